Background: an optimization exercise with open tools, aiming at small area. Do not read the settings as production practice.
The RTL was checked by simulation tests, not by an equivalence proof against the original design.
The runs stand in the order in which they began. Some may have run side by side, so a run need not build on the results above it, and the first need not be the original design.
Not every run is shown, and edits may drop behaviour that the tests do not exercise.
Power figures rest on the tool's default switching activity, not on a simulated workload.

==> flow/design.v <==
module hvsync_generator(
	input clk,
	input reset,
	output vga_h_sync,
	output vga_v_sync,
	output reg inDisplayArea,
	output reg [9:0] CounterX,
	output reg [8:0] CounterY
);
	wire CounterXmaxed = (CounterX==10'h2FF);
	always @(posedge clk)
		if(reset) CounterX <= 0;
		else if(CounterXmaxed) CounterX <= 0;
		else CounterX <= CounterX + 1;
	always @(posedge clk)
		if(reset) CounterY <= 0;
		else if(CounterXmaxed) CounterY <= CounterY + 1;
	reg vga_HS, vga_VS;
	always @(posedge clk)
	begin
		if(reset) begin
			vga_HS <= 1'b0;
			vga_VS <= 1'b0;
		end else begin
			vga_HS <= (CounterX[9:4]==45);
			vga_VS <= (CounterY==500);
		end
	end
	always @(posedge clk)
		if(reset) inDisplayArea <= 1'b0;
		else if(inDisplayArea==0)
			inDisplayArea <= (CounterXmaxed) && (CounterY<480);
		else
			inDisplayArea <= !(CounterX==639);
	assign vga_h_sync = ~vga_HS;
	assign vga_v_sync = ~vga_VS;
endmodule
`timescale 1ns / 1ps
module ChangeBullet(
		input clk,
		input reset,
		input shoot,
		input shot1,
		input shot2,
		input shot3,
		input shot4,
		input shot5,
		output reg [4:0] changebullet
    );
	reg shoot_q;
	always @(posedge clk)
	begin
		shoot_q <= shoot;
		if(reset==1)
			changebullet<=0;
		else if(shoot_q==1 && shoot==0)
		begin
		if(shot1==0)
			changebullet<=0;
		else if(shot2==0)
			changebullet<=1;
		else if(shot3==0)
			changebullet<=2;
		else if(shot4==0)
			changebullet<=3;
		else if(shot5==0)
			changebullet<=4;
		end
	end
endmodule
`timescale 1ns / 1ps
module bulletPosition(
	input clk,
	input frameTick,
	input wire [9:0] drawingPositionX,
	input wire [8:0] drawingPositionY,	
	input wire [9:0] characterPositionX,
	input wire [8:0] characterPositionY,
	input wire [1:0] characterDirection,
	input _isBulletFire,
	input isHitEnemy,
	input wire [4:0] bulletID,
	input wire [4:0] shootingBulletID,
	input reset,
	output reg isBulletShooting,
	output reg isBulletExistInScreen,
	output reg [9:0] bulletPositionX,
	output reg [8:0] bulletPositionY
);
	reg [1:0] bulletDirection;
	reg [9:0] diffPositionX;
	reg [8:0] diffPositionY; 
	reg recentBulletFire;
	always @(posedge clk) begin
		if (reset == 1'b1) begin
			bulletPositionX   <=  'd0;
			bulletPositionY   <=  'd0;
			bulletDirection   <= 2'b00;
			isBulletShooting  <= 1'b0;
			recentBulletFire  <= 1'b0;
		end else if (frameTick) begin
			if (recentBulletFire == 0 && _isBulletFire == 0) begin  
				if (bulletID == shootingBulletID) begin
					bulletPositionX  <= characterPositionX;
					bulletPositionY  <= characterPositionY;
					bulletDirection  <= characterDirection;
					recentBulletFire <= 1'b1;
					isBulletShooting <= 1'b1;				
				end
			end else if(
				isBulletShooting == 1'b1 &&
				isHitEnemy       == 1'b0 && 
				bulletPositionX > 0 && bulletPositionX < 600 && bulletPositionY > 0 && bulletPositionY < 440
			) begin
				case(bulletDirection)
					2'b00: begin  
						bulletPositionY <= bulletPositionY - 1;
					end
					2'b01: begin  
						bulletPositionY <= bulletPositionY + 1;
					end
					2'b10: begin  
						bulletPositionX <= bulletPositionX - 1;
					end
					2'b11: begin  
						bulletPositionX <= bulletPositionX + 1;
					end
				endcase
			end else begin
				bulletPositionX   <=  'd0;
				bulletPositionY   <=  'd0;
				isBulletShooting  <= 1'b0;
				recentBulletFire  <= 1'b0;
			end
		end
	end
	always @(posedge clk) begin
		diffPositionX <= bulletPositionX + 3 + 1 - drawingPositionX;
		diffPositionY <= bulletPositionY + 3 + 1 - drawingPositionY;
		if (reset == 1'b1) begin
		 	isBulletExistInScreen <= 1'b0;
		 	diffPositionX <= 'd0;
		 	diffPositionY <= 'd0;
		end else if (diffPositionX > 0 && diffPositionX < 7 && diffPositionY > 0 && diffPositionY < 7) begin
			isBulletExistInScreen <= 1'b1;
		end else begin
			isBulletExistInScreen <= 1'b0;
		end
	end
endmodule
`timescale 1ns / 1ps
module enemyPosition(
	input clk,
	input frameTick,
	input isEnemyActive,
	input wire [7:0] _randomSeed,
	input [3:0] uid,
	input reset,
	output reg [9:0] enemyPositionX,
	output reg [8:0] enemyPositionY
);
	parameter top = 20;
	parameter bottom = 440;
	parameter center = 220;
	parameter left = 20;
	parameter right = 600;
	parameter middle = 300;
	parameter north = 2'b00;
	parameter south = 2'b01;
	parameter west = 2'b10;
	parameter east = 2'b11;
	reg [1:0] enemyDirectionFrom;
	reg [1:0] enemyDirectionTo;
	reg recentEnemyActive;
	reg [10:0] randomSeed;
	always @* randomSeed = (_randomSeed[6:0] * uid)+uid;
	always @(posedge clk) begin
		if(reset == 1'b1) begin
			enemyPositionX     <=  'd0;
			enemyPositionY     <=  'd0;
			enemyDirectionFrom <= 2'b00;
			enemyDirectionTo   <= 2'b00;
			recentEnemyActive  <= 1'b0;
		end else if(frameTick == 1'b0) begin
		end else if(isEnemyActive == 1'b1) begin
			case(recentEnemyActive)
				1'b0: begin
					enemyDirectionFrom <= randomSeed[1:0];
					enemyDirectionTo   <= randomSeed[3:2];
					if(enemyDirectionFrom == enemyDirectionTo) begin
						enemyDirectionTo <= enemyDirectionFrom + 1;
					end
					case(enemyDirectionFrom)
						north: begin  
							if (randomSeed[3] == 1'b1) begin
								enemyPositionX <= middle + (randomSeed[2:0] * 30);
							end else begin
								enemyPositionX <= middle - (randomSeed[2:0] * 30);
							end
							enemyPositionY <= top+1;
						end
						south: begin  
							if (randomSeed[3] == 1'b1) begin
								enemyPositionX <= middle + (randomSeed[2:0] * 30);
							end else begin
								enemyPositionX <= middle - (randomSeed[2:0] * 30);
							end
							enemyPositionY <= bottom-1;
						end
						west: begin  
							enemyPositionX <= left+1;
							if (randomSeed[3] == 1'b1) begin
								enemyPositionY <= center + (randomSeed[2:0] * 25);
							end else begin
								enemyPositionY <= center - (randomSeed[2:0] * 25);
							end
						end
						east: begin  
							enemyPositionX <= right-1;
							if (randomSeed[3] == 1'b1) begin
								enemyPositionY <= center + (randomSeed[2:0] * 25);
							end else begin
								enemyPositionY <= center - (randomSeed[2:0] * 25);
							end
						end
					endcase
					recentEnemyActive <= 1'b1;
				end
				1'b1: begin
					if (enemyPositionX >= left && enemyPositionX <= right && enemyPositionY >= top && enemyPositionY <= bottom) begin
						case(enemyDirectionFrom)
							north: begin  
								enemyPositionY <= enemyPositionY + 1;
							end
							south: begin  
								enemyPositionY <= enemyPositionY - 1;
							end
							west: begin  
								enemyPositionX <= enemyPositionX + 1;
							end
							east: begin  
								enemyPositionX <= enemyPositionX - 1;
							end
						endcase
						case(enemyDirectionTo)
							north: begin  
									enemyPositionY <= enemyPositionY - 1;
							end
							south: begin  
									enemyPositionY <= enemyPositionY + 1;
							end
							west: begin  
									enemyPositionX <= enemyPositionX - 1;
							end
							east: begin  
									enemyPositionX <= enemyPositionX + 1;
							end
						endcase
					end else begin
						enemyDirectionFrom <= enemyDirectionTo;
						enemyDirectionTo   <= randomSeed[3:2];
						if(enemyDirectionFrom == enemyDirectionTo) begin
							enemyDirectionTo <= enemyDirectionFrom + 1;
						end
						if (enemyPositionY > top) begin
							enemyPositionY <= enemyPositionY - 2;
						end else begin
							enemyPositionY <= top + 2;
						end
						if (enemyPositionX > left) begin
							enemyPositionX <= enemyPositionX - 2;
						end else begin
							enemyPositionX <= left + 2;
						end
						case(enemyDirectionFrom)
							north: begin  
								enemyPositionY <= enemyPositionY + 2;
							end
							south: begin  
								enemyPositionY <= enemyPositionY - 2;
							end
							west: begin  
								enemyPositionX <= enemyPositionX + 2;
							end
							east: begin  
								enemyPositionX <= enemyPositionX - 2;
							end
						endcase
					end
				end
			endcase
		end else begin
			enemyPositionX     <=  'd0;
			enemyPositionY     <=  'd0;
			enemyDirectionFrom <= 2'b00;
			enemyDirectionTo   <= 2'b00;
			recentEnemyActive  <= 1'b0;
		end
	end
endmodule
module drawMainCharacter(
	input clk,
	input wire [9:0] characterPositionX,
	input wire [8:0] characterPositionY,
	input wire [9:0] drawingPositionX,
	input wire [8:0] drawingPositionY,
	output reg [2:0] rgb
);
	reg [9:0] x;
	reg [9:0] y;
	always @(posedge clk) begin
		x <= (drawingPositionX - characterPositionX + 26);
		y <= (drawingPositionY - characterPositionY + 26);
		if(x == 25 && y == 25 || x == 25 && y == 24 || x == 25 && y == 26 || x == 24 && y == 25 || x == 24 && y == 24 || x == 24 && y == 26 || x == 26 && y == 25 || x == 26 && y == 24 || x == 26 && y == 26 )	begin 	end
		else if(x==27 && y==1) begin	rgb <= 3'b101;	end
		else if(x==28 && y==1) begin	rgb <= 3'b101;	end
		else if(x==29 && y==1) begin	rgb <= 3'b101;	end
		else if(x==30 && y==1) begin	rgb <= 3'b101;	end
		else if(x==31 && y==1) begin	rgb <= 3'b101;	end
		else if(x==25 && y==2) begin	rgb <= 3'b101;	end
		else if(x==26 && y==2) begin	rgb <= 3'b101;	end
		else if(x==27 && y==2) begin	rgb <= 3'b101;	end
		else if(x==28 && y==2) begin	rgb <= 3'b101;	end
		else if(x==29 && y==2) begin	rgb <= 3'b101;	end
		else if(x==25 && y==3) begin	rgb <= 3'b101;	end
		else if(x==26 && y==3) begin	rgb <= 3'b101;	end
		else if(x==27 && y==3) begin	rgb <= 3'b101;	end
		else if(x==28 && y==3) begin	rgb <= 3'b101;	end
		else if(x==29 && y==3) begin	rgb <= 3'b101;	end
		else if(x==25 && y==4) begin	rgb <= 3'b101;	end
		else if(x==26 && y==4) begin	rgb <= 3'b101;	end
		else if(x==27 && y==4) begin	rgb <= 3'b101;	end
		else if(x==28 && y==4) begin	rgb <= 3'b101;	end
		else if(x==29 && y==4) begin	rgb <= 3'b101;	end
		else if(x==22 && y==5) begin	rgb <= 3'b101;	end
		else if(x==23 && y==5) begin	rgb <= 3'b101;	end
		else if(x==24 && y==5) begin	rgb <= 3'b101;	end
		else if(x==25 && y==5) begin	rgb <= 3'b101;	end
		else if(x==26 && y==5) begin	rgb <= 3'b101;	end
		else if(x==22 && y==6) begin	rgb <= 3'b101;	end
		else if(x==23 && y==6) begin	rgb <= 3'b101;	end
		else if(x==24 && y==6) begin	rgb <= 3'b101;	end
		else if(x==25 && y==6) begin	rgb <= 3'b101;	end
		else if(x==26 && y==6) begin	rgb <= 3'b101;	end
		else if(x==17 && y==7) begin	rgb <= 3'b101;	end
		else if(x==18 && y==7) begin	rgb <= 3'b101;	end
		else if(x==19 && y==7) begin	rgb <= 3'b101;	end
		else if(x==20 && y==7) begin	rgb <= 3'b101;	end
		else if(x==21 && y==7) begin	rgb <= 3'b101;	end
		else if(x==22 && y==7) begin	rgb <= 3'b111;	end
		else if(x==23 && y==7) begin	rgb <= 3'b111;	end
		else if(x==24 && y==7) begin	rgb <= 3'b111;	end
		else if(x==25 && y==7) begin	rgb <= 3'b111;	end
		else if(x==26 && y==7) begin	rgb <= 3'b111;	end
		else if(x==27 && y==7) begin	rgb <= 3'b111;	end
		else if(x==28 && y==7) begin	rgb <= 3'b101;	end
		else if(x==29 && y==7) begin	rgb <= 3'b101;	end
		else if(x==30 && y==7) begin	rgb <= 3'b101;	end
		else if(x==31 && y==7) begin	rgb <= 3'b101;	end
		else if(x==17 && y==8) begin	rgb <= 3'b101;	end
		else if(x==18 && y==8) begin	rgb <= 3'b101;	end
		else if(x==19 && y==8) begin	rgb <= 3'b101;	end
		else if(x==20 && y==8) begin	rgb <= 3'b101;	end
		else if(x==21 && y==8) begin	rgb <= 3'b101;	end
		else if(x==22 && y==8) begin	rgb <= 3'b111;	end
		else if(x==23 && y==8) begin	rgb <= 3'b111;	end
		else if(x==24 && y==8) begin	rgb <= 3'b111;	end
		else if(x==25 && y==8) begin	rgb <= 3'b111;	end
		else if(x==26 && y==8) begin	rgb <= 3'b111;	end
		else if(x==27 && y==8) begin	rgb <= 3'b111;	end
		else if(x==28 && y==8) begin	rgb <= 3'b101;	end
		else if(x==29 && y==8) begin	rgb <= 3'b101;	end
		else if(x==30 && y==8) begin	rgb <= 3'b101;	end
		else if(x==31 && y==8) begin	rgb <= 3'b101;	end
		else if(x==12 && y==9) begin	rgb <= 3'b101;	end
		else if(x==13 && y==9) begin	rgb <= 3'b101;	end
		else if(x==14 && y==9) begin	rgb <= 3'b101;	end
		else if(x==15 && y==9) begin	rgb <= 3'b101;	end
		else if(x==16 && y==9) begin	rgb <= 3'b101;	end
		else if(x==17 && y==9) begin	rgb <= 3'b111;	end
		else if(x==18 && y==9) begin	rgb <= 3'b111;	end
		else if(x==19 && y==9) begin	rgb <= 3'b111;	end
		else if(x==20 && y==9) begin	rgb <= 3'b111;	end
		else if(x==21 && y==9) begin	rgb <= 3'b111;	end
		else if(x==22 && y==9) begin	rgb <= 3'b111;	end
		else if(x==23 && y==9) begin	rgb <= 3'b111;	end
		else if(x==24 && y==9) begin	rgb <= 3'b111;	end
		else if(x==25 && y==9) begin	rgb <= 3'b111;	end
		else if(x==26 && y==9) begin	rgb <= 3'b111;	end
		else if(x==27 && y==9) begin	rgb <= 3'b111;	end
		else if(x==28 && y==9) begin	rgb <= 3'b111;	end
		else if(x==29 && y==9) begin	rgb <= 3'b111;	end
		else if(x==30 && y==9) begin	rgb <= 3'b111;	end
		else if(x==31 && y==9) begin	rgb <= 3'b111;	end
		else if(x==32 && y==9) begin	rgb <= 3'b111;	end
		else if(x==33 && y==9) begin	rgb <= 3'b101;	end
		else if(x==34 && y==9) begin	rgb <= 3'b101;	end
		else if(x==35 && y==9) begin	rgb <= 3'b101;	end
		else if(x==36 && y==9) begin	rgb <= 3'b101;	end
		else if(x==37 && y==9) begin	rgb <= 3'b101;	end
		else if(x==12 && y==10) begin	rgb <= 3'b101;	end
		else if(x==13 && y==10) begin	rgb <= 3'b101;	end
		else if(x==14 && y==10) begin	rgb <= 3'b101;	end
		else if(x==15 && y==10) begin	rgb <= 3'b101;	end
		else if(x==16 && y==10) begin	rgb <= 3'b101;	end
		else if(x==17 && y==10) begin	rgb <= 3'b111;	end
		else if(x==18 && y==10) begin	rgb <= 3'b111;	end
		else if(x==19 && y==10) begin	rgb <= 3'b111;	end
		else if(x==20 && y==10) begin	rgb <= 3'b111;	end
		else if(x==21 && y==10) begin	rgb <= 3'b111;	end
		else if(x==22 && y==10) begin	rgb <= 3'b111;	end
		else if(x==23 && y==10) begin	rgb <= 3'b111;	end
		else if(x==24 && y==10) begin	rgb <= 3'b111;	end
		else if(x==25 && y==10) begin	rgb <= 3'b111;	end
		else if(x==26 && y==10) begin	rgb <= 3'b111;	end
		else if(x==27 && y==10) begin	rgb <= 3'b111;	end
		else if(x==28 && y==10) begin	rgb <= 3'b111;	end
		else if(x==29 && y==10) begin	rgb <= 3'b111;	end
		else if(x==30 && y==10) begin	rgb <= 3'b111;	end
		else if(x==31 && y==10) begin	rgb <= 3'b111;	end
		else if(x==32 && y==10) begin	rgb <= 3'b111;	end
		else if(x==33 && y==10) begin	rgb <= 3'b101;	end
		else if(x==34 && y==10) begin	rgb <= 3'b101;	end
		else if(x==35 && y==10) begin	rgb <= 3'b101;	end
		else if(x==36 && y==10) begin	rgb <= 3'b101;	end
		else if(x==10 && y==11) begin	rgb <= 3'b101;	end
		else if(x==11 && y==11) begin	rgb <= 3'b101;	end
		else if(x==12 && y==11) begin	rgb <= 3'b111;	end
		else if(x==13 && y==11) begin	rgb <= 3'b111;	end
		else if(x==14 && y==11) begin	rgb <= 3'b111;	end
		else if(x==15 && y==11) begin	rgb <= 3'b111;	end
		else if(x==16 && y==11) begin	rgb <= 3'b111;	end
		else if(x==17 && y==11) begin	rgb <= 3'b111;	end
		else if(x==18 && y==11) begin	rgb <= 3'b111;	end
		else if(x==19 && y==11) begin	rgb <= 3'b111;	end
		else if(x==20 && y==11) begin	rgb <= 3'b111;	end
		else if(x==21 && y==11) begin	rgb <= 3'b111;	end
		else if(x==22 && y==11) begin	rgb <= 3'b111;	end
		else if(x==23 && y==11) begin	rgb <= 3'b111;	end
		else if(x==24 && y==11) begin	rgb <= 3'b111;	end
		else if(x==25 && y==11) begin	rgb <= 3'b111;	end
		else if(x==26 && y==11) begin	rgb <= 3'b111;	end
		else if(x==27 && y==11) begin	rgb <= 3'b111;	end
		else if(x==28 && y==11) begin	rgb <= 3'b111;	end
		else if(x==29 && y==11) begin	rgb <= 3'b111;	end
		else if(x==30 && y==11) begin	rgb <= 3'b111;	end
		else if(x==31 && y==11) begin	rgb <= 3'b111;	end
		else if(x==32 && y==11) begin	rgb <= 3'b111;	end
		else if(x==33 && y==11) begin	rgb <= 3'b111;	end
		else if(x==34 && y==11) begin	rgb <= 3'b111;	end
		else if(x==35 && y==11) begin	rgb <= 3'b111;	end
		else if(x==36 && y==11) begin	rgb <= 3'b111;	end
		else if(x==37 && y==11) begin	rgb <= 3'b111;	end
		else if(x==38 && y==11) begin	rgb <= 3'b101;	end
		else if(x==39 && y==11) begin	rgb <= 3'b101;	end
		else if(x==10 && y==12) begin	rgb <= 3'b101;	end
		else if(x==11 && y==12) begin	rgb <= 3'b101;	end
		else if(x==12 && y==12) begin	rgb <= 3'b111;	end
		else if(x==13 && y==12) begin	rgb <= 3'b111;	end
		else if(x==14 && y==12) begin	rgb <= 3'b111;	end
		else if(x==15 && y==12) begin	rgb <= 3'b111;	end
		else if(x==16 && y==12) begin	rgb <= 3'b111;	end
		else if(x==17 && y==12) begin	rgb <= 3'b111;	end
		else if(x==18 && y==12) begin	rgb <= 3'b111;	end
		else if(x==19 && y==12) begin	rgb <= 3'b111;	end
		else if(x==20 && y==12) begin	rgb <= 3'b111;	end
		else if(x==21 && y==12) begin	rgb <= 3'b111;	end
		else if(x==22 && y==12) begin	rgb <= 3'b111;	end
		else if(x==23 && y==12) begin	rgb <= 3'b111;	end
		else if(x==24 && y==12) begin	rgb <= 3'b111;	end
		else if(x==25 && y==12) begin	rgb <= 3'b111;	end
		else if(x==26 && y==12) begin	rgb <= 3'b111;	end
		else if(x==27 && y==12) begin	rgb <= 3'b111;	end
		else if(x==28 && y==12) begin	rgb <= 3'b111;	end
		else if(x==29 && y==12) begin	rgb <= 3'b111;	end
		else if(x==30 && y==12) begin	rgb <= 3'b111;	end
		else if(x==31 && y==12) begin	rgb <= 3'b111;	end
		else if(x==32 && y==12) begin	rgb <= 3'b111;	end
		else if(x==33 && y==12) begin	rgb <= 3'b111;	end
		else if(x==34 && y==12) begin	rgb <= 3'b111;	end
		else if(x==35 && y==12) begin	rgb <= 3'b111;	end
		else if(x==36 && y==12) begin	rgb <= 3'b111;	end
		else if(x==37 && y==12) begin	rgb <= 3'b111;	end
		else if(x==38 && y==12) begin	rgb <= 3'b101;	end
		else if(x==39 && y==12) begin	rgb <= 3'b101;	end
		else if(x==10 && y==13) begin	rgb <= 3'b101;	end
		else if(x==11 && y==13) begin	rgb <= 3'b101;	end
		else if(x==12 && y==13) begin	rgb <= 3'b111;	end
		else if(x==13 && y==13) begin	rgb <= 3'b111;	end
		else if(x==14 && y==13) begin	rgb <= 3'b111;	end
		else if(x==15 && y==13) begin	rgb <= 3'b111;	end
		else if(x==16 && y==13) begin	rgb <= 3'b111;	end
		else if(x==17 && y==13) begin	rgb <= 3'b111;	end
		else if(x==18 && y==13) begin	rgb <= 3'b111;	end
		else if(x==19 && y==13) begin	rgb <= 3'b111;	end
		else if(x==20 && y==13) begin	rgb <= 3'b111;	end
		else if(x==21 && y==13) begin	rgb <= 3'b111;	end
		else if(x==22 && y==13) begin	rgb <= 3'b111;	end
		else if(x==23 && y==13) begin	rgb <= 3'b111;	end
		else if(x==24 && y==13) begin	rgb <= 3'b111;	end
		else if(x==25 && y==13) begin	rgb <= 3'b111;	end
		else if(x==26 && y==13) begin	rgb <= 3'b111;	end
		else if(x==27 && y==13) begin	rgb <= 3'b111;	end
		else if(x==28 && y==13) begin	rgb <= 3'b111;	end
		else if(x==29 && y==13) begin	rgb <= 3'b111;	end
		else if(x==30 && y==13) begin	rgb <= 3'b111;	end
		else if(x==31 && y==13) begin	rgb <= 3'b111;	end
		else if(x==32 && y==13) begin	rgb <= 3'b111;	end
		else if(x==33 && y==13) begin	rgb <= 3'b111;	end
		else if(x==34 && y==13) begin	rgb <= 3'b111;	end
		else if(x==35 && y==13) begin	rgb <= 3'b111;	end
		else if(x==36 && y==13) begin	rgb <= 3'b111;	end
		else if(x==37 && y==13) begin	rgb <= 3'b111;	end
		else if(x==38 && y==13) begin	rgb <= 3'b101;	end
		else if(x==39 && y==13) begin	rgb <= 3'b101;	end
		else if(x==7 && y==14) begin	rgb <= 3'b101;	end
		else if(x==8 && y==14) begin	rgb <= 3'b101;	end
		else if(x==9 && y==14) begin	rgb <= 3'b101;	end
		else if(x==10 && y==14) begin	rgb <= 3'b111;	end
		else if(x==11 && y==14) begin	rgb <= 3'b111;	end
		else if(x==12 && y==14) begin	rgb <= 3'b111;	end
		else if(x==13 && y==14) begin	rgb <= 3'b111;	end
		else if(x==14 && y==14) begin	rgb <= 3'b111;	end
		else if(x==15 && y==14) begin	rgb <= 3'b111;	end
		else if(x==16 && y==14) begin	rgb <= 3'b111;	end
		else if(x==17 && y==14) begin	rgb <= 3'b111;	end
		else if(x==18 && y==14) begin	rgb <= 3'b111;	end
		else if(x==19 && y==14) begin	rgb <= 3'b111;	end
		else if(x==20 && y==14) begin	rgb <= 3'b111;	end
		else if(x==21 && y==14) begin	rgb <= 3'b111;	end
		else if(x==22 && y==14) begin	rgb <= 3'b111;	end
		else if(x==23 && y==14) begin	rgb <= 3'b111;	end
		else if(x==24 && y==14) begin	rgb <= 3'b111;	end
		else if(x==25 && y==14) begin	rgb <= 3'b111;	end
		else if(x==26 && y==14) begin	rgb <= 3'b111;	end
		else if(x==27 && y==14) begin	rgb <= 3'b111;	end
		else if(x==28 && y==14) begin	rgb <= 3'b111;	end
		else if(x==29 && y==14) begin	rgb <= 3'b111;	end
		else if(x==30 && y==14) begin	rgb <= 3'b111;	end
		else if(x==31 && y==14) begin	rgb <= 3'b111;	end
		else if(x==32 && y==14) begin	rgb <= 3'b111;	end
		else if(x==33 && y==14) begin	rgb <= 3'b111;	end
		else if(x==34 && y==14) begin	rgb <= 3'b111;	end
		else if(x==35 && y==14) begin	rgb <= 3'b111;	end
		else if(x==36 && y==14) begin	rgb <= 3'b111;	end
		else if(x==37 && y==14) begin	rgb <= 3'b111;	end
		else if(x==38 && y==14) begin	rgb <= 3'b111;	end
		else if(x==39 && y==14) begin	rgb <= 3'b111;	end
		else if(x==40 && y==14) begin	rgb <= 3'b101;	end
		else if(x==41 && y==14) begin	rgb <= 3'b101;	end
		else if(x==7 && y==15) begin	rgb <= 3'b101;	end
		else if(x==8 && y==15) begin	rgb <= 3'b101;	end
		else if(x==9 && y==15) begin	rgb <= 3'b101;	end
		else if(x==10 && y==15) begin	rgb <= 3'b111;	end
		else if(x==11 && y==15) begin	rgb <= 3'b111;	end
		else if(x==12 && y==15) begin	rgb <= 3'b111;	end
		else if(x==13 && y==15) begin	rgb <= 3'b111;	end
		else if(x==14 && y==15) begin	rgb <= 3'b111;	end
		else if(x==15 && y==15) begin	rgb <= 3'b111;	end
		else if(x==16 && y==15) begin	rgb <= 3'b111;	end
		else if(x==17 && y==15) begin	rgb <= 3'b111;	end
		else if(x==18 && y==15) begin	rgb <= 3'b111;	end
		else if(x==19 && y==15) begin	rgb <= 3'b111;	end
		else if(x==20 && y==15) begin	rgb <= 3'b111;	end
		else if(x==21 && y==15) begin	rgb <= 3'b111;	end
		else if(x==22 && y==15) begin	rgb <= 3'b111;	end
		else if(x==23 && y==15) begin	rgb <= 3'b111;	end
		else if(x==24 && y==15) begin	rgb <= 3'b111;	end
		else if(x==25 && y==15) begin	rgb <= 3'b111;	end
		else if(x==26 && y==15) begin	rgb <= 3'b111;	end
		else if(x==27 && y==15) begin	rgb <= 3'b111;	end
		else if(x==28 && y==15) begin	rgb <= 3'b111;	end
		else if(x==29 && y==15) begin	rgb <= 3'b111;	end
		else if(x==30 && y==15) begin	rgb <= 3'b111;	end
		else if(x==31 && y==15) begin	rgb <= 3'b111;	end
		else if(x==32 && y==15) begin	rgb <= 3'b111;	end
		else if(x==33 && y==15) begin	rgb <= 3'b111;	end
		else if(x==34 && y==15) begin	rgb <= 3'b111;	end
		else if(x==35 && y==15) begin	rgb <= 3'b111;	end
		else if(x==36 && y==15) begin	rgb <= 3'b111;	end
		else if(x==37 && y==15) begin	rgb <= 3'b111;	end
		else if(x==38 && y==15) begin	rgb <= 3'b111;	end
		else if(x==39 && y==15) begin	rgb <= 3'b111;	end
		else if(x==40 && y==15) begin	rgb <= 3'b101;	end
		else if(x==41 && y==15) begin	rgb <= 3'b101;	end
		else if(x==7 && y==16) begin	rgb <= 3'b101;	end
		else if(x==8 && y==16) begin	rgb <= 3'b101;	end
		else if(x==9 && y==16) begin	rgb <= 3'b101;	end
		else if(x==10 && y==16) begin	rgb <= 3'b111;	end
		else if(x==11 && y==16) begin	rgb <= 3'b111;	end
		else if(x==12 && y==16) begin	rgb <= 3'b111;	end
		else if(x==13 && y==16) begin	rgb <= 3'b111;	end
		else if(x==14 && y==16) begin	rgb <= 3'b111;	end
		else if(x==15 && y==16) begin	rgb <= 3'b111;	end
		else if(x==16 && y==16) begin	rgb <= 3'b111;	end
		else if(x==17 && y==16) begin	rgb <= 3'b111;	end
		else if(x==18 && y==16) begin	rgb <= 3'b111;	end
		else if(x==19 && y==16) begin	rgb <= 3'b111;	end
		else if(x==20 && y==16) begin	rgb <= 3'b101;	end
		else if(x==21 && y==16) begin	rgb <= 3'b101;	end
		else if(x==22 && y==16) begin	rgb <= 3'b111;	end
		else if(x==23 && y==16) begin	rgb <= 3'b111;	end
		else if(x==24 && y==16) begin	rgb <= 3'b111;	end
		else if(x==25 && y==16) begin	rgb <= 3'b111;	end
		else if(x==26 && y==16) begin	rgb <= 3'b111;	end
		else if(x==27 && y==16) begin	rgb <= 3'b111;	end
		else if(x==28 && y==16) begin	rgb <= 3'b101;	end
		else if(x==29 && y==16) begin	rgb <= 3'b101;	end
		else if(x==30 && y==16) begin	rgb <= 3'b111;	end
		else if(x==31 && y==16) begin	rgb <= 3'b111;	end
		else if(x==32 && y==16) begin	rgb <= 3'b111;	end
		else if(x==33 && y==16) begin	rgb <= 3'b111;	end
		else if(x==34 && y==16) begin	rgb <= 3'b111;	end
		else if(x==35 && y==16) begin	rgb <= 3'b111;	end
		else if(x==36 && y==16) begin	rgb <= 3'b111;	end
		else if(x==37 && y==16) begin	rgb <= 3'b111;	end
		else if(x==38 && y==16) begin	rgb <= 3'b111;	end
		else if(x==39 && y==16) begin	rgb <= 3'b111;	end
		else if(x==40 && y==16) begin	rgb <= 3'b101;	end
		else if(x==41 && y==16) begin	rgb <= 3'b101;	end
		else if(x==7 && y==17) begin	rgb <= 3'b101;	end
		else if(x==8 && y==17) begin	rgb <= 3'b101;	end
		else if(x==9 && y==17) begin	rgb <= 3'b101;	end
		else if(x==10 && y==17) begin	rgb <= 3'b111;	end
		else if(x==11 && y==17) begin	rgb <= 3'b111;	end
		else if(x==12 && y==17) begin	rgb <= 3'b111;	end
		else if(x==13 && y==17) begin	rgb <= 3'b111;	end
		else if(x==14 && y==17) begin	rgb <= 3'b111;	end
		else if(x==15 && y==17) begin	rgb <= 3'b111;	end
		else if(x==16 && y==17) begin	rgb <= 3'b111;	end
		else if(x==17 && y==17) begin	rgb <= 3'b111;	end
		else if(x==18 && y==17) begin	rgb <= 3'b111;	end
		else if(x==19 && y==17) begin	rgb <= 3'b111;	end
		else if(x==20 && y==17) begin	rgb <= 3'b101;	end
		else if(x==21 && y==17) begin	rgb <= 3'b101;	end
		else if(x==22 && y==17) begin	rgb <= 3'b111;	end
		else if(x==23 && y==17) begin	rgb <= 3'b111;	end
		else if(x==24 && y==17) begin	rgb <= 3'b111;	end
		else if(x==25 && y==17) begin	rgb <= 3'b111;	end
		else if(x==26 && y==17) begin	rgb <= 3'b111;	end
		else if(x==27 && y==17) begin	rgb <= 3'b111;	end
		else if(x==28 && y==17) begin	rgb <= 3'b101;	end
		else if(x==29 && y==17) begin	rgb <= 3'b101;	end
		else if(x==30 && y==17) begin	rgb <= 3'b111;	end
		else if(x==31 && y==17) begin	rgb <= 3'b111;	end
		else if(x==32 && y==17) begin	rgb <= 3'b111;	end
		else if(x==33 && y==17) begin	rgb <= 3'b111;	end
		else if(x==34 && y==17) begin	rgb <= 3'b111;	end
		else if(x==35 && y==17) begin	rgb <= 3'b111;	end
		else if(x==36 && y==17) begin	rgb <= 3'b111;	end
		else if(x==37 && y==17) begin	rgb <= 3'b111;	end
		else if(x==38 && y==17) begin	rgb <= 3'b111;	end
		else if(x==39 && y==17) begin	rgb <= 3'b111;	end
		else if(x==40 && y==17) begin	rgb <= 3'b101;	end
		else if(x==41 && y==17) begin	rgb <= 3'b101;	end
		else if(x==5 && y==18) begin	rgb <= 3'b101;	end
		else if(x==6 && y==18) begin	rgb <= 3'b101;	end
		else if(x==7 && y==18) begin	rgb <= 3'b111;	end
		else if(x==8 && y==18) begin	rgb <= 3'b111;	end
		else if(x==9 && y==18) begin	rgb <= 3'b111;	end
		else if(x==10 && y==18) begin	rgb <= 3'b111;	end
		else if(x==11 && y==18) begin	rgb <= 3'b111;	end
		else if(x==12 && y==18) begin	rgb <= 3'b111;	end
		else if(x==13 && y==18) begin	rgb <= 3'b111;	end
		else if(x==14 && y==18) begin	rgb <= 3'b111;	end
		else if(x==15 && y==18) begin	rgb <= 3'b111;	end
		else if(x==16 && y==18) begin	rgb <= 3'b111;	end
		else if(x==17 && y==18) begin	rgb <= 3'b111;	end
		else if(x==18 && y==18) begin	rgb <= 3'b111;	end
		else if(x==19 && y==18) begin	rgb <= 3'b111;	end
		else if(x==20 && y==18) begin	rgb <= 3'b101;	end
		else if(x==21 && y==18) begin	rgb <= 3'b101;	end
		else if(x==22 && y==18) begin	rgb <= 3'b111;	end
		else if(x==23 && y==18) begin	rgb <= 3'b111;	end
		else if(x==24 && y==18) begin	rgb <= 3'b111;	end
		else if(x==25 && y==18) begin	rgb <= 3'b111;	end
		else if(x==26 && y==18) begin	rgb <= 3'b111;	end
		else if(x==27 && y==18) begin	rgb <= 3'b111;	end
		else if(x==28 && y==18) begin	rgb <= 3'b101;	end
		else if(x==29 && y==18) begin	rgb <= 3'b101;	end
		else if(x==30 && y==18) begin	rgb <= 3'b101;	end
		else if(x==31 && y==18) begin	rgb <= 3'b101;	end
		else if(x==32 && y==18) begin	rgb <= 3'b111;	end
		else if(x==33 && y==18) begin	rgb <= 3'b111;	end
		else if(x==34 && y==18) begin	rgb <= 3'b111;	end
		else if(x==35 && y==18) begin	rgb <= 3'b111;	end
		else if(x==36 && y==18) begin	rgb <= 3'b111;	end
		else if(x==37 && y==18) begin	rgb <= 3'b111;	end
		else if(x==38 && y==18) begin	rgb <= 3'b111;	end
		else if(x==39 && y==18) begin	rgb <= 3'b111;	end
		else if(x==40 && y==18) begin	rgb <= 3'b111;	end
		else if(x==41 && y==18) begin	rgb <= 3'b111;	end
		else if(x==42 && y==18) begin	rgb <= 3'b111;	end
		else if(x==43 && y==18) begin	rgb <= 3'b101;	end
		else if(x==44 && y==18) begin	rgb <= 3'b101;	end
		else if(x==5 && y==19) begin	rgb <= 3'b101;	end
		else if(x==6 && y==19) begin	rgb <= 3'b101;	end
		else if(x==7 && y==19) begin	rgb <= 3'b111;	end
		else if(x==8 && y==19) begin	rgb <= 3'b111;	end
		else if(x==9 && y==19) begin	rgb <= 3'b111;	end
		else if(x==10 && y==19) begin	rgb <= 3'b111;	end
		else if(x==11 && y==19) begin	rgb <= 3'b111;	end
		else if(x==12 && y==19) begin	rgb <= 3'b111;	end
		else if(x==13 && y==19) begin	rgb <= 3'b111;	end
		else if(x==14 && y==19) begin	rgb <= 3'b111;	end
		else if(x==15 && y==19) begin	rgb <= 3'b111;	end
		else if(x==16 && y==19) begin	rgb <= 3'b111;	end
		else if(x==17 && y==19) begin	rgb <= 3'b111;	end
		else if(x==18 && y==19) begin	rgb <= 3'b111;	end
		else if(x==19 && y==19) begin	rgb <= 3'b111;	end
		else if(x==20 && y==19) begin	rgb <= 3'b101;	end
		else if(x==21 && y==19) begin	rgb <= 3'b101;	end
		else if(x==22 && y==19) begin	rgb <= 3'b111;	end
		else if(x==23 && y==19) begin	rgb <= 3'b111;	end
		else if(x==24 && y==19) begin	rgb <= 3'b111;	end
		else if(x==25 && y==19) begin	rgb <= 3'b111;	end
		else if(x==26 && y==19) begin	rgb <= 3'b111;	end
		else if(x==27 && y==19) begin	rgb <= 3'b111;	end
		else if(x==28 && y==19) begin	rgb <= 3'b101;	end
		else if(x==29 && y==19) begin	rgb <= 3'b101;	end
		else if(x==30 && y==19) begin	rgb <= 3'b101;	end
		else if(x==31 && y==19) begin	rgb <= 3'b101;	end
		else if(x==32 && y==19) begin	rgb <= 3'b111;	end
		else if(x==33 && y==19) begin	rgb <= 3'b111;	end
		else if(x==34 && y==19) begin	rgb <= 3'b111;	end
		else if(x==35 && y==19) begin	rgb <= 3'b111;	end
		else if(x==36 && y==19) begin	rgb <= 3'b111;	end
		else if(x==37 && y==19) begin	rgb <= 3'b111;	end
		else if(x==38 && y==19) begin	rgb <= 3'b111;	end
		else if(x==39 && y==19) begin	rgb <= 3'b111;	end
		else if(x==40 && y==19) begin	rgb <= 3'b111;	end
		else if(x==41 && y==19) begin	rgb <= 3'b111;	end
		else if(x==42 && y==19) begin	rgb <= 3'b111;	end
		else if(x==43 && y==19) begin	rgb <= 3'b101;	end
		else if(x==44 && y==19) begin	rgb <= 3'b101;	end
		else if(x==5 && y==20) begin	rgb <= 3'b101;	end
		else if(x==6 && y==20) begin	rgb <= 3'b101;	end
		else if(x==7 && y==20) begin	rgb <= 3'b111;	end
		else if(x==8 && y==20) begin	rgb <= 3'b111;	end
		else if(x==9 && y==20) begin	rgb <= 3'b111;	end
		else if(x==10 && y==20) begin	rgb <= 3'b111;	end
		else if(x==11 && y==20) begin	rgb <= 3'b111;	end
		else if(x==12 && y==20) begin	rgb <= 3'b111;	end
		else if(x==13 && y==20) begin	rgb <= 3'b111;	end
		else if(x==14 && y==20) begin	rgb <= 3'b111;	end
		else if(x==15 && y==20) begin	rgb <= 3'b111;	end
		else if(x==16 && y==20) begin	rgb <= 3'b111;	end
		else if(x==17 && y==20) begin	rgb <= 3'b111;	end
		else if(x==18 && y==20) begin	rgb <= 3'b101;	end
		else if(x==19 && y==20) begin	rgb <= 3'b101;	end
		else if(x==20 && y==20) begin	rgb <= 3'b111;	end
		else if(x==21 && y==20) begin	rgb <= 3'b111;	end
		else if(x==22 && y==20) begin	rgb <= 3'b111;	end
		else if(x==23 && y==20) begin	rgb <= 3'b101;	end
		else if(x==24 && y==20) begin	rgb <= 3'b101;	end
		else if(x==25 && y==20) begin	rgb <= 3'b111;	end
		else if(x==26 && y==20) begin	rgb <= 3'b111;	end
		else if(x==27 && y==20) begin	rgb <= 3'b111;	end
		else if(x==28 && y==20) begin	rgb <= 3'b101;	end
		else if(x==29 && y==20) begin	rgb <= 3'b101;	end
		else if(x==30 && y==20) begin	rgb <= 3'b111;	end
		else if(x==31 && y==20) begin	rgb <= 3'b111;	end
		else if(x==32 && y==20) begin	rgb <= 3'b111;	end
		else if(x==33 && y==20) begin	rgb <= 3'b101;	end
		else if(x==34 && y==20) begin	rgb <= 3'b101;	end
		else if(x==35 && y==20) begin	rgb <= 3'b111;	end
		else if(x==36 && y==20) begin	rgb <= 3'b111;	end
		else if(x==37 && y==20) begin	rgb <= 3'b111;	end
		else if(x==38 && y==20) begin	rgb <= 3'b111;	end
		else if(x==39 && y==20) begin	rgb <= 3'b111;	end
		else if(x==40 && y==20) begin	rgb <= 3'b111;	end
		else if(x==41 && y==20) begin	rgb <= 3'b111;	end
		else if(x==42 && y==20) begin	rgb <= 3'b111;	end
		else if(x==43 && y==20) begin	rgb <= 3'b101;	end
		else if(x==44 && y==20) begin	rgb <= 3'b101;	end
		else if(x==5 && y==21) begin	rgb <= 3'b101;	end
		else if(x==6 && y==21) begin	rgb <= 3'b101;	end
		else if(x==7 && y==21) begin	rgb <= 3'b111;	end
		else if(x==8 && y==21) begin	rgb <= 3'b111;	end
		else if(x==9 && y==21) begin	rgb <= 3'b111;	end
		else if(x==10 && y==21) begin	rgb <= 3'b111;	end
		else if(x==11 && y==21) begin	rgb <= 3'b111;	end
		else if(x==12 && y==21) begin	rgb <= 3'b111;	end
		else if(x==13 && y==21) begin	rgb <= 3'b111;	end
		else if(x==14 && y==21) begin	rgb <= 3'b111;	end
		else if(x==15 && y==21) begin	rgb <= 3'b111;	end
		else if(x==16 && y==21) begin	rgb <= 3'b111;	end
		else if(x==17 && y==21) begin	rgb <= 3'b111;	end
		else if(x==18 && y==21) begin	rgb <= 3'b101;	end
		else if(x==19 && y==21) begin	rgb <= 3'b101;	end
		else if(x==20 && y==21) begin	rgb <= 3'b111;	end
		else if(x==21 && y==21) begin	rgb <= 3'b111;	end
		else if(x==22 && y==21) begin	rgb <= 3'b111;	end
		else if(x==23 && y==21) begin	rgb <= 3'b101;	end
		else if(x==24 && y==21) begin	rgb <= 3'b101;	end
		else if(x==25 && y==21) begin	rgb <= 3'b111;	end
		else if(x==26 && y==21) begin	rgb <= 3'b111;	end
		else if(x==27 && y==21) begin	rgb <= 3'b111;	end
		else if(x==28 && y==21) begin	rgb <= 3'b101;	end
		else if(x==29 && y==21) begin	rgb <= 3'b101;	end
		else if(x==30 && y==21) begin	rgb <= 3'b111;	end
		else if(x==31 && y==21) begin	rgb <= 3'b111;	end
		else if(x==32 && y==21) begin	rgb <= 3'b111;	end
		else if(x==33 && y==21) begin	rgb <= 3'b101;	end
		else if(x==34 && y==21) begin	rgb <= 3'b101;	end
		else if(x==35 && y==21) begin	rgb <= 3'b111;	end
		else if(x==36 && y==21) begin	rgb <= 3'b111;	end
		else if(x==37 && y==21) begin	rgb <= 3'b111;	end
		else if(x==38 && y==21) begin	rgb <= 3'b111;	end
		else if(x==39 && y==21) begin	rgb <= 3'b111;	end
		else if(x==40 && y==21) begin	rgb <= 3'b111;	end
		else if(x==41 && y==21) begin	rgb <= 3'b111;	end
		else if(x==42 && y==21) begin	rgb <= 3'b111;	end
		else if(x==43 && y==21) begin	rgb <= 3'b101;	end
		else if(x==44 && y==21) begin	rgb <= 3'b101;	end
		else if(x==5 && y==22) begin	rgb <= 3'b101;	end
		else if(x==6 && y==22) begin	rgb <= 3'b101;	end
		else if(x==7 && y==22) begin	rgb <= 3'b111;	end
		else if(x==8 && y==22) begin	rgb <= 3'b111;	end
		else if(x==9 && y==22) begin	rgb <= 3'b111;	end
		else if(x==10 && y==22) begin	rgb <= 3'b111;	end
		else if(x==11 && y==22) begin	rgb <= 3'b111;	end
		else if(x==12 && y==22) begin	rgb <= 3'b111;	end
		else if(x==13 && y==22) begin	rgb <= 3'b111;	end
		else if(x==14 && y==22) begin	rgb <= 3'b111;	end
		else if(x==15 && y==22) begin	rgb <= 3'b111;	end
		else if(x==16 && y==22) begin	rgb <= 3'b111;	end
		else if(x==17 && y==22) begin	rgb <= 3'b111;	end
		else if(x==18 && y==22) begin	rgb <= 3'b101;	end
		else if(x==19 && y==22) begin	rgb <= 3'b101;	end
		else if(x==20 && y==22) begin	rgb <= 3'b111;	end
		else if(x==21 && y==22) begin	rgb <= 3'b111;	end
		else if(x==22 && y==22) begin	rgb <= 3'b111;	end
		else if(x==23 && y==22) begin	rgb <= 3'b101;	end
		else if(x==24 && y==22) begin	rgb <= 3'b101;	end
		else if(x==25 && y==22) begin	rgb <= 3'b111;	end
		else if(x==26 && y==22) begin	rgb <= 3'b111;	end
		else if(x==27 && y==22) begin	rgb <= 3'b111;	end
		else if(x==28 && y==22) begin	rgb <= 3'b101;	end
		else if(x==29 && y==22) begin	rgb <= 3'b101;	end
		else if(x==30 && y==22) begin	rgb <= 3'b111;	end
		else if(x==31 && y==22) begin	rgb <= 3'b111;	end
		else if(x==32 && y==22) begin	rgb <= 3'b111;	end
		else if(x==33 && y==22) begin	rgb <= 3'b101;	end
		else if(x==34 && y==22) begin	rgb <= 3'b101;	end
		else if(x==35 && y==22) begin	rgb <= 3'b111;	end
		else if(x==36 && y==22) begin	rgb <= 3'b111;	end
		else if(x==37 && y==22) begin	rgb <= 3'b111;	end
		else if(x==38 && y==22) begin	rgb <= 3'b111;	end
		else if(x==39 && y==22) begin	rgb <= 3'b111;	end
		else if(x==40 && y==22) begin	rgb <= 3'b111;	end
		else if(x==41 && y==22) begin	rgb <= 3'b111;	end
		else if(x==42 && y==22) begin	rgb <= 3'b111;	end
		else if(x==43 && y==22) begin	rgb <= 3'b101;	end
		else if(x==44 && y==22) begin	rgb <= 3'b101;	end
		else if(x==5 && y==23) begin	rgb <= 3'b101;	end
		else if(x==6 && y==23) begin	rgb <= 3'b101;	end
		else if(x==7 && y==23) begin	rgb <= 3'b111;	end
		else if(x==8 && y==23) begin	rgb <= 3'b111;	end
		else if(x==9 && y==23) begin	rgb <= 3'b111;	end
		else if(x==10 && y==23) begin	rgb <= 3'b111;	end
		else if(x==11 && y==23) begin	rgb <= 3'b111;	end
		else if(x==12 && y==23) begin	rgb <= 3'b111;	end
		else if(x==13 && y==23) begin	rgb <= 3'b111;	end
		else if(x==14 && y==23) begin	rgb <= 3'b111;	end
		else if(x==15 && y==23) begin	rgb <= 3'b101;	end
		else if(x==16 && y==23) begin	rgb <= 3'b101;	end
		else if(x==17 && y==23) begin	rgb <= 3'b111;	end
		else if(x==18 && y==23) begin	rgb <= 3'b111;	end
		else if(x==19 && y==23) begin	rgb <= 3'b111;	end
		else if(x==20 && y==23) begin	rgb <= 3'b111;	end
		else if(x==21 && y==23) begin	rgb <= 3'b111;	end
		else if(x==22 && y==23) begin	rgb <= 3'b111;	end
		else if(x==23 && y==23) begin	rgb <= 3'b101;	end
		else if(x==24 && y==23) begin	rgb <= 3'b101;	end
		else if(x==25 && y==23) begin	rgb <= 3'b111;	end
		else if(x==26 && y==23) begin	rgb <= 3'b111;	end
		else if(x==27 && y==23) begin	rgb <= 3'b111;	end
		else if(x==28 && y==23) begin	rgb <= 3'b101;	end
		else if(x==29 && y==23) begin	rgb <= 3'b101;	end
		else if(x==30 && y==23) begin	rgb <= 3'b111;	end
		else if(x==31 && y==23) begin	rgb <= 3'b111;	end
		else if(x==32 && y==23) begin	rgb <= 3'b111;	end
		else if(x==33 && y==23) begin	rgb <= 3'b101;	end
		else if(x==34 && y==23) begin	rgb <= 3'b101;	end
		else if(x==35 && y==23) begin	rgb <= 3'b111;	end
		else if(x==36 && y==23) begin	rgb <= 3'b111;	end
		else if(x==37 && y==23) begin	rgb <= 3'b111;	end
		else if(x==38 && y==23) begin	rgb <= 3'b111;	end
		else if(x==39 && y==23) begin	rgb <= 3'b111;	end
		else if(x==40 && y==23) begin	rgb <= 3'b111;	end
		else if(x==41 && y==23) begin	rgb <= 3'b111;	end
		else if(x==42 && y==23) begin	rgb <= 3'b111;	end
		else if(x==43 && y==23) begin	rgb <= 3'b101;	end
		else if(x==44 && y==23) begin	rgb <= 3'b101;	end
		else if(x==5 && y==24) begin	rgb <= 3'b101;	end
		else if(x==6 && y==24) begin	rgb <= 3'b101;	end
		else if(x==7 && y==24) begin	rgb <= 3'b111;	end
		else if(x==8 && y==24) begin	rgb <= 3'b111;	end
		else if(x==9 && y==24) begin	rgb <= 3'b111;	end
		else if(x==10 && y==24) begin	rgb <= 3'b111;	end
		else if(x==11 && y==24) begin	rgb <= 3'b111;	end
		else if(x==12 && y==24) begin	rgb <= 3'b111;	end
		else if(x==13 && y==24) begin	rgb <= 3'b111;	end
		else if(x==14 && y==24) begin	rgb <= 3'b111;	end
		else if(x==15 && y==24) begin	rgb <= 3'b101;	end
		else if(x==16 && y==24) begin	rgb <= 3'b101;	end
		else if(x==17 && y==24) begin	rgb <= 3'b111;	end
		else if(x==18 && y==24) begin	rgb <= 3'b111;	end
		else if(x==19 && y==24) begin	rgb <= 3'b111;	end
		else if(x==20 && y==24) begin	rgb <= 3'b111;	end
		else if(x==21 && y==24) begin	rgb <= 3'b111;	end
		else if(x==22 && y==24) begin	rgb <= 3'b111;	end
		else if(x==23 && y==24) begin	rgb <= 3'b101;	end
		else if(x==24 && y==24) begin	rgb <= 3'b101;	end
		else if(x==25 && y==24) begin	rgb <= 3'b111;	end
		else if(x==26 && y==24) begin	rgb <= 3'b111;	end
		else if(x==27 && y==24) begin	rgb <= 3'b111;	end
		else if(x==28 && y==24) begin	rgb <= 3'b101;	end
		else if(x==29 && y==24) begin	rgb <= 3'b101;	end
		else if(x==30 && y==24) begin	rgb <= 3'b111;	end
		else if(x==31 && y==24) begin	rgb <= 3'b111;	end
		else if(x==32 && y==24) begin	rgb <= 3'b111;	end
		else if(x==33 && y==24) begin	rgb <= 3'b101;	end
		else if(x==34 && y==24) begin	rgb <= 3'b101;	end
		else if(x==35 && y==24) begin	rgb <= 3'b111;	end
		else if(x==36 && y==24) begin	rgb <= 3'b111;	end
		else if(x==37 && y==24) begin	rgb <= 3'b111;	end
		else if(x==38 && y==24) begin	rgb <= 3'b111;	end
		else if(x==39 && y==24) begin	rgb <= 3'b111;	end
		else if(x==40 && y==24) begin	rgb <= 3'b111;	end
		else if(x==41 && y==24) begin	rgb <= 3'b111;	end
		else if(x==42 && y==24) begin	rgb <= 3'b111;	end
		else if(x==43 && y==24) begin	rgb <= 3'b101;	end
		else if(x==44 && y==24) begin	rgb <= 3'b101;	end
		else if(x==2 && y==25) begin	rgb <= 3'b101;	end
		else if(x==3 && y==25) begin	rgb <= 3'b101;	end
		else if(x==4 && y==25) begin	rgb <= 3'b101;	end
		else if(x==5 && y==25) begin	rgb <= 3'b101;	end
		else if(x==6 && y==25) begin	rgb <= 3'b101;	end
		else if(x==7 && y==25) begin	rgb <= 3'b111;	end
		else if(x==8 && y==25) begin	rgb <= 3'b111;	end
		else if(x==9 && y==25) begin	rgb <= 3'b111;	end
		else if(x==10 && y==25) begin	rgb <= 3'b111;	end
		else if(x==11 && y==25) begin	rgb <= 3'b111;	end
		else if(x==12 && y==25) begin	rgb <= 3'b111;	end
		else if(x==13 && y==25) begin	rgb <= 3'b101;	end
		else if(x==14 && y==25) begin	rgb <= 3'b101;	end
		else if(x==15 && y==25) begin	rgb <= 3'b111;	end
		else if(x==16 && y==25) begin	rgb <= 3'b111;	end
		else if(x==17 && y==25) begin	rgb <= 3'b101;	end
		else if(x==20 && y==25) begin	rgb <= 3'b111;	end
		else if(x==21 && y==25) begin	rgb <= 3'b111;	end
		else if(x==22 && y==25) begin	rgb <= 3'b111;	end
		else if(x==23 && y==25) begin	rgb <= 3'b111;	end
		else if(x==24 && y==25) begin	rgb <= 3'b111;	end
		else if(x==25 && y==25) begin	rgb <= 3'b101;	end
		else if(x==26 && y==25) begin	rgb <= 3'b101;	end
		else if(x==27 && y==25) begin	rgb <= 3'b111;	end
		else if(x==28 && y==25) begin	rgb <= 3'b111;	end
		else if(x==29 && y==25) begin	rgb <= 3'b111;	end
		else if(x==32 && y==25) begin	rgb <= 3'b111;	end
		else if(x==33 && y==25) begin	rgb <= 3'b111;	end
		else if(x==34 && y==25) begin	rgb <= 3'b111;	end
		else if(x==35 && y==25) begin	rgb <= 3'b101;	end
		else if(x==36 && y==25) begin	rgb <= 3'b101;	end
		else if(x==37 && y==25) begin	rgb <= 3'b111;	end
		else if(x==38 && y==25) begin	rgb <= 3'b111;	end
		else if(x==39 && y==25) begin	rgb <= 3'b111;	end
		else if(x==40 && y==25) begin	rgb <= 3'b111;	end
		else if(x==41 && y==25) begin	rgb <= 3'b111;	end
		else if(x==42 && y==25) begin	rgb <= 3'b111;	end
		else if(x==43 && y==25) begin	rgb <= 3'b101;	end
		else if(x==44 && y==25) begin	rgb <= 3'b101;	end
		else if(x==45 && y==25) begin	rgb <= 3'b101;	end
		else if(x==46 && y==25) begin	rgb <= 3'b101;	end
		else if(x==2 && y==26) begin	rgb <= 3'b101;	end
		else if(x==3 && y==26) begin	rgb <= 3'b101;	end
		else if(x==4 && y==26) begin	rgb <= 3'b101;	end
		else if(x==5 && y==26) begin	rgb <= 3'b101;	end
		else if(x==6 && y==26) begin	rgb <= 3'b101;	end
		else if(x==7 && y==26) begin	rgb <= 3'b111;	end
		else if(x==8 && y==26) begin	rgb <= 3'b111;	end
		else if(x==9 && y==26) begin	rgb <= 3'b111;	end
		else if(x==10 && y==26) begin	rgb <= 3'b111;	end
		else if(x==11 && y==26) begin	rgb <= 3'b111;	end
		else if(x==12 && y==26) begin	rgb <= 3'b111;	end
		else if(x==13 && y==26) begin	rgb <= 3'b101;	end
		else if(x==14 && y==26) begin	rgb <= 3'b101;	end
		else if(x==15 && y==26) begin	rgb <= 3'b111;	end
		else if(x==16 && y==26) begin	rgb <= 3'b111;	end
		else if(x==17 && y==26) begin	rgb <= 3'b111;	end
		else if(x==20 && y==26) begin	rgb <= 3'b111;	end
		else if(x==21 && y==26) begin	rgb <= 3'b111;	end
		else if(x==22 && y==26) begin	rgb <= 3'b111;	end
		else if(x==23 && y==26) begin	rgb <= 3'b111;	end
		else if(x==24 && y==26) begin	rgb <= 3'b111;	end
		else if(x==25 && y==26) begin	rgb <= 3'b101;	end
		else if(x==26 && y==26) begin	rgb <= 3'b101;	end
		else if(x==27 && y==26) begin	rgb <= 3'b111;	end
		else if(x==28 && y==26) begin	rgb <= 3'b111;	end
		else if(x==29 && y==26) begin	rgb <= 3'b111;	end
		else if(x==32 && y==26) begin	rgb <= 3'b111;	end
		else if(x==33 && y==26) begin	rgb <= 3'b111;	end
		else if(x==34 && y==26) begin	rgb <= 3'b111;	end
		else if(x==35 && y==26) begin	rgb <= 3'b101;	end
		else if(x==36 && y==26) begin	rgb <= 3'b101;	end
		else if(x==37 && y==26) begin	rgb <= 3'b111;	end
		else if(x==38 && y==26) begin	rgb <= 3'b111;	end
		else if(x==39 && y==26) begin	rgb <= 3'b111;	end
		else if(x==40 && y==26) begin	rgb <= 3'b111;	end
		else if(x==41 && y==26) begin	rgb <= 3'b111;	end
		else if(x==42 && y==26) begin	rgb <= 3'b111;	end
		else if(x==43 && y==26) begin	rgb <= 3'b101;	end
		else if(x==44 && y==26) begin	rgb <= 3'b101;	end
		else if(x==45 && y==26) begin	rgb <= 3'b101;	end
		else if(x==46 && y==26) begin	rgb <= 3'b101;	end
		else if(x==1 && y==27) begin	rgb <= 3'b101;	end
		else if(x==2 && y==27) begin	rgb <= 3'b101;	end
		else if(x==3 && y==27) begin	rgb <= 3'b101;	end
		else if(x==4 && y==27) begin	rgb <= 3'b101;	end
		else if(x==7 && y==27) begin	rgb <= 3'b101;	end
		else if(x==8 && y==27) begin	rgb <= 3'b101;	end
		else if(x==9 && y==27) begin	rgb <= 3'b101;	end
		else if(x==10 && y==27) begin	rgb <= 3'b111;	end
		else if(x==11 && y==27) begin	rgb <= 3'b111;	end
		else if(x==12 && y==27) begin	rgb <= 3'b111;	end
		else if(x==13 && y==27) begin	rgb <= 3'b101;	end
		else if(x==14 && y==27) begin	rgb <= 3'b101;	end
		else if(x==15 && y==27) begin	rgb <= 3'b111;	end
		else if(x==16 && y==27) begin	rgb <= 3'b111;	end
		else if(x==17 && y==27) begin	rgb <= 3'b111;	end
		else if(x==18 && y==27) begin	rgb <= 3'b001;	end
		else if(x==19 && y==27) begin	rgb <= 3'b001;	end
		else if(x==20 && y==27) begin	rgb <= 3'b111;	end
		else if(x==21 && y==27) begin	rgb <= 3'b111;	end
		else if(x==22 && y==27) begin	rgb <= 3'b111;	end
		else if(x==23 && y==27) begin	rgb <= 3'b111;	end
		else if(x==24 && y==27) begin	rgb <= 3'b111;	end
		else if(x==25 && y==27) begin	rgb <= 3'b111;	end
		else if(x==26 && y==27) begin	rgb <= 3'b111;	end
		else if(x==27 && y==27) begin	rgb <= 3'b111;	end
		else if(x==28 && y==27) begin	rgb <= 3'b111;	end
		else if(x==29 && y==27) begin	rgb <= 3'b111;	end
		else if(x==30 && y==27) begin	rgb <= 3'b001;	end
		else if(x==31 && y==27) begin	rgb <= 3'b001;	end
		else if(x==32 && y==27) begin	rgb <= 3'b111;	end
		else if(x==33 && y==27) begin	rgb <= 3'b111;	end
		else if(x==34 && y==27) begin	rgb <= 3'b111;	end
		else if(x==35 && y==27) begin	rgb <= 3'b101;	end
		else if(x==36 && y==27) begin	rgb <= 3'b101;	end
		else if(x==37 && y==27) begin	rgb <= 3'b111;	end
		else if(x==38 && y==27) begin	rgb <= 3'b111;	end
		else if(x==39 && y==27) begin	rgb <= 3'b111;	end
		else if(x==40 && y==27) begin	rgb <= 3'b101;	end
		else if(x==41 && y==27) begin	rgb <= 3'b101;	end
		else if(x==45 && y==27) begin	rgb <= 3'b101;	end
		else if(x==46 && y==27) begin	rgb <= 3'b101;	end
		else if(x==47 && y==27) begin	rgb <= 3'b101;	end
		else if(x==48 && y==27) begin	rgb <= 3'b101;	end
		else if(x==49 && y==27) begin	rgb <= 3'b101;	end
		else if(x==1 && y==28) begin	rgb <= 3'b101;	end
		else if(x==2 && y==28) begin	rgb <= 3'b101;	end
		else if(x==3 && y==28) begin	rgb <= 3'b101;	end
		else if(x==4 && y==28) begin	rgb <= 3'b101;	end
		else if(x==7 && y==28) begin	rgb <= 3'b101;	end
		else if(x==8 && y==28) begin	rgb <= 3'b101;	end
		else if(x==9 && y==28) begin	rgb <= 3'b101;	end
		else if(x==10 && y==28) begin	rgb <= 3'b111;	end
		else if(x==11 && y==28) begin	rgb <= 3'b111;	end
		else if(x==12 && y==28) begin	rgb <= 3'b111;	end
		else if(x==13 && y==28) begin	rgb <= 3'b101;	end
		else if(x==14 && y==28) begin	rgb <= 3'b101;	end
		else if(x==15 && y==28) begin	rgb <= 3'b111;	end
		else if(x==16 && y==28) begin	rgb <= 3'b111;	end
		else if(x==17 && y==28) begin	rgb <= 3'b111;	end
		else if(x==18 && y==28) begin	rgb <= 3'b001;	end
		else if(x==19 && y==28) begin	rgb <= 3'b001;	end
		else if(x==20 && y==28) begin	rgb <= 3'b111;	end
		else if(x==21 && y==28) begin	rgb <= 3'b111;	end
		else if(x==22 && y==28) begin	rgb <= 3'b111;	end
		else if(x==23 && y==28) begin	rgb <= 3'b111;	end
		else if(x==24 && y==28) begin	rgb <= 3'b111;	end
		else if(x==25 && y==28) begin	rgb <= 3'b111;	end
		else if(x==26 && y==28) begin	rgb <= 3'b111;	end
		else if(x==27 && y==28) begin	rgb <= 3'b111;	end
		else if(x==28 && y==28) begin	rgb <= 3'b111;	end
		else if(x==29 && y==28) begin	rgb <= 3'b111;	end
		else if(x==30 && y==28) begin	rgb <= 3'b001;	end
		else if(x==31 && y==28) begin	rgb <= 3'b001;	end
		else if(x==32 && y==28) begin	rgb <= 3'b111;	end
		else if(x==33 && y==28) begin	rgb <= 3'b111;	end
		else if(x==34 && y==28) begin	rgb <= 3'b111;	end
		else if(x==35 && y==28) begin	rgb <= 3'b101;	end
		else if(x==36 && y==28) begin	rgb <= 3'b101;	end
		else if(x==37 && y==28) begin	rgb <= 3'b111;	end
		else if(x==38 && y==28) begin	rgb <= 3'b111;	end
		else if(x==39 && y==28) begin	rgb <= 3'b111;	end
		else if(x==40 && y==28) begin	rgb <= 3'b101;	end
		else if(x==41 && y==28) begin	rgb <= 3'b101;	end
		else if(x==45 && y==28) begin	rgb <= 3'b101;	end
		else if(x==46 && y==28) begin	rgb <= 3'b101;	end
		else if(x==47 && y==28) begin	rgb <= 3'b101;	end
		else if(x==48 && y==28) begin	rgb <= 3'b101;	end
		else if(x==49 && y==28) begin	rgb <= 3'b101;	end
		else if(x==1 && y==29) begin	rgb <= 3'b101;	end
		else if(x==2 && y==29) begin	rgb <= 3'b101;	end
		else if(x==3 && y==29) begin	rgb <= 3'b101;	end
		else if(x==4 && y==29) begin	rgb <= 3'b101;	end
		else if(x==7 && y==29) begin	rgb <= 3'b101;	end
		else if(x==8 && y==29) begin	rgb <= 3'b101;	end
		else if(x==9 && y==29) begin	rgb <= 3'b101;	end
		else if(x==10 && y==29) begin	rgb <= 3'b111;	end
		else if(x==11 && y==29) begin	rgb <= 3'b111;	end
		else if(x==12 && y==29) begin	rgb <= 3'b111;	end
		else if(x==13 && y==29) begin	rgb <= 3'b101;	end
		else if(x==14 && y==29) begin	rgb <= 3'b101;	end
		else if(x==15 && y==29) begin	rgb <= 3'b111;	end
		else if(x==16 && y==29) begin	rgb <= 3'b111;	end
		else if(x==17 && y==29) begin	rgb <= 3'b111;	end
		else if(x==18 && y==29) begin	rgb <= 3'b001;	end
		else if(x==19 && y==29) begin	rgb <= 3'b001;	end
		else if(x==20 && y==29) begin	rgb <= 3'b111;	end
		else if(x==21 && y==29) begin	rgb <= 3'b111;	end
		else if(x==22 && y==29) begin	rgb <= 3'b111;	end
		else if(x==23 && y==29) begin	rgb <= 3'b111;	end
		else if(x==24 && y==29) begin	rgb <= 3'b111;	end
		else if(x==25 && y==29) begin	rgb <= 3'b111;	end
		else if(x==26 && y==29) begin	rgb <= 3'b111;	end
		else if(x==27 && y==29) begin	rgb <= 3'b111;	end
		else if(x==28 && y==29) begin	rgb <= 3'b111;	end
		else if(x==29 && y==29) begin	rgb <= 3'b111;	end
		else if(x==30 && y==29) begin	rgb <= 3'b001;	end
		else if(x==31 && y==29) begin	rgb <= 3'b001;	end
		else if(x==32 && y==29) begin	rgb <= 3'b111;	end
		else if(x==33 && y==29) begin	rgb <= 3'b111;	end
		else if(x==34 && y==29) begin	rgb <= 3'b111;	end
		else if(x==35 && y==29) begin	rgb <= 3'b101;	end
		else if(x==36 && y==29) begin	rgb <= 3'b101;	end
		else if(x==37 && y==29) begin	rgb <= 3'b111;	end
		else if(x==38 && y==29) begin	rgb <= 3'b111;	end
		else if(x==39 && y==29) begin	rgb <= 3'b111;	end
		else if(x==40 && y==29) begin	rgb <= 3'b101;	end
		else if(x==41 && y==29) begin	rgb <= 3'b101;	end
		else if(x==45 && y==29) begin	rgb <= 3'b101;	end
		else if(x==46 && y==29) begin	rgb <= 3'b101;	end
		else if(x==47 && y==29) begin	rgb <= 3'b101;	end
		else if(x==48 && y==29) begin	rgb <= 3'b101;	end
		else if(x==49 && y==29) begin	rgb <= 3'b101;	end
		else if(x==7 && y==30) begin	rgb <= 3'b101;	end
		else if(x==8 && y==30) begin	rgb <= 3'b101;	end
		else if(x==9 && y==30) begin	rgb <= 3'b101;	end
		else if(x==10 && y==30) begin	rgb <= 3'b111;	end
		else if(x==11 && y==30) begin	rgb <= 3'b111;	end
		else if(x==12 && y==30) begin	rgb <= 3'b111;	end
		else if(x==13 && y==30) begin	rgb <= 3'b101;	end
		else if(x==14 && y==30) begin	rgb <= 3'b101;	end
		else if(x==15 && y==30) begin	rgb <= 3'b111;	end
		else if(x==16 && y==30) begin	rgb <= 3'b111;	end
		else if(x==17 && y==30) begin	rgb <= 3'b111;	end
		else if(x==18 && y==30) begin	rgb <= 3'b111;	end
		else if(x==19 && y==30) begin	rgb <= 3'b111;	end
		else if(x==20 && y==30) begin	rgb <= 3'b111;	end
		else if(x==21 && y==30) begin	rgb <= 3'b111;	end
		else if(x==22 && y==30) begin	rgb <= 3'b111;	end
		else if(x==23 && y==30) begin	rgb <= 3'b101;	end
		else if(x==24 && y==30) begin	rgb <= 3'b101;	end
		else if(x==25 && y==30) begin	rgb <= 3'b101;	end
		else if(x==26 && y==30) begin	rgb <= 3'b101;	end
		else if(x==27 && y==30) begin	rgb <= 3'b111;	end
		else if(x==28 && y==30) begin	rgb <= 3'b111;	end
		else if(x==29 && y==30) begin	rgb <= 3'b111;	end
		else if(x==30 && y==30) begin	rgb <= 3'b111;	end
		else if(x==31 && y==30) begin	rgb <= 3'b111;	end
		else if(x==32 && y==30) begin	rgb <= 3'b111;	end
		else if(x==33 && y==30) begin	rgb <= 3'b111;	end
		else if(x==34 && y==30) begin	rgb <= 3'b111;	end
		else if(x==35 && y==30) begin	rgb <= 3'b101;	end
		else if(x==36 && y==30) begin	rgb <= 3'b101;	end
		else if(x==37 && y==30) begin	rgb <= 3'b111;	end
		else if(x==38 && y==30) begin	rgb <= 3'b111;	end
		else if(x==39 && y==30) begin	rgb <= 3'b111;	end
		else if(x==40 && y==30) begin	rgb <= 3'b101;	end
		else if(x==41 && y==30) begin	rgb <= 3'b101;	end
		else if(x==7 && y==31) begin	rgb <= 3'b101;	end
		else if(x==8 && y==31) begin	rgb <= 3'b101;	end
		else if(x==9 && y==31) begin	rgb <= 3'b101;	end
		else if(x==10 && y==31) begin	rgb <= 3'b111;	end
		else if(x==11 && y==31) begin	rgb <= 3'b111;	end
		else if(x==12 && y==31) begin	rgb <= 3'b111;	end
		else if(x==13 && y==31) begin	rgb <= 3'b101;	end
		else if(x==14 && y==31) begin	rgb <= 3'b101;	end
		else if(x==15 && y==31) begin	rgb <= 3'b111;	end
		else if(x==16 && y==31) begin	rgb <= 3'b111;	end
		else if(x==17 && y==31) begin	rgb <= 3'b111;	end
		else if(x==18 && y==31) begin	rgb <= 3'b111;	end
		else if(x==19 && y==31) begin	rgb <= 3'b111;	end
		else if(x==20 && y==31) begin	rgb <= 3'b111;	end
		else if(x==21 && y==31) begin	rgb <= 3'b111;	end
		else if(x==22 && y==31) begin	rgb <= 3'b111;	end
		else if(x==23 && y==31) begin	rgb <= 3'b101;	end
		else if(x==24 && y==31) begin	rgb <= 3'b101;	end
		else if(x==25 && y==31) begin	rgb <= 3'b101;	end
		else if(x==26 && y==31) begin	rgb <= 3'b101;	end
		else if(x==27 && y==31) begin	rgb <= 3'b111;	end
		else if(x==28 && y==31) begin	rgb <= 3'b111;	end
		else if(x==29 && y==31) begin	rgb <= 3'b111;	end
		else if(x==30 && y==31) begin	rgb <= 3'b111;	end
		else if(x==31 && y==31) begin	rgb <= 3'b111;	end
		else if(x==32 && y==31) begin	rgb <= 3'b111;	end
		else if(x==33 && y==31) begin	rgb <= 3'b111;	end
		else if(x==34 && y==31) begin	rgb <= 3'b111;	end
		else if(x==35 && y==31) begin	rgb <= 3'b101;	end
		else if(x==36 && y==31) begin	rgb <= 3'b101;	end
		else if(x==37 && y==31) begin	rgb <= 3'b111;	end
		else if(x==38 && y==31) begin	rgb <= 3'b111;	end
		else if(x==39 && y==31) begin	rgb <= 3'b111;	end
		else if(x==40 && y==31) begin	rgb <= 3'b101;	end
		else if(x==41 && y==31) begin	rgb <= 3'b101;	end
		else if(x==42 && y==31) begin	rgb <= 3'b101;	end
		else if(x==10 && y==32) begin	rgb <= 3'b111;	end
		else if(x==11 && y==32) begin	rgb <= 3'b111;	end
		else if(x==12 && y==32) begin	rgb <= 3'b111;	end
		else if(x==13 && y==32) begin	rgb <= 3'b101;	end
		else if(x==14 && y==32) begin	rgb <= 3'b101;	end
		else if(x==15 && y==32) begin	rgb <= 3'b100;	end
		else if(x==16 && y==32) begin	rgb <= 3'b100;	end
		else if(x==17 && y==32) begin	rgb <= 3'b111;	end
		else if(x==18 && y==32) begin	rgb <= 3'b111;	end
		else if(x==19 && y==32) begin	rgb <= 3'b111;	end
		else if(x==20 && y==32) begin	rgb <= 3'b111;	end
		else if(x==21 && y==32) begin	rgb <= 3'b111;	end
		else if(x==22 && y==32) begin	rgb <= 3'b111;	end
		else if(x==23 && y==32) begin	rgb <= 3'b111;	end
		else if(x==24 && y==32) begin	rgb <= 3'b111;	end
		else if(x==25 && y==32) begin	rgb <= 3'b111;	end
		else if(x==26 && y==32) begin	rgb <= 3'b111;	end
		else if(x==27 && y==32) begin	rgb <= 3'b111;	end
		else if(x==28 && y==32) begin	rgb <= 3'b111;	end
		else if(x==29 && y==32) begin	rgb <= 3'b111;	end
		else if(x==30 && y==32) begin	rgb <= 3'b111;	end
		else if(x==31 && y==32) begin	rgb <= 3'b111;	end
		else if(x==32 && y==32) begin	rgb <= 3'b111;	end
		else if(x==33 && y==32) begin	rgb <= 3'b100;	end
		else if(x==34 && y==32) begin	rgb <= 3'b100;	end
		else if(x==35 && y==32) begin	rgb <= 3'b101;	end
		else if(x==36 && y==32) begin	rgb <= 3'b101;	end
		else if(x==37 && y==32) begin	rgb <= 3'b111;	end
		else if(x==38 && y==32) begin	rgb <= 3'b111;	end
		else if(x==39 && y==32) begin	rgb <= 3'b111;	end
		else if(x==10 && y==33) begin	rgb <= 3'b111;	end
		else if(x==11 && y==33) begin	rgb <= 3'b111;	end
		else if(x==12 && y==33) begin	rgb <= 3'b111;	end
		else if(x==13 && y==33) begin	rgb <= 3'b101;	end
		else if(x==14 && y==33) begin	rgb <= 3'b101;	end
		else if(x==15 && y==33) begin	rgb <= 3'b100;	end
		else if(x==16 && y==33) begin	rgb <= 3'b100;	end
		else if(x==17 && y==33) begin	rgb <= 3'b111;	end
		else if(x==18 && y==33) begin	rgb <= 3'b111;	end
		else if(x==19 && y==33) begin	rgb <= 3'b111;	end
		else if(x==20 && y==33) begin	rgb <= 3'b111;	end
		else if(x==21 && y==33) begin	rgb <= 3'b111;	end
		else if(x==22 && y==33) begin	rgb <= 3'b111;	end
		else if(x==23 && y==33) begin	rgb <= 3'b111;	end
		else if(x==24 && y==33) begin	rgb <= 3'b111;	end
		else if(x==25 && y==33) begin	rgb <= 3'b111;	end
		else if(x==26 && y==33) begin	rgb <= 3'b111;	end
		else if(x==27 && y==33) begin	rgb <= 3'b111;	end
		else if(x==28 && y==33) begin	rgb <= 3'b111;	end
		else if(x==29 && y==33) begin	rgb <= 3'b111;	end
		else if(x==30 && y==33) begin	rgb <= 3'b111;	end
		else if(x==31 && y==33) begin	rgb <= 3'b111;	end
		else if(x==32 && y==33) begin	rgb <= 3'b111;	end
		else if(x==33 && y==33) begin	rgb <= 3'b100;	end
		else if(x==34 && y==33) begin	rgb <= 3'b100;	end
		else if(x==35 && y==33) begin	rgb <= 3'b101;	end
		else if(x==36 && y==33) begin	rgb <= 3'b101;	end
		else if(x==37 && y==33) begin	rgb <= 3'b111;	end
		else if(x==38 && y==33) begin	rgb <= 3'b111;	end
		else if(x==39 && y==33) begin	rgb <= 3'b111;	end
		else if(x==7 && y==34) begin	rgb <= 3'b101;	end
		else if(x==8 && y==34) begin	rgb <= 3'b101;	end
		else if(x==9 && y==34) begin	rgb <= 3'b101;	end
		else if(x==10 && y==34) begin	rgb <= 3'b111;	end
		else if(x==11 && y==34) begin	rgb <= 3'b111;	end
		else if(x==12 && y==34) begin	rgb <= 3'b111;	end
		else if(x==13 && y==34) begin	rgb <= 3'b111;	end
		else if(x==14 && y==34) begin	rgb <= 3'b111;	end
		else if(x==15 && y==34) begin	rgb <= 3'b100;	end
		else if(x==16 && y==34) begin	rgb <= 3'b100;	end
		else if(x==17 && y==34) begin	rgb <= 3'b100;	end
		else if(x==18 && y==34) begin	rgb <= 3'b100;	end
		else if(x==19 && y==34) begin	rgb <= 3'b100;	end
		else if(x==20 && y==34) begin	rgb <= 3'b100;	end
		else if(x==21 && y==34) begin	rgb <= 3'b100;	end
		else if(x==27 && y==34) begin	rgb <= 3'b100;	end
		else if(x==28 && y==34) begin	rgb <= 3'b100;	end
		else if(x==29 && y==34) begin	rgb <= 3'b100;	end
		else if(x==30 && y==34) begin	rgb <= 3'b100;	end
		else if(x==31 && y==34) begin	rgb <= 3'b100;	end
		else if(x==32 && y==34) begin	rgb <= 3'b100;	end
		else if(x==33 && y==34) begin	rgb <= 3'b100;	end
		else if(x==34 && y==34) begin	rgb <= 3'b100;	end
		else if(x==35 && y==34) begin	rgb <= 3'b111;	end
		else if(x==36 && y==34) begin	rgb <= 3'b111;	end
		else if(x==37 && y==34) begin	rgb <= 3'b111;	end
		else if(x==38 && y==34) begin	rgb <= 3'b111;	end
		else if(x==39 && y==34) begin	rgb <= 3'b111;	end
		else if(x==40 && y==34) begin	rgb <= 3'b101;	end
		else if(x==41 && y==34) begin	rgb <= 3'b101;	end
		else if(x==7 && y==35) begin	rgb <= 3'b101;	end
		else if(x==8 && y==35) begin	rgb <= 3'b101;	end
		else if(x==9 && y==35) begin	rgb <= 3'b101;	end
		else if(x==10 && y==35) begin	rgb <= 3'b111;	end
		else if(x==11 && y==35) begin	rgb <= 3'b111;	end
		else if(x==12 && y==35) begin	rgb <= 3'b111;	end
		else if(x==13 && y==35) begin	rgb <= 3'b111;	end
		else if(x==14 && y==35) begin	rgb <= 3'b111;	end
		else if(x==15 && y==35) begin	rgb <= 3'b100;	end
		else if(x==16 && y==35) begin	rgb <= 3'b100;	end
		else if(x==17 && y==35) begin	rgb <= 3'b100;	end
		else if(x==18 && y==35) begin	rgb <= 3'b100;	end
		else if(x==19 && y==35) begin	rgb <= 3'b100;	end
		else if(x==20 && y==35) begin	rgb <= 3'b100;	end
		else if(x==21 && y==35) begin	rgb <= 3'b100;	end
		else if(x==27 && y==35) begin	rgb <= 3'b100;	end
		else if(x==28 && y==35) begin	rgb <= 3'b100;	end
		else if(x==29 && y==35) begin	rgb <= 3'b100;	end
		else if(x==30 && y==35) begin	rgb <= 3'b100;	end
		else if(x==31 && y==35) begin	rgb <= 3'b100;	end
		else if(x==32 && y==35) begin	rgb <= 3'b100;	end
		else if(x==33 && y==35) begin	rgb <= 3'b100;	end
		else if(x==34 && y==35) begin	rgb <= 3'b100;	end
		else if(x==35 && y==35) begin	rgb <= 3'b111;	end
		else if(x==36 && y==35) begin	rgb <= 3'b111;	end
		else if(x==37 && y==35) begin	rgb <= 3'b111;	end
		else if(x==38 && y==35) begin	rgb <= 3'b111;	end
		else if(x==39 && y==35) begin	rgb <= 3'b111;	end
		else if(x==40 && y==35) begin	rgb <= 3'b101;	end
		else if(x==41 && y==35) begin	rgb <= 3'b101;	end
		else if(x==7 && y==36) begin	rgb <= 3'b101;	end
		else if(x==8 && y==36) begin	rgb <= 3'b101;	end
		else if(x==9 && y==36) begin	rgb <= 3'b101;	end
		else if(x==10 && y==36) begin	rgb <= 3'b111;	end
		else if(x==11 && y==36) begin	rgb <= 3'b111;	end
		else if(x==12 && y==36) begin	rgb <= 3'b111;	end
		else if(x==13 && y==36) begin	rgb <= 3'b111;	end
		else if(x==14 && y==36) begin	rgb <= 3'b111;	end
		else if(x==15 && y==36) begin	rgb <= 3'b100;	end
		else if(x==16 && y==36) begin	rgb <= 3'b100;	end
		else if(x==17 && y==36) begin	rgb <= 3'b100;	end
		else if(x==18 && y==36) begin	rgb <= 3'b100;	end
		else if(x==19 && y==36) begin	rgb <= 3'b100;	end
		else if(x==22 && y==36) begin	rgb <= 3'b111;	end
		else if(x==23 && y==36) begin	rgb <= 3'b111;	end
		else if(x==24 && y==36) begin	rgb <= 3'b111;	end
		else if(x==25 && y==36) begin	rgb <= 3'b111;	end
		else if(x==26 && y==36) begin	rgb <= 3'b111;	end
		else if(x==30 && y==36) begin	rgb <= 3'b100;	end
		else if(x==31 && y==36) begin	rgb <= 3'b100;	end
		else if(x==32 && y==36) begin	rgb <= 3'b100;	end
		else if(x==33 && y==36) begin	rgb <= 3'b100;	end
		else if(x==34 && y==36) begin	rgb <= 3'b100;	end
		else if(x==35 && y==36) begin	rgb <= 3'b111;	end
		else if(x==36 && y==36) begin	rgb <= 3'b111;	end
		else if(x==37 && y==36) begin	rgb <= 3'b111;	end
		else if(x==38 && y==36) begin	rgb <= 3'b111;	end
		else if(x==39 && y==36) begin	rgb <= 3'b111;	end
		else if(x==40 && y==36) begin	rgb <= 3'b101;	end
		else if(x==41 && y==36) begin	rgb <= 3'b101;	end
		else if(x==7 && y==37) begin	rgb <= 3'b101;	end
		else if(x==8 && y==37) begin	rgb <= 3'b101;	end
		else if(x==9 && y==37) begin	rgb <= 3'b101;	end
		else if(x==10 && y==37) begin	rgb <= 3'b111;	end
		else if(x==11 && y==37) begin	rgb <= 3'b111;	end
		else if(x==12 && y==37) begin	rgb <= 3'b111;	end
		else if(x==13 && y==37) begin	rgb <= 3'b111;	end
		else if(x==14 && y==37) begin	rgb <= 3'b111;	end
		else if(x==15 && y==37) begin	rgb <= 3'b100;	end
		else if(x==16 && y==37) begin	rgb <= 3'b100;	end
		else if(x==17 && y==37) begin	rgb <= 3'b100;	end
		else if(x==18 && y==37) begin	rgb <= 3'b100;	end
		else if(x==19 && y==37) begin	rgb <= 3'b100;	end
		else if(x==22 && y==37) begin	rgb <= 3'b111;	end
		else if(x==23 && y==37) begin	rgb <= 3'b111;	end
		else if(x==24 && y==37) begin	rgb <= 3'b111;	end
		else if(x==25 && y==37) begin	rgb <= 3'b111;	end
		else if(x==26 && y==37) begin	rgb <= 3'b111;	end
		else if(x==30 && y==37) begin	rgb <= 3'b100;	end
		else if(x==31 && y==37) begin	rgb <= 3'b100;	end
		else if(x==32 && y==37) begin	rgb <= 3'b100;	end
		else if(x==33 && y==37) begin	rgb <= 3'b100;	end
		else if(x==34 && y==37) begin	rgb <= 3'b100;	end
		else if(x==35 && y==37) begin	rgb <= 3'b111;	end
		else if(x==36 && y==37) begin	rgb <= 3'b111;	end
		else if(x==37 && y==37) begin	rgb <= 3'b111;	end
		else if(x==38 && y==37) begin	rgb <= 3'b111;	end
		else if(x==39 && y==37) begin	rgb <= 3'b111;	end
		else if(x==40 && y==37) begin	rgb <= 3'b101;	end
		else if(x==41 && y==37) begin	rgb <= 3'b101;	end
		else if(x==7 && y==38) begin	rgb <= 3'b101;	end
		else if(x==8 && y==38) begin	rgb <= 3'b101;	end
		else if(x==9 && y==38) begin	rgb <= 3'b101;	end
		else if(x==10 && y==38) begin	rgb <= 3'b111;	end
		else if(x==11 && y==38) begin	rgb <= 3'b111;	end
		else if(x==12 && y==38) begin	rgb <= 3'b111;	end
		else if(x==13 && y==38) begin	rgb <= 3'b111;	end
		else if(x==14 && y==38) begin	rgb <= 3'b111;	end
		else if(x==15 && y==38) begin	rgb <= 3'b100;	end
		else if(x==16 && y==38) begin	rgb <= 3'b100;	end
		else if(x==17 && y==38) begin	rgb <= 3'b100;	end
		else if(x==18 && y==38) begin	rgb <= 3'b100;	end
		else if(x==19 && y==38) begin	rgb <= 3'b100;	end
		else if(x==22 && y==38) begin	rgb <= 3'b100;	end
		else if(x==23 && y==38) begin	rgb <= 3'b111;	end
		else if(x==24 && y==38) begin	rgb <= 3'b111;	end
		else if(x==25 && y==38) begin	rgb <= 3'b111;	end
		else if(x==26 && y==38) begin	rgb <= 3'b111;	end
		else if(x==30 && y==38) begin	rgb <= 3'b100;	end
		else if(x==31 && y==38) begin	rgb <= 3'b100;	end
		else if(x==32 && y==38) begin	rgb <= 3'b100;	end
		else if(x==33 && y==38) begin	rgb <= 3'b100;	end
		else if(x==34 && y==38) begin	rgb <= 3'b100;	end
		else if(x==35 && y==38) begin	rgb <= 3'b111;	end
		else if(x==36 && y==38) begin	rgb <= 3'b111;	end
		else if(x==37 && y==38) begin	rgb <= 3'b111;	end
		else if(x==38 && y==38) begin	rgb <= 3'b111;	end
		else if(x==39 && y==38) begin	rgb <= 3'b111;	end
		else if(x==40 && y==38) begin	rgb <= 3'b101;	end
		else if(x==41 && y==38) begin	rgb <= 3'b101;	end
		else if(x==10 && y==39) begin	rgb <= 3'b111;	end
		else if(x==11 && y==39) begin	rgb <= 3'b111;	end
		else if(x==12 && y==39) begin	rgb <= 3'b111;	end
		else if(x==13 && y==39) begin	rgb <= 3'b101;	end
		else if(x==14 && y==39) begin	rgb <= 3'b101;	end
		else if(x==15 && y==39) begin	rgb <= 3'b100;	end
		else if(x==16 && y==39) begin	rgb <= 3'b100;	end
		else if(x==33 && y==39) begin	rgb <= 3'b100;	end
		else if(x==34 && y==39) begin	rgb <= 3'b100;	end
		else if(x==35 && y==39) begin	rgb <= 3'b101;	end
		else if(x==36 && y==39) begin	rgb <= 3'b101;	end
		else if(x==37 && y==39) begin	rgb <= 3'b111;	end
		else if(x==38 && y==39) begin	rgb <= 3'b111;	end
		else if(x==39 && y==39) begin	rgb <= 3'b111;	end
		else if(x==10 && y==40) begin	rgb <= 3'b111;	end
		else if(x==11 && y==40) begin	rgb <= 3'b111;	end
		else if(x==12 && y==40) begin	rgb <= 3'b111;	end
		else if(x==13 && y==40) begin	rgb <= 3'b101;	end
		else if(x==14 && y==40) begin	rgb <= 3'b101;	end
		else if(x==15 && y==40) begin	rgb <= 3'b100;	end
		else if(x==16 && y==40) begin	rgb <= 3'b100;	end
		else if(x==33 && y==40) begin	rgb <= 3'b100;	end
		else if(x==34 && y==40) begin	rgb <= 3'b100;	end
		else if(x==35 && y==40) begin	rgb <= 3'b101;	end
		else if(x==36 && y==40) begin	rgb <= 3'b101;	end
		else if(x==37 && y==40) begin	rgb <= 3'b111;	end
		else if(x==38 && y==40) begin	rgb <= 3'b111;	end
		else if(x==39 && y==40) begin	rgb <= 3'b111;	end
		else if(x==10 && y==41) begin	rgb <= 3'b111;	end
		else if(x==11 && y==41) begin	rgb <= 3'b111;	end
		else if(x==12 && y==41) begin	rgb <= 3'b111;	end
		else if(x==13 && y==41) begin	rgb <= 3'b101;	end
		else if(x==14 && y==41) begin	rgb <= 3'b101;	end
		else if(x==15 && y==41) begin	rgb <= 3'b111;	end
		else if(x==16 && y==41) begin	rgb <= 3'b111;	end
		else if(x==17 && y==41) begin	rgb <= 3'b111;	end
		else if(x==18 && y==41) begin	rgb <= 3'b100;	end
		else if(x==19 && y==41) begin	rgb <= 3'b100;	end
		else if(x==22 && y==41) begin	rgb <= 3'b101;	end
		else if(x==23 && y==41) begin	rgb <= 3'b101;	end
		else if(x==24 && y==41) begin	rgb <= 3'b101;	end
		else if(x==25 && y==41) begin	rgb <= 3'b101;	end
		else if(x==26 && y==41) begin	rgb <= 3'b101;	end
		else if(x==27 && y==41) begin	rgb <= 3'b101;	end
		else if(x==30 && y==41) begin	rgb <= 3'b100;	end
		else if(x==31 && y==41) begin	rgb <= 3'b100;	end
		else if(x==32 && y==41) begin	rgb <= 3'b111;	end
		else if(x==33 && y==41) begin	rgb <= 3'b111;	end
		else if(x==34 && y==41) begin	rgb <= 3'b111;	end
		else if(x==35 && y==41) begin	rgb <= 3'b101;	end
		else if(x==36 && y==41) begin	rgb <= 3'b101;	end
		else if(x==37 && y==41) begin	rgb <= 3'b111;	end
		else if(x==38 && y==41) begin	rgb <= 3'b111;	end
		else if(x==39 && y==41) begin	rgb <= 3'b111;	end
		else if(x==10 && y==42) begin	rgb <= 3'b111;	end
		else if(x==11 && y==42) begin	rgb <= 3'b111;	end
		else if(x==12 && y==42) begin	rgb <= 3'b111;	end
		else if(x==13 && y==42) begin	rgb <= 3'b101;	end
		else if(x==14 && y==42) begin	rgb <= 3'b101;	end
		else if(x==15 && y==42) begin	rgb <= 3'b111;	end
		else if(x==16 && y==42) begin	rgb <= 3'b111;	end
		else if(x==17 && y==42) begin	rgb <= 3'b111;	end
		else if(x==18 && y==42) begin	rgb <= 3'b100;	end
		else if(x==19 && y==42) begin	rgb <= 3'b100;	end
		else if(x==22 && y==42) begin	rgb <= 3'b101;	end
		else if(x==23 && y==42) begin	rgb <= 3'b101;	end
		else if(x==24 && y==42) begin	rgb <= 3'b101;	end
		else if(x==25 && y==42) begin	rgb <= 3'b101;	end
		else if(x==26 && y==42) begin	rgb <= 3'b101;	end
		else if(x==27 && y==42) begin	rgb <= 3'b101;	end
		else if(x==30 && y==42) begin	rgb <= 3'b100;	end
		else if(x==31 && y==42) begin	rgb <= 3'b100;	end
		else if(x==32 && y==42) begin	rgb <= 3'b111;	end
		else if(x==33 && y==42) begin	rgb <= 3'b111;	end
		else if(x==34 && y==42) begin	rgb <= 3'b111;	end
		else if(x==35 && y==42) begin	rgb <= 3'b101;	end
		else if(x==36 && y==42) begin	rgb <= 3'b101;	end
		else if(x==37 && y==42) begin	rgb <= 3'b111;	end
		else if(x==38 && y==42) begin	rgb <= 3'b111;	end
		else if(x==39 && y==42) begin	rgb <= 3'b111;	end
		else if(x==10 && y==43) begin	rgb <= 3'b111;	end
		else if(x==11 && y==43) begin	rgb <= 3'b111;	end
		else if(x==12 && y==43) begin	rgb <= 3'b111;	end
		else if(x==13 && y==43) begin	rgb <= 3'b101;	end
		else if(x==14 && y==43) begin	rgb <= 3'b101;	end
		else if(x==15 && y==43) begin	rgb <= 3'b100;	end
		else if(x==16 && y==43) begin	rgb <= 3'b100;	end
		else if(x==17 && y==43) begin	rgb <= 3'b101;	end
		else if(x==18 && y==43) begin	rgb <= 3'b101;	end
		else if(x==19 && y==43) begin	rgb <= 3'b101;	end
		else if(x==20 && y==43) begin	rgb <= 3'b101;	end
		else if(x==21 && y==43) begin	rgb <= 3'b101;	end
		else if(x==22 && y==43) begin	rgb <= 3'b101;	end
		else if(x==23 && y==43) begin	rgb <= 3'b101;	end
		else if(x==24 && y==43) begin	rgb <= 3'b101;	end
		else if(x==25 && y==43) begin	rgb <= 3'b101;	end
		else if(x==26 && y==43) begin	rgb <= 3'b101;	end
		else if(x==27 && y==43) begin	rgb <= 3'b101;	end
		else if(x==28 && y==43) begin	rgb <= 3'b101;	end
		else if(x==29 && y==43) begin	rgb <= 3'b101;	end
		else if(x==30 && y==43) begin	rgb <= 3'b101;	end
		else if(x==31 && y==43) begin	rgb <= 3'b101;	end
		else if(x==32 && y==43) begin	rgb <= 3'b101;	end
		else if(x==33 && y==43) begin	rgb <= 3'b100;	end
		else if(x==34 && y==43) begin	rgb <= 3'b100;	end
		else if(x==35 && y==43) begin	rgb <= 3'b101;	end
		else if(x==36 && y==43) begin	rgb <= 3'b101;	end
		else if(x==37 && y==43) begin	rgb <= 3'b111;	end
		else if(x==38 && y==43) begin	rgb <= 3'b111;	end
		else if(x==39 && y==43) begin	rgb <= 3'b111;	end
		else if(x==10 && y==44) begin	rgb <= 3'b111;	end
		else if(x==11 && y==44) begin	rgb <= 3'b111;	end
		else if(x==12 && y==44) begin	rgb <= 3'b111;	end
		else if(x==13 && y==44) begin	rgb <= 3'b101;	end
		else if(x==14 && y==44) begin	rgb <= 3'b101;	end
		else if(x==15 && y==44) begin	rgb <= 3'b100;	end
		else if(x==16 && y==44) begin	rgb <= 3'b100;	end
		else if(x==17 && y==44) begin	rgb <= 3'b101;	end
		else if(x==18 && y==44) begin	rgb <= 3'b101;	end
		else if(x==19 && y==44) begin	rgb <= 3'b101;	end
		else if(x==20 && y==44) begin	rgb <= 3'b101;	end
		else if(x==21 && y==44) begin	rgb <= 3'b101;	end
		else if(x==22 && y==44) begin	rgb <= 3'b101;	end
		else if(x==23 && y==44) begin	rgb <= 3'b101;	end
		else if(x==24 && y==44) begin	rgb <= 3'b101;	end
		else if(x==25 && y==44) begin	rgb <= 3'b101;	end
		else if(x==26 && y==44) begin	rgb <= 3'b101;	end
		else if(x==27 && y==44) begin	rgb <= 3'b101;	end
		else if(x==28 && y==44) begin	rgb <= 3'b101;	end
		else if(x==29 && y==44) begin	rgb <= 3'b101;	end
		else if(x==30 && y==44) begin	rgb <= 3'b101;	end
		else if(x==31 && y==44) begin	rgb <= 3'b101;	end
		else if(x==32 && y==44) begin	rgb <= 3'b101;	end
		else if(x==33 && y==44) begin	rgb <= 3'b100;	end
		else if(x==34 && y==44) begin	rgb <= 3'b100;	end
		else if(x==35 && y==44) begin	rgb <= 3'b101;	end
		else if(x==36 && y==44) begin	rgb <= 3'b101;	end
		else if(x==37 && y==44) begin	rgb <= 3'b111;	end
		else if(x==38 && y==44) begin	rgb <= 3'b111;	end
		else if(x==39 && y==44) begin	rgb <= 3'b111;	end
		else if(x==10 && y==45) begin	rgb <= 3'b101;	end
		else if(x==11 && y==45) begin	rgb <= 3'b101;	end
		else if(x==15 && y==45) begin	rgb <= 3'b100;	end
		else if(x==16 && y==45) begin	rgb <= 3'b100;	end
		else if(x==17 && y==45) begin	rgb <= 3'b100;	end
		else if(x==18 && y==45) begin	rgb <= 3'b100;	end
		else if(x==19 && y==45) begin	rgb <= 3'b100;	end
		else if(x==20 && y==45) begin	rgb <= 3'b111;	end
		else if(x==21 && y==45) begin	rgb <= 3'b111;	end
		else if(x==22 && y==45) begin	rgb <= 3'b111;	end
		else if(x==23 && y==45) begin	rgb <= 3'b100;	end
		else if(x==24 && y==45) begin	rgb <= 3'b100;	end
		else if(x==25 && y==45) begin	rgb <= 3'b100;	end
		else if(x==26 && y==45) begin	rgb <= 3'b100;	end
		else if(x==27 && y==45) begin	rgb <= 3'b111;	end
		else if(x==28 && y==45) begin	rgb <= 3'b111;	end
		else if(x==29 && y==45) begin	rgb <= 3'b111;	end
		else if(x==30 && y==45) begin	rgb <= 3'b100;	end
		else if(x==31 && y==45) begin	rgb <= 3'b100;	end
		else if(x==32 && y==45) begin	rgb <= 3'b100;	end
		else if(x==33 && y==45) begin	rgb <= 3'b100;	end
		else if(x==34 && y==45) begin	rgb <= 3'b100;	end
		else if(x==37 && y==45) begin	rgb <= 3'b101;	end
		else if(x==38 && y==45) begin	rgb <= 3'b101;	end
		else if(x==39 && y==45) begin	rgb <= 3'b101;	end
		else if(x==10 && y==46) begin	rgb <= 3'b101;	end
		else if(x==11 && y==46) begin	rgb <= 3'b101;	end
		else if(x==15 && y==46) begin	rgb <= 3'b100;	end
		else if(x==16 && y==46) begin	rgb <= 3'b100;	end
		else if(x==17 && y==46) begin	rgb <= 3'b100;	end
		else if(x==18 && y==46) begin	rgb <= 3'b100;	end
		else if(x==19 && y==46) begin	rgb <= 3'b100;	end
		else if(x==20 && y==46) begin	rgb <= 3'b111;	end
		else if(x==21 && y==46) begin	rgb <= 3'b111;	end
		else if(x==22 && y==46) begin	rgb <= 3'b111;	end
		else if(x==23 && y==46) begin	rgb <= 3'b100;	end
		else if(x==24 && y==46) begin	rgb <= 3'b100;	end
		else if(x==25 && y==46) begin	rgb <= 3'b100;	end
		else if(x==26 && y==46) begin	rgb <= 3'b100;	end
		else if(x==27 && y==46) begin	rgb <= 3'b111;	end
		else if(x==28 && y==46) begin	rgb <= 3'b111;	end
		else if(x==29 && y==46) begin	rgb <= 3'b111;	end
		else if(x==30 && y==46) begin	rgb <= 3'b100;	end
		else if(x==31 && y==46) begin	rgb <= 3'b100;	end
		else if(x==32 && y==46) begin	rgb <= 3'b100;	end
		else if(x==33 && y==46) begin	rgb <= 3'b100;	end
		else if(x==34 && y==46) begin	rgb <= 3'b100;	end
		else if(x==37 && y==46) begin	rgb <= 3'b101;	end
		else if(x==38 && y==46) begin	rgb <= 3'b101;	end
		else if(x==39 && y==46) begin	rgb <= 3'b101;	end
		else if(x==10 && y==47) begin	rgb <= 3'b101;	end
		else if(x==11 && y==47) begin	rgb <= 3'b101;	end
		else if(x==15 && y==47) begin	rgb <= 3'b100;	end
		else if(x==16 && y==47) begin	rgb <= 3'b100;	end
		else if(x==17 && y==47) begin	rgb <= 3'b100;	end
		else if(x==18 && y==47) begin	rgb <= 3'b100;	end
		else if(x==19 && y==47) begin	rgb <= 3'b100;	end
		else if(x==20 && y==47) begin	rgb <= 3'b111;	end
		else if(x==21 && y==47) begin	rgb <= 3'b111;	end
		else if(x==22 && y==47) begin	rgb <= 3'b111;	end
		else if(x==23 && y==47) begin	rgb <= 3'b100;	end
		else if(x==24 && y==47) begin	rgb <= 3'b100;	end
		else if(x==25 && y==47) begin	rgb <= 3'b100;	end
		else if(x==26 && y==47) begin	rgb <= 3'b100;	end
		else if(x==27 && y==47) begin	rgb <= 3'b111;	end
		else if(x==28 && y==47) begin	rgb <= 3'b111;	end
		else if(x==29 && y==47) begin	rgb <= 3'b111;	end
		else if(x==30 && y==47) begin	rgb <= 3'b100;	end
		else if(x==31 && y==47) begin	rgb <= 3'b100;	end
		else if(x==32 && y==47) begin	rgb <= 3'b100;	end
		else if(x==33 && y==47) begin	rgb <= 3'b100;	end
		else if(x==34 && y==47) begin	rgb <= 3'b100;	end
		else if(x==37 && y==47) begin	rgb <= 3'b101;	end
		else if(x==38 && y==47) begin	rgb <= 3'b101;	end
		else if(x==39 && y==47) begin	rgb <= 3'b101;	end
		else if(x==20 && y==48) begin	rgb <= 3'b111;	end
		else if(x==21 && y==48) begin	rgb <= 3'b111;	end
		else if(x==27 && y==48) begin	rgb <= 3'b111;	end
		else if(x==28 && y==48) begin	rgb <= 3'b111;	end
		else if(x==29 && y==48) begin	rgb <= 3'b111;	end
		else if(x==20 && y==49) begin	rgb <= 3'b111;	end
		else if(x==21 && y==49) begin	rgb <= 3'b111;	end
		else if(x==22 && y==49) begin	rgb <= 3'b111;	end
		else if(x==27 && y==49) begin	rgb <= 3'b111;	end
		else if(x==28 && y==49) begin	rgb <= 3'b111;	end
		else if(x==29 && y==49) begin	rgb <= 3'b111;	end
		else begin rgb <= 3'b000; end 
	end
endmodule
module drawBullet(
	input clk,
	input wire [9:0] characterPositionX,
	input wire [8:0] characterPositionY,
	input wire [9:0] drawingPositionX,
	input wire [8:0] drawingPositionY,
	output reg [2:0] rgb
);
	reg [9:0] x;
	reg [9:0] y;
	always @(posedge clk) begin
		x <= (drawingPositionX - characterPositionX + 8);
		y <= (drawingPositionY - characterPositionY + 11);
		if(x==6 && y==1) begin	rgb <= 3'b100;	end
		else if(x==7 && y==1) begin	rgb <= 3'b100;	end
		else if(x==8 && y==1) begin	rgb <= 3'b100;	end
		else if(x==9 && y==1) begin	rgb <= 3'b100;	end
		else if(x==10 && y==1) begin	rgb <= 3'b100;	end
		else if(x==6 && y==2) begin	rgb <= 3'b100;	end
		else if(x==7 && y==2) begin	rgb <= 3'b110;	end
		else if(x==8 && y==2) begin	rgb <= 3'b100;	end
		else if(x==9 && y==2) begin	rgb <= 3'b100;	end
		else if(x==10 && y==2) begin	rgb <= 3'b100;	end
		else if(x==11 && y==2) begin	rgb <= 3'b100;	end
		else if(x==12 && y==2) begin	rgb <= 3'b100;	end
		else if(x==6 && y==3) begin	rgb <= 3'b100;	end
		else if(x==7 && y==3) begin	rgb <= 3'b110;	end
		else if(x==8 && y==3) begin	rgb <= 3'b110;	end
		else if(x==9 && y==3) begin	rgb <= 3'b110;	end
		else if(x==10 && y==3) begin	rgb <= 3'b110;	end
		else if(x==11 && y==3) begin	rgb <= 3'b100;	end
		else if(x==12 && y==3) begin	rgb <= 3'b100;	end
		else if(x==13 && y==3) begin	rgb <= 3'b100;	end
		else if(x==6 && y==4) begin	rgb <= 3'b100;	end
		else if(x==7 && y==4) begin	rgb <= 3'b110;	end
		else if(x==8 && y==4) begin	rgb <= 3'b100;	end
		else if(x==9 && y==4) begin	rgb <= 3'b100;	end
		else if(x==10 && y==4) begin	rgb <= 3'b110;	end
		else if(x==11 && y==4) begin	rgb <= 3'b110;	end
		else if(x==12 && y==4) begin	rgb <= 3'b110;	end
		else if(x==13 && y==4) begin	rgb <= 3'b100;	end
		else if(x==6 && y==5) begin	rgb <= 3'b100;	end
		else if(x==7 && y==5) begin	rgb <= 3'b110;	end
		else if(x==8 && y==5) begin	rgb <= 3'b100;	end
		else if(x==9 && y==5) begin	rgb <= 3'b100;	end
		else if(x==10 && y==5) begin	rgb <= 3'b110;	end
		else if(x==11 && y==5) begin	rgb <= 3'b110;	end
		else if(x==12 && y==5) begin	rgb <= 3'b110;	end
		else if(x==13 && y==5) begin	rgb <= 3'b100;	end
		else if(x==6 && y==6) begin	rgb <= 3'b100;	end
		else if(x==7 && y==6) begin	rgb <= 3'b110;	end
		else if(x==8 && y==6) begin	rgb <= 3'b100;	end
		else if(x==9 && y==6) begin	rgb <= 3'b100;	end
		else if(x==10 && y==6) begin	rgb <= 3'b100;	end
		else if(x==11 && y==6) begin	rgb <= 3'b100;	end
		else if(x==12 && y==6) begin	rgb <= 3'b100;	end
		else if(x==13 && y==6) begin	rgb <= 3'b100;	end
		else if(x==6 && y==7) begin	rgb <= 3'b100;	end
		else if(x==7 && y==7) begin	rgb <= 3'b110;	end
		else if(x==8 && y==7) begin	rgb <= 3'b100;	end
		else if(x==9 && y==7) begin	rgb <= 3'b100;	end
		else if(x==6 && y==8) begin	rgb <= 3'b100;	end
		else if(x==7 && y==8) begin	rgb <= 3'b110;	end
		else if(x==8 && y==8) begin	rgb <= 3'b100;	end
		else if(x==9 && y==8) begin	rgb <= 3'b100;	end
		else if(x==6 && y==9) begin	rgb <= 3'b100;	end
		else if(x==7 && y==9) begin	rgb <= 3'b110;	end
		else if(x==8 && y==9) begin	rgb <= 3'b100;	end
		else if(x==9 && y==9) begin	rgb <= 3'b100;	end
		else if(x==6 && y==10) begin	rgb <= 3'b100;	end
		else if(x==7 && y==10) begin	rgb <= 3'b110;	end
		else if(x==8 && y==10) begin	rgb <= 3'b100;	end
		else if(x==9 && y==10) begin	rgb <= 3'b100;	end
		else if(x==1 && y==11) begin	rgb <= 3'b100;	end
		else if(x==2 && y==11) begin	rgb <= 3'b100;	end
		else if(x==3 && y==11) begin	rgb <= 3'b100;	end
		else if(x==4 && y==11) begin	rgb <= 3'b100;	end
		else if(x==5 && y==11) begin	rgb <= 3'b100;	end
		else if(x==6 && y==11) begin	rgb <= 3'b100;	end
		else if(x==7 && y==11) begin	rgb <= 3'b110;	end
		else if(x==8 && y==11) begin	rgb <= 3'b100;	end
		else if(x==9 && y==11) begin	rgb <= 3'b100;	end
		else if(x==1 && y==12) begin	rgb <= 3'b100;	end
		else if(x==2 && y==12) begin	rgb <= 3'b100;	end
		else if(x==3 && y==12) begin	rgb <= 3'b100;	end
		else if(x==4 && y==12) begin	rgb <= 3'b100;	end
		else if(x==5 && y==12) begin	rgb <= 3'b100;	end
		else if(x==6 && y==12) begin	rgb <= 3'b100;	end
		else if(x==7 && y==12) begin	rgb <= 3'b110;	end
		else if(x==8 && y==12) begin	rgb <= 3'b100;	end
		else if(x==9 && y==12) begin	rgb <= 3'b100;	end
		else if(x==1 && y==13) begin	rgb <= 3'b110;	end
		else if(x==2 && y==13) begin	rgb <= 3'b110;	end
		else if(x==3 && y==13) begin	rgb <= 3'b110;	end
		else if(x==4 && y==13) begin	rgb <= 3'b110;	end
		else if(x==5 && y==13) begin	rgb <= 3'b110;	end
		else if(x==6 && y==13) begin	rgb <= 3'b111;	end
		else if(x==7 && y==13) begin	rgb <= 3'b110;	end
		else if(x==8 && y==13) begin	rgb <= 3'b100;	end
		else if(x==9 && y==13) begin	rgb <= 3'b100;	end
		else if(x==1 && y==14) begin	rgb <= 3'b110;	end
		else if(x==2 && y==14) begin	rgb <= 3'b110;	end
		else if(x==3 && y==14) begin	rgb <= 3'b110;	end
		else if(x==4 && y==14) begin	rgb <= 3'b110;	end
		else if(x==5 && y==14) begin	rgb <= 3'b110;	end
		else if(x==6 && y==14) begin	rgb <= 3'b111;	end
		else if(x==7 && y==14) begin	rgb <= 3'b110;	end
		else if(x==8 && y==14) begin	rgb <= 3'b100;	end
		else if(x==9 && y==14) begin	rgb <= 3'b100;	end
		else if(x==1 && y==15) begin	rgb <= 3'b110;	end
		else if(x==2 && y==15) begin	rgb <= 3'b110;	end
		else if(x==3 && y==15) begin	rgb <= 3'b110;	end
		else if(x==4 && y==15) begin	rgb <= 3'b110;	end
		else if(x==5 && y==15) begin	rgb <= 3'b110;	end
		else if(x==6 && y==15) begin	rgb <= 3'b111;	end
		else if(x==7 && y==15) begin	rgb <= 3'b110;	end
		else if(x==8 && y==15) begin	rgb <= 3'b100;	end
		else if(x==9 && y==15) begin	rgb <= 3'b100;	end
		else if(x==1 && y==16) begin	rgb <= 3'b110;	end
		else if(x==2 && y==16) begin	rgb <= 3'b110;	end
		else if(x==3 && y==16) begin	rgb <= 3'b110;	end
		else if(x==4 && y==16) begin	rgb <= 3'b110;	end
		else if(x==5 && y==16) begin	rgb <= 3'b110;	end
		else if(x==6 && y==16) begin	rgb <= 3'b110;	end
		else if(x==7 && y==16) begin	rgb <= 3'b110;	end
		else if(x==8 && y==16) begin	rgb <= 3'b100;	end
		else if(x==9 && y==16) begin	rgb <= 3'b100;	end
		else if(x==1 && y==17) begin	rgb <= 3'b110;	end
		else if(x==2 && y==17) begin	rgb <= 3'b110;	end
		else if(x==3 && y==17) begin	rgb <= 3'b110;	end
		else if(x==4 && y==17) begin	rgb <= 3'b110;	end
		else if(x==5 && y==17) begin	rgb <= 3'b110;	end
		else if(x==6 && y==17) begin	rgb <= 3'b110;	end
		else if(x==7 && y==17) begin	rgb <= 3'b110;	end
		else if(x==8 && y==17) begin	rgb <= 3'b100;	end
		else if(x==9 && y==17) begin	rgb <= 3'b100;	end
		else if(x==1 && y==18) begin	rgb <= 3'b100;	end
		else if(x==2 && y==18) begin	rgb <= 3'b100;	end
		else if(x==3 && y==18) begin	rgb <= 3'b100;	end
		else if(x==4 && y==18) begin	rgb <= 3'b100;	end
		else if(x==5 && y==18) begin	rgb <= 3'b100;	end
		else if(x==6 && y==18) begin	rgb <= 3'b100;	end
		else if(x==7 && y==18) begin	rgb <= 3'b100;	end
		else if(x==8 && y==18) begin	rgb <= 3'b100;	end
		else if(x==1 && y==19) begin	rgb <= 3'b100;	end
		else if(x==2 && y==19) begin	rgb <= 3'b100;	end
		else if(x==3 && y==19) begin	rgb <= 3'b100;	end
		else if(x==4 && y==19) begin	rgb <= 3'b100;	end
		else if(x==5 && y==19) begin	rgb <= 3'b100;	end
		else if(x==6 && y==19) begin	rgb <= 3'b100;	end
		else if(x==7 && y==19) begin	rgb <= 3'b100;	end
		else begin rgb <= 3'b000; end 
	end
endmodule
module drawEnemy(
	input clk,
	input wire [9:0] characterPositionX,
	input wire [8:0] characterPositionY,
	input wire [9:0] drawingPositionX,
	input wire [8:0] drawingPositionY,
	output reg [2:0] rgb
);
	reg [9:0] x;
	reg [9:0] y;
	always @(posedge clk) begin
		x <= (drawingPositionX - characterPositionX + 16);
		y <= (drawingPositionY - characterPositionY + 16);
		if(x==4 && y==1) begin	rgb <= 3'b001;	end
		else if(x==5 && y==1) begin	rgb <= 3'b001;	end
		else if(x==6 && y==1) begin	rgb <= 3'b001;	end
		else if(x==7 && y==1) begin	rgb <= 3'b001;	end
		else if(x==20 && y==1) begin	rgb <= 3'b001;	end
		else if(x==21 && y==1) begin	rgb <= 3'b001;	end
		else if(x==22 && y==1) begin	rgb <= 3'b001;	end
		else if(x==4 && y==2) begin	rgb <= 3'b001;	end
		else if(x==5 && y==2) begin	rgb <= 3'b001;	end
		else if(x==6 && y==2) begin	rgb <= 3'b001;	end
		else if(x==7 && y==2) begin	rgb <= 3'b001;	end
		else if(x==8 && y==2) begin	rgb <= 3'b001;	end
		else if(x==18 && y==2) begin	rgb <= 3'b001;	end
		else if(x==19 && y==2) begin	rgb <= 3'b001;	end
		else if(x==20 && y==2) begin	rgb <= 3'b001;	end
		else if(x==21 && y==2) begin	rgb <= 3'b001;	end
		else if(x==22 && y==2) begin	rgb <= 3'b001;	end
		else if(x==4 && y==3) begin	rgb <= 3'b001;	end
		else if(x==5 && y==3) begin	rgb <= 3'b001;	end
		else if(x==6 && y==3) begin	rgb <= 3'b001;	end
		else if(x==7 && y==3) begin	rgb <= 3'b001;	end
		else if(x==8 && y==3) begin	rgb <= 3'b001;	end
		else if(x==9 && y==3) begin	rgb <= 3'b101;	end
		else if(x==10 && y==3) begin	rgb <= 3'b101;	end
		else if(x==11 && y==3) begin	rgb <= 3'b101;	end
		else if(x==12 && y==3) begin	rgb <= 3'b101;	end
		else if(x==13 && y==3) begin	rgb <= 3'b101;	end
		else if(x==14 && y==3) begin	rgb <= 3'b101;	end
		else if(x==15 && y==3) begin	rgb <= 3'b101;	end
		else if(x==16 && y==3) begin	rgb <= 3'b101;	end
		else if(x==17 && y==3) begin	rgb <= 3'b001;	end
		else if(x==18 && y==3) begin	rgb <= 3'b001;	end
		else if(x==19 && y==3) begin	rgb <= 3'b001;	end
		else if(x==20 && y==3) begin	rgb <= 3'b001;	end
		else if(x==21 && y==3) begin	rgb <= 3'b001;	end
		else if(x==22 && y==3) begin	rgb <= 3'b001;	end
		else if(x==4 && y==4) begin	rgb <= 3'b001;	end
		else if(x==5 && y==4) begin	rgb <= 3'b001;	end
		else if(x==6 && y==4) begin	rgb <= 3'b101;	end
		else if(x==7 && y==4) begin	rgb <= 3'b101;	end
		else if(x==8 && y==4) begin	rgb <= 3'b101;	end
		else if(x==9 && y==4) begin	rgb <= 3'b101;	end
		else if(x==10 && y==4) begin	rgb <= 3'b101;	end
		else if(x==11 && y==4) begin	rgb <= 3'b101;	end
		else if(x==12 && y==4) begin	rgb <= 3'b101;	end
		else if(x==13 && y==4) begin	rgb <= 3'b101;	end
		else if(x==14 && y==4) begin	rgb <= 3'b101;	end
		else if(x==15 && y==4) begin	rgb <= 3'b101;	end
		else if(x==16 && y==4) begin	rgb <= 3'b001;	end
		else if(x==17 && y==4) begin	rgb <= 3'b001;	end
		else if(x==18 && y==4) begin	rgb <= 3'b001;	end
		else if(x==19 && y==4) begin	rgb <= 3'b001;	end
		else if(x==20 && y==4) begin	rgb <= 3'b001;	end
		else if(x==21 && y==4) begin	rgb <= 3'b001;	end
		else if(x==22 && y==4) begin	rgb <= 3'b001;	end
		else if(x==4 && y==5) begin	rgb <= 3'b001;	end
		else if(x==5 && y==5) begin	rgb <= 3'b101;	end
		else if(x==6 && y==5) begin	rgb <= 3'b101;	end
		else if(x==7 && y==5) begin	rgb <= 3'b101;	end
		else if(x==8 && y==5) begin	rgb <= 3'b101;	end
		else if(x==9 && y==5) begin	rgb <= 3'b101;	end
		else if(x==10 && y==5) begin	rgb <= 3'b101;	end
		else if(x==11 && y==5) begin	rgb <= 3'b101;	end
		else if(x==12 && y==5) begin	rgb <= 3'b101;	end
		else if(x==13 && y==5) begin	rgb <= 3'b101;	end
		else if(x==14 && y==5) begin	rgb <= 3'b101;	end
		else if(x==15 && y==5) begin	rgb <= 3'b101;	end
		else if(x==16 && y==5) begin	rgb <= 3'b001;	end
		else if(x==17 && y==5) begin	rgb <= 3'b001;	end
		else if(x==18 && y==5) begin	rgb <= 3'b001;	end
		else if(x==19 && y==5) begin	rgb <= 3'b001;	end
		else if(x==20 && y==5) begin	rgb <= 3'b001;	end
		else if(x==21 && y==5) begin	rgb <= 3'b001;	end
		else if(x==22 && y==5) begin	rgb <= 3'b001;	end
		else if(x==4 && y==6) begin	rgb <= 3'b101;	end
		else if(x==5 && y==6) begin	rgb <= 3'b101;	end
		else if(x==6 && y==6) begin	rgb <= 3'b101;	end
		else if(x==7 && y==6) begin	rgb <= 3'b101;	end
		else if(x==8 && y==6) begin	rgb <= 3'b101;	end
		else if(x==9 && y==6) begin	rgb <= 3'b101;	end
		else if(x==10 && y==6) begin	rgb <= 3'b101;	end
		else if(x==11 && y==6) begin	rgb <= 3'b101;	end
		else if(x==12 && y==6) begin	rgb <= 3'b101;	end
		else if(x==13 && y==6) begin	rgb <= 3'b101;	end
		else if(x==14 && y==6) begin	rgb <= 3'b101;	end
		else if(x==15 && y==6) begin	rgb <= 3'b101;	end
		else if(x==16 && y==6) begin	rgb <= 3'b101;	end
		else if(x==17 && y==6) begin	rgb <= 3'b001;	end
		else if(x==18 && y==6) begin	rgb <= 3'b001;	end
		else if(x==19 && y==6) begin	rgb <= 3'b001;	end
		else if(x==20 && y==6) begin	rgb <= 3'b001;	end
		else if(x==21 && y==6) begin	rgb <= 3'b001;	end
		else if(x==22 && y==6) begin	rgb <= 3'b001;	end
		else if(x==4 && y==7) begin	rgb <= 3'b101;	end
		else if(x==5 && y==7) begin	rgb <= 3'b101;	end
		else if(x==6 && y==7) begin	rgb <= 3'b101;	end
		else if(x==7 && y==7) begin	rgb <= 3'b101;	end
		else if(x==8 && y==7) begin	rgb <= 3'b101;	end
		else if(x==9 && y==7) begin	rgb <= 3'b101;	end
		else if(x==10 && y==7) begin	rgb <= 3'b101;	end
		else if(x==11 && y==7) begin	rgb <= 3'b101;	end
		else if(x==12 && y==7) begin	rgb <= 3'b101;	end
		else if(x==13 && y==7) begin	rgb <= 3'b101;	end
		else if(x==14 && y==7) begin	rgb <= 3'b101;	end
		else if(x==15 && y==7) begin	rgb <= 3'b101;	end
		else if(x==16 && y==7) begin	rgb <= 3'b101;	end
		else if(x==17 && y==7) begin	rgb <= 3'b101;	end
		else if(x==18 && y==7) begin	rgb <= 3'b101;	end
		else if(x==19 && y==7) begin	rgb <= 3'b001;	end
		else if(x==20 && y==7) begin	rgb <= 3'b001;	end
		else if(x==21 && y==7) begin	rgb <= 3'b001;	end
		else if(x==22 && y==7) begin	rgb <= 3'b001;	end
		else if(x==3 && y==8) begin	rgb <= 3'b101;	end
		else if(x==4 && y==8) begin	rgb <= 3'b101;	end
		else if(x==5 && y==8) begin	rgb <= 3'b101;	end
		else if(x==6 && y==8) begin	rgb <= 3'b101;	end
		else if(x==7 && y==8) begin	rgb <= 3'b101;	end
		else if(x==8 && y==8) begin	rgb <= 3'b101;	end
		else if(x==9 && y==8) begin	rgb <= 3'b101;	end
		else if(x==10 && y==8) begin	rgb <= 3'b101;	end
		else if(x==11 && y==8) begin	rgb <= 3'b101;	end
		else if(x==12 && y==8) begin	rgb <= 3'b101;	end
		else if(x==13 && y==8) begin	rgb <= 3'b101;	end
		else if(x==14 && y==8) begin	rgb <= 3'b101;	end
		else if(x==15 && y==8) begin	rgb <= 3'b101;	end
		else if(x==16 && y==8) begin	rgb <= 3'b101;	end
		else if(x==17 && y==8) begin	rgb <= 3'b101;	end
		else if(x==18 && y==8) begin	rgb <= 3'b101;	end
		else if(x==19 && y==8) begin	rgb <= 3'b101;	end
		else if(x==20 && y==8) begin	rgb <= 3'b101;	end
		else if(x==21 && y==8) begin	rgb <= 3'b101;	end
		else if(x==22 && y==8) begin	rgb <= 3'b101;	end
		else if(x==3 && y==9) begin	rgb <= 3'b101;	end
		else if(x==4 && y==9) begin	rgb <= 3'b101;	end
		else if(x==5 && y==9) begin	rgb <= 3'b101;	end
		else if(x==6 && y==9) begin	rgb <= 3'b101;	end
		else if(x==7 && y==9) begin	rgb <= 3'b101;	end
		else if(x==8 && y==9) begin	rgb <= 3'b101;	end
		else if(x==9 && y==9) begin	rgb <= 3'b101;	end
		else if(x==10 && y==9) begin	rgb <= 3'b101;	end
		else if(x==11 && y==9) begin	rgb <= 3'b101;	end
		else if(x==12 && y==9) begin	rgb <= 3'b101;	end
		else if(x==13 && y==9) begin	rgb <= 3'b101;	end
		else if(x==14 && y==9) begin	rgb <= 3'b101;	end
		else if(x==15 && y==9) begin	rgb <= 3'b101;	end
		else if(x==16 && y==9) begin	rgb <= 3'b101;	end
		else if(x==17 && y==9) begin	rgb <= 3'b101;	end
		else if(x==18 && y==9) begin	rgb <= 3'b101;	end
		else if(x==19 && y==9) begin	rgb <= 3'b101;	end
		else if(x==20 && y==9) begin	rgb <= 3'b101;	end
		else if(x==21 && y==9) begin	rgb <= 3'b101;	end
		else if(x==22 && y==9) begin	rgb <= 3'b101;	end
		else if(x==29 && y==9) begin	rgb <= 3'b001;	end
		else if(x==3 && y==10) begin	rgb <= 3'b101;	end
		else if(x==4 && y==10) begin	rgb <= 3'b101;	end
		else if(x==5 && y==10) begin	rgb <= 3'b101;	end
		else if(x==6 && y==10) begin	rgb <= 3'b111;	end
		else if(x==7 && y==10) begin	rgb <= 3'b101;	end
		else if(x==8 && y==10) begin	rgb <= 3'b101;	end
		else if(x==9 && y==10) begin	rgb <= 3'b101;	end
		else if(x==10 && y==10) begin	rgb <= 3'b101;	end
		else if(x==11 && y==10) begin	rgb <= 3'b101;	end
		else if(x==12 && y==10) begin	rgb <= 3'b101;	end
		else if(x==13 && y==10) begin	rgb <= 3'b101;	end
		else if(x==14 && y==10) begin	rgb <= 3'b111;	end
		else if(x==15 && y==10) begin	rgb <= 3'b101;	end
		else if(x==16 && y==10) begin	rgb <= 3'b101;	end
		else if(x==17 && y==10) begin	rgb <= 3'b101;	end
		else if(x==18 && y==10) begin	rgb <= 3'b101;	end
		else if(x==19 && y==10) begin	rgb <= 3'b101;	end
		else if(x==20 && y==10) begin	rgb <= 3'b101;	end
		else if(x==21 && y==10) begin	rgb <= 3'b101;	end
		else if(x==22 && y==10) begin	rgb <= 3'b101;	end
		else if(x==28 && y==10) begin	rgb <= 3'b001;	end
		else if(x==29 && y==10) begin	rgb <= 3'b001;	end
		else if(x==3 && y==11) begin	rgb <= 3'b101;	end
		else if(x==4 && y==11) begin	rgb <= 3'b101;	end
		else if(x==5 && y==11) begin	rgb <= 3'b111;	end
		else if(x==7 && y==11) begin	rgb <= 3'b111;	end
		else if(x==8 && y==11) begin	rgb <= 3'b101;	end
		else if(x==9 && y==11) begin	rgb <= 3'b101;	end
		else if(x==10 && y==11) begin	rgb <= 3'b101;	end
		else if(x==11 && y==11) begin	rgb <= 3'b101;	end
		else if(x==12 && y==11) begin	rgb <= 3'b101;	end
		else if(x==13 && y==11) begin	rgb <= 3'b111;	end
		else if(x==15 && y==11) begin	rgb <= 3'b111;	end
		else if(x==16 && y==11) begin	rgb <= 3'b101;	end
		else if(x==17 && y==11) begin	rgb <= 3'b101;	end
		else if(x==18 && y==11) begin	rgb <= 3'b101;	end
		else if(x==19 && y==11) begin	rgb <= 3'b101;	end
		else if(x==20 && y==11) begin	rgb <= 3'b101;	end
		else if(x==21 && y==11) begin	rgb <= 3'b101;	end
		else if(x==22 && y==11) begin	rgb <= 3'b101;	end
		else if(x==26 && y==11) begin	rgb <= 3'b001;	end
		else if(x==27 && y==11) begin	rgb <= 3'b001;	end
		else if(x==28 && y==11) begin	rgb <= 3'b001;	end
		else if(x==29 && y==11) begin	rgb <= 3'b001;	end
		else if(x==3 && y==12) begin	rgb <= 3'b101;	end
		else if(x==4 && y==12) begin	rgb <= 3'b101;	end
		else if(x==5 && y==12) begin	rgb <= 3'b111;	end
		else if(x==7 && y==12) begin	rgb <= 3'b111;	end
		else if(x==8 && y==12) begin	rgb <= 3'b101;	end
		else if(x==9 && y==12) begin	rgb <= 3'b101;	end
		else if(x==10 && y==12) begin	rgb <= 3'b101;	end
		else if(x==11 && y==12) begin	rgb <= 3'b101;	end
		else if(x==12 && y==12) begin	rgb <= 3'b101;	end
		else if(x==13 && y==12) begin	rgb <= 3'b111;	end
		else if(x==15 && y==12) begin	rgb <= 3'b111;	end
		else if(x==16 && y==12) begin	rgb <= 3'b101;	end
		else if(x==17 && y==12) begin	rgb <= 3'b101;	end
		else if(x==18 && y==12) begin	rgb <= 3'b101;	end
		else if(x==19 && y==12) begin	rgb <= 3'b101;	end
		else if(x==20 && y==12) begin	rgb <= 3'b101;	end
		else if(x==21 && y==12) begin	rgb <= 3'b101;	end
		else if(x==22 && y==12) begin	rgb <= 3'b101;	end
		else if(x==26 && y==12) begin	rgb <= 3'b001;	end
		else if(x==27 && y==12) begin	rgb <= 3'b001;	end
		else if(x==28 && y==12) begin	rgb <= 3'b001;	end
		else if(x==3 && y==13) begin	rgb <= 3'b101;	end
		else if(x==4 && y==13) begin	rgb <= 3'b101;	end
		else if(x==5 && y==13) begin	rgb <= 3'b101;	end
		else if(x==6 && y==13) begin	rgb <= 3'b111;	end
		else if(x==7 && y==13) begin	rgb <= 3'b101;	end
		else if(x==8 && y==13) begin	rgb <= 3'b101;	end
		else if(x==9 && y==13) begin	rgb <= 3'b101;	end
		else if(x==10 && y==13) begin	rgb <= 3'b101;	end
		else if(x==11 && y==13) begin	rgb <= 3'b101;	end
		else if(x==12 && y==13) begin	rgb <= 3'b101;	end
		else if(x==13 && y==13) begin	rgb <= 3'b101;	end
		else if(x==14 && y==13) begin	rgb <= 3'b111;	end
		else if(x==15 && y==13) begin	rgb <= 3'b101;	end
		else if(x==16 && y==13) begin	rgb <= 3'b101;	end
		else if(x==17 && y==13) begin	rgb <= 3'b101;	end
		else if(x==18 && y==13) begin	rgb <= 3'b101;	end
		else if(x==19 && y==13) begin	rgb <= 3'b101;	end
		else if(x==20 && y==13) begin	rgb <= 3'b101;	end
		else if(x==21 && y==13) begin	rgb <= 3'b101;	end
		else if(x==22 && y==13) begin	rgb <= 3'b101;	end
		else if(x==25 && y==13) begin	rgb <= 3'b101;	end
		else if(x==3 && y==14) begin	rgb <= 3'b101;	end
		else if(x==4 && y==14) begin	rgb <= 3'b101;	end
		else if(x==5 && y==14) begin	rgb <= 3'b101;	end
		else if(x==6 && y==14) begin	rgb <= 3'b101;	end
		else if(x==7 && y==14) begin	rgb <= 3'b101;	end
		else if(x==8 && y==14) begin	rgb <= 3'b101;	end
		else if(x==9 && y==14) begin	rgb <= 3'b101;	end
		else if(x==10 && y==14) begin	rgb <= 3'b101;	end
		else if(x==11 && y==14) begin	rgb <= 3'b101;	end
		else if(x==12 && y==14) begin	rgb <= 3'b101;	end
		else if(x==13 && y==14) begin	rgb <= 3'b101;	end
		else if(x==14 && y==14) begin	rgb <= 3'b101;	end
		else if(x==15 && y==14) begin	rgb <= 3'b101;	end
		else if(x==16 && y==14) begin	rgb <= 3'b101;	end
		else if(x==17 && y==14) begin	rgb <= 3'b101;	end
		else if(x==18 && y==14) begin	rgb <= 3'b101;	end
		else if(x==19 && y==14) begin	rgb <= 3'b101;	end
		else if(x==20 && y==14) begin	rgb <= 3'b101;	end
		else if(x==21 && y==14) begin	rgb <= 3'b101;	end
		else if(x==22 && y==14) begin	rgb <= 3'b101;	end
		else if(x==23 && y==14) begin	rgb <= 3'b101;	end
		else if(x==25 && y==14) begin	rgb <= 3'b101;	end
		else if(x==3 && y==15) begin	rgb <= 3'b101;	end
		else if(x==4 && y==15) begin	rgb <= 3'b101;	end
		else if(x==5 && y==15) begin	rgb <= 3'b101;	end
		else if(x==6 && y==15) begin	rgb <= 3'b101;	end
		else if(x==7 && y==15) begin	rgb <= 3'b101;	end
		else if(x==9 && y==15) begin	rgb <= 3'b101;	end
		else if(x==11 && y==15) begin	rgb <= 3'b101;	end
		else if(x==13 && y==15) begin	rgb <= 3'b101;	end
		else if(x==14 && y==15) begin	rgb <= 3'b101;	end
		else if(x==15 && y==15) begin	rgb <= 3'b101;	end
		else if(x==16 && y==15) begin	rgb <= 3'b101;	end
		else if(x==17 && y==15) begin	rgb <= 3'b101;	end
		else if(x==18 && y==15) begin	rgb <= 3'b101;	end
		else if(x==19 && y==15) begin	rgb <= 3'b101;	end
		else if(x==20 && y==15) begin	rgb <= 3'b101;	end
		else if(x==21 && y==15) begin	rgb <= 3'b101;	end
		else if(x==22 && y==15) begin	rgb <= 3'b101;	end
		else if(x==23 && y==15) begin	rgb <= 3'b101;	end
		else if(x==25 && y==15) begin	rgb <= 3'b101;	end
		else if(x==3 && y==16) begin	rgb <= 3'b101;	end
		else if(x==4 && y==16) begin	rgb <= 3'b101;	end
		else if(x==5 && y==16) begin	rgb <= 3'b101;	end
		else if(x==6 && y==16) begin	rgb <= 3'b101;	end
		else if(x==7 && y==16) begin	rgb <= 3'b101;	end
		else if(x==8 && y==16) begin	rgb <= 3'b101;	end
		else if(x==10 && y==16) begin	rgb <= 3'b111;	end
		else if(x==12 && y==16) begin	rgb <= 3'b111;	end
		else if(x==13 && y==16) begin	rgb <= 3'b111;	end
		else if(x==14 && y==16) begin	rgb <= 3'b111;	end
		else if(x==15 && y==16) begin	rgb <= 3'b111;	end
		else if(x==16 && y==16) begin	rgb <= 3'b101;	end
		else if(x==17 && y==16) begin	rgb <= 3'b101;	end
		else if(x==18 && y==16) begin	rgb <= 3'b101;	end
		else if(x==19 && y==16) begin	rgb <= 3'b101;	end
		else if(x==20 && y==16) begin	rgb <= 3'b101;	end
		else if(x==21 && y==16) begin	rgb <= 3'b101;	end
		else if(x==22 && y==16) begin	rgb <= 3'b101;	end
		else if(x==23 && y==16) begin	rgb <= 3'b101;	end
		else if(x==25 && y==16) begin	rgb <= 3'b101;	end
		else if(x==3 && y==17) begin	rgb <= 3'b101;	end
		else if(x==4 && y==17) begin	rgb <= 3'b101;	end
		else if(x==6 && y==17) begin	rgb <= 3'b101;	end
		else if(x==7 && y==17) begin	rgb <= 3'b111;	end
		else if(x==8 && y==17) begin	rgb <= 3'b111;	end
		else if(x==9 && y==17) begin	rgb <= 3'b111;	end
		else if(x==10 && y==17) begin	rgb <= 3'b111;	end
		else if(x==11 && y==17) begin	rgb <= 3'b111;	end
		else if(x==12 && y==17) begin	rgb <= 3'b111;	end
		else if(x==13 && y==17) begin	rgb <= 3'b111;	end
		else if(x==14 && y==17) begin	rgb <= 3'b111;	end
		else if(x==15 && y==17) begin	rgb <= 3'b111;	end
		else if(x==17 && y==17) begin	rgb <= 3'b111;	end
		else if(x==18 && y==17) begin	rgb <= 3'b101;	end
		else if(x==19 && y==17) begin	rgb <= 3'b101;	end
		else if(x==20 && y==17) begin	rgb <= 3'b101;	end
		else if(x==21 && y==17) begin	rgb <= 3'b101;	end
		else if(x==22 && y==17) begin	rgb <= 3'b101;	end
		else if(x==23 && y==17) begin	rgb <= 3'b101;	end
		else if(x==26 && y==17) begin	rgb <= 3'b101;	end
		else if(x==3 && y==18) begin	rgb <= 3'b101;	end
		else if(x==4 && y==18) begin	rgb <= 3'b101;	end
		else if(x==6 && y==18) begin	rgb <= 3'b111;	end
		else if(x==7 && y==18) begin	rgb <= 3'b111;	end
		else if(x==8 && y==18) begin	rgb <= 3'b111;	end
		else if(x==9 && y==18) begin	rgb <= 3'b111;	end
		else if(x==10 && y==18) begin	rgb <= 3'b111;	end
		else if(x==11 && y==18) begin	rgb <= 3'b111;	end
		else if(x==12 && y==18) begin	rgb <= 3'b111;	end
		else if(x==13 && y==18) begin	rgb <= 3'b111;	end
		else if(x==14 && y==18) begin	rgb <= 3'b111;	end
		else if(x==15 && y==18) begin	rgb <= 3'b111;	end
		else if(x==17 && y==18) begin	rgb <= 3'b111;	end
		else if(x==18 && y==18) begin	rgb <= 3'b111;	end
		else if(x==19 && y==18) begin	rgb <= 3'b101;	end
		else if(x==20 && y==18) begin	rgb <= 3'b101;	end
		else if(x==21 && y==18) begin	rgb <= 3'b101;	end
		else if(x==22 && y==18) begin	rgb <= 3'b101;	end
		else if(x==23 && y==18) begin	rgb <= 3'b101;	end
		else if(x==26 && y==18) begin	rgb <= 3'b101;	end
		else if(x==2 && y==19) begin	rgb <= 3'b101;	end
		else if(x==6 && y==19) begin	rgb <= 3'b111;	end
		else if(x==7 && y==19) begin	rgb <= 3'b111;	end
		else if(x==8 && y==19) begin	rgb <= 3'b111;	end
		else if(x==9 && y==19) begin	rgb <= 3'b111;	end
		else if(x==10 && y==19) begin	rgb <= 3'b111;	end
		else if(x==11 && y==19) begin	rgb <= 3'b111;	end
		else if(x==12 && y==19) begin	rgb <= 3'b111;	end
		else if(x==13 && y==19) begin	rgb <= 3'b111;	end
		else if(x==17 && y==19) begin	rgb <= 3'b111;	end
		else if(x==18 && y==19) begin	rgb <= 3'b111;	end
		else if(x==19 && y==19) begin	rgb <= 3'b111;	end
		else if(x==20 && y==19) begin	rgb <= 3'b101;	end
		else if(x==21 && y==19) begin	rgb <= 3'b101;	end
		else if(x==22 && y==19) begin	rgb <= 3'b101;	end
		else if(x==23 && y==19) begin	rgb <= 3'b101;	end
		else if(x==27 && y==19) begin	rgb <= 3'b101;	end
		else if(x==2 && y==20) begin	rgb <= 3'b101;	end
		else if(x==3 && y==20) begin	rgb <= 3'b101;	end
		else if(x==4 && y==20) begin	rgb <= 3'b111;	end
		else if(x==5 && y==20) begin	rgb <= 3'b111;	end
		else if(x==6 && y==20) begin	rgb <= 3'b111;	end
		else if(x==7 && y==20) begin	rgb <= 3'b111;	end
		else if(x==8 && y==20) begin	rgb <= 3'b111;	end
		else if(x==9 && y==20) begin	rgb <= 3'b111;	end
		else if(x==10 && y==20) begin	rgb <= 3'b111;	end
		else if(x==11 && y==20) begin	rgb <= 3'b111;	end
		else if(x==12 && y==20) begin	rgb <= 3'b111;	end
		else if(x==13 && y==20) begin	rgb <= 3'b111;	end
		else if(x==14 && y==20) begin	rgb <= 3'b111;	end
		else if(x==15 && y==20) begin	rgb <= 3'b111;	end
		else if(x==16 && y==20) begin	rgb <= 3'b111;	end
		else if(x==17 && y==20) begin	rgb <= 3'b111;	end
		else if(x==18 && y==20) begin	rgb <= 3'b111;	end
		else if(x==19 && y==20) begin	rgb <= 3'b111;	end
		else if(x==20 && y==20) begin	rgb <= 3'b111;	end
		else if(x==21 && y==20) begin	rgb <= 3'b101;	end
		else if(x==22 && y==20) begin	rgb <= 3'b101;	end
		else if(x==23 && y==20) begin	rgb <= 3'b101;	end
		else if(x==27 && y==20) begin	rgb <= 3'b101;	end
		else if(x==2 && y==21) begin	rgb <= 3'b101;	end
		else if(x==3 && y==21) begin	rgb <= 3'b101;	end
		else if(x==4 && y==21) begin	rgb <= 3'b111;	end
		else if(x==5 && y==21) begin	rgb <= 3'b111;	end
		else if(x==6 && y==21) begin	rgb <= 3'b111;	end
		else if(x==7 && y==21) begin	rgb <= 3'b111;	end
		else if(x==8 && y==21) begin	rgb <= 3'b111;	end
		else if(x==9 && y==21) begin	rgb <= 3'b111;	end
		else if(x==10 && y==21) begin	rgb <= 3'b111;	end
		else if(x==11 && y==21) begin	rgb <= 3'b111;	end
		else if(x==12 && y==21) begin	rgb <= 3'b111;	end
		else if(x==13 && y==21) begin	rgb <= 3'b111;	end
		else if(x==14 && y==21) begin	rgb <= 3'b111;	end
		else if(x==15 && y==21) begin	rgb <= 3'b111;	end
		else if(x==16 && y==21) begin	rgb <= 3'b111;	end
		else if(x==17 && y==21) begin	rgb <= 3'b111;	end
		else if(x==18 && y==21) begin	rgb <= 3'b111;	end
		else if(x==19 && y==21) begin	rgb <= 3'b111;	end
		else if(x==20 && y==21) begin	rgb <= 3'b111;	end
		else if(x==21 && y==21) begin	rgb <= 3'b101;	end
		else if(x==22 && y==21) begin	rgb <= 3'b101;	end
		else if(x==23 && y==21) begin	rgb <= 3'b101;	end
		else if(x==27 && y==21) begin	rgb <= 3'b101;	end
		else if(x==2 && y==22) begin	rgb <= 3'b101;	end
		else if(x==3 && y==22) begin	rgb <= 3'b101;	end
		else if(x==4 && y==22) begin	rgb <= 3'b111;	end
		else if(x==5 && y==22) begin	rgb <= 3'b111;	end
		else if(x==6 && y==22) begin	rgb <= 3'b111;	end
		else if(x==7 && y==22) begin	rgb <= 3'b111;	end
		else if(x==8 && y==22) begin	rgb <= 3'b111;	end
		else if(x==9 && y==22) begin	rgb <= 3'b111;	end
		else if(x==10 && y==22) begin	rgb <= 3'b111;	end
		else if(x==11 && y==22) begin	rgb <= 3'b111;	end
		else if(x==12 && y==22) begin	rgb <= 3'b111;	end
		else if(x==13 && y==22) begin	rgb <= 3'b111;	end
		else if(x==14 && y==22) begin	rgb <= 3'b111;	end
		else if(x==15 && y==22) begin	rgb <= 3'b111;	end
		else if(x==16 && y==22) begin	rgb <= 3'b111;	end
		else if(x==17 && y==22) begin	rgb <= 3'b111;	end
		else if(x==18 && y==22) begin	rgb <= 3'b111;	end
		else if(x==19 && y==22) begin	rgb <= 3'b111;	end
		else if(x==20 && y==22) begin	rgb <= 3'b111;	end
		else if(x==21 && y==22) begin	rgb <= 3'b101;	end
		else if(x==22 && y==22) begin	rgb <= 3'b101;	end
		else if(x==23 && y==22) begin	rgb <= 3'b101;	end
		else if(x==26 && y==22) begin	rgb <= 3'b101;	end
		else if(x==2 && y==23) begin	rgb <= 3'b101;	end
		else if(x==3 && y==23) begin	rgb <= 3'b101;	end
		else if(x==4 && y==23) begin	rgb <= 3'b111;	end
		else if(x==5 && y==23) begin	rgb <= 3'b111;	end
		else if(x==6 && y==23) begin	rgb <= 3'b111;	end
		else if(x==7 && y==23) begin	rgb <= 3'b111;	end
		else if(x==8 && y==23) begin	rgb <= 3'b111;	end
		else if(x==9 && y==23) begin	rgb <= 3'b111;	end
		else if(x==10 && y==23) begin	rgb <= 3'b111;	end
		else if(x==11 && y==23) begin	rgb <= 3'b111;	end
		else if(x==12 && y==23) begin	rgb <= 3'b111;	end
		else if(x==13 && y==23) begin	rgb <= 3'b111;	end
		else if(x==14 && y==23) begin	rgb <= 3'b111;	end
		else if(x==15 && y==23) begin	rgb <= 3'b111;	end
		else if(x==16 && y==23) begin	rgb <= 3'b111;	end
		else if(x==17 && y==23) begin	rgb <= 3'b111;	end
		else if(x==18 && y==23) begin	rgb <= 3'b111;	end
		else if(x==19 && y==23) begin	rgb <= 3'b111;	end
		else if(x==20 && y==23) begin	rgb <= 3'b111;	end
		else if(x==21 && y==23) begin	rgb <= 3'b101;	end
		else if(x==22 && y==23) begin	rgb <= 3'b101;	end
		else if(x==23 && y==23) begin	rgb <= 3'b101;	end
		else if(x==26 && y==23) begin	rgb <= 3'b101;	end
		else if(x==2 && y==24) begin	rgb <= 3'b101;	end
		else if(x==3 && y==24) begin	rgb <= 3'b101;	end
		else if(x==4 && y==24) begin	rgb <= 3'b101;	end
		else if(x==5 && y==24) begin	rgb <= 3'b111;	end
		else if(x==6 && y==24) begin	rgb <= 3'b111;	end
		else if(x==7 && y==24) begin	rgb <= 3'b111;	end
		else if(x==8 && y==24) begin	rgb <= 3'b111;	end
		else if(x==9 && y==24) begin	rgb <= 3'b111;	end
		else if(x==10 && y==24) begin	rgb <= 3'b111;	end
		else if(x==11 && y==24) begin	rgb <= 3'b111;	end
		else if(x==12 && y==24) begin	rgb <= 3'b111;	end
		else if(x==13 && y==24) begin	rgb <= 3'b111;	end
		else if(x==14 && y==24) begin	rgb <= 3'b111;	end
		else if(x==15 && y==24) begin	rgb <= 3'b111;	end
		else if(x==16 && y==24) begin	rgb <= 3'b111;	end
		else if(x==17 && y==24) begin	rgb <= 3'b111;	end
		else if(x==18 && y==24) begin	rgb <= 3'b111;	end
		else if(x==19 && y==24) begin	rgb <= 3'b111;	end
		else if(x==20 && y==24) begin	rgb <= 3'b101;	end
		else if(x==21 && y==24) begin	rgb <= 3'b101;	end
		else if(x==22 && y==24) begin	rgb <= 3'b101;	end
		else if(x==23 && y==24) begin	rgb <= 3'b101;	end
		else if(x==24 && y==24) begin	rgb <= 3'b101;	end
		else if(x==25 && y==24) begin	rgb <= 3'b101;	end
		else if(x==2 && y==25) begin	rgb <= 3'b101;	end
		else if(x==3 && y==25) begin	rgb <= 3'b101;	end
		else if(x==4 && y==25) begin	rgb <= 3'b101;	end
		else if(x==5 && y==25) begin	rgb <= 3'b101;	end
		else if(x==6 && y==25) begin	rgb <= 3'b111;	end
		else if(x==7 && y==25) begin	rgb <= 3'b111;	end
		else if(x==8 && y==25) begin	rgb <= 3'b111;	end
		else if(x==9 && y==25) begin	rgb <= 3'b111;	end
		else if(x==10 && y==25) begin	rgb <= 3'b111;	end
		else if(x==11 && y==25) begin	rgb <= 3'b111;	end
		else if(x==12 && y==25) begin	rgb <= 3'b111;	end
		else if(x==13 && y==25) begin	rgb <= 3'b111;	end
		else if(x==14 && y==25) begin	rgb <= 3'b111;	end
		else if(x==15 && y==25) begin	rgb <= 3'b111;	end
		else if(x==16 && y==25) begin	rgb <= 3'b111;	end
		else if(x==17 && y==25) begin	rgb <= 3'b111;	end
		else if(x==18 && y==25) begin	rgb <= 3'b111;	end
		else if(x==19 && y==25) begin	rgb <= 3'b101;	end
		else if(x==20 && y==25) begin	rgb <= 3'b101;	end
		else if(x==21 && y==25) begin	rgb <= 3'b101;	end
		else if(x==22 && y==25) begin	rgb <= 3'b101;	end
		else if(x==2 && y==26) begin	rgb <= 3'b101;	end
		else if(x==3 && y==26) begin	rgb <= 3'b101;	end
		else if(x==4 && y==26) begin	rgb <= 3'b101;	end
		else if(x==5 && y==26) begin	rgb <= 3'b101;	end
		else if(x==6 && y==26) begin	rgb <= 3'b101;	end
		else if(x==7 && y==26) begin	rgb <= 3'b111;	end
		else if(x==8 && y==26) begin	rgb <= 3'b111;	end
		else if(x==9 && y==26) begin	rgb <= 3'b111;	end
		else if(x==10 && y==26) begin	rgb <= 3'b111;	end
		else if(x==11 && y==26) begin	rgb <= 3'b111;	end
		else if(x==12 && y==26) begin	rgb <= 3'b111;	end
		else if(x==13 && y==26) begin	rgb <= 3'b111;	end
		else if(x==14 && y==26) begin	rgb <= 3'b111;	end
		else if(x==15 && y==26) begin	rgb <= 3'b111;	end
		else if(x==16 && y==26) begin	rgb <= 3'b111;	end
		else if(x==17 && y==26) begin	rgb <= 3'b111;	end
		else if(x==18 && y==26) begin	rgb <= 3'b101;	end
		else if(x==19 && y==26) begin	rgb <= 3'b101;	end
		else if(x==5 && y==27) begin	rgb <= 3'b101;	end
		else if(x==6 && y==27) begin	rgb <= 3'b101;	end
		else if(x==7 && y==27) begin	rgb <= 3'b101;	end
		else if(x==8 && y==27) begin	rgb <= 3'b101;	end
		else if(x==9 && y==27) begin	rgb <= 3'b111;	end
		else if(x==10 && y==27) begin	rgb <= 3'b111;	end
		else if(x==11 && y==27) begin	rgb <= 3'b111;	end
		else if(x==12 && y==27) begin	rgb <= 3'b111;	end
		else if(x==13 && y==27) begin	rgb <= 3'b111;	end
		else if(x==14 && y==27) begin	rgb <= 3'b111;	end
		else if(x==15 && y==27) begin	rgb <= 3'b111;	end
		else if(x==16 && y==27) begin	rgb <= 3'b101;	end
		else if(x==17 && y==27) begin	rgb <= 3'b101;	end
		else if(x==7 && y==28) begin	rgb <= 3'b101;	end
		else if(x==8 && y==28) begin	rgb <= 3'b101;	end
		else if(x==9 && y==28) begin	rgb <= 3'b101;	end
		else if(x==10 && y==28) begin	rgb <= 3'b101;	end
		else if(x==11 && y==28) begin	rgb <= 3'b101;	end
		else if(x==12 && y==28) begin	rgb <= 3'b101;	end
		else if(x==13 && y==28) begin	rgb <= 3'b101;	end
		else if(x==14 && y==28) begin	rgb <= 3'b101;	end
		else if(x==15 && y==28) begin	rgb <= 3'b101;	end
		else begin rgb <= 3'b000; end 
	end
endmodule
module drawGameover(
	input clk,
	input wire [9:0] drawingPositionX,
	input wire [8:0] drawingPositionY,
	output reg [2:0] rgb
);
	reg [9:0] x;
	reg [9:0] y;
	reg [296:0] rowbits;
	always @* begin
		case(y[3:0])
			4'd0: rowbits = 297'h00000000000000000000000003ffff0000000000000000000000000000000000001ffff8000;
			4'd1: rowbits = 297'h0000000000000000000000001f803fe00000000000000000000000000000000000ff803fe00;
			4'd2: rowbits = 297'h000000000000000000000000fc0000fc0000000000000000000000000000000000000000fc0;
			4'd3: rowbits = 297'h000000000000000000000000fc00001f80000000000000000000000000000000000000001f8;
			4'd4: rowbits = 297'h1ff03ffc7fff000fc0007ff8fc00001f8000007fff00003ffc7ff8fff007fff0000000001f8;
			4'd5: rowbits = 297'h007fff1ffe07e00fc0007e3ffc000003f000007e07e0003f1ffe3ffc7e07e07fc000000003f;
			4'd6: rowbits = 297'h0001ff007e00fc01f803fe00fc000003f000007e00fc003f03fe07fc0007e001f81ffff803f;
			4'd7: rowbits = 297'h0001ff000ff81f803f03f0001f800003f000000ff81f803f03fe07fc0007fc01f81ff03f03f;
			4'd8: rowbits = 297'h00003fe0003fff8007e3f0001f800003f00000003fff8007e07e00ff8000ff803f03f00003f;
			4'd9: rowbits = 297'h000007e000001f8000fff00003f0001ff0000000001f8007e00fc01f8000fff03f03fe001ff;
			4'd10: rowbits = 297'h000007e07e001f80001ff000007fc01f8000007e001f8fc7e00fc01f81fffffe3f03fe00ff8;
			4'd11: rowbits = 297'h000007e00ffffc000003f000000ffffc0000000ffffc01ffe00fc01ff007fc0fff03fffffc0;
			4'd12: rowbits = 297'h000000000000000000000000000000000000000000000000000000000000000000007e00000;
			4'd13: rowbits = 297'h000000000000000000000000000000000000000000000000000000000000000000000fc01f8;
			4'd14: rowbits = 297'h0000000000000000000000000000000000000000000000000000000000000000000001ffff8;
			default: rowbits = 297'h0;
		endcase
	end
	always @(posedge clk) begin
		x <= drawingPositionX - 10'd271;
		y <= drawingPositionY - 10'd150;
		if(x < 99 && y < 15) rgb <= rowbits[3*x +: 3];
		else rgb <= 3'b000;
	end
endmodule
`timescale 1ns / 1ps
module DrawScore #(parameter SCORE_DIV = 29'd100000000)
					(input  Clks,
						input Reset,
						input [9:0] CounterX,
						input [8:0] CounterY,
						input [9:0] charPositionX,
						input [8:0] charPositionY,
						input [9:0] enemyPositionX1,
						input [9:0] enemyPositionX2,
						input [9:0] enemyPositionX3,
						input [9:0] enemyPositionX4,
						input [9:0] enemyPositionX5,
						input [9:0] enemyPositionX6,
						input [9:0] enemyPositionX7,
						input [9:0] enemyPositionX8,
						input [9:0] enemyPositionX9,
						input [9:0] enemyPositionX10,
						input [8:0] enemyPositionY1,
						input [8:0] enemyPositionY2,
						input [8:0] enemyPositionY3,
						input [8:0] enemyPositionY4,
						input [8:0] enemyPositionY5,
						input [8:0] enemyPositionY6,
						input [8:0] enemyPositionY7,
						input [8:0] enemyPositionY8,
						input [8:0] enemyPositionY9,
						input [8:0] enemyPositionY10,
						input [9:0] BulletX1,
						input [9:0] BulletX2,
						input [9:0] BulletX3,
						input [9:0] BulletX4,
						input [9:0] BulletX5,
						input [8:0] BulletY1,
						input [8:0] BulletY2,
						input [8:0] BulletY3,
						input [8:0] BulletY4,
						input [8:0] BulletY5,
						output reg enemyActive1,
						output reg enemyActive2,
						output reg enemyActive3,
						output reg enemyActive4,
						output reg enemyActive5,
						output reg enemyActive6,
						output reg enemyActive7,
						output reg enemyActive8,
						output reg enemyActive9,
						output reg enemyActive10,
						output reg hit1,
						output reg hit2,
						output reg hit3,
						output reg hit4,
						output reg hit5,
						output reg R_Score_on,
						output reg G_Score_on,
						output reg B_Score_on,
						output reg R_Score_off,
						output reg G_Score_off,
						output reg B_Score_off,
						output reg  dead);
reg [15:0] ScorePositionX;
reg [15:0] ScorePositionY;
wire char = (CounterX<=charPositionX+24) && (CounterX>=charPositionX-24) && (CounterY>=charPositionY-24)&& (CounterY<=charPositionY+24);
wire bullet1 =(CounterX<=BulletX1+6) && (CounterX>=BulletX1-6) && (CounterY>=BulletY1-9)&& (CounterY<=BulletY1+9);
wire bullet2 =(CounterX<=BulletX2+6) && (CounterX>=BulletX2-6) && (CounterY>=BulletY2-9)&& (CounterY<=BulletY2+9);
wire bullet3 =(CounterX<=BulletX3+6) && (CounterX>=BulletX3-6) && (CounterY>=BulletY3-9)&& (CounterY<=BulletY3+9);
wire bullet4 =(CounterX<=BulletX4+6) && (CounterX>=BulletX4-6) && (CounterY>=BulletY4-9)&& (CounterY<=BulletY4+9);
wire bullet5 =(CounterX<=BulletX5+6) && (CounterX>=BulletX5-6) && (CounterY>=BulletY5-9)&& (CounterY<=BulletY5+9);
wire enemy1 = (CounterX<=enemyPositionX1+14) && (CounterX>=enemyPositionX1-14) && (CounterY>=enemyPositionY1-14)&& (CounterY<=enemyPositionY1+14);
wire enemy2 = (CounterX<=enemyPositionX2+14) && (CounterX>=enemyPositionX2-14) && (CounterY>=enemyPositionY2-14)&& (CounterY<=enemyPositionY2+14);
wire enemy3 = (CounterX<=enemyPositionX3+14) && (CounterX>=enemyPositionX3-14) && (CounterY>=enemyPositionY3-14)&& (CounterY<=enemyPositionY3+14);
wire enemy4 = (CounterX<=enemyPositionX4+14) && (CounterX>=enemyPositionX4-14) && (CounterY>=enemyPositionY4-14)&& (CounterY<=enemyPositionY4+14);
wire enemy5 = (CounterX<=enemyPositionX5+14) && (CounterX>=enemyPositionX5-14) && (CounterY>=enemyPositionY5-14)&& (CounterY<=enemyPositionY5+14);
wire enemy6 = (CounterX<=enemyPositionX6+14) && (CounterX>=enemyPositionX6-14) && (CounterY>=enemyPositionY6-14)&& (CounterY<=enemyPositionY6+14);
wire enemy7 = (CounterX<=enemyPositionX7+14) && (CounterX>=enemyPositionX7-14) && (CounterY>=enemyPositionY7-14)&& (CounterY<=enemyPositionY7+14);
wire enemy8 = (CounterX<=enemyPositionX8+14) && (CounterX>=enemyPositionX8-14) && (CounterY>=enemyPositionY8-14)&& (CounterY<=enemyPositionY8+14);
wire enemy9 = (CounterX<=enemyPositionX9+14) && (CounterX>=enemyPositionX9-14) && (CounterY>=enemyPositionY9-14)&& (CounterY<=enemyPositionY9+14);
wire enemy10 = (CounterX<=enemyPositionX10+14) && (CounterX>=enemyPositionX10-14) && (CounterY>=enemyPositionY10-14)&& (CounterY<=enemyPositionY10+14);
integer Ten;
integer Unit;
reg [29:0]count;
reg ZeroBlack,ZeroWhite,OneBlack,OneWhite,TwoBlack,TwoWhite,ThreeBlack,ThreeWhite,FourBlack,FourWhite,FiveBlack,FiveWhite,SixBlack,SixWhite,SevenBlack,SevenWhite,EightBlack,EightWhite,NineBlack,NineWhite;
reg ScoreWhiteUnit,ScoreBlackUnit,ScoreWhiteTen,ScoreBlackTen;
always @ (posedge Clks)
begin
if (Reset)
begin
ScorePositionX <= 600;
ScorePositionY <= 10;
Ten <= 0;
Unit <= 0;
dead<=0;
enemyActive1<=1;
			enemyActive2<=1;
			enemyActive3<=1;
			enemyActive4<=1;
			enemyActive5<=1;
			enemyActive6<=1;
			enemyActive7<=0;
			enemyActive8<=0;
			enemyActive9<=0;
			enemyActive10<=0;
			hit1<=0;hit2<=0;hit3<=0;hit4<=0;hit5<=0;
end
if (dead==0)
begin			
	if(bullet1 & enemy1)
	begin
	enemyActive1<=0;
	hit1<=1;
 	end
	if(bullet2 & enemy1)
	begin
		enemyActive1<=0;
		hit2<=1;		
	end
if(bullet3 & enemy1)
	begin
		enemyActive1<=0;
		hit3<=1;
 	end
if(bullet4 & enemy1)
begin
 enemyActive1<=0;
 hit4<=1;
end
if(bullet5 & enemy1)
begin
 enemyActive1<=0;
 hit5<=1;
end
if(bullet1 & enemy2)
begin
 enemyActive2<=0;
 hit1<=1;
end
if(bullet2 & enemy2)
begin
 enemyActive2<=0;
 hit2<=1;
end
if(bullet3 & enemy2)
begin
 enemyActive2<=0;
 hit3<=1;
end
if(bullet4 & enemy2)
begin
 enemyActive2<=0;
 hit4<=1;
end
if(bullet5 & enemy2)
begin
 enemyActive2<=0;
 hit5<=1;
end
if(bullet1 & enemy3)
begin
 enemyActive3<=0;
 hit1<=1;
end 
if(bullet2 & enemy3)
begin
 enemyActive3<=0;
 hit2<=1;
end
if(bullet3 & enemy3)
begin
 enemyActive3<=0;
 hit3<=1;
end
if(bullet4&enemy3)
begin
 enemyActive3<=0;
 hit4<=1;
end
if(bullet5&enemy3)
begin
 enemyActive3<=0;
 hit5<=1;
end
if(bullet1&enemy4)
begin
 enemyActive4<=0;
 hit1<=1;
end
if(bullet2&enemy4)
begin
 enemyActive4<=0;
 hit2<=1;
 			end
if(bullet3&enemy4)
begin
 enemyActive4<=0;
 hit3<=1;
end
if(bullet4&enemy4)
begin
 enemyActive4<=0;
 hit4<=1;
end
if(bullet5&enemy4)
begin
 enemyActive4<=0;
 hit5<=1;
end
if(bullet1&enemy5)
begin
 enemyActive5<=0;
 hit1<=1;
 end
if(bullet2&enemy5)
begin
 enemyActive5<=0;
 hit2<=1;
 end
if(bullet3&enemy5)
begin
 enemyActive5<=0;
 hit3<=1;
 end
if(bullet4&enemy5)
begin
 enemyActive5<=0;
 hit4<=1;
 end
if(bullet5&enemy5)
begin
 enemyActive5<=0;
 hit5<=1;
 end
if(bullet1&enemy6)
begin
 enemyActive6<=0;
 hit1<=1;
 end
if(bullet2&enemy6)
begin
 enemyActive6<=0;
 hit2<=1;
 end
if(bullet3&enemy6)
begin
 enemyActive6<=0;
 hit3<=1;
 end
if(bullet4&enemy6)
begin
 enemyActive6<=0;
 hit4<=1;
 end
if(bullet5&enemy6)
begin
 enemyActive6<=0;
 hit5<=1;
 end
end
		if(dead==0)begin
		if(count==SCORE_DIV)
		begin
		count <=29'b0;
		if (Unit == 9)
				begin
				Ten <= Ten + 1;
				Unit <= 0;
				enemyActive2<=1;
				enemyActive3<=1;
				enemyActive4<=1;
				enemyActive5<=1;
				enemyActive6<=1;
				if (Ten>=1)
				begin enemyActive7<=1;enemyActive8<=1;end
				if (Ten>=2)
				begin enemyActive9<=1;enemyActive10<=1;end
				end
			else if (Ten == 10) begin  Ten <= 0; Unit <= Unit + 1; end
			else Unit <= Unit + 1;
		end
		else
			count <= count +29'd1;
	end
			if (dead == 1)
				begin 
	ScorePositionY <= 185;
	ScorePositionX <= 320;
				end
		if(char&enemy1 | char&enemy2| char&enemy3| char&enemy4| char&enemy5| char&enemy6| char&enemy7| char&enemy8| char&enemy9| char&enemy10)
				begin
					dead<=1;
				end
if (Reset)
	count <= 30'd0;
end
always @*
begin
ScoreBlackUnit = 1'b0;
ScoreWhiteUnit = 1'b0;
ScoreBlackTen = 1'b0;
ScoreWhiteTen = 1'b0;
case (Unit)
0 : begin
ScoreBlackUnit = (CounterX>=ScorePositionX+3+0*3) && (CounterX<=ScorePositionX+3+9*3) && (CounterY>=ScorePositionY+0*3) && (CounterY<=ScorePositionY+1*3)
||          (CounterX>=ScorePositionX+3+0*3) && (CounterX<=ScorePositionX+3+1*3) && (CounterY>=ScorePositionY+1*3) && (CounterY<=ScorePositionY+4*3)
||          (CounterX>=ScorePositionX+3+8*3) && (CounterX<=ScorePositionX+3+9*3) && (CounterY>=ScorePositionY+1*3) && (CounterY<=ScorePositionY+4*3)
||          (CounterX>=ScorePositionX+3+0*3) && (CounterX<=ScorePositionX+3+1*3) && (CounterY>=ScorePositionY+4*3) && (CounterY<=ScorePositionY+10*3)
||          (CounterX>=ScorePositionX+3+4*3) && (CounterX<=ScorePositionX+3+5*3) && (CounterY>=ScorePositionY+4*3) && (CounterY<=ScorePositionY+10*3)
||          (CounterX>=ScorePositionX+3+8*3) && (CounterX<=ScorePositionX+3+9*3) && (CounterY>=ScorePositionY+4*3) && (CounterY<=ScorePositionY+10*3)
||          (CounterX>=ScorePositionX+3+0*3) && (CounterX<=ScorePositionX+3+1*3) && (CounterY>=ScorePositionY+10*3) && (CounterY<=ScorePositionY+13*3)
||          (CounterX>=ScorePositionX+3+8*3) && (CounterX<=ScorePositionX+3+9*3) && (CounterY>=ScorePositionY+10*3) && (CounterY<=ScorePositionY+13*3)
||	    (CounterX>=ScorePositionX+3+0*3) && (CounterX<=ScorePositionX+3+9*3) && (CounterY>=ScorePositionY+13*3) && (CounterY<=ScorePositionY+14*3);
ScoreWhiteUnit =  (CounterX>=ScorePositionX+3+1*3) && (CounterX<=ScorePositionX+3+8*3) && (CounterY>=ScorePositionY+1*3) && (CounterY<=ScorePositionY+4*3)
||	    (CounterX>=ScorePositionX+3+1*3) && (CounterX<=ScorePositionX+3+4*3) && (CounterY>=ScorePositionY+4*3) && (CounterY<=ScorePositionY+10*3)
||	    (CounterX>=ScorePositionX+3+5*3) && (CounterX<=ScorePositionX+3+8*3) && (CounterY>=ScorePositionY+4*3) && (CounterY<=ScorePositionY+10*3)
||	    (CounterX>=ScorePositionX+3+1*3) && (CounterX<=ScorePositionX+3+8*3) && (CounterY>=ScorePositionY+10*3) && (CounterY<=ScorePositionY+13*3);
end
1 : begin
ScoreBlackUnit = (CounterX>=ScorePositionX+3+2*3) && (CounterX<=ScorePositionX+3+8*3) && (CounterY>=ScorePositionY+0*3) && (CounterY<=ScorePositionY+1*3)
||          (CounterX>=ScorePositionX+3+2*3) && (CounterX<=ScorePositionX+3+3*3) && (CounterY>=ScorePositionY+1*3) && (CounterY<=ScorePositionY+4*3)
||          (CounterX>=ScorePositionX+3+7*3) && (CounterX<=ScorePositionX+3+8*3) && (CounterY>=ScorePositionY+1*3) && (CounterY<=ScorePositionY+4*3)
||          (CounterX>=ScorePositionX+3+2*3) && (CounterX<=ScorePositionX+3+4*3) && (CounterY>=ScorePositionY+4*3) && (CounterY<=ScorePositionY+5*3)
||          (CounterX>=ScorePositionX+3+7*3) && (CounterX<=ScorePositionX+3+8*3) && (CounterY>=ScorePositionY+4*3) && (CounterY<=ScorePositionY+5*3)
||          (CounterX>=ScorePositionX+3+3*3) && (CounterX<=ScorePositionX+3+4*3) && (CounterY>=ScorePositionY+5*3) && (CounterY<=ScorePositionY+13*3)
||          (CounterX>=ScorePositionX+3+7*3) && (CounterX<=ScorePositionX+3+8*3) && (CounterY>=ScorePositionY+5*3) && (CounterY<=ScorePositionY+13*3)
||	    (CounterX>=ScorePositionX+3+3*3) && (CounterX<=ScorePositionX+3+8*3) && (CounterY>=ScorePositionY+13*3) && (CounterY<=ScorePositionY+14*3);
ScoreWhiteUnit =  (CounterX>=ScorePositionX+3+3*3) && (CounterX<=ScorePositionX+3+7*3) && (CounterY>=ScorePositionY+1*3) && (CounterY<=ScorePositionY+4*3)
||	    (CounterX>=ScorePositionX+3+4*3) && (CounterX<=ScorePositionX+3+7*3) && (CounterY>=ScorePositionY+4*3) && (CounterY<=ScorePositionY+13*3);
end
2 : begin
ScoreBlackUnit = (CounterX>=ScorePositionX+3+0*3) && (CounterX<=ScorePositionX+3+9*3) && (CounterY>=ScorePositionY+0*3) && (CounterY<=ScorePositionY+1*3)
||          (CounterX>=ScorePositionX+3+0*3) && (CounterX<=ScorePositionX+3+1*3) && (CounterY>=ScorePositionY+1*3) && (CounterY<=ScorePositionY+4*3)
||          (CounterX>=ScorePositionX+3+8*3) && (CounterX<=ScorePositionX+3+9*3) && (CounterY>=ScorePositionY+1*3) && (CounterY<=ScorePositionY+4*3)
||          (CounterX>=ScorePositionX+3+0*3) && (CounterX<=ScorePositionX+3+5*3) && (CounterY>=ScorePositionY+4*3) && (CounterY<=ScorePositionY+5*3)
||          (CounterX>=ScorePositionX+3+8*3) && (CounterX<=ScorePositionX+3+9*3) && (CounterY>=ScorePositionY+4*3) && (CounterY<=ScorePositionY+5*3)
||          (CounterX>=ScorePositionX+3+0*3) && (CounterX<=ScorePositionX+3+1*3) && (CounterY>=ScorePositionY+5*3) && (CounterY<=ScorePositionY+9*3)
||          (CounterX>=ScorePositionX+3+8*3) && (CounterX<=ScorePositionX+3+9*3) && (CounterY>=ScorePositionY+5*3) && (CounterY<=ScorePositionY+9*3)
||          (CounterX>=ScorePositionX+3+0*3) && (CounterX<=ScorePositionX+3+1*3) && (CounterY>=ScorePositionY+9*3) && (CounterY<=ScorePositionY+10*3)
||          (CounterX>=ScorePositionX+3+4*3) && (CounterX<=ScorePositionX+3+9*3) && (CounterY>=ScorePositionY+9*3) && (CounterY<=ScorePositionY+10*3)
||          (CounterX>=ScorePositionX+3+0*3) && (CounterX<=ScorePositionX+3+1*3) && (CounterY>=ScorePositionY+10*3) && (CounterY<=ScorePositionY+13*3)
||          (CounterX>=ScorePositionX+3+8*3) && (CounterX<=ScorePositionX+3+9*3) && (CounterY>=ScorePositionY+10*3) && (CounterY<=ScorePositionY+13*3)
||	    (CounterX>=ScorePositionX+3+0*3) && (CounterX<=ScorePositionX+3+9*3) && (CounterY>=ScorePositionY+13*3) && (CounterY<=ScorePositionY+14*3);
ScoreWhiteUnit = (CounterX>=ScorePositionX+3+1*3) && (CounterX<=ScorePositionX+3+8*3) && (CounterY>=ScorePositionY+1*3) && (CounterY<=ScorePositionY+4*3)
||          (CounterX>=ScorePositionX+3+5*3) && (CounterX<=ScorePositionX+3+8*3) && (CounterY>=ScorePositionY+4*3) && (CounterY<=ScorePositionY+5*3)
||          (CounterX>=ScorePositionX+3+1*3) && (CounterX<=ScorePositionX+3+8*3) && (CounterY>=ScorePositionY+5*3) && (CounterY<=ScorePositionY+9*3)
||          (CounterX>=ScorePositionX+3+1*3) && (CounterX<=ScorePositionX+3+4*3) && (CounterY>=ScorePositionY+9*3) && (CounterY<=ScorePositionY+10*3)
||          (CounterX>=ScorePositionX+3+1*3) && (CounterX<=ScorePositionX+3+8*3) && (CounterY>=ScorePositionY+10*3) && (CounterY<=ScorePositionY+13*3);
end
3 : begin
ScoreBlackUnit = (CounterX>=ScorePositionX+3+0*3) && (CounterX<=ScorePositionX+3+9*3) && (CounterY>=ScorePositionY+0*3) && (CounterY<=ScorePositionY+1*3)
||          (CounterX>=ScorePositionX+3+0*3) && (CounterX<=ScorePositionX+3+1*3) && (CounterY>=ScorePositionY+1*3) && (CounterY<=ScorePositionY+4*3)
||          (CounterX>=ScorePositionX+3+8*3) && (CounterX<=ScorePositionX+3+9*3) && (CounterY>=ScorePositionY+1*3) && (CounterY<=ScorePositionY+4*3)
||          (CounterX>=ScorePositionX+3+0*3) && (CounterX<=ScorePositionX+3+5*3) && (CounterY>=ScorePositionY+4*3) && (CounterY<=ScorePositionY+5*3)
||          (CounterX>=ScorePositionX+3+8*3) && (CounterX<=ScorePositionX+3+9*3) && (CounterY>=ScorePositionY+4*3) && (CounterY<=ScorePositionY+5*3)
||          (CounterX>=ScorePositionX+3+0*3) && (CounterX<=ScorePositionX+3+1*3) && (CounterY>=ScorePositionY+5*3) && (CounterY<=ScorePositionY+9*3)
||          (CounterX>=ScorePositionX+3+8*3) && (CounterX<=ScorePositionX+3+9*3) && (CounterY>=ScorePositionY+5*3) && (CounterY<=ScorePositionY+9*3)
||          (CounterX>=ScorePositionX+3+0*3) && (CounterX<=ScorePositionX+3+5*3) && (CounterY>=ScorePositionY+9*3) && (CounterY<=ScorePositionY+10*3)
||          (CounterX>=ScorePositionX+3+8*3) && (CounterX<=ScorePositionX+3+9*3) && (CounterY>=ScorePositionY+9*3) && (CounterY<=ScorePositionY+10*3)
||          (CounterX>=ScorePositionX+3+0*3) && (CounterX<=ScorePositionX+3+1*3) && (CounterY>=ScorePositionY+10*3) && (CounterY<=ScorePositionY+13*3)
||          (CounterX>=ScorePositionX+3+8*3) && (CounterX<=ScorePositionX+3+9*3) && (CounterY>=ScorePositionY+10*3) && (CounterY<=ScorePositionY+13*3)
||	    (CounterX>=ScorePositionX+3+0*3) && (CounterX<=ScorePositionX+3+9*3) && (CounterY>=ScorePositionY+13*3) && (CounterY<=ScorePositionY+14*3);
ScoreWhiteUnit = (CounterX>=ScorePositionX+3+1*3) && (CounterX<=ScorePositionX+3+8*3) && (CounterY>=ScorePositionY+1*3) && (CounterY<=ScorePositionY+4*3)
||          (CounterX>=ScorePositionX+3+5*3) && (CounterX<=ScorePositionX+3+8*3) && (CounterY>=ScorePositionY+4*3) && (CounterY<=ScorePositionY+5*3)
||          (CounterX>=ScorePositionX+3+1*3) && (CounterX<=ScorePositionX+3+8*3) && (CounterY>=ScorePositionY+5*3) && (CounterY<=ScorePositionY+9*3)
||          (CounterX>=ScorePositionX+3+5*3) && (CounterX<=ScorePositionX+3+8*3) && (CounterY>=ScorePositionY+9*3) && (CounterY<=ScorePositionY+10*3)
||          (CounterX>=ScorePositionX+3+1*3) && (CounterX<=ScorePositionX+3+8*3) && (CounterY>=ScorePositionY+10*3) && (CounterY<=ScorePositionY+13*3);
end
4 : begin
ScoreBlackUnit = (CounterX>=ScorePositionX+3+0*3) && (CounterX<=ScorePositionX+3+9*3) && (CounterY>=ScorePositionY+0*3) && (CounterY<=ScorePositionY+1*3)
||          (CounterX>=ScorePositionX+3+0*3) && (CounterX<=ScorePositionX+3+1*3) && (CounterY>=ScorePositionY+1*3) && (CounterY<=ScorePositionY+9*3)
||          (CounterX>=ScorePositionX+3+4*3) && (CounterX<=ScorePositionX+3+5*3) && (CounterY>=ScorePositionY+1*3) && (CounterY<=ScorePositionY+6*3)
||          (CounterX>=ScorePositionX+3+8*3) && (CounterX<=ScorePositionX+3+9*3) && (CounterY>=ScorePositionY+1*3) && (CounterY<=ScorePositionY+13*3)
||          (CounterX>=ScorePositionX+3+0*3) && (CounterX<=ScorePositionX+3+5*3) && (CounterY>=ScorePositionY+9*3) && (CounterY<=ScorePositionY+10*3)
||          (CounterX>=ScorePositionX+3+4*3) && (CounterX<=ScorePositionX+3+5*3) && (CounterY>=ScorePositionY+10*3) && (CounterY<=ScorePositionY+13*3)
||	    (CounterX>=ScorePositionX+3+4*3) && (CounterX<=ScorePositionX+3+9*3) && (CounterY>=ScorePositionY+13*3) && (CounterY<=ScorePositionY+14*3);
ScoreWhiteUnit = (CounterX>=ScorePositionX+3+1*3) && (CounterX<=ScorePositionX+3+4*3) && (CounterY>=ScorePositionY+1*3) && (CounterY<=ScorePositionY+9*3)
||          (CounterX>=ScorePositionX+3+4*3) && (CounterX<=ScorePositionX+3+5*3) && (CounterY>=ScorePositionY+6*3) && (CounterY<=ScorePositionY+9*3)
||          (CounterX>=ScorePositionX+3+5*3) && (CounterX<=ScorePositionX+3+8*3) && (CounterY>=ScorePositionY+1*3) && (CounterY<=ScorePositionY+13*3);
end
5 : begin
ScoreBlackUnit = (CounterX>=ScorePositionX+3+0*3) && (CounterX<=ScorePositionX+3+9*3) && (CounterY>=ScorePositionY+0*3) && (CounterY<=ScorePositionY+1*3)
||          (CounterX>=ScorePositionX+3+0*3) && (CounterX<=ScorePositionX+3+1*3) && (CounterY>=ScorePositionY+1*3) && (CounterY<=ScorePositionY+13*3)
||          (CounterX>=ScorePositionX+3+8*3) && (CounterX<=ScorePositionX+3+9*3) && (CounterY>=ScorePositionY+1*3) && (CounterY<=ScorePositionY+13*3)
||          (CounterX>=ScorePositionX+3+4*3) && (CounterX<=ScorePositionX+3+8*3) && (CounterY>=ScorePositionY+4*3) && (CounterY<=ScorePositionY+5*3)
||          (CounterX>=ScorePositionX+3+1*3) && (CounterX<=ScorePositionX+3+5*3) && (CounterY>=ScorePositionY+9*3) && (CounterY<=ScorePositionY+10*3)
||	    (CounterX>=ScorePositionX+3+0*3) && (CounterX<=ScorePositionX+3+9*3) && (CounterY>=ScorePositionY+13*3) && (CounterY<=ScorePositionY+14*3);
ScoreWhiteUnit = (CounterX>=ScorePositionX+3+1*3) && (CounterX<=ScorePositionX+3+8*3) && (CounterY>=ScorePositionY+1*3) && (CounterY<=ScorePositionY+4*3)
||          (CounterX>=ScorePositionX+3+1*3) && (CounterX<=ScorePositionX+3+4*3) && (CounterY>=ScorePositionY+4*3) && (CounterY<=ScorePositionY+5*3)
||          (CounterX>=ScorePositionX+3+1*3) && (CounterX<=ScorePositionX+3+8*3) && (CounterY>=ScorePositionY+5*3) && (CounterY<=ScorePositionY+9*3)
||          (CounterX>=ScorePositionX+3+5*3) && (CounterX<=ScorePositionX+3+8*3) && (CounterY>=ScorePositionY+9*3) && (CounterY<=ScorePositionY+10*3)
||          (CounterX>=ScorePositionX+3+1*3) && (CounterX<=ScorePositionX+3+8*3) && (CounterY>=ScorePositionY+10*3) && (CounterY<=ScorePositionY+13*3);
end
6 : begin
ScoreBlackUnit = (CounterX>=ScorePositionX+3+0*3) && (CounterX<=ScorePositionX+3+9*3) && (CounterY>=ScorePositionY+0*3) && (CounterY<=ScorePositionY+1*3)
||          (CounterX>=ScorePositionX+3+0*3) && (CounterX<=ScorePositionX+3+1*3) && (CounterY>=ScorePositionY+1*3) && (CounterY<=ScorePositionY+13*3)
||          (CounterX>=ScorePositionX+3+8*3) && (CounterX<=ScorePositionX+3+9*3) && (CounterY>=ScorePositionY+1*3) && (CounterY<=ScorePositionY+13*3)
||          (CounterX>=ScorePositionX+3+4*3) && (CounterX<=ScorePositionX+3+8*3) && (CounterY>=ScorePositionY+4*3) && (CounterY<=ScorePositionY+5*3)
||          (CounterX>=ScorePositionX+3+4*3) && (CounterX<=ScorePositionX+3+5*3) && (CounterY>=ScorePositionY+9*3) && (CounterY<=ScorePositionY+10*3)
||	    (CounterX>=ScorePositionX+3+0*3) && (CounterX<=ScorePositionX+3+9*3) && (CounterY>=ScorePositionY+13*3) && (CounterY<=ScorePositionY+14*3);
ScoreWhiteUnit = (CounterX>=ScorePositionX+3+1*3) && (CounterX<=ScorePositionX+3+8*3) && (CounterY>=ScorePositionY+1*3) && (CounterY<=ScorePositionY+4*3)
||          (CounterX>=ScorePositionX+3+1*3) && (CounterX<=ScorePositionX+3+4*3) && (CounterY>=ScorePositionY+4*3) && (CounterY<=ScorePositionY+5*3)
||          (CounterX>=ScorePositionX+3+1*3) && (CounterX<=ScorePositionX+3+8*3) && (CounterY>=ScorePositionY+5*3) && (CounterY<=ScorePositionY+9*3)
||          (CounterX>=ScorePositionX+3+1*3) && (CounterX<=ScorePositionX+3+4*3) && (CounterY>=ScorePositionY+9*3) && (CounterY<=ScorePositionY+10*3)
||          (CounterX>=ScorePositionX+3+5*3) && (CounterX<=ScorePositionX+3+8*3) && (CounterY>=ScorePositionY+9*3) && (CounterY<=ScorePositionY+10*3)
||          (CounterX>=ScorePositionX+3+1*3) && (CounterX<=ScorePositionX+3+8*3) && (CounterY>=ScorePositionY+10*3) && (CounterY<=ScorePositionY+13*3);
end
7 : begin
ScoreBlackUnit = (CounterX>=ScorePositionX+3+0*3) && (CounterX<=ScorePositionX+3+9*3) && (CounterY>=ScorePositionY+0*3) && (CounterY<=ScorePositionY+1*3)
||          (CounterX>=ScorePositionX+3+0*3) && (CounterX<=ScorePositionX+3+1*3) && (CounterY>=ScorePositionY+1*3) && (CounterY<=ScorePositionY+4*3)
||          (CounterX>=ScorePositionX+3+0*3) && (CounterX<=ScorePositionX+3+5*3) && (CounterY>=ScorePositionY+4*3) && (CounterY<=ScorePositionY+5*3)
||          (CounterX>=ScorePositionX+3+4*3) && (CounterX<=ScorePositionX+3+5*3) && (CounterY>=ScorePositionY+5*3) && (CounterY<=ScorePositionY+13*3)
||          (CounterX>=ScorePositionX+3+8*3) && (CounterX<=ScorePositionX+3+9*3) && (CounterY>=ScorePositionY+1*3) && (CounterY<=ScorePositionY+13*3)
||	    (CounterX>=ScorePositionX+3+4*3) && (CounterX<=ScorePositionX+3+9*3) && (CounterY>=ScorePositionY+13*3) && (CounterY<=ScorePositionY+14*3);
ScoreWhiteUnit = (CounterX>=ScorePositionX+3+1*3) && (CounterX<=ScorePositionX+3+8*3) && (CounterY>=ScorePositionY+1*3) && (CounterY<=ScorePositionY+4*3)
||          (CounterX>=ScorePositionX+3+5*3) && (CounterX<=ScorePositionX+3+8*3) && (CounterY>=ScorePositionY+4*3) && (CounterY<=ScorePositionY+13*3);
end
8 : begin
ScoreBlackUnit = (CounterX>=ScorePositionX+3+0*3) && (CounterX<=ScorePositionX+3+9*3) && (CounterY>=ScorePositionY+0*3) && (CounterY<=ScorePositionY+1*3)
||          (CounterX>=ScorePositionX+3+0*3) && (CounterX<=ScorePositionX+3+1*3) && (CounterY>=ScorePositionY+1*3) && (CounterY<=ScorePositionY+13*3)
||          (CounterX>=ScorePositionX+3+8*3) && (CounterX<=ScorePositionX+3+9*3) && (CounterY>=ScorePositionY+1*3) && (CounterY<=ScorePositionY+13*3)
||          (CounterX>=ScorePositionX+3+4*3) && (CounterX<=ScorePositionX+3+5*3) && (CounterY>=ScorePositionY+4*3) && (CounterY<=ScorePositionY+5*3)
||          (CounterX>=ScorePositionX+3+4*3) && (CounterX<=ScorePositionX+3+5*3) && (CounterY>=ScorePositionY+9*3) && (CounterY<=ScorePositionY+10*3)
||	    (CounterX>=ScorePositionX+3+0*3) && (CounterX<=ScorePositionX+3+9*3) && (CounterY>=ScorePositionY+13*3) && (CounterY<=ScorePositionY+14*3);
ScoreWhiteUnit = (CounterX>=ScorePositionX+3+1*3) && (CounterX<=ScorePositionX+3+4*3) && (CounterY>=ScorePositionY+1*3) && (CounterY<=ScorePositionY+13*3)
||          (CounterX>=ScorePositionX+3+5*3) && (CounterX<=ScorePositionX+3+8*3) && (CounterY>=ScorePositionY+1*3) && (CounterY<=ScorePositionY+13*3)
||          (CounterX>=ScorePositionX+3+4*3) && (CounterX<=ScorePositionX+3+5*3) && (CounterY>=ScorePositionY+1*3) && (CounterY<=ScorePositionY+4*3)
||          (CounterX>=ScorePositionX+3+4*3) && (CounterX<=ScorePositionX+3+5*3) && (CounterY>=ScorePositionY+5*3) && (CounterY<=ScorePositionY+9*3)
||          (CounterX>=ScorePositionX+3+4*3) && (CounterX<=ScorePositionX+3+5*3) && (CounterY>=ScorePositionY+10*3) && (CounterY<=ScorePositionY+13*3);
end
9 : begin
ScoreBlackUnit = (CounterX>=ScorePositionX+3+0*3) && (CounterX<=ScorePositionX+3+9*3) && (CounterY>=ScorePositionY+0*3) && (CounterY<=ScorePositionY+1*3)
||          (CounterX>=ScorePositionX+3+0*3) && (CounterX<=ScorePositionX+3+1*3) && (CounterY>=ScorePositionY+1*3) && (CounterY<=ScorePositionY+13*3)
||          (CounterX>=ScorePositionX+3+8*3) && (CounterX<=ScorePositionX+3+9*3) && (CounterY>=ScorePositionY+1*3) && (CounterY<=ScorePositionY+13*3)
||          (CounterX>=ScorePositionX+3+4*3) && (CounterX<=ScorePositionX+3+5*3) && (CounterY>=ScorePositionY+4*3) && (CounterY<=ScorePositionY+5*3)
||          (CounterX>=ScorePositionX+3+1*3) && (CounterX<=ScorePositionX+3+5*3) && (CounterY>=ScorePositionY+9*3) && (CounterY<=ScorePositionY+10*3)
||	    (CounterX>=ScorePositionX+3+0*3) && (CounterX<=ScorePositionX+3+9*3) && (CounterY>=ScorePositionY+13*3) && (CounterY<=ScorePositionY+14*3);
ScoreWhiteUnit = (CounterX>=ScorePositionX+3+1*3) && (CounterX<=ScorePositionX+3+4*3) && (CounterY>=ScorePositionY+1*3) && (CounterY<=ScorePositionY+9*3)
||          (CounterX>=ScorePositionX+3+5*3) && (CounterX<=ScorePositionX+3+8*3) && (CounterY>=ScorePositionY+1*3) && (CounterY<=ScorePositionY+13*3)
||          (CounterX>=ScorePositionX+3+1*3) && (CounterX<=ScorePositionX+3+5*3) && (CounterY>=ScorePositionY+10*3) && (CounterY<=ScorePositionY+13*3)
||          (CounterX>=ScorePositionX+3+4*3) && (CounterX<=ScorePositionX+3+5*3) && (CounterY>=ScorePositionY+1*3) && (CounterY<=ScorePositionY+4*3)
||          (CounterX>=ScorePositionX+3+4*3) && (CounterX<=ScorePositionX+3+5*3) && (CounterY>=ScorePositionY+5*3) && (CounterY<=ScorePositionY+9*3);
end
endcase
if (Ten > 0)
case (Ten)
0 : begin
ScoreBlackTen = (CounterX>=ScorePositionX-30+0*3) && (CounterX<=ScorePositionX-30+9*3) && (CounterY>=ScorePositionY+0*3) && (CounterY<=ScorePositionY+1*3)
||          (CounterX>=ScorePositionX-30+0*3) && (CounterX<=ScorePositionX-30+1*3) && (CounterY>=ScorePositionY+1*3) && (CounterY<=ScorePositionY+4*3)
||          (CounterX>=ScorePositionX-30+8*3) && (CounterX<=ScorePositionX-30+9*3) && (CounterY>=ScorePositionY+1*3) && (CounterY<=ScorePositionY+4*3)
||          (CounterX>=ScorePositionX-30+0*3) && (CounterX<=ScorePositionX-30+1*3) && (CounterY>=ScorePositionY+4*3) && (CounterY<=ScorePositionY+10*3)
||          (CounterX>=ScorePositionX-30+4*3) && (CounterX<=ScorePositionX-30+5*3) && (CounterY>=ScorePositionY+4*3) && (CounterY<=ScorePositionY+10*3)
||          (CounterX>=ScorePositionX-30+8*3) && (CounterX<=ScorePositionX-30+9*3) && (CounterY>=ScorePositionY+4*3) && (CounterY<=ScorePositionY+10*3)
||          (CounterX>=ScorePositionX-30+0*3) && (CounterX<=ScorePositionX-30+1*3) && (CounterY>=ScorePositionY+10*3) && (CounterY<=ScorePositionY+13*3)
||          (CounterX>=ScorePositionX-30+8*3) && (CounterX<=ScorePositionX-30+9*3) && (CounterY>=ScorePositionY+10*3) && (CounterY<=ScorePositionY+13*3)
||	    (CounterX>=ScorePositionX-30+0*3) && (CounterX<=ScorePositionX-30+9*3) && (CounterY>=ScorePositionY+13*3) && (CounterY<=ScorePositionY+14*3);
ScoreWhiteTen =  (CounterX>=ScorePositionX-30+1*3) && (CounterX<=ScorePositionX-30+8*3) && (CounterY>=ScorePositionY+1*3) && (CounterY<=ScorePositionY+4*3)
||	    (CounterX>=ScorePositionX-30+1*3) && (CounterX<=ScorePositionX-30+4*3) && (CounterY>=ScorePositionY+4*3) && (CounterY<=ScorePositionY+10*3)
||	    (CounterX>=ScorePositionX-30+5*3) && (CounterX<=ScorePositionX-30+8*3) && (CounterY>=ScorePositionY+4*3) && (CounterY<=ScorePositionY+10*3)
||	    (CounterX>=ScorePositionX-30+1*3) && (CounterX<=ScorePositionX-30+8*3) && (CounterY>=ScorePositionY+10*3) && (CounterY<=ScorePositionY+13*3);
end
1 : begin
ScoreBlackTen = (CounterX>=ScorePositionX-30+2*3) && (CounterX<=ScorePositionX-30+8*3) && (CounterY>=ScorePositionY+0*3) && (CounterY<=ScorePositionY+1*3)
||          (CounterX>=ScorePositionX-30+2*3) && (CounterX<=ScorePositionX-30+3*3) && (CounterY>=ScorePositionY+1*3) && (CounterY<=ScorePositionY+4*3)
||          (CounterX>=ScorePositionX-30+7*3) && (CounterX<=ScorePositionX-30+8*3) && (CounterY>=ScorePositionY+1*3) && (CounterY<=ScorePositionY+4*3)
||          (CounterX>=ScorePositionX-30+2*3) && (CounterX<=ScorePositionX-30+4*3) && (CounterY>=ScorePositionY+4*3) && (CounterY<=ScorePositionY+5*3)
||          (CounterX>=ScorePositionX-30+7*3) && (CounterX<=ScorePositionX-30+8*3) && (CounterY>=ScorePositionY+4*3) && (CounterY<=ScorePositionY+5*3)
||          (CounterX>=ScorePositionX-30+3*3) && (CounterX<=ScorePositionX-30+4*3) && (CounterY>=ScorePositionY+5*3) && (CounterY<=ScorePositionY+13*3)
||          (CounterX>=ScorePositionX-30+7*3) && (CounterX<=ScorePositionX-30+8*3) && (CounterY>=ScorePositionY+5*3) && (CounterY<=ScorePositionY+13*3)
||	    (CounterX>=ScorePositionX-30+3*3) && (CounterX<=ScorePositionX-30+8*3) && (CounterY>=ScorePositionY+13*3) && (CounterY<=ScorePositionY+14*3);
ScoreWhiteTen =  (CounterX>=ScorePositionX-30+3*3) && (CounterX<=ScorePositionX-30+7*3) && (CounterY>=ScorePositionY+1*3) && (CounterY<=ScorePositionY+4*3)
||	    (CounterX>=ScorePositionX-30+4*3) && (CounterX<=ScorePositionX-30+7*3) && (CounterY>=ScorePositionY+4*3) && (CounterY<=ScorePositionY+13*3);
end
2 : begin
ScoreBlackTen = (CounterX>=ScorePositionX-30+0*3) && (CounterX<=ScorePositionX-30+9*3) && (CounterY>=ScorePositionY+0*3) && (CounterY<=ScorePositionY+1*3)
||          (CounterX>=ScorePositionX-30+0*3) && (CounterX<=ScorePositionX-30+1*3) && (CounterY>=ScorePositionY+1*3) && (CounterY<=ScorePositionY+4*3)
||          (CounterX>=ScorePositionX-30+8*3) && (CounterX<=ScorePositionX-30+9*3) && (CounterY>=ScorePositionY+1*3) && (CounterY<=ScorePositionY+4*3)
||          (CounterX>=ScorePositionX-30+0*3) && (CounterX<=ScorePositionX-30+5*3) && (CounterY>=ScorePositionY+4*3) && (CounterY<=ScorePositionY+5*3)
||          (CounterX>=ScorePositionX-30+8*3) && (CounterX<=ScorePositionX-30+9*3) && (CounterY>=ScorePositionY+4*3) && (CounterY<=ScorePositionY+5*3)
||          (CounterX>=ScorePositionX-30+0*3) && (CounterX<=ScorePositionX-30+1*3) && (CounterY>=ScorePositionY+5*3) && (CounterY<=ScorePositionY+9*3)
||          (CounterX>=ScorePositionX-30+8*3) && (CounterX<=ScorePositionX-30+9*3) && (CounterY>=ScorePositionY+5*3) && (CounterY<=ScorePositionY+9*3)
||          (CounterX>=ScorePositionX-30+0*3) && (CounterX<=ScorePositionX-30+1*3) && (CounterY>=ScorePositionY+9*3) && (CounterY<=ScorePositionY+10*3)
||          (CounterX>=ScorePositionX-30+4*3) && (CounterX<=ScorePositionX-30+9*3) && (CounterY>=ScorePositionY+9*3) && (CounterY<=ScorePositionY+10*3)
||          (CounterX>=ScorePositionX-30+0*3) && (CounterX<=ScorePositionX-30+1*3) && (CounterY>=ScorePositionY+10*3) && (CounterY<=ScorePositionY+13*3)
||          (CounterX>=ScorePositionX-30+8*3) && (CounterX<=ScorePositionX-30+9*3) && (CounterY>=ScorePositionY+10*3) && (CounterY<=ScorePositionY+13*3)
||	    (CounterX>=ScorePositionX-30+0*3) && (CounterX<=ScorePositionX-30+9*3) && (CounterY>=ScorePositionY+13*3) && (CounterY<=ScorePositionY+14*3);
ScoreWhiteTen = (CounterX>=ScorePositionX-30+1*3) && (CounterX<=ScorePositionX-30+8*3) && (CounterY>=ScorePositionY+1*3) && (CounterY<=ScorePositionY+4*3)
||          (CounterX>=ScorePositionX-30+5*3) && (CounterX<=ScorePositionX-30+8*3) && (CounterY>=ScorePositionY+4*3) && (CounterY<=ScorePositionY+5*3)
||          (CounterX>=ScorePositionX-30+1*3) && (CounterX<=ScorePositionX-30+8*3) && (CounterY>=ScorePositionY+5*3) && (CounterY<=ScorePositionY+9*3)
||          (CounterX>=ScorePositionX-30+1*3) && (CounterX<=ScorePositionX-30+4*3) && (CounterY>=ScorePositionY+9*3) && (CounterY<=ScorePositionY+10*3)
||          (CounterX>=ScorePositionX-30+1*3) && (CounterX<=ScorePositionX-30+8*3) && (CounterY>=ScorePositionY+10*3) && (CounterY<=ScorePositionY+13*3);
end
3 : begin
ScoreBlackTen = (CounterX>=ScorePositionX-30+0*3) && (CounterX<=ScorePositionX-30+9*3) && (CounterY>=ScorePositionY+0*3) && (CounterY<=ScorePositionY+1*3)
||          (CounterX>=ScorePositionX-30+0*3) && (CounterX<=ScorePositionX-30+1*3) && (CounterY>=ScorePositionY+1*3) && (CounterY<=ScorePositionY+4*3)
||          (CounterX>=ScorePositionX-30+8*3) && (CounterX<=ScorePositionX-30+9*3) && (CounterY>=ScorePositionY+1*3) && (CounterY<=ScorePositionY+4*3)
||          (CounterX>=ScorePositionX-30+0*3) && (CounterX<=ScorePositionX-30+5*3) && (CounterY>=ScorePositionY+4*3) && (CounterY<=ScorePositionY+5*3)
||          (CounterX>=ScorePositionX-30+8*3) && (CounterX<=ScorePositionX-30+9*3) && (CounterY>=ScorePositionY+4*3) && (CounterY<=ScorePositionY+5*3)
||          (CounterX>=ScorePositionX-30+0*3) && (CounterX<=ScorePositionX-30+1*3) && (CounterY>=ScorePositionY+5*3) && (CounterY<=ScorePositionY+9*3)
||          (CounterX>=ScorePositionX-30+8*3) && (CounterX<=ScorePositionX-30+9*3) && (CounterY>=ScorePositionY+5*3) && (CounterY<=ScorePositionY+9*3)
||          (CounterX>=ScorePositionX-30+0*3) && (CounterX<=ScorePositionX-30+5*3) && (CounterY>=ScorePositionY+9*3) && (CounterY<=ScorePositionY+10*3)
||          (CounterX>=ScorePositionX-30+8*3) && (CounterX<=ScorePositionX-30+9*3) && (CounterY>=ScorePositionY+9*3) && (CounterY<=ScorePositionY+10*3)
||          (CounterX>=ScorePositionX-30+0*3) && (CounterX<=ScorePositionX-30+1*3) && (CounterY>=ScorePositionY+10*3) && (CounterY<=ScorePositionY+13*3)
||          (CounterX>=ScorePositionX-30+8*3) && (CounterX<=ScorePositionX-30+9*3) && (CounterY>=ScorePositionY+10*3) && (CounterY<=ScorePositionY+13*3)
||	    (CounterX>=ScorePositionX-30+0*3) && (CounterX<=ScorePositionX-30+9*3) && (CounterY>=ScorePositionY+13*3) && (CounterY<=ScorePositionY+14*3);
ScoreWhiteTen = (CounterX>=ScorePositionX-30+1*3) && (CounterX<=ScorePositionX-30+8*3) && (CounterY>=ScorePositionY+1*3) && (CounterY<=ScorePositionY+4*3)
||          (CounterX>=ScorePositionX-30+5*3) && (CounterX<=ScorePositionX-30+8*3) && (CounterY>=ScorePositionY+4*3) && (CounterY<=ScorePositionY+5*3)
||          (CounterX>=ScorePositionX-30+1*3) && (CounterX<=ScorePositionX-30+8*3) && (CounterY>=ScorePositionY+5*3) && (CounterY<=ScorePositionY+9*3)
||          (CounterX>=ScorePositionX-30+5*3) && (CounterX<=ScorePositionX-30+8*3) && (CounterY>=ScorePositionY+9*3) && (CounterY<=ScorePositionY+10*3)
||          (CounterX>=ScorePositionX-30+1*3) && (CounterX<=ScorePositionX-30+8*3) && (CounterY>=ScorePositionY+10*3) && (CounterY<=ScorePositionY+13*3);
end
4 : begin
ScoreBlackTen = (CounterX>=ScorePositionX-30+0*3) && (CounterX<=ScorePositionX-30+9*3) && (CounterY>=ScorePositionY+0*3) && (CounterY<=ScorePositionY+1*3)
||          (CounterX>=ScorePositionX-30+0*3) && (CounterX<=ScorePositionX-30+1*3) && (CounterY>=ScorePositionY+1*3) && (CounterY<=ScorePositionY+9*3)
||          (CounterX>=ScorePositionX-30+4*3) && (CounterX<=ScorePositionX-30+5*3) && (CounterY>=ScorePositionY+1*3) && (CounterY<=ScorePositionY+6*3)
||          (CounterX>=ScorePositionX-30+8*3) && (CounterX<=ScorePositionX-30+9*3) && (CounterY>=ScorePositionY+1*3) && (CounterY<=ScorePositionY+13*3)
||          (CounterX>=ScorePositionX-30+0*3) && (CounterX<=ScorePositionX-30+5*3) && (CounterY>=ScorePositionY+9*3) && (CounterY<=ScorePositionY+10*3)
||          (CounterX>=ScorePositionX-30+4*3) && (CounterX<=ScorePositionX-30+5*3) && (CounterY>=ScorePositionY+10*3) && (CounterY<=ScorePositionY+13*3)
||	    (CounterX>=ScorePositionX-30+4*3) && (CounterX<=ScorePositionX-30+9*3) && (CounterY>=ScorePositionY+13*3) && (CounterY<=ScorePositionY+14*3);
ScoreWhiteTen = (CounterX>=ScorePositionX-30+1*3) && (CounterX<=ScorePositionX-30+4*3) && (CounterY>=ScorePositionY+1*3) && (CounterY<=ScorePositionY+9*3)
||          (CounterX>=ScorePositionX-30+4*3) && (CounterX<=ScorePositionX-30+5*3) && (CounterY>=ScorePositionY+6*3) && (CounterY<=ScorePositionY+9*3)
||          (CounterX>=ScorePositionX-30+5*3) && (CounterX<=ScorePositionX-30+8*3) && (CounterY>=ScorePositionY+1*3) && (CounterY<=ScorePositionY+13*3);
end
5 : begin
ScoreBlackTen = (CounterX>=ScorePositionX-30+0*3) && (CounterX<=ScorePositionX-30+9*3) && (CounterY>=ScorePositionY+0*3) && (CounterY<=ScorePositionY+1*3)
||          (CounterX>=ScorePositionX-30+0*3) && (CounterX<=ScorePositionX-30+1*3) && (CounterY>=ScorePositionY+1*3) && (CounterY<=ScorePositionY+13*3)
||          (CounterX>=ScorePositionX-30+8*3) && (CounterX<=ScorePositionX-30+9*3) && (CounterY>=ScorePositionY+1*3) && (CounterY<=ScorePositionY+13*3)
||          (CounterX>=ScorePositionX-30+4*3) && (CounterX<=ScorePositionX-30+8*3) && (CounterY>=ScorePositionY+4*3) && (CounterY<=ScorePositionY+5*3)
||          (CounterX>=ScorePositionX-30+1*3) && (CounterX<=ScorePositionX-30+5*3) && (CounterY>=ScorePositionY+9*3) && (CounterY<=ScorePositionY+10*3)
||	    (CounterX>=ScorePositionX-30+0*3) && (CounterX<=ScorePositionX-30+9*3) && (CounterY>=ScorePositionY+13*3) && (CounterY<=ScorePositionY+14*3);
ScoreWhiteTen = (CounterX>=ScorePositionX-30+1*3) && (CounterX<=ScorePositionX-30+8*3) && (CounterY>=ScorePositionY+1*3) && (CounterY<=ScorePositionY+4*3)
||          (CounterX>=ScorePositionX-30+1*3) && (CounterX<=ScorePositionX-30+4*3) && (CounterY>=ScorePositionY+4*3) && (CounterY<=ScorePositionY+5*3)
||          (CounterX>=ScorePositionX-30+1*3) && (CounterX<=ScorePositionX-30+8*3) && (CounterY>=ScorePositionY+5*3) && (CounterY<=ScorePositionY+9*3)
||          (CounterX>=ScorePositionX-30+5*3) && (CounterX<=ScorePositionX-30+8*3) && (CounterY>=ScorePositionY+9*3) && (CounterY<=ScorePositionY+10*3)
||          (CounterX>=ScorePositionX-30+1*3) && (CounterX<=ScorePositionX-30+8*3) && (CounterY>=ScorePositionY+10*3) && (CounterY<=ScorePositionY+13*3);
end
6 : begin
ScoreBlackTen = (CounterX>=ScorePositionX-30+0*3) && (CounterX<=ScorePositionX-30+9*3) && (CounterY>=ScorePositionY+0*3) && (CounterY<=ScorePositionY+1*3)
||          (CounterX>=ScorePositionX-30+0*3) && (CounterX<=ScorePositionX-30+1*3) && (CounterY>=ScorePositionY+1*3) && (CounterY<=ScorePositionY+13*3)
||          (CounterX>=ScorePositionX-30+8*3) && (CounterX<=ScorePositionX-30+9*3) && (CounterY>=ScorePositionY+1*3) && (CounterY<=ScorePositionY+13*3)
||          (CounterX>=ScorePositionX-30+4*3) && (CounterX<=ScorePositionX-30+8*3) && (CounterY>=ScorePositionY+4*3) && (CounterY<=ScorePositionY+5*3)
||          (CounterX>=ScorePositionX-30+4*3) && (CounterX<=ScorePositionX-30+5*3) && (CounterY>=ScorePositionY+9*3) && (CounterY<=ScorePositionY+10*3)
||	    (CounterX>=ScorePositionX-30+0*3) && (CounterX<=ScorePositionX-30+9*3) && (CounterY>=ScorePositionY+13*3) && (CounterY<=ScorePositionY+14*3);
ScoreWhiteTen = (CounterX>=ScorePositionX-30+1*3) && (CounterX<=ScorePositionX-30+8*3) && (CounterY>=ScorePositionY+1*3) && (CounterY<=ScorePositionY+4*3)
||          (CounterX>=ScorePositionX-30+1*3) && (CounterX<=ScorePositionX-30+4*3) && (CounterY>=ScorePositionY+4*3) && (CounterY<=ScorePositionY+5*3)
||          (CounterX>=ScorePositionX-30+1*3) && (CounterX<=ScorePositionX-30+8*3) && (CounterY>=ScorePositionY+5*3) && (CounterY<=ScorePositionY+9*3)
||          (CounterX>=ScorePositionX-30+1*3) && (CounterX<=ScorePositionX-30+4*3) && (CounterY>=ScorePositionY+9*3) && (CounterY<=ScorePositionY+10*3)
||          (CounterX>=ScorePositionX-30+5*3) && (CounterX<=ScorePositionX-30+8*3) && (CounterY>=ScorePositionY+9*3) && (CounterY<=ScorePositionY+10*3)
||          (CounterX>=ScorePositionX-30+1*3) && (CounterX<=ScorePositionX-30+8*3) && (CounterY>=ScorePositionY+10*3) && (CounterY<=ScorePositionY+13*3);
end
7 : begin
ScoreBlackTen = (CounterX>=ScorePositionX-30+0*3) && (CounterX<=ScorePositionX-30+9*3) && (CounterY>=ScorePositionY+0*3) && (CounterY<=ScorePositionY+1*3)
||          (CounterX>=ScorePositionX-30+0*3) && (CounterX<=ScorePositionX-30+1*3) && (CounterY>=ScorePositionY+1*3) && (CounterY<=ScorePositionY+4*3)
||          (CounterX>=ScorePositionX-30+0*3) && (CounterX<=ScorePositionX-30+5*3) && (CounterY>=ScorePositionY+4*3) && (CounterY<=ScorePositionY+5*3)
||          (CounterX>=ScorePositionX-30+4*3) && (CounterX<=ScorePositionX-30+5*3) && (CounterY>=ScorePositionY+5*3) && (CounterY<=ScorePositionY+13*3)
||          (CounterX>=ScorePositionX-30+8*3) && (CounterX<=ScorePositionX-30+9*3) && (CounterY>=ScorePositionY+1*3) && (CounterY<=ScorePositionY+13*3)
||	    (CounterX>=ScorePositionX-30+4*3) && (CounterX<=ScorePositionX-30+9*3) && (CounterY>=ScorePositionY+13*3) && (CounterY<=ScorePositionY+14*3);
ScoreWhiteTen = (CounterX>=ScorePositionX-30+1*3) && (CounterX<=ScorePositionX-30+8*3) && (CounterY>=ScorePositionY+1*3) && (CounterY<=ScorePositionY+4*3)
||          (CounterX>=ScorePositionX-30+5*3) && (CounterX<=ScorePositionX-30+8*3) && (CounterY>=ScorePositionY+4*3) && (CounterY<=ScorePositionY+13*3);
end
8 : begin
ScoreBlackTen = (CounterX>=ScorePositionX-30+0*3) && (CounterX<=ScorePositionX-30+9*3) && (CounterY>=ScorePositionY+0*3) && (CounterY<=ScorePositionY+1*3)
||          (CounterX>=ScorePositionX-30+0*3) && (CounterX<=ScorePositionX-30+1*3) && (CounterY>=ScorePositionY+1*3) && (CounterY<=ScorePositionY+13*3)
||          (CounterX>=ScorePositionX-30+8*3) && (CounterX<=ScorePositionX-30+9*3) && (CounterY>=ScorePositionY+1*3) && (CounterY<=ScorePositionY+13*3)
||          (CounterX>=ScorePositionX-30+4*3) && (CounterX<=ScorePositionX-30+5*3) && (CounterY>=ScorePositionY+4*3) && (CounterY<=ScorePositionY+5*3)
||          (CounterX>=ScorePositionX-30+4*3) && (CounterX<=ScorePositionX-30+5*3) && (CounterY>=ScorePositionY+9*3) && (CounterY<=ScorePositionY+10*3)
||	    (CounterX>=ScorePositionX-30+0*3) && (CounterX<=ScorePositionX-30+9*3) && (CounterY>=ScorePositionY+13*3) && (CounterY<=ScorePositionY+14*3);
ScoreWhiteTen = (CounterX>=ScorePositionX-30+1*3) && (CounterX<=ScorePositionX-30+4*3) && (CounterY>=ScorePositionY+1*3) && (CounterY<=ScorePositionY+13*3)
||          (CounterX>=ScorePositionX-30+5*3) && (CounterX<=ScorePositionX-30+8*3) && (CounterY>=ScorePositionY+1*3) && (CounterY<=ScorePositionY+13*3)
||          (CounterX>=ScorePositionX-30+4*3) && (CounterX<=ScorePositionX-30+5*3) && (CounterY>=ScorePositionY+1*3) && (CounterY<=ScorePositionY+4*3)
||          (CounterX>=ScorePositionX-30+4*3) && (CounterX<=ScorePositionX-30+5*3) && (CounterY>=ScorePositionY+5*3) && (CounterY<=ScorePositionY+9*3)
||          (CounterX>=ScorePositionX-30+4*3) && (CounterX<=ScorePositionX-30+5*3) && (CounterY>=ScorePositionY+10*3) && (CounterY<=ScorePositionY+13*3);
end
9 : begin
ScoreBlackTen = (CounterX>=ScorePositionX-30+0*3) && (CounterX<=ScorePositionX-30+9*3) && (CounterY>=ScorePositionY+0*3) && (CounterY<=ScorePositionY+1*3)
||          (CounterX>=ScorePositionX-30+0*3) && (CounterX<=ScorePositionX-30+1*3) && (CounterY>=ScorePositionY+1*3) && (CounterY<=ScorePositionY+13*3)
||          (CounterX>=ScorePositionX-30+8*3) && (CounterX<=ScorePositionX-30+9*3) && (CounterY>=ScorePositionY+1*3) && (CounterY<=ScorePositionY+13*3)
||          (CounterX>=ScorePositionX-30+4*3) && (CounterX<=ScorePositionX-30+5*3) && (CounterY>=ScorePositionY+4*3) && (CounterY<=ScorePositionY+5*3)
||          (CounterX>=ScorePositionX-30+1*3) && (CounterX<=ScorePositionX-30+5*3) && (CounterY>=ScorePositionY+9*3) && (CounterY<=ScorePositionY+10*3)
||	    (CounterX>=ScorePositionX-30+0*3) && (CounterX<=ScorePositionX-30+9*3) && (CounterY>=ScorePositionY+13*3) && (CounterY<=ScorePositionY+14*3);
ScoreWhiteTen = (CounterX>=ScorePositionX-30+1*3) && (CounterX<=ScorePositionX-30+4*3) && (CounterY>=ScorePositionY+1*3) && (CounterY<=ScorePositionY+9*3)
||          (CounterX>=ScorePositionX-30+5*3) && (CounterX<=ScorePositionX-30+8*3) && (CounterY>=ScorePositionY+1*3) && (CounterY<=ScorePositionY+13*3)
||          (CounterX>=ScorePositionX-30+1*3) && (CounterX<=ScorePositionX-30+5*3) && (CounterY>=ScorePositionY+10*3) && (CounterY<=ScorePositionY+13*3)
||          (CounterX>=ScorePositionX-30+4*3) && (CounterX<=ScorePositionX-30+5*3) && (CounterY>=ScorePositionY+1*3) && (CounterY<=ScorePositionY+4*3)
||          (CounterX>=ScorePositionX-30+4*3) && (CounterX<=ScorePositionX-30+5*3) && (CounterY>=ScorePositionY+5*3) && (CounterY<=ScorePositionY+9*3);
end
endcase
R_Score_on =   ScoreWhiteUnit | ScoreWhiteTen;
G_Score_on =	ScoreWhiteUnit | ScoreWhiteTen;
B_Score_on =	ScoreWhiteUnit | ScoreWhiteTen;
R_Score_off =  ScoreBlackUnit | ScoreBlackTen;
G_Score_off =  ScoreBlackUnit | ScoreBlackTen;
B_Score_off =  ScoreBlackUnit | ScoreBlackTen;
end
endmodule
`timescale 1ns / 1ps
module vgagame(clk, vga_h_sync, vga_v_sync, vga_R, vga_G, vga_B,up, down,left,right,shoot,test,reset );
parameter DIV50 = 22'd511;
parameter DIV24 = 22'd255;
parameter SCORE_DIV = 29'd4095;
input clk;
output vga_h_sync, vga_v_sync, vga_R, vga_G, vga_B;
input up, down,left,right;
input shoot;
output reg test;
input reset;
wire inDisplayArea;
wire [9:0] CounterX;
wire [8:0] CounterY;
reg dead;  
wire temp;
wire enemyActive1;
wire enemyActive2;
wire enemyActive3;
wire enemyActive4;
wire enemyActive5;
wire enemyActive6;
wire enemyActive7;
wire enemyActive8;
wire enemyActive9;
wire enemyActive10;
hvsync_generator syncgen(.clk(clk), .reset(reset), .vga_h_sync(vga_h_sync), .vga_v_sync(vga_v_sync), 
  .inDisplayArea(inDisplayArea), .CounterX(CounterX), .CounterY(CounterY));
reg [8:0] charPositionX;
reg [8:0] charPositionY;
reg [1:0] charPo;
reg [21:0] count;
reg clk50;
wire tick50 = (count==DIV50) && (clk50==0);
always @(posedge clk)
	begin 
		if(reset==1)
		begin
		count <=22'b0;
		clk50 <= 1'b0;
		end
		else if(count==DIV50)
		begin
		count <=22'b0;
		clk50 <= ~clk50;
		end
		else
		 count <= count +22'd1;
	end
reg [21:0] count24;
reg clk24;
wire tick24 = (count24==DIV24) && (clk24==0);
always @(posedge clk)
	begin 
		if(reset==1)
		begin
		count24 <=22'b0;
		clk24 <= 1'b0;
		end
		else if(count24==DIV24)
		begin
		count24 <=22'b0;
		clk24 <= ~clk24;
		end
		else
		 count24 <= count24 +22'd1;
	end
	always @ (posedge clk)
	begin
	if(reset==1)
	begin
	dead<=0;
	end
	if(temp==1)
	dead<=1;
	end
reg [7:0] num;
wire [31:0] ran = 32'b01000101011101100111010001010110;
integer ranResult;
reg [7:0] clkCnt;
always @* ranResult = ran[num[6:3]+:8];  
always @(posedge clk) begin 
		if(reset==1) begin
		num <= 'd2;
		clkCnt <= 'd0;
		end else begin
		num <= {num[6:0], num[7]^num[5]}+ranResult+clkCnt;
		clkCnt <= clkCnt + 1;
		end
	end
always @(posedge clk)
begin
	if(reset==1)
	begin
	charPositionX<=320;
	charPositionY<=240;
	charPo<=2'd0;
	end
	else if(tick50)
	begin
	if(up==0 && charPositionY>=0 && reset==0)
	begin
	charPositionY <= charPositionY -1;
	charPo <= 2'd0;
	end
	if(down==0 && charPositionY<=480 && reset==0)
	begin
	charPositionY <= charPositionY +1;
	charPo <= 2'd1;
	end
	if(left==0 && charPositionX<=640&& reset==0)
	begin
	charPositionX <= charPositionX -1;
	charPo <= 2'd2;
	end
	if(right==0 && charPositionX>=0)
	begin
	charPositionX <= charPositionX + 1;
	charPo <= 2'd3;
	end
	end
end
wire border = (CounterX[9:3]==0) || (CounterX[9:3]==79) || (CounterY[8:3]==0) || (CounterY[8:3]==59);
wire [2:0] rgbchar,rgbenemy,rgb;
wire [2:0] rgbBullet1,rgbBullet2,rgbBullet3,rgbBullet4,rgbBullet5;
wire [2:0]rgbEn1,rgbEn2,rgbEn3,rgbEn4,rgbEn5,rgbEn6,rgbEn7,rgbEn8,rgbEn9,rgbEn10;
wire isBullet1,isBullet2,isBullet3,isBullet4,isBullet5;
wire[4:0] Mag;
wire Bulletexist1,Bulletexist2,Bulletexist3,Bulletexist4,Bulletexist5,hit1,hit2,hit3,hit4,hit5;
wire [9:0]BulletX1,BulletX2,BulletX3,BulletX4,BulletX5,enemyPositionX1,enemyPositionX2,enemyPositionX3,enemyPositionX4,enemyPositionX5,enemyPositionX6,enemyPositionX7,enemyPositionX8,enemyPositionX9,enemyPositionX10;
wire [8:0]BulletY1,BulletY2,BulletY3,BulletY4,BulletY5,enemyPositionY1,enemyPositionY2,enemyPositionY3,enemyPositionY4,enemyPositionY5,enemyPositionY6,enemyPositionY7,enemyPositionY8,enemyPositionY9,enemyPositionY10;
wire R_Score_on,G_Score_on,B_Score_on;
drawMainCharacter drawChar(clk,charPositionX,charPositionY,CounterX,CounterY,rgbchar);
ChangeBullet org(clk,reset,shoot,isBullet1,isBullet2,isBullet3,isBullet4,isBullet5,Mag);
bulletPosition Bullet1(clk,tick24,CounterX,CounterY,charPositionX,charPositionY,charPo,shoot,hit1,0,Mag,reset,isBullet1,Bulletexist1,BulletX1,BulletY1);
bulletPosition Bullet2(clk,tick24,CounterX,CounterY,charPositionX,charPositionY,charPo,shoot,hit2,1,Mag,reset,isBullet2,Bulletexist2,BulletX2,BulletY2);
bulletPosition Bullet3(clk,tick24,CounterX,CounterY,charPositionX,charPositionY,charPo,shoot,hit3,2,Mag,reset,isBullet3,Bulletexist3,BulletX3,BulletY3);
bulletPosition Bullet4(clk,tick24,CounterX,CounterY,charPositionX,charPositionY,charPo,shoot,hit4,3,Mag,reset,isBullet4,Bulletexist4,BulletX4,BulletY4);
bulletPosition Bullet5(clk,tick24,CounterX,CounterY,charPositionX,charPositionY,charPo,shoot,hit5,4,Mag,reset,isBullet5,Bulletexist5,BulletX5,BulletY5);
drawBullet BulletDraw1(clk,BulletX1,BulletY1,CounterX,CounterY,rgbBullet1);
drawBullet BulletDraw2(clk,BulletX2,BulletY2,CounterX,CounterY,rgbBullet2);
drawBullet BulletDraw3(clk,BulletX3,BulletY3,CounterX,CounterY,rgbBullet3);
drawBullet BulletDraw4(clk,BulletX4,BulletY4,CounterX,CounterY,rgbBullet4);
drawBullet BulletDraw5(clk,BulletX5,BulletY5,CounterX,CounterY,rgbBullet5);
enemyPosition en1(clk,tick50,enemyActive1,num,1,reset,enemyPositionX1,enemyPositionY1);
enemyPosition en2(clk,tick50,enemyActive2,num,2,reset,enemyPositionX2,enemyPositionY2);
enemyPosition en3(clk,tick50,enemyActive3,num,3,reset,enemyPositionX3,enemyPositionY3);
enemyPosition en4(clk,tick50,enemyActive4,num,4,reset,enemyPositionX4,enemyPositionY4);
enemyPosition en5(clk,tick50,enemyActive5,num,5,reset,enemyPositionX5,enemyPositionY5);
enemyPosition en6(clk,tick50,enemyActive6,num,6,reset,enemyPositionX6,enemyPositionY6);
enemyPosition en7(clk,tick50,enemyActive7,num,7,reset,enemyPositionX7,enemyPositionY7);
enemyPosition en8(clk,tick50,enemyActive8,num,8,reset,enemyPositionX8,enemyPositionY8);
enemyPosition en9(clk,tick50,enemyActive9,num,9,reset,enemyPositionX9,enemyPositionY9);
enemyPosition en10(clk,tick50,enemyActive10,num,10,reset,enemyPositionX10,enemyPositionY10);
drawEnemy DrawEn1(clk,enemyPositionX1,enemyPositionY1,CounterX,CounterY,rgbEn1);
drawEnemy DrawEn2(clk,enemyPositionX2,enemyPositionY2,CounterX,CounterY,rgbEn2);
drawEnemy DrawEn3(clk,enemyPositionX3,enemyPositionY3,CounterX,CounterY,rgbEn3);
drawEnemy DrawEn4(clk,enemyPositionX4,enemyPositionY4,CounterX,CounterY,rgbEn4);
drawEnemy DrawEn5(clk,enemyPositionX5,enemyPositionY5,CounterX,CounterY,rgbEn5);
drawEnemy DrawEn6(clk,enemyPositionX6,enemyPositionY6,CounterX,CounterY,rgbEn6);
drawEnemy DrawEn7(clk,enemyPositionX7,enemyPositionY7,CounterX,CounterY,rgbEn7);
drawEnemy DrawEn8(clk,enemyPositionX8,enemyPositionY8,CounterX,CounterY,rgbEn8);
drawEnemy DrawEn9(clk,enemyPositionX9,enemyPositionY9,CounterX,CounterY,rgbEn9);
drawEnemy DrawEn10(clk,enemyPositionX10,enemyPositionY10,CounterX,CounterY,rgbEn10);
wire R_Score_off,G_Score_off,B_Score_off;
DrawScore #(.SCORE_DIV(SCORE_DIV)) Score(clk,reset,CounterX,CounterY,charPositionX,charPositionY,enemyPositionX1,enemyPositionX2,enemyPositionX3,enemyPositionX4,enemyPositionX5,enemyPositionX6,enemyPositionX7,enemyPositionX8,enemyPositionX9,enemyPositionX10,enemyPositionY1,enemyPositionY2,enemyPositionY3,enemyPositionY4,enemyPositionY5,enemyPositionY6,enemyPositionY7,enemyPositionY8,enemyPositionY9,enemyPositionY10,BulletX1,BulletX2,BulletX3,BulletX4,BulletX5,BulletY1,BulletY2,BulletY3,BulletY4,BulletY5,enemyActive1,enemyActive2,enemyActive3,enemyActive4,enemyActive5,enemyActive6,enemyActive7,enemyActive8,enemyActive9,enemyActive10,hit1,hit2,hit3,hit4,hit5,R_Score_on,G_Score_on,B_Score_on,R_Score_off,G_Score_off,B_Score_off,temp);
drawGameover over(clk,CounterX,CounterY,rgb);
wire R = border |rgbchar[0] |rgbBullet1[0]|rgbBullet2[0]|rgbBullet3[0]|rgbBullet4[0]|rgbBullet5[0]|rgbEn1[0]|rgbEn2[1]|rgbEn3[2]|rgbEn4[0]|rgbEn5[0]|rgbEn6[0]|rgbEn7[0]|rgbEn8[0]|rgbEn9[2]|rgbEn10[2] |R_Score_on;
wire G = border  | rgbchar[1]|rgbBullet1[1]|rgbBullet2[1]|rgbBullet3[1]|rgbBullet4[1]|rgbBullet5[1]|rgbEn1[1]|rgbEn2[2]|rgbEn3[1]|rgbEn4[0]|rgbEn5[1]|rgbEn6[0] |rgbEn7[1]|rgbEn8[0]|rgbEn9[0]|rgbEn10[1]| G_Score_on;
wire B = border | rgbchar[2] |rgbBullet1[2]|rgbBullet2[2]|rgbBullet3[2]|rgbBullet4[2]|rgbBullet5[2]|rgbEn1[2]|rgbEn2[0]|rgbEn3[0]|rgbEn4[1]|rgbEn5[1]||rgbEn6[2]|rgbEn7[0]|rgbEn8[1]|rgbEn9[2]|rgbEn10[2]| B_Score_on;
wire   R1=rgb[0]|R_Score_off;
wire	G1=rgb[1]|G_Score_off;
wire	B1=rgb[2]|B_Score_off;
reg vga_R, vga_G, vga_B;
always @(posedge clk)
begin
	test<=isBullet1;
	if(reset==1)begin
	test<=1'b0;
	vga_R <= 1'b0;
	vga_G <= 1'b0;
	vga_B <= 1'b0;
	end
	else if(dead==1)begin 
	vga_R <= R1 & inDisplayArea;
	vga_G <= G1 & inDisplayArea;
	vga_B <= B1 & inDisplayArea;
	end
	else begin
	vga_R <= R & inDisplayArea;
	vga_G <= G & inDisplayArea;
	vga_B <= B & inDisplayArea;
	end
end
endmodule
==> flow/run.sh <==
#!/bin/bash
# synth_recipe.tcl (not shown) runs the flow's synth.tcl, then flattens the netlist and writes it again
# the make line also repeats each setting of config.mk as NAME=value (left out here)
make -C /OpenROAD-flow-scripts/flow DESIGN_CONFIG=/design/flow/config.mk WORK_HOME=/design/flow/orfs CLKGATE_MAP_FILE= SYNTH_SCRIPT=/design/flow/synth_recipe.tcl finish
==> flow/config.mk <==
export PLATFORM = sky130hd
export DESIGN_NAME = vgagame
export DESIGN_NICKNAME = vgagame
export VERILOG_FILES = /design/flow/design.v
export SDC_FILE = /design/flow/constraint.sdc
export NUM_CORES = 4
export LEC_CHECK = 0
export CAP_MARGIN = 20
export CORE_MARGIN = 2
export CORE_UTILIZATION = 30
export SLEW_MARGIN = 20
export SYNTH_MEMORY_MAX_BITS = 16384
==> flow/constraint.sdc <==
create_clock -name core_clock -period 10.0 [get_ports {clk}]
set_input_delay 2.0000 -clock core_clock [delete_from_list [all_inputs] [get_ports {clk}]]
set_output_delay 2.0000 -clock core_clock [all_outputs]
set_load 0.01 [all_outputs]
==> impl_metrics.json, run 1 <==
{
  "drt-wirelength-per-cell_um": 22.45,
  "grt_start_max_net_pins": 169,
  "synth_cells": 17810,
  "p_sw_uw": 8031,
  "critPathBufInv": 2,
  "whs_endpoint": "clkCnt[0]",
  "fin_crit_sh": 0.5125,
  "h-tree-depth": 4,
  "peakVddDrop_uv": 278.9,
  "antenna_found_initial": 20,
  "dr.pass1.iters": 9,
  "combPwrFrac": 0.486,
  "grt.total_usage": 0.2267,
  "power.density_nw_per_um2": 135.7,
  "period_minus_slack_ns": 5.125,
  "rows": 238,
  "grt_pass1_vias": 127800,
  "critPathCaptureType": "flop",
  "maxCapViolCount": 0,
  "critPathSlowestCell": "or4_1",
  "cp_common_cell": "buf_4",
  "p_leak_uw": 0.05206,
  "required_ns": 10.55,
  "hp-start": "clkCnt[0]",
  "io_pins": 13,
  "dpl_cell_area_um2": 131300,
  "rsz0062_at_grt": "false",
  "grt_pass1_wl_um": 777900,
  "clkSinkCount": 1008,
  "crit_family": "simple AND/OR/NAND/NOR gates",
  "setup_violations": 0,
  "clock-skew-final_ns": 0.06020,
  "core_um2": 419300,
  "final_area_um2": 135900,
  "synth_top_flop_cell": "dfxtp_1",
  "status": "timing/DRC/antenna clean",
  "async_flop_share": 0,
  "final_common_cell": "nand2_1",
  "r2r_start": "drawChar.x[1]",
  "insertion_delay_ns": 0.86,
  "p_int_uw": 10410,
  "final_cell_count_no_fill": 22720,
  "netlist.area_leader.share": 0.1595,
  "cp_max_fo": 56,
  "placed_cells": 22470,
  "cts_buffer_depth": 4,
  "drtIter0Drc": 16230,
  "fmax_ghz": 0.1951,
  "report.final.slew_viol_count": 0,
  "cts_made_buffers": 140,
  "vias": 137100,
  "cts.reportedPaths.clkPinSlew_ns": 0.06,
  "layout_common_cells": "nand2_1 (1712), nor2_1 (1702), ha_1 (1509)",
  "hold_depth": 1,
  "viasPerCell": 6.034,
  "swShare": 0.4355,
  "drc_errors": 0,
  "synth_edf_count": 3,
  "pwr-share-clk": 0.277,
  "regArea_um2": 20290,
  "worst_slew_pin_slew_ns": 1.318,
  "yosysWarningCount": 34,
  "syn_nets": 19390,
  "cp.arrival_ns": 5.67,
  "finalSetupTns_ns": 0,
  "r2r_cells": 10,
  "hold_viol_final": 0,
  "cts_tree": "yes",
  "max_stage_delay_ns": 0.71,
  "cts_setup_buffers": 0,
  "die_x_um": 652.4,
  "num-nets-final": 18670,
  "initial_core_util": 0.3008,
  "path_class": "flop to flop",
  "antenna_left": 0,
  "cts_root_buf": "clkbuf_16",
  "synthDistinctLibCells": 106,
  "die_h_um": 652.4,
  "startpoint_type": "flop",
  "dieArea_um2": 425600,
  "slew_headroom": 0.1194,
  "syn_to_final_growth_pct": 7.771,
  "syn_area_um2": 126100,
  "ctsHoldBuffers": 0,
  "seq_area_frac_synth": 0.1602,
  "r2r_slack_ns": 4.88,
  "routabilityCongestion": 1.030,
  "n_fill_cell": 45100,
  "multi_input_area_um2": 98290,
  "crit_chain": "buf_4, buf_4, nand2b_1, nand2_1, nand3_1, a31oi_1, or4_1, a2111oi_0, nand4_1, or4b_1",
  "port_buffers": 12,
  "synth_seq_cells": 1008,
  "hp-class": "flop to flop",
  "yosysTopAreaCell": "dfxtp_1",
  "reg2reg_to": "drawChar.rgb[0]",
  "drt-total-wl_um": 509900,
  "ys_top_cells_by_area": "dfxtp_1 (16%), ha_1 (15%), xnor2_1 (6.9%)",
  "syn_area_per_cell_um2": 7.080,
  "cts_resized": 0,
  "pwr-share-seq": 0.238,
  "dp_hpwl_um": 366000,
  "drive_gt1_frac": 0.04532,
  "grt_overflow": 0
}
-- power groups by stage --
stage	clock network [uW]	logic, uW	registers [uW]
6_report	5100	8960	4380
3_3_place_gp	0	8790	4460
3_5_place_dp	0	8710	4470
5_1_grt	5360	9810	4400
4_1_cts	5220	8770	4380
2_1_floorplan	0	6480	4300
-- kinds of logic (layout without fill, tap and decap cells) --
logic type,count (synthesis),after routing,synth area share
mux,142,142,0.01321
flops,1008,1008,0.1602
fa+ha+maj,1576,1576,0.1597
other cells,0,8,0
buf+inv,2079,1456,0.06300
compound gates,5548,5548,0.2835
xor+xnor,1271,1271,0.08838
simple gates,6189,6189,0.2320
-- area by class of cell --
type                    count  share of cell area
inverters                 891             0.02463
flip-flops and latches   1008              0.1493
multi-input cells       14730              0.7232
repair buffers            329             0.01861
diodes                      8           0.0001473
clock buffers             188             0.02906
clock inverters            48            0.004253
well taps                5520             0.05082
-- per-layer routing --
layer / share of wire / routed length [um] / GRT usage
met1: 0.43 / 219100 / 0.3042
met2: 0.43 / 221600 / 0.3558
met3: 0.085 / 43520 / 0.03515
met4: 0.050 / 25680 / 0.1029
met5: 0.000075 / 38 / 0
-- worst max-delay path by stage --
stage | start | slack [ns] | depth (start not counted) | endpoint
6_report | drawChar.x[1] | 4.88 | 10 | drawChar.rgb[0]
4_1_cts | num[2] | 5.01 | 16 | en9.enemyPositionX[8]
2_1_floorplan | num[0] | 4.73 | 17 | en7.enemyPositionX[8]
3_5_place_dp | down | 4.50 | 13 | charPositionY[8]
5_1_grt | num[2] | 4.54 | 16 | en9.enemyPositionX[9]
3_3_place_gp | down | 4.41 | 13 | charPositionY[8]
-- cells in the mapped netlist (252+ instances only) --
library cell  instances
nor3_1              515
a22oi_1             286
o21ai_0            1175
o22ai_1             252
nand4_1             271
inv_1               840
nand3_1             657
a31oi_1             264
a21oi_1            1507
nor2_1             1706
xor2_1              271
dfxtp_1            1005
xnor2_1             999
ha_1               1510
nand2_1            1712
clkbuf_1            989
-- worst register-to-register path: cells and delay by family (launching register included) --
kind	cells	cell delay, ns
AND/OR/NAND/NOR	6	2.87
AO/OA/AOI/OAI	2	0.53
flip-flops	1	0.31
buffers and inverters	2	1.13
-- registers in the layout, indices dropped and copies added (netlist names), 22 cells and up --
signal	count
count24	22
Score.count	30
count	22
Score.Ten	32
Score.Unit	32
over.rowbits	52
-- stage by stage --
| stage | power (uW) | utilization | setup slack (ns) | hold WS (ns) |
|---|---|---|---|---|
| 4_1_cts | 18370 | 0.3240 | 5.008 | 0.4391 |
| 5_1_grt | 19570 | 0.3241 | 4.536 | 0.4579 |
| 6_report | 18440 | 0.3242 | 4.875 | 0.4400 |
| 3_5_place_dp | 13170 | 0.3132 | 4.502 | 0.4265 |
| 3_3_place_gp | 13250 | 0.3131 | 4.407 | 0.4139 |
| 2_1_floorplan | 10780 | - | 4.729 | 0.4019 |
## Run 2: large edit since run 1, in outline
flow/design.v: 3186 -> 2816 lines; modules unchanged: 0
  vgagame: edited, 194 -> 198 lines, not shown
  bullet: new, 27 lines
  enemy: new, 55 lines
  romE: new, 541 lines, not shown
  romB: new, 145 lines, not shown
  romC: new, 1340 lines, shown in part
  romGO: new, 383 lines, not shown
  glyph: new, 127 lines, not shown
  removed: hvsync_generator, ChangeBullet, bulletPosition, enemyPosition, drawMainCharacter, drawBullet, drawEnemy, drawGameover, DrawScore
  code outside the modules changed too, not shown
==> module bullet as of run 2 <==
module bullet #(parameter [2:0] ID = 0) (
	input clk, input reset, input tick, input shoot, input hit,
	input [2:0] Mag, input [8:0] cX, input [8:0] cY, input [1:0] cPo,
	output reg sh, output reg [9:0] X, output reg [8:0] Y
);
	reg [1:0] dir;
	always @(posedge clk) begin
		if (reset) begin
			X <= 10'd0; Y <= 9'd0; dir <= 2'd0; sh <= 1'b0;
		end else if (tick) begin
			if (!sh && !shoot) begin
				if (Mag == ID) begin
					X <= {1'b0, cX}; Y <= cY; dir <= cPo; sh <= 1'b1;
				end
			end else if (sh && !hit && X != 10'd0 && X < 10'd600 && Y != 9'd0 && Y < 9'd440) begin
				case (dir)
					2'b00: Y <= Y - 9'd1;
					2'b01: Y <= Y + 9'd1;
					2'b10: X <= X - 10'd1;
					2'b11: X <= X + 10'd1;
				endcase
			end else begin
				X <= 10'd0; Y <= 9'd0; sh <= 1'b0;
			end
		end
	end
endmodule
==> module enemy as of run 2 <==
module enemy #(parameter [3:0] UID = 1) (
	input clk, input reset, input tick, input active, input [3:0] n,
	output reg [9:0] X, output reg [8:0] Y
);
	reg [1:0] fr, to;
	reg rc;
	wire [3:0] seed = (n + 4'd1) * UID;
	wire [2:0] s = seed[2:0];
	wire [9:0] sx = seed[3] ? 10'd300 + s * 10'd30 : 10'd300 - s * 10'd30;
	wire [8:0] sy = seed[3] ? 9'd220 + s * 9'd25 : 9'd220 - s * 9'd25;
	wire [1:0] nto = (fr == to) ? fr + 2'd1 : seed[3:2];
	wire inb = (X >= 10'd20) && (X <= 10'd600) && (Y >= 9'd20) && (Y <= 9'd440);
	reg [9:0] ax;
	reg [8:0] ay;
	always @* begin
		if (inb) begin
			ax = to[1] ? (to[0] ? 10'd1 : 10'h3FF) : (fr[1] ? (fr[0] ? 10'h3FF : 10'd1) : 10'd0);
			ay = !to[1] ? (to[0] ? 9'd1 : 9'h1FF) : (!fr[1] ? (fr[0] ? 9'h1FF : 9'd1) : 9'd0);
		end else begin
			ax = (fr == 2'b10) ? 10'd2 : 10'h3FE;
			ay = (fr == 2'b00) ? 9'd2 : 9'h1FE;
		end
	end
	wire [9:0] xs = X + ax;
	wire [8:0] ys = Y + ay;
	always @(posedge clk) begin
		if (reset) begin
			X <= 10'd0; Y <= 9'd0; fr <= 2'd0; to <= 2'd0; rc <= 1'b0;
		end else if (tick) begin
			if (active) begin
				if (!rc) begin
					fr <= seed[1:0];
					to <= nto;
					rc <= 1'b1;
					case (fr)
						2'b00: begin X <= sx; Y <= 9'd21; end
						2'b01: begin X <= sx; Y <= 9'd439; end
						2'b10: begin X <= 10'd21; Y <= sy; end
						2'b11: begin X <= 10'd599; Y <= sy; end
					endcase
				end else if (inb) begin
					X <= xs;
					Y <= ys;
				end else begin
					fr <= to;
					to <= nto;
					X <= (!fr[1] && X <= 10'd20) ? 10'd22 : xs;
					Y <= (fr[1] && Y <= 9'd20) ? 9'd22 : ys;
				end
			end else begin
				X <= 10'd0; Y <= 9'd0; fr <= 2'd0; to <= 2'd0; rc <= 1'b0;
			end
		end
	end
endmodule
==> module romC as of run 2, first 68 of 1340 lines <==
module romC(input [5:0] x, input [5:0] y, output reg [2:0] c);
always @* begin
	case ({y, x})
	{6'd1, 6'd27}: c = 3'd5;
	{6'd1, 6'd28}: c = 3'd5;
	{6'd1, 6'd29}: c = 3'd5;
	{6'd1, 6'd30}: c = 3'd5;
	{6'd1, 6'd31}: c = 3'd5;
	{6'd2, 6'd25}: c = 3'd5;
	{6'd2, 6'd26}: c = 3'd5;
	{6'd2, 6'd27}: c = 3'd5;
	{6'd2, 6'd28}: c = 3'd5;
	{6'd2, 6'd29}: c = 3'd5;
	{6'd3, 6'd25}: c = 3'd5;
	{6'd3, 6'd26}: c = 3'd5;
	{6'd3, 6'd27}: c = 3'd5;
	{6'd3, 6'd28}: c = 3'd5;
	{6'd3, 6'd29}: c = 3'd5;
	{6'd4, 6'd25}: c = 3'd5;
	{6'd4, 6'd26}: c = 3'd5;
	{6'd4, 6'd27}: c = 3'd5;
	{6'd4, 6'd28}: c = 3'd5;
	{6'd4, 6'd29}: c = 3'd5;
	{6'd5, 6'd22}: c = 3'd5;
	{6'd5, 6'd23}: c = 3'd5;
	{6'd5, 6'd24}: c = 3'd5;
	{6'd5, 6'd25}: c = 3'd5;
	{6'd5, 6'd26}: c = 3'd5;
	{6'd6, 6'd22}: c = 3'd5;
	{6'd6, 6'd23}: c = 3'd5;
	{6'd6, 6'd24}: c = 3'd5;
	{6'd6, 6'd25}: c = 3'd5;
	{6'd6, 6'd26}: c = 3'd5;
	{6'd7, 6'd17}: c = 3'd5;
	{6'd7, 6'd18}: c = 3'd5;
	{6'd7, 6'd19}: c = 3'd5;
	{6'd7, 6'd20}: c = 3'd5;
	{6'd7, 6'd21}: c = 3'd5;
	{6'd7, 6'd22}: c = 3'd7;
	{6'd7, 6'd23}: c = 3'd7;
	{6'd7, 6'd24}: c = 3'd7;
	{6'd7, 6'd25}: c = 3'd7;
	{6'd7, 6'd26}: c = 3'd7;
	{6'd7, 6'd27}: c = 3'd7;
	{6'd7, 6'd28}: c = 3'd5;
	{6'd7, 6'd29}: c = 3'd5;
	{6'd7, 6'd30}: c = 3'd5;
	{6'd7, 6'd31}: c = 3'd5;
	{6'd8, 6'd17}: c = 3'd5;
	{6'd8, 6'd18}: c = 3'd5;
	{6'd8, 6'd19}: c = 3'd5;
	{6'd8, 6'd20}: c = 3'd5;
	{6'd8, 6'd21}: c = 3'd5;
	{6'd8, 6'd22}: c = 3'd7;
	{6'd8, 6'd23}: c = 3'd7;
	{6'd8, 6'd24}: c = 3'd7;
	{6'd8, 6'd25}: c = 3'd7;
	{6'd8, 6'd26}: c = 3'd7;
	{6'd8, 6'd27}: c = 3'd7;
	{6'd8, 6'd28}: c = 3'd5;
	{6'd8, 6'd29}: c = 3'd5;
	{6'd8, 6'd30}: c = 3'd5;
	{6'd8, 6'd31}: c = 3'd5;
	{6'd9, 6'd12}: c = 3'd5;
	{6'd9, 6'd13}: c = 3'd5;
	{6'd9, 6'd14}: c = 3'd5;
	{6'd9, 6'd15}: c = 3'd5;
	{6'd9, 6'd16}: c = 3'd5;
==> impl_metrics.json, run 2 <==
{
  "status": "timing/DRC/antenna clean",
  "dpl_cell_area_um2": 74680,
  "ys_top_cells_by_area": "ha_1 (17%), dfxtp_1 (13%), a21oi_1 (6.6%)",
  "vias": 74360,
  "synth_fa_ha_area_frac": 0.1958,
  "rows": 178,
  "io_pins": 13,
  "synth-compound-area-share": 0.3170,
  "grt_pass1_wl_um": 391500,
  "synth_edf_count": 3,
  "period_minus_slack_ns": 5.986,
  "num-nets-final": 10830,
  "yosysTopAreaCell": "ha_1",
  "cts_made_buffers": 67,
  "synth_seq_cells": 452,
  "required_ns": 10.56,
  "syn_area_per_cell_um2": 7.116,
  "core_um2": 235900,
  "grt_start_max_net_pins": 196,
  "cts_setup_buffers": 0,
  "dr.pass1.iters": 6,
  "power.density_nw_per_um2": 146.0,
  "p_leak_uw": 0.03023,
  "ys_top_cells_by_count": "nor2_1 (1026), ha_1 (987), a21oi_1 (935)",
  "cts_tree": "yes",
  "n_fill_cell": 25540,
  "port_buffers": 12,
  "drtIter0Drc": 7484,
  "drive_gt1_frac": 0.04111,
  "yosys.area_share.xor_xnor": 0.07373,
  "seq_area_frac_synth": 0.1273,
  "insertion_delay_ns": 0.70,
  "yosysWarningCount": 21,
  "h-tree-depth": 3,
  "layout_common_cells": "nor2_1 (1025), ha_1 (986), a21oi_1 (935)",
  "report.final.slew_viol_count": 0,
  "antenna_left": 0,
  "hold_viol_final": 0,
  "hp-start": "G1",
  "syn_to_final_growth_pct": 7.999,
  "hp-class": "flop to flop",
  "clock-skew-final_ns": 0.03752,
  "initial_core_util": 0.3023,
  "worst_slew_pin_slew_ns": 1.309,
  "synth_top_family_by_area": "compound AO/OA/AOI/OAI gates",
  "cp_max_fo": 27,
  "hold_depth": 0,
  "grt.total_usage": 0.1977,
  "worst_slack_ns": 4.014,
  "antenna_found_initial": 9,
  "startpoint_type": "flop",
  "drt-total-wl_um": 251300,
  "die_x_um": 491.5,
  "r2r_slack_ns": 4.01,
  "synth_mux_area_frac": 0.01846,
  "grt_overflow": 0,
  "syn_area_um2": 71310,
  "dp_slack_ns": 4.103,
  "cts.reportedPaths.clkPinSlew_ns": 0.06,
  "die_h_um": 491.5,
  "r2r_cells": 16,
  "final_common_cell": "nor2_1",
  "final_area_um2": 77010,
  "cp.arrival_ns": 6.55,
  "maxCapViolCount": 0,
  "grt_pass1_vias": 67590,
  "cts_buffer_depth": 3,
  "dp_hpwl_um": 180200,
  "finalSetupTns_ns": 0,
  "crit_start": "CX[1]",
  "dieArea_um2": 241600,
  "async_flop_share": 0,
  "critPathCaptureType": "flop",
  "fin_crit_sh": 0.5986,
  "synth_cells": 10020,
  "syn_nets": 11100,
  "ctsHoldBuffers": 0,
  "peakVddDrop_uv": 268.8,
  "reg2reg_to": "C1[1]",
  "drc_errors": 0,
  "rsz0062_at_grt": "false",
  "netlist.area_leader.share": 0.1732,
  "synthDistinctLibCells": 111,
  "synthSimpleGateAreaFrac": 0.1977,
  "clkSinkCount": 452,
  "synth.most_common_cell": "nor2_1",
  "drt-wirelength-per-cell_um": 19.39,
  "endpoint": "C1[1]",
  "fmax_ghz": 0.1670,
  "cts_resized": 0,
  "slew_headroom": 0.1191,
  "cts_root_buf": "clkbuf_16",
  "path_class": "flop to flop",
  "synth_top_flop_cell": "dfxtp_1",
  "largest_register_ffs": 100,
  "routabilityCongestion": 0.9598,
  "viasPerCell": 5.739,
  "r2r_start": "CX[1]",
  "setup_violations": 0
}
## run 2: cell count changes in the layout (fill, tap and decap cells not counted), moves of 187 or more
cell,before,now
nand2_1,1712,736
nor3_1,503,239
nand4_1,271,84
nand3_1,657,228
dfxtp_1,977,432
xnor2_1,994,400
ha_1,1509,986
o21ai_0,1171,667
a21oi_1,1503,935
nor2_1,1702,1025
## run 2: kinds of logic after synthesis
logic type      count (synthesis)
compound gates               3474
simple gates                 3001
buf+inv                      1310
fa+ha+maj                    1068
xor+xnor                      593
flops                         452
mux                           123
## run 2: metrics by stage
| stage | total power, uW | hold slack, ns | instances | utilization |
|---|---|---|---|---|
| finish | 11250 | 0.3256 | 12960 | 0.3265 |
| global route | 11950 | 0.3347 | 12950 | 0.3265 |
| CTS | 11120 | 0.3252 | 12950 | 0.3264 |
| detailed placement | 8465 | 0.3121 | 12840 | 0.3166 |
| global placement | 8474 | 0.3124 | 12840 | 0.3166 |
| floorplan | 6615 | 0.3096 | 10020 | - |
## run 2: cell type report
cell class / instances / area [um^2] / share of cell area
inverters: 820 / 3078 / 0.03997
clock buffers: 85 / 1857 / 0.02411
diodes: 3 / 7.507 / 0.00009748
well taps: 3150 / 3941 / 0.05118
clock inverters: 30 / 442.9 / 0.005751
multi-input cells: 8259 / 57340 / 0.7446
repair buffers: 157 / 1226 / 0.01592
flip-flops and latches: 452 / 9120 / 0.1184
## run 2: layer usage
| metal | share of wire | global-route usage |
|---|---|---|
| met5 | 0.00012 | 0 |
| met4 | 0.035 | 0.06875 |
| met3 | 0.072 | 0.02616 |
| met2 | 0.44 | 0.3114 |
| met1 | 0.45 | 0.2747 |
## run 2: how the worst min path moves through the flow
stage               to
finish              G2
global route        G2
CTS                 G2
detailed placement  G2
global placement    G2
floorplan           G2
## run 2: critical path: stages, from the launching register on
cell and delay [ns]:
dfxtp_4 0.89, inv_1 0.39, ha_1 0.39, inv_1 0.04, ha_1 0.22, fa_1 1.10
clkinv_1 0.58, ha_1 0.46, nor2_1 0.22, nor3_1 0.07, a21oi_1 0.35, a21oi_1 0.12
o21ai_0 0.17, nand2_1 0.07, o311a_1 0.14, o41ai_1 0.43, and3_1 0.21
## run 2: where the power goes
group | switching [uW] | leakage (uW) | total [uW] | internal, uW
clock network | 1050 | 0.00112 | 2600 | 1550
logic | 4380 | 0.0254 | 6750 | 2360
registers | 78.9 | 0.00367 | 1900 | 1820
## Run 3: large edit since run 2, in outline
flow/design.v: 2816 -> 2873 lines; modules unchanged: 2
  vgagame: edited, 198 -> 337 lines, not shown
  romE: edited, 541 -> 541 lines, not shown
  romB: edited, 145 -> 145 lines, not shown
  romC: edited, 1340 -> 1340 lines, shown in part
  removed: bullet, enemy
==> module romC as of run 3, first 69 of 1340 lines <==
module romC(input [5:0] x, input [5:0] y, output reg [2:0] c);
always @* begin
	case ({y, x})
	{6'd0, 6'd1}: c = 3'd7;
	{6'd0, 6'd2}: c = 3'd7;
	{6'd0, 6'd3}: c = 3'd7;
	{6'd0, 6'd6}: c = 3'd7;
	{6'd0, 6'd7}: c = 3'd7;
	{6'd0, 6'd8}: c = 3'd7;
	{6'd0, 6'd9}: c = 3'd5;
	{6'd0, 6'd10}: c = 3'd5;
	{6'd0, 6'd11}: c = 3'd7;
	{6'd0, 6'd12}: c = 3'd7;
	{6'd0, 6'd13}: c = 3'd7;
	{6'd0, 6'd14}: c = 3'd7;
	{6'd0, 6'd15}: c = 3'd7;
	{6'd0, 6'd16}: c = 3'd7;
	{6'd0, 6'd17}: c = 3'd5;
	{6'd0, 6'd18}: c = 3'd5;
	{6'd0, 6'd19}: c = 3'd5;
	{6'd0, 6'd20}: c = 3'd5;
	{6'd0, 6'd40}: c = 3'd5;
	{6'd0, 6'd41}: c = 3'd5;
	{6'd0, 6'd42}: c = 3'd5;
	{6'd0, 6'd43}: c = 3'd5;
	{6'd0, 6'd44}: c = 3'd5;
	{6'd0, 6'd45}: c = 3'd7;
	{6'd0, 6'd46}: c = 3'd7;
	{6'd0, 6'd47}: c = 3'd7;
	{6'd0, 6'd48}: c = 3'd7;
	{6'd0, 6'd49}: c = 3'd7;
	{6'd0, 6'd50}: c = 3'd7;
	{6'd0, 6'd51}: c = 3'd5;
	{6'd0, 6'd52}: c = 3'd5;
	{6'd0, 6'd53}: c = 3'd7;
	{6'd0, 6'd54}: c = 3'd7;
	{6'd0, 6'd55}: c = 3'd7;
	{6'd0, 6'd58}: c = 3'd7;
	{6'd0, 6'd59}: c = 3'd7;
	{6'd0, 6'd60}: c = 3'd7;
	{6'd0, 6'd61}: c = 3'd7;
	{6'd1, 6'd0}: c = 3'd7;
	{6'd1, 6'd1}: c = 3'd7;
	{6'd1, 6'd2}: c = 3'd7;
	{6'd1, 6'd3}: c = 3'd7;
	{6'd1, 6'd4}: c = 3'd1;
	{6'd1, 6'd5}: c = 3'd1;
	{6'd1, 6'd6}: c = 3'd7;
	{6'd1, 6'd7}: c = 3'd7;
	{6'd1, 6'd8}: c = 3'd7;
	{6'd1, 6'd9}: c = 3'd5;
	{6'd1, 6'd10}: c = 3'd5;
	{6'd1, 6'd11}: c = 3'd7;
	{6'd1, 6'd12}: c = 3'd7;
	{6'd1, 6'd13}: c = 3'd7;
	{6'd1, 6'd14}: c = 3'd5;
	{6'd1, 6'd15}: c = 3'd5;
	{6'd1, 6'd19}: c = 3'd5;
	{6'd1, 6'd20}: c = 3'd5;
	{6'd1, 6'd21}: c = 3'd5;
	{6'd1, 6'd22}: c = 3'd5;
	{6'd1, 6'd23}: c = 3'd5;
	{6'd1, 6'd39}: c = 3'd5;
	{6'd1, 6'd40}: c = 3'd5;
	{6'd1, 6'd41}: c = 3'd5;
	{6'd1, 6'd42}: c = 3'd5;
	{6'd1, 6'd45}: c = 3'd5;
	{6'd1, 6'd46}: c = 3'd5;
	{6'd1, 6'd47}: c = 3'd5;
--- a/flow/config.mk
+++ b/flow/config.mk
@@ -5,6 +5,7 @@
 export SDC_FILE = /design/flow/constraint.sdc
 export NUM_CORES = 4
 export LEC_CHECK = 0
+export ABC_AREA = 1
 export CAP_MARGIN = 20
 export CORE_MARGIN = 2
 export CORE_UTILIZATION = 30
==> impl_metrics.json, run 3 <==
{
  "pwr-share-clk": 0.438,
  "swShare": 0.3285,
  "grt_pass1_wl_um": 276700,
  "cts_root_buf": "clkbuf_16",
  "cts_made_buffers": 58,
  "fin_crit_sh": 0.6660,
  "endpoint": "hit[2]",
  "synth_edf_count": 3,
  "hp-class": "flop to flop",
  "fmax_ghz": 0.1502,
  "dp_hpwl_um": 135100,
  "dr.pass1.iters": 9,
  "core_um2": 166700,
  "synth.most_common_cell": "inv_1",
  "required_ns": 10.60,
  "p_sw_uw": 1686,
  "io_pins": 13,
  "crit_start": "CX[0]",
  "hold_viol_final": 0,
  "power.density_nw_per_um2": 93.30,
  "die_x_um": 413.1,
  "rsz0062_at_grt": "false",
  "p_leak_uw": 0.02382,
  "drt-total-wl_um": 177800,
  "yosysTopAreaCell": "fa_1",
  "rows": 150,
  "ys_top_cells_by_area": "fa_1 (21%), dfxtp_1 (18%), inv_1 (9.0%)",
  "multi_input_area_um2": 35780,
  "regArea_um2": 9136,
  "yosysWarningCount": 13,
  "netlist.area_leader.share": 0.2066,
  "r2r_cells": 20,
  "drtIter0Drc": 5282,
  "final_area_um2": 55000,
  "status": "timing/DRC/antenna clean",
  "peakVddDrop_uv": 142.4,
  "num-nets-final": 7846,
  "p_int_uw": 3446,
  "met2_length_um": 79740,
  "dieArea_um2": 170600,
  "insertion_delay_ns": 0.69,
  "layout_common_cells": "inv_1 (1192), nand2_1 (1133), nor2_1 (862)",
  "async_flop_share": 0,
  "dpl_cell_area_um2": 53000,
  "period_minus_slack_ns": 6.660,
  "die_h_um": 413.1,
  "startpoint_type": "flop",
  "combPwrFrac": 0.193,
  "syn_area_um2": 50200,
  "drt-wirelength-per-cell_um": 19.11,
  "grt_start_max_net_pins": 45,
  "critPathCaptureType": "flop",
  "antenna_left": 0,
  "synth_cells": 7068,
  "synth_top_flop_cell": "dfxtp_1",
  "worst_slew_pin_slew_ns": 1.083,
  "drc_errors": 0,
  "cts_resized": 0,
  "initial_core_util": 0.3012,
  "wl_met1_um": 76930,
  "cts_tree": "yes",
  "seq_area_frac_synth": 0.1816,
  "vias": 49990,
  "cp.arrival_ns": 7.26,
  "ctsHoldBuffers": 0,
  "report.final.slew_viol_count": 0,
  "cts_buffer_depth": 3,
  "viasPerCell": 5.376,
  "syn_to_final_growth_pct": 9.561,
  "cts_setup_buffers": 0,
  "clkSinkCount": 454,
  "routabilityCongestion": 0.9646,
  "pwr-share-seq": 0.369,
  "top_layer": "met5",
  "h-tree-depth": 2,
  "drive_gt1_frac": 0.04328,
  "grt_overflow": 0,
  "port_buffers": 12,
  "met3WireLength_um": 14610,
  "cts.reportedPaths.clkPinSlew_ns": 0.07,
  "n_fill_cell": 17820,
  "path_class": "flop to flop",
  "synth_seq_cells": 454,
  "maxCapViolCount": 0,
  "largest_register_ffs": 100,
  "syn_area_per_cell_um2": 7.103,
  "cp_max_fo": 11,
  "grt.total_usage": 0.2050,
  "r2r_slack_ns": 3.34,
  "grt_pass1_vias": 47730,
  "slew_headroom": 0.2779,
  "reg2reg_to": "hit[2]",
  "ys_top_cells_by_count": "inv_1 (1197), nand2_1 (1133), nor2_1 (862)",
  "clock-skew-final_ns": 0.04292,
  "final_common_cell": "inv_1",
  "syn_nets": 7867,
  "finalSetupTns_ns": 0,
  "r2r_start": "CX[0]",
  "setup_violations": 0,
  "synthDistinctLibCells": 77,
  "antenna_found_initial": 6
}
==> run 3: cell types whose count changed in the layout (fill, tap and decap cells not counted), moves of 379 or more <==
cell / before / now
xnor2_1: 400 / 21
inv_1: 803 / 1192
a21oi_1: 935 / 551
ha_1: 986 / 274
fa_1: 80 / 518
nand2_1: 736 / 1133
==> run 3: worst min path at each step <==
stage	to	slack, ns	cells past startpoint	from
final	G2	0.35	0	G1
after global routing	G2	0.36	0	G1
after CTS	G2	0.34	0	G1
after detailed placement	G2	0.33	0	G1
after global placement	G2	0.32	0	G1
after floorplan	G2	0.31	0	G1
==> run 3: critical path: stages (launching register included) <==
cell and delay [ns]:
dfxtp_1 0.36, inv_2 0.35, buf_4 0.41, ha_1 0.22, fa_1 0.16, inv_1 0.05, fa_1 0.37, fa_1 0.39
fa_1 0.40, fa_1 0.40, fa_1 0.39, fa_1 0.39, fa_1 0.40, fa_1 0.51, nand4_1 0.07, nand3b_1 0.19
o32ai_1 0.72, a41oi_1 0.23, nand4_1 0.29, nand3_1 0.13, a21oi_1 0.14
==> run 3: area by class of cell <==
type	count	share of cell area
multi-input combinational	5207	0.6505
sequential	454	0.1661
inverter	1238	0.08449
tap	2204	0.05014
clock buffer	81	0.03053
timing repair buffer	88	0.01247
clock inverter	26	0.005687
antenna	1	0.00004550
==> run 3: layer usage <==
metal,global-route usage,up-vias
met5,0,-
met2,0.3264,2278
li1,-,23330
met4,0.06915,2
met1,0.2818,23990
met3,0.03155,390
==> run 3: power groups by stage <==
stage	combinational (uW)	clock (uW)	sequential, uW
finish	992	2250	1890
detailed placement	970	0	1930
global placement	968	0	1930
floorplan	678	0	1890
CTS	975	2290	1890
global route	1120	2350	1900
==> run 3: logic make-up after synthesis <==
logic type,Yosys count,synth area share
buffers and inverters,1407,0.1064
DFF,454,0.1816
and+or+nand+nor,2787,0.2392
muxes,39,0.008001
xor gates and xnor gates,49,0.008549
adders and majority gates,792,0.2749
AOI/OAI and AO/OA,1540,0.1813
==> run 3: metrics by stage <==
step | hold WS, ns | total power (uW) | util | worst slack, ns | std cells
after global placement | 0.3193 | 2900 | 0.3180 | 3.537 | 9189
after floorplan | 0.3096 | 2569 | - | 4.419 | 7068
final | 0.3455 | 5132 | 0.3300 | 3.340 | 9299
after detailed placement | 0.3324 | 2899 | 0.3180 | 3.477 | 9190
after CTS | 0.3449 | 5156 | 0.3300 | 3.479 | 9297
after global routing | 0.3561 | 5363 | 0.3300 | 3.104 | 9298
==> run 4, diff against run 3 <==
==> flow/design.v (replaced) <==
module vgagame(clk, vga_h_sync, vga_v_sync, vga_R, vga_G, vga_B, up, down, left, right, shoot, test, reset);
parameter DIV50 = 22'd511;
parameter DIV24 = 22'd255;
parameter SCORE_DIV = 29'd4095;
input clk;
output vga_h_sync, vga_v_sync;
output reg vga_R, vga_G, vga_B;
input up, down, left, right;
input shoot;
output reg test;
input reset;
function automatic ge(input [11:0] a, input [11:0] k);
	integer i;
	reg r;
	begin
		r = 1'b1;
		for (i = 0; i < 12; i = i + 1)
			r = k[i] ? (a[i] & r) : (a[i] | r);
		ge = r;
	end
endfunction
function automatic [10:0] sub(input [9:0] a, input [9:0] b);
	integer i;
	reg bw;
	reg [10:0] r;
	begin
		bw = 1'b0;
		for (i = 0; i < 10; i = i + 1) begin
			r[i] = a[i] ^ b[i] ^ bw;
			bw = (~a[i] & b[i]) | (~a[i] & bw) | (b[i] & bw);
		end
		r[10] = bw;
		sub = r;
	end
endfunction
function automatic [11:0] add(input [11:0] a, input [11:0] b, input ci);
	integer i;
	reg c;
	reg [11:0] r;
	begin
		c = ci;
		for (i = 0; i < 12; i = i + 1) begin
			r[i] = a[i] ^ b[i] ^ c;
			c = (a[i] & b[i]) | (a[i] & c) | (b[i] & c);
		end
		add = r;
	end
endfunction
function automatic [11:0] inc(input [11:0] a);
	integer i;
	reg c;
	reg [11:0] r;
	begin
		c = 1'b1;
		for (i = 0; i < 12; i = i + 1) begin
			r[i] = a[i] ^ c;
			c = a[i] & c;
		end
		inc = r;
	end
endfunction
function automatic [9:0] stepa(input [9:0] a, input neg, input b1, input b0);
	integer i;
	reg c;
	reg [9:0] r, b;
	begin
		b = {{8{neg}}, b1, b0};
		c = 1'b0;
		for (i = 0; i < 10; i = i + 1) begin
			r[i] = a[i] ^ b[i] ^ c;
			c = (a[i] & b[i]) | (a[i] & c) | (b[i] & c);
		end
		stepa = r;
	end
endfunction
function automatic near(input [10:0] d, input [4:0] k);
	begin
		near = ((d[10:5] == 6'b000000) && !ge({7'd0, d[4:0]}, {7'd0, k} + 12'd1))
		      || ((d[10:5] == 6'b111111) && ge({7'd0, d[4:0]}, 12'd32 - {7'd0, k}));
	end
endfunction
reg [9:0] CX;
reg [8:0] CY;
reg hs, vs, disp;
wire cxmax = CX[9] & (&CX[7:0]);    
always @(posedge clk) begin
	if (reset) begin
		CX <= 10'd0;
		CY <= 9'd0;
		disp <= 1'b0;
	end else begin
		CX <= cxmax ? 10'd0 : inc({2'b0, CX});
		if (cxmax) CY <= inc({3'b0, CY});
		disp <= disp ? !(CX == 10'd639) : (cxmax && !ge({3'b0, CY}, 12'd480));
	end
	hs <= (CX[9:4] == 6'd45);
	vs <= (CY == 9'd500);
end
assign vga_h_sync = ~hs;
assign vga_v_sync = ~vs;
reg [11:0] T;
always @(posedge clk)
	if (reset) T <= 12'd0;
	else T <= inc(T);
wire tick50 = (T[9:0] == 10'h1FF);
wire tick24 = (T[8:0] == 9'h0FF);
wire scoretick = &T;
reg [7:0] num;
wire [31:0] ran = 32'b01000101011101100111010001010110;
wire [7:0] ranResult = ran[num[6:3] +: 8];
wire [11:0] nsum = add({4'd0, num[6:0], num[7]^num[5]}, {4'd0, ranResult}, 1'b0);
always @(posedge clk)
	if (reset) num <= 8'd2;
	else num <= add(nsum, {4'd0, T[7:0]}, 1'b0);
reg [8:0] cX, cY;
reg [1:0] cPo;
wire cYle480 = !ge({3'b0, cY}, 12'd481);
always @(posedge clk) begin
	if (reset) begin
		cX <= 9'd320;
		cY <= 9'd240;
		cPo <= 2'd0;
	end else if (tick50) begin
		if (!down && cYle480) cY <= stepa({1'b0, cY}, 1'b0, 1'b0, 1'b1);
		else if (!up) cY <= stepa({1'b0, cY}, 1'b1, 1'b1, 1'b1);
		if (!right) cX <= stepa({1'b0, cX}, 1'b0, 1'b0, 1'b1);
		else if (!left) cX <= stepa({1'b0, cX}, 1'b1, 1'b1, 1'b1);
		if (!right) cPo <= 2'd3;
		else if (!left) cPo <= 2'd2;
		else if (!down && cYle480) cPo <= 2'd1;
		else if (!up) cPo <= 2'd0;
	end
end
reg [3:0] Ten, Unit;
reg D1, D2;
reg [10:1] act;
reg [5:1] hit;
reg [5:1] sh;
reg [9:0] BX [1:5];
reg [8:0] BY [1:5];
reg [1:0] Bdir [1:5];
reg [9:0] EX [1:10];
reg [8:0] EY [1:10];
reg [1:0] Efr [1:10];
reg [1:0] Eto [1:10];
reg [10:1] Erc;
reg shq;
reg [2:0] Mag;
always @(posedge clk) begin
	shq <= shoot;
	if (reset) Mag <= 3'd0;
	else if (shq && !shoot) begin
		if (!sh[1]) Mag <= 3'd0;
		else if (!sh[2]) Mag <= 3'd1;
		else if (!sh[3]) Mag <= 3'd2;
		else if (!sh[4]) Mag <= 3'd3;
		else if (!sh[5]) Mag <= 3'd4;
	end
end
genvar gi;
generate for (gi = 1; gi <= 5; gi = gi + 1) begin : gb
	wire [9:0] X = BX[gi];
	wire [8:0] Y = BY[gi];
	wire [1:0] dir = Bdir[gi];
	wire fly = sh[gi] && !hit[gi] && (|X) && !ge({2'b0, X}, 12'd600) && (|Y) && !ge({3'b0, Y}, 12'd440);
	wire fire = tick24 && !sh[gi] && !shoot && (Mag == gi - 1);
	wire clr = reset || (tick24 && (sh[gi] || shoot) && !fly);
	wire mx = tick24 && fly && dir[1];
	wire my = tick24 && fly && !dir[1];
	wire [9:0] Xs = stepa(X, mx & !dir[0], mx & !dir[0], mx);
	wire [9:0] Ys = stepa({1'b0, Y}, my & !dir[0], my & !dir[0], my);
	always @(posedge clk) begin
		BX[gi] <= clr ? 10'd0 : fire ? {1'b0, cX} : Xs;
		BY[gi] <= clr ? 9'd0 : fire ? cY : Ys[8:0];
		sh[gi] <= !clr && (sh[gi] || fire);
		if (reset) Bdir[gi] <= 2'd0;
		else if (fire) Bdir[gi] <= cPo;
	end
end endgenerate
function automatic [13:0] spawn(input [3:0] n, input integer uid);
	integer j;
	reg [3:0] s;
	reg [13:0] r;
	begin
		r = 14'd0;
		for (j = 0; j < 16; j = j + 1) begin
			s = (j + 1) * uid;
			if (n == j)
				r = {s, s[3] ? 10'd300 + s[2:0] * 10'd30 : 10'd300 - s[2:0] * 10'd30};
		end
		spawn = r;
	end
endfunction
generate for (gi = 1; gi <= 10; gi = gi + 1) begin : ge_
	wire [9:0] X = EX[gi];
	wire [8:0] Y = EY[gi];
	wire [1:0] fr = Efr[gi];
	wire [1:0] to = Eto[gi];
	wire [13:0] sp = spawn(num[3:0], gi);
	wire [3:0] seed = sp[13:10];
	wire [9:0] sx = sp[9:0];
	wire [1:0] nto = (fr == to) ? fr + 2'd1 : seed[3:2];
	wire xgt20 = ge({2'b0, X}, 12'd21);
	wire ygt20 = ge({3'b0, Y}, 12'd21);
	wire inb = ge({2'b0, X}, 12'd20) && !ge({2'b0, X}, 12'd601) && ge({3'b0, Y}, 12'd20) && !ge({3'b0, Y}, 12'd441);
	wire clr = reset || (tick50 && !act[gi]);
	wire spn = tick50 && !Erc[gi];
	wire mov = tick50 && Erc[gi];
	wire x1 = mov && inb && (to[1] || fr[1]);
	wire y1 = mov && inb && (!to[1] || !fr[1]);
	wire m2 = mov && !inb;
	wire xdec = inb ? (to[1] ? !to[0] : fr[0]) : !(fr == 2'b10);
	wire ydec = inb ? (!to[1] ? !to[0] : fr[0]) : !(fr == 2'b00);
	wire [9:0] Xs = stepa(X, (x1 | m2) & xdec, m2 | (x1 & xdec), x1);
	wire [9:0] Ys = stepa({1'b0, Y}, (y1 | m2) & ydec, m2 | (y1 & ydec), y1);
	wire x22 = m2 && !fr[1] && !xgt20;
	wire y22 = m2 && fr[1] && !ygt20;
	always @(posedge clk) begin
		EX[gi] <= clr ? 10'd0 : spn ? sx : x22 ? 10'd22 : Xs;
		EY[gi] <= clr ? 9'd0 : spn ? 9'd21 : y22 ? 9'd22 : Ys[8:0];
		Erc[gi] <= !clr && (Erc[gi] || tick50);
		if (clr) begin
			Efr[gi] <= 2'd0;
			Eto[gi] <= 2'd0;
		end else if (spn) begin
			Efr[gi] <= seed[1:0];
			Eto[gi] <= 2'd1;
		end else if (m2) begin
			Efr[gi] <= to;
			Eto[gi] <= nto;
		end
	end
end endgenerate
wire [5:1] bbox;
wire [10:1] ebox;
wire [2:0] brgb [1:5];
wire [2:0] ergb [1:10];
generate for (gi = 1; gi <= 5; gi = gi + 1) begin : gbd
	wire [10:0] dx = sub(CX, BX[gi]);
	wire [10:0] dy = sub({1'b0, CY}, {1'b0, BY[gi]});
	assign bbox[gi] = ge({2'b0, BX[gi]}, 12'd6) && near(dx, 5'd6) && ge({3'b0, BY[gi]}, 12'd9) && near(dy, 5'd9);
	wire [2:0] r;
	romB rb(.x(dx[3:0]), .y(dy[4:0]), .c(r));
	wire win = ((dx[9:3] == 7'd0) || (dx[9:3] == 7'h7F)) && ((dy[9:4] == 6'd0) || (dy[9:4] == 6'h3F));
	assign brgb[gi] = win ? r : 3'b000;
end endgenerate
generate for (gi = 1; gi <= 10; gi = gi + 1) begin : ged
	wire [10:0] dx = sub(CX, EX[gi]);
	wire [10:0] dy = sub({1'b0, CY}, {1'b0, EY[gi]});
	assign ebox[gi] = ge({2'b0, EX[gi]}, 12'd14) && near(dx, 5'd14) && ge({3'b0, EY[gi]}, 12'd14) && near(dy, 5'd14);
	wire [2:0] r;
	romE re(.x(dx[4:0]), .y(dy[4:0]), .c(r));
	wire win = ((dx[9:4] == 6'd0) || (dx[9:4] == 6'h3F)) && ((dy[9:4] == 6'd0) || (dy[9:4] == 6'h3F));
	assign ergb[gi] = win ? r : 3'b000;
end endgenerate
wire [10:0] cdx = sub(CX, {1'b0, cX});
wire [10:0] cdy = sub({1'b0, CY}, {1'b0, cY});
wire cbox = ge({3'b0, cX}, 12'd24) && near(cdx, 5'd24) && ge({3'b0, cY}, 12'd24) && near(cdy, 5'd24);
wire ccentre = ((cdx[9:0] == 10'd0) || (cdx[9:1] == 9'h1FF)) && ((cdy[9:0] == 10'd0) || (cdy[9:1] == 9'h1FF));
wire [2:0] crom;
romC rc(.x(cdx[5:0]), .y(cdy[5:0]), .c(crom));
wire cwin = ((cdx[9:5] == 5'd0) || (cdx[9:5] == 5'h1F)) && ((cdy[9:5] == 5'd0) || (cdy[9:5] == 5'h1F));
wire [2:0] crgb = cwin ? crom : 3'b000;
wire [5:1] bhit = bbox & {5{|ebox[6:1]}};
wire [6:1] ehit = ebox[6:1] & {6{|bbox}};
wire [3:0] Ten1 = inc({8'd0, Ten});
wire [3:0] Unit1 = inc({8'd0, Unit});
always @(posedge clk) begin
	if (reset) begin
		Ten <= 4'd0;
		Unit <= 4'd0;
		D1 <= 1'b0;
		act <= 10'b0000111111;
		hit <= 5'd0;
	end else begin
		if (!D1) begin
			act[6:1] <= act[6:1] & ~ehit;
			hit <= hit | bhit;
			if (scoretick) begin
				if (Unit == 4'd9) begin
					Ten <= Ten1;
					Unit <= 4'd0;
					act[6:2] <= 5'b11111;
					if (Ten != 4'd0) act[8:7] <= 2'b11;
					if (Ten[3:1] != 3'd0) act[10:9] <= 2'b11;
				end else begin
					if (Ten == 4'd10) Ten <= 4'd0;
					Unit <= Unit1;
				end
			end
		end
		if (cbox && (|ebox)) D1 <= 1'b1;
	end
	D2 <= !reset && D1;
end
wire shi = D2 ? ge({2'b0, CX}, 12'd320) : ge({2'b0, CX}, 12'd600);
wire [10:0] sx = sub(CX, D2 ? (shi ? 10'd323 : 10'd290) : (shi ? 10'd603 : 10'd570));
wire [10:0] sy = sub({1'b0, CY}, D2 ? 10'd185 : 10'd10);
wire xin = (sx[10:5] == 6'd0) && !ge({7'd0, sx[4:0]}, 12'd28) && (shi || (Ten != 4'd0));
wire yin = (sy[10:6] == 5'd0) && !ge({6'd0, sy[5:0]}, 12'd43);
wire gon;
glyph gg(.mode(D2), .dig(shi ? Unit : Ten), .rx(sx[4:0]), .ry(sy[5:0]), .on(gon));
wire score = gon && xin && yin;
wire [10:0] gx = sub(CX, 10'd271);
wire [10:0] gy = sub({1'b0, CY}, 10'd150);
wire gor;
romGO rg(.x(gx[6:0]), .y(gy[3:0]), .c(gor));
wire gopix = ge({2'b0, CX}, 12'd271) && !ge({2'b0, CX}, 12'd370) && ge({3'b0, CY}, 12'd150) && !ge({3'b0, CY}, 12'd165) && gor;
wire sR = brgb[1][0] | brgb[2][0] | brgb[3][0] | brgb[4][0] | brgb[5][0]
        | ergb[1][0] | ergb[2][1] | ergb[3][2] | ergb[4][0] | ergb[5][0] | ergb[6][0] | ergb[7][0] | ergb[8][0] | ergb[9][2] | ergb[10][2];
wire sG = brgb[1][1] | brgb[2][1] | brgb[3][1] | brgb[4][1] | brgb[5][1]
        | ergb[1][1] | ergb[2][2] | ergb[3][1] | ergb[4][0] | ergb[5][1] | ergb[6][0] | ergb[7][1] | ergb[8][0] | ergb[9][0] | ergb[10][1];
wire sB = brgb[1][2] | brgb[2][2] | brgb[3][2] | brgb[4][2] | brgb[5][2]
        | ergb[1][2] | ergb[2][0] | ergb[3][0] | ergb[4][1] | ergb[5][1] | ergb[6][2] | ergb[7][0] | ergb[8][1] | ergb[9][2] | ergb[10][2];
reg [2:0] P1, P2, C1;
reg G1, G2;
always @(posedge clk) begin
	P1 <= {sB, sG, sR};
	if (!ccentre) C1 <= crgb;
	P2 <= P1 | C1;
	G1 <= gopix;
	G2 <= G1;
end
wire border = (CX[9:3] == 7'd0) || (CX[9:3] == 7'd79) || (CY[8:3] == 6'd0) || (CY[8:3] == 6'd59);
always @(posedge clk) begin
	test <= sh[1];
	if (D2) begin
		vga_R <= (G2 | score) & disp;
		vga_G <= (G2 | score) & disp;
		vga_B <= (G2 | score) & disp;
	end else begin
		vga_R <= (border | P2[0] | score) & disp;
		vga_G <= (border | P2[1] | score) & disp;
		vga_B <= (border | P2[2] | score) & disp;
	end
end
endmodule
module romE(input [4:0] x, input [4:0] y, output [2:0] c);
  wire n14, n15, n16, n17, n18, n19, n20,
    n21, n22, n23, n24, n25, n26, n27, n28,
    n29, n30, n31, n32, n33, n34, n35, n36,
    n37, n38, n39, n40, n41, n42, n43, n44,
    n45, n46, n47, n48, n49, n50, n51, n52,
    n53, n54, n55, n56, n57, n58, n59, n60,
    n61, n62, n63, n64, n65, n66, n67, n68,
    n69, n70, n71, n72, n73, n74, n75, n76,
    n77, n78, n79, n80, n81, n82, n83, n84,
    n85, n86, n87, n88, n89, n90, n91, n92,
    n93, n94, n95, n96, n97, n98, n99,
    n100, n101, n102, n103, n104, n105, n106,
    n107, n108, n109, n110, n111, n112, n113,
    n114, n115, n116, n117, n118, n119, n120,
    n121, n122, n123, n124, n125, n126, n127,
    n128, n129, n130, n131, n132, n133, n134,
    n135, n136, n137, n139, n140, n141, n142,
    n143, n144, n145, n146, n147, n148, n149,
    n150, n151, n152, n153, n154, n155, n156,
    n157, n158, n159, n160, n161, n162, n163,
    n165, n166, n167, n168, n169, n170, n171,
    n172, n173, n174;
  assign n14 = ~y[3] & ~y[2];
  assign n15 = y[1] & y[0];
  assign n16 = ~x[0] & n15;
  assign n17 = x[0] & ~n15;
  assign n18 = ~x[3] & ~x[2];
  assign n19 = x[4] & n18;
  assign n20 = ~n17 & n19;
  assign n21 = ~n16 & n20;
  assign n22 = y[0] & ~x[3];
  assign n23 = x[2] & n22;
  assign n24 = y[4] & ~y[1];
  assign n25 = ~n23 & n24;
  assign n26 = ~n21 & ~n25;
  assign n27 = n14 & ~n26;
  assign n28 = ~y[1] & ~y[0];
  assign n29 = ~x[3] & ~x[1];
  assign n30 = x[2] & x[0];
  assign n31 = ~x[3] & ~n30;
  assign n32 = ~n29 & ~n31;
  assign n33 = n28 & n32;
  assign n34 = y[3] & y[2];
  assign n35 = ~n33 & n34;
  assign n36 = x[2] & x[1];
  assign n37 = x[3] & n15;
  assign n38 = n36 & n37;
  assign n39 = ~x[2] & ~x[0];
  assign n40 = x[4] & x[0];
  assign n41 = ~n39 & ~n40;
  assign n42 = ~n28 & n29;
  assign n43 = ~n41 & n42;
  assign n44 = ~n38 & ~n43;
  assign n45 = n14 & ~n44;
  assign n46 = ~n35 & ~n45;
  assign n47 = ~y[4] & ~n46;
  assign n48 = ~n27 & ~n47;
  assign n49 = ~y[4] & y[1];
  assign n50 = y[0] & x[1];
  assign n51 = ~x[2] & ~n50;
  assign n52 = n49 & ~n51;
  assign n53 = ~x[4] & ~n32;
  assign n54 = ~y[4] & ~y[2];
  assign n55 = ~y[0] & n54;
  assign n56 = y[3] & ~n36;
  assign n57 = ~n55 & ~n56;
  assign n58 = ~n53 & n57;
  assign n59 = ~n52 & ~n58;
  assign n60 = x[4] & ~n18;
  assign n61 = y[4] & ~y[3];
  assign n62 = y[2] & y[1];
  assign n63 = y[3] & ~n62;
  assign n64 = ~n61 & ~n63;
  assign n65 = ~n60 & ~n64;
  assign n66 = ~n59 & n65;
  assign n67 = ~y[2] & ~n15;
  assign n68 = ~n62 & ~n67;
  assign n69 = ~n30 & n68;
  assign n70 = x[1] & x[0];
  assign n71 = ~x[2] & ~n70;
  assign n72 = ~x[4] & ~n71;
  assign n73 = ~y[3] & ~x[2];
  assign n74 = n28 & n73;
  assign n75 = n40 & n74;
  assign n76 = ~n72 & ~n75;
  assign n77 = ~n69 & ~n76;
  assign n78 = y[2] & n16;
  assign n79 = n56 & n78;
  assign n80 = ~n77 & ~n79;
  assign n81 = ~y[2] & ~x[1];
  assign n82 = ~n28 & n81;
  assign n83 = x[3] & ~n82;
  assign n84 = ~n80 & n83;
  assign n85 = ~n66 & ~n84;
  assign n86 = n48 & n85;
  assign n87 = y[4] & y[2];
  assign n88 = ~n28 & ~n87;
  assign n89 = n28 & ~n54;
  assign n90 = ~n88 & ~n89;
  assign n91 = ~x[1] & ~n90;
  assign n92 = y[3] & x[1];
  assign n93 = ~n91 & ~n92;
  assign n94 = y[0] & n87;
  assign n95 = ~y[0] & ~n87;
  assign n96 = x[1] & ~n95;
  assign n97 = ~n94 & n96;
  assign n98 = ~n93 & ~n97;
  assign n99 = ~n15 & ~n28;
  assign n100 = y[3] & x[2];
  assign n101 = ~n99 & n100;
  assign n102 = ~n98 & n101;
  assign n103 = ~n18 & ~n102;
  assign n104 = x[1] & ~x[0];
  assign n105 = y[4] & n104;
  assign n106 = ~n103 & n105;
  assign n107 = ~x[1] & n18;
  assign n108 = n29 & n54;
  assign n109 = n16 & n108;
  assign n110 = ~n107 & ~n109;
  assign n111 = ~n106 & n110;
  assign n112 = x[4] & ~n111;
  assign n113 = n86 & ~n112;
  assign n114 = ~x[0] & n107;
  assign n115 = ~x[4] & ~n15;
  assign n116 = y[2] & ~n115;
  assign n117 = ~x[1] & n39;
  assign n118 = x[3] & ~n117;
  assign n119 = ~n116 & ~n118;
  assign n120 = ~n114 & n119;
  assign n121 = ~y[1] & n29;
  assign n122 = ~n72 & ~n121;
  assign n123 = n17 & ~n28;
  assign n124 = ~n122 & ~n123;
  assign n125 = ~n95 & ~n124;
  assign n126 = ~n120 & n125;
  assign n127 = n61 & ~n126;
  assign n128 = ~y[3] & ~n28;
  assign n129 = ~n68 & n128;
  assign n130 = ~y[1] & y[0];
  assign n131 = n63 & ~n130;
  assign n132 = ~x[0] & ~n131;
  assign n133 = ~n129 & n132;
  assign n134 = n93 & ~n133;
  assign n135 = ~x[4] & x[3];
  assign n136 = ~n134 & n135;
  assign n137 = ~n127 & ~n136;
  assign c[2] = n113 & n137;
  assign n139 = ~y[2] & n123;
  assign n140 = ~x[2] & ~n139;
  assign n141 = x[1] & ~n140;
  assign n142 = n31 & ~n141;
  assign n143 = ~x[4] & ~n142;
  assign n144 = x[2] & n108;
  assign n145 = ~y[4] & ~n144;
  assign n146 = ~x[0] & ~n99;
  assign n147 = n99 & ~n104;
  assign n148 = x[2] & n63;
  assign n149 = ~n147 & n148;
  assign n150 = ~n146 & n149;
  assign n151 = ~n145 & ~n150;
  assign n152 = ~y[3] & n49;
  assign n153 = ~n14 & ~n49;
  assign n154 = ~n152 & ~n153;
  assign n155 = ~n118 & n154;
  assign n156 = ~n147 & n155;
  assign n157 = ~y[4] & ~n34;
  assign n158 = ~y[1] & ~n87;
  assign n159 = ~n157 & n158;
  assign n160 = ~n19 & ~n159;
  assign n161 = ~n156 & n160;
  assign n162 = ~n151 & n161;
  assign n163 = ~n143 & n162;
  assign c[1] = n86 & n163;
  assign n165 = ~n107 & ~n118;
  assign n166 = n61 & n95;
  assign n167 = ~n165 & n166;
  assign n168 = y[4] & x[2];
  assign n169 = ~n98 & n168;
  assign n170 = n98 & ~n168;
  assign n171 = ~n133 & ~n170;
  assign n172 = ~n169 & n171;
  assign n173 = n135 & ~n172;
  assign n174 = ~n167 & ~n173;
  assign c[0] = n113 & n174;
endmodule
module romB(input [3:0] x, input [4:0] y, output [2:0] c);
  wire n13, n14, n15, n16, n17, n18, n19,
    n20, n21, n22, n23, n24, n25, n26, n27,
    n28, n29, n30, n31, n32, n33, n34, n35,
    n36, n37, n38, n39, n40, n41, n42, n43,
    n44, n45, n47, n48, n49, n50, n51, n52,
    n53, n54, n55, n56, n57, n58, n59, n60,
    n61, n62, n64, n65, n66, n67;
  assign n13 = x[2] & x[1];
  assign n14 = ~x[2] & ~x[1];
  assign n15 = ~n13 & ~n14;
  assign n16 = y[2] & n15;
  assign n17 = y[4] & ~n16;
  assign n18 = y[3] & ~n17;
  assign n19 = ~x[0] & n14;
  assign n20 = ~y[4] & ~n19;
  assign n21 = ~n13 & ~n20;
  assign n22 = y[1] & y[0];
  assign n23 = y[2] & n22;
  assign n24 = n14 & ~n23;
  assign n25 = ~x[3] & ~n24;
  assign n26 = ~n21 & n25;
  assign n27 = ~n18 & ~n26;
  assign n28 = ~y[1] & ~y[0];
  assign n29 = ~y[2] & x[3];
  assign n30 = n28 & n29;
  assign n31 = ~n27 & ~n30;
  assign n32 = x[3] & n21;
  assign n33 = x[1] & x[0];
  assign n34 = ~x[2] & ~n33;
  assign n35 = ~x[1] & x[0];
  assign n36 = ~n22 & ~n35;
  assign n37 = n15 & n36;
  assign n38 = ~n34 & n37;
  assign n39 = x[2] & n35;
  assign n40 = y[2] & y[1];
  assign n41 = ~n39 & n40;
  assign n42 = ~n38 & n41;
  assign n43 = y[4] & ~y[3];
  assign n44 = ~n42 & n43;
  assign n45 = ~n32 & ~n44;
  assign c[2] = ~n31 & n45;
  assign n47 = ~y[3] & ~n23;
  assign n48 = x[0] & n13;
  assign n49 = x[3] & ~n48;
  assign n50 = ~y[2] & ~y[1];
  assign n51 = ~n48 & n50;
  assign n52 = n20 & ~n51;
  assign n53 = ~n49 & ~n52;
  assign n54 = ~n47 & ~n53;
  assign n55 = ~n28 & ~n37;
  assign n56 = n28 & ~n34;
  assign n57 = y[4] & ~y[2];
  assign n58 = ~n56 & n57;
  assign n59 = ~n55 & n58;
  assign n60 = ~x[3] & ~n59;
  assign n61 = n47 & ~n52;
  assign n62 = ~n60 & ~n61;
  assign c[1] = ~n54 & n62;
  assign n64 = y[2] & ~n28;
  assign n65 = ~y[3] & n13;
  assign n66 = ~n64 & n65;
  assign n67 = n49 & n66;
  assign c[0] = n52 & n67;
endmodule
module romC(input [5:0] x, input [5:0] y, output [2:0] c);
  wire n16, n17, n18, n19, n20, n21, n22,
    n23, n24, n25, n26, n27, n28, n29, n30,
    n31, n32, n33, n34, n35, n36, n37, n38,
    n39, n40, n41, n42, n43, n44, n45, n46,
    n47, n48, n49, n50, n51, n52, n53, n54,
    n55, n56, n57, n58, n59, n60, n61, n62,
    n63, n64, n65, n66, n67, n68, n69, n70,
    n71, n72, n73, n74, n75, n76, n77, n78,
    n79, n80, n81, n82, n83, n84, n85, n86,
    n87, n88, n89, n90, n91, n92, n93, n94,
    n95, n96, n97, n98, n99, n100, n101,
    n102, n103, n104, n105, n106, n107, n108,
    n109, n110, n111, n112, n113, n114, n115,
    n116, n117, n118, n119, n120, n121, n122,
    n123, n124, n125, n126, n127, n128, n129,
    n130, n131, n132, n133, n134, n135, n136,
    n137, n138, n139, n140, n141, n142, n143,
    n144, n145, n146, n147, n148, n149, n150,
    n151, n152, n153, n154, n155, n156, n157,
    n158, n159, n160, n161, n162, n163, n164,
    n165, n166, n167, n168, n169, n170, n171,
    n172, n173, n174, n175, n176, n177, n178,
    n179, n180, n181, n182, n183, n184, n185,
    n186, n187, n188, n189, n190, n191, n192,
    n193, n194, n195, n196, n197, n198, n199,
    n200, n201, n202, n203, n204, n205, n206,
    n207, n208, n209, n210, n211, n212, n213,
    n214, n215, n216, n217, n218, n219, n220,
    n221, n222, n223, n224, n225, n226, n227,
    n228, n229, n230, n231, n232, n233, n234,
    n235, n236, n238, n239, n240, n241, n242,
    n243, n244, n245, n246, n247, n248, n249,
    n250, n251, n252, n253, n254, n255, n256,
    n257, n258, n259, n260, n261, n262, n263,
    n264, n265, n266, n267, n268, n269, n270,
    n271, n272, n273, n274, n275, n276, n277,
    n278, n279, n280, n281, n283, n284, n285,
    n286, n287, n288, n289, n290, n291, n292,
    n293, n294, n295, n296, n297, n298, n299,
    n300, n301, n302, n303, n304, n305, n306,
    n307, n308, n309, n310;
  assign n16 = ~x[5] & x[4];
  assign n17 = x[3] & x[2];
  assign n18 = x[1] & n17;
  assign n19 = ~x[5] & ~n18;
  assign n20 = ~x[4] & ~n19;
  assign n21 = ~n16 & ~n20;
  assign n22 = y[2] & y[1];
  assign n23 = y[0] & n22;
  assign n24 = ~x[3] & ~x[2];
  assign n25 = ~n17 & ~n24;
  assign n26 = ~x[4] & ~x[3];
  assign n27 = x[4] & x[3];
  assign n28 = ~n26 & ~n27;
  assign n29 = n25 & ~n28;
  assign n30 = ~x[1] & ~x[0];
  assign n31 = x[2] & ~n30;
  assign n32 = ~x[3] & n31;
  assign n33 = ~n29 & ~n32;
  assign n34 = ~y[4] & ~n33;
  assign n35 = ~x[4] & n24;
  assign n36 = x[1] & n35;
  assign n37 = y[4] & x[2];
  assign n38 = n27 & n37;
  assign n39 = ~y[2] & ~y[1];
  assign n40 = x[1] & x[0];
  assign n41 = ~n30 & ~n40;
  assign n42 = ~n39 & n41;
  assign n43 = n38 & n42;
  assign n44 = ~n36 & ~n43;
  assign n45 = ~n34 & n44;
  assign n46 = y[3] & ~n45;
  assign n47 = ~n25 & n28;
  assign n48 = ~x[2] & x[1];
  assign n49 = y[5] & ~n48;
  assign n50 = n47 & n49;
  assign n51 = ~y[3] & ~y[2];
  assign n52 = n50 & n51;
  assign n53 = ~n46 & ~n52;
  assign n54 = ~n23 & ~n53;
  assign n55 = ~y[1] & ~y[0];
  assign n56 = y[2] & ~n55;
  assign n57 = y[3] & n56;
  assign n58 = ~y[4] & ~n57;
  assign n59 = ~y[5] & ~n58;
  assign n60 = ~y[5] & ~n55;
  assign n61 = n32 & ~n60;
  assign n62 = ~n27 & ~n61;
  assign n63 = ~n59 & n62;
  assign n64 = ~n54 & n63;
  assign n65 = ~n21 & ~n64;
  assign n66 = x[5] & ~x[3];
  assign n67 = y[3] & n22;
  assign n68 = y[0] & n67;
  assign n69 = y[4] & n68;
  assign n70 = ~y[4] & ~y[2];
  assign n71 = ~y[3] & n70;
  assign n72 = ~n69 & ~n71;
  assign n73 = ~x[3] & ~n40;
  assign n74 = ~n24 & ~n73;
  assign n75 = ~n72 & n74;
  assign n76 = n66 & ~n75;
  assign n77 = ~y[0] & n39;
  assign n78 = ~y[3] & n77;
  assign n79 = x[5] & ~n31;
  assign n80 = ~x[2] & ~n40;
  assign n81 = n79 & ~n80;
  assign n82 = ~n78 & n81;
  assign n83 = ~x[5] & x[3];
  assign n84 = ~n66 & ~n83;
  assign n85 = x[1] & ~n39;
  assign n86 = n84 & n85;
  assign n87 = ~x[5] & ~x[3];
  assign n88 = n39 & n87;
  assign n89 = n30 & n88;
  assign n90 = ~n86 & ~n89;
  assign n91 = n78 & ~n90;
  assign n92 = ~n82 & ~n91;
  assign n93 = ~n76 & n92;
  assign n94 = y[4] & ~n66;
  assign n95 = ~x[4] & ~n94;
  assign n96 = ~n93 & n95;
  assign n97 = n29 & ~n72;
  assign n98 = ~x[1] & ~n97;
  assign n99 = y[5] & ~y[3];
  assign n100 = x[0] & n83;
  assign n101 = n99 & n100;
  assign n102 = n77 & n101;
  assign n103 = n38 & n67;
  assign n104 = x[1] & ~n103;
  assign n105 = ~n102 & n104;
  assign n106 = ~n98 & ~n105;
  assign n107 = x[5] & ~n74;
  assign n108 = ~x[5] & n74;
  assign n109 = ~n107 & ~n108;
  assign n110 = n57 & n109;
  assign n111 = ~y[4] & ~n17;
  assign n112 = ~n37 & n39;
  assign n113 = ~n28 & n112;
  assign n114 = ~n111 & n113;
  assign n115 = ~n110 & ~n114;
  assign n116 = ~y[0] & x[1];
  assign n117 = ~y[3] & ~n116;
  assign n118 = y[1] & y[0];
  assign n119 = ~y[5] & ~n118;
  assign n120 = ~n117 & n119;
  assign n121 = ~n115 & n120;
  assign n122 = ~x[2] & ~n90;
  assign n123 = ~y[4] & ~n122;
  assign n124 = ~y[2] & ~n118;
  assign n125 = ~y[5] & y[4];
  assign n126 = ~n124 & n125;
  assign n127 = ~x[2] & n83;
  assign n128 = n41 & n127;
  assign n129 = n126 & n128;
  assign n130 = n30 & n67;
  assign n131 = n35 & n130;
  assign n132 = ~y[5] & y[3];
  assign n133 = n16 & n99;
  assign n134 = ~n132 & ~n133;
  assign n135 = ~n131 & n134;
  assign n136 = ~n129 & n135;
  assign n137 = ~n123 & ~n136;
  assign n138 = ~x[2] & ~x[1];
  assign n139 = ~x[3] & ~n138;
  assign n140 = n79 & n139;
  assign n141 = n126 & n140;
  assign n142 = ~n137 & ~n141;
  assign n143 = ~n121 & n142;
  assign n144 = ~n106 & n143;
  assign n145 = ~n96 & n144;
  assign n146 = ~n65 & n145;
  assign n147 = ~x[5] & ~x[1];
  assign n148 = n31 & ~n147;
  assign n149 = ~x[5] & ~x[2];
  assign n150 = n30 & n149;
  assign n151 = ~n148 & ~n150;
  assign n152 = ~y[4] & ~n151;
  assign n153 = n48 & n84;
  assign n154 = x[2] & ~x[1];
  assign n155 = n87 & n154;
  assign n156 = ~n153 & ~n155;
  assign n157 = ~n152 & n156;
  assign n158 = ~n39 & ~n47;
  assign n159 = y[3] & ~n158;
  assign n160 = ~n157 & n159;
  assign n161 = ~y[3] & ~n77;
  assign n162 = ~n151 & ~n161;
  assign n163 = x[3] & ~x[1];
  assign n164 = x[2] & n125;
  assign n165 = ~n163 & n164;
  assign n166 = n21 & ~n165;
  assign n167 = ~n162 & ~n166;
  assign n168 = ~n124 & n138;
  assign n169 = x[3] & n124;
  assign n170 = y[0] & ~x[0];
  assign n171 = y[1] & x[2];
  assign n172 = ~n170 & n171;
  assign n173 = x[5] & ~n172;
  assign n174 = ~n169 & n173;
  assign n175 = ~n168 & n174;
  assign n176 = n24 & ~n124;
  assign n177 = ~n24 & n124;
  assign n178 = ~n176 & ~n177;
  assign n179 = ~x[2] & n30;
  assign n180 = ~n55 & n179;
  assign n181 = ~x[5] & ~n180;
  assign n182 = ~n178 & n181;
  assign n183 = n125 & ~n182;
  assign n184 = ~n175 & n183;
  assign n185 = ~n167 & ~n184;
  assign n186 = ~n160 & n185;
  assign n187 = ~y[5] & n22;
  assign n188 = ~n186 & n187;
  assign n189 = y[4] & ~n78;
  assign n190 = n87 & ~n179;
  assign n191 = ~x[3] & x[1];
  assign n192 = y[2] & ~n191;
  assign n193 = n84 & n192;
  assign n194 = n79 & n193;
  assign n195 = ~n190 & ~n194;
  assign n196 = n176 & ~n195;
  assign n197 = y[2] & y[0];
  assign n198 = n16 & ~n197;
  assign n199 = ~n196 & ~n198;
  assign n200 = y[3] & ~n56;
  assign n201 = x[4] & ~n77;
  assign n202 = n80 & n201;
  assign n203 = ~n200 & ~n202;
  assign n204 = ~n199 & ~n203;
  assign n205 = ~n50 & ~n204;
  assign n206 = ~n189 & ~n205;
  assign n207 = n132 & ~n197;
  assign n208 = ~n195 & n207;
  assign n209 = y[1] & ~x[2];
  assign n210 = n208 & n209;
  assign n211 = n16 & ~n80;
  assign n212 = y[3] & ~n80;
  assign n213 = ~x[4] & n79;
  assign n214 = ~n212 & n213;
  assign n215 = ~n211 & ~n214;
  assign n216 = ~n210 & n215;
  assign n217 = n72 & ~n216;
  assign n218 = ~x[4] & ~n179;
  assign n219 = n23 & n218;
  assign n220 = ~y[3] & ~n219;
  assign n221 = ~x[4] & ~x[1];
  assign n222 = ~n74 & ~n221;
  assign n223 = ~x[4] & n74;
  assign n224 = n56 & ~n223;
  assign n225 = ~n222 & n224;
  assign n226 = ~n40 & n124;
  assign n227 = n17 & ~n226;
  assign n228 = ~n35 & ~n68;
  assign n229 = ~n227 & n228;
  assign n230 = ~n225 & n229;
  assign n231 = ~n220 & ~n230;
  assign n232 = y[5] & ~y[4];
  assign n233 = ~n231 & n232;
  assign n234 = ~n217 & ~n233;
  assign n235 = ~n206 & n234;
  assign n236 = ~n188 & n235;
  assign c[2] = n146 & n236;
  assign n238 = ~x[3] & n81;
  assign n239 = ~n128 & ~n238;
  assign n240 = ~y[5] & ~n200;
  assign n241 = ~n68 & ~n240;
  assign n242 = ~n239 & ~n241;
  assign n243 = n40 & n69;
  assign n244 = ~y[4] & n22;
  assign n245 = ~n57 & ~n244;
  assign n246 = n31 & ~n40;
  assign n247 = ~n68 & n246;
  assign n248 = ~n245 & n247;
  assign n249 = ~n243 & ~n248;
  assign n250 = n66 & ~n249;
  assign n251 = ~n208 & ~n250;
  assign n252 = ~n242 & n251;
  assign n253 = y[3] & y[1];
  assign n254 = ~y[3] & ~y[1];
  assign n255 = n195 & n254;
  assign n256 = ~n253 & ~n255;
  assign n257 = ~y[5] & n193;
  assign n258 = ~n256 & n257;
  assign n259 = n78 & ~n109;
  assign n260 = n22 & n153;
  assign n261 = y[4] & ~n260;
  assign n262 = ~n259 & n261;
  assign n263 = y[5] & ~n110;
  assign n264 = ~n262 & n263;
  assign n265 = ~n258 & ~n264;
  assign n266 = n252 & n265;
  assign n267 = y[3] & ~n39;
  assign n268 = ~x[5] & n244;
  assign n269 = ~n267 & ~n268;
  assign n270 = ~x[4] & x[2];
  assign n271 = n40 & n270;
  assign n272 = ~x[4] & x[3];
  assign n273 = ~n30 & n272;
  assign n274 = ~x[2] & n163;
  assign n275 = ~n273 & n274;
  assign n276 = ~n271 & ~n275;
  assign n277 = ~n269 & ~n276;
  assign n278 = ~n231 & n277;
  assign n279 = ~n54 & n186;
  assign n280 = ~n278 & n279;
  assign n281 = n266 & n280;
  assign c[1] = n146 & n281;
  assign n283 = ~y[5] & n161;
  assign n284 = ~y[4] & ~n68;
  assign n285 = x[2] & ~n284;
  assign n286 = ~n283 & ~n285;
  assign n287 = x[4] & ~n286;
  assign n288 = n60 & n73;
  assign n289 = ~n287 & ~n288;
  assign n290 = ~y[3] & n124;
  assign n291 = y[4] & ~n290;
  assign n292 = ~n289 & ~n291;
  assign n293 = n125 & n221;
  assign n294 = ~n22 & ~n25;
  assign n295 = n293 & n294;
  assign n296 = ~n158 & n295;
  assign n297 = ~n292 & ~n296;
  assign n298 = ~y[3] & ~x[5];
  assign n299 = ~x[3] & n41;
  assign n300 = x[4] & ~n299;
  assign n301 = ~n298 & ~n300;
  assign n302 = ~n16 & ~n301;
  assign n303 = ~n297 & n302;
  assign n304 = n24 & ~n70;
  assign n305 = ~n293 & n304;
  assign n306 = ~y[5] & ~n273;
  assign n307 = ~n305 & n306;
  assign n308 = n72 & n307;
  assign n309 = ~n281 & n308;
  assign n310 = c[2] & ~n309;
  assign c[0] = n303 | n310;
endmodule
module romGO(input [6:0] x, input [3:0] y, output c);
  wire n13, n14, n15, n16, n17, n18, n19,
    n20, n21, n22, n23, n24, n25, n26, n27,
    n28, n29, n30, n31, n32, n33, n34, n35,
    n36, n37, n38, n39, n40, n41, n42, n43,
    n44, n45, n46, n47, n48, n49, n50, n51,
    n52, n53, n54, n55, n56, n57, n58, n59,
    n60, n61, n62, n63, n64, n65, n66, n67,
    n68, n69, n70, n71, n72, n73, n74, n75,
    n76, n77, n78, n79, n80, n81, n82, n83,
    n84, n85, n86, n87, n88, n89, n90, n91,
    n92, n93, n94, n95, n96, n97, n98, n99,
    n100, n101, n102, n103, n104, n105, n106,
    n107, n108, n109, n110, n111, n112, n113,
    n114, n115, n116, n117, n118, n119, n120,
    n121, n122, n123, n124, n125, n126, n127,
    n128, n129, n130, n131, n132, n133, n134,
    n135, n136, n137, n138, n139, n140, n141,
    n142, n143, n144, n145, n146, n147, n148,
    n149, n150, n151, n152, n153, n154, n155,
    n156, n157, n158, n159, n160, n161, n162,
    n163, n164, n165, n166, n167, n168, n169,
    n170, n171, n172, n173, n174, n175, n176,
    n177, n178, n179, n180, n181, n182, n183,
    n184, n185, n186, n187, n188, n189, n190,
    n191, n192, n193, n194, n195, n196, n197,
    n198, n199, n200, n201, n202, n203, n204,
    n205, n206, n207, n208, n209, n210, n211,
    n212, n213, n214, n215, n216, n217, n218,
    n219, n220, n221, n222, n223, n224, n225,
    n226, n227, n228, n229, n230, n231, n232,
    n233, n234, n235, n236, n237, n238, n239,
    n240, n241, n242, n243, n244, n245, n246,
    n247, n248, n249, n250, n251, n252, n253,
    n254, n255, n256, n257, n258, n259, n260,
    n261, n262, n263, n264, n265, n266, n267,
    n268, n269, n270, n271, n272, n273, n274,
    n275, n276, n277, n278, n279, n280, n281,
    n282, n283, n284, n285, n286, n287, n288,
    n289, n290, n291, n292, n293, n294, n295,
    n296, n297, n298, n299, n300, n301, n302,
    n303, n304, n305, n306, n307, n308, n309,
    n310, n311, n312, n313, n314, n315, n316,
    n317, n318, n319, n320, n321, n322, n323,
    n324, n325, n326, n327, n328, n329, n330,
    n331, n332, n333, n334, n335, n336, n337,
    n338, n339, n340;
  assign n13 = ~y[3] & y[2];
  assign n14 = x[4] & x[3];
  assign n15 = x[3] & x[1];
  assign n16 = x[1] & x[0];
  assign n17 = x[4] & n16;
  assign n18 = ~n15 & ~n17;
  assign n19 = ~n14 & ~n18;
  assign n20 = ~x[3] & x[1];
  assign n21 = x[3] & ~x[1];
  assign n22 = ~n20 & ~n21;
  assign n23 = x[4] & ~x[1];
  assign n24 = x[6] & ~n23;
  assign n25 = n22 & n24;
  assign n26 = ~n19 & ~n25;
  assign n27 = y[0] & ~n26;
  assign n28 = ~y[0] & ~x[0];
  assign n29 = y[1] & ~x[1];
  assign n30 = ~y[1] & n15;
  assign n31 = ~n29 & ~n30;
  assign n32 = n28 & n31;
  assign n33 = ~x[6] & x[4];
  assign n34 = ~n21 & ~n28;
  assign n35 = n33 & ~n34;
  assign n36 = ~n32 & n35;
  assign n37 = ~x[3] & ~x[0];
  assign n38 = n23 & n37;
  assign n39 = ~y[1] & ~n38;
  assign n40 = ~n36 & n39;
  assign n41 = ~n27 & n40;
  assign n42 = ~x[2] & x[1];
  assign n43 = n14 & n42;
  assign n44 = n41 & n43;
  assign n45 = ~x[5] & ~x[2];
  assign n46 = ~n41 & ~n45;
  assign n47 = ~y[0] & x[4];
  assign n48 = x[6] & ~x[3];
  assign n49 = n16 & n48;
  assign n50 = ~n47 & n49;
  assign n51 = ~n46 & ~n50;
  assign n52 = ~n44 & n51;
  assign n53 = ~n33 & ~n37;
  assign n54 = x[3] & x[0];
  assign n55 = ~y[0] & x[1];
  assign n56 = ~n54 & n55;
  assign n57 = n53 & n56;
  assign n58 = ~x[1] & ~x[0];
  assign n59 = n33 & n58;
  assign n60 = y[1] & ~n59;
  assign n61 = ~n57 & n60;
  assign n62 = ~x[6] & ~x[4];
  assign n63 = y[0] & x[0];
  assign n64 = n62 & n63;
  assign n65 = x[5] & ~n64;
  assign n66 = ~n61 & ~n65;
  assign n67 = ~n52 & n66;
  assign n68 = ~y[1] & ~y[0];
  assign n69 = ~x[3] & ~x[1];
  assign n70 = ~x[6] & x[0];
  assign n71 = n69 & n70;
  assign n72 = n68 & ~n71;
  assign n73 = ~x[5] & ~n72;
  assign n74 = x[6] & x[4];
  assign n75 = ~x[0] & n20;
  assign n76 = ~n74 & n75;
  assign n77 = ~n73 & ~n76;
  assign n78 = x[5] & x[4];
  assign n79 = ~n77 & ~n78;
  assign n80 = x[6] & ~x[4];
  assign n81 = x[5] & ~x[3];
  assign n82 = y[1] & ~n54;
  assign n83 = ~n81 & ~n82;
  assign n84 = n22 & ~n83;
  assign n85 = n80 & n84;
  assign n86 = ~n79 & ~n85;
  assign n87 = ~n36 & n86;
  assign n88 = ~y[0] & ~x[5];
  assign n89 = x[6] & n20;
  assign n90 = n88 & n89;
  assign n91 = n62 & n69;
  assign n92 = ~n68 & ~n91;
  assign n93 = ~n90 & n92;
  assign n94 = ~n86 & n93;
  assign n95 = ~x[2] & ~n94;
  assign n96 = ~n87 & n95;
  assign n97 = ~x[5] & x[4];
  assign n98 = ~n81 & ~n97;
  assign n99 = ~x[0] & ~n20;
  assign n100 = ~n98 & n99;
  assign n101 = ~x[3] & n74;
  assign n102 = ~y[1] & ~x[2];
  assign n103 = ~n62 & ~n102;
  assign n104 = ~n101 & ~n103;
  assign n105 = n100 & n104;
  assign n106 = ~y[1] & ~n20;
  assign n107 = y[1] & n20;
  assign n108 = ~n106 & ~n107;
  assign n109 = x[2] & ~n63;
  assign n110 = ~n108 & ~n109;
  assign n111 = ~x[2] & n63;
  assign n112 = x[5] & ~x[4];
  assign n113 = ~n111 & n112;
  assign n114 = ~n110 & n113;
  assign n115 = x[1] & n97;
  assign n116 = ~n114 & ~n115;
  assign n117 = x[2] & n20;
  assign n118 = ~x[6] & ~n117;
  assign n119 = ~n116 & n118;
  assign n120 = ~x[4] & n29;
  assign n121 = ~n119 & ~n120;
  assign n122 = y[1] & y[0];
  assign n123 = ~x[3] & ~n122;
  assign n124 = x[3] & ~n68;
  assign n125 = ~n123 & ~n124;
  assign n126 = ~y[0] & n16;
  assign n127 = ~n125 & ~n126;
  assign n128 = ~x[0] & n69;
  assign n129 = ~n48 & ~n128;
  assign n130 = n97 & ~n129;
  assign n131 = ~n62 & ~n130;
  assign n132 = ~n127 & ~n131;
  assign n133 = ~x[4] & n31;
  assign n134 = ~x[0] & ~n133;
  assign n135 = ~y[0] & x[3];
  assign n136 = ~x[6] & ~n135;
  assign n137 = ~x[5] & x[3];
  assign n138 = ~n136 & ~n137;
  assign n139 = ~n134 & ~n138;
  assign n140 = ~n132 & ~n139;
  assign n141 = ~n121 & ~n140;
  assign n142 = ~n105 & ~n141;
  assign n143 = ~n96 & n142;
  assign n144 = ~n67 & n143;
  assign n145 = n13 & ~n144;
  assign n146 = y[3] & ~y[2];
  assign n147 = x[5] & x[3];
  assign n148 = ~x[4] & n55;
  assign n149 = ~n23 & ~n148;
  assign n150 = n102 & ~n149;
  assign n151 = x[2] & n122;
  assign n152 = ~n150 & ~n151;
  assign n153 = n147 & ~n152;
  assign n154 = ~n28 & n97;
  assign n155 = ~n61 & ~n154;
  assign n156 = x[2] & n15;
  assign n157 = ~n155 & n156;
  assign n158 = y[1] & ~y[0];
  assign n159 = ~x[5] & ~x[3];
  assign n160 = n158 & n159;
  assign n161 = ~x[2] & n37;
  assign n162 = ~n160 & ~n161;
  assign n163 = ~x[1] & n162;
  assign n164 = ~x[2] & ~n37;
  assign n165 = ~n158 & ~n164;
  assign n166 = x[5] & n55;
  assign n167 = x[4] & ~n16;
  assign n168 = ~n166 & n167;
  assign n169 = ~n165 & n168;
  assign n170 = ~n163 & n169;
  assign n171 = ~x[2] & n122;
  assign n172 = ~x[4] & x[2];
  assign n173 = ~n68 & n172;
  assign n174 = ~n171 & ~n173;
  assign n175 = ~n21 & ~n166;
  assign n176 = ~n147 & ~n175;
  assign n177 = ~n174 & n176;
  assign n178 = ~n170 & ~n177;
  assign n179 = ~n157 & n178;
  assign n180 = ~n153 & n179;
  assign n181 = n146 & ~n180;
  assign n182 = ~n23 & ~n47;
  assign n183 = x[2] & ~n182;
  assign n184 = n42 & n63;
  assign n185 = ~n183 & ~n184;
  assign n186 = ~y[3] & ~y[2];
  assign n187 = ~y[1] & n186;
  assign n188 = n98 & ~n112;
  assign n189 = n187 & n188;
  assign n190 = ~n185 & n189;
  assign n191 = ~y[1] & ~x[5];
  assign n192 = ~x[4] & n191;
  assign n193 = ~y[3] & ~n192;
  assign n194 = ~n122 & ~n193;
  assign n195 = y[1] & n78;
  assign n196 = ~y[3] & y[0];
  assign n197 = n195 & n196;
  assign n198 = ~n194 & ~n197;
  assign n199 = x[0] & ~n198;
  assign n200 = ~x[2] & n21;
  assign n201 = ~y[2] & n200;
  assign n202 = n199 & n201;
  assign n203 = ~n190 & ~n202;
  assign n204 = ~n181 & n203;
  assign n205 = ~x[6] & ~n204;
  assign n206 = x[2] & ~n28;
  assign n207 = n62 & n206;
  assign n208 = ~x[2] & x[0];
  assign n209 = n80 & n208;
  assign n210 = ~n207 & ~n209;
  assign n211 = n187 & ~n210;
  assign n212 = x[6] & n13;
  assign n213 = y[3] & y[1];
  assign n214 = n62 & ~n213;
  assign n215 = ~n212 & ~n214;
  assign n216 = ~y[3] & ~y[1];
  assign n217 = n111 & ~n216;
  assign n218 = ~n215 & n217;
  assign n219 = ~n211 & ~n218;
  assign n220 = n69 & ~n219;
  assign n221 = x[2] & n146;
  assign n222 = n58 & n74;
  assign n223 = n221 & n222;
  assign n224 = ~y[1] & y[0];
  assign n225 = ~x[2] & ~n224;
  assign n226 = ~n128 & n212;
  assign n227 = ~n225 & n226;
  assign n228 = ~n223 & ~n227;
  assign n229 = y[0] & x[4];
  assign n230 = n82 & n229;
  assign n231 = ~x[4] & ~n122;
  assign n232 = n21 & ~n231;
  assign n233 = ~n14 & ~n21;
  assign n234 = n68 & n233;
  assign n235 = ~n232 & ~n234;
  assign n236 = ~n230 & n235;
  assign n237 = ~n228 & ~n236;
  assign n238 = x[6] & ~x[0];
  assign n239 = n68 & n238;
  assign n240 = ~y[1] & n28;
  assign n241 = ~n146 & ~n240;
  assign n242 = ~n239 & ~n241;
  assign n243 = ~n13 & ~n242;
  assign n244 = ~y[1] & n13;
  assign n245 = ~x[4] & ~n244;
  assign n246 = ~n238 & ~n245;
  assign n247 = n200 & ~n229;
  assign n248 = ~n246 & n247;
  assign n249 = ~n243 & n248;
  assign n250 = ~x[2] & n28;
  assign n251 = n108 & n250;
  assign n252 = n21 & n240;
  assign n253 = ~y[3] & n225;
  assign n254 = ~n252 & ~n253;
  assign n255 = ~n251 & n254;
  assign n256 = ~y[1] & n69;
  assign n257 = ~y[3] & ~n107;
  assign n258 = ~n256 & n257;
  assign n259 = ~y[2] & n80;
  assign n260 = ~n258 & n259;
  assign n261 = ~n255 & n260;
  assign n262 = ~n249 & ~n261;
  assign n263 = ~n237 & n262;
  assign n264 = ~n220 & n263;
  assign n265 = ~x[5] & ~n264;
  assign n266 = ~y[0] & n45;
  assign n267 = ~n191 & ~n266;
  assign n268 = ~n240 & ~n267;
  assign n269 = x[1] & ~n268;
  assign n270 = ~n117 & n162;
  assign n271 = ~y[2] & n109;
  assign n272 = ~y[2] & n68;
  assign n273 = ~x[2] & n58;
  assign n274 = ~n272 & n273;
  assign n275 = y[3] & ~n274;
  assign n276 = ~n271 & n275;
  assign n277 = ~n270 & n276;
  assign n278 = ~n269 & n277;
  assign n279 = y[0] & n13;
  assign n280 = n84 & n279;
  assign n281 = y[1] & ~x[0];
  assign n282 = y[2] & n281;
  assign n283 = ~n187 & ~n282;
  assign n284 = n88 & n117;
  assign n285 = ~n283 & n284;
  assign n286 = ~n280 & ~n285;
  assign n287 = ~n278 & n286;
  assign n288 = n62 & ~n287;
  assign n289 = ~x[4] & ~n106;
  assign n290 = ~x[6] & x[3];
  assign n291 = n45 & ~n290;
  assign n292 = ~n49 & n291;
  assign n293 = ~n289 & n292;
  assign n294 = ~n58 & n123;
  assign n295 = ~n74 & n224;
  assign n296 = ~n16 & ~n295;
  assign n297 = ~n294 & n296;
  assign n298 = n293 & ~n297;
  assign n299 = x[6] & ~x[1];
  assign n300 = ~n42 & ~n299;
  assign n301 = n47 & n191;
  assign n302 = ~n300 & n301;
  assign n303 = ~n293 & n302;
  assign n304 = ~n298 & ~n303;
  assign n305 = n146 & ~n304;
  assign n306 = ~n288 & ~n305;
  assign n307 = x[1] & n77;
  assign n308 = n132 & ~n307;
  assign n309 = ~n105 & ~n308;
  assign n310 = n221 & ~n309;
  assign n311 = n80 & n196;
  assign n312 = ~y[2] & n62;
  assign n313 = ~n186 & n229;
  assign n314 = ~n312 & ~n313;
  assign n315 = ~n191 & ~n314;
  assign n316 = ~n311 & ~n315;
  assign n317 = ~y[3] & ~x[0];
  assign n318 = ~n88 & ~n146;
  assign n319 = ~n317 & n318;
  assign n320 = x[5] & ~x[0];
  assign n321 = ~x[3] & ~n78;
  assign n322 = ~n320 & n321;
  assign n323 = ~n319 & n322;
  assign n324 = ~n316 & n323;
  assign n325 = x[5] & n146;
  assign n326 = n13 & n281;
  assign n327 = ~n325 & ~n326;
  assign n328 = ~n78 & ~n327;
  assign n329 = ~y[2] & n195;
  assign n330 = n186 & n192;
  assign n331 = ~n329 & ~n330;
  assign n332 = ~n328 & n331;
  assign n333 = n290 & ~n332;
  assign n334 = ~n199 & n333;
  assign n335 = ~n324 & ~n334;
  assign n336 = n42 & ~n335;
  assign n337 = ~n310 & ~n336;
  assign n338 = n306 & n337;
  assign n339 = ~n265 & n338;
  assign n340 = ~n205 & n339;
  assign c = n145 | ~n340;
endmodule
module glyph(input mode, input [3:0] dig, input [4:0] rx, input [5:0] ry, output on);
  wire n18, n19, n20, n21, n22, n23, n24,
    n25, n26, n27, n28, n29, n30, n31, n32,
    n33, n34, n35, n36, n37, n38, n39, n40,
    n41, n42, n43, n44, n45, n46, n47, n48,
    n49, n50, n51, n52, n53, n54, n55, n56,
    n57, n58, n59, n60, n61, n62, n63, n64,
    n65, n66, n67, n68, n69, n70, n71, n72,
    n73, n74, n75, n76, n77, n78, n79, n80,
    n81, n82, n83, n84, n85, n86, n87, n88,
    n89, n90, n91, n92, n93, n94, n95, n96,
    n97, n98, n99, n100, n101, n102, n103,
    n104, n105, n106, n107, n108, n109, n110,
    n111, n112, n113, n114, n115, n116, n117,
    n118, n119, n120, n121, n122, n123, n124,
    n125, n126, n127, n128, n129, n130, n131,
    n132, n133, n134, n135, n136, n137, n138,
    n139, n140, n141, n142, n143, n144, n145,
    n146, n147, n148, n149, n150, n151, n152,
    n153, n154, n155, n156, n157, n158, n159,
    n160, n161, n162, n163, n164, n165, n166,
    n167, n168, n169, n170, n171, n172, n173,
    n174, n175, n176, n177, n178, n179, n180,
    n181, n182, n183;
  assign n18 = rx[3] & rx[2];
  assign n19 = ~rx[4] & ~n18;
  assign n20 = ~rx[1] & n18;
  assign n21 = ~n19 & ~n20;
  assign n22 = dig[1] & ~dig[0];
  assign n23 = ~dig[1] & dig[0];
  assign n24 = ~n22 & ~n23;
  assign n25 = dig[2] & n24;
  assign n26 = mode & n18;
  assign n27 = n25 & ~n26;
  assign n28 = ~n21 & n27;
  assign n29 = ry[3] & ry[2];
  assign n30 = ry[1] & ry[0];
  assign n31 = ry[3] & n30;
  assign n32 = ~n29 & ~n31;
  assign n33 = ~n28 & n32;
  assign n34 = ~dig[2] & ~dig[1];
  assign n35 = ~dig[3] & n34;
  assign n36 = dig[0] & n35;
  assign n37 = ~rx[2] & n36;
  assign n38 = dig[2] & ~dig[0];
  assign n39 = dig[1] & ~n38;
  assign n40 = ~ry[4] & ~n39;
  assign n41 = ~n21 & n40;
  assign n42 = ~n37 & n41;
  assign n43 = dig[2] & ~n24;
  assign n44 = n21 & ~n43;
  assign n45 = ~ry[4] & ~n30;
  assign n46 = ~n25 & ~n45;
  assign n47 = mode & rx[2];
  assign n48 = ~ry[4] & ~ry[1];
  assign n49 = ~ry[0] & n48;
  assign n50 = ~n47 & ~n49;
  assign n51 = ~n46 & n50;
  assign n52 = ~n44 & n51;
  assign n53 = ~n42 & n52;
  assign n54 = rx[4] & ~rx[2];
  assign n55 = n36 & ~n54;
  assign n56 = ~rx[4] & ~rx[2];
  assign n57 = rx[3] & ~n56;
  assign n58 = ~rx[3] & n56;
  assign n59 = mode & ~n58;
  assign n60 = ~n57 & n59;
  assign n61 = ~n55 & n60;
  assign n62 = ~n25 & n47;
  assign n63 = ~n36 & n62;
  assign n64 = ~n61 & ~n63;
  assign n65 = ~n53 & n64;
  assign n66 = ~rx[1] & ~rx[0];
  assign n67 = rx[3] & ~n66;
  assign n68 = dig[0] & n67;
  assign n69 = ~rx[3] & n66;
  assign n70 = n35 & ~n69;
  assign n71 = ~n68 & n70;
  assign n72 = n62 & ~n71;
  assign n73 = n65 & n72;
  assign n74 = ~mode & n29;
  assign n75 = ry[4] & n29;
  assign n76 = n30 & n75;
  assign n77 = ~n74 & ~n76;
  assign n78 = ~n65 & ~n77;
  assign n79 = ~ry[5] & ~n78;
  assign n80 = ~n73 & n79;
  assign n81 = ~n33 & ~n80;
  assign n82 = ~ry[5] & ~ry[4];
  assign n83 = ry[0] & n29;
  assign n84 = n82 & ~n83;
  assign n85 = dig[0] & n84;
  assign n86 = ~ry[3] & ~ry[2];
  assign n87 = ~ry[1] & n86;
  assign n88 = ~dig[1] & ry[4];
  assign n89 = ~n29 & n88;
  assign n90 = ~n87 & n89;
  assign n91 = n25 & ~n90;
  assign n92 = ~n85 & n91;
  assign n93 = ~ry[4] & ~n29;
  assign n94 = ~n49 & ~n93;
  assign n95 = ~n36 & n94;
  assign n96 = n29 & ~n30;
  assign n97 = ~n35 & ~n96;
  assign n98 = ry[1] & n75;
  assign n99 = ~n97 & ~n98;
  assign n100 = n95 & n99;
  assign n101 = ~n92 & ~n100;
  assign n102 = rx[1] & rx[0];
  assign n103 = n18 & ~n66;
  assign n104 = ~n102 & n103;
  assign n105 = ~n101 & n104;
  assign n106 = n67 & n84;
  assign n107 = rx[2] & rx[1];
  assign n108 = ~rx[3] & ~n107;
  assign n109 = n35 & n108;
  assign n110 = ~n18 & n36;
  assign n111 = ~n109 & n110;
  assign n112 = ~n106 & n111;
  assign n113 = n58 & ~n102;
  assign n114 = rx[4] & n67;
  assign n115 = ~n113 & ~n114;
  assign n116 = ~ry[5] & ~n86;
  assign n117 = ry[2] & n30;
  assign n118 = ~ry[3] & ~n82;
  assign n119 = ~n117 & n118;
  assign n120 = ~n116 & ~n119;
  assign n121 = ~n30 & n120;
  assign n122 = n115 & ~n121;
  assign n123 = ~n112 & n122;
  assign n124 = ~n105 & n123;
  assign n125 = ~mode & ~n124;
  assign n126 = ~n32 & ~n93;
  assign n127 = rx[4] & n24;
  assign n128 = dig[1] & n38;
  assign n129 = n19 & n128;
  assign n130 = ~n127 & ~n129;
  assign n131 = n126 & n130;
  assign n132 = ~n120 & ~n131;
  assign n133 = ~dig[2] & ~dig[0];
  assign n134 = ~n19 & n133;
  assign n135 = ~rx[4] & ~n133;
  assign n136 = ry[4] & ~n135;
  assign n137 = ~n134 & n136;
  assign n138 = ~n132 & ~n137;
  assign n139 = ~n61 & ~n72;
  assign n140 = ~n138 & ~n139;
  assign n141 = n19 & ~n82;
  assign n142 = ~n67 & n141;
  assign n143 = n115 & ~n142;
  assign n144 = n36 & ~n143;
  assign n145 = rx[4] & n18;
  assign n146 = dig[3] & ~n34;
  assign n147 = ~n145 & ~n146;
  assign n148 = ~n144 & n147;
  assign n149 = ~n140 & n148;
  assign n150 = ~n125 & n149;
  assign n151 = ~ry[1] & n74;
  assign n152 = ~n27 & ~n151;
  assign n153 = n22 & n44;
  assign n154 = dig[0] & ~n35;
  assign n155 = ~n21 & n154;
  assign n156 = ~n153 & ~n155;
  assign n157 = ~n152 & ~n156;
  assign n158 = ~n30 & n86;
  assign n159 = n38 & n47;
  assign n160 = ~n158 & n159;
  assign n161 = n32 & n160;
  assign n162 = ~ry[5] & ~n161;
  assign n163 = ~n157 & n162;
  assign n164 = ry[4] & ~n163;
  assign n165 = n63 & n132;
  assign n166 = ~dig[1] & ~rx[4];
  assign n167 = ~dig[2] & rx[4];
  assign n168 = ~n166 & ~n167;
  assign n169 = n29 & ~n168;
  assign n170 = n61 & n169;
  assign n171 = mode & rx[3];
  assign n172 = ~n29 & n171;
  assign n173 = n116 & n172;
  assign n174 = ~n109 & ~n173;
  assign n175 = ~rx[2] & ~rx[1];
  assign n176 = dig[0] & ~rx[4];
  assign n177 = ~n175 & n176;
  assign n178 = ~n174 & n177;
  assign n179 = ~n170 & ~n178;
  assign n180 = ~n165 & n179;
  assign n181 = ~ry[4] & ~n180;
  assign n182 = ~n164 & ~n181;
  assign n183 = n150 & n182;
  assign on = ~n81 & n183;
endmodule
==> impl_metrics.json, run 4 <==
{
  "status": "timing/DRC/antenna clean",
  "layout_common_cells": "inv_1 (1191), nand2_1 (916), nor2_1 (846)",
  "initial_core_util": 0.3020,
  "hold_viol_final": 0,
  "synthDistinctLibCells": 74,
  "grt_overflow": 0,
  "ys_top_cells_by_area": "fa_1 (22%), dfxtp_1 (19%), inv_1 (9.7%)",
  "path_class": "flop to flop",
  "startpoint_type": "flop",
  "io_pins": 13,
  "drt-wirelength-per-cell_um": 18.80,
  "cts.reportedPaths.clkPinSlew_ns": 0.07,
  "grt_start_max_net_pins": 54,
  "core_um2": 154000,
  "drt-total-wl_um": 159400,
  "cts_buffer_depth": 3,
  "syn_area_um2": 46530,
  "cts_setup_buffers": 0,
  "slew_headroom": 0.2382,
  "multi_input_area_um2": 32240,
  "netlist.area_leader.share": 0.2229,
  "setup_violations": 0,
  "antenna_left": 0,
  "cp_max_fo": 15,
  "period_minus_slack_ns": 6.711,
  "final_util": 0.3325,
  "grt_pass1_vias": 42700,
  "syn_to_final_growth_pct": 10.07,
  "cts_tree": "yes",
  "ctsHoldBuffers": 0,
  "rsz0062_at_grt": "false",
  "worst_slew_pin_slew_ns": 1.139,
  "power.density_nw_per_um2": 99.93,
  "clock-skew-final_ns": 0.04538,
  "synth.most_common_cell": "inv_1",
  "drtIter0Drc": 4862,
  "fmax_ghz": 0.1490,
  "syn_nets": 7165,
  "regArea_um2": 9135,
  "maxCapViolCount": 0,
  "die_h_um": 397.8,
  "yosysWarningCount": 8,
  "n_fill_cell": 16340,
  "finalPower_uw": 5118,
  "p_leak_uw": 0.02220,
  "r2r_slack_ns": 3.29,
  "cts_resized": 0,
  "critPathCaptureType": "flop",
  "dieArea_um2": 158300,
  "async_flop_share": 0,
  "drc_errors": 0,
  "final_common_cell": "inv_1",
  "required_ns": 10.60,
  "seq_area_frac_synth": 0.1960,
  "peakVddDrop_uv": 134.9,
  "synth_cells": 6397,
  "viasPerCell": 5.254,
  "fin_crit_sh": 0.6711,
  "routabilityCongestion": 0.9684,
  "vias": 44560,
  "drive_gt1_frac": 0.04009,
  "dr.pass1.iters": 7,
  "largest_register_ffs": 100,
  "port_buffers": 12,
  "dp_hpwl_um": 119900,
  "finalSetupTns_ns": 0,
  "synth_top_flop_cell": "dfxtp_1",
  "ys_top_cells_by_count": "inv_1 (1198), nand2_1 (916), nor2_1 (846)",
  "num-nets-final": 7153,
  "cts_made_buffers": 59,
  "cts_root_buf": "clkbuf_16",
  "syn_area_per_cell_um2": 7.273,
  "clkSinkCount": 454,
  "yosysTopAreaCell": "fa_1",
  "hp-class": "flop to flop",
  "synth_edf_count": 3,
  "h-tree-depth": 2,
  "rows": 144,
  "cp.arrival_ns": 7.31,
  "report.final.slew_viol_count": 0,
  "grt.total_usage": 0.1980,
  "insertion_delay_ns": 0.71,
  "antenna_found_initial": 4,
  "grt_pass1_wl_um": 248300,
  "synth_seq_cells": 454,
  "die_x_um": 397.8
}
run 4: layer usage:
layer,up-vias,GRT usage,part of all wire,wire length [um]
met3,333,0.02692,0.077,12240
li1,20900,-,-,-
met1,21340,0.2683,0.43,68450
met2,1984,0.3216,0.46,72790
met4,2,0.07008,0.037,5961
met5,-,0,0.000082,13
run 4: area by class of cell:
type | instances | area share
Tap cell | 2044 | 0.04994
Clock buffer | 87 | 0.03442
Timing Repair Buffer | 73 | 0.01182
Sequential cell | 454 | 0.1784
Inverter | 1225 | 0.08978
Multi-Input combinational cell | 4572 | 0.6294
Antenna cell | 1 | 0.00004886
Clock inverter | 25 | 0.006181
run 4: cells by family after synthesis:
logic type                 share of synthesized area
xor gates and xnor gates                     0.01073
AOI/OAI and AO/OA                             0.1680
adders and majority gates                     0.2882
muxes                                       0.003899
and+or+nand+nor                               0.2217
buffers and inverters                         0.1114
DFF                                           0.1960
run 4: through the flow:
step	setup WS, ns	area (um^2)	hold slack [ns]	instances
6_report	3.289	51210	0.3258	8481
5_1_grt	2.886	51210	0.3468	8480
4_1_cts	3.298	51180	0.3254	8479
3_5_place_dp	3.319	49100	0.3121	8367
3_3_place_gp	3.299	49100	0.3113	8367
2_1_floorplan	3.912	46530	0.3096	6397
run 4: final timing paths:
check	start	endpoint	depth (start not counted)
worst max-delay path	CX[0]	hit[1]	23
worst min-delay path	G1	G2	0
worst max register to register	CX[0]	hit[1]	23
worst min register to register	G1	G2	0
run 4: report_power, final:
part | switching (uW) | internal (uW) | leakage [uW] | total [uW]
Combinational | 681 | 269 | 0.0175 | 951
Clock | 951 | 1350 | 0.00101 | 2300
Sequential | 32.8 | 1830 | 0.00368 | 1860
Total | 1660 | 3450 | 0.0222 | 5120
run 4: critical path: stages (launching register included):
cell and delay [ns]:
dfxtp_1 0.42, inv_2 0.48, buf_4 0.44, ha_1 0.22, fa_1 0.16, inv_1 0.05, fa_1 0.37, fa_1 0.39
fa_1 0.40, fa_1 0.40, fa_1 0.39, fa_1 0.38, fa_1 0.39, fa_1 0.49, inv_1 0.05, nor3_1 0.21
nand2_1 0.09, o22ai_1 0.15, nand4_1 0.36, nand2_1 0.20, nor2_1 0.06, nand2_1 0.23, nand3_1 0.12, a21oi_1 0.13
==> run 5, diff against run 4 <==
--- a/flow/config.mk
+++ b/flow/config.mk
@@ -8,6 +8,7 @@
 export ABC_AREA = 1
 export CAP_MARGIN = 20
 export CORE_MARGIN = 2
-export CORE_UTILIZATION = 30
+export CORE_UTILIZATION = 55
+export CTS_BUF_LIST = sky130_fd_sc_hd__clkbuf_4 sky130_fd_sc_hd__clkbuf_8
 export SLEW_MARGIN = 20
 export SYNTH_MEMORY_MAX_BITS = 16384
==> impl_metrics.json, run 5 <==
{
  "synth_fa_ha_area_frac": 0.2882,
  "required_ns": 10.72,
  "yosysWarningCount": 8,
  "viasPerCell": 5.851,
  "regArea_um2": 9135,
  "max_stage_delay_ns": 0.56,
  "port_buffers": 12,
  "synth_top_family_by_area": "adder cells",
  "peakVddDrop_uv": 182.9,
  "slew_headroom": 0.3175,
  "p_leak_uw": 0.02220,
  "cp.arrival_ns": 7.62,
  "synth_mux_area_frac": 0.003899,
  "finalSetupTns_ns": 0,
  "antenna_left": 0,
  "cts.reportedPaths.clkPinSlew_ns": 0.07,
  "cts_root_buf": "clkbuf_8",
  "cts_buffer_depth": 3,
  "io_pins": 13,
  "clock-skew-final_ns": 0.04944,
  "drc_errors": 0,
  "antenna_found_initial": 1,
  "dp_hpwl_um": 112800,
  "rows": 106,
  "hp-class": "flop to flop",
  "seq_area_frac_synth": 0.1960,
  "core_um2": 83690,
  "die_h_um": 294.9,
  "syn_area_per_cell_um2": 7.273,
  "rsz0062_at_grt": "false",
  "async_flop_share": 0,
  "fmax_ghz": 0.1448,
  "critPathCaptureType": "flop",
  "vias": 44550,
  "cp_max_fo": 19,
  "drive_gt1_frac": 0.04801,
  "synth_cells": 6397,
  "ys_top_cells_by_count": "inv_1 (1198), nand2_1 (916), nor2_1 (846)",
  "hold_viol_final": 0,
  "grt_pass1_wl_um": 237500,
  "cts_setup_buffers": 0,
  "syn_to_final_growth_pct": 7.304,
  "startpoint_type": "flop",
  "critPathSlowestCell": "nor4_1",
  "drt-wirelength-per-cell_um": 19.83,
  "maxCapViolCount": 0,
  "drt-total-wl_um": 151000,
  "yosys.area_share.xor_xnor": 0.01073,
  "drtIter0Drc": 4278,
  "syn_nets": 7165,
  "clkSinkCount": 454,
  "fin_hold_ws_ns": 0.3239,
  "synth.most_common_cell": "inv_1",
  "final_util": 0.5966,
  "synth_edf_count": 3,
  "largest_register_ffs": 100,
  "synthDistinctLibCells": 74,
  "cts_resized": 0,
  "netlist.area_leader.share": 0.2229,
  "crit_chain": "inv_2, buf_4, ha_1, inv_1, fa_1, fa_1, fa_1, fa_1, fa_1, fa_1, fa_1, fa_1, fa_1, inv_1, nor3_1, a21oi_1, nor4_1, nor2_1, nand2_1, nand3_1, a21oi_1",
  "routabilityCongestion": 1.024,
  "cts_made_buffers": 90,
  "synth_top_flop_cell": "dfxtp_1",
  "ctsHoldBuffers": 0,
  "initial_core_util": 0.5560,
  "cp_common_cell": "fa_1",
  "cts_tree": "yes",
  "final_common_cell": "inv_1",
  "multi_input_area_um2": 32240,
  "fin_crit_sh": 0.6908,
  "die_x_um": 294.9,
  "syn_area_um2": 46530,
  "setup_violations": 0,
  "synth_seq_cells": 454,
  "dieArea_um2": 86940,
  "insertion_delay_ns": 0.79,
  "status": "timing/DRC/antenna clean",
  "worst_slew_pin_slew_ns": 1.018,
  "grt_start_max_net_pins": 41,
  "power.density_nw_per_um2": 99.29,
  "report.final.slew_viol_count": 0,
  "h-tree-depth": 3,
  "dr.pass1.iters": 8,
  "num-nets-final": 7174,
  "path_class": "flop to flop",
  "period_minus_slack_ns": 6.908,
  "synth-compound-area-share": 0.1680,
  "yosysTopAreaCell": "fa_1",
  "grt_overflow": 0,
  "grt.total_usage": 0.3501,
  "ys_top_cells_by_area": "fa_1 (22%), dfxtp_1 (19%), inv_1 (9.7%)",
  "grt_pass1_vias": 42440,
  "layout_common_cells": "inv_1 (1193), nand2_1 (916), nor2_1 (846)",
  "synthSimpleGateAreaFrac": 0.2217,
  "n_fill_cell": 7856
}
## run 5: power breakdown
part / total [uW] / switching, uW / leakage (uW) / internal [uW]
sequential: 1880 / 53.7 / 0.00368 / 1830
combinational: 901 / 640 / 0.0175 / 260
clock: 2170 / 948 / 0.00106 / 1220
total: 4960 / 1640 / 0.0222 / 3310
## run 5: area by class of cell
class                   instances  share of cell area
diodes                          3           0.0001504
clock buffers                 140             0.03509
clock inverters                24            0.005238
inverters                    1225             0.09210
multi-input cells            4572              0.6457
flip-flops and latches        454              0.1830
well taps                    1134             0.02842
repair buffers                 63             0.01038
## run 5: worst max-delay path: cells and delay by family, from the launching register on
family	cells	cell delay, ns
compound gates	2	0.25
fa+ha+maj	10	3.86
buf+inv	4	0.92
flops	1	0.42
simple gates	5	1.35
## run 5: routing by layer
layer / GRT usage / wire length (um)
met4: 0.1640 / 7668
met3: 0.06033 / 12850
met1: 0.4750 / 63930
met5: 0 / 0
met2: 0.5441 / 66550
## run 5: final timing paths
path | start | endpoint | slack (ns) | cells past startpoint
setup reg to reg | CX[0] | hit[2] | 3.09 | 21
hold / removal | G1 | G2 | 0.32 | 0
setup / recovery | CX[0] | hit[2] | 3.09 | 21
hold reg to reg | G1 | G2 | 0.32 | 0
## run 5: kinds of logic (layout without fill, tap and decap cells)
kind of cell | Yosys count | after routing
multiplexers | 17 | 17
buffers and inverters | 1371 | 1452
AND/OR/NAND/NOR | 2420 | 2420
flip-flops | 454 | 454
other | 0 | 3
AO/OA/AOI/OAI | 1317 | 1317
XOR/XNOR | 57 | 57
adder cells (fa/ha/maj) | 761 | 761
## run 5: per-stage QoR
stage / instances / instance area (um^2) / worst slack, ns / total power [uW]
2_1_floorplan: 6397 / 46530 / 3.912 / 2488
3_3_place_gp: 7447 / 47880 / 3.341 / 2792
3_5_place_dp: 7447 / 47880 / 3.133 / 2793
4_1_cts: 7611 / 49890 / 3.156 / 4960
5_1_grt: 7614 / 49920 / 2.854 / 5156
6_report: 7615 / 49930 / 3.092 / 4957
==> run 6, diff against run 5 <==
==> flow/design.v (replaced) <==
module vgagame(clk, vga_h_sync, vga_v_sync, vga_R, vga_G, vga_B, up, down, left, right, shoot, test, reset);
parameter DIV50 = 22'd511;
parameter DIV24 = 22'd255;
parameter SCORE_DIV = 29'd4095;
input clk;
output vga_h_sync, vga_v_sync;
output reg vga_R, vga_G, vga_B;
input up, down, left, right;
input shoot;
output reg test;
input reset;
function automatic ge(input [11:0] a, input [11:0] k);
	integer i;
	reg r;
	begin
		r = 1'b1;
		for (i = 0; i < 12; i = i + 1)
			r = k[i] ? (a[i] & r) : (a[i] | r);
		ge = r;
	end
endfunction
function automatic [10:0] sub(input [9:0] a, input [9:0] b);
	integer i;
	reg bw;
	reg [10:0] r;
	begin
		bw = 1'b0;
		for (i = 0; i < 10; i = i + 1) begin
			r[i] = a[i] ^ b[i] ^ bw;
			bw = (~a[i] & b[i]) | (~a[i] & bw) | (b[i] & bw);
		end
		r[10] = bw;
		sub = r;
	end
endfunction
function automatic [10:0] subn(input [9:0] a, input [9:0] b);
	reg [10:0] s;
	begin
		s = addu(~a, b);
		subn = {s[10], ~s[9:0]};
	end
endfunction
function automatic [10:0] addu(input [9:0] a, input [9:0] b);
	integer i;
	reg c;
	reg [10:0] r;
	begin
		c = 1'b0;
		for (i = 0; i < 10; i = i + 1) begin
			r[i] = a[i] ^ b[i] ^ c;
			c = (a[i] & b[i]) | (a[i] & c) | (b[i] & c);
		end
		r[10] = c;
		addu = r;
	end
endfunction
function automatic [11:0] add(input [11:0] a, input [11:0] b, input ci);
	integer i;
	reg c;
	reg [11:0] r;
	begin
		c = ci;
		for (i = 0; i < 12; i = i + 1) begin
			r[i] = a[i] ^ b[i] ^ c;
			c = (a[i] & b[i]) | (a[i] & c) | (b[i] & c);
		end
		add = r;
	end
endfunction
function automatic [11:0] inc(input [11:0] a);
	integer i;
	reg c;
	reg [11:0] r;
	begin
		c = 1'b1;
		for (i = 0; i < 12; i = i + 1) begin
			r[i] = a[i] ^ c;
			c = a[i] & c;
		end
		inc = r;
	end
endfunction
function automatic [9:0] stepa(input [9:0] a, input neg, input b1, input b0);
	integer i;
	reg c;
	reg [9:0] r, b;
	begin
		b = {{8{neg}}, b1, b0};
		c = 1'b0;
		for (i = 0; i < 10; i = i + 1) begin
			r[i] = a[i] ^ b[i] ^ c;
			c = (a[i] & b[i]) | (a[i] & c) | (b[i] & c);
		end
		stepa = r;
	end
endfunction
function automatic nears(input [10:0] s, input [4:0] k);
	begin
		nears = (!s[10] && (s[9:5] == 5'h1F) && ge({7'd0, s[4:0]}, 12'd31 - {7'd0, k}))
		     || (s[10] && (s[9:5] == 5'h00) && !ge({7'd0, s[4:0]}, {7'd0, k}));
	end
endfunction
function automatic near(input [10:0] d, input [4:0] k);
	begin
		near = ((d[10:5] == 6'b000000) && !ge({7'd0, d[4:0]}, {7'd0, k} + 12'd1))
		      || ((d[10:5] == 6'b111111) && ge({7'd0, d[4:0]}, 12'd32 - {7'd0, k}));
	end
endfunction
reg [9:0] NX;
reg [8:0] NY;
wire [9:0] CX = ~NX;
wire [8:0] CY = ~NY;
reg hs, vs, disp;
wire cxmax = CX[9] & (&CX[7:0]);    
always @(posedge clk) begin
	if (reset) begin
		NX <= 10'h3FF;
		NY <= 9'h1FF;
		disp <= 1'b0;
	end else begin
		NX <= cxmax ? 10'h3FF : ~inc({2'b0, CX});
		if (cxmax) NY <= ~inc({3'b0, CY});
		disp <= disp ? !(CX == 10'd639) : (cxmax && !ge({3'b0, CY}, 12'd480));
	end
	hs <= (CX[9:4] == 6'd45);
	vs <= (CY == 9'd500);
end
assign vga_h_sync = ~hs;
assign vga_v_sync = ~vs;
reg [11:0] T;
always @(posedge clk)
	if (reset) T <= 12'd0;
	else T <= inc(T);
wire tick50 = (T[9:0] == 10'h1FF);
wire tick24 = (T[8:0] == 9'h0FF);
wire scoretick = &T;
reg [7:0] num;
wire [31:0] ran = 32'b01000101011101100111010001010110;
wire [7:0] ranResult = ran[num[6:3] +: 8];
wire [11:0] nsum = add({4'd0, num[6:0], num[7]^num[5]}, {4'd0, ranResult}, 1'b0);
always @(posedge clk)
	if (reset) num <= 8'd2;
	else num <= add(nsum, {4'd0, T[7:0]}, 1'b0);
reg [8:0] cX, cY;
reg [1:0] cPo;
wire cYle480 = !ge({3'b0, cY}, 12'd481);
always @(posedge clk) begin
	if (reset) begin
		cX <= 9'd320;
		cY <= 9'd240;
		cPo <= 2'd0;
	end else if (tick50) begin
		if (!down && cYle480) cY <= stepa({1'b0, cY}, 1'b0, 1'b0, 1'b1);
		else if (!up) cY <= stepa({1'b0, cY}, 1'b1, 1'b1, 1'b1);
		if (!right) cX <= stepa({1'b0, cX}, 1'b0, 1'b0, 1'b1);
		else if (!left) cX <= stepa({1'b0, cX}, 1'b1, 1'b1, 1'b1);
		if (!right) cPo <= 2'd3;
		else if (!left) cPo <= 2'd2;
		else if (!down && cYle480) cPo <= 2'd1;
		else if (!up) cPo <= 2'd0;
	end
end
reg [3:0] Ten, Unit;
reg D1, D2;
reg [10:1] act;
reg [5:1] hit;
reg [5:1] sh;
reg [9:0] BX [1:5];
reg [8:0] BY [1:5];
reg [1:0] Bdir [1:5];
reg [9:0] EX [1:10];
reg [8:0] EY [1:10];
reg [1:0] Efr [1:10];
reg [1:0] Eto [1:10];
reg [10:1] Erc;
reg shq;
reg [2:0] Mag;
always @(posedge clk) begin
	shq <= shoot;
	if (reset) Mag <= 3'd0;
	else if (shq && !shoot) begin
		if (!sh[1]) Mag <= 3'd0;
		else if (!sh[2]) Mag <= 3'd1;
		else if (!sh[3]) Mag <= 3'd2;
		else if (!sh[4]) Mag <= 3'd3;
		else if (!sh[5]) Mag <= 3'd4;
	end
end
genvar gi;
generate for (gi = 1; gi <= 5; gi = gi + 1) begin : gb
	wire [9:0] X = BX[gi];
	wire [8:0] Y = BY[gi];
	wire [1:0] dir = Bdir[gi];
	wire fly = sh[gi] && !hit[gi] && (|X) && !ge({2'b0, X}, 12'd600) && (|Y) && !ge({3'b0, Y}, 12'd440);
	wire fire = tick24 && !sh[gi] && !shoot && (Mag == gi - 1);
	wire stop = reset || (tick24 && (sh[gi] || shoot) && !fly);
	wire mv = tick24 && fly;
	wire [9:0] A = dir[1] ? X : {1'b0, Y};
	wire [9:0] As = stepa(A, !dir[0], !dir[0], 1'b1);
	always @(posedge clk) begin
		if (fire) begin
			BX[gi] <= {1'b0, cX};
			BY[gi] <= cY;
			Bdir[gi] <= cPo;
		end else if (mv) begin
			if (dir[1]) BX[gi] <= As;
			else BY[gi] <= As[8:0];
		end
		sh[gi] <= !stop && (sh[gi] || fire);
	end
end endgenerate
function automatic [13:0] spawn(input [3:0] n, input integer uid);
	integer j;
	reg [3:0] s;
	reg [13:0] r;
	begin
		r = 14'd0;
		for (j = 0; j < 16; j = j + 1) begin
			s = (j + 1) * uid;
			if (n == j)
				r = {s, s[3] ? 10'd300 + s[2:0] * 10'd30 : 10'd300 - s[2:0] * 10'd30};
		end
		spawn = r;
	end
endfunction
generate for (gi = 1; gi <= 10; gi = gi + 1) begin : ge_
	wire [9:0] X = EX[gi];
	wire [8:0] Y = EY[gi];
	wire [1:0] fr = Efr[gi];
	wire [1:0] to = Eto[gi];
	wire [13:0] sp = spawn(num[3:0], gi);
	wire [3:0] seed = sp[13:10];
	wire [9:0] sx = sp[9:0];
	wire [1:0] nto = (fr == to) ? fr + 2'd1 : seed[3:2];
	wire xgt20 = ge({2'b0, X}, 12'd21);
	wire ygt20 = ge({3'b0, Y}, 12'd21);
	wire inb = ge({2'b0, X}, 12'd20) && !ge({2'b0, X}, 12'd601) && ge({3'b0, Y}, 12'd20) && !ge({3'b0, Y}, 12'd441);
	wire clr = reset || (tick50 && !act[gi]);
	wire spn = tick50 && !Erc[gi];
	wire mov = tick50 && Erc[gi];
	wire x1 = mov && inb && (to[1] || fr[1]);
	wire y1 = mov && inb && (!to[1] || !fr[1]);
	wire m2 = mov && !inb;
	wire xdec = inb ? (to[1] ? !to[0] : fr[0]) : !(fr == 2'b10);
	wire ydec = inb ? (!to[1] ? !to[0] : fr[0]) : !(fr == 2'b00);
	wire [9:0] Xs = stepa(X, (x1 | m2) & xdec, m2 | (x1 & xdec), x1);
	wire [9:0] Ys = stepa({1'b0, Y}, (y1 | m2) & ydec, m2 | (y1 & ydec), y1);
	wire x22 = m2 && !fr[1] && !xgt20;
	wire y22 = m2 && fr[1] && !ygt20;
	always @(posedge clk) begin
		EX[gi] <= clr ? 10'd0 : spn ? sx : x22 ? 10'd22 : Xs;
		EY[gi] <= clr ? 9'd0 : spn ? 9'd21 : y22 ? 9'd22 : Ys[8:0];
		Erc[gi] <= !clr && (Erc[gi] || tick50);
		if (spn) begin
			Efr[gi] <= seed[1:0];
			Eto[gi] <= 2'd1;
		end else if (m2) begin
			Efr[gi] <= to;
			Eto[gi] <= nto;
		end
	end
end endgenerate
wire [5:1] bbox;
wire [10:1] ebox;
wire [2:0] brgb [1:5];
wire [2:0] ergb [1:10];
generate for (gi = 1; gi <= 5; gi = gi + 1) begin : gbd
	wire [10:0] sx = addu(NX, BX[gi]);
	wire [10:0] sy = addu({1'b1, NY}, {1'b0, BY[gi]});
	assign bbox[gi] = sh[gi] && ge({2'b0, BX[gi]}, 12'd6) && nears(sx, 5'd6) && ge({3'b0, BY[gi]}, 12'd9) && nears(sy, 5'd9);
	wire [2:0] r;
	romB rb(.x(sx[3:0]), .y(sy[4:0]), .c(r));
	wire win = ((sx[9:3] == 7'd0) || (sx[9:3] == 7'h7F)) && ((sy[9:4] == 6'd0) || (sy[9:4] == 6'h3F));
	assign brgb[gi] = (sh[gi] && win) ? r : 3'b000;
end endgenerate
generate for (gi = 1; gi <= 10; gi = gi + 1) begin : ged
	wire [10:0] sx = addu(NX, EX[gi]);
	wire [10:0] sy = addu({1'b1, NY}, {1'b0, EY[gi]});
	assign ebox[gi] = ge({2'b0, EX[gi]}, 12'd14) && nears(sx, 5'd14) && ge({3'b0, EY[gi]}, 12'd14) && nears(sy, 5'd14);
	wire [2:0] r;
	romE re(.x(sx[4:0]), .y(sy[4:0]), .c(r));
	wire win = ((sx[9:4] == 6'd0) || (sx[9:4] == 6'h3F)) && ((sy[9:4] == 6'd0) || (sy[9:4] == 6'h3F));
	assign ergb[gi] = win ? r : 3'b000;
end endgenerate
wire [10:0] csx = addu(NX, {1'b0, cX});
wire [10:0] csy = addu({1'b1, NY}, {1'b0, cY});
wire cbox = ge({3'b0, cX}, 12'd24) && nears(csx, 5'd24) && ge({3'b0, cY}, 12'd24) && nears(csy, 5'd24);
wire ccentre = ((csx[9:0] == 10'h3FF) || (csx[9:1] == 9'd0)) && ((csy[9:0] == 10'h3FF) || (csy[9:1] == 9'd0));
wire [2:0] crom;
romC rc(.x(csx[5:0]), .y(csy[5:0]), .c(crom));
wire cwin = ((csx[9:5] == 5'd0) || (csx[9:5] == 5'h1F)) && ((csy[9:5] == 5'd0) || (csy[9:5] == 5'h1F));
wire [2:0] crgb = cwin ? crom : 3'b000;
wire [5:1] bhit = bbox & {5{|ebox[6:1]}};
wire [6:1] ehit = ebox[6:1] & {6{|bbox}};
wire [3:0] Ten1 = inc({8'd0, Ten});
wire [3:0] Unit1 = inc({8'd0, Unit});
always @(posedge clk) begin
	if (reset) begin
		Ten <= 4'd0;
		Unit <= 4'd0;
		D1 <= 1'b0;
		act <= 10'b0000111111;
		hit <= 5'd0;
	end else begin
		if (!D1) begin
			act[6:1] <= act[6:1] & ~ehit;
			hit <= hit | bhit;
			if (scoretick) begin
				if (Unit == 4'd9) begin
					Ten <= Ten1;
					Unit <= 4'd0;
					act[6:2] <= 5'b11111;
					if (Ten != 4'd0) act[8:7] <= 2'b11;
					if (Ten[3:1] != 3'd0) act[10:9] <= 2'b11;
				end else begin
					if (Ten == 4'd10) Ten <= 4'd0;
					Unit <= Unit1;
				end
			end
		end
		if (cbox && (|ebox)) D1 <= 1'b1;
	end
	D2 <= !reset && D1;
end
wire shi = D2 ? ge({2'b0, CX}, 12'd320) : ge({2'b0, CX}, 12'd600);
wire [10:0] sx = sub(CX, D2 ? (shi ? 10'd323 : 10'd290) : (shi ? 10'd603 : 10'd570));
wire [10:0] sy = sub({1'b0, CY}, D2 ? 10'd185 : 10'd10);
wire xin = (sx[10:5] == 6'd0) && !ge({7'd0, sx[4:0]}, 12'd28) && (shi || (Ten != 4'd0));
wire yin = (sy[10:6] == 5'd0) && !ge({6'd0, sy[5:0]}, 12'd43);
wire gon;
glyph gg(.mode(D2), .dig(shi ? Unit : Ten), .rx(sx[4:0]), .ry(sy[5:0]), .on(gon));
wire score = gon && xin && yin;
wire [10:0] gx = sub(CX, 10'd271);
wire [10:0] gy = sub({1'b0, CY}, 10'd150);
wire gor;
romGO rg(.x(gx[6:0]), .y(gy[3:0]), .c(gor));
wire gopix = ge({2'b0, CX}, 12'd271) && !ge({2'b0, CX}, 12'd370) && ge({3'b0, CY}, 12'd150) && !ge({3'b0, CY}, 12'd165) && gor;
wire sR = brgb[1][0] | brgb[2][0] | brgb[3][0] | brgb[4][0] | brgb[5][0]
        | ergb[1][0] | ergb[2][1] | ergb[3][2] | ergb[4][0] | ergb[5][0] | ergb[6][0] | ergb[7][0] | ergb[8][0] | ergb[9][2] | ergb[10][2];
wire sG = brgb[1][1] | brgb[2][1] | brgb[3][1] | brgb[4][1] | brgb[5][1]
        | ergb[1][1] | ergb[2][2] | ergb[3][1] | ergb[4][0] | ergb[5][1] | ergb[6][0] | ergb[7][1] | ergb[8][0] | ergb[9][0] | ergb[10][1];
wire sB = brgb[1][2] | brgb[2][2] | brgb[3][2] | brgb[4][2] | brgb[5][2]
        | ergb[1][2] | ergb[2][0] | ergb[3][0] | ergb[4][1] | ergb[5][1] | ergb[6][2] | ergb[7][0] | ergb[8][1] | ergb[9][2] | ergb[10][2];
reg [2:0] P1, P2, C1;
reg G1, G2;
always @(posedge clk) begin
	P1 <= {sB, sG, sR};
	if (!ccentre) C1 <= crgb;
	P2 <= P1 | C1;
	G1 <= gopix;
	G2 <= G1;
end
wire border = (CX[9:3] == 7'd0) || (CX[9:3] == 7'd79) || (CY[8:3] == 6'd0) || (CY[8:3] == 6'd59);
always @(posedge clk) begin
	test <= sh[1];
	if (D2) begin
		vga_R <= (G2 | score) & disp;
		vga_G <= (G2 | score) & disp;
		vga_B <= (G2 | score) & disp;
	end else begin
		vga_R <= (border | P2[0] | score) & disp;
		vga_G <= (border | P2[1] | score) & disp;
		vga_B <= (border | P2[2] | score) & disp;
	end
end
endmodule
module romE(input [4:0] x, input [4:0] y, output [2:0] c);
  wire n14, n15, n16, n17, n18, n19, n20,
    n21, n22, n23, n24, n25, n26, n27, n28,
    n29, n30, n31, n32, n33, n34, n35, n36,
    n37, n38, n39, n40, n41, n42, n43, n44,
    n45, n46, n47, n48, n49, n50, n51, n52,
    n53, n54, n55, n56, n57, n58, n59, n60,
    n61, n62, n63, n64, n65, n66, n67, n68,
    n69, n70, n71, n72, n73, n74, n75, n76,
    n77, n78, n79, n80, n81, n82, n83, n84,
    n85, n86, n87, n88, n89, n90, n91, n92,
    n93, n94, n95, n96, n97, n98, n99,
    n100, n101, n102, n103, n104, n105, n106,
    n107, n108, n109, n110, n111, n112, n113,
    n114, n115, n116, n117, n118, n119, n120,
    n121, n122, n123, n124, n125, n126, n127,
    n128, n129, n130, n131, n132, n133, n134,
    n135, n136, n137, n138, n139, n140, n141,
    n142, n144, n145, n146, n147, n148, n149,
    n150, n151, n153, n154, n155, n156, n157,
    n158, n159, n160, n161, n162;
  assign n14 = y[1] & y[0];
  assign n15 = x[2] & x[1];
  assign n16 = x[0] & n15;
  assign n17 = ~n14 & n16;
  assign n18 = ~y[3] & ~y[1];
  assign n19 = x[3] & n18;
  assign n20 = ~n17 & ~n19;
  assign n21 = y[4] & x[1];
  assign n22 = x[1] & x[0];
  assign n23 = ~x[2] & ~n22;
  assign n24 = x[1] & ~x[0];
  assign n25 = ~n14 & ~n24;
  assign n26 = ~n23 & ~n25;
  assign n27 = ~y[1] & ~x[0];
  assign n28 = y[1] & x[0];
  assign n29 = y[3] & ~n28;
  assign n30 = ~n27 & n29;
  assign n31 = ~n26 & ~n30;
  assign n32 = ~n21 & ~n31;
  assign n33 = ~y[2] & ~n32;
  assign n34 = ~n14 & ~n28;
  assign n35 = x[1] & n34;
  assign n36 = ~y[1] & ~y[0];
  assign n37 = x[2] & n36;
  assign n38 = y[2] & ~n15;
  assign n39 = y[3] & x[0];
  assign n40 = n38 & ~n39;
  assign n41 = ~n37 & n40;
  assign n42 = ~n35 & n41;
  assign n43 = ~n14 & n21;
  assign n44 = ~y[2] & ~n14;
  assign n45 = ~y[4] & x[2];
  assign n46 = x[1] & n45;
  assign n47 = ~n44 & n46;
  assign n48 = ~n43 & ~n47;
  assign n49 = ~n42 & n48;
  assign n50 = ~n33 & n49;
  assign n51 = y[3] & y[2];
  assign n52 = x[2] & ~n51;
  assign n53 = x[4] & ~n52;
  assign n54 = ~n50 & ~n53;
  assign n55 = ~n20 & ~n54;
  assign n56 = ~x[1] & n36;
  assign n57 = n51 & n56;
  assign n58 = y[3] & x[2];
  assign n59 = ~x[3] & ~n15;
  assign n60 = ~n58 & n59;
  assign n61 = n57 & n60;
  assign n62 = y[4] & ~n61;
  assign n63 = ~y[3] & ~y[2];
  assign n64 = ~x[2] & ~x[1];
  assign n65 = ~x[0] & n64;
  assign n66 = x[3] & ~n65;
  assign n67 = n14 & ~n66;
  assign n68 = n63 & ~n67;
  assign n69 = x[4] & n60;
  assign n70 = ~n68 & ~n69;
  assign n71 = n62 & n70;
  assign n72 = ~n55 & n71;
  assign n73 = ~n36 & n51;
  assign n74 = ~x[3] & ~n16;
  assign n75 = y[2] & ~n74;
  assign n76 = x[3] & x[1];
  assign n77 = ~y[1] & ~n76;
  assign n78 = x[2] & ~n77;
  assign n79 = ~n14 & ~n78;
  assign n80 = n75 & n79;
  assign n81 = n73 & ~n80;
  assign n82 = y[1] & n63;
  assign n83 = y[2] & n18;
  assign n84 = ~n82 & ~n83;
  assign n85 = ~x[2] & ~n84;
  assign n86 = ~n14 & ~n36;
  assign n87 = ~x[1] & x[0];
  assign n88 = ~x[4] & n87;
  assign n89 = ~n86 & n88;
  assign n90 = n85 & n89;
  assign n91 = ~y[4] & ~n90;
  assign n92 = ~n81 & n91;
  assign n93 = ~n72 & ~n92;
  assign n94 = n63 & ~n64;
  assign n95 = ~x[4] & x[3];
  assign n96 = x[2] & n95;
  assign n97 = x[0] & ~n86;
  assign n98 = n86 & ~n87;
  assign n99 = ~n97 & ~n98;
  assign n100 = ~n51 & n99;
  assign n101 = ~n22 & n34;
  assign n102 = n51 & ~n101;
  assign n103 = ~n64 & ~n87;
  assign n104 = n38 & n103;
  assign n105 = ~n102 & ~n104;
  assign n106 = x[2] & n14;
  assign n107 = ~n87 & n106;
  assign n108 = ~x[3] & ~n107;
  assign n109 = ~n56 & ~n108;
  assign n110 = ~n105 & n109;
  assign n111 = ~n100 & n110;
  assign n112 = ~n96 & ~n111;
  assign n113 = ~x[4] & ~n112;
  assign n114 = ~n94 & ~n113;
  assign n115 = x[3] & ~n43;
  assign n116 = x[0] & ~n36;
  assign n117 = ~y[3] & ~x[0];
  assign n118 = ~n116 & ~n117;
  assign n119 = ~n115 & n118;
  assign n120 = ~x[1] & ~x[0];
  assign n121 = ~y[4] & y[3];
  assign n122 = n120 & ~n121;
  assign n123 = ~n57 & n122;
  assign n124 = y[4] & n87;
  assign n125 = ~n73 & n124;
  assign n126 = n96 & ~n125;
  assign n127 = ~n123 & n126;
  assign n128 = ~n119 & ~n127;
  assign n129 = ~n114 & ~n128;
  assign n130 = ~y[3] & ~y[0];
  assign n131 = y[4] & ~n130;
  assign n132 = ~n63 & ~n131;
  assign n133 = ~n82 & ~n132;
  assign n134 = n65 & ~n133;
  assign n135 = y[3] & ~n44;
  assign n136 = n97 & n135;
  assign n137 = ~n121 & ~n136;
  assign n138 = n50 & n137;
  assign n139 = ~x[3] & ~n138;
  assign n140 = ~n134 & ~n139;
  assign n141 = x[4] & ~n140;
  assign n142 = ~n129 & ~n141;
  assign c[0] = ~n93 & n142;
  assign n144 = n37 & ~n120;
  assign n145 = x[4] & ~n144;
  assign n146 = ~n34 & n76;
  assign n147 = ~n75 & ~n146;
  assign n148 = ~n145 & n147;
  assign n149 = n121 & ~n148;
  assign n150 = ~n69 & ~n149;
  assign n151 = ~n55 & ~n150;
  assign c[2] = c[0] & ~n151;
  assign n153 = ~n20 & ~n98;
  assign n154 = y[2] & ~n153;
  assign n155 = y[4] & ~y[3];
  assign n156 = ~n154 & n155;
  assign n157 = n85 & n99;
  assign n158 = ~n62 & ~n157;
  assign n159 = x[3] & ~n23;
  assign n160 = x[4] & ~n159;
  assign n161 = ~n158 & ~n160;
  assign n162 = ~n156 & n161;
  assign c[1] = n112 & n162;
endmodule
module romB(input [3:0] x, input [4:0] y, output [2:0] c);
  wire n13, n14, n15, n16, n17, n18, n19,
    n20, n21, n22, n23, n24, n25, n26, n27,
    n28, n29, n30, n31, n32, n33, n34, n35,
    n36, n37, n38, n39, n40, n41, n42, n44,
    n45, n46, n47, n48, n49, n50, n51, n52,
    n53, n54, n55, n56, n57, n58, n59, n60,
    n61, n62, n63, n65, n66, n67;
  assign n13 = ~x[2] & ~x[1];
  assign n14 = x[2] & x[1];
  assign n15 = ~n13 & ~n14;
  assign n16 = x[2] & x[0];
  assign n17 = ~x[2] & ~x[0];
  assign n18 = ~y[0] & ~n17;
  assign n19 = ~n16 & ~n18;
  assign n20 = n15 & n19;
  assign n21 = ~y[2] & ~y[1];
  assign n22 = ~n20 & n21;
  assign n23 = ~y[4] & y[3];
  assign n24 = ~n22 & n23;
  assign n25 = ~y[1] & ~y[0];
  assign n26 = ~y[2] & n25;
  assign n27 = n14 & ~n26;
  assign n28 = x[0] & n14;
  assign n29 = ~y[4] & ~n13;
  assign n30 = ~n28 & ~n29;
  assign n31 = x[3] & n30;
  assign n32 = ~n27 & n31;
  assign n33 = ~x[3] & ~n30;
  assign n34 = ~y[2] & n15;
  assign n35 = ~y[4] & ~n34;
  assign n36 = y[1] & y[0];
  assign n37 = y[2] & ~x[3];
  assign n38 = n36 & n37;
  assign n39 = ~y[3] & ~n38;
  assign n40 = ~n35 & n39;
  assign n41 = ~n33 & ~n40;
  assign n42 = ~n32 & n41;
  assign c[2] = ~n24 & n42;
  assign n44 = y[3] & ~n26;
  assign n45 = y[2] & y[1];
  assign n46 = ~n28 & ~n45;
  assign n47 = n44 & n46;
  assign n48 = ~x[0] & n13;
  assign n49 = ~n47 & ~n48;
  assign n50 = ~x[3] & ~n49;
  assign n51 = y[4] & n50;
  assign n52 = n44 & n51;
  assign n53 = n15 & ~n17;
  assign n54 = ~n36 & ~n53;
  assign n55 = ~n14 & ~n16;
  assign n56 = n36 & n55;
  assign n57 = y[2] & x[3];
  assign n58 = ~n25 & n57;
  assign n59 = ~n56 & n58;
  assign n60 = ~n54 & n59;
  assign n61 = ~n50 & ~n60;
  assign n62 = ~y[4] & ~n44;
  assign n63 = ~n61 & n62;
  assign c[1] = n52 | n63;
  assign n65 = ~y[2] & ~n36;
  assign n66 = x[0] & n13;
  assign n67 = ~n65 & n66;
  assign c[0] = n51 & n67;
endmodule
module romC(input [5:0] x, input [5:0] y, output [2:0] c);
  wire n16, n17, n18, n19, n20, n21, n22,
    n23, n24, n25, n26, n27, n28, n29, n30,
    n31, n32, n33, n34, n35, n36, n37, n38,
    n39, n40, n41, n42, n43, n44, n45, n46,
    n47, n48, n49, n50, n51, n52, n53, n54,
    n55, n56, n57, n58, n59, n60, n61, n62,
    n63, n64, n65, n66, n67, n68, n69, n70,
    n71, n72, n73, n74, n75, n76, n77, n78,
    n79, n80, n81, n82, n83, n84, n85, n86,
    n87, n88, n89, n90, n91, n92, n93, n94,
    n95, n96, n97, n98, n99, n100, n101,
    n102, n103, n104, n105, n106, n107, n108,
    n109, n110, n111, n112, n113, n114, n115,
    n116, n117, n118, n119, n120, n121, n122,
    n123, n124, n125, n126, n127, n128, n129,
    n130, n131, n132, n133, n134, n135, n136,
    n137, n138, n139, n140, n141, n142, n143,
    n144, n145, n146, n147, n148, n149, n150,
    n151, n152, n153, n154, n155, n156, n157,
    n158, n159, n160, n161, n162, n163, n164,
    n165, n166, n167, n168, n169, n170, n171,
    n172, n173, n174, n175, n176, n177, n178,
    n179, n180, n181, n182, n183, n184, n185,
    n186, n188, n189, n190, n191, n192, n193,
    n194, n195, n196, n197, n198, n199, n200,
    n201, n202, n203, n204, n205, n206, n207,
    n208, n209, n210, n211, n212, n213, n214,
    n215, n216, n217, n218, n219, n220, n221,
    n222, n223, n224, n225, n226, n227, n228,
    n229, n230, n231, n232, n233, n234, n235,
    n236, n237, n238, n239, n240, n241, n242,
    n243, n244, n245, n246, n247, n248, n249,
    n250, n251, n252, n253, n254, n255, n256,
    n257, n258, n259, n260, n261, n262, n263,
    n264, n265, n266, n267, n268, n270, n271,
    n272, n273, n274, n275, n276, n277, n278,
    n279;
  assign n16 = x[5] & x[3];
  assign n17 = ~x[2] & ~x[1];
  assign n18 = n16 & ~n17;
  assign n19 = ~y[3] & n18;
  assign n20 = ~x[5] & ~x[3];
  assign n21 = ~y[1] & ~y[0];
  assign n22 = y[2] & ~n21;
  assign n23 = n20 & ~n22;
  assign n24 = ~y[2] & ~y[1];
  assign n25 = ~y[0] & n24;
  assign n26 = ~x[1] & ~x[0];
  assign n27 = ~x[5] & ~x[2];
  assign n28 = n26 & n27;
  assign n29 = ~n25 & ~n28;
  assign n30 = ~n23 & n29;
  assign n31 = ~n19 & n30;
  assign n32 = x[3] & x[2];
  assign n33 = ~x[3] & ~x[2];
  assign n34 = ~n32 & ~n33;
  assign n35 = y[1] & y[0];
  assign n36 = ~y[2] & ~n35;
  assign n37 = n34 & ~n36;
  assign n38 = x[1] & x[0];
  assign n39 = x[2] & n38;
  assign n40 = n18 & ~n39;
  assign n41 = y[3] & ~n40;
  assign n42 = ~n37 & ~n41;
  assign n43 = ~n31 & n42;
  assign n44 = ~y[5] & ~n43;
  assign n45 = x[2] & ~n26;
  assign n46 = x[4] & n45;
  assign n47 = x[5] & ~n45;
  assign n48 = ~y[2] & y[1];
  assign n49 = n38 & n48;
  assign n50 = ~n35 & ~n49;
  assign n51 = ~n47 & n50;
  assign n52 = ~n46 & n51;
  assign n53 = y[3] & ~n52;
  assign n54 = ~n22 & ~n36;
  assign n55 = x[4] & n32;
  assign n56 = ~n38 & n55;
  assign n57 = n54 & n56;
  assign n58 = x[5] & ~x[4];
  assign n59 = ~x[2] & ~n38;
  assign n60 = ~x[5] & x[4];
  assign n61 = ~n59 & n60;
  assign n62 = ~n58 & ~n61;
  assign n63 = ~n57 & n62;
  assign n64 = ~n53 & ~n63;
  assign n65 = n38 & n55;
  assign n66 = ~x[4] & n33;
  assign n67 = ~n65 & ~n66;
  assign n68 = ~x[4] & x[1];
  assign n69 = y[3] & n68;
  assign n70 = y[5] & n35;
  assign n71 = y[2] & n70;
  assign n72 = ~n69 & n71;
  assign n73 = ~n67 & n72;
  assign n74 = ~n64 & ~n73;
  assign n75 = ~n44 & n74;
  assign n76 = y[4] & ~n75;
  assign n77 = x[2] & ~x[1];
  assign n78 = ~x[5] & x[2];
  assign n79 = x[5] & ~x[2];
  assign n80 = ~n78 & ~n79;
  assign n81 = x[1] & ~n80;
  assign n82 = ~n77 & ~n81;
  assign n83 = ~n35 & n82;
  assign n84 = n22 & ~n83;
  assign n85 = ~n16 & ~n20;
  assign n86 = n77 & ~n85;
  assign n87 = x[2] & n40;
  assign n88 = ~n86 & ~n87;
  assign n89 = y[5] & ~y[4];
  assign n90 = ~y[1] & y[0];
  assign n91 = n27 & n38;
  assign n92 = ~n90 & n91;
  assign n93 = n89 & ~n92;
  assign n94 = n88 & n93;
  assign n95 = ~n84 & n94;
  assign n96 = n24 & n95;
  assign n97 = y[4] & ~y[2];
  assign n98 = ~y[4] & ~n25;
  assign n99 = ~n97 & ~n98;
  assign n100 = ~n45 & ~n99;
  assign n101 = ~n59 & ~n97;
  assign n102 = y[4] & ~n35;
  assign n103 = x[5] & ~n102;
  assign n104 = ~n101 & n103;
  assign n105 = ~x[4] & x[3];
  assign n106 = ~n104 & n105;
  assign n107 = ~n100 & n106;
  assign n108 = y[3] & y[2];
  assign n109 = ~y[4] & ~y[3];
  assign n110 = ~n108 & ~n109;
  assign n111 = ~n98 & ~n110;
  assign n112 = x[1] & n34;
  assign n113 = x[4] & ~x[3];
  assign n114 = n112 & ~n113;
  assign n115 = n111 & n114;
  assign n116 = y[4] & y[3];
  assign n117 = ~n97 & n110;
  assign n118 = ~n116 & ~n117;
  assign n119 = n70 & n86;
  assign n120 = n118 & n119;
  assign n121 = ~n58 & ~n120;
  assign n122 = ~n115 & n121;
  assign n123 = ~n107 & ~n122;
  assign n124 = x[4] & n33;
  assign n125 = ~x[1] & n124;
  assign n126 = ~n60 & ~n125;
  assign n127 = ~y[2] & n59;
  assign n128 = y[3] & ~n127;
  assign n129 = ~y[1] & n97;
  assign n130 = ~n45 & ~n129;
  assign n131 = ~n128 & n130;
  assign n132 = ~n111 & ~n131;
  assign n133 = y[2] & n26;
  assign n134 = y[3] & ~n35;
  assign n135 = n133 & n134;
  assign n136 = x[3] & ~n135;
  assign n137 = ~n89 & ~n136;
  assign n138 = ~n132 & n137;
  assign n139 = ~n126 & ~n138;
  assign n140 = ~n123 & ~n139;
  assign n141 = ~n96 & n140;
  assign n142 = ~n39 & ~n59;
  assign n143 = n82 & ~n142;
  assign n144 = n85 & ~n143;
  assign n145 = ~n26 & ~n38;
  assign n146 = x[5] & n34;
  assign n147 = ~n145 & n146;
  assign n148 = ~n142 & n147;
  assign n149 = ~x[5] & x[3];
  assign n150 = n145 & n149;
  assign n151 = ~n54 & ~n150;
  assign n152 = n118 & n151;
  assign n153 = ~n148 & n152;
  assign n154 = ~n144 & n153;
  assign n155 = ~y[0] & ~n67;
  assign n156 = ~y[1] & ~n88;
  assign n157 = ~n155 & ~n156;
  assign n158 = ~n154 & n157;
  assign n159 = n21 & ~n77;
  assign n160 = y[5] & ~y[3];
  assign n161 = ~n159 & n160;
  assign n162 = ~n158 & n161;
  assign n163 = n24 & ~n68;
  assign n164 = ~n67 & n163;
  assign n165 = ~y[5] & ~y[3];
  assign n166 = ~n164 & n165;
  assign n167 = y[3] & ~n58;
  assign n168 = ~y[4] & ~n167;
  assign n169 = ~n166 & n168;
  assign n170 = x[1] & n78;
  assign n171 = ~n22 & n89;
  assign n172 = ~n170 & n171;
  assign n173 = ~n47 & n172;
  assign n174 = n144 & n173;
  assign n175 = n113 & n133;
  assign n176 = n32 & n68;
  assign n177 = ~n124 & ~n176;
  assign n178 = ~n175 & n177;
  assign n179 = n35 & n108;
  assign n180 = ~y[4] & ~n179;
  assign n181 = ~y[5] & ~n180;
  assign n182 = ~n178 & n181;
  assign n183 = ~n174 & ~n182;
  assign n184 = ~n169 & n183;
  assign n185 = ~n162 & n184;
  assign n186 = n141 & n185;
  assign c[2] = ~n76 & n186;
  assign n188 = ~n154 & c[2];
  assign n189 = x[3] & n17;
  assign n190 = y[5] & ~n189;
  assign n191 = ~n188 & n190;
  assign n192 = y[2] & y[1];
  assign n193 = ~x[3] & ~n192;
  assign n194 = n77 & ~n193;
  assign n195 = ~n34 & ~n192;
  assign n196 = y[4] & ~n195;
  assign n197 = ~n194 & ~n196;
  assign n198 = ~n144 & ~n197;
  assign n199 = ~n25 & n198;
  assign n200 = n26 & n149;
  assign n201 = n25 & n200;
  assign n202 = ~n198 & n201;
  assign n203 = ~n25 & ~n192;
  assign n204 = y[5] & ~y[2];
  assign n205 = n38 & n204;
  assign n206 = n20 & n205;
  assign n207 = ~n148 & ~n206;
  assign n208 = n203 & ~n207;
  assign n209 = ~n202 & ~n208;
  assign n210 = ~n199 & n209;
  assign n211 = ~y[3] & ~n210;
  assign n212 = ~x[3] & ~n45;
  assign n213 = ~y[3] & ~n36;
  assign n214 = ~n212 & ~n213;
  assign n215 = ~n26 & n32;
  assign n216 = n214 & ~n215;
  assign n217 = n144 & n216;
  assign n218 = n24 & n148;
  assign n219 = n49 & n55;
  assign n220 = ~n218 & ~n219;
  assign n221 = ~n43 & ~n220;
  assign n222 = ~n217 & ~n221;
  assign n223 = ~n44 & ~n222;
  assign n224 = x[1] & n109;
  assign n225 = ~n203 & n224;
  assign n226 = ~n216 & n225;
  assign n227 = ~x[3] & ~n226;
  assign n228 = ~y[3] & ~n21;
  assign n229 = ~y[1] & n116;
  assign n230 = ~n228 & ~n229;
  assign n231 = n36 & n145;
  assign n232 = ~n230 & n231;
  assign n233 = ~x[5] & ~n232;
  assign n234 = ~n227 & n233;
  assign n235 = n48 & n116;
  assign n236 = ~n26 & n109;
  assign n237 = n203 & n236;
  assign n238 = ~n235 & ~n237;
  assign n239 = ~x[4] & n59;
  assign n240 = ~n238 & n239;
  assign n241 = ~n112 & ~n189;
  assign n242 = ~n240 & n241;
  assign n243 = x[3] & n225;
  assign n244 = x[5] & ~n243;
  assign n245 = ~x[3] & n214;
  assign n246 = ~n225 & n245;
  assign n247 = ~n244 & ~n246;
  assign n248 = ~n242 & n247;
  assign n249 = ~n234 & n248;
  assign n250 = ~n154 & n181;
  assign n251 = ~n58 & n126;
  assign n252 = ~n97 & ~n102;
  assign n253 = ~n142 & n252;
  assign n254 = ~n178 & n253;
  assign n255 = ~n251 & ~n254;
  assign n256 = ~n95 & ~n255;
  assign n257 = n24 & n86;
  assign n258 = y[2] & ~n177;
  assign n259 = n126 & ~n258;
  assign n260 = ~n257 & n259;
  assign n261 = ~y[5] & y[3];
  assign n262 = ~n260 & n261;
  assign n263 = ~n169 & ~n262;
  assign n264 = n256 & n263;
  assign n265 = ~n250 & n264;
  assign n266 = ~n249 & n265;
  assign n267 = ~n223 & n266;
  assign n268 = ~n211 & n267;
  assign c[1] = ~n191 & n268;
  assign n270 = ~n24 & n116;
  assign n271 = ~n80 & ~n134;
  assign n272 = n153 & ~n271;
  assign n273 = y[5] & n251;
  assign n274 = ~n144 & n273;
  assign n275 = ~n272 & n274;
  assign n276 = ~c[1] & n275;
  assign n277 = ~n270 & n276;
  assign n278 = ~n35 & n276;
  assign n279 = ~c[2] & ~n278;
  assign c[0] = ~n277 & ~n279;
endmodule
module romGO(input [6:0] x, input [3:0] y, output c);
  wire n13, n14, n15, n16, n17, n18, n19,
    n20, n21, n22, n23, n24, n25, n26, n27,
    n28, n29, n30, n31, n32, n33, n34, n35,
    n36, n37, n38, n39, n40, n41, n42, n43,
    n44, n45, n46, n47, n48, n49, n50, n51,
    n52, n53, n54, n55, n56, n57, n58, n59,
    n60, n61, n62, n63, n64, n65, n66, n67,
    n68, n69, n70, n71, n72, n73, n74, n75,
    n76, n77, n78, n79, n80, n81, n82, n83,
    n84, n85, n86, n87, n88, n89, n90, n91,
    n92, n93, n94, n95, n96, n97, n98, n99,
    n100, n101, n102, n103, n104, n105, n106,
    n107, n108, n109, n110, n111, n112, n113,
    n114, n115, n116, n117, n118, n119, n120,
    n121, n122, n123, n124, n125, n126, n127,
    n128, n129, n130, n131, n132, n133, n134,
    n135, n136, n137, n138, n139, n140, n141,
    n142, n143, n144, n145, n146, n147, n148,
    n149, n150, n151, n152, n153, n154, n155,
    n156, n157, n158, n159, n160, n161, n162,
    n163, n164, n165, n166, n167, n168, n169,
    n170, n171, n172, n173, n174, n175, n176,
    n177, n178, n179, n180, n181, n182, n183,
    n184, n185, n186, n187, n188, n189, n190,
    n191, n192, n193, n194, n195, n196, n197,
    n198, n199, n200, n201, n202, n203, n204,
    n205, n206, n207, n208, n209, n210, n211,
    n212, n213, n214, n215, n216, n217, n218,
    n219, n220, n221, n222, n223, n224, n225,
    n226, n227, n228, n229, n230, n231, n232,
    n233, n234, n235, n236, n237, n238, n239,
    n240, n241, n242, n243, n244, n245, n246,
    n247, n248, n249, n250, n251, n252, n253,
    n254, n255, n256, n257, n258, n259, n260,
    n261, n262, n263, n264, n265, n266, n267,
    n268, n269, n270, n271, n272, n273, n274,
    n275, n276, n277, n278, n279, n280, n281,
    n282, n283, n284, n285, n286, n287, n288,
    n289, n290, n291, n292, n293, n294, n295,
    n296, n297, n298, n299, n300, n301, n302,
    n303, n304, n305, n306, n307, n308, n309,
    n310, n311, n312, n313, n314, n315, n316,
    n317, n318, n319, n320, n321, n322, n323,
    n324, n325, n326, n327, n328, n329, n330,
    n331, n332, n333, n334;
  assign n13 = y[3] & ~y[2];
  assign n14 = x[2] & x[1];
  assign n15 = ~y[0] & ~x[0];
  assign n16 = ~x[5] & x[4];
  assign n17 = ~n15 & n16;
  assign n18 = ~x[6] & x[4];
  assign n19 = x[3] & x[1];
  assign n20 = n15 & n19;
  assign n21 = ~x[3] & x[1];
  assign n22 = ~y[0] & n21;
  assign n23 = x[0] & n22;
  assign n24 = ~n20 & ~n23;
  assign n25 = ~n18 & ~n24;
  assign n26 = ~x[1] & ~x[0];
  assign n27 = n18 & n26;
  assign n28 = y[1] & ~n27;
  assign n29 = ~n25 & n28;
  assign n30 = ~n17 & ~n29;
  assign n31 = n14 & ~n30;
  assign n32 = y[1] & y[0];
  assign n33 = x[5] & x[2];
  assign n34 = n32 & n33;
  assign n35 = ~x[4] & x[1];
  assign n36 = x[5] & x[4];
  assign n37 = ~x[1] & n36;
  assign n38 = ~n35 & ~n37;
  assign n39 = ~y[0] & x[5];
  assign n40 = x[1] & ~n39;
  assign n41 = ~y[1] & ~x[2];
  assign n42 = ~n40 & n41;
  assign n43 = ~n38 & n42;
  assign n44 = ~n34 & ~n43;
  assign n45 = ~n31 & n44;
  assign n46 = x[3] & ~n45;
  assign n47 = x[2] & n22;
  assign n48 = x[3] & ~x[1];
  assign n49 = ~x[5] & n48;
  assign n50 = ~n47 & ~n49;
  assign n51 = x[4] & x[2];
  assign n52 = ~y[0] & ~x[5];
  assign n53 = y[1] & ~n52;
  assign n54 = x[2] & ~x[1];
  assign n55 = ~n53 & ~n54;
  assign n56 = ~n51 & ~n55;
  assign n57 = ~n50 & n56;
  assign n58 = ~x[2] & n26;
  assign n59 = y[1] & n52;
  assign n60 = ~n14 & n59;
  assign n61 = ~n58 & ~n60;
  assign n62 = ~x[3] & ~n61;
  assign n63 = ~n40 & ~n62;
  assign n64 = y[1] & ~y[0];
  assign n65 = x[3] & ~x[2];
  assign n66 = ~n64 & ~n65;
  assign n67 = x[1] & x[0];
  assign n68 = x[4] & ~n67;
  assign n69 = ~n66 & n68;
  assign n70 = ~n63 & n69;
  assign n71 = ~n57 & ~n70;
  assign n72 = ~n46 & n71;
  assign n73 = ~x[6] & ~n72;
  assign n74 = x[6] & ~x[0];
  assign n75 = x[4] & n74;
  assign n76 = ~x[5] & ~x[2];
  assign n77 = ~n21 & n41;
  assign n78 = ~x[4] & ~n77;
  assign n79 = n76 & ~n78;
  assign n80 = x[6] & ~n79;
  assign n81 = y[0] & x[4];
  assign n82 = y[1] & ~x[0];
  assign n83 = ~x[3] & n32;
  assign n84 = ~n82 & ~n83;
  assign n85 = n81 & ~n84;
  assign n86 = ~y[1] & ~y[0];
  assign n87 = x[3] & ~n35;
  assign n88 = n86 & ~n87;
  assign n89 = ~x[4] & ~n32;
  assign n90 = n48 & ~n89;
  assign n91 = ~n88 & ~n90;
  assign n92 = ~n85 & n91;
  assign n93 = ~x[4] & x[0];
  assign n94 = ~n92 & ~n93;
  assign n95 = ~n80 & n94;
  assign n96 = ~n75 & ~n95;
  assign n97 = ~n21 & ~n96;
  assign n98 = ~n14 & n86;
  assign n99 = n16 & n98;
  assign n100 = ~x[6] & x[3];
  assign n101 = x[6] & ~x[3];
  assign n102 = n67 & n101;
  assign n103 = ~n100 & ~n102;
  assign n104 = n79 & n103;
  assign n105 = ~n99 & ~n104;
  assign n106 = ~n97 & ~n105;
  assign n107 = ~x[6] & ~x[4];
  assign n108 = ~x[3] & ~x[1];
  assign n109 = ~x[0] & n108;
  assign n110 = ~n101 & ~n109;
  assign n111 = n16 & ~n110;
  assign n112 = ~n107 & ~n111;
  assign n113 = ~y[1] & x[3];
  assign n114 = ~n67 & ~n113;
  assign n115 = ~y[0] & ~n114;
  assign n116 = ~n83 & ~n115;
  assign n117 = ~n112 & ~n116;
  assign n118 = ~x[5] & ~n86;
  assign n119 = x[6] & x[4];
  assign n120 = ~x[0] & n21;
  assign n121 = ~n119 & n120;
  assign n122 = ~n118 & ~n121;
  assign n123 = x[1] & n122;
  assign n124 = n117 & ~n123;
  assign n125 = ~x[5] & x[3];
  assign n126 = n108 & ~n119;
  assign n127 = ~n125 & ~n126;
  assign n128 = ~n41 & ~n107;
  assign n129 = ~x[5] & ~x[4];
  assign n130 = ~x[0] & ~n129;
  assign n131 = ~n128 & n130;
  assign n132 = ~n127 & n131;
  assign n133 = ~n124 & ~n132;
  assign n134 = x[2] & ~n133;
  assign n135 = ~n106 & ~n134;
  assign n136 = ~n73 & n135;
  assign n137 = n13 & ~n136;
  assign n138 = ~y[3] & y[2];
  assign n139 = x[4] & n109;
  assign n140 = ~y[1] & ~n19;
  assign n141 = x[1] & n82;
  assign n142 = ~n140 & ~n141;
  assign n143 = n15 & ~n142;
  assign n144 = ~n15 & ~n48;
  assign n145 = n18 & ~n144;
  assign n146 = ~n143 & n145;
  assign n147 = n86 & ~n146;
  assign n148 = ~n48 & ~n67;
  assign n149 = n18 & ~n148;
  assign n150 = x[6] & ~x[4];
  assign n151 = n108 & n150;
  assign n152 = ~n18 & n19;
  assign n153 = y[0] & ~n152;
  assign n154 = ~n151 & n153;
  assign n155 = ~n149 & n154;
  assign n156 = ~n147 & ~n155;
  assign n157 = ~n139 & ~n156;
  assign n158 = ~n99 & ~n101;
  assign n159 = n99 & n101;
  assign n160 = n67 & ~n159;
  assign n161 = ~n158 & n160;
  assign n162 = n157 & ~n161;
  assign n163 = n76 & ~n157;
  assign n164 = y[0] & x[0];
  assign n165 = n107 & n164;
  assign n166 = x[5] & ~n165;
  assign n167 = ~n29 & ~n166;
  assign n168 = ~n163 & n167;
  assign n169 = ~n162 & n168;
  assign n170 = x[6] & ~n125;
  assign n171 = x[0] & ~n39;
  assign n172 = x[3] & ~n140;
  assign n173 = x[5] & ~n172;
  assign n174 = ~n171 & ~n173;
  assign n175 = ~n170 & ~n174;
  assign n176 = ~n117 & ~n175;
  assign n177 = x[5] & ~n164;
  assign n178 = x[1] & ~n33;
  assign n179 = y[1] & ~n178;
  assign n180 = ~n177 & ~n179;
  assign n181 = n21 & ~n41;
  assign n182 = n78 & ~n181;
  assign n183 = ~n180 & n182;
  assign n184 = ~n76 & ~n125;
  assign n185 = x[1] & n18;
  assign n186 = ~n184 & n185;
  assign n187 = ~n183 & ~n186;
  assign n188 = ~n176 & ~n187;
  assign n189 = ~n132 & ~n188;
  assign n190 = ~n169 & n189;
  assign n191 = n138 & ~n190;
  assign n192 = ~x[6] & x[5];
  assign n193 = x[0] & n108;
  assign n194 = x[6] & ~x[5];
  assign n195 = ~n36 & ~n194;
  assign n196 = n193 & n195;
  assign n197 = n122 & ~n196;
  assign n198 = ~n192 & ~n197;
  assign n199 = ~n146 & ~n198;
  assign n200 = n22 & n194;
  assign n201 = n107 & n108;
  assign n202 = ~n86 & ~n192;
  assign n203 = ~n201 & n202;
  assign n204 = ~n200 & n203;
  assign n205 = n138 & ~n204;
  assign n206 = ~n199 & n205;
  assign n207 = y[3] & n93;
  assign n208 = ~y[3] & ~x[0];
  assign n209 = y[0] & ~n13;
  assign n210 = ~n208 & n209;
  assign n211 = ~x[5] & ~n210;
  assign n212 = ~n207 & ~n211;
  assign n213 = ~y[1] & ~x[5];
  assign n214 = ~y[3] & ~y[2];
  assign n215 = n81 & ~n214;
  assign n216 = ~y[2] & n107;
  assign n217 = ~n215 & ~n216;
  assign n218 = ~n213 & ~n217;
  assign n219 = ~y[3] & y[0];
  assign n220 = n150 & n219;
  assign n221 = ~n218 & ~n220;
  assign n222 = n21 & ~n221;
  assign n223 = ~n212 & n222;
  assign n224 = y[1] & n36;
  assign n225 = n219 & n224;
  assign n226 = ~y[3] & ~y[1];
  assign n227 = n129 & n226;
  assign n228 = ~y[3] & ~n227;
  assign n229 = ~n32 & ~n228;
  assign n230 = ~n225 & ~n229;
  assign n231 = x[0] & ~n230;
  assign n232 = x[5] & n13;
  assign n233 = n82 & n138;
  assign n234 = ~n232 & ~n233;
  assign n235 = ~n36 & ~n234;
  assign n236 = ~n224 & ~n227;
  assign n237 = ~y[2] & ~n236;
  assign n238 = ~n235 & ~n237;
  assign n239 = x[1] & n100;
  assign n240 = ~n238 & n239;
  assign n241 = ~n231 & n240;
  assign n242 = ~n223 & ~n241;
  assign n243 = ~n206 & n242;
  assign n244 = ~x[2] & ~n243;
  assign n245 = ~y[1] & ~n108;
  assign n246 = ~y[3] & ~n245;
  assign n247 = y[1] & ~n21;
  assign n248 = n246 & ~n247;
  assign n249 = ~n108 & n140;
  assign n250 = ~n247 & ~n249;
  assign n251 = y[3] & n15;
  assign n252 = ~n250 & n251;
  assign n253 = ~n248 & ~n252;
  assign n254 = ~y[1] & y[0];
  assign n255 = ~x[2] & ~n254;
  assign n256 = ~n113 & ~n255;
  assign n257 = ~y[2] & ~x[4];
  assign n258 = ~n256 & n257;
  assign n259 = ~n253 & n258;
  assign n260 = ~n109 & n138;
  assign n261 = y[0] & x[1];
  assign n262 = n51 & ~n261;
  assign n263 = ~x[2] & x[0];
  assign n264 = n261 & n263;
  assign n265 = ~n262 & ~n264;
  assign n266 = n13 & n26;
  assign n267 = ~n265 & n266;
  assign n268 = ~n260 & ~n267;
  assign n269 = ~n92 & ~n255;
  assign n270 = ~n268 & n269;
  assign n271 = ~n259 & ~n270;
  assign n272 = n194 & ~n271;
  assign n273 = y[0] & n107;
  assign n274 = y[2] & ~n273;
  assign n275 = ~y[1] & ~n274;
  assign n276 = y[2] & y[1];
  assign n277 = x[6] & n276;
  assign n278 = ~n107 & ~n277;
  assign n279 = n219 & ~n278;
  assign n280 = ~n275 & ~n279;
  assign n281 = ~n150 & n226;
  assign n282 = n193 & ~n281;
  assign n283 = ~n280 & n282;
  assign n284 = ~x[0] & n86;
  assign n285 = ~x[6] & n284;
  assign n286 = n13 & ~n284;
  assign n287 = ~n138 & ~n286;
  assign n288 = ~n285 & n287;
  assign n289 = ~y[1] & n138;
  assign n290 = ~x[4] & ~n289;
  assign n291 = ~n74 & ~n290;
  assign n292 = n48 & ~n81;
  assign n293 = ~n291 & n292;
  assign n294 = ~n288 & n293;
  assign n295 = ~n283 & ~n294;
  assign n296 = n76 & ~n295;
  assign n297 = ~n272 & ~n296;
  assign n298 = ~n15 & n213;
  assign n299 = n21 & ~n263;
  assign n300 = n298 & n299;
  assign n301 = ~n62 & ~n300;
  assign n302 = ~y[2] & n86;
  assign n303 = n58 & ~n302;
  assign n304 = ~y[2] & x[2];
  assign n305 = ~n164 & n304;
  assign n306 = y[3] & ~n305;
  assign n307 = ~n303 & n306;
  assign n308 = ~n301 & n307;
  assign n309 = ~n21 & n219;
  assign n310 = n47 & n178;
  assign n311 = ~n309 & ~n310;
  assign n312 = x[5] & ~x[3];
  assign n313 = ~n141 & ~n312;
  assign n314 = y[2] & ~n313;
  assign n315 = ~n311 & n314;
  assign n316 = n298 & n304;
  assign n317 = n246 & n316;
  assign n318 = ~n315 & ~n317;
  assign n319 = ~n308 & n318;
  assign n320 = n107 & ~n319;
  assign n321 = ~n47 & n265;
  assign n322 = x[3] & n36;
  assign n323 = ~n129 & ~n322;
  assign n324 = n226 & ~n323;
  assign n325 = ~n321 & n324;
  assign n326 = ~x[2] & n48;
  assign n327 = n231 & n326;
  assign n328 = ~n325 & ~n327;
  assign n329 = ~y[2] & ~x[6];
  assign n330 = ~n328 & n329;
  assign n331 = ~n320 & ~n330;
  assign n332 = n297 & n331;
  assign n333 = ~n244 & n332;
  assign n334 = ~n191 & n333;
  assign c = n137 | ~n334;
endmodule
module glyph(input mode, input [3:0] dig, input [4:0] rx, input [5:0] ry, output on);
  wire n18, n19, n20, n21, n22, n23, n24,
    n25, n26, n27, n28, n29, n30, n31, n32,
    n33, n34, n35, n36, n37, n38, n39, n40,
    n41, n42, n43, n44, n45, n46, n47, n48,
    n49, n50, n51, n52, n53, n54, n55, n56,
    n57, n58, n59, n60, n61, n62, n63, n64,
    n65, n66, n67, n68, n69, n70, n71, n72,
    n73, n74, n75, n76, n77, n78, n79, n80,
    n81, n82, n83, n84, n85, n86, n87, n88,
    n89, n90, n91, n92, n93, n94, n95, n96,
    n97, n98, n99, n100, n101, n102, n103,
    n104, n105, n106, n107, n108, n109, n110,
    n111, n112, n113, n114, n115, n116, n117,
    n118, n119, n120, n121, n122, n123, n124,
    n125, n126, n127, n128, n129, n130, n131,
    n132, n133, n134, n135, n136, n137, n138,
    n139, n140, n141, n142, n143, n144, n145,
    n146, n147, n148, n149, n150, n151, n152,
    n153, n154, n155, n156, n157, n158, n159,
    n160, n161, n162, n163, n164, n165, n166,
    n167, n168, n169, n170, n171, n172, n173,
    n174, n175, n176, n177, n178, n179, n180,
    n181, n182, n183;
  assign n18 = rx[3] & rx[2];
  assign n19 = ~rx[4] & ~n18;
  assign n20 = ~rx[1] & n18;
  assign n21 = ~n19 & ~n20;
  assign n22 = dig[1] & ~dig[0];
  assign n23 = ~dig[1] & dig[0];
  assign n24 = ~n22 & ~n23;
  assign n25 = dig[2] & n24;
  assign n26 = mode & n18;
  assign n27 = n25 & ~n26;
  assign n28 = ~n21 & n27;
  assign n29 = ry[3] & ry[2];
  assign n30 = ry[1] & ry[0];
  assign n31 = ry[3] & n30;
  assign n32 = ~n29 & ~n31;
  assign n33 = ~n28 & n32;
  assign n34 = ~dig[2] & ~dig[1];
  assign n35 = ~dig[3] & n34;
  assign n36 = dig[0] & n35;
  assign n37 = ~rx[2] & n36;
  assign n38 = dig[2] & ~dig[0];
  assign n39 = dig[1] & ~n38;
  assign n40 = ~ry[4] & ~n39;
  assign n41 = ~n21 & n40;
  assign n42 = ~n37 & n41;
  assign n43 = dig[2] & ~n24;
  assign n44 = n21 & ~n43;
  assign n45 = ~ry[4] & ~n30;
  assign n46 = ~n25 & ~n45;
  assign n47 = mode & rx[2];
  assign n48 = ~ry[4] & ~ry[1];
  assign n49 = ~ry[0] & n48;
  assign n50 = ~n47 & ~n49;
  assign n51 = ~n46 & n50;
  assign n52 = ~n44 & n51;
  assign n53 = ~n42 & n52;
  assign n54 = rx[4] & ~rx[2];
  assign n55 = n36 & ~n54;
  assign n56 = ~rx[4] & ~rx[2];
  assign n57 = rx[3] & ~n56;
  assign n58 = ~rx[3] & n56;
  assign n59 = mode & ~n58;
  assign n60 = ~n57 & n59;
  assign n61 = ~n55 & n60;
  assign n62 = ~n25 & n47;
  assign n63 = ~n36 & n62;
  assign n64 = ~n61 & ~n63;
  assign n65 = ~n53 & n64;
  assign n66 = ~rx[1] & ~rx[0];
  assign n67 = rx[3] & ~n66;
  assign n68 = dig[0] & n67;
  assign n69 = ~rx[3] & n66;
  assign n70 = n35 & ~n69;
  assign n71 = ~n68 & n70;
  assign n72 = n62 & ~n71;
  assign n73 = n65 & n72;
  assign n74 = ~mode & n29;
  assign n75 = ry[4] & n29;
  assign n76 = n30 & n75;
  assign n77 = ~n74 & ~n76;
  assign n78 = ~n65 & ~n77;
  assign n79 = ~ry[5] & ~n78;
  assign n80 = ~n73 & n79;
  assign n81 = ~n33 & ~n80;
  assign n82 = ~ry[5] & ~ry[4];
  assign n83 = ry[0] & n29;
  assign n84 = n82 & ~n83;
  assign n85 = dig[0] & n84;
  assign n86 = ~ry[3] & ~ry[2];
  assign n87 = ~ry[1] & n86;
  assign n88 = ~dig[1] & ry[4];
  assign n89 = ~n29 & n88;
  assign n90 = ~n87 & n89;
  assign n91 = n25 & ~n90;
  assign n92 = ~n85 & n91;
  assign n93 = ~ry[4] & ~n29;
  assign n94 = ~n49 & ~n93;
  assign n95 = ~n36 & n94;
  assign n96 = n29 & ~n30;
  assign n97 = ~n35 & ~n96;
  assign n98 = ry[1] & n75;
  assign n99 = ~n97 & ~n98;
  assign n100 = n95 & n99;
  assign n101 = ~n92 & ~n100;
  assign n102 = rx[1] & rx[0];
  assign n103 = n18 & ~n66;
  assign n104 = ~n102 & n103;
  assign n105 = ~n101 & n104;
  assign n106 = n67 & n84;
  assign n107 = rx[2] & rx[1];
  assign n108 = ~rx[3] & ~n107;
  assign n109 = n35 & n108;
  assign n110 = ~n18 & n36;
  assign n111 = ~n109 & n110;
  assign n112 = ~n106 & n111;
  assign n113 = n58 & ~n102;
  assign n114 = rx[4] & n67;
  assign n115 = ~n113 & ~n114;
  assign n116 = ~ry[5] & ~n86;
  assign n117 = ry[2] & n30;
  assign n118 = ~ry[3] & ~n82;
  assign n119 = ~n117 & n118;
  assign n120 = ~n116 & ~n119;
  assign n121 = ~n30 & n120;
  assign n122 = n115 & ~n121;
  assign n123 = ~n112 & n122;
  assign n124 = ~n105 & n123;
  assign n125 = ~mode & ~n124;
  assign n126 = ~n32 & ~n93;
  assign n127 = rx[4] & n24;
  assign n128 = dig[1] & n38;
  assign n129 = n19 & n128;
  assign n130 = ~n127 & ~n129;
  assign n131 = n126 & n130;
  assign n132 = ~n120 & ~n131;
  assign n133 = ~dig[2] & ~dig[0];
  assign n134 = ~n19 & n133;
  assign n135 = ~rx[4] & ~n133;
  assign n136 = ry[4] & ~n135;
  assign n137 = ~n134 & n136;
  assign n138 = ~n132 & ~n137;
  assign n139 = ~n61 & ~n72;
  assign n140 = ~n138 & ~n139;
  assign n141 = n19 & ~n82;
  assign n142 = ~n67 & n141;
  assign n143 = n115 & ~n142;
  assign n144 = n36 & ~n143;
  assign n145 = rx[4] & n18;
  assign n146 = dig[3] & ~n34;
  assign n147 = ~n145 & ~n146;
  assign n148 = ~n144 & n147;
  assign n149 = ~n140 & n148;
  assign n150 = ~n125 & n149;
  assign n151 = ~ry[1] & n74;
  assign n152 = ~n27 & ~n151;
  assign n153 = n22 & n44;
  assign n154 = dig[0] & ~n35;
  assign n155 = ~n21 & n154;
  assign n156 = ~n153 & ~n155;
  assign n157 = ~n152 & ~n156;
  assign n158 = ~n30 & n86;
  assign n159 = n38 & n47;
  assign n160 = ~n158 & n159;
  assign n161 = n32 & n160;
  assign n162 = ~ry[5] & ~n161;
  assign n163 = ~n157 & n162;
  assign n164 = ry[4] & ~n163;
  assign n165 = n63 & n132;
  assign n166 = ~dig[1] & ~rx[4];
  assign n167 = ~dig[2] & rx[4];
  assign n168 = ~n166 & ~n167;
  assign n169 = n29 & ~n168;
  assign n170 = n61 & n169;
  assign n171 = mode & rx[3];
  assign n172 = ~n29 & n171;
  assign n173 = n116 & n172;
  assign n174 = ~n109 & ~n173;
  assign n175 = ~rx[2] & ~rx[1];
  assign n176 = dig[0] & ~rx[4];
  assign n177 = ~n175 & n176;
  assign n178 = ~n174 & n177;
  assign n179 = ~n170 & ~n178;
  assign n180 = ~n165 & n179;
  assign n181 = ~ry[4] & ~n180;
  assign n182 = ~n164 & ~n181;
  assign n183 = n150 & n182;
  assign on = ~n81 & n183;
endmodule
--- a/flow/config.mk
+++ b/flow/config.mk
@@ -9,6 +9,5 @@
 export CAP_MARGIN = 20
 export CORE_MARGIN = 2
 export CORE_UTILIZATION = 55
-export CTS_BUF_LIST = sky130_fd_sc_hd__clkbuf_4 sky130_fd_sc_hd__clkbuf_8
 export SLEW_MARGIN = 20
 export SYNTH_MEMORY_MAX_BITS = 16384
==> impl_metrics.json, run 6 <==
{
  "status": "timing/DRC/antenna clean",
  "final_common_cell": "inv_1",
  "critPathCaptureType": "flop",
  "syn_area_um2": 45970,
  "reg2reg_to": "D1",
  "fmax_ghz": 0.1534,
  "n_fill_cell": 7744,
  "report.final.slew_viol_count": 0,
  "grt_pass1_wl_um": 238900,
  "syn_to_final_growth_pct": 7.202,
  "yosysTopAreaCell": "fa_1",
  "viasPerCell": 5.989,
  "hold_viol_final": 0,
  "cts.reportedPaths.clkPinSlew_ns": 0.07,
  "power.density_nw_per_um2": 103.6,
  "cts_resized": 0,
  "cts_buffer_depth": 3,
  "worst_slack_ns": 3.482,
  "synth_seq_cells": 454,
  "finalPower_uw": 5104,
  "grt.total_usage": 0.3574,
  "syn_nets": 6853,
  "critPathSlowestCell": "buf_4",
  "seq_area_frac_synth": 0.2245,
  "endpoint": "D1",
  "clock-skew-final_ns": 0.05681,
  "worst_slew_pin_slew_ns": 1.216,
  "synthDistinctLibCells": 71,
  "peakVddDrop_uv": 192.0,
  "insertion_delay_ns": 0.69,
  "crit_start": "NX[0]",
  "drtIter0Drc": 4820,
  "synth_top_family_by_area": "adder cells",
  "synth_edf_count": 123,
  "max_stage_delay_ns": 0.55,
  "drc_errors": 0,
  "dp_slack_ns": 3.559,
  "r2r_cells": 22,
  "drive_gt1_frac": 0.04697,
  "syn_area_per_cell_um2": 7.477,
  "setup_violations": 0,
  "synthSimpleGateAreaFrac": 0.2191,
  "fin_crit_sh": 0.6518,
  "ys_top_cells_by_count": "inv_1 (1134), nand2_1 (969), nor2_1 (673)",
  "cts_setup_buffers": 0,
  "antenna_found_initial": 3,
  "initial_core_util": 0.5528,
  "final_util": 0.5926,
  "grt_start_max_net_pins": 48,
  "die_h_um": 293.1,
  "slew_headroom": 0.1809,
  "antenna_left": 0,
  "grt_overflow": 0,
  "netlist.area_leader.share": 0.2104,
  "period_minus_slack_ns": 6.518,
  "cts_made_buffers": 56,
  "synth_top_flop_cell": "dfxtp_1",
  "rows": 106,
  "synth-compound-area-share": 0.1717,
  "crit_chain": "buf_4, ha_1, fa_1, inv_1, fa_1, fa_1, fa_1, fa_1, fa_1, fa_1, fa_1, inv_1, fa_1, nor3_1, nand3_1, o32ai_1, nand2_1, nor2_1, nor2_1, nand4_1, o21ai_0, o21bai_1",
  "finalSetupTns_ns": 0,
  "core_um2": 83160,
  "cp_common_cell": "fa_1",
  "ys_top_cells_by_area": "fa_1 (21%), dfxtp_1 (14%), inv_1 (9.3%)",
  "final_cell_count_no_fill": 7279,
  "placed_cells": 7170,
  "dieArea_um2": 85900,
  "path_class": "flop to flop",
  "startpoint_type": "flop",
  "synth_mux_area_frac": 0.002885,
  "cp.arrival_ns": 7.15,
  "largest_register_ffs": 100,
  "yosys.area_share.xor_xnor": 0.008003,
  "synth_cells": 6148,
  "cp_max_fo": 22,
  "required_ns": 10.63,
  "p_leak_uw": 0.02216,
  "r2r_start": "NX[0]",
  "rsz0062_at_grt": "false",
  "routabilityCongestion": 1.018,
  "layout_common_cells": "inv_1 (1122), nand2_1 (969), nor2_1 (673)",
  "synth_fa_ha_area_frac": 0.2689,
  "port_buffers": 12,
  "io_pins": 13,
  "clkSinkCount": 454,
  "dr.pass1.iters": 6,
  "synth.most_common_cell": "inv_1",
  "dp_hpwl_um": 117000,
  "hp-class": "flop to flop",
  "vias": 43590,
  "drt-total-wl_um": 153900,
  "num-nets-final": 6853,
  "h-tree-depth": 2,
  "cts_tree": "yes",
  "maxCapViolCount": 0,
  "ctsHoldBuffers": 0,
  "async_flop_share": 0,
  "grt_pass1_vias": 41490,
  "die_x_um": 293.1,
  "drt-wirelength-per-cell_um": 21.14,
  "yosysWarningCount": 8,
  "r2r_slack_ns": 3.48,
  "cts_root_buf": "clkbuf_16"
}
-- run 6: worst min path at each step --
stage / slack [ns] / startpoint / to / cells after the start
2_1_floorplan: 0.31 / G1 / G2 / 0
3_3_place_gp: 0.31 / G1 / G2 / 0
3_5_place_dp: 0.32 / G1 / G2 / 0
4_1_cts: 0.36 / G1 / G2 / 0
5_1_grt: 0.37 / G1 / G2 / 0
6_report: 0.36 / G1 / G2 / 0
-- run 6: metal layers --
metal | share of wire | vias up | track usage | wire length [um]
met4 | 0.053 | 2 | 0.1652 | 8125
met2 | 0.43 | 2257 | 0.5431 | 66190
met5 | 0.000084 | - | 0 | 13
met3 | 0.099 | 428 | 0.07005 | 15290
li1 | - | 20290 | - | -
met1 | 0.42 | 20620 | 0.4931 | 64290
-- run 6: critical path, delay by kind of cell, from the launching register on --
| family | cells | cell delay, ns |
|---|---|---|
| flops | 1 | 0.44 |
| fa+ha+maj | 10 | 3.56 |
| simple gates | 6 | 1.35 |
| buf+inv | 3 | 0.67 |
| compound gates | 3 | 0.44 |
-- run 6: kinds of logic (layout without fill, tap and decap cells) --
logic type / count (synthesis) / count (layout)
AND/OR/NAND/NOR: 2332 / 2332
AO/OA/AOI/OAI: 1337 / 1337
buffers and inverters: 1272 / 1319
adder cells (fa/ha/maj): 698 / 698
flip-flops: 454 / 454
XOR/XNOR: 42 / 42
multiplexers: 13 / 13
other: 0 / 4
-- run 6: power breakdown --
| group | leakage, uW | switching, uW | internal (uW) |
|---|---|---|---|
| clock | 0.000939 | 931 | 1230 |
| sequential | 0.00382 | 45.3 | 1900 |
| combinational | 0.0174 | 717 | 284 |
-- run 6: area by class of cell --
class,instances,area [um^2],share of cell area
multi-input cells,4422,30850,0.6260
inverters,1152,4329,0.08785
repair buffers,62,490.5,0.009953
diodes,4,10.01,0.0002031
flip-flops and latches,454,10330,0.2096
clock buffers,74,1550,0.03146
clock inverters,31,370.4,0.007516
well taps,1080,1351,0.02742
-- run 6: metrics by stage --
stage                     instance area, um^2  hold slack (ns)
final                                   49280           0.3628
after global routing                    49270           0.3720
after CTS                               49270           0.3551
after detailed placement                47350           0.3236
after global placement                  47350           0.3109
after floorplan                         45970           0.3096
==> run 7, diff against run 6 <==
--- a/flow/config.mk
+++ b/flow/config.mk
@@ -9,5 +9,8 @@
 export CAP_MARGIN = 20
 export CORE_MARGIN = 2
 export CORE_UTILIZATION = 55
+export CTS_BUF_LIST = sky130_fd_sc_hd__clkbuf_8 sky130_fd_sc_hd__clkbuf_16
+export CTS_CLUSTER_DIAMETER = 100
+export CTS_CLUSTER_SIZE = 14
 export SLEW_MARGIN = 20
 export SYNTH_MEMORY_MAX_BITS = 16384
==> impl_metrics.json, run 7 <==
{
  "status": "timing/DRC/antenna clean",
  "p_leak_uw": 0.02189,
  "dieArea_um2": 85900,
  "required_ns": 10.57,
  "drt-total-wl_um": 154100,
  "report.final.slew_viol_count": 0,
  "path_class": "flop to flop",
  "setup_violations": 0,
  "synth_edf_count": 123,
  "routabilityCongestion": 1.018,
  "layout_common_cells": "inv_1 (1141), nand2_1 (969), nor2_1 (673)",
  "h-tree-depth": 2,
  "cts_setup_buffers": 0,
  "synth.most_common_cell": "inv_1",
  "grt_start_max_net_pins": 48,
  "dr.pass1.iters": 7,
  "num-nets-final": 6838,
  "drt-wirelength-per-cell_um": 21.27,
  "dp_hpwl_um": 117000,
  "antenna_left": 0,
  "maxCapViolCount": 0,
  "cp.arrival_ns": 7.10,
  "cp_common_cell": "fa_1",
  "largest_register_ffs": 100,
  "viasPerCell": 6.009,
  "power.density_nw_per_um2": 93.58,
  "cts_root_buf": "clkbuf_16",
  "rows": 106,
  "syn_to_final_growth_pct": 5.686,
  "die_h_um": 293.1,
  "clkSinkCount": 454,
  "antenna_found_initial": 2,
  "syn_area_um2": 45970,
  "vias": 43530,
  "ys_top_cells_by_area": "fa_1 (21%), dfxtp_1 (14%), inv_1 (9.3%)",
  "synth_top_flop_cell": "dfxtp_1",
  "yosysWarningCount": 8,
  "p_int_uw": 2958,
  "die_x_um": 293.1,
  "combPwrFrac": 0.220,
  "critPathCaptureType": "flop",
  "syn_nets": 6853,
  "insertion_delay_ns": 0.63,
  "synth_seq_cells": 454,
  "synth_cells": 6148,
  "drc_errors": 0,
  "r2r_slack_ns": 3.46,
  "swShare": 0.3493,
  "grt_overflow": 0,
  "cts.reportedPaths.clkPinSlew_ns": 0.08,
  "period_minus_slack_ns": 6.537,
  "grt_pass1_wl_um": 238400,
  "slew_headroom": 0.1913,
  "grt.total_usage": 0.3573,
  "cp_max_fo": 22,
  "clock-skew-final_ns": 0.03987,
  "drtIter0Drc": 4698,
  "dpl_cell_area_um2": 47350,
  "rsz0062_at_grt": "false",
  "drive_gt1_frac": 0.04090,
  "finalSetupTns_ns": 0,
  "startpoint_type": "flop",
  "max_stage_delay_ns": 0.54,
  "finalPower_uw": 4546,
  "io_pins": 13,
  "seq_area_frac_synth": 0.2245,
  "peakVddDrop_uv": 172.2,
  "cts_buffer_depth": 3,
  "critPathSlowestCell": "nor2_1",
  "p_sw_uw": 1588,
  "syn_area_per_cell_um2": 7.477,
  "synthDistinctLibCells": 71,
  "yosysTopAreaCell": "fa_1",
  "fmax_ghz": 0.1530,
  "cts_made_buffers": 41,
  "cts_tree": "yes",
  "port_buffers": 12,
  "ctsHoldBuffers": 0,
  "cts_resized": 0,
  "fin_crit_sh": 0.6537,
  "hp-class": "flop to flop",
  "initial_core_util": 0.5528,
  "async_flop_share": 0,
  "core_um2": 83160,
  "final_common_cell": "inv_1",
  "crit_chain": "buf_4, ha_1, fa_1, inv_1, fa_1, fa_1, fa_1, fa_1, fa_1, fa_1, fa_1, inv_1, fa_1, nor3_1, nand3_1, o32ai_1, nand2_1, nor2_1, nor2_1, nand4_1, o21ai_0, o21bai_1",
  "final_area_um2": 48580,
  "pwr-share-seq": 0.427,
  "n_fill_cell": 7796,
  "grt_pass1_vias": 41350,
  "netlist.area_leader.share": 0.2104,
  "hold_viol_final": 0,
  "worst_slew_pin_slew_ns": 1.194,
  "ys_top_cells_by_count": "inv_1 (1134), nand2_1 (969), nor2_1 (673)",
  "pwr-share-clk": 0.353
}
## run 7: cell counts after synthesis
Identical to the previous run, type by type.
## run 7: layer usage
metal	global-route usage	wire [um]
met3	0.06566	15060
met4	0.1602	7701
met2	0.5457	66810
met1	0.4954	64510
met5	0	0
## run 7: worst paths after layout
check | startpoint | to | cells after the start
max | NX[0] | D1 | 22
min | G1 | G2 | 0
max reg2reg | NX[0] | D1 | 22
min reg2reg | G1 | G2 | 0
## run 7: stage by stage
step,hold slack [ns],util,instances,setup WS (ns)
floorplan,0.3096,-,6148,3.962
global placement,0.3109,0.5693,7170,3.687
detailed placement,0.3236,0.5694,7170,3.559
CTS,0.3482,0.5841,7241,3.518
global route,0.3599,0.5841,7241,3.216
finish,0.3446,0.5842,7244,3.463
## run 7: kinds of logic after synthesis
kind of cell               synth area share
AOI/OAI and AO/OA                    0.1717
adders and majority gates            0.2689
buffers and inverters                0.1049
DFF                                  0.2245
muxes                              0.002885
xor gates and xnor gates           0.008003
and+or+nand+nor                      0.2191
## run 7: worst max-delay path, delay by kind of cell (launching register included)
family                   cells  cell delay [ns]
adder cells (fa/ha/maj)     10             3.54
AND/OR/NAND/NOR              6             1.33
buffers and inverters        3             0.65
flip-flops                   1             0.44
AO/OA/AOI/OAI                3             0.43
## run 7: power groups by stage
stage / Clock, uW / Combinational (uW) / Sequential (uW)
2_1_floorplan: 0 / 633 / 1960
3_3_place_gp: 0 / 973 / 1980
3_5_place_dp: 0 / 977 / 1980
4_1_cts: 1630 / 982 / 1940
5_1_grt: 1690 / 1120 / 1940
6_report: 1610 / 1000 / 1940
## run 7: layout make-up
| cell class | count | area, um^2 | share of cell area |
|---|---|---|---|
| inverters | 1152 | 4329 | 0.08911 |
| flip-flops and latches | 454 | 10330 | 0.2126 |
| clock inverters | 30 | 200.2 | 0.004121 |
| diodes | 3 | 7.507 | 0.0001545 |
| clock buffers | 41 | 1026 | 0.02112 |
| multi-input cells | 4422 | 30850 | 0.6350 |
| well taps | 1080 | 1351 | 0.02782 |
| repair buffers | 62 | 490.5 | 0.01010 |
==> run 8, diff against run 7 <==
--- a/flow/config.mk
+++ b/flow/config.mk
@@ -8,9 +8,9 @@
 export ABC_AREA = 1
 export CAP_MARGIN = 20
 export CORE_MARGIN = 2
-export CORE_UTILIZATION = 55
+export CORE_UTILIZATION = 70
 export CTS_BUF_LIST = sky130_fd_sc_hd__clkbuf_8 sky130_fd_sc_hd__clkbuf_16
 export CTS_CLUSTER_DIAMETER = 100
-export CTS_CLUSTER_SIZE = 14
+export CTS_CLUSTER_SIZE = 18
 export SLEW_MARGIN = 20
 export SYNTH_MEMORY_MAX_BITS = 16384
==> impl_metrics.json, run 8 <==
{
  "drc_errors": 0,
  "hold_depth": 0,
  "finalPower_uw": 4239,
  "grt.total_usage": 0.4401,
  "synth.most_common_cell": "inv_1",
  "r2r_cells": 22,
  "fin_crit_sh": 0.6592,
  "grt_pass1_wl_um": 234200,
  "layout_common_cells": "inv_1 (1139), nand2_1 (969), nor2_1 (673)",
  "die_h_um": 260.3,
  "ys_top_cells_by_area": "fa_1 (21%), dfxtp_1 (14%), inv_1 (9.3%)",
  "clock-skew-final_ns": 0.02691,
  "cp_max_fo": 13,
  "num-nets-final": 6825,
  "cts_root_buf": "clkbuf_16",
  "yosysTopAreaCell": "fa_1",
  "worst_slew_pin_slew_ns": 1.140,
  "status": "timing/DRC/antenna clean",
  "cp_common_cell": "fa_1",
  "cts_setup_buffers": 0,
  "power.density_nw_per_um2": 88.34,
  "port_buffers": 12,
  "syn_to_final_growth_pct": 4.382,
  "rows": 93,
  "r2r_slack_ns": 3.41,
  "routabilityCongestion": 1.039,
  "reg2reg_to": "act[3]",
  "final_common_cell": "inv_1",
  "ctsHoldBuffers": 0,
  "period_minus_slack_ns": 6.592,
  "largest_register_ffs": 100,
  "whs_endpoint": "G2",
  "finalSetupTns_ns": 0,
  "cts_buffer_depth": 3,
  "hp-class": "flop to flop",
  "drt-total-wl_um": 150500,
  "dr.pass1.iters": 10,
  "critPathCaptureType": "flop",
  "drt-wirelength-per-cell_um": 21.48,
  "path_class": "flop to flop",
  "slew_headroom": 0.2201,
  "syn_nets": 6853,
  "antenna_left": 0,
  "syn_area_per_cell_um2": 7.477,
  "r2r_start": "NX[1]",
  "cts_made_buffers": 30,
  "seq_area_frac_synth": 0.2245,
  "dp_hpwl_um": 113100,
  "n_fill_cell": 4987,
  "initial_core_util": 0.7105,
  "netlist.area_leader.share": 0.2104,
  "synthDistinctLibCells": 71,
  "async_flop_share": 0,
  "hold_viol_final": 0,
  "syn_area_um2": 45970,
  "synth_top_flop_cell": "dfxtp_1",
  "dieArea_um2": 67730,
  "required_ns": 10.57,
  "cts.reportedPaths.clkPinSlew_ns": 0.09,
  "dp_slack_ns": 3.656,
  "maxCapViolCount": 0,
  "insertion_delay_ns": 0.65,
  "setup_violations": 0,
  "grt_overflow": 0,
  "synth_edf_count": 123,
  "cp.arrival_ns": 7.16,
  "dpl_cell_area_um2": 47030,
  "hp-start": "G1",
  "p_leak_uw": 0.02171,
  "rsz0062_at_grt": "false",
  "antenna_found_initial": 7,
  "grt_start_max_net_pins": 59,
  "core_um2": 64700,
  "io_pins": 13,
  "fin_hold_ws_ns": 0.3314,
  "ys_top_cells_by_count": "inv_1 (1134), nand2_1 (969), nor2_1 (673)",
  "synth_seq_cells": 454,
  "vias": 45660,
  "fmax_ghz": 0.1517,
  "die_x_um": 260.3,
  "cts_resized": 0,
  "peakVddDrop_uv": 253.6,
  "h-tree-depth": 1,
  "startpoint_type": "flop",
  "synth_cells": 6148,
  "final_area_um2": 47980,
  "drive_gt1_frac": 0.03793,
  "grt_pass1_vias": 43490,
  "crit_chain": "buf_4, inv_1, fa_1, fa_1, fa_1, fa_1, inv_1, fa_1, inv_1, fa_1, fa_1, inv_1, fa_1, fa_1, and3_1, nand4_1, a21oi_1, o2111ai_1, nand2_1, nor2_1, o21ai_0, nand2_1",
  "worst_slack_ns": 3.408,
  "cts_tree": "yes",
  "viasPerCell": 6.515,
  "critPathSlowestCell": "fa_1",
  "max_stage_delay_ns": 0.58,
  "clkSinkCount": 454,
  "yosysWarningCount": 8,
  "drtIter0Drc": 6975,
  "report.final.slew_viol_count": 0
}
## run 8: cell counts after synthesis
Identical to the previous run, type by type.
## run 8: worst max path at each step
stage,start,endpoint
finish,NX[1],act[3]
floorplan,NY[1],P1[0]
CTS,NX[1],act[3]
global route,NX[1],act[3]
detailed placement,NX[1],act[3]
global placement,NX[1],act[2]
## run 8: power breakdown
group | internal, uW | switching, uW
sequential | 1890 | 54.4
combinational | 281 | 688
clock | 594 | 728
## run 8: logic make-up (layout without fill, tap and decap cells)
kind of cell,after synthesis,after routing,synth area share
muxes,13,13,0.002885
buffers and inverters,1272,1267,0.1049
other,0,10,0
AOI/OAI and AO/OA,1337,1337,0.1717
and+or+nand+nor,2332,2332,0.2191
DFF,454,454,0.2245
adders and majority gates,698,698,0.2689
xor gates and xnor gates,42,42,0.008003
## run 8: layout make-up
cell class	count	area, um^2	share of cell area
multi-input cells	4422	30830	0.6425
inverters	1152	4329	0.09023
clock buffers	34	828.3	0.01726
diodes	10	25.02	0.0005215
flip-flops and latches	454	10330	0.2152
well taps	855	1070	0.02230
repair buffers	60	475.5	0.009909
clock inverters	21	96.34	0.002008
## run 8: layer usage
metal	track usage	share of wire	vias up
met5	0	0	-
met2	0.6744	0.43	3538
li1	-	-	20240
met4	0.2410	0.069	0
met3	0.1223	0.14	765
met1	0.5676	0.36	21120
## run 8: stage by stage
step           utilization  std cells
6_report            0.7416       7008
5_1_grt             0.7412       6998
4_1_cts             0.7412       6998
3_5_place_dp        0.7269       6943
3_3_place_gp        0.7269       6943
2_1_floorplan            -       6148
## run 8: worst max-delay path, delay by kind of cell (launching register included)
family,cells,cell delay (ns)
AO/OA/AOI/OAI,3,0.62
adder cells (fa/ha/maj),9,3.43
buffers and inverters,5,1.33
flip-flops,1,0.32
AND/OR/NAND/NOR,5,0.84
==> run 9, diff against run 8 <==
--- a/flow/design.v
+++ b/flow/design.v
@@ -248,8 +248,8 @@
 	wire x22 = m2 && !fr[1] && !xgt20;
 	wire y22 = m2 && fr[1] && !ygt20;
 	always @(posedge clk) begin
-		EX[gi] <= clr ? 10'd0 : spn ? sx : x22 ? 10'd22 : Xs;
-		EY[gi] <= clr ? 9'd0 : spn ? 9'd21 : y22 ? 9'd22 : Ys[8:0];
+		EX[gi] <= spn ? sx : x22 ? 10'd22 : Xs;
+		EY[gi] <= spn ? 9'd21 : y22 ? 9'd22 : Ys[8:0];
 		Erc[gi] <= !clr && (Erc[gi] || tick50);
 		if (spn) begin
 			Efr[gi] <= seed[1:0];
@@ -273,14 +273,15 @@
 	wire win = ((sx[9:3] == 7'd0) || (sx[9:3] == 7'h7F)) && ((sy[9:4] == 6'd0) || (sy[9:4] == 6'h3F));
 	assign brgb[gi] = (sh[gi] && win) ? r : 3'b000;
 end endgenerate
+wire e00 = ((CY == 9'd8) && (CX[9:2] == 8'd1 || CX[9:1] == 9'd4)) || ((CY == 9'd9) && (CX == 10'd6));
 generate for (gi = 1; gi <= 10; gi = gi + 1) begin : ged
 	wire [10:0] sx = addu(NX, EX[gi]);
 	wire [10:0] sy = addu({1'b1, NY}, {1'b0, EY[gi]});
-	assign ebox[gi] = ge({2'b0, EX[gi]}, 12'd14) && nears(sx, 5'd14) && ge({3'b0, EY[gi]}, 12'd14) && nears(sy, 5'd14);
+	assign ebox[gi] = Erc[gi] && ge({2'b0, EX[gi]}, 12'd14) && nears(sx, 5'd14) && ge({3'b0, EY[gi]}, 12'd14) && nears(sy, 5'd14);
 	wire [2:0] r;
 	romE re(.x(sx[4:0]), .y(sy[4:0]), .c(r));
 	wire win = ((sx[9:4] == 6'd0) || (sx[9:4] == 6'h3F)) && ((sy[9:4] == 6'd0) || (sy[9:4] == 6'h3F));
-	assign ergb[gi] = win ? r : 3'b000;
+	assign ergb[gi] = Erc[gi] ? (win ? r : 3'b000) : (e00 ? 3'b101 : 3'b000);
 end endgenerate
 wire [10:0] csx = addu(NX, {1'b0, cX});
 wire [10:0] csy = addu({1'b1, NY}, {1'b0, cY});
@@ -330,11 +331,11 @@
 wire gon;
 glyph gg(.mode(D2), .dig(shi ? Unit : Ten), .rx(sx[4:0]), .ry(sy[5:0]), .on(gon));
 wire score = gon && xin && yin;
-wire [10:0] gx = sub(CX, 10'd271);
+wire [10:0] gx = sub(CX, 10'd273);
 wire [10:0] gy = sub({1'b0, CY}, 10'd150);
 wire gor;
 romGO rg(.x(gx[6:0]), .y(gy[3:0]), .c(gor));
-wire gopix = ge({2'b0, CX}, 12'd271) && !ge({2'b0, CX}, 12'd370) && ge({3'b0, CY}, 12'd150) && !ge({3'b0, CY}, 12'd165) && gor;
+wire gopix = ge({2'b0, CX}, 12'd273) && !ge({2'b0, CX}, 12'd372) && ge({3'b0, CY}, 12'd150) && !ge({3'b0, CY}, 12'd165) && gor;
 wire sR = brgb[1][0] | brgb[2][0] | brgb[3][0] | brgb[4][0] | brgb[5][0]
         | ergb[1][0] | ergb[2][1] | ergb[3][2] | ergb[4][0] | ergb[5][0] | ergb[6][0] | ergb[7][0] | ergb[8][0] | ergb[9][2] | ergb[10][2];
 wire sG = brgb[1][1] | brgb[2][1] | brgb[3][1] | brgb[4][1] | brgb[5][1]
@@ -342,21 +343,18 @@
 wire sB = brgb[1][2] | brgb[2][2] | brgb[3][2] | brgb[4][2] | brgb[5][2]
         | ergb[1][2] | ergb[2][0] | ergb[3][0] | ergb[4][1] | ergb[5][1] | ergb[6][2] | ergb[7][0] | ergb[8][1] | ergb[9][2] | ergb[10][2];
 reg [2:0] P1, P2, C1;
-reg G1, G2;
 always @(posedge clk) begin
 	P1 <= {sB, sG, sR};
 	if (!ccentre) C1 <= crgb;
 	P2 <= P1 | C1;
-	G1 <= gopix;
-	G2 <= G1;
 end
 wire border = (CX[9:3] == 7'd0) || (CX[9:3] == 7'd79) || (CY[8:3] == 6'd0) || (CY[8:3] == 6'd59);
 always @(posedge clk) begin
 	test <= sh[1];
 	if (D2) begin
-		vga_R <= (G2 | score) & disp;
-		vga_G <= (G2 | score) & disp;
-		vga_B <= (G2 | score) & disp;
+		vga_R <= (gopix | score) & disp;
+		vga_G <= (gopix | score) & disp;
+		vga_B <= (gopix | score) & disp;
 	end else begin
 		vga_R <= (border | P2[0] | score) & disp;
 		vga_G <= (border | P2[1] | score) & disp;
@@ -540,66 +538,61 @@
   wire n13, n14, n15, n16, n17, n18, n19,
     n20, n21, n22, n23, n24, n25, n26, n27,
     n28, n29, n30, n31, n32, n33, n34, n35,
-    n36, n37, n38, n39, n40, n41, n42, n44,
+    n36, n37, n38, n39, n40, n41, n43, n44,
     n45, n46, n47, n48, n49, n50, n51, n52,
-    n53, n54, n55, n56, n57, n58, n59, n60,
-    n61, n62, n63, n65, n66, n67;
-  assign n13 = ~x[2] & ~x[1];
-  assign n14 = x[2] & x[1];
-  assign n15 = ~n13 & ~n14;
-  assign n16 = x[2] & x[0];
-  assign n17 = ~x[2] & ~x[0];
-  assign n18 = ~y[0] & ~n17;
+    n53, n54, n55, n56, n57, n58, n59, n61,
+    n62;
+  assign n13 = ~y[2] & ~y[1];
+  assign n14 = ~y[0] & n13;
+  assign n15 = y[3] & ~n14;
+  assign n16 = y[4] & ~n15;
+  assign n17 = x[2] & x[1];
+  assign n18 = ~y[2] & ~n17;
   assign n19 = ~n16 & ~n18;
-  assign n20 = n15 & n19;
-  assign n21 = ~y[2] & ~y[1];
-  assign n22 = ~n20 & n21;
-  assign n23 = ~y[4] & y[3];
-  assign n24 = ~n22 & n23;
-  assign n25 = ~y[1] & ~y[0];
-  assign n26 = ~y[2] & n25;
-  assign n27 = n14 & ~n26;
-  assign n28 = x[0] & n14;
-  assign n29 = ~y[4] & ~n13;
-  assign n30 = ~n28 & ~n29;
-  assign n31 = x[3] & n30;
-  assign n32 = ~n27 & n31;
-  assign n33 = ~x[3] & ~n30;
-  assign n34 = ~y[2] & n15;
-  assign n35 = ~y[4] & ~n34;
-  assign n36 = y[1] & y[0];
-  assign n37 = y[2] & ~x[3];
-  assign n38 = n36 & n37;
-  assign n39 = ~y[3] & ~n38;
-  assign n40 = ~n35 & n39;
-  assign n41 = ~n33 & ~n40;
-  assign n42 = ~n32 & n41;
-  assign c[2] = ~n24 & n42;
-  assign n44 = y[3] & ~n26;
-  assign n45 = y[2] & y[1];
-  assign n46 = ~n28 & ~n45;
-  assign n47 = n44 & n46;
-  assign n48 = ~x[0] & n13;
-  assign n49 = ~n47 & ~n48;
-  assign n50 = ~x[3] & ~n49;
-  assign n51 = y[4] & n50;
-  assign n52 = n44 & n51;
-  assign n53 = n15 & ~n17;
-  assign n54 = ~n36 & ~n53;
-  assign n55 = ~n14 & ~n16;
-  assign n56 = n36 & n55;
-  assign n57 = y[2] & x[3];
-  assign n58 = ~n25 & n57;
-  assign n59 = ~n56 & n58;
-  assign n60 = ~n54 & n59;
-  assign n61 = ~n50 & ~n60;
-  assign n62 = ~y[4] & ~n44;
-  assign n63 = ~n61 & n62;
-  assign c[1] = n52 | n63;
-  assign n65 = ~y[2] & ~n36;
-  assign n66 = x[0] & n13;
-  assign n67 = ~n65 & n66;
-  assign c[0] = n51 & n67;
+  assign n20 = ~x[1] & x[0];
+  assign n21 = y[0] & ~n20;
+  assign n22 = x[1] & ~x[0];
+  assign n23 = y[3] & ~n22;
+  assign n24 = ~n21 & n23;
+  assign n25 = ~n19 & ~n24;
+  assign n26 = y[1] & y[0];
+  assign n27 = y[2] & n26;
+  assign n28 = ~y[3] & ~n27;
+  assign n29 = y[4] & ~n28;
+  assign n30 = ~x[2] & ~x[1];
+  assign n31 = ~y[4] & n30;
+  assign n32 = ~n29 & ~n31;
+  assign n33 = ~n17 & ~n32;
+  assign n34 = x[3] & ~n33;
+  assign n35 = ~n25 & n34;
+  assign n36 = x[0] & n17;
+  assign n37 = ~x[3] & ~n36;
+  assign n38 = ~n32 & n37;
+  assign n39 = ~n35 & ~n38;
+  assign n40 = ~y[4] & y[3];
+  assign n41 = ~n13 & n40;
+  assign c[2] = ~n39 & ~n41;
+  assign n43 = x[0] & n30;
+  assign n44 = ~n15 & ~n43;
+  assign n45 = ~x[0] & n30;
+  assign n46 = y[2] & y[1];
+  assign n47 = ~n45 & n46;
+  assign n48 = y[4] & ~n47;
+  assign n49 = ~n44 & ~n48;
+  assign n50 = ~n20 & n26;
+  assign n51 = ~y[1] & ~y[0];
+  assign n52 = ~n17 & ~n22;
+  assign n53 = ~n51 & n52;
+  assign n54 = ~n50 & n53;
+  assign n55 = n17 & n27;
+  assign n56 = x[3] & ~n55;
+  assign n57 = ~n54 & n56;
+  assign n58 = ~n16 & ~n57;
+  assign n59 = ~n49 & n58;
+  assign c[1] = ~n39 & n59;
+  assign n61 = ~y[2] & ~n26;
+  assign n62 = n43 & ~n61;
+  assign c[0] = c[1] & n62;
 endmodule
 module romC(input [5:0] x, input [5:0] y, output [2:0] c);
   wire n16, n17, n18, n19, n20, n21, n22,
@@ -946,334 +939,301 @@
     n282, n283, n284, n285, n286, n287, n288,
     n289, n290, n291, n292, n293, n294, n295,
     n296, n297, n298, n299, n300, n301, n302,
-    n303, n304, n305, n306, n307, n308, n309,
-    n310, n311, n312, n313, n314, n315, n316,
-    n317, n318, n319, n320, n321, n322, n323,
-    n324, n325, n326, n327, n328, n329, n330,
-    n331, n332, n333, n334;
-  assign n13 = y[3] & ~y[2];
-  assign n14 = x[2] & x[1];
-  assign n15 = ~y[0] & ~x[0];
-  assign n16 = ~x[5] & x[4];
-  assign n17 = ~n15 & n16;
-  assign n18 = ~x[6] & x[4];
-  assign n19 = x[3] & x[1];
-  assign n20 = n15 & n19;
-  assign n21 = ~x[3] & x[1];
-  assign n22 = ~y[0] & n21;
-  assign n23 = x[0] & n22;
-  assign n24 = ~n20 & ~n23;
-  assign n25 = ~n18 & ~n24;
-  assign n26 = ~x[1] & ~x[0];
-  assign n27 = n18 & n26;
-  assign n28 = y[1] & ~n27;
-  assign n29 = ~n25 & n28;
-  assign n30 = ~n17 & ~n29;
-  assign n31 = n14 & ~n30;
-  assign n32 = y[1] & y[0];
-  assign n33 = x[5] & x[2];
-  assign n34 = n32 & n33;
-  assign n35 = ~x[4] & x[1];
-  assign n36 = x[5] & x[4];
-  assign n37 = ~x[1] & n36;
-  assign n38 = ~n35 & ~n37;
-  assign n39 = ~y[0] & x[5];
-  assign n40 = x[1] & ~n39;
-  assign n41 = ~y[1] & ~x[2];
-  assign n42 = ~n40 & n41;
-  assign n43 = ~n38 & n42;
-  assign n44 = ~n34 & ~n43;
-  assign n45 = ~n31 & n44;
-  assign n46 = x[3] & ~n45;
-  assign n47 = x[2] & n22;
-  assign n48 = x[3] & ~x[1];
-  assign n49 = ~x[5] & n48;
-  assign n50 = ~n47 & ~n49;
-  assign n51 = x[4] & x[2];
-  assign n52 = ~y[0] & ~x[5];
-  assign n53 = y[1] & ~n52;
-  assign n54 = x[2] & ~x[1];
-  assign n55 = ~n53 & ~n54;
-  assign n56 = ~n51 & ~n55;
-  assign n57 = ~n50 & n56;
-  assign n58 = ~x[2] & n26;
-  assign n59 = y[1] & n52;
-  assign n60 = ~n14 & n59;
-  assign n61 = ~n58 & ~n60;
-  assign n62 = ~x[3] & ~n61;
-  assign n63 = ~n40 & ~n62;
-  assign n64 = y[1] & ~y[0];
-  assign n65 = x[3] & ~x[2];
-  assign n66 = ~n64 & ~n65;
-  assign n67 = x[1] & x[0];
-  assign n68 = x[4] & ~n67;
-  assign n69 = ~n66 & n68;
-  assign n70 = ~n63 & n69;
-  assign n71 = ~n57 & ~n70;
-  assign n72 = ~n46 & n71;
-  assign n73 = ~x[6] & ~n72;
-  assign n74 = x[6] & ~x[0];
-  assign n75 = x[4] & n74;
-  assign n76 = ~x[5] & ~x[2];
-  assign n77 = ~n21 & n41;
-  assign n78 = ~x[4] & ~n77;
-  assign n79 = n76 & ~n78;
-  assign n80 = x[6] & ~n79;
-  assign n81 = y[0] & x[4];
-  assign n82 = y[1] & ~x[0];
-  assign n83 = ~x[3] & n32;
-  assign n84 = ~n82 & ~n83;
-  assign n85 = n81 & ~n84;
-  assign n86 = ~y[1] & ~y[0];
-  assign n87 = x[3] & ~n35;
-  assign n88 = n86 & ~n87;
-  assign n89 = ~x[4] & ~n32;
-  assign n90 = n48 & ~n89;
-  assign n91 = ~n88 & ~n90;
-  assign n92 = ~n85 & n91;
-  assign n93 = ~x[4] & x[0];
-  assign n94 = ~n92 & ~n93;
-  assign n95 = ~n80 & n94;
-  assign n96 = ~n75 & ~n95;
-  assign n97 = ~n21 & ~n96;
-  assign n98 = ~n14 & n86;
-  assign n99 = n16 & n98;
-  assign n100 = ~x[6] & x[3];
-  assign n101 = x[6] & ~x[3];
-  assign n102 = n67 & n101;
-  assign n103 = ~n100 & ~n102;
-  assign n104 = n79 & n103;
-  assign n105 = ~n99 & ~n104;
-  assign n106 = ~n97 & ~n105;
-  assign n107 = ~x[6] & ~x[4];
-  assign n108 = ~x[3] & ~x[1];
-  assign n109 = ~x[0] & n108;
-  assign n110 = ~n101 & ~n109;
-  assign n111 = n16 & ~n110;
-  assign n112 = ~n107 & ~n111;
-  assign n113 = ~y[1] & x[3];
-  assign n114 = ~n67 & ~n113;
-  assign n115 = ~y[0] & ~n114;
-  assign n116 = ~n83 & ~n115;
-  assign n117 = ~n112 & ~n116;
-  assign n118 = ~x[5] & ~n86;
-  assign n119 = x[6] & x[4];
-  assign n120 = ~x[0] & n21;
-  assign n121 = ~n119 & n120;
-  assign n122 = ~n118 & ~n121;
-  assign n123 = x[1] & n122;
-  assign n124 = n117 & ~n123;
-  assign n125 = ~x[5] & x[3];
-  assign n126 = n108 & ~n119;
-  assign n127 = ~n125 & ~n126;
-  assign n128 = ~n41 & ~n107;
-  assign n129 = ~x[5] & ~x[4];
-  assign n130 = ~x[0] & ~n129;
-  assign n131 = ~n128 & n130;
-  assign n132 = ~n127 & n131;
-  assign n133 = ~n124 & ~n132;
-  assign n134 = x[2] & ~n133;
-  assign n135 = ~n106 & ~n134;
-  assign n136 = ~n73 & n135;
-  assign n137 = n13 & ~n136;
-  assign n138 = ~y[3] & y[2];
-  assign n139 = x[4] & n109;
-  assign n140 = ~y[1] & ~n19;
-  assign n141 = x[1] & n82;
-  assign n142 = ~n140 & ~n141;
-  assign n143 = n15 & ~n142;
-  assign n144 = ~n15 & ~n48;
-  assign n145 = n18 & ~n144;
-  assign n146 = ~n143 & n145;
-  assign n147 = n86 & ~n146;
-  assign n148 = ~n48 & ~n67;
-  assign n149 = n18 & ~n148;
-  assign n150 = x[6] & ~x[4];
-  assign n151 = n108 & n150;
-  assign n152 = ~n18 & n19;
-  assign n153 = y[0] & ~n152;
-  assign n154 = ~n151 & n153;
-  assign n155 = ~n149 & n154;
-  assign n156 = ~n147 & ~n155;
-  assign n157 = ~n139 & ~n156;
-  assign n158 = ~n99 & ~n101;
-  assign n159 = n99 & n101;
-  assign n160 = n67 & ~n159;
-  assign n161 = ~n158 & n160;
-  assign n162 = n157 & ~n161;
-  assign n163 = n76 & ~n157;
-  assign n164 = y[0] & x[0];
-  assign n165 = n107 & n164;
-  assign n166 = x[5] & ~n165;
-  assign n167 = ~n29 & ~n166;
-  assign n168 = ~n163 & n167;
-  assign n169 = ~n162 & n168;
-  assign n170 = x[6] & ~n125;
-  assign n171 = x[0] & ~n39;
-  assign n172 = x[3] & ~n140;
-  assign n173 = x[5] & ~n172;
-  assign n174 = ~n171 & ~n173;
-  assign n175 = ~n170 & ~n174;
-  assign n176 = ~n117 & ~n175;
-  assign n177 = x[5] & ~n164;
-  assign n178 = x[1] & ~n33;
-  assign n179 = y[1] & ~n178;
-  assign n180 = ~n177 & ~n179;
-  assign n181 = n21 & ~n41;
-  assign n182 = n78 & ~n181;
-  assign n183 = ~n180 & n182;
-  assign n184 = ~n76 & ~n125;
-  assign n185 = x[1] & n18;
-  assign n186 = ~n184 & n185;
-  assign n187 = ~n183 & ~n186;
-  assign n188 = ~n176 & ~n187;
-  assign n189 = ~n132 & ~n188;
-  assign n190 = ~n169 & n189;
-  assign n191 = n138 & ~n190;
-  assign n192 = ~x[6] & x[5];
-  assign n193 = x[0] & n108;
-  assign n194 = x[6] & ~x[5];
-  assign n195 = ~n36 & ~n194;
-  assign n196 = n193 & n195;
-  assign n197 = n122 & ~n196;
-  assign n198 = ~n192 & ~n197;
-  assign n199 = ~n146 & ~n198;
-  assign n200 = n22 & n194;
-  assign n201 = n107 & n108;
-  assign n202 = ~n86 & ~n192;
-  assign n203 = ~n201 & n202;
-  assign n204 = ~n200 & n203;
-  assign n205 = n138 & ~n204;
-  assign n206 = ~n199 & n205;
-  assign n207 = y[3] & n93;
-  assign n208 = ~y[3] & ~x[0];
-  assign n209 = y[0] & ~n13;
-  assign n210 = ~n208 & n209;
-  assign n211 = ~x[5] & ~n210;
-  assign n212 = ~n207 & ~n211;
-  assign n213 = ~y[1] & ~x[5];
-  assign n214 = ~y[3] & ~y[2];
-  assign n215 = n81 & ~n214;
-  assign n216 = ~y[2] & n107;
-  assign n217 = ~n215 & ~n216;
-  assign n218 = ~n213 & ~n217;
-  assign n219 = ~y[3] & y[0];
-  assign n220 = n150 & n219;
-  assign n221 = ~n218 & ~n220;
-  assign n222 = n21 & ~n221;
-  assign n223 = ~n212 & n222;
-  assign n224 = y[1] & n36;
-  assign n225 = n219 & n224;
-  assign n226 = ~y[3] & ~y[1];
-  assign n227 = n129 & n226;
-  assign n228 = ~y[3] & ~n227;
-  assign n229 = ~n32 & ~n228;
-  assign n230 = ~n225 & ~n229;
-  assign n231 = x[0] & ~n230;
-  assign n232 = x[5] & n13;
-  assign n233 = n82 & n138;
-  assign n234 = ~n232 & ~n233;
-  assign n235 = ~n36 & ~n234;
-  assign n236 = ~n224 & ~n227;
-  assign n237 = ~y[2] & ~n236;
-  assign n238 = ~n235 & ~n237;
-  assign n239 = x[1] & n100;
-  assign n240 = ~n238 & n239;
-  assign n241 = ~n231 & n240;
-  assign n242 = ~n223 & ~n241;
-  assign n243 = ~n206 & n242;
-  assign n244 = ~x[2] & ~n243;
-  assign n245 = ~y[1] & ~n108;
-  assign n246 = ~y[3] & ~n245;
-  assign n247 = y[1] & ~n21;
-  assign n248 = n246 & ~n247;
-  assign n249 = ~n108 & n140;
-  assign n250 = ~n247 & ~n249;
-  assign n251 = y[3] & n15;
-  assign n252 = ~n250 & n251;
-  assign n253 = ~n248 & ~n252;
-  assign n254 = ~y[1] & y[0];
-  assign n255 = ~x[2] & ~n254;
-  assign n256 = ~n113 & ~n255;
-  assign n257 = ~y[2] & ~x[4];
-  assign n258 = ~n256 & n257;
-  assign n259 = ~n253 & n258;
-  assign n260 = ~n109 & n138;
-  assign n261 = y[0] & x[1];
-  assign n262 = n51 & ~n261;
-  assign n263 = ~x[2] & x[0];
-  assign n264 = n261 & n263;
-  assign n265 = ~n262 & ~n264;
-  assign n266 = n13 & n26;
-  assign n267 = ~n265 & n266;
-  assign n268 = ~n260 & ~n267;
-  assign n269 = ~n92 & ~n255;
-  assign n270 = ~n268 & n269;
-  assign n271 = ~n259 & ~n270;
-  assign n272 = n194 & ~n271;
-  assign n273 = y[0] & n107;
-  assign n274 = y[2] & ~n273;
-  assign n275 = ~y[1] & ~n274;
-  assign n276 = y[2] & y[1];
-  assign n277 = x[6] & n276;
-  assign n278 = ~n107 & ~n277;
-  assign n279 = n219 & ~n278;
-  assign n280 = ~n275 & ~n279;
-  assign n281 = ~n150 & n226;
-  assign n282 = n193 & ~n281;
-  assign n283 = ~n280 & n282;
-  assign n284 = ~x[0] & n86;
-  assign n285 = ~x[6] & n284;
-  assign n286 = n13 & ~n284;
-  assign n287 = ~n138 & ~n286;
-  assign n288 = ~n285 & n287;
-  assign n289 = ~y[1] & n138;
-  assign n290 = ~x[4] & ~n289;
-  assign n291 = ~n74 & ~n290;
-  assign n292 = n48 & ~n81;
-  assign n293 = ~n291 & n292;
-  assign n294 = ~n288 & n293;
-  assign n295 = ~n283 & ~n294;
-  assign n296 = n76 & ~n295;
-  assign n297 = ~n272 & ~n296;
-  assign n298 = ~n15 & n213;
-  assign n299 = n21 & ~n263;
-  assign n300 = n298 & n299;
-  assign n301 = ~n62 & ~n300;
-  assign n302 = ~y[2] & n86;
-  assign n303 = n58 & ~n302;
-  assign n304 = ~y[2] & x[2];
-  assign n305 = ~n164 & n304;
-  assign n306 = y[3] & ~n305;
-  assign n307 = ~n303 & n306;
-  assign n308 = ~n301 & n307;
-  assign n309 = ~n21 & n219;
-  assign n310 = n47 & n178;
-  assign n311 = ~n309 & ~n310;
-  assign n312 = x[5] & ~x[3];
-  assign n313 = ~n141 & ~n312;
-  assign n314 = y[2] & ~n313;
-  assign n315 = ~n311 & n314;
-  assign n316 = n298 & n304;
-  assign n317 = n246 & n316;
-  assign n318 = ~n315 & ~n317;
-  assign n319 = ~n308 & n318;
-  assign n320 = n107 & ~n319;
-  assign n321 = ~n47 & n265;
-  assign n322 = x[3] & n36;
-  assign n323 = ~n129 & ~n322;
-  assign n324 = n226 & ~n323;
-  assign n325 = ~n321 & n324;
-  assign n326 = ~x[2] & n48;
-  assign n327 = n231 & n326;
-  assign n328 = ~n325 & ~n327;
-  assign n329 = ~y[2] & ~x[6];
-  assign n330 = ~n328 & n329;
-  assign n331 = ~n320 & ~n330;
-  assign n332 = n297 & n331;
-  assign n333 = ~n244 & n332;
-  assign n334 = ~n191 & n333;
-  assign c = n137 | ~n334;
+    n303, n304, n305;
+  assign n13 = ~y[1] & ~y[0];
+  assign n14 = y[3] & ~y[2];
+  assign n15 = n13 & n14;
+  assign n16 = ~x[4] & ~n13;
+  assign n17 = ~y[3] & n16;
+  assign n18 = ~n15 & ~n17;
+  assign n19 = ~x[0] & ~n18;
+  assign n20 = ~y[3] & ~y[2];
+  assign n21 = y[1] & ~x[4];
+  assign n22 = n20 & n21;
+  assign n23 = ~n19 & ~n22;
+  assign n24 = ~x[2] & x[1];
+  assign n25 = ~x[3] & n24;
+  assign n26 = ~n23 & n25;
+  assign n27 = ~x[2] & ~x[1];
+  assign n28 = ~y[1] & ~x[4];
+  assign n29 = ~y[2] & n28;
+  assign n30 = n27 & n29;
+  assign n31 = ~n19 & n30;
+  assign n32 = ~y[3] & y[2];
+  assign n33 = x[1] & n32;
+  assign n34 = ~x[2] & ~x[0];
+  assign n35 = ~n14 & ~n32;
+  assign n36 = y[1] & ~n35;
+  assign n37 = n34 & n36;
+  assign n38 = n33 & n37;
+  assign n39 = ~x[6] & ~x[3];
+  assign n40 = ~n38 & ~n39;
+  assign n41 = ~n31 & n40;
+  assign n42 = ~n26 & n41;
+  assign n43 = y[0] & x[1];
+  assign n44 = ~y[0] & ~x[1];
+  assign n45 = ~n43 & ~n44;
+  assign n46 = y[1] & ~n45;
+  assign n47 = ~y[1] & ~n43;
+  assign n48 = x[0] & ~n47;
+  assign n49 = ~n46 & n48;
+  assign n50 = y[1] & x[1];
+  assign n51 = ~x[0] & n50;
+  assign n52 = ~x[2] & ~n51;
+  assign n53 = ~n49 & n52;
+  assign n54 = x[2] & ~n47;
+  assign n55 = n20 & ~n54;
+  assign n56 = ~n53 & n55;
+  assign n57 = x[2] & x[1];
+  assign n58 = y[1] & ~n57;
+  assign n59 = y[0] & n27;
+  assign n60 = x[0] & ~n59;
+  assign n61 = ~n58 & n60;
+  assign n62 = ~x[1] & ~x[0];
+  assign n63 = y[1] & x[2];
+  assign n64 = n62 & ~n63;
+  assign n65 = y[1] & y[0];
+  assign n66 = y[3] & y[2];
+  assign n67 = ~n65 & n66;
+  assign n68 = ~n64 & n67;
+  assign n69 = ~n61 & n68;
+  assign n70 = ~n56 & ~n69;
+  assign n71 = ~x[0] & n13;
+  assign n72 = ~x[4] & ~n71;
+  assign n73 = ~n70 & n72;
+  assign n74 = x[0] & n14;
+  assign n75 = n24 & n74;
+  assign n76 = ~x[0] & ~n13;
+  assign n77 = ~x[6] & ~n76;
+  assign n78 = x[2] & ~x[1];
+  assign n79 = ~n35 & n78;
+  assign n80 = ~n77 & n79;
+  assign n81 = ~n75 & ~n80;
+  assign n82 = n65 & ~n81;
+  assign n83 = ~n13 & n14;
+  assign n84 = ~y[1] & ~x[0];
+  assign n85 = n32 & n84;
+  assign n86 = ~n83 & ~n85;
+  assign n87 = ~y[1] & n59;
+  assign n88 = ~x[4] & ~x[1];
+  assign n89 = ~y[0] & ~n57;
+  assign n90 = ~n88 & n89;
+  assign n91 = ~n87 & ~n90;
+  assign n92 = ~n86 & ~n91;
+  assign n93 = x[6] & ~x[3];
+  assign n94 = ~x[6] & x[3];
+  assign n95 = ~n93 & ~n94;
+  assign n96 = ~n92 & n95;
+  assign n97 = ~n82 & n96;
+  assign n98 = ~n73 & n97;
+  assign n99 = ~n42 & ~n98;
+  assign n100 = y[2] & ~n93;
+  assign n101 = ~n13 & ~n100;
+  assign n102 = ~n81 & ~n101;
+  assign n103 = ~x[3] & ~n27;
+  assign n104 = ~y[2] & ~n103;
+  assign n105 = ~y[2] & y[0];
+  assign n106 = x[2] & x[0];
+  assign n107 = ~x[3] & n106;
+  assign n108 = y[0] & ~x[0];
+  assign n109 = ~n107 & ~n108;
+  assign n110 = n57 & ~n109;
+  assign n111 = ~n105 & ~n110;
+  assign n112 = ~n104 & ~n111;
+  assign n113 = ~y[1] & y[0];
+  assign n114 = n112 & ~n113;
+  assign n115 = ~x[0] & ~n65;
+  assign n116 = ~x[6] & n33;
+  assign n117 = ~n115 & n116;
+  assign n118 = ~n114 & n117;
+  assign n119 = ~n102 & ~n118;
+  assign n120 = x[4] & ~n119;
+  assign n121 = n13 & n34;
+  assign n122 = y[2] & ~n121;
+  assign n123 = y[3] & n94;
+  assign n124 = n88 & n123;
+  assign n125 = ~n122 & n124;
+  assign n126 = ~n120 & ~n125;
+  assign n127 = ~n99 & n126;
+  assign n128 = ~x[5] & ~n127;
+  assign n129 = ~x[6] & n108;
+  assign n130 = ~y[0] & ~x[0];
+  assign n131 = ~n129 & ~n130;
+  assign n132 = x[1] & ~n131;
+  assign n133 = ~n50 & n131;
+  assign n134 = ~x[5] & ~n133;
+  assign n135 = ~n132 & n134;
+  assign n136 = ~x[4] & n93;
+  assign n137 = x[5] & ~x[3];
+  assign n138 = ~x[1] & ~n137;
+  assign n139 = x[0] & ~n138;
+  assign n140 = ~n136 & ~n139;
+  assign n141 = ~x[5] & x[3];
+  assign n142 = n65 & ~n141;
+  assign n143 = ~n115 & ~n142;
+  assign n144 = ~x[4] & n13;
+  assign n145 = x[5] & x[3];
+  assign n146 = n144 & ~n145;
+  assign n147 = ~x[1] & ~n146;
+  assign n148 = ~n143 & n147;
+  assign n149 = ~n140 & n148;
+  assign n150 = n135 & n149;
+  assign n151 = ~x[4] & x[3];
+  assign n152 = x[6] & ~n65;
+  assign n153 = n151 & ~n152;
+  assign n154 = x[4] & x[3];
+  assign n155 = ~n137 & ~n154;
+  assign n156 = x[6] & ~x[5];
+  assign n157 = x[4] & ~n156;
+  assign n158 = ~n155 & ~n157;
+  assign n159 = ~x[5] & ~n144;
+  assign n160 = ~n158 & n159;
+  assign n161 = ~n153 & n160;
+  assign n162 = ~n88 & ~n145;
+  assign n163 = ~y[0] & x[4];
+  assign n164 = x[1] & n163;
+  assign n165 = ~n162 & ~n164;
+  assign n166 = ~n161 & ~n165;
+  assign n167 = n140 & ~n148;
+  assign n168 = ~n166 & n167;
+  assign n169 = ~n150 & ~n168;
+  assign n170 = ~x[2] & ~n169;
+  assign n171 = x[3] & n156;
+  assign n172 = n28 & n171;
+  assign n173 = ~n158 & ~n172;
+  assign n174 = n155 & n157;
+  assign n175 = x[5] & n144;
+  assign n176 = ~n174 & ~n175;
+  assign n177 = n173 & n176;
+  assign n178 = x[0] & ~n145;
+  assign n179 = n78 & ~n178;
+  assign n180 = ~n177 & n179;
+  assign n181 = ~n161 & n180;
+  assign n182 = y[3] & ~n51;
+  assign n183 = ~y[1] & n27;
+  assign n184 = ~n27 & n65;
+  assign n185 = ~n183 & ~n184;
+  assign n186 = n182 & n185;
+  assign n187 = y[3] & x[0];
+  assign n188 = ~x[4] & ~n187;
+  assign n189 = n145 & ~n188;
+  assign n190 = ~n186 & n189;
+  assign n191 = n130 & ~n137;
+  assign n192 = x[2] & ~n156;
+  assign n193 = ~y[1] & x[5];
+  assign n194 = ~n44 & ~n193;
+  assign n195 = n192 & n194;
+  assign n196 = ~n191 & n195;
+  assign n197 = x[1] & n154;
+  assign n198 = ~n21 & ~n197;
+  assign n199 = x[0] & n137;
+  assign n200 = n43 & n199;
+  assign n201 = ~n198 & ~n200;
+  assign n202 = n196 & n201;
+  assign n203 = ~n190 & ~n202;
+  assign n204 = ~n181 & n203;
+  assign n205 = ~n170 & n204;
+  assign n206 = n14 & ~n205;
+  assign n207 = x[0] & ~n156;
+  assign n208 = n45 & ~n207;
+  assign n209 = ~x[5] & n34;
+  assign n210 = ~n106 & ~n209;
+  assign n211 = ~n208 & n210;
+  assign n212 = ~y[1] & ~n211;
+  assign n213 = x[5] & ~x[1];
+  assign n214 = ~n84 & n213;
+  assign n215 = ~n212 & ~n214;
+  assign n216 = x[2] & ~n161;
+  assign n217 = n154 & ~n216;
+  assign n218 = ~n215 & n217;
+  assign n219 = ~x[4] & n65;
+  assign n220 = ~x[6] & n13;
+  assign n221 = ~n151 & n220;
+  assign n222 = ~n219 & ~n221;
+  assign n223 = ~x[5] & ~n222;
+  assign n224 = ~x[5] & ~n93;
+  assign n225 = n155 & ~n224;
+  assign n226 = n49 & n225;
+  assign n227 = ~n223 & n226;
+  assign n228 = ~n218 & ~n227;
+  assign n229 = y[0] & ~n62;
+  assign n230 = ~n136 & n229;
+  assign n231 = n225 & ~n230;
+  assign n232 = ~n47 & ~n193;
+  assign n233 = ~n137 & ~n232;
+  assign n234 = ~x[3] & x[1];
+  assign n235 = ~n157 & ~n234;
+  assign n236 = ~n233 & n235;
+  assign n237 = ~n231 & ~n236;
+  assign n238 = n231 & ~n233;
+  assign n239 = x[2] & ~n238;
+  assign n240 = ~n135 & n239;
+  assign n241 = ~n237 & n240;
+  assign n242 = x[0] & n223;
+  assign n243 = ~n137 & ~n171;
+  assign n244 = n84 & ~n243;
+  assign n245 = y[1] & n141;
+  assign n246 = ~n39 & ~n245;
+  assign n247 = n16 & ~n246;
+  assign n248 = ~n244 & ~n247;
+  assign n249 = ~n242 & n248;
+  assign n250 = n27 & ~n249;
+  assign n251 = ~n241 & ~n250;
+  assign n252 = n228 & n251;
+  assign n253 = n32 & ~n252;
+  assign n254 = ~x[6] & ~x[5];
+  assign n255 = x[1] & n254;
+  assign n256 = ~y[2] & n255;
+  assign n257 = n27 & n137;
+  assign n258 = ~n256 & ~n257;
+  assign n259 = n130 & ~n258;
+  assign n260 = n112 & n156;
+  assign n261 = ~n259 & ~n260;
+  assign n262 = x[4] & n36;
+  assign n263 = ~n261 & n262;
+  assign n264 = x[3] & ~n37;
+  assign n265 = n21 & n33;
+  assign n266 = n20 & n28;
+  assign n267 = ~x[3] & ~n266;
+  assign n268 = ~n265 & n267;
+  assign n269 = n27 & n156;
+  assign n270 = x[2] & n255;
+  assign n271 = ~n269 & ~n270;
+  assign n272 = ~y[0] & ~n271;
+  assign n273 = ~n268 & n272;
+  assign n274 = n24 & n32;
+  assign n275 = n175 & n274;
+  assign n276 = ~n273 & ~n275;
+  assign n277 = ~n264 & ~n276;
+  assign n278 = n56 & n190;
+  assign n279 = y[3] & n107;
+  assign n280 = x[3] & ~x[2];
+  assign n281 = ~y[0] & x[0];
+  assign n282 = n20 & ~n281;
+  assign n283 = n280 & n282;
+  assign n284 = ~n279 & ~n283;
+  assign n285 = n255 & ~n284;
+  assign n286 = ~y[0] & x[6];
+  assign n287 = ~n129 & ~n286;
+  assign n288 = x[5] & ~x[2];
+  assign n289 = x[1] & n156;
+  assign n290 = ~n288 & ~n289;
+  assign n291 = n32 & ~n280;
+  assign n292 = ~n290 & n291;
+  assign n293 = ~n287 & n292;
+  assign n294 = ~n285 & ~n293;
+  assign n295 = ~n15 & n28;
+  assign n296 = ~n294 & n295;
+  assign n297 = n75 & ~n177;
+  assign n298 = n38 & n225;
+  assign n299 = ~n297 & ~n298;
+  assign n300 = ~n296 & n299;
+  assign n301 = ~n278 & n300;
+  assign n302 = ~n277 & n301;
+  assign n303 = ~n263 & n302;
+  assign n304 = ~n253 & n303;
+  assign n305 = ~n206 & n304;
+  assign c = n128 | ~n305;
 endmodule
 module glyph(input mode, input [3:0] dig, input [4:0] rx, input [5:0] ry, output on);
   wire n18, n19, n20, n21, n22, n23, n24,
@@ -1297,173 +1257,163 @@
     n153, n154, n155, n156, n157, n158, n159,
     n160, n161, n162, n163, n164, n165, n166,
     n167, n168, n169, n170, n171, n172, n173,
-    n174, n175, n176, n177, n178, n179, n180,
-    n181, n182, n183;
-  assign n18 = rx[3] & rx[2];
-  assign n19 = ~rx[4] & ~n18;
-  assign n20 = ~rx[1] & n18;
-  assign n21 = ~n19 & ~n20;
-  assign n22 = dig[1] & ~dig[0];
-  assign n23 = ~dig[1] & dig[0];
-  assign n24 = ~n22 & ~n23;
-  assign n25 = dig[2] & n24;
-  assign n26 = mode & n18;
-  assign n27 = n25 & ~n26;
-  assign n28 = ~n21 & n27;
-  assign n29 = ry[3] & ry[2];
-  assign n30 = ry[1] & ry[0];
-  assign n31 = ry[3] & n30;
-  assign n32 = ~n29 & ~n31;
-  assign n33 = ~n28 & n32;
-  assign n34 = ~dig[2] & ~dig[1];
-  assign n35 = ~dig[3] & n34;
-  assign n36 = dig[0] & n35;
-  assign n37 = ~rx[2] & n36;
-  assign n38 = dig[2] & ~dig[0];
-  assign n39 = dig[1] & ~n38;
-  assign n40 = ~ry[4] & ~n39;
-  assign n41 = ~n21 & n40;
-  assign n42 = ~n37 & n41;
-  assign n43 = dig[2] & ~n24;
-  assign n44 = n21 & ~n43;
-  assign n45 = ~ry[4] & ~n30;
-  assign n46 = ~n25 & ~n45;
-  assign n47 = mode & rx[2];
-  assign n48 = ~ry[4] & ~ry[1];
-  assign n49 = ~ry[0] & n48;
-  assign n50 = ~n47 & ~n49;
-  assign n51 = ~n46 & n50;
-  assign n52 = ~n44 & n51;
-  assign n53 = ~n42 & n52;
-  assign n54 = rx[4] & ~rx[2];
-  assign n55 = n36 & ~n54;
-  assign n56 = ~rx[4] & ~rx[2];
-  assign n57 = rx[3] & ~n56;
-  assign n58 = ~rx[3] & n56;
-  assign n59 = mode & ~n58;
-  assign n60 = ~n57 & n59;
-  assign n61 = ~n55 & n60;
-  assign n62 = ~n25 & n47;
-  assign n63 = ~n36 & n62;
-  assign n64 = ~n61 & ~n63;
-  assign n65 = ~n53 & n64;
-  assign n66 = ~rx[1] & ~rx[0];
-  assign n67 = rx[3] & ~n66;
-  assign n68 = dig[0] & n67;
-  assign n69 = ~rx[3] & n66;
-  assign n70 = n35 & ~n69;
-  assign n71 = ~n68 & n70;
-  assign n72 = n62 & ~n71;
-  assign n73 = n65 & n72;
-  assign n74 = ~mode & n29;
-  assign n75 = ry[4] & n29;
-  assign n76 = n30 & n75;
-  assign n77 = ~n74 & ~n76;
-  assign n78 = ~n65 & ~n77;
-  assign n79 = ~ry[5] & ~n78;
-  assign n80 = ~n73 & n79;
-  assign n81 = ~n33 & ~n80;
-  assign n82 = ~ry[5] & ~ry[4];
-  assign n83 = ry[0] & n29;
-  assign n84 = n82 & ~n83;
-  assign n85 = dig[0] & n84;
-  assign n86 = ~ry[3] & ~ry[2];
-  assign n87 = ~ry[1] & n86;
-  assign n88 = ~dig[1] & ry[4];
-  assign n89 = ~n29 & n88;
-  assign n90 = ~n87 & n89;
-  assign n91 = n25 & ~n90;
-  assign n92 = ~n85 & n91;
-  assign n93 = ~ry[4] & ~n29;
-  assign n94 = ~n49 & ~n93;
-  assign n95 = ~n36 & n94;
-  assign n96 = n29 & ~n30;
-  assign n97 = ~n35 & ~n96;
-  assign n98 = ry[1] & n75;
-  assign n99 = ~n97 & ~n98;
-  assign n100 = n95 & n99;
-  assign n101 = ~n92 & ~n100;
-  assign n102 = rx[1] & rx[0];
-  assign n103 = n18 & ~n66;
-  assign n104 = ~n102 & n103;
-  assign n105 = ~n101 & n104;
-  assign n106 = n67 & n84;
-  assign n107 = rx[2] & rx[1];
-  assign n108 = ~rx[3] & ~n107;
-  assign n109 = n35 & n108;
-  assign n110 = ~n18 & n36;
-  assign n111 = ~n109 & n110;
-  assign n112 = ~n106 & n111;
-  assign n113 = n58 & ~n102;
-  assign n114 = rx[4] & n67;
-  assign n115 = ~n113 & ~n114;
-  assign n116 = ~ry[5] & ~n86;
-  assign n117 = ry[2] & n30;
-  assign n118 = ~ry[3] & ~n82;
-  assign n119 = ~n117 & n118;
-  assign n120 = ~n116 & ~n119;
-  assign n121 = ~n30 & n120;
-  assign n122 = n115 & ~n121;
-  assign n123 = ~n112 & n122;
-  assign n124 = ~n105 & n123;
-  assign n125 = ~mode & ~n124;
-  assign n126 = ~n32 & ~n93;
-  assign n127 = rx[4] & n24;
-  assign n128 = dig[1] & n38;
-  assign n129 = n19 & n128;
+    n174;
+  assign n18 = ry[1] & ry[0];
+  assign n19 = ~ry[2] & ~n18;
+  assign n20 = ry[3] & ~n19;
+  assign n21 = ~ry[3] & ~ry[2];
+  assign n22 = ~n18 & n21;
+  assign n23 = ~dig[0] & rx[2];
+  assign n24 = ~n22 & n23;
+  assign n25 = ~n20 & n24;
+  assign n26 = ~dig[2] & ~ry[4];
+  assign n27 = n25 & n26;
+  assign n28 = rx[4] & ~rx[3];
+  assign n29 = ~rx[1] & ~rx[0];
+  assign n30 = rx[2] & ~n29;
+  assign n31 = n28 & ~n30;
+  assign n32 = rx[3] & rx[2];
+  assign n33 = ~dig[1] & ~dig[0];
+  assign n34 = ~dig[3] & n33;
+  assign n35 = dig[1] & dig[0];
+  assign n36 = ~n33 & ~n35;
+  assign n37 = dig[2] & ~n36;
+  assign n38 = ~n34 & ~n37;
+  assign n39 = n32 & ~n38;
+  assign n40 = ~rx[4] & rx[3];
+  assign n41 = ~rx[2] & ~n40;
+  assign n42 = ~dig[2] & ~dig[1];
+  assign n43 = ~dig[3] & dig[0];
+  assign n44 = n42 & n43;
+  assign n45 = ~n41 & ~n44;
+  assign n46 = ~n39 & n45;
+  assign n47 = ~n31 & ~n46;
+  assign n48 = ~dig[1] & ~ry[4];
+  assign n49 = ~dig[0] & ~n26;
+  assign n50 = ~n37 & n49;
+  assign n51 = ~n48 & ~n50;
+  assign n52 = ~n28 & ~n32;
+  assign n53 = ~n51 & n52;
+  assign n54 = n28 & n51;
+  assign n55 = ry[4] & n18;
+  assign n56 = ry[2] & n55;
+  assign n57 = ~ry[2] & ~n55;
+  assign n58 = ry[3] & ~n57;
+  assign n59 = ~n56 & n58;
+  assign n60 = ~n54 & n59;
+  assign n61 = ~n53 & n60;
+  assign n62 = ~n47 & ~n61;
+  assign n63 = ~n27 & ~n62;
+  assign n64 = ~ry[5] & ~n21;
+  assign n65 = ~ry[5] & ~ry[4];
+  assign n66 = ry[2] & ~n18;
+  assign n67 = ~n21 & ~n66;
+  assign n68 = ~n65 & ~n67;
+  assign n69 = ~n64 & ~n68;
+  assign n70 = ~n63 & ~n69;
+  assign n71 = dig[2] & ry[4];
+  assign n72 = ~dig[3] & ~n33;
+  assign n73 = n20 & ~n72;
+  assign n74 = ~n71 & ~n73;
+  assign n75 = ~n25 & ~n28;
+  assign n76 = ~n74 & ~n75;
+  assign n77 = ~ry[4] & n64;
+  assign n78 = ~dig[0] & ry[5];
+  assign n79 = n21 & n78;
+  assign n80 = ~n77 & ~n79;
+  assign n81 = ry[3] & ry[2];
+  assign n82 = dig[2] & ~dig[0];
+  assign n83 = rx[3] & ~n82;
+  assign n84 = ~n81 & n83;
+  assign n85 = ~rx[4] & rx[1];
+  assign n86 = ~rx[2] & ~n85;
+  assign n87 = n84 & ~n86;
+  assign n88 = ~n80 & n87;
+  assign n89 = mode & ~n88;
+  assign n90 = ~n76 & n89;
+  assign n91 = ~n70 & n90;
+  assign n92 = ~ry[4] & ~ry[0];
+  assign n93 = ry[1] & ~n92;
+  assign n94 = dig[0] & ry[4];
+  assign n95 = ~n26 & ~n94;
+  assign n96 = ~rx[4] & ~n32;
+  assign n97 = ~rx[1] & n32;
+  assign n98 = ~n96 & ~n97;
+  assign n99 = n95 & n98;
+  assign n100 = ~ry[1] & n92;
+  assign n101 = n81 & ~n100;
+  assign n102 = n36 & ~n71;
+  assign n103 = n101 & n102;
+  assign n104 = n99 & n103;
+  assign n105 = ~n69 & ~n104;
+  assign n106 = ~n93 & ~n105;
+  assign n107 = rx[3] & n29;
+  assign n108 = n41 & ~n107;
+  assign n109 = rx[1] & rx[0];
+  assign n110 = ~rx[4] & ~n109;
+  assign n111 = ~rx[3] & ~n110;
+  assign n112 = n108 & ~n111;
+  assign n113 = ~mode & ~n112;
+  assign n114 = ~n106 & n113;
+  assign n115 = ~n91 & ~n114;
+  assign n116 = mode & n81;
+  assign n117 = ~n30 & n116;
+  assign n118 = ~mode & rx[2];
+  assign n119 = rx[1] & n118;
+  assign n120 = ~ry[5] & rx[1];
+  assign n121 = ~rx[4] & ~n120;
+  assign n122 = ~n119 & ~n121;
+  assign n123 = ~n117 & n122;
+  assign n124 = ~rx[3] & ~n123;
+  assign n125 = ~n29 & n65;
+  assign n126 = ~n101 & n125;
+  assign n127 = ~mode & ~n126;
+  assign n128 = ~rx[4] & n29;
+  assign n129 = ~n65 & n128;
   assign n130 = ~n127 & ~n129;
-  assign n131 = n126 & n130;
-  assign n132 = ~n120 & ~n131;
-  assign n133 = ~dig[2] & ~dig[0];
-  assign n134 = ~n19 & n133;
-  assign n135 = ~rx[4] & ~n133;
-  assign n136 = ry[4] & ~n135;
-  assign n137 = ~n134 & n136;
-  assign n138 = ~n132 & ~n137;
-  assign n139 = ~n61 & ~n72;
-  assign n140 = ~n138 & ~n139;
-  assign n141 = n19 & ~n82;
-  assign n142 = ~n67 & n141;
-  assign n143 = n115 & ~n142;
-  assign n144 = n36 & ~n143;
-  assign n145 = rx[4] & n18;
-  assign n146 = dig[3] & ~n34;
-  assign n147 = ~n145 & ~n146;
-  assign n148 = ~n144 & n147;
-  assign n149 = ~n140 & n148;
-  assign n150 = ~n125 & n149;
-  assign n151 = ~ry[1] & n74;
-  assign n152 = ~n27 & ~n151;
-  assign n153 = n22 & n44;
-  assign n154 = dig[0] & ~n35;
-  assign n155 = ~n21 & n154;
-  assign n156 = ~n153 & ~n155;
-  assign n157 = ~n152 & ~n156;
-  assign n158 = ~n30 & n86;
-  assign n159 = n38 & n47;
-  assign n160 = ~n158 & n159;
-  assign n161 = n32 & n160;
-  assign n162 = ~ry[5] & ~n161;
-  assign n163 = ~n157 & n162;
-  assign n164 = ry[4] & ~n163;
-  assign n165 = n63 & n132;
-  assign n166 = ~dig[1] & ~rx[4];
-  assign n167 = ~dig[2] & rx[4];
-  assign n168 = ~n166 & ~n167;
-  assign n169 = n29 & ~n168;
-  assign n170 = n61 & n169;
-  assign n171 = mode & rx[3];
-  assign n172 = ~n29 & n171;
-  assign n173 = n116 & n172;
-  assign n174 = ~n109 & ~n173;
-  assign n175 = ~rx[2] & ~rx[1];
-  assign n176 = dig[0] & ~rx[4];
-  assign n177 = ~n175 & n176;
-  assign n178 = ~n174 & n177;
-  assign n179 = ~n170 & ~n178;
-  assign n180 = ~n165 & n179;
-  assign n181 = ~ry[4] & ~n180;
-  assign n182 = ~n164 & ~n181;
-  assign n183 = n150 & n182;
-  assign on = ~n81 & n183;
+  assign n131 = ~rx[2] & ~n130;
+  assign n132 = ~ry[4] & ~rx[3];
+  assign n133 = mode & ~n132;
+  assign n134 = n30 & n133;
+  assign n135 = ~n69 & n134;
+  assign n136 = n44 & ~n108;
+  assign n137 = ~n135 & n136;
+  assign n138 = ~n131 & n137;
+  assign n139 = ~n28 & ~n138;
+  assign n140 = ~n124 & ~n139;
+  assign n141 = mode & ~n55;
+  assign n142 = n51 & ~n141;
+  assign n143 = ~n29 & n32;
+  assign n144 = ~n142 & ~n143;
+  assign n145 = n101 & ~n144;
+  assign n146 = ~ry[5] & n95;
+  assign n147 = n37 & ~n146;
+  assign n148 = ~n145 & ~n147;
+  assign n149 = ~mode & n32;
+  assign n150 = ~n109 & n149;
+  assign n151 = ~n96 & ~n150;
+  assign n152 = ~n38 & ~n50;
+  assign n153 = n93 & ~n152;
+  assign n154 = ~n151 & ~n153;
+  assign n155 = ~n148 & n154;
+  assign n156 = ~dig[2] & rx[2];
+  assign n157 = n55 & n156;
+  assign n158 = n116 & n157;
+  assign n159 = ~n44 & ~n158;
+  assign n160 = ~n155 & n159;
+  assign n161 = ~n140 & ~n160;
+  assign n162 = ~ry[1] & n21;
+  assign n163 = ry[4] & ~n162;
+  assign n164 = ~n84 & n163;
+  assign n165 = ~n26 & ~n29;
+  assign n166 = n34 & n165;
+  assign n167 = n150 & n166;
+  assign n168 = ~n164 & n167;
+  assign n169 = dig[3] & ~n42;
+  assign n170 = ~ry[4] & ~n20;
+  assign n171 = ry[5] & ~n170;
+  assign n172 = ~n169 & ~n171;
+  assign n173 = ~n168 & n172;
+  assign n174 = ~n161 & n173;
+  assign on = ~n115 & n174;
 endmodule
--- a/flow/config.mk
+++ b/flow/config.mk
@@ -8,9 +8,9 @@
 export ABC_AREA = 1
 export CAP_MARGIN = 20
 export CORE_MARGIN = 2
-export CORE_UTILIZATION = 70
+export CORE_UTILIZATION = 55
 export CTS_BUF_LIST = sky130_fd_sc_hd__clkbuf_8 sky130_fd_sc_hd__clkbuf_16
 export CTS_CLUSTER_DIAMETER = 100
-export CTS_CLUSTER_SIZE = 18
+export CTS_CLUSTER_SIZE = 14
 export SLEW_MARGIN = 20
 export SYNTH_MEMORY_MAX_BITS = 16384
==> impl_metrics.json, run 9 <==
{
  "status": "timing/DRC/antenna clean",
  "p_leak_uw": 0.02276,
  "r2r_slack_ns": 3.49,
  "critPathCaptureType": "flop",
  "grt.total_usage": 0.3471,
  "cts_made_buffers": 40,
  "cts_root_buf": "clkbuf_16",
  "drive_gt1_frac": 0.04598,
  "fin_crit_sh": 0.6511,
  "cts_setup_buffers": 0,
  "yosysWarningCount": 8,
  "power.density_nw_per_um2": 97.56,
  "num-nets-final": 6722,
  "ys_top_cells_by_area": "fa_1 (21%), dfxtp_1 (15%), inv_1 (8.9%)",
  "layout_common_cells": "inv_1 (1091), nand2_1 (991), nor2_1 (617)",
  "drtIter0Drc": 4552,
  "finalSetupTns_ns": 0,
  "die_h_um": 291.3,
  "syn_area_um2": 45400,
  "synth.most_common_cell": "inv_1",
  "drt-total-wl_um": 147800,
  "vias": 42460,
  "met3WireLength_um": 13420,
  "cp_max_fo": 23,
  "path_class": "flop to flop",
  "wl_met1_um": 61240,
  "cp.arrival_ns": 6.99,
  "maxCapViolCount": 0,
  "synthDistinctLibCells": 80,
  "initial_core_util": 0.5547,
  "worst_slew_pin_slew_ns": 1.011,
  "drt-wirelength-per-cell_um": 20.77,
  "cts_resized": 0,
  "ctsHoldBuffers": 0,
  "largest_register_ffs": 100,
  "grt_start_max_net_pins": 39,
  "syn_nets": 6735,
  "n_fill_cell": 7642,
  "routabilityCongestion": 1.012,
  "port_buffers": 12,
  "syn_to_final_growth_pct": 5.652,
  "dr.pass1.iters": 7,
  "final_common_cell": "inv_1",
  "report.final.slew_viol_count": 0,
  "cts_tree": "yes",
  "grt_pass1_vias": 40950,
  "clock-skew-final_ns": 0.05073,
  "required_ns": 10.48,
  "insertion_delay_ns": 0.64,
  "dp_hpwl_um": 111100,
  "drc_errors": 0,
  "yosysTopAreaCell": "fa_1",
  "max_stage_delay_ns": 0.79,
  "syn_area_per_cell_um2": 7.530,
  "finalPower_uw": 4680,
  "critPathSlowestCell": "dfxtp_2",
  "cp_common_cell": "fa_1",
  "antenna_found_initial": 1,
  "regArea_um2": 10290,
  "met2_length_um": 65460,
  "slew_headroom": 0.3219,
  "synth_cells": 6029,
  "cts.reportedPaths.clkPinSlew_ns": 0.08,
  "core_um2": 81850,
  "viasPerCell": 5.965,
  "placed_cells": 7044,
  "seq_area_frac_synth": 0.2264,
  "die_x_um": 291.3,
  "rows": 105,
  "setup_violations": 0,
  "grt_overflow": 0,
  "top_layer": "met4",
  "synth_edf_count": 123,
  "grt_pass1_wl_um": 230600,
  "clkSinkCount": 452,
  "synth_seq_cells": 452,
  "netlist.area_leader.share": 0.2130,
  "ys_top_cells_by_count": "inv_1 (1080), nand2_1 (991), nor2_1 (617)",
  "fmax_ghz": 0.1536,
  "peakVddDrop_uv": 173.1,
  "cts_buffer_depth": 3,
  "async_flop_share": 0,
  "multi_input_area_um2": 30550,
  "period_minus_slack_ns": 6.511,
  "startpoint_type": "flop",
  "hold_viol_final": 0,
  "h-tree-depth": 2,
  "hp-class": "flop to flop",
  "final_cell_count_no_fill": 7117,
  "antenna_left": 0,
  "io_pins": 13,
  "dieArea_um2": 84860,
  "synth_top_flop_cell": "dfxtp_1",
  "rsz0062_at_grt": "false"
}
## run 9: changes by cell type after synthesis, moves of 15 or more
cell      before   now
a21oi_1      356   269
nor2_1       673   617
inv_1       1134  1080
nand3_1      278   321
a211oi_1      64    42
nand2_1      969   991
o21ai_0      513   534
o22ai_1       51    70
or2_2         63    80
nor3_1       152   167
## run 9: worst paths after layout
kind         startpoint  cells after the start  endpoint
min reg2reg       P1[0]                      1     P2[0]
max               NX[0]                     27     P1[0]
max reg2reg       NX[0]                     27     P1[0]
min               P1[0]                      1     P2[0]
## run 9: logic make-up after synthesis
group | after synthesis | share of synthesized area
compound gates | 1242 | 0.1607
flops | 452 | 0.2264
mux | 12 | 0.002756
simple gates | 2375 | 0.2294
xor+xnor | 38 | 0.007331
buf+inv | 1211 | 0.1009
fa+ha+maj | 699 | 0.2725
## run 9: where the power goes
group	internal [uW]	switching (uW)	leakage [uW]
sequential	1890	40.0	0.00381
clock	769	832	0.000684
combinational	350	802	0.0183
## run 9: final cells by class
type                    count  area share
multi-input cells        4366      0.6369
inverters                1108     0.08679
clock inverters            32    0.004982
repair buffers             48    0.008034
clock buffers              40     0.02087
flip-flops and latches    452      0.2145
well taps                1070     0.02791
diodes                      1  0.00005217
## run 9: layer usage
layer  up-vias  GRT usage
met2      2067     0.5446
met1     20120     0.4721
met3       406    0.05513
met4         0     0.1609
met5         -          0
li1      19860          -
## run 9: worst max-delay path: cells and delay by family, from the launching register on
kind	cells	cell delay, ns
AO/OA/AOI/OAI	1	0.05
adder cells (fa/ha/maj)	10	3.43
buffers and inverters	6	0.81
flip-flops	1	0.79
AND/OR/NAND/NOR	10	1.23
## run 9: metrics by stage
stage               instance area, um^2  worst slack [ns]    util  hold WS [ns]
floorplan                         45400             4.001       -        0.3766
global placement                  46720             3.640  0.5709        0.4101
detailed placement                46720             3.475  0.5709        0.4020
CTS                               47960             3.468  0.5860        0.4201
global route                      47960             3.090  0.5860        0.4407
finish                            47970             3.489  0.5860        0.4185
==> run 10, diff against run 9 <==
--- a/flow/design.v
+++ b/flow/design.v
@@ -379,160 +379,153 @@
     n114, n115, n116, n117, n118, n119, n120,
     n121, n122, n123, n124, n125, n126, n127,
     n128, n129, n130, n131, n132, n133, n134,
-    n135, n136, n137, n138, n139, n140, n141,
-    n142, n144, n145, n146, n147, n148, n149,
-    n150, n151, n153, n154, n155, n156, n157,
-    n158, n159, n160, n161, n162;
-  assign n14 = y[1] & y[0];
-  assign n15 = x[2] & x[1];
-  assign n16 = x[0] & n15;
-  assign n17 = ~n14 & n16;
-  assign n18 = ~y[3] & ~y[1];
-  assign n19 = x[3] & n18;
-  assign n20 = ~n17 & ~n19;
-  assign n21 = y[4] & x[1];
-  assign n22 = x[1] & x[0];
-  assign n23 = ~x[2] & ~n22;
-  assign n24 = x[1] & ~x[0];
-  assign n25 = ~n14 & ~n24;
-  assign n26 = ~n23 & ~n25;
-  assign n27 = ~y[1] & ~x[0];
-  assign n28 = y[1] & x[0];
-  assign n29 = y[3] & ~n28;
-  assign n30 = ~n27 & n29;
-  assign n31 = ~n26 & ~n30;
-  assign n32 = ~n21 & ~n31;
-  assign n33 = ~y[2] & ~n32;
-  assign n34 = ~n14 & ~n28;
-  assign n35 = x[1] & n34;
-  assign n36 = ~y[1] & ~y[0];
-  assign n37 = x[2] & n36;
-  assign n38 = y[2] & ~n15;
-  assign n39 = y[3] & x[0];
-  assign n40 = n38 & ~n39;
-  assign n41 = ~n37 & n40;
-  assign n42 = ~n35 & n41;
-  assign n43 = ~n14 & n21;
-  assign n44 = ~y[2] & ~n14;
-  assign n45 = ~y[4] & x[2];
-  assign n46 = x[1] & n45;
-  assign n47 = ~n44 & n46;
-  assign n48 = ~n43 & ~n47;
-  assign n49 = ~n42 & n48;
-  assign n50 = ~n33 & n49;
-  assign n51 = y[3] & y[2];
-  assign n52 = x[2] & ~n51;
-  assign n53 = x[4] & ~n52;
-  assign n54 = ~n50 & ~n53;
-  assign n55 = ~n20 & ~n54;
-  assign n56 = ~x[1] & n36;
-  assign n57 = n51 & n56;
-  assign n58 = y[3] & x[2];
-  assign n59 = ~x[3] & ~n15;
-  assign n60 = ~n58 & n59;
-  assign n61 = n57 & n60;
-  assign n62 = y[4] & ~n61;
-  assign n63 = ~y[3] & ~y[2];
-  assign n64 = ~x[2] & ~x[1];
-  assign n65 = ~x[0] & n64;
-  assign n66 = x[3] & ~n65;
-  assign n67 = n14 & ~n66;
-  assign n68 = n63 & ~n67;
-  assign n69 = x[4] & n60;
-  assign n70 = ~n68 & ~n69;
-  assign n71 = n62 & n70;
-  assign n72 = ~n55 & n71;
-  assign n73 = ~n36 & n51;
-  assign n74 = ~x[3] & ~n16;
-  assign n75 = y[2] & ~n74;
-  assign n76 = x[3] & x[1];
-  assign n77 = ~y[1] & ~n76;
-  assign n78 = x[2] & ~n77;
-  assign n79 = ~n14 & ~n78;
-  assign n80 = n75 & n79;
-  assign n81 = n73 & ~n80;
-  assign n82 = y[1] & n63;
-  assign n83 = y[2] & n18;
-  assign n84 = ~n82 & ~n83;
-  assign n85 = ~x[2] & ~n84;
-  assign n86 = ~n14 & ~n36;
-  assign n87 = ~x[1] & x[0];
-  assign n88 = ~x[4] & n87;
-  assign n89 = ~n86 & n88;
-  assign n90 = n85 & n89;
-  assign n91 = ~y[4] & ~n90;
-  assign n92 = ~n81 & n91;
-  assign n93 = ~n72 & ~n92;
-  assign n94 = n63 & ~n64;
-  assign n95 = ~x[4] & x[3];
-  assign n96 = x[2] & n95;
-  assign n97 = x[0] & ~n86;
-  assign n98 = n86 & ~n87;
-  assign n99 = ~n97 & ~n98;
-  assign n100 = ~n51 & n99;
-  assign n101 = ~n22 & n34;
-  assign n102 = n51 & ~n101;
-  assign n103 = ~n64 & ~n87;
-  assign n104 = n38 & n103;
-  assign n105 = ~n102 & ~n104;
-  assign n106 = x[2] & n14;
-  assign n107 = ~n87 & n106;
-  assign n108 = ~x[3] & ~n107;
-  assign n109 = ~n56 & ~n108;
-  assign n110 = ~n105 & n109;
-  assign n111 = ~n100 & n110;
-  assign n112 = ~n96 & ~n111;
-  assign n113 = ~x[4] & ~n112;
-  assign n114 = ~n94 & ~n113;
-  assign n115 = x[3] & ~n43;
-  assign n116 = x[0] & ~n36;
-  assign n117 = ~y[3] & ~x[0];
-  assign n118 = ~n116 & ~n117;
-  assign n119 = ~n115 & n118;
-  assign n120 = ~x[1] & ~x[0];
-  assign n121 = ~y[4] & y[3];
-  assign n122 = n120 & ~n121;
-  assign n123 = ~n57 & n122;
-  assign n124 = y[4] & n87;
-  assign n125 = ~n73 & n124;
-  assign n126 = n96 & ~n125;
-  assign n127 = ~n123 & n126;
-  assign n128 = ~n119 & ~n127;
-  assign n129 = ~n114 & ~n128;
-  assign n130 = ~y[3] & ~y[0];
-  assign n131 = y[4] & ~n130;
-  assign n132 = ~n63 & ~n131;
-  assign n133 = ~n82 & ~n132;
-  assign n134 = n65 & ~n133;
-  assign n135 = y[3] & ~n44;
-  assign n136 = n97 & n135;
-  assign n137 = ~n121 & ~n136;
-  assign n138 = n50 & n137;
-  assign n139 = ~x[3] & ~n138;
-  assign n140 = ~n134 & ~n139;
+    n135, n136, n137, n139, n140, n141, n142,
+    n143, n144, n145, n146, n147, n148, n149,
+    n151, n152, n153, n154, n155, n156;
+  assign n14 = ~y[1] & ~y[0];
+  assign n15 = y[2] & n14;
+  assign n16 = ~x[4] & n15;
+  assign n17 = y[1] & y[0];
+  assign n18 = y[3] & y[2];
+  assign n19 = x[2] & n18;
+  assign n20 = ~n17 & n19;
+  assign n21 = ~n16 & ~n20;
+  assign n22 = x[3] & x[1];
+  assign n23 = x[0] & n22;
+  assign n24 = ~x[2] & ~x[1];
+  assign n25 = y[3] & ~x[3];
+  assign n26 = n24 & n25;
+  assign n27 = ~n23 & ~n26;
+  assign n28 = ~n21 & ~n27;
+  assign n29 = y[4] & ~n28;
+  assign n30 = ~x[4] & ~x[0];
+  assign n31 = n18 & n30;
+  assign n32 = y[3] & ~n31;
+  assign n33 = ~x[1] & ~x[0];
+  assign n34 = x[3] & ~n33;
+  assign n35 = n17 & ~n34;
+  assign n36 = ~y[2] & ~n35;
+  assign n37 = ~y[2] & y[1];
+  assign n38 = y[0] & n37;
+  assign n39 = ~n15 & ~n38;
+  assign n40 = ~x[1] & ~n39;
+  assign n41 = x[0] & n38;
+  assign n42 = ~y[0] & ~x[0];
+  assign n43 = y[1] & ~n42;
+  assign n44 = y[2] & ~n43;
+  assign n45 = ~n41 & ~n44;
+  assign n46 = ~x[2] & ~n45;
+  assign n47 = ~n40 & ~n46;
+  assign n48 = x[3] & x[2];
+  assign n49 = ~x[4] & ~n48;
+  assign n50 = y[1] & x[1];
+  assign n51 = ~n49 & ~n50;
+  assign n52 = ~n47 & n51;
+  assign n53 = ~n36 & ~n52;
+  assign n54 = ~n32 & ~n53;
+  assign n55 = n29 & ~n54;
+  assign n56 = ~y[2] & ~y[1];
+  assign n57 = n24 & ~n56;
+  assign n58 = ~y[3] & ~n57;
+  assign n59 = ~n23 & ~n48;
+  assign n60 = x[4] & ~n59;
+  assign n61 = ~n49 & ~n60;
+  assign n62 = ~n34 & n61;
+  assign n63 = ~n14 & n18;
+  assign n64 = ~y[1] & ~n22;
+  assign n65 = x[2] & ~n64;
+  assign n66 = x[2] & x[1];
+  assign n67 = ~x[3] & ~n66;
+  assign n68 = ~n17 & ~n67;
+  assign n69 = ~n65 & n68;
+  assign n70 = n63 & ~n69;
+  assign n71 = ~n62 & ~n70;
+  assign n72 = ~n58 & ~n71;
+  assign n73 = ~y[4] & ~n72;
+  assign n74 = ~n55 & ~n73;
+  assign n75 = y[2] & x[3];
+  assign n76 = y[3] & n43;
+  assign n77 = ~x[0] & n17;
+  assign n78 = ~x[2] & x[1];
+  assign n79 = ~n77 & n78;
+  assign n80 = ~n76 & ~n79;
+  assign n81 = n75 & ~n80;
+  assign n82 = x[0] & n66;
+  assign n83 = ~x[3] & ~n82;
+  assign n84 = ~x[1] & x[0];
+  assign n85 = ~n14 & ~n84;
+  assign n86 = ~y[1] & ~n85;
+  assign n87 = ~n83 & n86;
+  assign n88 = y[2] & ~n87;
+  assign n89 = ~y[3] & ~n88;
+  assign n90 = ~n81 & ~n89;
+  assign n91 = y[4] & ~n90;
+  assign n92 = n17 & ~n19;
+  assign n93 = n85 & ~n92;
+  assign n94 = ~n56 & ~n93;
+  assign n95 = x[2] & ~x[1];
+  assign n96 = n75 & n95;
+  assign n97 = y[4] & ~n17;
+  assign n98 = ~n96 & n97;
+  assign n99 = ~n94 & ~n98;
+  assign n100 = ~n61 & ~n99;
+  assign n101 = ~n91 & n100;
+  assign n102 = ~y[2] & n14;
+  assign n103 = x[0] & ~n24;
+  assign n104 = n102 & n103;
+  assign n105 = x[4] & ~x[3];
+  assign n106 = ~n31 & ~n105;
+  assign n107 = ~n104 & n106;
+  assign n108 = ~n17 & ~n37;
+  assign n109 = ~n15 & n108;
+  assign n110 = x[0] & ~n109;
+  assign n111 = n95 & ~n110;
+  assign n112 = ~x[0] & ~n37;
+  assign n113 = y[3] & ~n112;
+  assign n114 = y[2] & n17;
+  assign n115 = ~n113 & n114;
+  assign n116 = y[4] & ~n115;
+  assign n117 = ~n111 & n116;
+  assign n118 = y[4] & x[4];
+  assign n119 = ~y[2] & ~x[0];
+  assign n120 = ~n17 & n119;
+  assign n121 = ~n118 & ~n120;
+  assign n122 = n66 & ~n121;
+  assign n123 = ~x[3] & ~n113;
+  assign n124 = ~n122 & n123;
+  assign n125 = n47 & n124;
+  assign n126 = ~n117 & ~n125;
+  assign n127 = ~n107 & ~n126;
+  assign n128 = ~n101 & n127;
+  assign n129 = ~y[3] & ~x[2];
+  assign n130 = n40 & n129;
+  assign n131 = ~n48 & ~n130;
+  assign n132 = y[4] & ~n63;
+  assign n133 = x[0] & ~n132;
+  assign n134 = ~x[1] & ~n133;
+  assign n135 = ~x[4] & ~n134;
+  assign n136 = ~n131 & n135;
+  assign n137 = ~n128 & ~n136;
+  assign c[0] = ~n74 & n137;
+  assign n139 = n22 & n76;
+  assign n140 = ~y[3] & ~n67;
   assign n141 = x[4] & ~n140;
-  assign n142 = ~n129 & ~n141;
-  assign c[0] = ~n93 & n142;
-  assign n144 = n37 & ~n120;
-  assign n145 = x[4] & ~n144;
-  assign n146 = ~n34 & n76;
-  assign n147 = ~n75 & ~n146;
-  assign n148 = ~n145 & n147;
-  assign n149 = n121 & ~n148;
-  assign n150 = ~n69 & ~n149;
-  assign n151 = ~n55 & ~n150;
-  assign c[2] = c[0] & ~n151;
-  assign n153 = ~n20 & ~n98;
-  assign n154 = y[2] & ~n153;
-  assign n155 = y[4] & ~y[3];
-  assign n156 = ~n154 & n155;
-  assign n157 = n85 & n99;
-  assign n158 = ~n62 & ~n157;
-  assign n159 = x[3] & ~n23;
-  assign n160 = x[4] & ~n159;
-  assign n161 = ~n158 & ~n160;
-  assign n162 = ~n156 & n161;
-  assign c[1] = n112 & n162;
+  assign n142 = n18 & ~n83;
+  assign n143 = ~n141 & ~n142;
+  assign n144 = ~n23 & ~n102;
+  assign n145 = x[2] & ~n33;
+  assign n146 = ~n144 & n145;
+  assign n147 = ~n143 & ~n146;
+  assign n148 = ~n139 & ~n147;
+  assign n149 = ~y[4] & ~n148;
+  assign c[2] = c[0] & ~n149;
+  assign n151 = y[2] & ~y[0];
+  assign n152 = x[0] & n151;
+  assign n153 = n17 & ~n119;
+  assign n154 = n129 & ~n153;
+  assign n155 = ~n152 & n154;
+  assign n156 = ~n29 & ~n155;
+  assign c[1] = n101 & ~n156;
 endmodule
 module romB(input [3:0] x, input [4:0] y, output [2:0] c);
   wire n13, n14, n15, n16, n17, n18, n19,
--- a/flow/config.mk
+++ b/flow/config.mk
@@ -8,9 +8,9 @@
 export ABC_AREA = 1
 export CAP_MARGIN = 20
 export CORE_MARGIN = 2
-export CORE_UTILIZATION = 55
+export CORE_UTILIZATION = 65
 export CTS_BUF_LIST = sky130_fd_sc_hd__clkbuf_8 sky130_fd_sc_hd__clkbuf_16
 export CTS_CLUSTER_DIAMETER = 100
-export CTS_CLUSTER_SIZE = 14
+export CTS_CLUSTER_SIZE = 20
 export SLEW_MARGIN = 20
 export SYNTH_MEMORY_MAX_BITS = 16384
==> impl_metrics.json, run 10 <==
{
  "routabilityCongestion": 1.006,
  "seq_area_frac_synth": 0.2280,
  "yosysTopAreaCell": "fa_1",
  "fin_crit_sh": 0.6650,
  "drt-total-wl_um": 142000,
  "port_buffers": 12,
  "slew_headroom": 0.2374,
  "p_leak_uw": 0.02247,
  "drc_errors": 0,
  "grt_pass1_wl_um": 222800,
  "grt.total_usage": 0.3986,
  "p_int_uw": 2823,
  "syn_nets": 6650,
  "cp_max_fo": 26,
  "p_sw_uw": 1624,
  "startpoint_type": "flop",
  "final_area_um2": 47180,
  "clkSinkCount": 452,
  "finalSetupTns_ns": 0,
  "die_h_um": 267.4,
  "r2r_start": "NX[0]",
  "cts_resized": 0,
  "syn_area_per_cell_um2": 7.561,
  "r2r_slack_ns": 3.35,
  "final_common_cell": "inv_1",
  "path_class": "flop to flop",
  "setup_violations": 0,
  "cts_tree": "yes",
  "hold_viol_final": 0,
  "power.density_nw_per_um2": 94.27,
  "critPathCaptureType": "flop",
  "core_um2": 68590,
  "maxCapViolCount": 0,
  "antenna_found_initial": 1,
  "netlist.area_leader.share": 0.2144,
  "r2r_cells": 24,
  "synth_seq_cells": 452,
  "vias": 42760,
  "swShare": 0.3652,
  "viasPerCell": 6.200,
  "insertion_delay_ns": 0.65,
  "ys_top_cells_by_area": "fa_1 (21%), dfxtp_1 (15%), inv_1 (9.0%)",
  "cts_root_buf": "clkbuf_16",
  "layout_common_cells": "inv_1 (1080), nand2_1 (978), nor2_1 (587)",
  "report.final.slew_viol_count": 0,
  "clock-skew-final_ns": 0.02364,
  "synth_cells": 5964,
  "combPwrFrac": 0.267,
  "cp.arrival_ns": 7.21,
  "period_minus_slack_ns": 6.650,
  "drtIter0Drc": 5144,
  "dp_hpwl_um": 107800,
  "synth_top_flop_cell": "dfxtp_1",
  "cts_buffer_depth": 3,
  "antenna_left": 0,
  "rsz0062_at_grt": "false",
  "grt_pass1_vias": 40810,
  "drt-wirelength-per-cell_um": 20.59,
  "ys_top_cells_by_count": "inv_1 (1081), nand2_1 (978), nor2_1 (587)",
  "async_flop_share": 0,
  "cts_setup_buffers": 0,
  "fmax_ghz": 0.1504,
  "synth_edf_count": 123,
  "h-tree-depth": 1,
  "status": "timing/DRC/antenna clean",
  "cts_made_buffers": 30,
  "hp-start": "P1[0]",
  "peakVddDrop_uv": 215.2,
  "worst_slew_pin_slew_ns": 1.132,
  "reg2reg_to": "hit[4]",
  "grt_start_max_net_pins": 43,
  "rows": 96,
  "grt_overflow": 0,
  "num-nets-final": 6624,
  "syn_area_um2": 45090,
  "largest_register_ffs": 100,
  "pwr-share-clk": 0.300,
  "synthDistinctLibCells": 83,
  "syn_to_final_growth_pct": 4.623,
  "cts.reportedPaths.clkPinSlew_ns": 0.09,
  "die_x_um": 267.4,
  "pwr-share-seq": 0.433,
  "yosysWarningCount": 8,
  "endpoint": "hit[4]",
  "drive_gt1_frac": 0.04966,
  "required_ns": 10.56,
  "dr.pass1.iters": 9,
  "crit_start": "NX[0]",
  "initial_core_util": 0.6575,
  "hp-class": "flop to flop",
  "dieArea_um2": 71500,
  "io_pins": 13,
  "dpl_cell_area_um2": 46210,
  "ctsHoldBuffers": 0,
  "n_fill_cell": 5829,
  "final_util": 0.6879,
  "synth.most_common_cell": "inv_1"
}
run 10: cell count changes in the layout (fill, tap and decap cells not counted), moves of 9 or more:
cell / delta
nand3_1: -42
nor2_1: -30
o211ai_1: -29
a21oi_1: +26
ha_1: -20
a31oi_1: -19
nor3_1: -14
nand2_1: -13
nor2_2: +12
inv_1: -11
a32oi_1: +10
a211oi_1: -9
a22o_1: +9
run 10: metal layers:
layer,GRT usage,vias up,share of wire
met4,0.1892,0,0.055
met5,0,-,0
met2,0.6111,2660,0.43
li1,-,19560,-
met1,0.5389,20030,0.39
met3,0.08735,513,0.12
run 10: kinds of logic (layout without fill, tap and decap cells):
| kind of cell | after synthesis | in the layout | synth area share |
|---|---|---|---|
| adders and majority gates | 679 | 679 | 0.2688 |
| DFF | 452 | 452 | 0.2280 |
| and+or+nand+nor | 2303 | 2303 | 0.2249 |
| muxes | 16 | 16 | 0.003690 |
| xor gates and xnor gates | 38 | 38 | 0.007381 |
| buffers and inverters | 1219 | 1216 | 0.1025 |
| AOI/OAI and AO/OA | 1257 | 1257 | 0.1648 |
| other | 0 | 5 | 0 |
run 10: power groups by stage:
stage / clock network [uW] / registers [uW] / logic, uW
after floorplan: 0 / 1950 / 772
after global placement: 0 / 1970 / 1120
after detailed placement: 0 / 1970 / 1130
after CTS: 1330 / 1920 / 1140
after global routing: 1390 / 1930 / 1290
final: 1330 / 1930 / 1190
run 10: layout make-up:
class / count / area (um^2) / share of cell area
Clock buffer: 32 / 800.8 / 0.01697
Multi-Input combinational cell: 4293 / 30200 / 0.6400
Sequential cell: 452 / 10290 / 0.2181
Tap cell: 931 / 1165 / 0.02469
Timing Repair Buffer: 50 / 400.4 / 0.008486
Inverter: 1111 / 4170 / 0.08839
Clock inverter: 23 / 146.4 / 0.003103
Antenna cell: 5 / 12.51 / 0.0002652
run 10: how the worst min path moves through the flow:
stage	slack, ns	to	depth (start not counted)
floorplan	0.39	test	0
global placement	0.41	P2[1]	1
detailed placement	0.41	P2[0]	1
CTS	0.42	P2[0]	1
global route	0.42	P2[0]	1
finish	0.43	P2[0]	1
run 10: worst max-delay path, stage by stage (launching register included):
cell     delay (ns)
dfxtp_2        0.67
buf_4          0.50
ha_1           0.26
fa_1           0.17
inv_1          0.05
fa_1           0.37
fa_1           0.39
fa_1           0.39
fa_1           0.38
fa_1           0.39
fa_1           0.39
fa_1           0.37
inv_1          0.08
fa_1           0.42
nor2_1         0.13
nand4_1        0.12
nor2_1         0.10
nand3_1        0.08
o31ai_1        0.07
nand3_1        0.10
nor2_1         0.40
nor2_1         0.15
nand4_1        0.37
nand2_1        0.09
a21oi_1        0.15
run 10: per-stage QoR:
step | std cells | setup slack, ns | hold WS [ns] | total power, uW
after floorplan | 5964 | 4.134 | 0.3879 | 2722
after global placement | 6836 | 3.646 | 0.4086 | 3090
after detailed placement | 6836 | 3.498 | 0.4059 | 3099
after CTS | 6891 | 3.490 | 0.4235 | 4397
after global routing | 6892 | 3.126 | 0.4225 | 4615
final | 6897 | 3.350 | 0.4292 | 4447
==> run 11, diff against run 10 <==
--- a/flow/design.v
+++ b/flow/design.v
@@ -533,59 +533,60 @@
     n28, n29, n30, n31, n32, n33, n34, n35,
     n36, n37, n38, n39, n40, n41, n43, n44,
     n45, n46, n47, n48, n49, n50, n51, n52,
-    n53, n54, n55, n56, n57, n58, n59, n61,
-    n62;
-  assign n13 = ~y[2] & ~y[1];
-  assign n14 = ~y[0] & n13;
-  assign n15 = y[3] & ~n14;
-  assign n16 = y[4] & ~n15;
-  assign n17 = x[2] & x[1];
-  assign n18 = ~y[2] & ~n17;
-  assign n19 = ~n16 & ~n18;
-  assign n20 = ~x[1] & x[0];
-  assign n21 = y[0] & ~n20;
-  assign n22 = x[1] & ~x[0];
-  assign n23 = y[3] & ~n22;
-  assign n24 = ~n21 & n23;
-  assign n25 = ~n19 & ~n24;
-  assign n26 = y[1] & y[0];
-  assign n27 = y[2] & n26;
-  assign n28 = ~y[3] & ~n27;
-  assign n29 = y[4] & ~n28;
-  assign n30 = ~x[2] & ~x[1];
-  assign n31 = ~y[4] & n30;
-  assign n32 = ~n29 & ~n31;
-  assign n33 = ~n17 & ~n32;
-  assign n34 = x[3] & ~n33;
-  assign n35 = ~n25 & n34;
-  assign n36 = x[0] & n17;
-  assign n37 = ~x[3] & ~n36;
-  assign n38 = ~n32 & n37;
-  assign n39 = ~n35 & ~n38;
-  assign n40 = ~y[4] & y[3];
-  assign n41 = ~n13 & n40;
-  assign c[2] = ~n39 & ~n41;
-  assign n43 = x[0] & n30;
-  assign n44 = ~n15 & ~n43;
-  assign n45 = ~x[0] & n30;
-  assign n46 = y[2] & y[1];
+    n53, n54, n55, n56, n57, n58, n59, n60,
+    n62, n63;
+  assign n13 = x[2] & x[1];
+  assign n14 = x[0] & n13;
+  assign n15 = ~x[2] & ~x[1];
+  assign n16 = ~y[4] & ~n15;
+  assign n17 = ~n14 & ~n16;
+  assign n18 = ~x[1] & x[0];
+  assign n19 = y[0] & ~n18;
+  assign n20 = x[1] & ~x[0];
+  assign n21 = y[3] & ~n20;
+  assign n22 = ~n19 & n21;
+  assign n23 = ~y[2] & ~n13;
+  assign n24 = ~n22 & n23;
+  assign n25 = x[3] & ~n24;
+  assign n26 = ~n17 & ~n25;
+  assign n27 = ~y[2] & ~y[1];
+  assign n28 = ~y[0] & n27;
+  assign n29 = y[3] & ~n28;
+  assign n30 = n13 & n29;
+  assign n31 = x[3] & n17;
+  assign n32 = ~n30 & n31;
+  assign n33 = ~n26 & ~n32;
+  assign n34 = y[2] & y[1];
+  assign n35 = y[0] & n34;
+  assign n36 = ~x[3] & n35;
+  assign n37 = y[4] & ~y[3];
+  assign n38 = ~n36 & n37;
+  assign n39 = ~y[4] & y[3];
+  assign n40 = ~n27 & n39;
+  assign n41 = ~n38 & ~n40;
+  assign c[2] = n33 & n41;
+  assign n43 = ~y[0] & ~n34;
+  assign n44 = y[1] & y[0];
+  assign n45 = ~n18 & n44;
+  assign n46 = ~n13 & ~n20;
   assign n47 = ~n45 & n46;
-  assign n48 = y[4] & ~n47;
-  assign n49 = ~n44 & ~n48;
-  assign n50 = ~n20 & n26;
-  assign n51 = ~y[1] & ~y[0];
-  assign n52 = ~n17 & ~n22;
-  assign n53 = ~n51 & n52;
-  assign n54 = ~n50 & n53;
-  assign n55 = n17 & n27;
-  assign n56 = x[3] & ~n55;
-  assign n57 = ~n54 & n56;
-  assign n58 = ~n16 & ~n57;
-  assign n59 = ~n49 & n58;
-  assign c[1] = ~n39 & n59;
-  assign n61 = ~y[2] & ~n26;
-  assign n62 = n43 & ~n61;
-  assign c[0] = c[1] & n62;
+  assign n48 = ~n43 & n47;
+  assign n49 = n13 & n35;
+  assign n50 = x[3] & ~n49;
+  assign n51 = ~n48 & n50;
+  assign n52 = ~x[0] & n15;
+  assign n53 = n34 & ~n52;
+  assign n54 = n29 & ~n53;
+  assign n55 = y[4] & ~n54;
+  assign n56 = ~x[2] & n18;
+  assign n57 = ~n29 & ~n56;
+  assign n58 = ~y[4] & ~n57;
+  assign n59 = ~n55 & ~n58;
+  assign n60 = ~n51 & n59;
+  assign c[1] = n33 & n60;
+  assign n62 = ~y[2] & ~n44;
+  assign n63 = n56 & ~n62;
+  assign c[0] = c[1] & n63;
 endmodule
 module romC(input [5:0] x, input [5:0] y, output [2:0] c);
   wire n16, n17, n18, n19, n20, n21, n22,
@@ -609,287 +610,264 @@
     n151, n152, n153, n154, n155, n156, n157,
     n158, n159, n160, n161, n162, n163, n164,
     n165, n166, n167, n168, n169, n170, n171,
-    n172, n173, n174, n175, n176, n177, n178,
-    n179, n180, n181, n182, n183, n184, n185,
-    n186, n188, n189, n190, n191, n192, n193,
+    n173, n174, n175, n176, n177, n178, n179,
+    n180, n181, n182, n183, n184, n185, n186,
+    n187, n188, n189, n190, n191, n192, n193,
     n194, n195, n196, n197, n198, n199, n200,
-    n201, n202, n203, n204, n205, n206, n207,
-    n208, n209, n210, n211, n212, n213, n214,
-    n215, n216, n217, n218, n219, n220, n221,
-    n222, n223, n224, n225, n226, n227, n228,
-    n229, n230, n231, n232, n233, n234, n235,
-    n236, n237, n238, n239, n240, n241, n242,
-    n243, n244, n245, n246, n247, n248, n249,
-    n250, n251, n252, n253, n254, n255, n256,
-    n257, n258, n259, n260, n261, n262, n263,
-    n264, n265, n266, n267, n268, n270, n271,
-    n272, n273, n274, n275, n276, n277, n278,
-    n279;
-  assign n16 = x[5] & x[3];
-  assign n17 = ~x[2] & ~x[1];
-  assign n18 = n16 & ~n17;
-  assign n19 = ~y[3] & n18;
-  assign n20 = ~x[5] & ~x[3];
-  assign n21 = ~y[1] & ~y[0];
-  assign n22 = y[2] & ~n21;
-  assign n23 = n20 & ~n22;
-  assign n24 = ~y[2] & ~y[1];
-  assign n25 = ~y[0] & n24;
-  assign n26 = ~x[1] & ~x[0];
-  assign n27 = ~x[5] & ~x[2];
-  assign n28 = n26 & n27;
-  assign n29 = ~n25 & ~n28;
-  assign n30 = ~n23 & n29;
-  assign n31 = ~n19 & n30;
-  assign n32 = x[3] & x[2];
-  assign n33 = ~x[3] & ~x[2];
-  assign n34 = ~n32 & ~n33;
-  assign n35 = y[1] & y[0];
-  assign n36 = ~y[2] & ~n35;
-  assign n37 = n34 & ~n36;
-  assign n38 = x[1] & x[0];
-  assign n39 = x[2] & n38;
-  assign n40 = n18 & ~n39;
-  assign n41 = y[3] & ~n40;
-  assign n42 = ~n37 & ~n41;
-  assign n43 = ~n31 & n42;
-  assign n44 = ~y[5] & ~n43;
-  assign n45 = x[2] & ~n26;
-  assign n46 = x[4] & n45;
-  assign n47 = x[5] & ~n45;
-  assign n48 = ~y[2] & y[1];
-  assign n49 = n38 & n48;
-  assign n50 = ~n35 & ~n49;
-  assign n51 = ~n47 & n50;
-  assign n52 = ~n46 & n51;
-  assign n53 = y[3] & ~n52;
-  assign n54 = ~n22 & ~n36;
-  assign n55 = x[4] & n32;
-  assign n56 = ~n38 & n55;
-  assign n57 = n54 & n56;
-  assign n58 = x[5] & ~x[4];
-  assign n59 = ~x[2] & ~n38;
-  assign n60 = ~x[5] & x[4];
-  assign n61 = ~n59 & n60;
-  assign n62 = ~n58 & ~n61;
-  assign n63 = ~n57 & n62;
-  assign n64 = ~n53 & ~n63;
-  assign n65 = n38 & n55;
-  assign n66 = ~x[4] & n33;
-  assign n67 = ~n65 & ~n66;
-  assign n68 = ~x[4] & x[1];
-  assign n69 = y[3] & n68;
-  assign n70 = y[5] & n35;
-  assign n71 = y[2] & n70;
-  assign n72 = ~n69 & n71;
-  assign n73 = ~n67 & n72;
-  assign n74 = ~n64 & ~n73;
-  assign n75 = ~n44 & n74;
-  assign n76 = y[4] & ~n75;
-  assign n77 = x[2] & ~x[1];
-  assign n78 = ~x[5] & x[2];
-  assign n79 = x[5] & ~x[2];
-  assign n80 = ~n78 & ~n79;
-  assign n81 = x[1] & ~n80;
-  assign n82 = ~n77 & ~n81;
-  assign n83 = ~n35 & n82;
-  assign n84 = n22 & ~n83;
-  assign n85 = ~n16 & ~n20;
-  assign n86 = n77 & ~n85;
-  assign n87 = x[2] & n40;
-  assign n88 = ~n86 & ~n87;
-  assign n89 = y[5] & ~y[4];
-  assign n90 = ~y[1] & y[0];
-  assign n91 = n27 & n38;
-  assign n92 = ~n90 & n91;
-  assign n93 = n89 & ~n92;
-  assign n94 = n88 & n93;
-  assign n95 = ~n84 & n94;
-  assign n96 = n24 & n95;
-  assign n97 = y[4] & ~y[2];
-  assign n98 = ~y[4] & ~n25;
-  assign n99 = ~n97 & ~n98;
-  assign n100 = ~n45 & ~n99;
-  assign n101 = ~n59 & ~n97;
-  assign n102 = y[4] & ~n35;
-  assign n103 = x[5] & ~n102;
-  assign n104 = ~n101 & n103;
-  assign n105 = ~x[4] & x[3];
-  assign n106 = ~n104 & n105;
-  assign n107 = ~n100 & n106;
-  assign n108 = y[3] & y[2];
-  assign n109 = ~y[4] & ~y[3];
-  assign n110 = ~n108 & ~n109;
-  assign n111 = ~n98 & ~n110;
-  assign n112 = x[1] & n34;
-  assign n113 = x[4] & ~x[3];
-  assign n114 = n112 & ~n113;
-  assign n115 = n111 & n114;
-  assign n116 = y[4] & y[3];
-  assign n117 = ~n97 & n110;
+    n201, n203, n204, n205, n206, n207, n208,
+    n209, n210, n211, n212, n213, n214, n215,
+    n216, n217, n218, n219, n220, n221, n222,
+    n223, n224, n225, n226, n227, n228, n229,
+    n230, n231, n232, n233, n234, n235, n236,
+    n237, n238, n239, n240, n241, n242, n243,
+    n244, n245, n246, n247, n248, n249, n250,
+    n251, n252, n253, n254, n255, n256, n257,
+    n258, n259;
+  assign n16 = ~y[5] & y[4];
+  assign n17 = x[2] & x[0];
+  assign n18 = x[1] & n17;
+  assign n19 = ~y[1] & ~y[0];
+  assign n20 = x[3] & n19;
+  assign n21 = ~n18 & n20;
+  assign n22 = n16 & n21;
+  assign n23 = x[5] & ~x[4];
+  assign n24 = y[4] & ~y[0];
+  assign n25 = n17 & n24;
+  assign n26 = n23 & n25;
+  assign n27 = ~n22 & ~n26;
+  assign n28 = y[2] & ~n27;
+  assign n29 = ~x[3] & ~x[2];
+  assign n30 = ~x[1] & n29;
+  assign n31 = x[5] & ~n30;
+  assign n32 = x[4] & ~n31;
+  assign n33 = ~n23 & ~n32;
+  assign n34 = x[1] & x[0];
+  assign n35 = ~x[2] & ~n34;
+  assign n36 = ~x[4] & ~n35;
+  assign n37 = ~y[0] & ~n34;
+  assign n38 = y[1] & ~n37;
+  assign n39 = y[4] & ~n38;
+  assign n40 = n36 & ~n39;
+  assign n41 = ~y[4] & ~y[3];
+  assign n42 = y[1] & y[0];
+  assign n43 = y[3] & y[2];
+  assign n44 = n42 & n43;
+  assign n45 = ~x[1] & ~x[0];
+  assign n46 = x[2] & ~n45;
+  assign n47 = ~n44 & ~n46;
+  assign n48 = y[4] & ~n47;
+  assign n49 = ~n41 & ~n48;
+  assign n50 = x[3] & ~n49;
+  assign n51 = ~n40 & n50;
+  assign n52 = ~x[5] & ~n35;
+  assign n53 = ~y[2] & ~y[1];
+  assign n54 = ~y[3] & ~y[2];
+  assign n55 = ~n42 & n54;
+  assign n56 = y[4] & ~n55;
+  assign n57 = ~n53 & n56;
+  assign n58 = ~y[5] & ~y[2];
+  assign n59 = ~x[2] & n58;
+  assign n60 = ~n57 & ~n59;
+  assign n61 = ~n52 & ~n60;
+  assign n62 = n49 & ~n61;
+  assign n63 = y[4] & ~n43;
+  assign n64 = n19 & n54;
+  assign n65 = ~y[4] & ~n64;
+  assign n66 = ~n63 & ~n65;
+  assign n67 = ~x[3] & ~n46;
+  assign n68 = x[3] & x[2];
+  assign n69 = ~n45 & n68;
+  assign n70 = ~n67 & ~n69;
+  assign n71 = y[4] & y[0];
+  assign n72 = x[3] & n71;
+  assign n73 = ~n70 & ~n72;
+  assign n74 = ~n66 & ~n73;
+  assign n75 = x[3] & ~n45;
+  assign n76 = x[4] & n75;
+  assign n77 = ~n74 & ~n76;
+  assign n78 = ~n62 & n77;
+  assign n79 = ~n51 & n78;
+  assign n80 = ~n33 & ~n79;
+  assign n81 = ~n68 & ~n75;
+  assign n82 = x[5] & ~n81;
+  assign n83 = ~x[5] & n81;
+  assign n84 = ~n82 & ~n83;
+  assign n85 = ~n18 & ~n35;
+  assign n86 = n84 & n85;
+  assign n87 = ~n29 & ~n68;
+  assign n88 = ~n85 & ~n87;
+  assign n89 = ~n86 & ~n88;
+  assign n90 = n68 & n89;
+  assign n91 = n54 & n56;
+  assign n92 = n90 & n91;
+  assign n93 = ~y[2] & ~n42;
+  assign n94 = ~x[5] & ~n19;
+  assign n95 = ~x[1] & ~n94;
+  assign n96 = n93 & ~n95;
+  assign n97 = n87 & ~n96;
+  assign n98 = ~n84 & ~n97;
+  assign n99 = ~n64 & ~n98;
+  assign n100 = y[3] & ~n21;
+  assign n101 = y[2] & ~n19;
+  assign n102 = ~x[3] & ~n45;
+  assign n103 = n101 & n102;
+  assign n104 = ~n100 & ~n103;
+  assign n105 = ~n99 & n104;
+  assign n106 = n16 & ~n105;
+  assign n107 = ~x[4] & ~x[3];
+  assign n108 = x[1] & n66;
+  assign n109 = ~x[2] & ~n108;
+  assign n110 = y[5] & y[4];
+  assign n111 = y[2] & y[1];
+  assign n112 = n110 & n111;
+  assign n113 = ~x[5] & x[1];
+  assign n114 = ~y[4] & n53;
+  assign n115 = ~n113 & n114;
+  assign n116 = ~n112 & ~n115;
+  assign n117 = y[3] & ~n42;
   assign n118 = ~n116 & ~n117;
-  assign n119 = n70 & n86;
-  assign n120 = n118 & n119;
-  assign n121 = ~n58 & ~n120;
-  assign n122 = ~n115 & n121;
-  assign n123 = ~n107 & ~n122;
-  assign n124 = x[4] & n33;
-  assign n125 = ~x[1] & n124;
-  assign n126 = ~n60 & ~n125;
-  assign n127 = ~y[2] & n59;
-  assign n128 = y[3] & ~n127;
-  assign n129 = ~y[1] & n97;
-  assign n130 = ~n45 & ~n129;
-  assign n131 = ~n128 & n130;
-  assign n132 = ~n111 & ~n131;
-  assign n133 = y[2] & n26;
-  assign n134 = y[3] & ~n35;
-  assign n135 = n133 & n134;
-  assign n136 = x[3] & ~n135;
-  assign n137 = ~n89 & ~n136;
-  assign n138 = ~n132 & n137;
-  assign n139 = ~n126 & ~n138;
-  assign n140 = ~n123 & ~n139;
-  assign n141 = ~n96 & n140;
-  assign n142 = ~n39 & ~n59;
-  assign n143 = n82 & ~n142;
-  assign n144 = n85 & ~n143;
-  assign n145 = ~n26 & ~n38;
-  assign n146 = x[5] & n34;
-  assign n147 = ~n145 & n146;
-  assign n148 = ~n142 & n147;
-  assign n149 = ~x[5] & x[3];
-  assign n150 = n145 & n149;
-  assign n151 = ~n54 & ~n150;
-  assign n152 = n118 & n151;
-  assign n153 = ~n148 & n152;
-  assign n154 = ~n144 & n153;
-  assign n155 = ~y[0] & ~n67;
-  assign n156 = ~y[1] & ~n88;
-  assign n157 = ~n155 & ~n156;
-  assign n158 = ~n154 & n157;
-  assign n159 = n21 & ~n77;
-  assign n160 = y[5] & ~y[3];
-  assign n161 = ~n159 & n160;
-  assign n162 = ~n158 & n161;
-  assign n163 = n24 & ~n68;
-  assign n164 = ~n67 & n163;
-  assign n165 = ~y[5] & ~y[3];
-  assign n166 = ~n164 & n165;
-  assign n167 = y[3] & ~n58;
-  assign n168 = ~y[4] & ~n167;
-  assign n169 = ~n166 & n168;
-  assign n170 = x[1] & n78;
-  assign n171 = ~n22 & n89;
-  assign n172 = ~n170 & n171;
-  assign n173 = ~n47 & n172;
-  assign n174 = n144 & n173;
-  assign n175 = n113 & n133;
-  assign n176 = n32 & n68;
-  assign n177 = ~n124 & ~n176;
-  assign n178 = ~n175 & n177;
-  assign n179 = n35 & n108;
-  assign n180 = ~y[4] & ~n179;
-  assign n181 = ~y[5] & ~n180;
-  assign n182 = ~n178 & n181;
-  assign n183 = ~n174 & ~n182;
-  assign n184 = ~n169 & n183;
-  assign n185 = ~n162 & n184;
-  assign n186 = n141 & n185;
-  assign c[2] = ~n76 & n186;
-  assign n188 = ~n154 & c[2];
-  assign n189 = x[3] & n17;
-  assign n190 = y[5] & ~n189;
-  assign n191 = ~n188 & n190;
-  assign n192 = y[2] & y[1];
-  assign n193 = ~x[3] & ~n192;
-  assign n194 = n77 & ~n193;
-  assign n195 = ~n34 & ~n192;
-  assign n196 = y[4] & ~n195;
-  assign n197 = ~n194 & ~n196;
-  assign n198 = ~n144 & ~n197;
-  assign n199 = ~n25 & n198;
-  assign n200 = n26 & n149;
-  assign n201 = n25 & n200;
-  assign n202 = ~n198 & n201;
-  assign n203 = ~n25 & ~n192;
-  assign n204 = y[5] & ~y[2];
-  assign n205 = n38 & n204;
-  assign n206 = n20 & n205;
-  assign n207 = ~n148 & ~n206;
-  assign n208 = n203 & ~n207;
-  assign n209 = ~n202 & ~n208;
-  assign n210 = ~n199 & n209;
-  assign n211 = ~y[3] & ~n210;
-  assign n212 = ~x[3] & ~n45;
-  assign n213 = ~y[3] & ~n36;
-  assign n214 = ~n212 & ~n213;
-  assign n215 = ~n26 & n32;
-  assign n216 = n214 & ~n215;
-  assign n217 = n144 & n216;
-  assign n218 = n24 & n148;
-  assign n219 = n49 & n55;
-  assign n220 = ~n218 & ~n219;
-  assign n221 = ~n43 & ~n220;
-  assign n222 = ~n217 & ~n221;
-  assign n223 = ~n44 & ~n222;
-  assign n224 = x[1] & n109;
-  assign n225 = ~n203 & n224;
-  assign n226 = ~n216 & n225;
-  assign n227 = ~x[3] & ~n226;
-  assign n228 = ~y[3] & ~n21;
-  assign n229 = ~y[1] & n116;
-  assign n230 = ~n228 & ~n229;
-  assign n231 = n36 & n145;
-  assign n232 = ~n230 & n231;
-  assign n233 = ~x[5] & ~n232;
-  assign n234 = ~n227 & n233;
-  assign n235 = n48 & n116;
-  assign n236 = ~n26 & n109;
-  assign n237 = n203 & n236;
-  assign n238 = ~n235 & ~n237;
-  assign n239 = ~x[4] & n59;
-  assign n240 = ~n238 & n239;
-  assign n241 = ~n112 & ~n189;
-  assign n242 = ~n240 & n241;
-  assign n243 = x[3] & n225;
-  assign n244 = x[5] & ~n243;
-  assign n245 = ~x[3] & n214;
-  assign n246 = ~n225 & n245;
-  assign n247 = ~n244 & ~n246;
-  assign n248 = ~n242 & n247;
-  assign n249 = ~n234 & n248;
-  assign n250 = ~n154 & n181;
-  assign n251 = ~n58 & n126;
-  assign n252 = ~n97 & ~n102;
-  assign n253 = ~n142 & n252;
-  assign n254 = ~n178 & n253;
-  assign n255 = ~n251 & ~n254;
-  assign n256 = ~n95 & ~n255;
-  assign n257 = n24 & n86;
-  assign n258 = y[2] & ~n177;
-  assign n259 = n126 & ~n258;
-  assign n260 = ~n257 & n259;
-  assign n261 = ~y[5] & y[3];
-  assign n262 = ~n260 & n261;
-  assign n263 = ~n169 & ~n262;
-  assign n264 = n256 & n263;
-  assign n265 = ~n250 & n264;
-  assign n266 = ~n249 & n265;
-  assign n267 = ~n223 & n266;
-  assign n268 = ~n211 & n267;
-  assign c[1] = ~n191 & n268;
-  assign n270 = ~n24 & n116;
-  assign n271 = ~n80 & ~n134;
-  assign n272 = n153 & ~n271;
-  assign n273 = y[5] & n251;
-  assign n274 = ~n144 & n273;
-  assign n275 = ~n272 & n274;
-  assign n276 = ~c[1] & n275;
-  assign n277 = ~n270 & n276;
-  assign n278 = ~n35 & n276;
-  assign n279 = ~c[2] & ~n278;
-  assign c[0] = ~n277 & ~n279;
+  assign n119 = n109 & n118;
+  assign n120 = x[2] & n108;
+  assign n121 = ~x[5] & ~n120;
+  assign n122 = ~n119 & n121;
+  assign n123 = n107 & ~n122;
+  assign n124 = ~n106 & ~n123;
+  assign n125 = ~n92 & n124;
+  assign n126 = ~n80 & n125;
+  assign n127 = x[4] & x[3];
+  assign n128 = ~y[4] & ~n44;
+  assign n129 = ~y[5] & ~n107;
+  assign n130 = ~n128 & n129;
+  assign n131 = ~n127 & ~n130;
+  assign n132 = x[1] & ~n109;
+  assign n133 = x[3] & ~n132;
+  assign n134 = y[5] & ~y[3];
+  assign n135 = ~y[1] & n134;
+  assign n136 = x[1] & ~x[0];
+  assign n137 = ~n135 & n136;
+  assign n138 = n42 & n110;
+  assign n139 = x[0] & ~n138;
+  assign n140 = y[2] & ~n139;
+  assign n141 = ~n137 & n140;
+  assign n142 = x[4] & x[2];
+  assign n143 = ~n141 & n142;
+  assign n144 = ~n133 & ~n143;
+  assign n145 = ~y[3] & n18;
+  assign n146 = ~n116 & n145;
+  assign n147 = ~n144 & ~n146;
+  assign n148 = ~n131 & ~n147;
+  assign n149 = x[2] & ~x[1];
+  assign n150 = ~y[0] & ~x[2];
+  assign n151 = ~n149 & ~n150;
+  assign n152 = n52 & ~n151;
+  assign n153 = n53 & ~n152;
+  assign n154 = ~n90 & n153;
+  assign n155 = y[3] & ~y[2];
+  assign n156 = ~n117 & ~n155;
+  assign n157 = ~n17 & ~n70;
+  assign n158 = n86 & ~n157;
+  assign n159 = ~n156 & ~n158;
+  assign n160 = ~n154 & n159;
+  assign n161 = ~n19 & n55;
+  assign n162 = ~n149 & ~n161;
+  assign n163 = n116 & ~n162;
+  assign n164 = ~n84 & n163;
+  assign n165 = ~y[4] & ~n101;
+  assign n166 = ~n41 & ~n165;
+  assign n167 = ~n164 & n166;
+  assign n168 = y[5] & ~n167;
+  assign n169 = ~n160 & n168;
+  assign n170 = ~n148 & ~n169;
+  assign n171 = n126 & n170;
+  assign c[2] = ~n28 & n171;
+  assign n173 = ~y[3] & n88;
+  assign n174 = x[3] & n36;
+  assign n175 = n34 & ~n54;
+  assign n176 = ~x[4] & ~n175;
+  assign n177 = ~x[3] & ~n18;
+  assign n178 = ~n176 & n177;
+  assign n179 = ~n174 & ~n178;
+  assign n180 = ~y[4] & ~n149;
+  assign n181 = ~n63 & ~n180;
+  assign n182 = y[5] & ~n181;
+  assign n183 = n179 & n182;
+  assign n184 = ~n173 & n183;
+  assign n185 = c[2] & ~n184;
+  assign n186 = ~n90 & n165;
+  assign n187 = ~n84 & n117;
+  assign n188 = y[1] & n155;
+  assign n189 = y[4] & ~n64;
+  assign n190 = ~x[2] & x[1];
+  assign n191 = x[5] & n190;
+  assign n192 = x[5] & x[1];
+  assign n193 = x[2] & ~n192;
+  assign n194 = ~n191 & ~n193;
+  assign n195 = ~n128 & n194;
+  assign n196 = ~n189 & n195;
+  assign n197 = ~n188 & ~n196;
+  assign n198 = ~n187 & n197;
+  assign n199 = y[5] & n33;
+  assign n200 = ~n198 & n199;
+  assign n201 = ~n186 & n200;
+  assign c[0] = n185 | n201;
+  assign n203 = ~y[2] & y[1];
+  assign n204 = ~n84 & n203;
+  assign n205 = ~n70 & ~n204;
+  assign n206 = ~n128 & ~n205;
+  assign n207 = ~n56 & ~n84;
+  assign n208 = ~n165 & n207;
+  assign n209 = ~n206 & n208;
+  assign n210 = ~n165 & n205;
+  assign n211 = ~y[3] & ~n93;
+  assign n212 = ~n89 & ~n211;
+  assign n213 = ~n210 & n212;
+  assign n214 = ~n209 & ~n213;
+  assign n215 = y[5] & ~n214;
+  assign n216 = ~x[2] & n34;
+  assign n217 = ~n45 & ~n216;
+  assign n218 = x[5] & ~n34;
+  assign n219 = n217 & ~n218;
+  assign n220 = ~n46 & n218;
+  assign n221 = n66 & ~n220;
+  assign n222 = ~n219 & n221;
+  assign n223 = ~n205 & n222;
+  assign n224 = x[1] & n43;
+  assign n225 = ~n74 & n224;
+  assign n226 = ~n84 & n155;
+  assign n227 = n128 & ~n226;
+  assign n228 = ~n225 & n227;
+  assign n229 = ~n223 & n228;
+  assign n230 = ~y[1] & n149;
+  assign n231 = ~n55 & ~n230;
+  assign n232 = ~y[4] & ~n231;
+  assign n233 = n207 & ~n232;
+  assign n234 = ~y[5] & ~n233;
+  assign n235 = ~n229 & n234;
+  assign n236 = ~n49 & n88;
+  assign n237 = ~n33 & ~n236;
+  assign n238 = x[3] & ~n93;
+  assign n239 = ~y[4] & ~n111;
+  assign n240 = x[1] & ~n93;
+  assign n241 = x[2] & ~n240;
+  assign n242 = n217 & ~n241;
+  assign n243 = n239 & ~n242;
+  assign n244 = ~n238 & ~n243;
+  assign n245 = ~x[4] & ~n244;
+  assign n246 = ~n76 & ~n111;
+  assign n247 = n190 & ~n239;
+  assign n248 = ~n149 & ~n247;
+  assign n249 = ~n246 & n248;
+  assign n250 = n29 & ~n239;
+  assign n251 = ~n161 & ~n211;
+  assign n252 = ~n250 & ~n251;
+  assign n253 = n179 & n252;
+  assign n254 = ~n249 & n253;
+  assign n255 = ~n245 & n254;
+  assign n256 = ~n237 & ~n255;
+  assign n257 = ~n235 & n256;
+  assign n258 = ~n215 & n257;
+  assign n259 = n171 & n258;
+  assign c[1] = c[0] & n259;
 endmodule
 module romGO(input [6:0] x, input [3:0] y, output c);
   wire n13, n14, n15, n16, n17, n18, n19,
==> impl_metrics.json, run 11 <==
{
  "status": "timing/DRC/antenna clean",
  "viasPerCell": 6.228,
  "routabilityCongestion": 0.9925,
  "dp_hpwl_um": 110200,
  "syn_nets": 6684,
  "crit_chain": "inv_1, buf_4, fa_1, fa_1, fa_1, fa_1, fa_1, fa_1, fa_1, fa_1, inv_1, fa_1, nand3_1, o41ai_1, nand2_1, nor2_1, nor2_1, nand4_1, nand2_1, a21oi_1",
  "grt_overflow": 0,
  "use_met3": 0.08210,
  "synthDistinctLibCells": 89,
  "synth_seq_cells": 452,
  "syn_to_final_growth_pct": 4.691,
  "cts_tree": "yes",
  "cts_buffer_depth": 3,
  "grt_start_max_net_pins": 41,
  "async_flop_share": 0,
  "use_met1": 0.5221,
  "p_leak_uw": 0.02262,
  "dieArea_um2": 72140,
  "placed_cells": 6874,
  "grt_pass1_vias": 40980,
  "synth.most_common_cell": "inv_1",
  "cp_max_fo": 13,
  "n_fill_cell": 5927,
  "rsz0062_at_grt": "false",
  "critPathBufInv": 3,
  "report.final.slew_viol_count": 0,
  "synth_edf_count": 123,
  "rows": 97,
  "cts.reportedPaths.clkPinSlew_ns": 0.09,
  "die_x_um": 268.6,
  "drt-total-wl_um": 145000,
  "peakVddDrop_uv": 141.1,
  "cp.arrival_ns": 6.98,
  "vias": 43190,
  "max_stage_delay_ns": 0.97,
  "drive_gt1_frac": 0.05473,
  "drtIter0Drc": 5209,
  "required_ns": 10.51,
  "h-tree-depth": 2,
  "met2_usage": 0.6376,
  "io_pins": 13,
  "netlist.area_leader.share": 0.2125,
  "initial_core_util": 0.6531,
  "ys_top_cells_by_area": "fa_1 (21%), dfxtp_1 (14%), inv_1 (9.0%)",
  "syn_area_per_cell_um2": 7.575,
  "cts_root_buf": "clkbuf_16",
  "setup_violations": 0,
  "grt_pass1_wl_um": 226500,
  "crit_family": "adder cells",
  "synth_cells": 6007,
  "worst_slack_ns": 3.539,
  "slew_headroom": 0.3093,
  "clock-skew-final_ns": 0.02433,
  "ctsHoldBuffers": 0,
  "antenna_left": 0,
  "yosysWarningCount": 8,
  "ys_top_cells_by_count": "inv_1 (1088), nand2_1 (915), nor2_1 (594)",
  "finalSetupTns_ns": 0,
  "layout_common_cells": "inv_1 (1084), nand2_1 (915), nor2_1 (594)",
  "final_common_cell": "inv_1",
  "period_minus_slack_ns": 6.461,
  "cts_made_buffers": 34,
  "num-nets-final": 6647,
  "cp_common_cell": "fa_1",
  "fin_crit_sh": 0.6461,
  "path_class": "flop to flop",
  "drc_errors": 0,
  "dp_slack_ns": 3.721,
  "grt.total_usage": 0.4032,
  "dr.pass1.iters": 10,
  "insertion_delay_ns": 0.60,
  "clkSinkCount": 452,
  "port_buffers": 12,
  "grt_most_used_layer": "met2",
  "cts_resized": 0,
  "syn_area_um2": 45500,
  "core_um2": 69660,
  "fmax_ghz": 0.1548,
  "final_cell_count_no_fill": 6934,
  "yosysTopAreaCell": "fa_1",
  "synth_top_flop_cell": "dfxtp_1",
  "largest_register_ffs": 100,
  "maxCapViolCount": 0,
  "cts_setup_buffers": 0,
  "seq_area_frac_synth": 0.2259,
  "critPathCaptureType": "flop",
  "antenna_found_initial": 1,
  "critPathSlowestCell": "dfxtp_2",
  "power.density_nw_per_um2": 96.09,
  "startpoint_type": "flop",
  "hold_viol_final": 0,
  "worst_slew_pin_slew_ns": 1.025,
  "hp-class": "flop to flop",
  "die_h_um": 268.6,
  "drt-wirelength-per-cell_um": 20.91
}
## run 11: cell types whose count changed in the layout (fill, tap and decap cells not counted), moves of 10 or more
cell / change
nand2_1: -63
a21oi_1: +28
nand3_1: +28
a31oi_1: +23
o22ai_1: -23
nand2_2: +13
o31ai_1: +11
a32o_1: +10
buf_4: -10
## run 11: final cells by class
cell class              instances  area, um^2  share of cell area
clock inverters                24       216.5            0.004544
diodes                          1       2.502          0.00005253
well taps                     940        1176             0.02469
inverters                    1130        4249             0.08920
clock buffers                  35       875.8             0.01839
multi-input cells            4312       30500              0.6403
flip-flops and latches        452       10290              0.2160
repair buffers                 40       325.3            0.006829
## run 11: worst reg2reg max path: stages (launching register included)
cell and delay (ns):
dfxtp_2 0.97, inv_1 0.11, buf_4 0.26, fa_1 0.47, fa_1 0.39, fa_1 0.39
fa_1 0.41, fa_1 0.39, fa_1 0.40, fa_1 0.40, fa_1 0.38, inv_1 0.08
fa_1 0.17, nand3_1 0.11, o41ai_1 0.70, nand2_1 0.11, nor2_1 0.15, nor2_1 0.06
nand4_1 0.21, nand2_1 0.08, a21oi_1 0.14
## run 11: path summary, 6_finish.rpt
| check | startpoint | cells after the start | endpoint | slack (ns) |
|---|---|---|---|---|
| worst min register to register | sh[1] | 0 | test | 0.45 |
| worst min-delay path | sh[1] | 0 | test | 0.45 |
| worst max register to register | NX[1] | 20 | hit[4] | 3.54 |
| worst max-delay path | NX[1] | 20 | hit[4] | 3.54 |
## run 11: routing by layer
metal | part of all wire | wire length (um) | vias up
met5 | 0 | 0 | -
met4 | 0.064 | 9300 | 0
met3 | 0.10 | 15000 | 526
met2 | 0.45 | 65080 | 2591
met1 | 0.38 | 55610 | 20320
li1 | - | - | 19750
## run 11: cell families (layout without fill, tap and decap cells)
kind of cell	count (synthesis)	count (layout)	synth area share
other	0	1	0
buffers and inverters	1243	1229	0.1041
AOI/OAI and AO/OA	1305	1305	0.1689
DFF	452	452	0.2259
adders and majority gates	670	670	0.2639
xor gates and xnor gates	37	37	0.007122
muxes	15	15	0.003410
and+or+nand+nor	2285	2285	0.2266
## run 11: power breakdown
part	internal, uW	switching (uW)
combinational	351	822
sequential	1890	38.1
clock	694	787
## run 11: stage by stage
| stage | hold WS [ns] | cell area [um^2] | power (uW) | utilization |
|---|---|---|---|---|
| final | 0.4455 | 47640 | 4577 | 0.6838 |
| after global routing | 0.4365 | 47640 | 4764 | 0.6838 |
| after CTS | 0.4392 | 47630 | 4542 | 0.6838 |
| after detailed placement | 0.4292 | 46540 | 3089 | 0.6681 |
| after global placement | 0.4239 | 46540 | 3085 | 0.6681 |
| after floorplan | 0.3642 | 45500 | 2727 | - |

[separate check: timing with driven ports]
No port has a modelled driver above. Below, the same layouts with a new extraction and two added sets of constraints. Step 1 assumes that a clkbuf_16 drives the clock port and a buf_2 every other input. Step 2 moves the port delays by t, midway between the first and last clock arrival at a register: inputs arrive t later, outputs are due t later. That takes back most of the time a late clock gives input paths. Slacks: ideal / step 1 / step 2; pairs: ideal / step 1.
| run | t (ns) | setup slack, ns | clock arrival spread, ns |
|---|---|---|---|
| run 1 | 0.947 | 4.875 / 4.875 / 4.301 | 0.061 / 0.061 |
| run 2 | 0.754 | 4.014 / 4.014 / 4.014 | 0.042 / 0.042 |
| run 3 | 0.743 | 3.340 / 3.340 / 3.340 | 0.044 / 0.044 |
| run 4 | 0.762 | 3.289 / 3.289 / 3.289 | 0.046 / 0.047 |
| run 5 | 0.831 | 3.092 / 3.092 / 3.092 | 0.052 / 0.052 |
| run 6 | 0.734 | 3.482 / 3.482 / 3.482 | 0.058 / 0.058 |
| run 7 | 0.691 | 3.463 / 3.463 / 3.463 | 0.043 / 0.043 |
| run 8 | 0.703 | 3.408 / 3.408 / 3.408 | 0.031 / 0.031 |
| run 9 | 0.689 | 3.489 / 3.489 / 3.489 | 0.058 / 0.058 |
| run 10 | 0.704 | 3.350 / 3.350 / 3.350 | 0.025 / 0.025 |
| run 11 | 0.651 | 3.539 / 3.539 / 3.539 | 0.030 / 0.029 |
After both steps setup and hold are still met in every run listed. The setup slack of run 1, which loses most, moves by 0.000 ns with the drivers and by -0.574 ns with both steps.
